What follows belongs to an exercise in optimizing a design on an open flow for small area and a short achievable clock period; a production flow would make more cautious choices.
Where RTL was checked, it was by simulation tests only, not by an equivalence proof against the original.
The runs stand in the order in which they began. Some may have run side by side, so a run need not build on the results above it, and the first need not be the original design.
Some runs may be left out. An edit can pass the tests and still lose a function that they never use.
For runs 3, 4, 6 to 13 and 18, only the layout was checked, not whether the RTL still works.
No driver is modelled on the clock port, so clocking that relies on it looks cheaper here than on a real chip.

[flow/config.mk]
export PLATFORM = sky130hd
export DESIGN_NAME = IIR
export DESIGN_NICKNAME = IIR
export VERILOG_FILES = /design/flow/design.v
export SDC_FILE = /design/flow/constraint.sdc
export NUM_CORES = 4
export LEC_CHECK = 0
export CAP_MARGIN = 20
export CORE_MARGIN = 2
export CORE_UTILIZATION = 40
export SLEW_MARGIN = 20
[flow/run.sh]
#!/bin/bash
# synth_recipe.tcl (not shown) runs the flow's synth.tcl, then flattens the netlist and writes it again
# the make line also repeats each setting of config.mk as NAME=value (left out here)
make -C /OpenROAD-flow-scripts/flow DESIGN_CONFIG=/design/flow/config.mk WORK_HOME=/design/flow/orfs CLKGATE_MAP_FILE= SYNTH_SCRIPT=/design/flow/synth_recipe.tcl finish
[flow/constraint.sdc]
create_clock -name core_clock -period 17.0 [get_ports {clk}]
set_input_delay 3.4000 -clock core_clock [delete_from_list [all_inputs] [get_ports {clk}]]
set_output_delay 3.4000 -clock core_clock [all_outputs]
set_load 0.01 [all_outputs]
[flow/design.v]
module IIR (
    input               clk,
    input               rst_n,
    input               [7:0] adc,        
    output              [7:0] dac ,        
    output              adc_clk,
    output              dac_clk
);
reg [7:0] clk_divide_counter;
reg clk_1M_reg;
wire clk_1M;
always @(posedge clk or negedge rst_n) begin
    if(!rst_n) begin
        clk_1M_reg <= 1'b0;  
        clk_divide_counter <= 8'd0;  
    end
    else begin
        if(clk_divide_counter == 8'd11) begin  
            clk_1M_reg <= ~clk_1M_reg;  
            clk_divide_counter <= 8'd0;  
        end
        else begin
            clk_divide_counter <= clk_divide_counter + 1'b1;  
        end
    end
end
assign clk_1M = clk_1M_reg;  
assign adc_clk = clk_1M_reg;  
assign dac_clk = clk_1M_reg;  
localparam signed [15:0] A0 = 16'sd276;     
localparam signed [15:0] A1 = 16'sd553;     
localparam signed [15:0] A2 = 16'sd276;     
localparam signed [15:0] B1 = -16'sd4682;   
localparam signed [15:0] B2 = 16'sd1691;    
reg signed [8:0] x_d1, x_d2;
reg signed [8:0] y_d1, y_d2;
wire signed [31:0] term_a0, term_a1, term_a2;
wire signed [31:0] term_b1, term_b2;
wire signed [31:0] y_full;
assign term_a0 = A0 * x;
assign term_a1 = A1 * x_d1;
assign term_a2 = A2 * x_d2;
assign term_b1 = B1 * y_d1;
assign term_b2 = B2 * y_d2;
assign y_full = term_a0 + term_a1 + term_a2 - term_b1 - term_b2;
wire signed [8:0] y;
wire signed [8:0] x;
assign x = {1'b0,adc};  
assign y = {y_full >>> 12};
assign dac = y[7:0];  
wire sample_en = (clk_divide_counter == 8'd11) && !clk_1M_reg;
always @(posedge clk or negedge rst_n) begin
    if (!rst_n) begin
        x_d1 <= 8'd0;
        x_d2 <= 8'd0;
        y_d1 <= 8'd0;
        y_d2 <= 8'd0;
    end else if (sample_en) begin
        x_d1 <= x;
        x_d2 <= x_d1;
        y_d1 <= y;
        y_d2 <= y_d1;
    end
end
endmodule
==> results of run 1 <==
path summary, 6_finish.rpt:
| path | end | slack (ns) | cells past startpoint |
|---|---|---|---|
| worst max-delay path | dac[7] | 1.22 | 33 |
| worst min-delay path | clk_divide_counter[0] | 0.48 | 1 |
| worst max register to register | y_d1[8] | 7.62 | 35 |
| worst min register to register | clk_divide_counter[0] | 0.48 | 1 |
| max in group asynchronous | x_d2[0] | 13.37 | 2 |
| min in group asynchronous | x_d1[3] | 3.18 | 2 |
layout make-up:
type | count | area, µm² | share of cell area, %
multi-input combinational | 685 | 7790 | 73.4
sequential | 43 | 1080 | 10.1
inverter | 258 | 968 | 9.12
tap | 324 | 405 | 3.82
timing repair buffer | 21 | 200 | 1.89
clock buffer | 6 | 139 | 1.31
clock inverter | 2 | 38.8 | 0.365
layout by cell type, fill, tap and decap left out, types with 4 or more instances in the layout:
master and count:
inv_1 258, ha_1 233, fa_1 133, xnor2_1 49
dfrtp_1 43, a21oi_1 31, nor2_1 28, mux2_2 25
nand2_1 24, o21ai_0 22, clkdlybuf4s50_1 18, nor3_1 15
xor2_1 14, nand3_1 12, o21a_1 10, a21o_1 9
o21bai_1 7, and3_1 6, nor2b_1 6, or2_2 5
clkbuf_16 5, a211oi_1 4
kinds of logic (layout without fill, tap and decap cells):
kind of cell               after synthesis  in the layout
adders and majority gates              366            366
DFF                                     43             43
buffers and inverters                  272            287
xor gates and xnor gates                64             64
AOI/OAI and AO/OA                      111            111
and+or+nand+nor                        116            116
muxes                                   28             28
worst max-delay path: cells and delay by family:
family                     cells  cell delay [ns]
buffers and inverters          6             1.37
xor gates and xnor gates       2             0.38
adders and majority gates     13             5.12
and+or+nand+nor                4             0.74
AOI/OAI and AO/OA              8             1.36
layer usage:
metal / share of wire (%) / routed length, µm / track usage, %
met1: 49 / 9590 / 22.6
met2: 48 / 9410 / 28.7
met3: 1.8 / 354 / 1.93
met4: 1.9 / 369 / 3.86
met5: 0 / 0 / 0
through the flow:
step / hold WS (ns) / area (µm²) / cells / setup slack, ns / util (%)
after detailed placement: 0.473 / 10400 / 1331 / 1.19 / 42.9
after CTS: 0.484 / 10600 / 1339 / 1.18 / 43.7
after floorplan: 0.446 / 9920 / 1000 / 2.65 / -
final: 0.478 / 10600 / 1339 / 1.22 / 43.7
after global routing: 0.520 / 10600 / 1339 / 0.636 / 43.7
after global placement: 0.470 / 10400 / 1331 / 1.34 / 42.9
==> run notes, run 1 <==
status=no timing/DRC/antenna violations; Synth area leaders=ha_1 (29%), fa_1 (27%), dfrtp_1 (11%); Std-Cell Rows=57; Post-Synthesis Cells=roughly 1,000; Largest regs=y_d1 (9), y_d2 (9); post-synthesis sequential area ratio=roughly 11%; Inserted Diodes=0; Yosys top cell by area=ha_1; Cell variety after synth=56; Clock Skews=around 0.011 ns; post-cts sizing count=0; pin count of the biggest net entering global routing=44; DRT antenna net count=0; clock period minus worst slack=15.78 ns; Area Growth Syn to Fin=7.10%; HPWL Detailed=between 15,000 and 20,000 µm; post-DR wirelength/cell=approximately 15 µm; mux cell area share after synthesis=3.21%; Clock Tree Root=clkbuf_16; Hold Fails Final Rpt=0; post-synthesis compound-gate area fraction=between 7 and 8%; setup_tns=0 ns; post-CTS setup buffers=0; worst skew pair latency=0.31 ns; Slew headroom=between 50 and 60%; Post-synth top flop=dfrtp_1; remaining global-route overflow=0; Worst EP required=13.60 ns; fmax=about 0.063 GHz; remaining routing DRC violations=0; Post-Synth XOR/XNOR Area=around 5.8%; Critical Path AT=12.38 ns; GRT Total Usage=~17%; # H-tree levels=2; Slew @ Worst Pin=approximately 0.66 ns; area of the core=24,300 µm²; share of cells above drive strength 1=about 5%; adder and majority gate portion of the synthesized area=56.3%; most frequent cells after synthesis=inv_1 (258), ha_1 (233), fa_1 (133); #FFs+latches synth=43; Buffers on Ports=19; CP max FO=5; DIE WIDTH=161 µm; fillcell total=between 2,000 and 2,500; via count=around 6,500; count leader, synth=inv_1; RePlAce Congestion=between 0.8 and 0.9; CP max stage delay=~0.57 ns; Top Ports=20; Synth Warn #=1; vias in the first global route=around 7,000; clock-pin slew on the worst setup and hold paths=0.07 ns; Synth Area per Inst=between 9 and 10 µm²; TritonCTS clock tree=yes; first-pass GRT wire length=around 35,000 µm; area share of the largest cell type after synthesis=29.4%; crit path launch type=primary input; ys async rst share=100%; layout net count=about 1,400; hold crit path type=flop to flop; synthesized area=between 9000 and 10,000 µm²; max-slew violation count=0; final setup violation count=0; drt first-iter violations=between 150 and 200; critical path class=primary input to output pin; largest family of logic cells by synthesized area=adder cells; EDFF count, synth=0; cts bufs inserted=5; worst r2r src=y_d1[0]; hold path startpoint=clk_divide_counter[0]; initial antenna violation count=0; Crit. End Element=output pin; slowest cell on the critical path=clkdlybuf4s50_1; die height=between 150 and 200 µm; clock sink count=43; final worst-path cycle share=between 90% and 100%; most numerous cell on the critical path=fa_1; starting density of the core=40.8%; crit path launch=adc[3]; drt pass-1 iters=4; Clock Path Buffers=2; Post-Synth Simple-Gate Area=5.75%; via/cell ratio=4.82; Detailed Route WL=~20,000 µm; MaxCap Viol Count=0; full die area=between 20,000 and 30,000 µm²; Hold Buf Count CTS=0; RSZ-0062 raised after global routing=no
Power of run 1 is left out: the tool's default activity adds up to more than one toggle a clock period on the data nets, which glitch-free logic cannot reach.
==> run 2, diff against run 1 <==
==> flow/design.v (replaced) <==
module IIR (
    input              clk,
    input              rst_n,
    input        [7:0] adc,
    output       [7:0] dac,
    output             adc_clk,
    output             dac_clk
);
reg [3:0] c;
reg       s;
always @(posedge clk or negedge rst_n)
    if (!rst_n) begin c <= 4'd0; s <= 1'b0; end
    else if (c == 4'd11) begin c <= 4'd0; s <= ~s; end
    else c <= c + 4'd1;
assign adc_clk = s;
assign dac_clk = s;
wire en = (c == 4'd11) & ~s;
reg [7:0] x1;
reg [8:0] y1, y2;
reg [7:0] x2;
always @(posedge clk or negedge rst_n)
    if (!rst_n) x2 <= 8'd0;
    else if (en) x2 <= x1;
wire [8:0] y = acc[20:12];
assign dac = y[7:0];
always @(posedge clk or negedge rst_n)
    if (!rst_n) begin x1 <= 8'd0; y1 <= 9'd0; y2 <= 9'd0; end
    else if (en) begin x1 <= adc; y1 <= y; y2 <= y1; end
wire i1;
wire i2;
wire i3;
wire i4;
wire i5;
wire i6;
wire i7;
wire i8;
wire i9;
wire i10;
wire s11;
wire c12;
wire s13;
wire c14;
wire s15;
wire c16;
wire s17;
wire c18;
wire s19;
wire c20;
wire s21;
wire c22;
wire s23;
wire c24;
wire s25;
wire c26;
wire s27;
wire c28;
wire s29;
wire c30;
wire s31;
wire c32;
wire s33;
wire c34;
wire s35;
wire c36;
wire s37;
wire c38;
wire s39;
wire c40;
wire s41;
wire c42;
wire s43;
wire c44;
wire s45;
wire c46;
wire s47;
wire c48;
wire s49;
wire c50;
wire s51;
wire c52;
wire s53;
wire c54;
wire s55;
wire c56;
wire s57;
wire c58;
wire s59;
wire c60;
wire s61;
wire c62;
wire s63;
wire c64;
wire s65;
wire c66;
wire s67;
wire c68;
wire s69;
wire c70;
wire s71;
wire c72;
wire s73;
wire c74;
wire s75;
wire c76;
wire s77;
wire c78;
wire s79;
wire c80;
wire s81;
wire c82;
wire s83;
wire c84;
wire s85;
wire c86;
wire s87;
wire c88;
wire s89;
wire c90;
wire s91;
wire c92;
wire s93;
wire c94;
wire s95;
wire c96;
wire s97;
wire c98;
wire s99;
wire c100;
wire s101;
wire c102;
wire s103;
wire c104;
wire s105;
wire c106;
wire s107;
wire c108;
wire s109;
wire c110;
wire s111;
wire c112;
wire s113;
wire c114;
wire s115;
wire c116;
wire s117;
wire c118;
wire s119;
wire c120;
wire s121;
wire c122;
wire s123;
wire c124;
wire s125;
wire c126;
wire s127;
wire c128;
wire s129;
wire c130;
wire s131;
wire c132;
wire s133;
wire c134;
wire s135;
wire c136;
wire s137;
wire c138;
wire s139;
wire c140;
wire s141;
wire c142;
wire s143;
wire c144;
wire s145;
wire c146;
wire s147;
wire c148;
wire s149;
wire c150;
wire s151;
wire c152;
wire s153;
wire c154;
wire s155;
wire c156;
wire s157;
wire c158;
wire s159;
wire c160;
wire s161;
wire c162;
wire s163;
wire c164;
wire s165;
wire c166;
wire s167;
wire c168;
wire s169;
wire c170;
wire s171;
wire c172;
wire s173;
wire c174;
wire s175;
wire c176;
wire s177;
wire c178;
wire s179;
wire c180;
wire s181;
wire c182;
wire s183;
wire c184;
wire s185;
wire c186;
wire s187;
wire c188;
wire s189;
wire c190;
wire s191;
wire c192;
wire s193;
wire c194;
wire s195;
wire c196;
wire s197;
wire c198;
wire s199;
wire c200;
wire s201;
wire c202;
wire s203;
wire c204;
wire s205;
wire c206;
wire s207;
wire c208;
wire s209;
wire c210;
wire s211;
wire c212;
wire s213;
wire c214;
wire s215;
wire c216;
wire s217;
wire c218;
wire s219;
wire c220;
wire s221;
wire c222;
wire s223;
wire c224;
wire s225;
wire c226;
wire s227;
wire c228;
wire s229;
wire c230;
wire s231;
wire c232;
wire s233;
wire c234;
wire s235;
wire c236;
wire s237;
wire c238;
wire s239;
wire c240;
wire s241;
wire c242;
wire s243;
wire c244;
wire s245;
wire c246;
wire s247;
wire c248;
wire s249;
wire c250;
wire s251;
wire c252;
wire s253;
wire c254;
wire s255;
wire c256;
wire s257;
wire c258;
wire s259;
wire c260;
wire s261;
wire c262;
wire s263;
wire c264;
wire s265;
wire c266;
wire s267;
wire c268;
wire s269;
wire c270;
wire s271;
wire c272;
wire s273;
wire c274;
wire s275;
wire c276;
wire s277;
wire c278;
wire s279;
wire c280;
wire s281;
wire c282;
wire s283;
wire c284;
wire s285;
wire c286;
wire s287;
wire c288;
wire s289;
wire c290;
wire s291;
wire c292;
wire s293;
wire c294;
wire s295;
wire c296;
wire s297;
wire c298;
wire s299;
wire c300;
wire s301;
wire c302;
wire s303;
wire c304;
wire s305;
wire c306;
wire s307;
wire c308;
wire s309;
wire c310;
wire s311;
wire c312;
wire s313;
wire c314;
wire s315;
wire c316;
wire s317;
wire c318;
wire s319;
wire c320;
wire s321;
wire c322;
wire [20:0] ra = {s321, s319, s315, s309, c288, s287, s271, c234, s233, s209, c158, c130, c104, s103, c60, c42, s41, s27, s17, s11, x1[0]};
wire [20:0] rb = {1'b0, 1'b0, 1'b0, 1'b0, s299, 1'b0, 1'b0, s253, 1'b0, 1'b0, s183, s157, s129, 1'b0, s79, s59, 1'b0, 1'b0, 1'b0, 1'b0, y2[0]};
wire [20:0] acc = ra + rb;
assign i1 = ~y1[8];
assign i2 = ~y2[8];
assign i3 = ~y2[0];
assign i4 = ~y2[1];
assign i5 = ~y2[2];
assign i6 = ~y2[3];
assign i7 = ~y2[4];
assign i8 = ~y2[5];
assign i9 = ~y2[6];
assign i10 = ~y2[7];
iir_fa us11 (.a(x1[1]), .b(y1[0]), .c(y2[1]), .s(s11), .co(c12));
iir_fa us13 (.a(x1[2]), .b(x2[0]), .c(y1[1]), .s(s13), .co(c14));
iir_fa us15 (.a(y2[2]), .b(y2[0]), .c(c12), .s(s15), .co(c16));
iir_fa us17 (.a(s13), .b(s15), .c(adc[0]), .s(s17), .co(c18));
iir_fa us19 (.a(x1[3]), .b(x1[0]), .c(x2[1]), .s(s19), .co(c20));
iir_fa us21 (.a(y1[2]), .b(y1[0]), .c(y2[3]), .s(s21), .co(c22));
iir_fa us23 (.a(y2[1]), .b(c14), .c(s19), .s(s23), .co(c24));
iir_fa us25 (.a(s21), .b(c16), .c(s23), .s(s25), .co(c26));
iir_fa us27 (.a(s25), .b(adc[1]), .c(c18), .s(s27), .co(c28));
iir_fa us29 (.a(x1[4]), .b(x1[1]), .c(x2[2]), .s(s29), .co(c30));
iir_fa us31 (.a(x2[0]), .b(y1[3]), .c(y1[1]), .s(s31), .co(c32));
iir_fa us33 (.a(y2[4]), .b(y2[2]), .c(c20), .s(s33), .co(c34));
iir_fa us35 (.a(c22), .b(s29), .c(s31), .s(s35), .co(c36));
iir_fa us37 (.a(c24), .b(s33), .c(s35), .s(s37), .co(c38));
iir_fa us39 (.a(c26), .b(s37), .c(adc[2]), .s(s39), .co(c40));
iir_fa us41 (.a(adc[0]), .b(s39), .c(c28), .s(s41), .co(c42));
iir_fa us43 (.a(1'b1), .b(x1[5]), .c(x1[2]), .s(s43), .co(c44));
iir_fa us45 (.a(x1[0]), .b(x2[3]), .c(x2[1]), .s(s45), .co(c46));
iir_fa us47 (.a(y1[4]), .b(y1[2]), .c(y2[5]), .s(s47), .co(c48));
iir_fa us49 (.a(y2[3]), .b(i3), .c(c30), .s(s49), .co(c50));
iir_fa us51 (.a(c32), .b(s43), .c(s45), .s(s51), .co(c52));
iir_fa us53 (.a(s47), .b(c34), .c(c36), .s(s53), .co(c54));
iir_fa us55 (.a(s49), .b(s51), .c(c38), .s(s55), .co(c56));
iir_fa us57 (.a(s53), .b(s55), .c(adc[3]), .s(s57), .co(c58));
iir_fa us59 (.a(adc[1]), .b(c40), .c(s57), .s(s59), .co(c60));
iir_fa us61 (.a(x1[6]), .b(x1[3]), .c(x1[1]), .s(s61), .co(c62));
iir_fa us63 (.a(x2[4]), .b(x2[2]), .c(y1[5]), .s(s63), .co(c64));
iir_fa us65 (.a(y1[3]), .b(y1[0]), .c(y2[6]), .s(s65), .co(c66));
iir_fa us67 (.a(y2[4]), .b(i4), .c(c44), .s(s67), .co(c68));
iir_fa us69 (.a(c46), .b(c48), .c(s61), .s(s69), .co(c70));
iir_fa us71 (.a(s63), .b(s65), .c(c50), .s(s71), .co(c72));
iir_fa us73 (.a(c52), .b(s67), .c(s69), .s(s73), .co(c74));
iir_fa us75 (.a(s71), .b(c54), .c(s73), .s(s75), .co(c76));
iir_fa us77 (.a(c56), .b(s75), .c(adc[4]), .s(s77), .co(c78));
iir_fa us79 (.a(adc[2]), .b(c58), .c(s77), .s(s79), .co(c80));
iir_fa us81 (.a(1'b1), .b(x1[7]), .c(x1[4]), .s(s81), .co(c82));
iir_fa us83 (.a(x1[2]), .b(x2[5]), .c(x2[3]), .s(s83), .co(c84));
iir_fa us85 (.a(y1[6]), .b(y1[4]), .c(y1[1]), .s(s85), .co(c86));
iir_fa us87 (.a(y2[7]), .b(y2[5]), .c(i5), .s(s87), .co(c88));
iir_fa us89 (.a(i3), .b(c62), .c(c64), .s(s89), .co(c90));
iir_fa us91 (.a(c66), .b(s81), .c(s83), .s(s91), .co(c92));
iir_fa us93 (.a(s85), .b(s87), .c(c68), .s(s93), .co(c94));
iir_fa us95 (.a(c70), .b(s89), .c(s91), .s(s95), .co(c96));
iir_fa us97 (.a(c72), .b(s93), .c(c74), .s(s97), .co(c98));
iir_fa us99 (.a(s95), .b(c76), .c(s97), .s(s99), .co(c100));
iir_fa us101 (.a(s99), .b(adc[5]), .c(adc[3]), .s(s101), .co(c102));
iir_fa us103 (.a(c78), .b(s101), .c(c80), .s(s103), .co(c104));
iir_fa us105 (.a(1'b1), .b(x1[5]), .c(x1[3]), .s(s105), .co(c106));
iir_fa us107 (.a(x2[6]), .b(x2[4]), .c(x2[0]), .s(s107), .co(c108));
iir_fa us109 (.a(y1[7]), .b(y1[5]), .c(y1[2]), .s(s109), .co(c110));
iir_fa us111 (.a(y2[6]), .b(i2), .c(i6), .s(s111), .co(c112));
iir_fa us113 (.a(i4), .b(c82), .c(c84), .s(s113), .co(c114));
iir_fa us115 (.a(c86), .b(s105), .c(s107), .s(s115), .co(c116));
iir_fa us117 (.a(s109), .b(c88), .c(s111), .s(s117), .co(c118));
iir_fa us119 (.a(c90), .b(c92), .c(s113), .s(s119), .co(c120));
iir_fa us121 (.a(s115), .b(s117), .c(c94), .s(s121), .co(c122));
iir_fa us123 (.a(c96), .b(s119), .c(s121), .s(s123), .co(c124));
iir_fa us125 (.a(c98), .b(s123), .c(c100), .s(s125), .co(c126));
iir_fa us127 (.a(s125), .b(adc[6]), .c(adc[4]), .s(s127), .co(c128));
iir_fa us129 (.a(adc[0]), .b(c102), .c(s127), .s(s129), .co(c130));
iir_fa us131 (.a(x1[6]), .b(x1[4]), .c(x1[0]), .s(s131), .co(c132));
iir_fa us133 (.a(x2[7]), .b(x2[5]), .c(x2[1]), .s(s133), .co(c134));
iir_fa us135 (.a(y1[6]), .b(y1[3]), .c(y1[0]), .s(s135), .co(c136));
iir_fa us137 (.a(y2[7]), .b(y2[0]), .c(i1), .s(s137), .co(c138));
iir_fa us139 (.a(i7), .b(i5), .c(c106), .s(s139), .co(c140));
iir_fa us141 (.a(c108), .b(c110), .c(s131), .s(s141), .co(c142));
iir_fa us143 (.a(s133), .b(s135), .c(c112), .s(s143), .co(c144));
iir_fa us145 (.a(s137), .b(c114), .c(c116), .s(s145), .co(c146));
iir_fa us147 (.a(s139), .b(s141), .c(c118), .s(s147), .co(c148));
iir_fa us149 (.a(s143), .b(c120), .c(s145), .s(s149), .co(c150));
iir_fa us151 (.a(s147), .b(c122), .c(s149), .s(s151), .co(c152));
iir_fa us153 (.a(c124), .b(s151), .c(c126), .s(s153), .co(c154));
iir_fa us155 (.a(s153), .b(adc[7]), .c(adc[5]), .s(s155), .co(c156));
iir_fa us157 (.a(adc[1]), .b(c128), .c(s155), .s(s157), .co(c158));
iir_fa us159 (.a(x1[7]), .b(x1[5]), .c(x1[1]), .s(s159), .co(c160));
iir_fa us161 (.a(x2[6]), .b(x2[2]), .c(y1[7]), .s(s161), .co(c162));
iir_fa us163 (.a(y1[4]), .b(y1[1]), .c(y2[1]), .s(s163), .co(c164));
iir_fa us165 (.a(i2), .b(i8), .c(i6), .s(s165), .co(c166));
iir_fa us167 (.a(c132), .b(c134), .c(c136), .s(s167), .co(c168));
iir_fa us169 (.a(s159), .b(s161), .c(s163), .s(s169), .co(c170));
iir_fa us171 (.a(c138), .b(s165), .c(c140), .s(s171), .co(c172));
iir_fa us173 (.a(c142), .b(s167), .c(c144), .s(s173), .co(c174));
iir_fa us175 (.a(s169), .b(s171), .c(c146), .s(s175), .co(c176));
iir_fa us177 (.a(c148), .b(s173), .c(c150), .s(s177), .co(c178));
iir_fa us179 (.a(s175), .b(c152), .c(s177), .s(s179), .co(c180));
iir_fa us181 (.a(s179), .b(c154), .c(adc[6]), .s(s181), .co(c182));
iir_fa us183 (.a(adc[2]), .b(c156), .c(s181), .s(s183), .co(c184));
iir_fa us185 (.a(1'b1), .b(x1[6]), .c(x1[2]), .s(s185), .co(c186));
iir_fa us187 (.a(x2[7]), .b(x2[3]), .c(y1[5]), .s(s187), .co(c188));
iir_fa us189 (.a(y1[2]), .b(y2[2]), .c(i1), .s(s189), .co(c190));
iir_fa us191 (.a(i9), .b(i7), .c(i3), .s(s191), .co(c192));
iir_fa us193 (.a(c160), .b(c162), .c(c164), .s(s193), .co(c194));
iir_fa us195 (.a(s185), .b(s187), .c(c166), .s(s195), .co(c196));
iir_fa us197 (.a(s189), .b(s191), .c(c168), .s(s197), .co(c198));
iir_fa us199 (.a(c170), .b(s193), .c(s195), .s(s199), .co(c200));
iir_fa us201 (.a(c172), .b(s197), .c(c174), .s(s201), .co(c202));
iir_fa us203 (.a(s199), .b(c176), .c(s201), .s(s203), .co(c204));
iir_fa us205 (.a(c178), .b(s203), .c(c180), .s(s205), .co(c206));
iir_fa us207 (.a(s205), .b(adc[7]), .c(adc[3]), .s(s207), .co(c208));
iir_fa us209 (.a(c182), .b(s207), .c(c184), .s(s209), .co(c210));
iir_fa us211 (.a(1'b1), .b(x1[7]), .c(x1[3]), .s(s211), .co(c212));
iir_fa us213 (.a(x2[4]), .b(y1[6]), .c(y1[3]), .s(s213), .co(c214));
iir_fa us215 (.a(y1[0]), .b(y2[3]), .c(i10), .s(s215), .co(c216));
iir_fa us217 (.a(i8), .b(i4), .c(c186), .s(s217), .co(c218));
iir_fa us219 (.a(c188), .b(s211), .c(s213), .s(s219), .co(c220));
iir_fa us221 (.a(c190), .b(c192), .c(s215), .s(s221), .co(c222));
iir_fa us223 (.a(c194), .b(s217), .c(c196), .s(s223), .co(c224));
iir_fa us225 (.a(s219), .b(s221), .c(c198), .s(s225), .co(c226));
iir_fa us227 (.a(s223), .b(c200), .c(s225), .s(s227), .co(c228));
iir_fa us229 (.a(c202), .b(s227), .c(c204), .s(s229), .co(c230));
iir_fa us231 (.a(s229), .b(c206), .c(adc[4]), .s(s231), .co(c232));
iir_fa us233 (.a(c208), .b(s231), .c(c210), .s(s233), .co(c234));
iir_fa us235 (.a(x1[4]), .b(x2[5]), .c(y1[7]), .s(s235), .co(c236));
iir_fa us237 (.a(y1[4]), .b(y1[1]), .c(y2[8]), .s(s237), .co(c238));
iir_fa us239 (.a(y2[4]), .b(i9), .c(i5), .s(s239), .co(c240));
iir_fa us241 (.a(c212), .b(c214), .c(s235), .s(s241), .co(c242));
iir_fa us243 (.a(s237), .b(c216), .c(s239), .s(s243), .co(c244));
iir_fa us245 (.a(c218), .b(c220), .c(s241), .s(s245), .co(c246));
iir_fa us247 (.a(c222), .b(s243), .c(c224), .s(s247), .co(c248));
iir_fa us249 (.a(s245), .b(c226), .c(s247), .s(s249), .co(c250));
iir_fa us251 (.a(c228), .b(s249), .c(c230), .s(s251), .co(c252));
iir_fa us253 (.a(s251), .b(adc[5]), .c(c232), .s(s253), .co(c254));
iir_fa us255 (.a(x1[5]), .b(x2[6]), .c(y1[5]), .s(s255), .co(c256));
iir_fa us257 (.a(y1[2]), .b(y2[5]), .c(i1), .s(s257), .co(c258));
iir_fa us259 (.a(i10), .b(i6), .c(c236), .s(s259), .co(c260));
iir_fa us261 (.a(c238), .b(s255), .c(c240), .s(s261), .co(c262));
iir_fa us263 (.a(s257), .b(c242), .c(s259), .s(s263), .co(c264));
iir_fa us265 (.a(c244), .b(s261), .c(c246), .s(s265), .co(c266));
iir_fa us267 (.a(s263), .b(c248), .c(s265), .s(s267), .co(c268));
iir_fa us269 (.a(c250), .b(s267), .c(c252), .s(s269), .co(c270));
iir_fa us271 (.a(adc[6]), .b(s269), .c(c254), .s(s271), .co(c272));
iir_fa us273 (.a(x1[6]), .b(x2[7]), .c(y1[6]), .s(s273), .co(c274));
iir_fa us275 (.a(y1[3]), .b(y2[8]), .c(y2[6]), .s(s275), .co(c276));
iir_fa us277 (.a(i7), .b(c256), .c(s273), .s(s277), .co(c278));
iir_fa us279 (.a(s275), .b(c258), .c(c260), .s(s279), .co(c280));
iir_fa us281 (.a(c262), .b(s277), .c(s279), .s(s281), .co(c282));
iir_fa us283 (.a(c264), .b(c266), .c(s281), .s(s283), .co(c284));
iir_fa us285 (.a(c268), .b(s283), .c(adc[7]), .s(s285), .co(c286));
iir_fa us287 (.a(c270), .b(s285), .c(c272), .s(s287), .co(c288));
iir_fa us289 (.a(1'b1), .b(x1[7]), .c(y1[7]), .s(s289), .co(c290));
iir_fa us291 (.a(y1[4]), .b(y2[7]), .c(i8), .s(s291), .co(c292));
iir_fa us293 (.a(c274), .b(c276), .c(s289), .s(s293), .co(c294));
iir_fa us295 (.a(s291), .b(c278), .c(s293), .s(s295), .co(c296));
iir_fa us297 (.a(c280), .b(s295), .c(c282), .s(s297), .co(c298));
iir_fa us299 (.a(c284), .b(s297), .c(c286), .s(s299), .co(c300));
iir_fa us301 (.a(1'b1), .b(y1[5]), .c(i1), .s(s301), .co(c302));
iir_fa us303 (.a(i2), .b(i9), .c(c290), .s(s303), .co(c304));
iir_fa us305 (.a(c292), .b(s301), .c(c294), .s(s305), .co(c306));
iir_fa us307 (.a(s303), .b(c296), .c(s305), .s(s307), .co(c308));
iir_fa us309 (.a(s307), .b(c298), .c(c300), .s(s309), .co(c310));
iir_fa us311 (.a(y1[6]), .b(i10), .c(c302), .s(s311), .co(c312));
iir_fa us313 (.a(c304), .b(s311), .c(c306), .s(s313), .co(c314));
iir_fa us315 (.a(c308), .b(s313), .c(c310), .s(s315), .co(c316));
iir_fa us317 (.a(y1[7]), .b(y2[8]), .c(c312), .s(s317), .co(c318));
iir_fa us319 (.a(s317), .b(c314), .c(c316), .s(s319), .co(c320));
iir_fa us321 (.a(i1), .b(c318), .c(c320), .s(s321), .co(c322));
endmodule
module iir_fa (input a, input b, input c, output s, output co);
assign s = a ^ b ^ c;
assign co = (a & b) | (a & c) | (b & c);
endmodule
--- a/flow/config.mk
+++ b/flow/config.mk
@@ -9,3 +9,5 @@
 export CORE_MARGIN = 2
 export CORE_UTILIZATION = 40
 export SLEW_MARGIN = 20
+export SYNTH_HIERARCHICAL = 1
+export SYNTH_MINIMUM_KEEP_SIZE = 0
==> run 2 against run 1 <==
Highest routed layer unchanged. Die area shrank 47%. Non-clock buffer count shrank 1. Global-route usage grew 3.5 points. Cell count shrank 58%. Worst setup slack gained 4.7 ns. Count of clock-buffer cells in the layout shrank 1. Flip-flop and latch count shrank 4. Cell area shrank 47%. Sequential share of layout area grew 7.2 points. Largest cell class unchanged. Clock skew shrank 0.0039 ns.
==> run notes, run 2 <==
status=no timing/DRC/antenna violations; cts bufs inserted=5 (unchanged); Std-Cell Rows=41 (-28%); CP max stage delay=0.64 ns (+0.07 ns); starting density of the core=40.8% (about the same); Finished Core Util=44.8% (+1.1 points); remaining routing DRC violations=0 (unchanged); Yosys top cell by area=fa_1; area of the core=12,600 µm² (-48%); Finished Cell Area=5630 µm² (-47%); Clock Skews=0.00685 ns (-0.00393 ns); commonest cells after routing, fill and taps aside=fa_1 (156), nand2_1 (66), dfrtp_1 (39), clkdlybuf4s50_1 (18), inv_1 (14); die height=117 µm (-27%); area share of the largest cell type after synthesis=61.0% (+32 points); drt pass-1 iters=4 (unchanged); FF-to-FF End=y1[5]; clock-pin slew on the worst setup and hold paths=0.06 ns (about the same); Crit. End Element=output pin; clock sink count=39 (-9.3%); DIE WIDTH=117 µm (-27%); Top Ports=20 (unchanged); Slew headroom=34.9% (-21 points); Slew @ Worst Pin=0.976 ns (+0.319 ns); TritonCTS clock tree=yes; post-synthesis sequential area ratio=19.0% (+8.2 points); worst r2r src=x1[2]; reg2reg path depth=17 (-51%); Largest regs=y1 (9), y2 (9); area post-placement=5460 µm² (-48%); Hold Path Depth=1 (unchanged); most numerous cell on the critical path=fa_1; layout net count=561 (-60%); final setup violation count=0 (unchanged); CP max FO=7 (+2); final worst-path cycle share=65.4% (-27 points); pin count of the biggest net entering global routing=46 (+4.5%); # H-tree levels=2 (unchanged); EDFF count, synth=0 (unchanged); placed cells=552 (-59%); fillcell total=1,150 (-51%); clock period minus worst slack=11.13 ns (-4.65 ns); Clock Tree Root=clkbuf_16; initial antenna violation count=0 (unchanged); worst skew pair latency=0.29 ns (-0.02 ns); GRT Total Usage=20.2% (+3.5 points); Cell Chain, Critical Path=fa_1, fa_1, fa_1, fa_1, fa_1, fa_1, fa_1, fa_1, fa_1, fa_1, fa_1, ha_1, and3_4, and3_4, a221oi_4, nor3_1, or2_2, clkdlybuf4s50_1; vias in the first global route=3,361 (-52%); post-DR wirelength/cell=21.6 µm (+46%); crit path launch=x1[2]; Hold EP=c[0]; Hold Fails Final Rpt=0 (unchanged); synthesized area=5120 µm² (-48%); commonest non-fill, non-tap cell in the layout=fa_1; crit path launch type=flop; Detailed Route WL=12,100 µm (-39%); post-cts sizing count=0 (unchanged); RSZ-0062 raised after global routing=no; Critical Path AT=7.73 ns (-4.65 ns); Clock Path Buffers=2 (unchanged); Worst EP required=13.60 ns (about the same); Post-Synthesis Cells=370 (-63%); post-CTS setup buffers=0 (unchanged); HPWL Detailed=9810 µm (-44%); RePlAce Congestion=0.914 (+11%); Synth Area per Inst=13.8 µm² (+40%); remaining global-route overflow=0 (unchanged); internal reg-to-reg setup slack=9.89 ns (+2.27 ns); max-slew violation count=0 (unchanged); critical path class=flop to output pin; Post-synth top flop=dfrtp_1; DRT antenna net count=0 (unchanged); Synth Warn #=7 (+6); #FFs+latches synth=39 (-9.3%); Area Growth Syn to Fin=9.82%; ys async rst share=100% (unchanged); slowest cell on the critical path=dfrtp_1; via count=2,868 (-56%); fin cells=560 (-58%); share of cells above drive strength 1=6.96% (+1.8 points); full die area=13,700 µm² (-47%); MaxCap Viol Count=0 (unchanged); Buffers on Ports=19 (unchanged); most frequent cells after synthesis=fa_1 (156), nand2_1 (66), dfrtp_1 (39); drt first-iter violations=199 (+7.6%); fmax=0.0899 GHz (+42%); Inserted Diodes=0 (unchanged); Synth area leaders=fa_1 (61%), dfrtp_1 (19%), nand2_1 (4.8%); Cell variety after synth=38 (-32%); count leader, synth=fa_1; hold crit path type=flop to flop; first-pass GRT wire length=19,300 µm (-44%); setup_tns=0 ns (unchanged); Hold Buf Count CTS=0 (unchanged); hold path startpoint=c[0]; via/cell ratio=5.12 (+6.3%)
==> run 2: changes by cell type after synthesis, moves of 14 or more <==
cell     previous run  this run
xnor2_1            49         4
nor3_1             15         1
inv_1             258        14
fa_1              133       156
nor2_1             29         6
ha_1              233         8
mux2_2             25         6
nand2_1            24        66
a21oi_1            31         4
==> run 2: worst max-delay path by stage <==
stage / end / slack, ns / cells past startpoint
floorplan: dac[7] / 6.94 / 18
global placement: dac[7] / 5.96 / 12
detailed placement: dac[7] / 5.94 / 12
CTS: dac[7] / 5.78 / 18
global route: dac[7] / 5.56 / 18
finish: dac[7] / 5.87 / 18
==> run 2: per-module statistics from Yosys (local to each module, per instance) <==
module  cells inside  area (µm²)  copies in the design
IIR              214        2000                     1
iir_fa             1        20.0                   156
==> run 2: through the flow <==
stage / hold slack, ns / setup slack (ns)
4_1_cts: 0.465 / 5.78
6_report: 0.457 / 5.87
2_1_floorplan: 0.430 / 6.94
3_5_place_dp: 0.455 / 5.94
3_3_place_gp: 0.447 / 5.96
5_1_grt: 0.498 / 5.56
==> run 2: cell type report <==
type / count / area [µm²] / share of cell area (%)
multi-input combinational: 307 / 4020 / 71.5
sequential: 39 / 976 / 17.3
clock buffer: 5 / 125 / 2.22
clock inverter: 3 / 43.8 / 0.778
inverter: 14 / 52.6 / 0.934
timing repair buffer: 20 / 193 / 3.42
tap: 172 / 215 / 3.82
==> run 2: cells by family (layout without fill, tap and decap cells) <==
group / after synthesis / in the layout / synth area share, %
buffers and inverters: 30 / 42 / 3.03
AO/OA/AOI/OAI: 29 / 29 / 3.96
adder cells (fa/ha/maj): 164 / 164 / 62.9
flip-flops: 39 / 39 / 19.0
AND/OR/NAND/NOR: 93 / 93 / 8.18
XOR/XNOR: 7 / 7 / 1.20
multiplexers: 7 / 7 / 1.61
other: 1 / 7 / 0.0732
==> run 2: worst max-delay path: cells and delay by family, from the launching register on <==
kind,cells,cell delay [ns]
flip-flops,1,0.64
AND/OR/NAND/NOR,4,0.74
buffers and inverters,1,0.48
adder cells (fa/ha/maj),12,5.16
AO/OA/AOI/OAI,1,0.41
==> run 2: routing by layer <==
metal | routed length (µm) | vias up | global-route usage [%]
li1 | - | 1193 | -
met1 | 5040 | 1576 | 26.7
met2 | 6070 | 75 | 33.9
met3 | 657 | 24 | 4.27
met4 | 320 | 0 | 6.12
met5 | 0 | - | 0
Power of run 2 is left out for the same reason.
==> run 3, diff against run 2 <==
==> flow/design.v (replaced) <==
module IIR (
    input              clk,
    input              rst_n,
    input        [7:0] adc,
    output       [7:0] dac,
    output             adc_clk,
    output             dac_clk
);
reg [3:0] c;
reg       s;
always @(posedge clk or negedge rst_n)
    if (!rst_n) begin c <= 4'd0; s <= 1'b0; end
    else if (c == 4'd11) begin c <= 4'd0; s <= ~s; end
    else c <= c + 4'd1;
assign adc_clk = s;
assign dac_clk = s;
wire en = (c == 4'd11) & ~s;
reg [7:0] x1;
reg [8:0] y1, y2;
reg [9:0] w;    
always @(posedge clk or negedge rst_n)
    if (!rst_n) w <= 10'd0;
    else if (en) w <= wn;
wire [9:0] wn = {c300, s299, s297, s295, s293, s291, s289, s287, s285, x1[0]};
wire [8:0] y = acc[20:12];
assign dac = y[7:0];
always @(posedge clk or negedge rst_n)
    if (!rst_n) begin x1 <= 8'd0; y1 <= 9'd0; y2 <= 9'd0; end
    else if (en) begin x1 <= adc; y1 <= y; y2 <= y1; end
wire i1;
wire i2;
wire i3;
wire i4;
wire i5;
wire i6;
wire i7;
wire i8;
wire i9;
wire i10;
wire s11;
wire c12;
wire s13;
wire c14;
wire s15;
wire c16;
wire s17;
wire c18;
wire s19;
wire c20;
wire s21;
wire c22;
wire s23;
wire c24;
wire s25;
wire c26;
wire s27;
wire c28;
wire s29;
wire c30;
wire s31;
wire c32;
wire s33;
wire c34;
wire s35;
wire c36;
wire s37;
wire c38;
wire s39;
wire c40;
wire s41;
wire c42;
wire s43;
wire c44;
wire s45;
wire c46;
wire s47;
wire c48;
wire s49;
wire c50;
wire s51;
wire c52;
wire s53;
wire c54;
wire s55;
wire c56;
wire s57;
wire c58;
wire s59;
wire c60;
wire s61;
wire c62;
wire s63;
wire c64;
wire s65;
wire c66;
wire s67;
wire c68;
wire s69;
wire c70;
wire s71;
wire c72;
wire s73;
wire c74;
wire s75;
wire c76;
wire s77;
wire c78;
wire s79;
wire c80;
wire s81;
wire c82;
wire s83;
wire c84;
wire s85;
wire c86;
wire s87;
wire c88;
wire s89;
wire c90;
wire s91;
wire c92;
wire s93;
wire c94;
wire s95;
wire c96;
wire s97;
wire c98;
wire s99;
wire c100;
wire s101;
wire c102;
wire s103;
wire c104;
wire s105;
wire c106;
wire s107;
wire c108;
wire s109;
wire c110;
wire s111;
wire c112;
wire s113;
wire c114;
wire s115;
wire c116;
wire s117;
wire c118;
wire s119;
wire c120;
wire s121;
wire c122;
wire s123;
wire c124;
wire s125;
wire c126;
wire s127;
wire c128;
wire s129;
wire c130;
wire s131;
wire c132;
wire s133;
wire c134;
wire s135;
wire c136;
wire s137;
wire c138;
wire s139;
wire c140;
wire s141;
wire c142;
wire s143;
wire c144;
wire s145;
wire c146;
wire s147;
wire c148;
wire s149;
wire c150;
wire s151;
wire c152;
wire s153;
wire c154;
wire s155;
wire c156;
wire s157;
wire c158;
wire s159;
wire c160;
wire s161;
wire c162;
wire s163;
wire c164;
wire s165;
wire c166;
wire s167;
wire c168;
wire s169;
wire c170;
wire s171;
wire c172;
wire s173;
wire c174;
wire s175;
wire c176;
wire s177;
wire c178;
wire s179;
wire c180;
wire s181;
wire c182;
wire s183;
wire c184;
wire s185;
wire c186;
wire s187;
wire c188;
wire s189;
wire c190;
wire s191;
wire c192;
wire s193;
wire c194;
wire s195;
wire c196;
wire s197;
wire c198;
wire s199;
wire c200;
wire s201;
wire c202;
wire s203;
wire c204;
wire s205;
wire c206;
wire s207;
wire c208;
wire s209;
wire c210;
wire s211;
wire c212;
wire s213;
wire c214;
wire s215;
wire c216;
wire s217;
wire c218;
wire s219;
wire c220;
wire s221;
wire c222;
wire s223;
wire c224;
wire s225;
wire c226;
wire s227;
wire c228;
wire s229;
wire c230;
wire s231;
wire c232;
wire s233;
wire c234;
wire s235;
wire c236;
wire s237;
wire c238;
wire s239;
wire c240;
wire s241;
wire c242;
wire s243;
wire c244;
wire s245;
wire c246;
wire s247;
wire c248;
wire s249;
wire c250;
wire s251;
wire c252;
wire s253;
wire c254;
wire s255;
wire c256;
wire s257;
wire c258;
wire s259;
wire c260;
wire s261;
wire c262;
wire s263;
wire c264;
wire s265;
wire c266;
wire s267;
wire c268;
wire s269;
wire c270;
wire s271;
wire c272;
wire s273;
wire c274;
wire s275;
wire c276;
wire s277;
wire c278;
wire s279;
wire c280;
wire s281;
wire c282;
wire s283;
wire c284;
wire s285;
wire c286;
wire s287;
wire c288;
wire s289;
wire c290;
wire s291;
wire c292;
wire s293;
wire c294;
wire s295;
wire c296;
wire s297;
wire c298;
wire s299;
wire c300;
wire [20:0] ra = {s283, s281, s277, c262, s261, s249, s235, c202, c182, c160, c138, s137, c92, c72, s71, s53, s37, c18, s17, s11, x1[0]};
wire [20:0] rb = {1'b0, 1'b0, 1'b0, s271, 1'b0, 1'b0, 1'b0, s219, s201, s181, s159, 1'b0, s113, s91, 1'b0, 1'b0, 1'b0, s25, 1'b0, 1'b0, y2[0]};
wire [20:0] acc = ra + rb;
assign i1 = ~y1[8];
assign i2 = ~y2[8];
assign i3 = ~y2[0];
assign i4 = ~y2[1];
assign i5 = ~y2[2];
assign i6 = ~y2[3];
assign i7 = ~y2[4];
assign i8 = ~y2[5];
assign i9 = ~y2[6];
assign i10 = ~y2[7];
iir_fa us11 (.a(x1[1]), .b(y1[0]), .c(y2[1]), .s(s11), .co(c12));
iir_fa us13 (.a(w[0]), .b(x1[2]), .c(y1[1]), .s(s13), .co(c14));
iir_fa us15 (.a(y2[2]), .b(y2[0]), .c(c12), .s(s15), .co(c16));
iir_fa us17 (.a(s13), .b(s15), .c(adc[0]), .s(s17), .co(c18));
iir_fa us19 (.a(w[1]), .b(x1[3]), .c(y1[2]), .s(s19), .co(c20));
iir_fa us21 (.a(y1[0]), .b(y2[3]), .c(y2[1]), .s(s21), .co(c22));
iir_fa us23 (.a(c14), .b(s19), .c(s21), .s(s23), .co(c24));
iir_fa us25 (.a(c16), .b(s23), .c(adc[1]), .s(s25), .co(c26));
iir_fa us27 (.a(w[2]), .b(w[0]), .c(x1[4]), .s(s27), .co(c28));
iir_fa us29 (.a(y1[3]), .b(y1[1]), .c(y2[4]), .s(s29), .co(c30));
iir_fa us31 (.a(y2[2]), .b(c20), .c(c22), .s(s31), .co(c32));
iir_fa us33 (.a(s27), .b(s29), .c(c24), .s(s33), .co(c34));
iir_fa us35 (.a(s31), .b(s33), .c(adc[2]), .s(s35), .co(c36));
iir_fa us37 (.a(adc[0]), .b(c26), .c(s35), .s(s37), .co(c38));
assign s39 = ~(w[3] ^ w[1]);
assign c40 = w[3] | w[1];
iir_fa us41 (.a(x1[5]), .b(y1[4]), .c(y1[2]), .s(s41), .co(c42));
iir_fa us43 (.a(y2[5]), .b(y2[3]), .c(i3), .s(s43), .co(c44));
iir_fa us45 (.a(s39), .b(c28), .c(c30), .s(s45), .co(c46));
iir_fa us47 (.a(s41), .b(s43), .c(c32), .s(s47), .co(c48));
iir_fa us49 (.a(s45), .b(c34), .c(s47), .s(s49), .co(c50));
iir_fa us51 (.a(s49), .b(adc[3]), .c(adc[1]), .s(s51), .co(c52));
iir_fa us53 (.a(c36), .b(s51), .c(c38), .s(s53), .co(c54));
iir_fa us55 (.a(w[4]), .b(w[2]), .c(x1[6]), .s(s55), .co(c56));
iir_fa us57 (.a(y1[5]), .b(y1[3]), .c(y1[0]), .s(s57), .co(c58));
iir_fa us59 (.a(y2[6]), .b(y2[4]), .c(i4), .s(s59), .co(c60));
iir_fa us61 (.a(c40), .b(c42), .c(s55), .s(s61), .co(c62));
iir_fa us63 (.a(s57), .b(c44), .c(s59), .s(s63), .co(c64));
iir_fa us65 (.a(c46), .b(s61), .c(s63), .s(s65), .co(c66));
iir_fa us67 (.a(c48), .b(s65), .c(c50), .s(s67), .co(c68));
iir_fa us69 (.a(s67), .b(adc[4]), .c(adc[2]), .s(s69), .co(c70));
iir_fa us71 (.a(c52), .b(s69), .c(c54), .s(s71), .co(c72));
assign s73 = ~(w[5] ^ w[3]);
assign c74 = w[5] | w[3];
iir_fa us75 (.a(x1[7]), .b(y1[6]), .c(y1[4]), .s(s75), .co(c76));
iir_fa us77 (.a(y1[1]), .b(y2[7]), .c(y2[5]), .s(s77), .co(c78));
iir_fa us79 (.a(i5), .b(i3), .c(s73), .s(s79), .co(c80));
iir_fa us81 (.a(c56), .b(c58), .c(s75), .s(s81), .co(c82));
iir_fa us83 (.a(s77), .b(c60), .c(s79), .s(s83), .co(c84));
iir_fa us85 (.a(c62), .b(s81), .c(c64), .s(s85), .co(c86));
iir_fa us87 (.a(s83), .b(c66), .c(s85), .s(s87), .co(c88));
iir_fa us89 (.a(s87), .b(c68), .c(adc[5]), .s(s89), .co(c90));
iir_fa us91 (.a(adc[3]), .b(c70), .c(s89), .s(s91), .co(c92));
assign s93 = ~(w[6] ^ w[4]);
assign c94 = w[6] | w[4];
iir_fa us95 (.a(w[0]), .b(y1[7]), .c(y1[5]), .s(s95), .co(c96));
iir_fa us97 (.a(y1[2]), .b(y2[6]), .c(i2), .s(s97), .co(c98));
iir_fa us99 (.a(i6), .b(i4), .c(c74), .s(s99), .co(c100));
iir_fa us101 (.a(s93), .b(c76), .c(c78), .s(s101), .co(c102));
iir_fa us103 (.a(s95), .b(s97), .c(c80), .s(s103), .co(c104));
iir_fa us105 (.a(s99), .b(c82), .c(s101), .s(s105), .co(c106));
iir_fa us107 (.a(s103), .b(c84), .c(s105), .s(s107), .co(c108));
iir_fa us109 (.a(c86), .b(s107), .c(c88), .s(s109), .co(c110));
iir_fa us111 (.a(s109), .b(adc[6]), .c(adc[4]), .s(s111), .co(c112));
iir_fa us113 (.a(adc[0]), .b(c90), .c(s111), .s(s113), .co(c114));
iir_fa us115 (.a(w[7]), .b(w[5]), .c(w[1]), .s(s115), .co(c116));
iir_fa us117 (.a(y1[6]), .b(y1[3]), .c(y1[0]), .s(s117), .co(c118));
iir_fa us119 (.a(y2[7]), .b(y2[0]), .c(i1), .s(s119), .co(c120));
iir_fa us121 (.a(i7), .b(i5), .c(c94), .s(s121), .co(c122));
iir_fa us123 (.a(c96), .b(s115), .c(s117), .s(s123), .co(c124));
iir_fa us125 (.a(c98), .b(s119), .c(c100), .s(s125), .co(c126));
iir_fa us127 (.a(s121), .b(c102), .c(s123), .s(s127), .co(c128));
iir_fa us129 (.a(c104), .b(s125), .c(c106), .s(s129), .co(c130));
iir_fa us131 (.a(s127), .b(c108), .c(s129), .s(s131), .co(c132));
iir_fa us133 (.a(s131), .b(c110), .c(adc[7]), .s(s133), .co(c134));
iir_fa us135 (.a(adc[5]), .b(adc[1]), .c(c112), .s(s135), .co(c136));
iir_fa us137 (.a(s133), .b(c114), .c(s135), .s(s137), .co(c138));
iir_fa us139 (.a(w[8]), .b(w[6]), .c(w[2]), .s(s139), .co(c140));
iir_fa us141 (.a(y1[7]), .b(y1[4]), .c(y1[1]), .s(s141), .co(c142));
iir_fa us143 (.a(y2[1]), .b(i2), .c(i8), .s(s143), .co(c144));
iir_fa us145 (.a(i6), .b(c116), .c(c118), .s(s145), .co(c146));
iir_fa us147 (.a(s139), .b(s141), .c(c120), .s(s147), .co(c148));
iir_fa us149 (.a(s143), .b(c122), .c(c124), .s(s149), .co(c150));
iir_fa us151 (.a(s145), .b(s147), .c(c126), .s(s151), .co(c152));
iir_fa us153 (.a(s149), .b(c128), .c(s151), .s(s153), .co(c154));
iir_fa us155 (.a(c130), .b(s153), .c(c132), .s(s155), .co(c156));
iir_fa us157 (.a(s155), .b(adc[6]), .c(adc[2]), .s(s157), .co(c158));
iir_fa us159 (.a(c134), .b(s157), .c(c136), .s(s159), .co(c160));
assign s161 = ~(w[9] ^ w[7]);
assign c162 = w[9] | w[7];
iir_fa us163 (.a(w[3]), .b(y1[5]), .c(y1[2]), .s(s163), .co(c164));
iir_fa us165 (.a(y2[2]), .b(i1), .c(i9), .s(s165), .co(c166));
iir_fa us167 (.a(i7), .b(i3), .c(s161), .s(s167), .co(c168));
iir_fa us169 (.a(c140), .b(c142), .c(s163), .s(s169), .co(c170));
iir_fa us171 (.a(c144), .b(s165), .c(s167), .s(s171), .co(c172));
iir_fa us173 (.a(c146), .b(c148), .c(s169), .s(s173), .co(c174));
iir_fa us175 (.a(s171), .b(c150), .c(s173), .s(s175), .co(c176));
iir_fa us177 (.a(c152), .b(s175), .c(c154), .s(s177), .co(c178));
iir_fa us179 (.a(s177), .b(c156), .c(adc[7]), .s(s179), .co(c180));
iir_fa us181 (.a(adc[3]), .b(c158), .c(s179), .s(s181), .co(c182));
assign s183 = ~(w[8] ^ w[4]);
assign c184 = w[8] | w[4];
iir_fa us185 (.a(y1[6]), .b(y1[3]), .c(y1[0]), .s(s185), .co(c186));
iir_fa us187 (.a(y2[3]), .b(i10), .c(i8), .s(s187), .co(c188));
iir_fa us189 (.a(i4), .b(c162), .c(s183), .s(s189), .co(c190));
iir_fa us191 (.a(c164), .b(s185), .c(c166), .s(s191), .co(c192));
iir_fa us193 (.a(s187), .b(c168), .c(s189), .s(s193), .co(c194));
iir_fa us195 (.a(c170), .b(s191), .c(c172), .s(s195), .co(c196));
iir_fa us197 (.a(s193), .b(c174), .c(s195), .s(s197), .co(c198));
iir_fa us199 (.a(c176), .b(s197), .c(c178), .s(s199), .co(c200));
iir_fa us201 (.a(s199), .b(adc[4]), .c(c180), .s(s201), .co(c202));
iir_fa us203 (.a(w[9]), .b(w[5]), .c(y1[7]), .s(s203), .co(c204));
iir_fa us205 (.a(y1[4]), .b(y1[1]), .c(y2[8]), .s(s205), .co(c206));
iir_fa us207 (.a(y2[4]), .b(i9), .c(i5), .s(s207), .co(c208));
iir_fa us209 (.a(c184), .b(c186), .c(s203), .s(s209), .co(c210));
iir_fa us211 (.a(s205), .b(c188), .c(s207), .s(s211), .co(c212));
iir_fa us213 (.a(c190), .b(c192), .c(s209), .s(s213), .co(c214));
iir_fa us215 (.a(s211), .b(c194), .c(s213), .s(s215), .co(c216));
iir_fa us217 (.a(c196), .b(s215), .c(c198), .s(s217), .co(c218));
iir_fa us219 (.a(s217), .b(c200), .c(adc[5]), .s(s219), .co(c220));
iir_fa us221 (.a(w[6]), .b(y1[5]), .c(y1[2]), .s(s221), .co(c222));
iir_fa us223 (.a(y2[5]), .b(i1), .c(i10), .s(s223), .co(c224));
iir_fa us225 (.a(i6), .b(c204), .c(c206), .s(s225), .co(c226));
iir_fa us227 (.a(s221), .b(c208), .c(s223), .s(s227), .co(c228));
iir_fa us229 (.a(c210), .b(s225), .c(c212), .s(s229), .co(c230));
iir_fa us231 (.a(s227), .b(c214), .c(s229), .s(s231), .co(c232));
iir_fa us233 (.a(c216), .b(s231), .c(c218), .s(s233), .co(c234));
iir_fa us235 (.a(s233), .b(adc[6]), .c(c220), .s(s235), .co(c236));
iir_fa us237 (.a(w[7]), .b(y1[6]), .c(y1[3]), .s(s237), .co(c238));
iir_fa us239 (.a(y2[8]), .b(y2[6]), .c(i7), .s(s239), .co(c240));
iir_fa us241 (.a(c222), .b(s237), .c(c224), .s(s241), .co(c242));
iir_fa us243 (.a(s239), .b(c226), .c(c228), .s(s243), .co(c244));
iir_fa us245 (.a(s241), .b(c230), .c(s243), .s(s245), .co(c246));
iir_fa us247 (.a(c232), .b(s245), .c(c234), .s(s247), .co(c248));
iir_fa us249 (.a(adc[7]), .b(s247), .c(c236), .s(s249), .co(c250));
assign s251 = ~(w[8] ^ y1[7]);
assign c252 = w[8] | y1[7];
iir_fa us253 (.a(y1[4]), .b(y2[7]), .c(i8), .s(s253), .co(c254));
iir_fa us255 (.a(s251), .b(c238), .c(c240), .s(s255), .co(c256));
iir_fa us257 (.a(s253), .b(c242), .c(s255), .s(s257), .co(c258));
iir_fa us259 (.a(c244), .b(s257), .c(c246), .s(s259), .co(c260));
iir_fa us261 (.a(s259), .b(c248), .c(c250), .s(s261), .co(c262));
assign s263 = ~(w[9] ^ y1[5]);
assign c264 = w[9] | y1[5];
iir_fa us265 (.a(i1), .b(i2), .c(i9), .s(s265), .co(c266));
iir_fa us267 (.a(c252), .b(s263), .c(c254), .s(s267), .co(c268));
iir_fa us269 (.a(s265), .b(c256), .c(s267), .s(s269), .co(c270));
iir_fa us271 (.a(c258), .b(s269), .c(c260), .s(s271), .co(c272));
iir_fa us273 (.a(y1[6]), .b(i10), .c(c264), .s(s273), .co(c274));
iir_fa us275 (.a(c266), .b(s273), .c(c268), .s(s275), .co(c276));
iir_fa us277 (.a(s275), .b(c270), .c(c272), .s(s277), .co(c278));
iir_fa us279 (.a(y1[7]), .b(y2[8]), .c(c274), .s(s279), .co(c280));
iir_fa us281 (.a(s279), .b(c276), .c(c278), .s(s281), .co(c282));
iir_fa us283 (.a(i1), .b(c280), .c(c282), .s(s283), .co(c284));
assign s285 = adc[0] ^ x1[1];
assign c286 = adc[0] & x1[1];
iir_fa us287 (.a(adc[1]), .b(x1[2]), .c(c286), .s(s287), .co(c288));
iir_fa us289 (.a(adc[2]), .b(x1[3]), .c(c288), .s(s289), .co(c290));
iir_fa us291 (.a(adc[3]), .b(x1[4]), .c(c290), .s(s291), .co(c292));
iir_fa us293 (.a(adc[4]), .b(x1[5]), .c(c292), .s(s293), .co(c294));
iir_fa us295 (.a(adc[5]), .b(x1[6]), .c(c294), .s(s295), .co(c296));
iir_fa us297 (.a(adc[6]), .b(x1[7]), .c(c296), .s(s297), .co(c298));
assign s299 = adc[7] ^ c298;
assign c300 = adc[7] & c298;
endmodule
module iir_fa (input a, input b, input c, output s, output co);
assign s = a ^ b ^ c;
assign co = (a & b) | (a & c) | (b & c);
endmodule
==> run 3 against run 2 <==
Critical path depth shrank 6. Sequential share of layout area grew 1.7 points. Hold slack gained 0.0017 ns. Wire length shrank 12%. First-iteration DRC count shrank 41%. Global-route usage shrank 1.9 points. Register-to-register slack gained 0.82 ns. Cell area shrank 4.3%. Cell count shrank 5.0%.
==> run notes, run 3 <==
RePlAce Congestion=0.902 (-1.3%); clock-pin slew on the worst setup and hold paths=0.06 ns (about the same); die height=115 µm (-2.0%); Post-synth top flop=dfrtp_1; # H-tree levels=2 (unchanged); multi-input logic area=3660 µm² (-9.0%); first-pass GRT wire length=17,800 µm (-8.0%); fmax=0.0916 GHz (+1.9%); internal reg-to-reg setup slack=10.71 ns (+0.82 ns); via count=2,817 (-1.8%); Slew headroom=55.2% (+20 points); TritonCTS clock tree=yes; max-slew violation count=0 (unchanged); DRT antenna net count=0 (unchanged); Yosys top cell by area=fa_1; hold crit path type=flop to flop; Largest regs=w (10), y1 (9), y2 (9); HPWL Detailed=8770 µm (-11%); GRT Total Usage=18.4% (-1.9 points); Synth Area per Inst=13.1 µm² (-5.2%); Buffers on Ports=19 (unchanged); area share of the largest cell type after synthesis=55.4% (-5.5 points); Synth Warn #=7 (unchanged); share of cells above drive strength 1=5.97% (-0.98 points); clock period minus worst slack=10.92 ns (-0.210 ns); Top Ports=20 (unchanged); ys async rst share=100% (unchanged); DIE WIDTH=115 µm (-2.0%); Storage cell area=1030 µm² (+5.1%); Hold Fails Final Rpt=0 (unchanged); Clock Skews=0.00780 ns (+0.000955 ns); Crit. End Element=output pin; final setup violation count=0 (unchanged); slowest cell on the critical path=clkdlybuf4s50_1; Critical Path AT=7.52 ns (-0.21 ns); count leader, synth=fa_1; Inserted Diodes=0 (unchanged); starting density of the core=40.9% (+0.12 points); MaxCap Viol Count=0 (unchanged); worst skew pair latency=0.30 ns (about the same); crit path launch type=primary input; Hold Buf Count CTS=0 (unchanged); most numerous cell on the critical path=fa_1; fillcell total=1,120 (-2.6%); EDFF count, synth=0 (unchanged); vias in the first global route=3,311 (-1.5%); most frequent cells after synthesis=fa_1 (136), nand2_1 (59), dfrtp_1 (41); Detailed Route WL=10,600 µm (-12%); post-cts sizing count=0 (unchanged); commonest cells after routing, fill and taps aside=fa_1 (136), nand2_1 (59), dfrtp_1 (41), inv_1 (35), o21ai_0 (19); post-DR wirelength/cell=19.9 µm (-7.7%); Clock Path Buffers=2 (unchanged); remaining global-route overflow=0 (unchanged); drt pass-1 iters=4 (unchanged); Reg with most FFs=w; Cell variety after synth=32 (-16%); Cell Chain, Critical Path=clkdlybuf4s50_1, fa_1, fa_1, fa_1, fa_1, ha_1, nand3_1, o21ai_1, a31o_4, a22o_4, xor2_2, clkdlybuf4s50_1; Clock Tree Root=clkbuf_16; RSZ-0062 raised after global routing=no; remaining routing DRC violations=0 (unchanged); post-CTS setup buffers=0 (unchanged); Synth area leaders=fa_1 (55%), dfrtp_1 (21%), ha_1 (4.6%); Area Growth Syn to Fin=9.68%; final worst-path cycle share=64.2% (-1.2 points); setup_tns=0 ns (unchanged); pin count of the biggest net entering global routing=55 (+20%); CP max FO=6 (-1); drt first-iter violations=118 (-41%); critical path class=primary input to output pin; Std-Cell Rows=40 (-2.4%); Worst EP required=13.60 ns (about the same); Post-Synthesis Cells=374 (+1.1%); #FFs+latches synth=41 (+5.1%); clock sink count=41 (+5.1%); synthesized area=4910 µm² (-4.2%); post-synthesis sequential area ratio=20.9% (+1.8 points); CP max stage delay=0.65 ns (about the same); full die area=13,200 µm² (-4.0%); Largest register FFs=10; layout net count=548 (-2.3%); Slew @ Worst Pin=0.672 ns (-0.304 ns); initial antenna violation count=0 (unchanged); via/cell ratio=5.30 (+3.4%); cts bufs inserted=5 (unchanged); commonest non-fill, non-tap cell in the layout=fa_1; status=no timing/DRC/antenna violations; area of the core=12,000 µm² (-4.4%)
==> run 3: kinds of logic (layout without fill, tap and decap cells) <==
group	count (synthesis)	count (layout)	synth area share (%)
buffers and inverters	52	63	4.71
flip-flops	41	41	20.9
AO/OA/AOI/OAI	31	31	3.80
XOR/XNOR	7	7	1.40
multiplexers	9	9	2.14
adder cells (fa/ha/maj)	154	154	60.0
AND/OR/NAND/NOR	80	80	7.03
==> run 3: area by class of cell <==
type / count / share of cell area [%]
Multi-Input combinational cell: 281 / 67.9
Sequential cell: 41 / 19.0
Timing Repair Buffer: 20 / 3.62
Tap cell: 147 / 3.41
Inverter: 35 / 2.44
Clock buffer: 5 / 2.32
Clock inverter: 3 / 1.21
==> run 3: per-stage QoR <==
stage          std cells  area, µm²  setup slack (ns)  hold slack [ns]  utilization (%)
2_1_floorplan        374       4910              7.40            0.430                -
3_3_place_gp         524       5190              6.18            0.440             43.2
3_5_place_dp         524       5190              6.11            0.454             43.2
4_1_cts              532       5380              6.08            0.462             44.8
5_1_grt              532       5390              5.87            0.481             44.8
6_report             532       5390              6.08            0.458             44.8
==> run 3: worst paths after layout <==
check                        from     end  cells after the start
setup reg to reg            y1[2]   y1[7]                     15
min in group asynchronous   rst_n   y1[1]                      1
hold / removal               c[0]    c[0]                      1
max in group asynchronous   rst_n   y2[0]                      1
hold reg to reg              c[0]    c[0]                      1
setup / recovery           adc[2]  dac[7]                     12
==> run 3: Yosys stat by module (local to each module, per instance) <==
module  cells  cell area, µm²
IIR       238            2190
iir_fa      1            20.0
==> run 3: worst max-delay path: cells and delay by family <==
kind                     cells  cell delay (ns)
adder cells (fa/ha/maj)      5             1.94
buffers and inverters        2             1.21
AO/OA/AOI/OAI                3             0.72
XOR/XNOR                     1             0.16
AND/OR/NAND/NOR              1             0.07
==> run 3: per-layer routing <==
| layer | vias to the layer above | part of all wire [%] | global-route usage (%) |
|---|---|---|---|
| met1 | 1566 | 43 | 24.9 |
| li1 | 1172 | - | - |
| met5 | - | 0 | 0 |
| met3 | 14 | 4.0 | 3.32 |
| met4 | 0 | 1.7 | 4.50 |
| met2 | 65 | 51 | 31.0 |
Power of run 3 is left out for the same reason.
==> run 4, diff against run 3 <==
==> flow/flow/run.sh (new file) <==
#!/bin/bash
# Standard ORFS layout, with plain buffers (buf_2) on the ports instead of the
# delay-cell buffers buffer_ports picks by default.
set -o pipefail
cp standard.sh standard_sh.txt
export BUFFER_PORTS_ARGS="-buffer_cell sky130_fd_sc_hd__buf_2"
bash standard.sh > standard.log 2>&1
==> flow/standard.sh (new file) <==
#!/bin/bash
# synth_recipe.tcl (not shown) runs the flow's synth.tcl, then flattens the netlist and writes it again
# the make line also repeats each setting of config.mk as NAME=value (left out here)
make -C /OpenROAD-flow-scripts/flow DESIGN_CONFIG=/design/flow/config.mk WORK_HOME=/design/flow/orfs CLKGATE_MAP_FILE= SYNTH_SCRIPT=/design/flow/synth_recipe.tcl "${@:-finish}"
removed: flow/run.sh
==> run 4 against run 3 <==
Clock skew grew 0.00054 ns. Core utilization down 0.75 points. Still clean. Global-route usage is 0.29 points lower. Register-to-register slack got worse by 0.02 ns. Sequential share of layout area grew 0.32 points.
==> run notes, run 4 <==
commonest cells after routing, fill and taps aside=fa_1 (136), nand2_1 (59), dfrtp_1 (41), inv_1 (35), o21ai_0 (19); Reg with most FFs=w; Clock Skews=0.00834 ns (+0.000536 ns); status=no timing/DRC/antenna violations; clock sink count=41 (unchanged); #FFs+latches synth=41 (unchanged); Slew headroom=54.3% (-0.88 points); full die area=13,200 µm² (unchanged); final setup violation count=0 (unchanged); layout net count=548 (unchanged); hold path startpoint=c[0]; hold crit path type=flop to flop; initial antenna violation count=0 (unchanged); DRT antenna net count=0 (unchanged); Critical Path AT=6.53 ns (-0.99 ns); die height=115 µm (unchanged); drt first-iter violations=142 (+20%); Slew @ Worst Pin=0.685 ns (+0.0131 ns); cts bufs inserted=5 (unchanged); EDFF count, synth=0 (unchanged); remaining routing DRC violations=0 (unchanged); DIE WIDTH=115 µm (unchanged); Worst EP required=13.60 ns (about the same); Synth Area per Inst=13.1 µm² (unchanged); Clock Path Buffers=2 (unchanged); Hold Buf Count CTS=0 (unchanged); fmax=0.101 GHz (+9.9%); max-slew violation count=0 (unchanged); Post-Synthesis Cells=374 (unchanged); FF-to-FF End=y1[7]; slowest cell on the critical path=fa_1; CP max FO=6 (unchanged); post-cts sizing count=0 (unchanged); GRT Total Usage=18.1% (-0.29 points); via/cell ratio=5.19 (-1.9%); Cell Chain, Critical Path=buf_2, fa_1, fa_1, fa_1, fa_1, ha_1, nand3_1, o21ai_1, a31o_4, a22o_4, xor2_2, buf_2; Crit. End Element=output pin; starting density of the core=40.9% (unchanged); final worst-path cycle share=58.4% (-5.8 points); Hold WS=0.455 ns (-0.00327 ns); Hold Path Depth=1 (unchanged); share of cells above drive strength 1=10.6% (+4.7 points); post-DR wirelength/cell=19.5 µm (-2.2%); Hold EP=c[0]; area of the core=12,000 µm² (unchanged); worst skew pair latency=0.30 ns (about the same); multi-input logic area=3660 µm² (unchanged); Largest register FFs=10 (unchanged); fillcell total=1,088 (-2.9%); remaining global-route overflow=0 (unchanged); Inserted Diodes=0 (unchanged); Hold Fails Final Rpt=0 (unchanged); Cell variety after synth=32 (unchanged); Clock Tree Root=clkbuf_16; via count=2,763 (-1.9%); Buffers on Ports=19 (unchanged); HPWL Detailed=8750 µm (-0.26%); Detailed Route WL=10,400 µm (-2.2%); Area Growth Syn to Fin=7.85%; Storage cell area=1030 µm² (unchanged); internal reg-to-reg setup slack=10.69 ns (-0.02 ns); Top Ports=20 (unchanged); RePlAce Congestion=0.875 (-2.9%); reg2reg path depth=15 (unchanged); fin cells=532 (unchanged); critical path class=primary input to output pin; post-CTS setup buffers=0 (unchanged); most numerous cell on the critical path=fa_1; placed cells=524 (unchanged); CP max stage delay=0.45 ns (-0.20 ns); MaxCap Viol Count=0 (unchanged); Largest regs=w (10), y1 (9), y2 (9); commonest non-fill, non-tap cell in the layout=fa_1; Std-Cell Rows=40 (unchanged); first-pass GRT wire length=17,400 µm (-2.2%); Synth Warn #=7 (unchanged); drt pass-1 iters=4 (unchanged); post-synthesis sequential area ratio=20.9% (unchanged); crit path launch type=primary input; clock-pin slew on the worst setup and hold paths=0.06 ns (about the same); ys async rst share=100% (unchanged); worst r2r src=y1[2]; count leader, synth=fa_1; pin count of the biggest net entering global routing=55 (unchanged); Synth area leaders=fa_1 (55%), dfrtp_1 (21%), ha_1 (4.6%); Post-synth top flop=dfrtp_1; area share of the largest cell type after synthesis=55.4% (unchanged); TritonCTS clock tree=yes; vias in the first global route=3,166 (-4.4%); # H-tree levels=2 (unchanged); synthesized area=4910 µm² (unchanged); most frequent cells after synthesis=fa_1 (136), nand2_1 (59), dfrtp_1 (41); RSZ-0062 raised after global routing=no; setup_tns=0 ns (unchanged); clock period minus worst slack=9.93 ns (-0.981 ns); Yosys top cell by area=fa_1
run 4: routing by layer:
| layer | global-route usage [%] | vias up | share of wire [%] |
|---|---|---|---|
| met3 | 2.69 | 16 | 2.6 |
| met2 | 29.7 | 42 | 51 |
| met1 | 25.3 | 1533 | 44 |
| met4 | 5.46 | 0 | 2.2 |
| met5 | 0 | - | 0 |
| li1 | - | 1172 | - |
run 4: logic make-up (layout without fill, tap and decap cells):
logic type,after synthesis,after routing,synth area share [%]
adder cells (fa/ha/maj),154,154,60.0
AND/OR/NAND/NOR,80,80,7.03
buffers and inverters,52,63,4.71
flip-flops,41,41,20.9
AO/OA/AOI/OAI,31,31,3.80
multiplexers,9,9,2.14
XOR/XNOR,7,7,1.40
run 4: how the worst max path moves through the flow:
stage | startpoint | endpoint | slack (ns) | cells past startpoint
6_report | adc[2] | dac[7] | 7.07 | 12
3_3_place_gp | adc[2] | dac[6] | 7.12 | 12
5_1_grt | adc[2] | dac[6] | 6.91 | 12
4_1_cts | adc[2] | dac[7] | 7.06 | 12
3_5_place_dp | adc[2] | dac[7] | 7.08 | 12
2_1_floorplan | adc[2] | dac[7] | 7.40 | 11
run 4: Yosys stat by module (local to each module, per instance):
module	times used	area, µm²	cells inside
IIR	1	2190	238
iir_fa	136	20.0	1
run 4: area by class of cell:
cell class                 instances  area share (%)
clock inverter                     3            1.23
clock buffer                       5            2.36
sequential                        41            19.4
inverter                          35            2.48
timing repair buffer              20            1.98
tap                              147            3.47
multi-input combinational        281            69.1
run 4: worst max-delay path, delay by kind of cell:
| family | cells | cell delay [ns] |
|---|---|---|
| fa+ha+maj | 5 | 1.90 |
| compound gates | 3 | 0.67 |
| buf+inv | 2 | 0.32 |
| xor+xnor | 1 | 0.15 |
| simple gates | 1 | 0.08 |
run 4: metrics by stage:
step	setup slack (ns)	utilization [%]	instance area, µm²
floorplan	7.40	-	4910
global route	6.91	44.1	5300
finish	7.07	44.1	5300
CTS	7.06	44.1	5290
global placement	7.12	42.5	5100
detailed placement	7.08	42.5	5100
Power of run 4 is left out for the same reason.
==> run 5, diff against run 4 <==
--- a/flow/design.v
+++ b/flow/design.v
@@ -416,7 +416,7 @@
 iir_fa us151 (.a(s145), .b(s147), .c(c126), .s(s151), .co(c152));
 iir_fa us153 (.a(s149), .b(c128), .c(s151), .s(s153), .co(c154));
 iir_fa us155 (.a(c130), .b(s153), .c(c132), .s(s155), .co(c156));
-iir_fa us157 (.a(s155), .b(adc[6]), .c(adc[2]), .s(s157), .co(c158));
+iir_fa us157 (.a(adc[6]), .b(adc[2]), .c(s155), .s(s157), .co(c158));
 iir_fa us159 (.a(c134), .b(s157), .c(c136), .s(s159), .co(c160));
 assign s161 = ~(w[9] ^ w[7]);
 assign c162 = w[9] | w[7];
@@ -428,8 +428,8 @@
 iir_fa us173 (.a(c146), .b(c148), .c(s169), .s(s173), .co(c174));
 iir_fa us175 (.a(s171), .b(c150), .c(s173), .s(s175), .co(c176));
 iir_fa us177 (.a(c152), .b(s175), .c(c154), .s(s177), .co(c178));
-iir_fa us179 (.a(s177), .b(c156), .c(adc[7]), .s(s179), .co(c180));
-iir_fa us181 (.a(adc[3]), .b(c158), .c(s179), .s(s181), .co(c182));
+iir_fa us179 (.a(s177), .b(adc[7]), .c(adc[3]), .s(s179), .co(c180));
+iir_fa us181 (.a(c156), .b(s179), .c(c158), .s(s181), .co(c182));
 assign s183 = ~(w[8] ^ w[4]);
 assign c184 = w[8] | w[4];
 iir_fa us185 (.a(y1[6]), .b(y1[3]), .c(y1[0]), .s(s185), .co(c186));
@@ -440,7 +440,7 @@
 iir_fa us195 (.a(c170), .b(s191), .c(c172), .s(s195), .co(c196));
 iir_fa us197 (.a(s193), .b(c174), .c(s195), .s(s197), .co(c198));
 iir_fa us199 (.a(c176), .b(s197), .c(c178), .s(s199), .co(c200));
-iir_fa us201 (.a(s199), .b(adc[4]), .c(c180), .s(s201), .co(c202));
+iir_fa us201 (.a(adc[4]), .b(s199), .c(c180), .s(s201), .co(c202));
 iir_fa us203 (.a(w[9]), .b(w[5]), .c(y1[7]), .s(s203), .co(c204));
 iir_fa us205 (.a(y1[4]), .b(y1[1]), .c(y2[8]), .s(s205), .co(c206));
 iir_fa us207 (.a(y2[4]), .b(i9), .c(i5), .s(s207), .co(c208));
@@ -449,7 +449,7 @@
 iir_fa us213 (.a(c190), .b(c192), .c(s209), .s(s213), .co(c214));
 iir_fa us215 (.a(s211), .b(c194), .c(s213), .s(s215), .co(c216));
 iir_fa us217 (.a(c196), .b(s215), .c(c198), .s(s217), .co(c218));
-iir_fa us219 (.a(s217), .b(c200), .c(adc[5]), .s(s219), .co(c220));
+iir_fa us219 (.a(adc[5]), .b(s217), .c(c200), .s(s219), .co(c220));
 iir_fa us221 (.a(w[6]), .b(y1[5]), .c(y1[2]), .s(s221), .co(c222));
 iir_fa us223 (.a(y2[5]), .b(i1), .c(i10), .s(s223), .co(c224));
 iir_fa us225 (.a(i6), .b(c204), .c(c206), .s(s225), .co(c226));
@@ -457,14 +457,14 @@
 iir_fa us229 (.a(c210), .b(s225), .c(c212), .s(s229), .co(c230));
 iir_fa us231 (.a(s227), .b(c214), .c(s229), .s(s231), .co(c232));
 iir_fa us233 (.a(c216), .b(s231), .c(c218), .s(s233), .co(c234));
-iir_fa us235 (.a(s233), .b(adc[6]), .c(c220), .s(s235), .co(c236));
+iir_fa us235 (.a(adc[6]), .b(s233), .c(c220), .s(s235), .co(c236));
 iir_fa us237 (.a(w[7]), .b(y1[6]), .c(y1[3]), .s(s237), .co(c238));
 iir_fa us239 (.a(y2[8]), .b(y2[6]), .c(i7), .s(s239), .co(c240));
 iir_fa us241 (.a(c222), .b(s237), .c(c224), .s(s241), .co(c242));
 iir_fa us243 (.a(s239), .b(c226), .c(c228), .s(s243), .co(c244));
 iir_fa us245 (.a(s241), .b(c230), .c(s243), .s(s245), .co(c246));
-iir_fa us247 (.a(c232), .b(s245), .c(c234), .s(s247), .co(c248));
-iir_fa us249 (.a(adc[7]), .b(s247), .c(c236), .s(s249), .co(c250));
+iir_fa us247 (.a(c232), .b(s245), .c(adc[7]), .s(s247), .co(c248));
+iir_fa us249 (.a(c234), .b(s247), .c(c236), .s(s249), .co(c250));
 assign s251 = ~(w[8] ^ y1[7]);
 assign c252 = w[8] | y1[7];
 iir_fa us253 (.a(y1[4]), .b(y2[7]), .c(i8), .s(s253), .co(c254));
==> run 5 against run 4 <==
Synthesized cell count is the same. Wire length grew 0.45%. Hold slack lost 0.0016 ns. Core utilization is essentially flat. Highest routed layer unchanged.
==> run notes, run 5 <==
Synth Warn #=7 (unchanged); Top Ports=20 (unchanged); Crit path max-delay family=adder cells; final worst-path cycle share=58.7% (+0.30 points); Largest regs=w (10), y1 (9), y2 (9); count leader, synth=fa_1; #FFs+latches synth=41 (unchanged); initial antenna violation count=0 (unchanged); post-CTS setup buffers=0 (unchanged); fmax=0.100 GHz (-0.51%); hold crit path type=flop to flop; RSZ-0062 raised after global routing=no; CP max FO=6 (unchanged); ys async rst share=100% (unchanged); vias in the first global route=3,208 (+1.3%); Post-synth top flop=dfrtp_1; Area Growth Syn to Fin=7.80% (about the same); Hold Fails Final Rpt=0 (unchanged); Yosys top cell by area=fa_1; critical path class=primary input to output pin; Post-Synthesis Cells=374 (unchanged); Clock Path Buffers=2 (unchanged); die height=115 µm (unchanged); Buffers on Ports=19 (unchanged); Hold Buf Count CTS=0 (unchanged); final setup violation count=0 (unchanged); synthesized area=4910 µm² (unchanged); clock sink count=41 (unchanged); cts bufs inserted=5 (unchanged); remaining global-route overflow=0 (unchanged); post-DR wirelength/cell=19.6 µm (+0.45%); Inserted Diodes=0 (unchanged); Critical Path AT=6.59 ns (+0.06 ns); Largest register FFs=10 (unchanged); Crit. End Element=output pin; post-cts sizing count=0 (unchanged); setup_tns=0 ns (unchanged); # H-tree levels=2 (unchanged); area of the core=12,000 µm² (unchanged); share of cells above drive strength 1=10.6% (unchanged); clock-pin slew on the worst setup and hold paths=0.06 ns (about the same); via/cell ratio=5.20 (about the same); placed cells=524 (unchanged); Detailed Route WL=10,400 µm (+0.45%); CP max stage delay=0.45 ns (about the same); remaining routing DRC violations=0 (unchanged); MaxCap Viol Count=0 (unchanged); via count=2,764 (+0.036%); commonest cells after routing, fill and taps aside=fa_1 (136), nand2_1 (59), dfrtp_1 (41), inv_1 (35); commonest non-fill, non-tap cell in the layout=fa_1; layout net count=548 (unchanged); Cell Chain, Critical Path=buf_2, fa_1, fa_1, fa_1, fa_1, ha_1, nand3_1, o21ai_1, a31o_4, a22o_4, a21oi_1, buf_2; fillcell total=1,113 (+2.3%); max-slew violation count=0 (unchanged); crit path launch type=primary input; DIE WIDTH=115 µm (unchanged); area share of the largest cell type after synthesis=55.4% (unchanged); most numerous cell on the critical path=fa_1; pin count of the biggest net entering global routing=55 (unchanged); Synth Area per Inst=13.1 µm² (unchanged); Slew headroom=36.9% (-17 points); RePlAce Congestion=0.896 (+2.4%); worst skew pair latency=0.29 ns (about the same); EDFF count, synth=0 (unchanged); Clock Skews=0.00813 ns (-0.000207 ns); TritonCTS clock tree=yes; Cell variety after synth=32 (unchanged); Storage cell area=1030 µm² (unchanged); clock period minus worst slack=9.99 ns (+0.0513 ns); most frequent cells after synthesis=fa_1 (136), nand2_1 (59), dfrtp_1 (41); slowest cell on the critical path=fa_1; Clock Tree Root=clkbuf_16; starting density of the core=40.9% (unchanged); GRT Total Usage=17.9% (-0.13 points); Synth area leaders=fa_1 (55%), dfrtp_1 (21%), ha_1 (4.6%); fin cells=532 (unchanged); status=no timing/DRC/antenna violations; full die area=13,200 µm² (unchanged); Std-Cell Rows=40 (unchanged); first-pass GRT wire length=17,200 µm (-0.83%); Worst EP required=13.60 ns (about the same); worst path bufs/invs=2 (unchanged); post-synthesis sequential area ratio=20.9% (unchanged); DRT antenna net count=0 (unchanged); drt pass-1 iters=4 (unchanged); HPWL Detailed=8810 µm (+0.69%); Reg with most FFs=w; multi-input logic area=3660 µm² (unchanged); drt first-iter violations=129 (-9.2%); Slew @ Worst Pin=0.946 ns (+0.261 ns)
## run 5: cell counts after synthesis
Identical to the previous run, type by type.
## run 5: stage by stage
stage                     util (%)  hold slack, ns  area [µm²]  setup slack [ns]
final                         44.1           0.453        5290              7.01
after global routing          44.1           0.475        5290              6.85
after CTS                     44.1           0.460        5290              7.00
after detailed placement      42.5           0.452        5100              6.99
after global placement        42.5           0.440        5100              7.11
after floorplan                  -           0.430        4910              7.40
## run 5: worst reg2reg max path, stage by stage, from the launching register on
cell     delay (ns)
dfrtp_1        0.66
fa_1           0.54
fa_1           0.42
fa_1           0.54
fa_1           0.43
fa_1           0.42
fa_1           0.39
fa_1           0.38
fa_1           0.41
fa_1           0.39
fa_1           0.37
ha_1           0.34
and4_1         0.18
a22o_4         0.25
xor2_2         0.15
mux2_4         0.25
## run 5: metal layers
metal | vias up | part of all wire (%) | wire length [µm] | track usage [%]
li1 | 1173 | - | - | -
met1 | 1510 | 42 | 4410 | 24.5
met2 | 67 | 51 | 5300 | 29.9
met3 | 14 | 4.4 | 453 | 2.64
met4 | 0 | 2.4 | 248 | 6.02
met5 | - | 0 | 0 | 0
## run 5: final timing paths
path                            startpoint     end  slack (ns)  cells after the start
worst max register to register       y1[1]   y1[7]       10.76                     15
worst min-delay path                  c[0]    c[0]        0.45                      1
worst max-delay path                adc[2]  dac[6]        7.01                     12
worst min register to register        c[0]    c[0]        0.45                      1
min in group asynchronous            rst_n    w[7]        3.25                      1
max in group asynchronous            rst_n    c[2]       13.16                      1
## run 5: per-module statistics from Yosys, one instance, submodules excluded
module	cell area, µm²	copies in the design	cells inside
IIR	2190	1	238
iir_fa	20.0	136	1
## run 5: logic make-up after synthesis
family,count (synthesis),synth area share [%]
AOI/OAI and AO/OA,31,3.80
xor gates and xnor gates,7,1.40
adders and majority gates,154,60.0
buffers and inverters,52,4.71
DFF,41,20.9
muxes,9,2.14
and+or+nand+nor,80,7.03
## run 5: cell type report
type,count,share of cell area (%)
inverters,35,2.48
repair buffers,20,1.94
flip-flops and latches,41,19.4
multi-input cells,281,69.1
clock buffers,5,2.36
well taps,147,3.47
clock inverters,3,1.23
Power of run 5 is left out for the same reason.
==> run 6, diff against run 5 <==
--- a/flow/design.v
+++ b/flow/design.v
@@ -21,7 +21,7 @@
 always @(posedge clk or negedge rst_n)
     if (!rst_n) w <= 10'd0;
     else if (en) w <= wn;
-wire [9:0] wn = {c300, s299, s297, s295, s293, s291, s289, s287, s285, x1[0]};
+wire [9:0] wn = {c426, s425, s423, s421, s419, s417, s415, s413, s411, x1[0]};
 wire [8:0] y = acc[20:12];
 assign dac = y[7:0];
 always @(posedge clk or negedge rst_n)
@@ -311,25 +311,149 @@
 wire c282;
 wire s283;
 wire c284;
-wire s285;
-wire c286;
-wire s287;
-wire c288;
-wire s289;
-wire c290;
-wire s291;
-wire c292;
-wire s293;
-wire c294;
-wire s295;
-wire c296;
-wire s297;
-wire c298;
-wire s299;
-wire c300;
-wire [20:0] ra = {s283, s281, s277, c262, s261, s249, s235, c202, c182, c160, c138, s137, c92, c72, s71, s53, s37, c18, s17, s11, x1[0]};
-wire [20:0] rb = {1'b0, 1'b0, 1'b0, s271, 1'b0, 1'b0, 1'b0, s219, s201, s181, s159, 1'b0, s113, s91, 1'b0, 1'b0, 1'b0, s25, 1'b0, 1'b0, y2[0]};
-wire [20:0] acc = ra + rb;
+wire g285;
+wire p286;
+wire g287;
+wire p288;
+wire g289;
+wire p290;
+wire g291;
+wire p292;
+wire g293;
+wire p294;
+wire g295;
+wire p296;
+wire g297;
+wire p298;
+wire g299;
+wire p300;
+wire g301;
+wire p302;
+wire g303;
+wire p304;
+wire g305;
+wire p306;
+wire g307;
+wire p308;
+wire g309;
+wire p310;
+wire g311;
+wire p312;
+wire g313;
+wire p314;
+wire g315;
+wire p316;
+wire g317;
+wire p318;
+wire g319;
+wire p320;
+wire g321;
+wire p322;
+wire g323;
+wire p324;
+wire g325;
+wire p326;
+wire G327;
+wire P328;
+wire G329;
+wire P330;
+wire G331;
+wire P332;
+wire G333;
+wire P334;
+wire G335;
+wire P336;
+wire G337;
+wire P338;
+wire G339;
+wire P340;
+wire G341;
+wire P342;
+wire G343;
+wire P344;
+wire G345;
+wire P346;
+wire G347;
+wire P348;
+wire G349;
+wire P350;
+wire G351;
+wire P352;
+wire G353;
+wire P354;
+wire G355;
+wire P356;
+wire G357;
+wire P358;
+wire G359;
+wire P360;
+wire G361;
+wire P362;
+wire G363;
+wire P364;
+wire G365;
+wire P366;
+wire G367;
+wire P368;
+wire G369;
+wire P370;
+wire G371;
+wire P372;
+wire G373;
+wire P374;
+wire G375;
+wire P376;
+wire G377;
+wire P378;
+wire G379;
+wire P380;
+wire G381;
+wire P382;
+wire G383;
+wire P384;
+wire G385;
+wire P386;
+wire G387;
+wire P388;
+wire G389;
+wire P390;
+wire G391;
+wire P392;
+wire G393;
+wire P394;
+wire G395;
+wire P396;
+wire G397;
+wire P398;
+wire G399;
+wire P400;
+wire G401;
+wire P402;
+wire G403;
+wire P404;
+wire G405;
+wire P406;
+wire G407;
+wire P408;
+wire G409;
+wire P410;
+wire s411;
+wire c412;
+wire s413;
+wire c414;
+wire s415;
+wire c416;
+wire s417;
+wire c418;
+wire s419;
+wire c420;
+wire s421;
+wire c422;
+wire s423;
+wire c424;
+wire s425;
+wire c426;
+wire [20:0] acc;
 assign i1 = ~y1[8];
 assign i2 = ~y2[8];
 assign i3 = ~y2[0];
@@ -484,16 +608,163 @@
 iir_fa us279 (.a(y1[7]), .b(y2[8]), .c(c274), .s(s279), .co(c280));
 iir_fa us281 (.a(s279), .b(c276), .c(c278), .s(s281), .co(c282));
 iir_fa us283 (.a(i1), .b(c280), .c(c282), .s(s283), .co(c284));
-assign s285 = adc[0] ^ x1[1];
-assign c286 = adc[0] & x1[1];
-iir_fa us287 (.a(adc[1]), .b(x1[2]), .c(c286), .s(s287), .co(c288));
-iir_fa us289 (.a(adc[2]), .b(x1[3]), .c(c288), .s(s289), .co(c290));
-iir_fa us291 (.a(adc[3]), .b(x1[4]), .c(c290), .s(s291), .co(c292));
-iir_fa us293 (.a(adc[4]), .b(x1[5]), .c(c292), .s(s293), .co(c294));
-iir_fa us295 (.a(adc[5]), .b(x1[6]), .c(c294), .s(s295), .co(c296));
-iir_fa us297 (.a(adc[6]), .b(x1[7]), .c(c296), .s(s297), .co(c298));
-assign s299 = adc[7] ^ c298;
-assign c300 = adc[7] & c298;
+assign g285 = x1[0] & y2[0];
+assign p286 = x1[0] ^ y2[0];
+assign g287 = s11 & 1'b0;
+assign p288 = s11 ^ 1'b0;
+assign g289 = s17 & 1'b0;
+assign p290 = s17 ^ 1'b0;
+assign g291 = c18 & s25;
+assign p292 = c18 ^ s25;
+assign g293 = s37 & 1'b0;
+assign p294 = s37 ^ 1'b0;
+assign g295 = s53 & 1'b0;
+assign p296 = s53 ^ 1'b0;
+assign g297 = s71 & 1'b0;
+assign p298 = s71 ^ 1'b0;
+assign g299 = c72 & s91;
+assign p300 = c72 ^ s91;
+assign g301 = c92 & s113;
+assign p302 = c92 ^ s113;
+assign g303 = s137 & 1'b0;
+assign p304 = s137 ^ 1'b0;
+assign g305 = c138 & s159;
+assign p306 = c138 ^ s159;
+assign g307 = c160 & s181;
+assign p308 = c160 ^ s181;
+assign g309 = c182 & s201;
+assign p310 = c182 ^ s201;
+assign g311 = c202 & s219;
+assign p312 = c202 ^ s219;
+assign g313 = s235 & 1'b0;
+assign p314 = s235 ^ 1'b0;
+assign g315 = s249 & 1'b0;
+assign p316 = s249 ^ 1'b0;
+assign g317 = s261 & 1'b0;
+assign p318 = s261 ^ 1'b0;
+assign g319 = c262 & s271;
+assign p320 = c262 ^ s271;
+assign g321 = s277 & 1'b0;
+assign p322 = s277 ^ 1'b0;
+assign g323 = s281 & 1'b0;
+assign p324 = s281 ^ 1'b0;
+assign g325 = s283 & 1'b0;
+assign p326 = s283 ^ 1'b0;
+assign G327 = g287 | (p288 & g285);
+assign P328 = p288 & p286;
+assign G329 = g291 | (p292 & g289);
+assign P330 = p292 & p290;
+assign G331 = g295 | (p296 & g293);
+assign P332 = p296 & p294;
+assign G333 = g299 | (p300 & g297);
+assign P334 = p300 & p298;
+assign G335 = g303 | (p304 & g301);
+assign P336 = p304 & p302;
+assign G337 = g307 | (p308 & g305);
+assign P338 = p308 & p306;
+assign G339 = g311 | (p312 & g309);
+assign P340 = p312 & p310;
+assign G341 = g315 | (p316 & g313);
+assign P342 = p316 & p314;
+assign G343 = g319 | (p320 & g317);
+assign P344 = p320 & p318;
+assign G345 = g323 | (p324 & g321);
+assign P346 = p324 & p322;
+assign G347 = g289 | (p290 & G327);
+assign P348 = p290 & P328;
+assign G349 = G329 | (P330 & G327);
+assign P350 = P330 & P328;
+assign G351 = g297 | (p298 & G331);
+assign P352 = p298 & P332;
+assign G353 = G333 | (P334 & G331);
+assign P354 = P334 & P332;
+assign G355 = g305 | (p306 & G335);
+assign P356 = p306 & P336;
+assign G357 = G337 | (P338 & G335);
+assign P358 = P338 & P336;
+assign G359 = g313 | (p314 & G339);
+assign P360 = p314 & P340;
+assign G361 = G341 | (P342 & G339);
+assign P362 = P342 & P340;
+assign G363 = g321 | (p322 & G343);
+assign P364 = p322 & P344;
+assign G365 = G345 | (P346 & G343);
+assign P366 = P346 & P344;
+assign G367 = g293 | (p294 & G349);
+assign P368 = p294 & P350;
+assign G369 = G331 | (P332 & G349);
+assign P370 = P332 & P350;
+assign G371 = G351 | (P352 & G349);
+assign P372 = P352 & P350;
+assign G373 = G353 | (P354 & G349);
+assign P374 = P354 & P350;
+assign G375 = g309 | (p310 & G357);
+assign P376 = p310 & P358;
+assign G377 = G339 | (P340 & G357);
+assign P378 = P340 & P358;
+assign G379 = G359 | (P360 & G357);
+assign P380 = P360 & P358;
+assign G381 = G361 | (P362 & G357);
+assign P382 = P362 & P358;
+assign G383 = g325 | (p326 & G365);
+assign P384 = p326 & P366;
+assign G385 = g301 | (p302 & G373);
+assign P386 = p302 & P374;
+assign G387 = G335 | (P336 & G373);
+assign P388 = P336 & P374;
+assign G389 = G355 | (P356 & G373);
+assign P390 = P356 & P374;
+assign G391 = G357 | (P358 & G373);
+assign P392 = P358 & P374;
+assign G393 = G375 | (P376 & G373);
+assign P394 = P376 & P374;
+assign G395 = G377 | (P378 & G373);
+assign P396 = P378 & P374;
+assign G397 = G379 | (P380 & G373);
+assign P398 = P380 & P374;
+assign G399 = G381 | (P382 & G373);
+assign P400 = P382 & P374;
+assign G401 = g317 | (p318 & G399);
+assign P402 = p318 & P400;
+assign G403 = G343 | (P344 & G399);
+assign P404 = P344 & P400;
+assign G405 = G363 | (P364 & G399);
+assign P406 = P364 & P400;
+assign G407 = G365 | (P366 & G399);
+assign P408 = P366 & P400;
+assign G409 = G383 | (P384 & G399);
+assign P410 = P384 & P400;
+assign acc[0] = p286 ^ 1'b0;
+assign acc[1] = p288 ^ g285;
+assign acc[2] = p290 ^ G327;
+assign acc[3] = p292 ^ G347;
+assign acc[4] = p294 ^ G349;
+assign acc[5] = p296 ^ G367;
+assign acc[6] = p298 ^ G369;
+assign acc[7] = p300 ^ G371;
+assign acc[8] = p302 ^ G373;
+assign acc[9] = p304 ^ G385;
+assign acc[10] = p306 ^ G387;
+assign acc[11] = p308 ^ G389;
+assign acc[12] = p310 ^ G391;
+assign acc[13] = p312 ^ G393;
+assign acc[14] = p314 ^ G395;
+assign acc[15] = p316 ^ G397;
+assign acc[16] = p318 ^ G399;
+assign acc[17] = p320 ^ G401;
+assign acc[18] = p322 ^ G403;
+assign acc[19] = p324 ^ G405;
+assign acc[20] = p326 ^ G407;
+assign s411 = adc[0] ^ x1[1];
+assign c412 = adc[0] & x1[1];
+iir_fa us413 (.a(adc[1]), .b(x1[2]), .c(c412), .s(s413), .co(c414));
+iir_fa us415 (.a(adc[2]), .b(x1[3]), .c(c414), .s(s415), .co(c416));
+iir_fa us417 (.a(adc[3]), .b(x1[4]), .c(c416), .s(s417), .co(c418));
+iir_fa us419 (.a(adc[4]), .b(x1[5]), .c(c418), .s(s419), .co(c420));
+iir_fa us421 (.a(adc[5]), .b(x1[6]), .c(c420), .s(s421), .co(c422));
+iir_fa us423 (.a(adc[6]), .b(x1[7]), .c(c422), .s(s423), .co(c424));
+assign s425 = adc[7] ^ c424;
+assign c426 = adc[7] & c424;
 endmodule
 module iir_fa (input a, input b, input c, output s, output co);
 assign s = a ^ b ^ c;
==> run 6 against run 5 <==
Worst setup slack worse by 0.46 ns. Cell area rose by 0.43%. Via count is 0.80% higher. Wire length grew 3.6%. Die area increased by 0.46%.
==> run notes, run 6 <==
placed cells=526 (+0.38%); Inserted Diodes=0 (unchanged); setup_tns=0 ns (unchanged); fin cells=535 (+0.56%); post-cts sizing count=0 (unchanged); GRT Total Usage=19.5% (+1.6 points); share of cells above drive strength 1=11.6% (+0.95 points); clock-pin slew on the worst setup and hold paths=0.06 ns (about the same); via/cell ratio=5.21 (+0.23%); post-synthesis sequential area ratio=20.8% (-0.10 points); max-slew violation count=0 (unchanged); Hold WS=0.460 ns (+0.00631 ns); Largest register FFs=10 (unchanged); Slew @ Worst Pin=0.550 ns (-0.397 ns); initial antenna violation count=0 (unchanged); DIE WIDTH=115 µm (+0.23%); Detailed Route WL=10,800 µm (+3.6%); area share of the largest cell type after synthesis=55.2% (-0.27 points); GR Util met3=4.53% (+1.9 points); Critical Path AT=7.04 ns (+0.45 ns); Cell variety after synth=37 (+16%); Reg with most FFs=w; Clock Tree Root=clkbuf_16; post-DR wirelength/cell=20.2 µm (+3.0%); synthesized area=4930 µm² (+0.48%); Hold Buf Count CTS=0 (unchanged); Yosys top cell by area=fa_1; count leader, synth=fa_1; final worst-path cycle share=61.4% (+2.7 points); RePlAce Congestion=0.942 (+5.1%); vias in the first global route=3,385 (+5.5%); drt first-iter violations=185 (+43%); Std-Cell Rows=40 (unchanged); full die area=13,200 µm² (+0.46%); fmax=0.0958 GHz (-4.4%); first-pass GRT wire length=18,600 µm (+8.1%); most numerous cell on the critical path=fa_1; EDFF count, synth=0 (unchanged); final setup violation count=0 (unchanged); status=no timing/DRC/antenna violations; Hold Fails Final Rpt=0 (unchanged); Post-Synthesis Cells=376 (+0.53%); clock sink count=41 (unchanged); met2 global-route usage=31.2% (+1.4 points); RSZ-0062 raised after global routing=no; layout net count=552 (+0.73%); clock period minus worst slack=10.44 ns (+0.457 ns); Top Ports=20 (unchanged); drt pass-1 iters=4 (unchanged); pin count of the biggest net entering global routing=55 (unchanged); critical path class=primary input to output pin; Finished Core Util=44.3% (+0.19 points); Clock Skews=0.00197 ns (-0.00616 ns); remaining global-route overflow=0 (unchanged); M1 GR Usage=27.5% (+3.0 points); #FFs+latches synth=41 (unchanged); cts bufs inserted=5 (unchanged); HPWL Detailed=9020 µm (+2.3%); Post-synth top flop=dfrtp_1; multi-input logic area=3680 µm² (+0.58%); CP max stage delay=0.44 ns (about the same); worst skew pair latency=0.29 ns (about the same); Largest regs=w (10), y1 (9), y2 (9); most frequent cells after synthesis=fa_1 (136), nand2_1 (60), dfrtp_1 (41); Synth Area per Inst=13.1 µm² (about the same); Crit. End Element=output pin; ys async rst share=100% (unchanged); MaxCap Viol Count=0 (unchanged); Storage cell area=1030 µm² (unchanged); Cell Chain, Critical Path=buf_2, fa_1, fa_1, fa_1, fa_1, ha_1, a41oi_1, or2_1, or2_1, a31oi_2, and3_1, ha_1, xor2_1, buf_2; slowest cell on the critical path=fa_1; die height=115 µm (+0.23%); Synth Warn #=7 (unchanged); Slew headroom=63.4% (+26 points); CP max FO=5 (-1); Worst EP required=13.60 ns (about the same); Synth area leaders=fa_1 (55%), dfrtp_1 (21%), ha_1 (4.8%); TritonCTS clock tree=yes; hold crit path type=flop to flop; crit path launch type=primary input; layer with the highest usage=met2; commonest cells after routing, fill and taps aside=fa_1 (136), nand2_1 (60), dfrtp_1 (41), inv_1 (37), o21ai_0 (22); DRT antenna net count=0 (unchanged); fillcell total=1,119 (+0.54%); via count=2,786 (+0.80%); remaining routing DRC violations=0 (unchanged); starting density of the core=41.1% (+0.20 points); Buffers on Ports=19 (unchanged); Area Growth Syn to Fin=7.73% (about the same); Clock Path Buffers=2 (unchanged); post-CTS setup buffers=0 (unchanged); commonest non-fill, non-tap cell in the layout=fa_1; # H-tree levels=2 (unchanged); area of the core=12,000 µm² (unchanged)
[run 6: cell types whose count changed in the layout (fill, tap and decap cells not counted), sizes merged, moves of 2 or more]
cell   change
and3       -2
inv        +3
nand3      -2
a311o      +2
or2        +5
mux2       -4
o21ai      +2
a21oi      -4
[run 6: per-layer routing]
layer  routed length [µm]  vias to the layer above
li1                     -                     1189
met1                 4910                     1507
met2                 5130                       74
met3                  559                       16
met4                  189                        0
met5                    0                        -
[run 6: modules after synthesis (local to each module, per instance)]
module	cells	copies in the design	cell area, µm²
IIR	240	1	2210
iir_fa	1	136	20.0
[run 6: cell type report]
cell class | count | area share, %
repair buffers | 20 | 2.21
well taps | 147 | 3.46
multi-input cells | 282 | 69.2
clock inverters | 3 | 0.824
clock buffers | 5 | 2.35
inverters | 37 | 2.61
flip-flops and latches | 41 | 19.3
[run 6: worst paths after layout]
kind | from | endpoint | slack, ns | cells after the start
setup / recovery | adc[2] | dac[5] | 6.56 | 14
hold / removal | c[0] | c[0] | 0.46 | 1
setup reg to reg | y1[2] | y1[7] | 10.37 | 17
hold reg to reg | c[0] | c[0] | 0.46 | 1
max in group asynchronous | rst_n | x1[2] | 13.54 | 1
min in group asynchronous | rst_n | w[9] | 3.09 | 1
[run 6: cell families after synthesis]
family	after synthesis	share of synthesized area (%)
xor+xnor	8	1.72
buf+inv	53	4.72
simple gates	80	7.10
mux	5	1.22
flops	41	20.8
compound gates	34	4.46
fa+ha+maj	155	60.0
[run 6: critical path, delay by kind of cell]
kind	cells	cell delay, ns
AO/OA/AOI/OAI	2	0.30
XOR/XNOR	1	0.22
adder cells (fa/ha/maj)	6	2.04
buffers and inverters	2	0.33
AND/OR/NAND/NOR	3	0.75
[run 6: stage by stage]
stage / cell area [µm²] / setup WS (ns)
2_1_floorplan: 4930 / 6.99
3_3_place_gp: 5120 / 6.61
3_5_place_dp: 5120 / 6.54
4_1_cts: 5290 / 6.55
5_1_grt: 5320 / 6.34
6_report: 5320 / 6.56
Power of run 6 is left out for the same reason.
==> run 7, diff against run 6 <==
==> flow/design.v (replaced) <==
module IIR (
    input              clk,
    input              rst_n,
    input        [7:0] adc,
    output       [7:0] dac,
    output             adc_clk,
    output             dac_clk
);
reg [3:0] c;
reg       s;
always @(posedge clk or negedge rst_n)
    if (!rst_n) begin c <= 4'd0; s <= 1'b0; end
    else if (c == 4'd11) begin c <= 4'd0; s <= ~s; end
    else c <= c + 4'd1;
assign adc_clk = s;
assign dac_clk = s;
wire en = (c == 4'd11) & ~s;
reg [7:0] x1;
reg [9:0] w;     
reg [8:0] y1, y2;
wire [8:0] y;
always @(posedge clk or negedge rst_n)
    if (!rst_n) begin x1 <= 8'd0; w <= 10'd0; y1 <= 9'd0; y2 <= 9'd0; end
    else if (en) begin x1 <= adc; w <= wn; y1 <= y; y2 <= y1; end
wire i1;
wire i2;
wire i3;
wire i4;
wire i5;
wire i6;
wire i7;
wire i8;
wire i9;
wire i10;
wire s11;
wire c12;
wire s13;
wire c14;
wire s15;
wire c16;
wire s17;
wire c18;
wire s19;
wire c20;
wire s21;
wire c22;
wire s23;
wire c24;
wire s25;
wire c26;
wire s27;
wire c28;
wire s29;
wire c30;
wire s31;
wire c32;
wire s33;
wire c34;
wire s35;
wire c36;
wire s37;
wire c38;
wire s39;
wire c40;
wire s41;
wire c42;
wire s43;
wire c44;
wire s45;
wire c46;
wire s47;
wire c48;
wire s49;
wire c50;
wire s51;
wire c52;
wire s53;
wire c54;
wire s55;
wire c56;
wire s57;
wire c58;
wire s59;
wire c60;
wire s61;
wire c62;
wire s63;
wire c64;
wire s65;
wire c66;
wire s67;
wire c68;
wire s69;
wire c70;
wire s71;
wire c72;
wire s73;
wire c74;
wire s75;
wire c76;
wire s77;
wire c78;
wire s79;
wire c80;
wire s81;
wire c82;
wire s83;
wire c84;
wire s85;
wire c86;
wire s87;
wire c88;
wire s89;
wire c90;
wire s91;
wire c92;
wire s93;
wire c94;
wire s95;
wire c96;
wire s97;
wire c98;
wire s99;
wire c100;
wire s101;
wire c102;
wire s103;
wire c104;
wire s105;
wire c106;
wire s107;
wire c108;
wire s109;
wire c110;
wire s111;
wire c112;
wire s113;
wire c114;
wire s115;
wire c116;
wire s117;
wire c118;
wire s119;
wire c120;
wire s121;
wire c122;
wire s123;
wire c124;
wire s125;
wire c126;
wire s127;
wire c128;
wire s129;
wire c130;
wire s131;
wire c132;
wire s133;
wire c134;
wire s135;
wire c136;
wire s137;
wire c138;
wire s139;
wire c140;
wire s141;
wire c142;
wire s143;
wire c144;
wire s145;
wire c146;
wire s147;
wire c148;
wire s149;
wire c150;
wire s151;
wire c152;
wire s153;
wire c154;
wire s155;
wire c156;
wire s157;
wire c158;
wire s159;
wire c160;
wire s161;
wire c162;
wire s163;
wire c164;
wire s165;
wire c166;
wire s167;
wire c168;
wire s169;
wire c170;
wire s171;
wire c172;
wire s173;
wire c174;
wire s175;
wire c176;
wire s177;
wire c178;
wire s179;
wire c180;
wire s181;
wire c182;
wire s183;
wire c184;
wire s185;
wire c186;
wire s187;
wire c188;
wire s189;
wire c190;
wire s191;
wire c192;
wire s193;
wire c194;
wire s195;
wire c196;
wire s197;
wire c198;
wire s199;
wire c200;
wire s201;
wire c202;
wire s203;
wire c204;
wire s205;
wire c206;
wire s207;
wire c208;
wire s209;
wire c210;
wire s211;
wire c212;
wire s213;
wire c214;
wire s215;
wire c216;
wire s217;
wire c218;
wire s219;
wire c220;
wire s221;
wire c222;
wire s223;
wire c224;
wire s225;
wire c226;
wire s227;
wire c228;
wire s229;
wire c230;
wire s231;
wire c232;
wire s233;
wire c234;
wire s235;
wire c236;
wire s237;
wire c238;
wire s239;
wire c240;
wire s241;
wire c242;
wire s243;
wire c244;
wire s245;
wire c246;
wire s247;
wire c248;
wire s249;
wire c250;
wire s251;
wire c252;
wire s253;
wire c254;
wire s255;
wire c256;
wire s257;
wire c258;
wire s259;
wire c260;
wire s261;
wire c262;
wire s263;
wire c264;
wire s265;
wire c266;
wire s267;
wire c268;
wire s269;
wire c270;
wire s271;
wire c272;
wire s273;
wire c274;
wire s275;
wire c276;
wire s277;
wire c278;
wire s279;
wire c280;
wire s281;
wire c282;
wire s283;
wire c284;
wire s285;
wire c286;
wire s287;
wire c288;
wire [20:0] sum1;
assign sum1 = {c286, c284, c282, c280, c278, c276, c274, c272, c270, c268, c266, c264, c262, c260, c258, c256, c254, c252, c250, s249, x1[0]} + {s287, s285, s283, s281, s279, s277, s275, s273, s271, s269, s267, s265, s263, s261, s259, s257, s255, s253, s251, y2[1], y2[0]};
wire [9:0] wn = {1'b0, adc, 1'b0} + {2'b0, x1};
assign i1 = ~y1[8];
assign i2 = ~y2[8];
assign i3 = ~y2[0];
assign i4 = ~y2[1];
assign i5 = ~y2[2];
assign i6 = ~y2[3];
assign i7 = ~y2[4];
assign i8 = ~y2[5];
assign i9 = ~y2[6];
assign i10 = ~y2[7];
assign s11 = ~w[6];
assign c12 = w[6];
iir_fa us13 (.a(w[7]), .b(w[5]), .c(w[1]), .s(s13), .co(c14));
assign s15 = ~(w[3] ^ w[1]);
assign c16 = w[3] | w[1];
iir_fa us17 (.a(w[4]), .b(w[2]), .c(x1[6]), .s(s17), .co(c18));
assign s19 = y1[5] ^ y1[3];
assign c20 = y1[5] & y1[3];
assign s21 = ~(w[5] ^ w[3]);
assign c22 = w[5] | w[3];
iir_fa us23 (.a(x1[7]), .b(y1[6]), .c(y1[4]), .s(s23), .co(c24));
iir_fa us25 (.a(y1[1]), .b(y2[7]), .c(y2[5]), .s(s25), .co(c26));
iir_fa us27 (.a(w[4]), .b(w[0]), .c(y1[7]), .s(s27), .co(c28));
iir_fa us29 (.a(y1[5]), .b(y1[2]), .c(y2[6]), .s(s29), .co(c30));
iir_fa us31 (.a(s11), .b(i2), .c(i6), .s(s31), .co(c32));
assign s33 = i4 ^ adc[6];
assign c34 = i4 & adc[6];
iir_fa us35 (.a(c12), .b(y1[6]), .c(y1[3]), .s(s35), .co(c36));
iir_fa us37 (.a(y1[0]), .b(y2[7]), .c(y2[0]), .s(s37), .co(c38));
iir_fa us39 (.a(i1), .b(i7), .c(i5), .s(s39), .co(c40));
iir_fa us41 (.a(s13), .b(adc[7]), .c(adc[5]), .s(s41), .co(c42));
iir_fa us43 (.a(w[8]), .b(w[6]), .c(w[2]), .s(s43), .co(c44));
iir_fa us45 (.a(y1[7]), .b(y1[4]), .c(y1[1]), .s(s45), .co(c46));
iir_fa us47 (.a(y2[1]), .b(i2), .c(i8), .s(s47), .co(c48));
iir_fa us49 (.a(i6), .b(c14), .c(adc[6]), .s(s49), .co(c50));
assign s51 = ~(w[9] ^ w[7]);
assign c52 = w[9] | w[7];
iir_fa us53 (.a(w[3]), .b(y1[5]), .c(y1[2]), .s(s53), .co(c54));
iir_fa us55 (.a(y2[2]), .b(i1), .c(i9), .s(s55), .co(c56));
iir_fa us57 (.a(i7), .b(i3), .c(adc[7]), .s(s57), .co(c58));
assign s59 = ~(w[8] ^ w[4]);
assign c60 = w[8] | w[4];
iir_fa us61 (.a(y1[6]), .b(y1[3]), .c(y1[0]), .s(s61), .co(c62));
iir_fa us63 (.a(y2[3]), .b(i10), .c(i8), .s(s63), .co(c64));
iir_fa us65 (.a(w[9]), .b(w[5]), .c(y1[7]), .s(s65), .co(c66));
iir_fa us67 (.a(y1[4]), .b(y1[1]), .c(y2[8]), .s(s67), .co(c68));
assign s69 = w[6] ^ y1[5];
assign c70 = w[6] & y1[5];
assign s71 = w[1] ^ x1[3];
assign c72 = w[1] & x1[3];
iir_fa us73 (.a(w[2]), .b(w[0]), .c(x1[4]), .s(s73), .co(c74));
iir_fa us75 (.a(y1[3]), .b(y1[1]), .c(y2[4]), .s(s75), .co(c76));
iir_fa us77 (.a(x1[5]), .b(y1[4]), .c(y1[2]), .s(s77), .co(c78));
iir_fa us79 (.a(y2[5]), .b(y2[3]), .c(i3), .s(s79), .co(c80));
assign s81 = s15 ^ adc[3];
assign c82 = s15 & adc[3];
iir_fa us83 (.a(y1[0]), .b(y2[6]), .c(y2[4]), .s(s83), .co(c84));
iir_fa us85 (.a(i4), .b(c16), .c(s19), .s(s85), .co(c86));
iir_fa us87 (.a(s17), .b(adc[4]), .c(adc[2]), .s(s87), .co(c88));
iir_fa us89 (.a(i5), .b(i3), .c(c20), .s(s89), .co(c90));
iir_fa us91 (.a(s21), .b(c18), .c(s23), .s(s91), .co(c92));
iir_fa us93 (.a(s25), .b(adc[5]), .c(adc[3]), .s(s93), .co(c94));
iir_fa us95 (.a(c22), .b(c24), .c(c26), .s(s95), .co(c96));
iir_fa us97 (.a(s27), .b(s29), .c(s31), .s(s97), .co(c98));
iir_fa us99 (.a(adc[4]), .b(adc[0]), .c(s33), .s(s99), .co(c100));
iir_fa us101 (.a(c28), .b(c30), .c(s35), .s(s101), .co(c102));
iir_fa us103 (.a(s37), .b(c32), .c(s39), .s(s103), .co(c104));
iir_fa us105 (.a(adc[1]), .b(c34), .c(s41), .s(s105), .co(c106));
iir_fa us107 (.a(c36), .b(c38), .c(s43), .s(s107), .co(c108));
iir_fa us109 (.a(s45), .b(c40), .c(s47), .s(s109), .co(c110));
iir_fa us111 (.a(adc[2]), .b(c42), .c(s49), .s(s111), .co(c112));
iir_fa us113 (.a(s51), .b(c44), .c(c46), .s(s113), .co(c114));
iir_fa us115 (.a(s53), .b(c48), .c(s55), .s(s115), .co(c116));
iir_fa us117 (.a(adc[3]), .b(c50), .c(s57), .s(s117), .co(c118));
iir_fa us119 (.a(i4), .b(c52), .c(s59), .s(s119), .co(c120));
iir_fa us121 (.a(c54), .b(s61), .c(c56), .s(s121), .co(c122));
iir_fa us123 (.a(s63), .b(adc[4]), .c(c58), .s(s123), .co(c124));
iir_fa us125 (.a(y2[4]), .b(i9), .c(i5), .s(s125), .co(c126));
iir_fa us127 (.a(c60), .b(c62), .c(s65), .s(s127), .co(c128));
iir_fa us129 (.a(s67), .b(c64), .c(adc[5]), .s(s129), .co(c130));
iir_fa us131 (.a(y1[2]), .b(y2[5]), .c(i1), .s(s131), .co(c132));
iir_fa us133 (.a(i10), .b(i6), .c(s69), .s(s133), .co(c134));
iir_fa us135 (.a(c66), .b(c68), .c(adc[6]), .s(s135), .co(c136));
iir_fa us137 (.a(w[7]), .b(y1[6]), .c(y1[3]), .s(s137), .co(c138));
iir_fa us139 (.a(y2[8]), .b(y2[6]), .c(i7), .s(s139), .co(c140));
assign s141 = c70 ^ adc[7];
assign c142 = c70 & adc[7];
assign s143 = ~(w[8] ^ y1[7]);
assign c144 = w[8] | y1[7];
assign s145 = y1[4] ^ y2[7];
assign c146 = y1[4] & y2[7];
assign s147 = ~(w[9] ^ y1[5]);
assign c148 = w[9] | y1[5];
iir_fa us149 (.a(w[0]), .b(x1[2]), .c(y1[1]), .s(s149), .co(c150));
iir_fa us151 (.a(y1[2]), .b(y1[0]), .c(y2[3]), .s(s151), .co(c152));
assign s153 = y2[1] ^ s71;
assign c154 = y2[1] & s71;
iir_fa us155 (.a(y2[2]), .b(c72), .c(s73), .s(s155), .co(c156));
iir_fa us157 (.a(s75), .b(adc[2]), .c(adc[0]), .s(s157), .co(c158));
iir_fa us159 (.a(c74), .b(c76), .c(s77), .s(s159), .co(c160));
iir_fa us161 (.a(s79), .b(adc[1]), .c(s81), .s(s161), .co(c162));
iir_fa us163 (.a(c78), .b(s83), .c(c80), .s(s163), .co(c164));
iir_fa us165 (.a(s85), .b(c82), .c(s87), .s(s165), .co(c166));
iir_fa us167 (.a(c84), .b(c86), .c(s89), .s(s167), .co(c168));
iir_fa us169 (.a(s91), .b(c88), .c(s93), .s(s169), .co(c170));
iir_fa us171 (.a(c90), .b(c92), .c(s95), .s(s171), .co(c172));
iir_fa us173 (.a(s97), .b(c94), .c(s99), .s(s173), .co(c174));
iir_fa us175 (.a(c96), .b(s101), .c(c98), .s(s175), .co(c176));
iir_fa us177 (.a(s103), .b(c100), .c(s105), .s(s177), .co(c178));
iir_fa us179 (.a(c102), .b(s107), .c(c104), .s(s179), .co(c180));
iir_fa us181 (.a(s109), .b(c106), .c(s111), .s(s181), .co(c182));
iir_fa us183 (.a(c108), .b(s113), .c(c110), .s(s183), .co(c184));
iir_fa us185 (.a(s115), .b(c112), .c(s117), .s(s185), .co(c186));
iir_fa us187 (.a(s119), .b(c114), .c(c116), .s(s187), .co(c188));
iir_fa us189 (.a(s121), .b(c118), .c(s123), .s(s189), .co(c190));
iir_fa us191 (.a(s125), .b(c120), .c(c122), .s(s191), .co(c192));
iir_fa us193 (.a(s127), .b(s129), .c(c124), .s(s193), .co(c194));
iir_fa us195 (.a(c126), .b(s131), .c(s133), .s(s195), .co(c196));
iir_fa us197 (.a(c128), .b(c130), .c(s135), .s(s197), .co(c198));
iir_fa us199 (.a(s137), .b(c132), .c(s139), .s(s199), .co(c200));
iir_fa us201 (.a(c134), .b(s141), .c(c136), .s(s201), .co(c202));
iir_fa us203 (.a(i8), .b(s143), .c(s145), .s(s203), .co(c204));
iir_fa us205 (.a(c138), .b(c140), .c(c142), .s(s205), .co(c206));
iir_fa us207 (.a(i1), .b(i2), .c(i9), .s(s207), .co(c208));
iir_fa us209 (.a(c144), .b(c146), .c(s147), .s(s209), .co(c210));
assign s211 = y1[6] ^ i10;
assign c212 = y1[6] & i10;
assign s213 = y2[2] ^ y2[0];
assign c214 = y2[2] & y2[0];
iir_fa us215 (.a(c150), .b(s151), .c(s153), .s(s215), .co(c216));
iir_fa us217 (.a(c152), .b(c154), .c(s155), .s(s217), .co(c218));
iir_fa us219 (.a(c156), .b(s159), .c(c158), .s(s219), .co(c220));
iir_fa us221 (.a(c160), .b(s163), .c(c162), .s(s221), .co(c222));
iir_fa us223 (.a(c164), .b(s167), .c(c166), .s(s223), .co(c224));
iir_fa us225 (.a(c168), .b(s171), .c(c170), .s(s225), .co(c226));
iir_fa us227 (.a(c172), .b(s175), .c(c174), .s(s227), .co(c228));
iir_fa us229 (.a(c176), .b(s179), .c(c178), .s(s229), .co(c230));
iir_fa us231 (.a(c180), .b(s183), .c(c182), .s(s231), .co(c232));
iir_fa us233 (.a(c184), .b(s187), .c(c186), .s(s233), .co(c234));
iir_fa us235 (.a(s191), .b(c188), .c(c190), .s(s235), .co(c236));
iir_fa us237 (.a(s195), .b(c192), .c(s197), .s(s237), .co(c238));
iir_fa us239 (.a(s199), .b(c196), .c(c198), .s(s239), .co(c240));
iir_fa us241 (.a(s203), .b(c200), .c(s205), .s(s241), .co(c242));
iir_fa us243 (.a(s207), .b(c204), .c(s209), .s(s243), .co(c244));
iir_fa us245 (.a(c148), .b(s211), .c(c208), .s(s245), .co(c246));
assign s247 = y1[7] ^ y2[8];
assign c248 = y1[7] & y2[8];
assign s249 = x1[1] ^ y1[0];
assign c250 = x1[1] & y1[0];
iir_fa us251 (.a(s213), .b(s149), .c(adc[0]), .s(s251), .co(c252));
iir_fa us253 (.a(c214), .b(s215), .c(adc[1]), .s(s253), .co(c254));
iir_fa us255 (.a(c216), .b(s217), .c(s157), .s(s255), .co(c256));
iir_fa us257 (.a(c218), .b(s161), .c(s219), .s(s257), .co(c258));
iir_fa us259 (.a(c220), .b(s165), .c(s221), .s(s259), .co(c260));
iir_fa us261 (.a(s169), .b(c222), .c(s223), .s(s261), .co(c262));
iir_fa us263 (.a(s173), .b(c224), .c(s225), .s(s263), .co(c264));
iir_fa us265 (.a(c226), .b(s177), .c(s227), .s(s265), .co(c266));
iir_fa us267 (.a(s181), .b(c228), .c(s229), .s(s267), .co(c268));
iir_fa us269 (.a(s185), .b(c230), .c(s231), .s(s269), .co(c270));
iir_fa us271 (.a(s189), .b(c232), .c(s233), .s(s271), .co(c272));
iir_fa us273 (.a(s193), .b(c234), .c(s235), .s(s273), .co(c274));
iir_fa us275 (.a(c194), .b(s237), .c(c236), .s(s275), .co(c276));
iir_fa us277 (.a(s201), .b(c238), .c(s239), .s(s277), .co(c278));
iir_fa us279 (.a(c202), .b(s241), .c(c240), .s(s279), .co(c280));
iir_fa us281 (.a(s243), .b(c206), .c(c242), .s(s281), .co(c282));
iir_fa us283 (.a(c210), .b(s245), .c(c244), .s(s283), .co(c284));
iir_fa us285 (.a(s247), .b(c212), .c(c246), .s(s285), .co(c286));
assign s287 = i1 ^ c248;
assign c288 = i1 & c248;
assign y = sum1[20:12];
assign dac = y[7:0];
endmodule
module iir_fa (input a, input b, input c, output s, output co);
assign s = a ^ b ^ c;
assign co = (a & b) | (a & c) | (b & c);
endmodule
==> run 7 against run 6 <==
Wire length increased by 14%. Non-clock buffer count unchanged. Flip-flop and latch count unchanged. Largest cell class unchanged. Highest routed layer unchanged.
==> run notes, run 7 <==
status=no timing/DRC/antenna violations; hold crit path type=flop to flop; RePlAce Congestion=0.864 (-8.2%); # H-tree levels=2 (unchanged); Detailed Route WL=12,300 µm (+14%); first-pass GRT wire length=20,700 µm (+11%); FF-to-FF End=y1[4]; worst skew pair latency=0.29 ns (about the same); synthesized area=5330 µm² (+8.1%); area share of the largest cell type after synthesis=45.0% (-10 points); Yosys top cell by area=fa_1; cts bufs inserted=5 (unchanged); RSZ-0062 raised after global routing=no; Largest regs=w (10), y1 (9), y2 (9); clock period minus worst slack=10.95 ns (+0.507 ns); Slew headroom=36.1% (-27 points); commonest non-fill, non-tap cell in the layout=fa_1; area post-placement=5570 µm² (+8.7%); pin count of the biggest net entering global routing=42 (-24%); post-CTS setup buffers=0 (unchanged); Hold EP=c[0]; initial antenna violation count=0 (unchanged); via/cell ratio=5.35 (+2.7%); fillcell total=1,252 (+12%); Synth Area per Inst=11.9 µm² (-9.1%); Cell variety after synth=40 (+8.1%); die height=119 µm (+3.8%); Clock Tree Root=clkbuf_16; GRT Total Usage=19.5% (+0.046 points); hold path startpoint=c[0]; ys async rst share=100% (unchanged); Inserted Diodes=0 (unchanged); Std-Cell Rows=42 (+5.0%); Finished Cell Area=5710 µm² (+7.4%); share of cells above drive strength 1=9.61% (-2.0 points); max-slew violation count=0 (unchanged); clock sink count=41 (unchanged); CP max FO=8 (+3); post-DR wirelength/cell=19.4 µm (-3.6%); crit path launch type=primary input; full die area=14,300 µm² (+7.8%); DRT antenna net count=0 (unchanged); Largest register FFs=10 (unchanged); Synth Warn #=7 (unchanged); drt first-iter violations=170 (-8.1%); Crit. End Element=output pin; Clock Path Buffers=2 (unchanged); Reg with most FFs=w; Hold Fails Final Rpt=0 (unchanged); Top Ports=20 (unchanged); Hold Path Depth=1 (unchanged); DIE WIDTH=119 µm (+3.8%); reg2reg path depth=14 (-3); drt pass-1 iters=4 (unchanged); Worst EP required=13.60 ns (about the same); M1 GR Usage=26.3% (-1.2 points); count leader, synth=fa_1; setup_tns=0 ns (unchanged); fmax=0.0913 GHz (-4.6%); Area Growth Syn to Fin=7.06%; EDFF count, synth=0 (unchanged); remaining routing DRC violations=0 (unchanged); via count=3,392 (+22%); post-cts sizing count=0 (unchanged); vias in the first global route=3,855 (+14%); MaxCap Viol Count=0 (unchanged); HPWL Detailed=10,500 µm (+16%); commonest cells after routing, fill and taps aside=fa_1 (120), nand2_1 (60), ha_1 (45), dfrtp_1 (41), inv_1 (36); Slew @ Worst Pin=0.958 ns (+0.409 ns); CP max stage delay=0.53 ns (+0.09 ns); most numerous cell on the critical path=fa_1; most frequent cells after synthesis=fa_1 (120), nand2_1 (60), ha_1 (45); clock-pin slew on the worst setup and hold paths=0.06 ns (about the same); layer with the highest usage=met2; critical path class=primary input to output pin; Clock Skews=0.00541 ns (+0.00345 ns); Critical Path AT=7.55 ns (+0.51 ns); Hold Buf Count CTS=0 (unchanged); #FFs+latches synth=41 (unchanged); post-synthesis sequential area ratio=19.2% (-1.6 points); worst r2r src=w[7]; internal reg-to-reg setup slack=11.82 ns (+1.45 ns); GR Util met3=4.74% (+0.21 points); final setup violation count=0 (unchanged); Buffers on Ports=19 (unchanged); TritonCTS clock tree=yes; Post-synth top flop=dfrtp_1; layout net count=632 (+14%); starting density of the core=40.6% (-0.48 points); Synth area leaders=fa_1 (45%), dfrtp_1 (19%), ha_1 (11%); remaining global-route overflow=0 (unchanged); Post-Synthesis Cells=447 (+19%); met2 global-route usage=31.4% (+0.21 points); slowest cell on the critical path=fa_1; final worst-path cycle share=64.4% (+3.0 points); area of the core=13,100 µm² (+9.4%); Cell Chain, Critical Path=buf_2, fa_1, fa_1, fa_1, fa_1, fa_1, ha_1, nand2_1, o21a_1, a21o_1, a21oi_1, a31oi_1, xnor2_1, buf_2
==> run 7: cell count changes in the layout (fill, tap and decap cells not counted), moves of 3 or more <==
cell / delta
ha_1: +26
a21oi_1: +17
fa_1: -16
a21o_1: +7
o21ai_1: +7
xnor2_1: +7
nor2_1: +4
nand2b_1: +3
nor3b_1: +3
o21a_1: +3
xor2_1: +3
==> run 7: per-module statistics from Yosys (local to each module, per instance) <==
module / cell area, µm² / flops+latches
iir_fa: 20.0 / 0
IIR: 2950 / 41
==> run 7: worst max-delay path by stage <==
stage,endpoint,from,cells past startpoint,slack (ns)
CTS,dac[4],adc[7],14,6.02
global placement,dac[4],adc[7],14,6.11
detailed placement,dac[4],adc[7],14,6.03
global route,dac[7],adc[7],14,5.89
finish,dac[4],adc[7],14,6.05
floorplan,dac[7],adc[7],13,6.51
==> run 7: area by class of cell <==
| cell class | instances | area, µm² | area share [%] |
|---|---|---|---|
| clock buffer | 6 | 129 | 2.26 |
| multi-input combinational | 353 | 4090 | 71.5 |
| tap | 176 | 220 | 3.86 |
| clock inverter | 2 | 10.0 | 0.175 |
| inverter | 36 | 135 | 2.37 |
| timing repair buffer | 20 | 105 | 1.84 |
| sequential | 41 | 1030 | 18.0 |
==> run 7: kinds of logic (layout without fill, tap and decap cells) <==
logic type | Yosys count | after routing | synth area share, %
mux | 8 | 8 | 1.74
simple gates | 93 | 93 | 7.91
compound gates | 71 | 71 | 8.52
xor+xnor | 16 | 16 | 2.63
buf+inv | 53 | 64 | 4.39
flops | 41 | 41 | 19.2
fa+ha+maj | 165 | 165 | 55.6
==> run 7: per-layer routing <==
layer,vias up,share of wire (%)
li1,1482,-
met1,1803,43
met2,83,49
met3,24,4.8
met4,0,2.5
met5,-,0
==> run 7: worst max-delay path, delay by kind of cell <==
family,cells,cell delay [ns]
adder cells (fa/ha/maj),6,2.67
AO/OA/AOI/OAI,4,0.86
buffers and inverters,2,0.34
XOR/XNOR,1,0.20
AND/OR/NAND/NOR,1,0.07
==> run 7: per-stage QoR <==
stage	instances	worst slack, ns	utilization, %	hold slack [ns]
5_1_grt	634	5.89	43.5	0.503
2_1_floorplan	447	6.51	-	0.430
3_3_place_gp	626	6.11	42.3	0.441
6_report	634	6.05	43.5	0.454
4_1_cts	634	6.02	43.4	0.456
3_5_place_dp	626	6.03	42.4	0.448
Power of run 7 is left out for the same reason.
==> run 8, diff against run 7 <==
==> flow/design.v (replaced) <==
module IIR (
    input              clk,
    input              rst_n,
    input        [7:0] adc,
    output       [7:0] dac,
    output             adc_clk,
    output             dac_clk
);
reg [3:0] c;
reg       s;
always @(posedge clk or negedge rst_n)
    if (!rst_n) begin c <= 4'd0; s <= 1'b0; end
    else if (c == 4'd11) begin c <= 4'd0; s <= ~s; end
    else c <= c + 4'd1;
assign adc_clk = s;
assign dac_clk = s;
wire en = (c == 4'd11) & ~s;
reg [18:0] d;
reg [7:0]  x1;
reg [8:0]  y1;
wire [8:0] y;
always @(posedge clk or negedge rst_n)
    if (!rst_n) begin d <= 19'd0; x1 <= 8'd0; y1 <= 9'd0; end
    else if (en) begin d <= sum2[20:2]; x1 <= adc; y1 <= y; end
wire s1;
wire c2;
wire s3;
wire c4;
wire s5;
wire c6;
wire s7;
wire c8;
wire s9;
wire c10;
wire s11;
wire c12;
wire s13;
wire c14;
wire s15;
wire c16;
wire s17;
wire c18;
wire s19;
wire c20;
wire s21;
wire c22;
wire s23;
wire c24;
wire s25;
wire c26;
wire s27;
wire c28;
wire s29;
wire c30;
wire s31;
wire c32;
wire i33;
wire i34;
wire i35;
wire i36;
wire i37;
wire i38;
wire i39;
wire i40;
wire i41;
wire i42;
wire s43;
wire c44;
wire s45;
wire c46;
wire s47;
wire c48;
wire s49;
wire c50;
wire s51;
wire c52;
wire s53;
wire c54;
wire s55;
wire c56;
wire s57;
wire c58;
wire s59;
wire c60;
wire s61;
wire c62;
wire s63;
wire c64;
wire s65;
wire c66;
wire s67;
wire c68;
wire s69;
wire c70;
wire s71;
wire c72;
wire s73;
wire c74;
wire s75;
wire c76;
wire s77;
wire c78;
wire s79;
wire c80;
wire s81;
wire c82;
wire s83;
wire c84;
wire s85;
wire c86;
wire s87;
wire c88;
wire s89;
wire c90;
wire s91;
wire c92;
wire s93;
wire c94;
wire s95;
wire c96;
wire s97;
wire c98;
wire s99;
wire c100;
wire s101;
wire c102;
wire s103;
wire c104;
wire s105;
wire c106;
wire s107;
wire c108;
wire s109;
wire c110;
wire s111;
wire c112;
wire s113;
wire c114;
wire s115;
wire c116;
wire s117;
wire c118;
wire s119;
wire c120;
wire s121;
wire c122;
wire s123;
wire c124;
wire s125;
wire c126;
wire s127;
wire c128;
wire s129;
wire c130;
wire s131;
wire c132;
wire s133;
wire c134;
wire s135;
wire c136;
wire s137;
wire c138;
wire s139;
wire c140;
wire s141;
wire c142;
wire s143;
wire c144;
wire s145;
wire c146;
wire s147;
wire c148;
wire s149;
wire c150;
wire s151;
wire c152;
wire s153;
wire c154;
wire s155;
wire c156;
wire s157;
wire c158;
wire s159;
wire c160;
wire s161;
wire c162;
wire s163;
wire c164;
wire s165;
wire c166;
wire s167;
wire c168;
wire s169;
wire c170;
wire s171;
wire c172;
wire s173;
wire c174;
wire s175;
wire c176;
wire s177;
wire c178;
wire s179;
wire c180;
wire s181;
wire c182;
wire s183;
wire c184;
wire s185;
wire c186;
wire s187;
wire c188;
wire s189;
wire c190;
wire s191;
wire c192;
wire s193;
wire c194;
wire s195;
wire c196;
wire s197;
wire c198;
wire s199;
wire c200;
wire s201;
wire c202;
wire s203;
wire c204;
wire s205;
wire c206;
wire s207;
wire c208;
wire s209;
wire c210;
wire s211;
wire c212;
wire s213;
wire c214;
wire s215;
wire c216;
wire s217;
wire c218;
wire s219;
wire c220;
wire s221;
wire c222;
wire s223;
wire c224;
wire s225;
wire c226;
wire s227;
wire c228;
wire s229;
wire c230;
wire s231;
wire c232;
wire s233;
wire c234;
wire s235;
wire c236;
wire s237;
wire c238;
wire s239;
wire c240;
wire s241;
wire c242;
wire s243;
wire c244;
wire s245;
wire c246;
wire s247;
wire c248;
wire s249;
wire c250;
wire s251;
wire c252;
wire s253;
wire c254;
wire s255;
wire c256;
wire s257;
wire c258;
wire s259;
wire c260;
wire s261;
wire c262;
wire s263;
wire c264;
wire s265;
wire c266;
wire s267;
wire c268;
wire s269;
wire c270;
wire s271;
wire c272;
wire s273;
wire c274;
wire s275;
wire c276;
wire s277;
wire c278;
wire s279;
wire c280;
wire s281;
wire c282;
wire s283;
wire c284;
wire s285;
wire c286;
wire s287;
wire c288;
wire s289;
wire c290;
wire s291;
wire c292;
wire s293;
wire c294;
wire s295;
wire c296;
wire s297;
wire c298;
wire s299;
wire c300;
wire s301;
wire c302;
wire s303;
wire c304;
wire s305;
wire c306;
wire s307;
wire c308;
wire s309;
wire c310;
wire s311;
wire c312;
wire s313;
wire c314;
wire s315;
wire c316;
wire s317;
wire c318;
wire [18:0] sum1;
assign sum1 = {d[18], d[17], d[16], d[15], c32, c30, c28, c26, c24, c22, c20, c18, c16, c14, c12, c10, s9, d[1], d[0]} + {1'b0, 1'b0, 1'b0, 1'b0, d[14], s31, s29, s27, s25, s23, s21, s19, s17, s15, s13, s11, adc[0], adc[1], adc[0]};
wire [20:0] sum2;
assign sum2 = {c316, c314, c312, c310, c308, c306, c304, c302, c300, c298, c296, c294, c292, c290, c288, c286, c284, c282, c280, s279, y1[0]} + {s317, s315, s313, s311, s309, s307, s305, s303, s301, s299, s297, s295, s293, s291, s289, s287, s285, s283, s281, y[0], adc[0]};
assign s1 = d[6] ^ adc[6];
assign c2 = d[6] & adc[6];
iir_fa us3 (.a(d[7]), .b(adc[7]), .c(adc[5]), .s(s3), .co(c4));
assign s5 = d[8] ^ adc[6];
assign c6 = d[8] & adc[6];
assign s7 = d[9] ^ adc[7];
assign c8 = d[9] & adc[7];
assign s9 = d[2] ^ adc[2];
assign c10 = d[2] & adc[2];
iir_fa us11 (.a(d[3]), .b(adc[3]), .c(adc[1]), .s(s11), .co(c12));
iir_fa us13 (.a(d[4]), .b(adc[4]), .c(adc[2]), .s(s13), .co(c14));
iir_fa us15 (.a(d[5]), .b(adc[5]), .c(adc[3]), .s(s15), .co(c16));
iir_fa us17 (.a(adc[4]), .b(adc[0]), .c(s1), .s(s17), .co(c18));
iir_fa us19 (.a(adc[1]), .b(c2), .c(s3), .s(s19), .co(c20));
iir_fa us21 (.a(adc[2]), .b(s5), .c(c4), .s(s21), .co(c22));
iir_fa us23 (.a(adc[3]), .b(c6), .c(s7), .s(s23), .co(c24));
iir_fa us25 (.a(d[10]), .b(adc[4]), .c(c8), .s(s25), .co(c26));
assign s27 = d[11] ^ adc[5];
assign c28 = d[11] & adc[5];
assign s29 = d[12] ^ adc[6];
assign c30 = d[12] & adc[6];
assign s31 = d[13] ^ adc[7];
assign c32 = d[13] & adc[7];
assign i33 = ~y1[8];
assign i34 = ~y1[0];
assign i35 = ~y1[1];
assign i36 = ~y1[2];
assign i37 = ~y1[3];
assign i38 = ~y1[4];
assign i39 = ~y1[5];
assign i40 = ~y1[6];
assign i41 = ~y1[7];
assign i42 = ~y[8];
assign s43 = x1[7] ^ x1[5];
assign c44 = x1[7] & x1[5];
assign s45 = ~(x1[3] ^ x1[1]);
assign c46 = x1[3] | x1[1];
iir_fa us47 (.a(x1[4]), .b(x1[2]), .c(y1[6]), .s(s47), .co(c48));
assign s49 = y1[4] ^ i35;
assign c50 = y1[4] & i35;
assign s51 = ~(x1[5] ^ x1[3]);
assign c52 = x1[5] | x1[3];
iir_fa us53 (.a(y1[7]), .b(y1[5]), .c(i36), .s(s53), .co(c54));
iir_fa us55 (.a(i34), .b(adc[7]), .c(adc[4]), .s(s55), .co(c56));
assign s57 = ~(x1[6] ^ x1[4]);
assign c58 = x1[6] | x1[4];
iir_fa us59 (.a(x1[0]), .b(y1[6]), .c(i33), .s(s59), .co(c60));
iir_fa us61 (.a(i37), .b(i35), .c(adc[5]), .s(s61), .co(c62));
assign s63 = adc[3] ^ y[7];
assign c64 = adc[3] & y[7];
iir_fa us65 (.a(x1[1]), .b(y1[7]), .c(y1[0]), .s(s65), .co(c66));
iir_fa us67 (.a(i38), .b(i36), .c(s43), .s(s67), .co(c68));
iir_fa us69 (.a(adc[6]), .b(adc[4]), .c(adc[0]), .s(s69), .co(c70));
iir_fa us71 (.a(y[6]), .b(y[3]), .c(y[0]), .s(s71), .co(c72));
iir_fa us73 (.a(x1[6]), .b(x1[2]), .c(y1[1]), .s(s73), .co(c74));
iir_fa us75 (.a(i33), .b(i39), .c(i37), .s(s75), .co(c76));
iir_fa us77 (.a(c44), .b(adc[7]), .c(adc[5]), .s(s77), .co(c78));
iir_fa us79 (.a(adc[1]), .b(y[7]), .c(y[4]), .s(s79), .co(c80));
assign s81 = ~(x1[7] ^ x1[3]);
assign c82 = x1[7] | x1[3];
iir_fa us83 (.a(y1[2]), .b(i40), .c(i38), .s(s83), .co(c84));
iir_fa us85 (.a(i34), .b(adc[6]), .c(adc[2]), .s(s85), .co(c86));
assign s87 = y[5] ^ y[2];
assign c88 = y[5] & y[2];
assign s89 = ~(x1[4] ^ y1[3]);
assign c90 = x1[4] | y1[3];
iir_fa us91 (.a(i41), .b(i39), .c(i35), .s(s91), .co(c92));
iir_fa us93 (.a(adc[7]), .b(adc[3]), .c(y[6]), .s(s93), .co(c94));
iir_fa us95 (.a(x1[5]), .b(y1[8]), .c(y1[4]), .s(s95), .co(c96));
assign s97 = i40 ^ i36;
assign c98 = i40 & i36;
assign s99 = x1[6] ^ y1[5];
assign c100 = x1[6] & y1[5];
assign s101 = x1[1] ^ y1[3];
assign c102 = x1[1] & y1[3];
iir_fa us103 (.a(x1[2]), .b(x1[0]), .c(y1[4]), .s(s103), .co(c104));
assign s105 = y1[2] ^ adc[4];
assign c106 = y1[2] & adc[4];
iir_fa us107 (.a(y1[5]), .b(y1[3]), .c(i34), .s(s107), .co(c108));
iir_fa us109 (.a(s45), .b(adc[5]), .c(adc[2]), .s(s109), .co(c110));
assign s111 = adc[0] ^ y[4];
assign c112 = adc[0] & y[4];
iir_fa us113 (.a(c46), .b(s49), .c(s47), .s(s113), .co(c114));
iir_fa us115 (.a(adc[6]), .b(adc[3]), .c(adc[1]), .s(s115), .co(c116));
iir_fa us117 (.a(y[5]), .b(y[3]), .c(y[0]), .s(s117), .co(c118));
iir_fa us119 (.a(s51), .b(c50), .c(c48), .s(s119), .co(c120));
iir_fa us121 (.a(s53), .b(adc[2]), .c(s55), .s(s121), .co(c122));
iir_fa us123 (.a(y[6]), .b(y[4]), .c(y[1]), .s(s123), .co(c124));
iir_fa us125 (.a(c52), .b(s57), .c(c54), .s(s125), .co(c126));
iir_fa us127 (.a(s59), .b(c56), .c(s61), .s(s127), .co(c128));
iir_fa us129 (.a(y[5]), .b(y[2]), .c(s63), .s(s129), .co(c130));
iir_fa us131 (.a(c58), .b(s65), .c(c60), .s(s131), .co(c132));
iir_fa us133 (.a(s67), .b(c62), .c(s69), .s(s133), .co(c134));
iir_fa us135 (.a(i42), .b(c64), .c(s71), .s(s135), .co(c136));
iir_fa us137 (.a(c66), .b(s73), .c(s75), .s(s137), .co(c138));
iir_fa us139 (.a(c68), .b(c70), .c(s77), .s(s139), .co(c140));
iir_fa us141 (.a(y[1]), .b(c72), .c(s79), .s(s141), .co(c142));
iir_fa us143 (.a(s81), .b(c74), .c(c76), .s(s143), .co(c144));
iir_fa us145 (.a(s83), .b(c78), .c(s85), .s(s145), .co(c146));
iir_fa us147 (.a(i42), .b(s87), .c(c80), .s(s147), .co(c148));
iir_fa us149 (.a(c82), .b(s89), .c(c84), .s(s149), .co(c150));
iir_fa us151 (.a(s91), .b(c86), .c(y[3]), .s(s151), .co(c152));
iir_fa us153 (.a(y[0]), .b(c88), .c(s93), .s(s153), .co(c154));
iir_fa us155 (.a(c90), .b(s97), .c(s95), .s(s155), .co(c156));
iir_fa us157 (.a(c92), .b(adc[4]), .c(y[7]), .s(s157), .co(c158));
iir_fa us159 (.a(y[4]), .b(y[1]), .c(c94), .s(s159), .co(c160));
iir_fa us161 (.a(i41), .b(i37), .c(s99), .s(s161), .co(c162));
iir_fa us163 (.a(c98), .b(c96), .c(adc[5]), .s(s163), .co(c164));
iir_fa us165 (.a(y[5]), .b(y[2]), .c(i42), .s(s165), .co(c166));
iir_fa us167 (.a(x1[7]), .b(y1[8]), .c(y1[6]), .s(s167), .co(c168));
iir_fa us169 (.a(i38), .b(c100), .c(adc[6]), .s(s169), .co(c170));
assign s171 = y[6] ^ y[3];
assign c172 = y[6] & y[3];
assign s173 = ~(y1[7] ^ i39);
assign c174 = y1[7] | i39;
assign s175 = adc[7] ^ y[7];
assign c176 = adc[7] & y[7];
assign s177 = ~i33;
assign c178 = i33;
assign s179 = x1[0] ^ y1[2];
assign c180 = x1[0] & y1[2];
iir_fa us181 (.a(y1[1]), .b(s101), .c(adc[3]), .s(s181), .co(c182));
assign s183 = adc[0] ^ y[2];
assign c184 = adc[0] & y[2];
iir_fa us185 (.a(c102), .b(s103), .c(adc[1]), .s(s185), .co(c186));
iir_fa us187 (.a(s105), .b(y[3]), .c(y[1]), .s(s187), .co(c188));
iir_fa us189 (.a(c104), .b(s107), .c(c106), .s(s189), .co(c190));
iir_fa us191 (.a(s109), .b(y[2]), .c(s111), .s(s191), .co(c192));
iir_fa us193 (.a(c108), .b(s113), .c(c110), .s(s193), .co(c194));
iir_fa us195 (.a(s115), .b(c112), .c(s117), .s(s195), .co(c196));
iir_fa us197 (.a(c114), .b(s119), .c(c116), .s(s197), .co(c198));
iir_fa us199 (.a(s121), .b(c118), .c(s123), .s(s199), .co(c200));
iir_fa us201 (.a(c120), .b(s125), .c(c122), .s(s201), .co(c202));
iir_fa us203 (.a(s127), .b(c124), .c(s129), .s(s203), .co(c204));
iir_fa us205 (.a(c126), .b(s131), .c(c128), .s(s205), .co(c206));
iir_fa us207 (.a(s133), .b(c130), .c(s135), .s(s207), .co(c208));
iir_fa us209 (.a(c132), .b(s137), .c(c134), .s(s209), .co(c210));
iir_fa us211 (.a(s139), .b(c136), .c(s141), .s(s211), .co(c212));
iir_fa us213 (.a(c138), .b(s143), .c(c140), .s(s213), .co(c214));
iir_fa us215 (.a(s145), .b(c142), .c(s147), .s(s215), .co(c216));
iir_fa us217 (.a(c144), .b(s149), .c(c146), .s(s217), .co(c218));
iir_fa us219 (.a(s151), .b(c148), .c(s153), .s(s219), .co(c220));
iir_fa us221 (.a(c150), .b(s155), .c(c152), .s(s221), .co(c222));
iir_fa us223 (.a(s157), .b(c154), .c(s159), .s(s223), .co(c224));
iir_fa us225 (.a(s161), .b(c156), .c(s163), .s(s225), .co(c226));
iir_fa us227 (.a(c158), .b(s165), .c(c160), .s(s227), .co(c228));
iir_fa us229 (.a(s167), .b(c162), .c(c164), .s(s229), .co(c230));
iir_fa us231 (.a(s169), .b(s171), .c(c166), .s(s231), .co(c232));
iir_fa us233 (.a(s173), .b(c168), .c(c170), .s(s233), .co(c234));
iir_fa us235 (.a(y[4]), .b(c172), .c(s175), .s(s235), .co(c236));
iir_fa us237 (.a(i40), .b(s177), .c(c174), .s(s237), .co(c238));
iir_fa us239 (.a(y[5]), .b(i42), .c(c176), .s(s239), .co(c240));
assign s241 = c178 ^ i41;
assign c242 = c178 & i41;
assign s243 = y1[0] ^ s179;
assign c244 = y1[0] & s179;
iir_fa us245 (.a(c180), .b(s181), .c(y[0]), .s(s245), .co(c246));
iir_fa us247 (.a(c182), .b(s185), .c(c184), .s(s247), .co(c248));
iir_fa us249 (.a(c186), .b(s189), .c(c188), .s(s249), .co(c250));
iir_fa us251 (.a(c190), .b(s193), .c(c192), .s(s251), .co(c252));
iir_fa us253 (.a(c194), .b(s197), .c(c196), .s(s253), .co(c254));
iir_fa us255 (.a(c198), .b(s201), .c(c200), .s(s255), .co(c256));
iir_fa us257 (.a(c202), .b(s205), .c(c204), .s(s257), .co(c258));
iir_fa us259 (.a(c206), .b(s209), .c(c208), .s(s259), .co(c260));
iir_fa us261 (.a(c210), .b(s213), .c(c212), .s(s261), .co(c262));
iir_fa us263 (.a(c214), .b(s217), .c(c216), .s(s263), .co(c264));
iir_fa us265 (.a(c218), .b(s221), .c(c220), .s(s265), .co(c266));
iir_fa us267 (.a(s225), .b(c222), .c(c224), .s(s267), .co(c268));
iir_fa us269 (.a(c226), .b(s229), .c(s231), .s(s269), .co(c270));
iir_fa us271 (.a(c230), .b(s233), .c(s235), .s(s271), .co(c272));
iir_fa us273 (.a(s237), .b(c234), .c(c236), .s(s273), .co(c274));
iir_fa us275 (.a(s241), .b(c238), .c(y[6]), .s(s275), .co(c276));
assign s277 = y1[8] ^ c242;
assign c278 = y1[8] & c242;
assign s279 = y1[1] ^ adc[1];
assign c280 = y1[1] & adc[1];
iir_fa us281 (.a(s243), .b(adc[2]), .c(y[1]), .s(s281), .co(c282));
iir_fa us283 (.a(c244), .b(s183), .c(s245), .s(s283), .co(c284));
iir_fa us285 (.a(c246), .b(s187), .c(s247), .s(s285), .co(c286));
iir_fa us287 (.a(c248), .b(s191), .c(s249), .s(s287), .co(c288));
iir_fa us289 (.a(c250), .b(s195), .c(s251), .s(s289), .co(c290));
iir_fa us291 (.a(s199), .b(c252), .c(s253), .s(s291), .co(c292));
iir_fa us293 (.a(s203), .b(c254), .c(s255), .s(s293), .co(c294));
iir_fa us295 (.a(c256), .b(s207), .c(s257), .s(s295), .co(c296));
iir_fa us297 (.a(s211), .b(c258), .c(s259), .s(s297), .co(c298));
iir_fa us299 (.a(s215), .b(c260), .c(s261), .s(s299), .co(c300));
iir_fa us301 (.a(s219), .b(c262), .c(s263), .s(s301), .co(c302));
iir_fa us303 (.a(s223), .b(c264), .c(s265), .s(s303), .co(c304));
iir_fa us305 (.a(s227), .b(c266), .c(s267), .s(s305), .co(c306));
iir_fa us307 (.a(c228), .b(s269), .c(c268), .s(s307), .co(c308));
iir_fa us309 (.a(c232), .b(s271), .c(c270), .s(s309), .co(c310));
iir_fa us311 (.a(s239), .b(c272), .c(s273), .s(s311), .co(c312));
iir_fa us313 (.a(s275), .b(c240), .c(c274), .s(s313), .co(c314));
iir_fa us315 (.a(s277), .b(y[7]), .c(c276), .s(s315), .co(c316));
assign s317 = c278 ^ i42;
assign c318 = c278 & i42;
assign y = sum1[18:10];
assign dac = y[7:0];
endmodule
module iir_fa (input a, input b, input c, output s, output co);
assign s = a ^ b ^ c;
assign co = (a & b) | (a & c) | (b & c);
endmodule
==> run 8 against run 7 <==
Hold slack gained 0.00053 ns. Count of clock-buffer cells in the layout decreased by 1. Synthesized area increased by 6.5%. Sequential share of layout area shrank 1.2 points. Die area is 6.3% higher. Via count rose by 4.2%. Critical path depth up 13. Worst setup slack worse by 0.089 ns. Largest cell class unchanged. Highest routed layer unchanged.
==> run notes, run 8 <==
Critical Path AT=11.22 ns (+3.67 ns); via count=3,535 (+4.2%); CP max FO=8 (unchanged); Slew @ Worst Pin=1.03 ns (+0.0743 ns); Clock Tree Root=clkbuf_16; clock-pin slew on the worst setup and hold paths=0.06 ns (about the same); fmax=0.0906 GHz (-0.81%); max-slew violation count=0 (unchanged); area of the core=13,900 µm² (+5.7%); commonest cells after routing, fill and taps aside=fa_1 (122), ha_1 (64), dfrtp_1 (41), nand2_1 (39), inv_1 (32); final setup violation count=0 (unchanged); share of cells above drive strength 1=11.2% (+1.6 points); Post-Synth Simple-Gate Area=7.09% (-0.81 points); layout net count=677 (+7.1%); Clock Path Buffers=2 (unchanged); post-cts sizing count=0 (unchanged); Hold Fails Final Rpt=0 (unchanged); Yosys top cell by area=fa_1; Detailed Route WL=12,600 µm (+2.5%); Clock Skews=0.00773 ns (+0.00232 ns); Largest register FFs=19 (+9); Post-Synth XOR/XNOR Area=3.24% (+0.61 points); post-synthesis sequential area ratio=18.1% (-1.2 points); commonest non-fill, non-tap cell in the layout=fa_1; remaining global-route overflow=0 (unchanged); Slew headroom=30.9% (-5.2 points); Post-Synthesis Cells=468 (+4.7%); most frequent cells after synthesis=fa_1 (122), ha_1 (64), dfrtp_1 (41); HPWL Detailed=10,300 µm (-1.7%); drt first-iter violations=149 (-12%); fillcell total=1,325 (+5.8%); remaining routing DRC violations=0 (unchanged); TritonCTS clock tree=yes; EDFF count, synth=0 (unchanged); Synth Warn #=7 (unchanged); post-synthesis compound-gate area fraction=7.73% (-0.78 points); final worst-path cycle share=64.9% (+0.53 points); Inserted Diodes=0 (unchanged); status=no timing/DRC/antenna violations; RePlAce Congestion=0.864 (unchanged); Synth area leaders=fa_1 (43%), dfrtp_1 (18%), ha_1 (14%); RSZ-0062 raised after global routing=no; Synth Area per Inst=12.1 µm² (+1.7%); first-pass GRT wire length=21,700 µm (+4.6%); GRT Total Usage=19.3% (-0.27 points); Largest regs=d (19), y1 (9), x1 (8); full die area=15,200 µm² (+6.3%); Top Ports=20 (unchanged); critical path class=primary input to flop; CP max stage delay=0.67 ns (+0.14 ns); clock sink count=41 (unchanged); clock period minus worst slack=11.04 ns (+0.0894 ns); synthesized area=5680 µm² (+6.5%); largest family of logic cells by synthesized area=adder cells; most numerous cell on the critical path=fa_1; slowest cell on the critical path=xnor2_1; crit path launch type=primary input; via/cell ratio=5.34 (-0.19%); post-CTS setup buffers=0 (unchanged); cts bufs inserted=5 (unchanged); Storage cell area=1030 µm² (unchanged); Hold Buf Count CTS=0 (unchanged); initial antenna violation count=0 (unchanged); starting density of the core=40.9% (+0.32 points); Post-synth top flop=dfrtp_1; DRT antenna net count=0 (unchanged); Area Growth Syn to Fin=7.93%; Buffers on Ports=19 (unchanged); worst skew pair latency=0.29 ns (about the same); post-DR wirelength/cell=19.1 µm (-1.8%); area share of the largest cell type after synthesis=43.0% (-2.0 points); Crit. End Element=flop; count leader, synth=fa_1; Reg with most FFs=d; vias in the first global route=4,088 (+6.0%); pin count of the biggest net entering global routing=61 (+45%); setup_tns=0 ns (unchanged); die height=123 µm (+3.1%); # H-tree levels=2 (unchanged); multi-input logic area=4440 µm² (+8.7%); #FFs+latches synth=41 (unchanged); adder and majority gate portion of the synthesized area=57.1% (+1.5 points); Worst EP required=17.18 ns (+3.58 ns); DIE WIDTH=123 µm (+3.1%); Std-Cell Rows=43 (+2.4%); Cell variety after synth=40 (unchanged); drt pass-1 iters=4 (unchanged); MaxCap Viol Count=0 (unchanged); ys async rst share=100% (unchanged); hold crit path type=flop to flop; mux cell area share after synthesis=2.95% (+1.2 points)
[run 8: cell count changes in the layout (fill, tap and decap cells not counted), sizes merged, moves of 4 or more]
cell	delta
nand2	-21
ha	+19
nor2	+13
mux2	+7
o21ai	-7
o31ai	+6
a21o	-4
inv	-4
nand3	+4
xor2	+4
[run 8: cell families (layout without fill, tap and decap cells)]
logic type	Yosys count	count (layout)
adder cells (fa/ha/maj)	186	186
AND/OR/NAND/NOR	91	91
AO/OA/AOI/OAI	65	65
buffers and inverters	49	63
flip-flops	41	41
XOR/XNOR	21	21
multiplexers	15	15
[run 8: per-module statistics from Yosys (local to each module, per instance)]
module,flip-flops and latches,times used
iir_fa,0,122
IIR,41,1
[run 8: worst paths after layout]
path,start,slack (ns),endpoint,depth (start not counted)
max,adc[5],5.96,d[18],27
min,c[0],0.45,c[0],1
max reg2reg,d[7],8.93,d[18],26
min reg2reg,c[0],0.45,c[0],1
max in group asynchronous,rst_n,13.49,d[14],1
min in group asynchronous,rst_n,3.11,y1[0],1
[run 8: layout make-up]
| type | count | share of cell area [%] |
|---|---|---|
| Multi-Input combinational cell | 378 | 72.4 |
| Clock buffer | 5 | 2.04 |
| Timing Repair Buffer | 23 | 2.08 |
| Inverter | 32 | 1.96 |
| Clock inverter | 3 | 1.06 |
| Tap cell | 180 | 3.67 |
| Sequential cell | 41 | 16.7 |
[run 8: metrics by stage]
step / area (µm²) / util (%) / hold slack [ns] / std cells / setup WS (ns)
after global routing: 6130 / 44.2 / 0.495 / 662 / 5.45
after detailed placement: 5930 / 42.8 / 0.450 / 654 / 5.68
after global placement: 5930 / 42.8 / 0.444 / 654 / 5.88
after floorplan: 5680 / - / 0.430 / 468 / 6.74
after CTS: 6120 / 44.1 / 0.459 / 662 / 5.98
final: 6130 / 44.2 / 0.454 / 662 / 5.96
[run 8: per-layer routing]
| metal | up-vias | routed length [µm] | GRT usage, % |
|---|---|---|---|
| met4 | 0 | 173 | 4.19 |
| met3 | 16 | 667 | 3.74 |
| met5 | - | 0 | 0 |
| li1 | 1594 | - | - |
| met2 | 76 | 6170 | 31.9 |
| met1 | 1849 | 5620 | 26.4 |
[run 8: worst max-delay path: cells and delay by family]
kind	cells	cell delay (ns)
adders and majority gates	9	3.89
AOI/OAI and AO/OA	9	2.12
xor gates and xnor gates	2	0.80
and+or+nand+nor	5	0.58
buffers and inverters	1	0.29
muxes	1	0.10
Power of run 8 is left out for the same reason.
==> run 9, diff against run 8 <==
==> flow/design.v (replaced) <==
module IIR (
    input              clk,
    input              rst_n,
    input        [7:0] adc,
    output       [7:0] dac,
    output             adc_clk,
    output             dac_clk
);
reg [3:0] c;
reg       s;
always @(posedge clk or negedge rst_n)
    if (!rst_n) begin c <= 4'd0; s <= 1'b0; end
    else if (c == 4'd11) begin c <= 4'd0; s <= ~s; end
    else c <= c + 4'd1;
assign adc_clk = s;
assign dac_clk = s;
wire en = (c == 4'd11) & ~s;
reg [7:0] x1;
reg [9:0] w;     
reg [8:0] y1, y2;
wire [8:0] y;
always @(posedge clk or negedge rst_n)
    if (!rst_n) begin x1 <= 8'd0; w <= 10'd0; y1 <= 9'd0; y2 <= 9'd0; end
    else if (en) begin x1 <= adc; w <= wn; y1 <= y; y2 <= y1; end
wire i1;
wire i2;
wire i3;
wire i4;
wire i5;
wire i6;
wire i7;
wire i8;
wire i9;
wire i10;
wire s11;
wire c12;
wire s13;
wire c14;
wire s15;
wire c16;
wire s17;
wire c18;
wire s19;
wire c20;
wire s21;
wire c22;
wire s23;
wire c24;
wire s25;
wire c26;
wire s27;
wire c28;
wire s29;
wire c30;
wire s31;
wire c32;
wire s33;
wire c34;
wire s35;
wire c36;
wire s37;
wire c38;
wire s39;
wire c40;
wire s41;
wire c42;
wire s43;
wire c44;
wire s45;
wire c46;
wire s47;
wire c48;
wire s49;
wire c50;
wire s51;
wire c52;
wire s53;
wire c54;
wire s55;
wire c56;
wire s57;
wire c58;
wire s59;
wire c60;
wire s61;
wire c62;
wire s63;
wire c64;
wire s65;
wire c66;
wire s67;
wire c68;
wire s69;
wire c70;
wire s71;
wire c72;
wire s73;
wire c74;
wire s75;
wire c76;
wire s77;
wire c78;
wire s79;
wire c80;
wire s81;
wire c82;
wire s83;
wire c84;
wire s85;
wire c86;
wire s87;
wire c88;
wire s89;
wire c90;
wire s91;
wire c92;
wire s93;
wire c94;
wire s95;
wire c96;
wire s97;
wire c98;
wire s99;
wire c100;
wire s101;
wire c102;
wire s103;
wire c104;
wire s105;
wire c106;
wire s107;
wire c108;
wire s109;
wire c110;
wire s111;
wire c112;
wire s113;
wire c114;
wire s115;
wire c116;
wire s117;
wire c118;
wire s119;
wire c120;
wire s121;
wire c122;
wire s123;
wire c124;
wire s125;
wire c126;
wire s127;
wire c128;
wire s129;
wire c130;
wire s131;
wire c132;
wire s133;
wire c134;
wire s135;
wire c136;
wire s137;
wire c138;
wire s139;
wire c140;
wire s141;
wire c142;
wire s143;
wire c144;
wire s145;
wire c146;
wire s147;
wire c148;
wire s149;
wire c150;
wire s151;
wire c152;
wire s153;
wire c154;
wire s155;
wire c156;
wire s157;
wire c158;
wire s159;
wire c160;
wire s161;
wire c162;
wire s163;
wire c164;
wire s165;
wire c166;
wire s167;
wire c168;
wire s169;
wire c170;
wire s171;
wire c172;
wire s173;
wire c174;
wire s175;
wire c176;
wire s177;
wire c178;
wire s179;
wire c180;
wire s181;
wire c182;
wire s183;
wire c184;
wire s185;
wire c186;
wire s187;
wire c188;
wire s189;
wire c190;
wire s191;
wire c192;
wire s193;
wire c194;
wire s195;
wire c196;
wire s197;
wire c198;
wire s199;
wire c200;
wire s201;
wire c202;
wire s203;
wire c204;
wire s205;
wire c206;
wire s207;
wire c208;
wire s209;
wire c210;
wire s211;
wire c212;
wire s213;
wire c214;
wire s215;
wire c216;
wire s217;
wire c218;
wire s219;
wire c220;
wire s221;
wire c222;
wire s223;
wire c224;
wire s225;
wire c226;
wire s227;
wire c228;
wire s229;
wire c230;
wire s231;
wire c232;
wire s233;
wire c234;
wire s235;
wire c236;
wire s237;
wire c238;
wire s239;
wire c240;
wire s241;
wire c242;
wire s243;
wire c244;
wire s245;
wire c246;
wire s247;
wire c248;
wire s249;
wire c250;
wire s251;
wire c252;
wire s253;
wire c254;
wire s255;
wire c256;
wire s257;
wire c258;
wire s259;
wire c260;
wire s261;
wire c262;
wire s263;
wire c264;
wire s265;
wire c266;
wire s267;
wire c268;
wire s269;
wire c270;
wire s271;
wire c272;
wire s273;
wire c274;
wire s275;
wire c276;
wire s277;
wire c278;
wire s279;
wire c280;
wire s281;
wire c282;
wire s283;
wire c284;
wire s285;
wire c286;
wire s287;
wire c288;
wire s289;
wire c290;
wire s291;
wire c292;
wire s293;
wire c294;
wire s295;
wire c296;
wire s297;
wire c298;
wire s299;
wire c300;
wire s301;
wire c302;
wire s303;
wire c304;
wire s305;
wire c306;
wire s307;
wire c308;
wire s309;
wire c310;
wire s311;
wire c312;
wire s313;
wire c314;
wire s315;
wire c316;
wire s317;
wire c318;
wire s319;
wire c320;
wire s321;
wire c322;
wire s323;
wire c324;
wire s325;
wire c326;
wire s327;
wire c328;
wire s329;
wire c330;
wire [20:0] sum1;
assign sum1 = {c328, c326, c324, c322, c320, c318, c316, c314, c312, c310, c308, c306, c304, c302, c300, c298, c296, c294, s293, y2[1], x1[0]} + {s329, s327, s325, s323, s321, s319, s317, s315, s313, s311, s309, s307, s305, s303, s301, s299, s297, s295, adc[0], s147, y2[0]};
wire [9:0] wn = {1'b0, adc, 1'b0} + {2'b0, x1};
assign i1 = ~y1[8];
assign i2 = ~y2[8];
assign i3 = ~y2[0];
assign i4 = ~y2[1];
assign i5 = ~y2[2];
assign i6 = ~y2[3];
assign i7 = ~y2[4];
assign i8 = ~y2[5];
assign i9 = ~y2[6];
assign i10 = ~y2[7];
assign s11 = w[2] ^ w[0];
assign c12 = w[2] & w[0];
assign s13 = ~(w[3] ^ w[1]);
assign c14 = w[3] | w[1];
assign s15 = x1[5] ^ y1[4];
assign c16 = x1[5] & y1[4];
iir_fa us17 (.a(w[4]), .b(w[2]), .c(x1[6]), .s(s17), .co(c18));
iir_fa us19 (.a(y1[5]), .b(y1[3]), .c(y1[0]), .s(s19), .co(c20));
assign s21 = ~(w[5] ^ w[3]);
assign c22 = w[5] | w[3];
iir_fa us23 (.a(x1[7]), .b(y1[6]), .c(y1[4]), .s(s23), .co(c24));
assign s25 = y1[1] ^ y2[7];
assign c26 = y1[1] & y2[7];
assign s27 = ~(w[6] ^ w[4]);
assign c28 = w[6] | w[4];
iir_fa us29 (.a(w[0]), .b(y1[7]), .c(y1[5]), .s(s29), .co(c30));
assign s31 = y1[2] ^ y2[6];
assign c32 = y1[2] & y2[6];
iir_fa us33 (.a(w[7]), .b(w[5]), .c(w[1]), .s(s33), .co(c34));
iir_fa us35 (.a(y1[6]), .b(y1[3]), .c(y1[0]), .s(s35), .co(c36));
assign s37 = y2[7] ^ y2[0];
assign c38 = y2[7] & y2[0];
iir_fa us39 (.a(w[8]), .b(w[6]), .c(w[2]), .s(s39), .co(c40));
iir_fa us41 (.a(y1[7]), .b(y1[4]), .c(y1[1]), .s(s41), .co(c42));
assign s43 = ~(w[9] ^ w[7]);
assign c44 = w[9] | w[7];
assign s45 = w[3] ^ y1[5];
assign c46 = w[3] & y1[5];
assign s47 = ~(w[8] ^ w[4]);
assign c48 = w[8] | w[4];
assign s49 = y1[6] ^ y1[3];
assign c50 = y1[6] & y1[3];
iir_fa us51 (.a(w[9]), .b(w[5]), .c(y1[7]), .s(s51), .co(c52));
assign s53 = y1[4] ^ y1[1];
assign c54 = y1[4] & y1[1];
assign s55 = w[0] ^ x1[2];
assign c56 = w[0] & x1[2];
iir_fa us57 (.a(w[1]), .b(x1[3]), .c(y1[2]), .s(s57), .co(c58));
assign s59 = y1[0] ^ y2[3];
assign c60 = y1[0] & y2[3];
iir_fa us61 (.a(x1[4]), .b(y1[3]), .c(y1[1]), .s(s61), .co(c62));
iir_fa us63 (.a(y2[4]), .b(y2[2]), .c(s11), .s(s63), .co(c64));
iir_fa us65 (.a(y1[2]), .b(y2[5]), .c(y2[3]), .s(s65), .co(c66));
iir_fa us67 (.a(c12), .b(s13), .c(s15), .s(s67), .co(c68));
iir_fa us69 (.a(y2[6]), .b(y2[4]), .c(c14), .s(s69), .co(c70));
iir_fa us71 (.a(c16), .b(s17), .c(s19), .s(s71), .co(c72));
iir_fa us73 (.a(y2[5]), .b(s21), .c(s25), .s(s73), .co(c74));
iir_fa us75 (.a(c18), .b(c20), .c(s23), .s(s75), .co(c76));
iir_fa us77 (.a(c22), .b(c26), .c(s27), .s(s77), .co(c78));
iir_fa us79 (.a(s31), .b(c24), .c(s29), .s(s79), .co(c80));
iir_fa us81 (.a(c28), .b(c32), .c(s37), .s(s81), .co(c82));
iir_fa us83 (.a(c30), .b(s33), .c(s35), .s(s83), .co(c84));
iir_fa us85 (.a(y2[1]), .b(c38), .c(c34), .s(s85), .co(c86));
iir_fa us87 (.a(c36), .b(s39), .c(s41), .s(s87), .co(c88));
iir_fa us89 (.a(y1[2]), .b(y2[2]), .c(s43), .s(s89), .co(c90));
iir_fa us91 (.a(s45), .b(c40), .c(c42), .s(s91), .co(c92));
iir_fa us93 (.a(y1[0]), .b(y2[3]), .c(c44), .s(s93), .co(c94));
iir_fa us95 (.a(c46), .b(s47), .c(s49), .s(s95), .co(c96));
iir_fa us97 (.a(y2[8]), .b(y2[4]), .c(c48), .s(s97), .co(c98));
iir_fa us99 (.a(c50), .b(s53), .c(s51), .s(s99), .co(c100));
iir_fa us101 (.a(w[6]), .b(y1[5]), .c(y1[2]), .s(s101), .co(c102));
iir_fa us103 (.a(y2[5]), .b(c54), .c(c52), .s(s103), .co(c104));
iir_fa us105 (.a(w[7]), .b(y1[6]), .c(y1[3]), .s(s105), .co(c106));
assign s107 = y2[8] ^ y2[6];
assign c108 = y2[8] & y2[6];
assign s109 = ~(w[8] ^ y1[7]);
assign c110 = w[8] | y1[7];
assign s111 = y1[4] ^ y2[7];
assign c112 = y1[4] & y2[7];
assign s113 = ~w[9];
assign c114 = w[9];
assign s115 = y1[1] ^ y2[2];
assign c116 = y1[1] & y2[2];
iir_fa us117 (.a(y2[1]), .b(c56), .c(s59), .s(s117), .co(c118));
iir_fa us119 (.a(c60), .b(c58), .c(s61), .s(s119), .co(c120));
iir_fa us121 (.a(c62), .b(s65), .c(c64), .s(s121), .co(c122));
iir_fa us123 (.a(c66), .b(c68), .c(s69), .s(s123), .co(c124));
iir_fa us125 (.a(c70), .b(s73), .c(c72), .s(s125), .co(c126));
iir_fa us127 (.a(c74), .b(s77), .c(c76), .s(s127), .co(c128));
iir_fa us129 (.a(c78), .b(s81), .c(c80), .s(s129), .co(c130));
iir_fa us131 (.a(c82), .b(c84), .c(s85), .s(s131), .co(c132));
iir_fa us133 (.a(s89), .b(c86), .c(c88), .s(s133), .co(c134));
iir_fa us135 (.a(c90), .b(s93), .c(s95), .s(s135), .co(c136));
iir_fa us137 (.a(c94), .b(c96), .c(s97), .s(s137), .co(c138));
iir_fa us139 (.a(s101), .b(c98), .c(c100), .s(s139), .co(c140));
iir_fa us141 (.a(s107), .b(c102), .c(s105), .s(s141), .co(c142));
iir_fa us143 (.a(c108), .b(s109), .c(s111), .s(s143), .co(c144));
iir_fa us145 (.a(y1[5]), .b(s113), .c(c110), .s(s145), .co(c146));
assign s147 = x1[1] ^ y1[0];
assign c148 = x1[1] & y1[0];
iir_fa us149 (.a(y2[0]), .b(s115), .c(s55), .s(s149), .co(c150));
iir_fa us151 (.a(c116), .b(s57), .c(s117), .s(s151), .co(c152));
iir_fa us153 (.a(c118), .b(s63), .c(s119), .s(s153), .co(c154));
iir_fa us155 (.a(s67), .b(c120), .c(s121), .s(s155), .co(c156));
iir_fa us157 (.a(s71), .b(c122), .c(s123), .s(s157), .co(c158));
iir_fa us159 (.a(s75), .b(c124), .c(s125), .s(s159), .co(c160));
iir_fa us161 (.a(s79), .b(c126), .c(s127), .s(s161), .co(c162));
iir_fa us163 (.a(s83), .b(c128), .c(s129), .s(s163), .co(c164));
iir_fa us165 (.a(s87), .b(c130), .c(s131), .s(s165), .co(c166));
iir_fa us167 (.a(s91), .b(c132), .c(s133), .s(s167), .co(c168));
iir_fa us169 (.a(c92), .b(s135), .c(c134), .s(s169), .co(c170));
iir_fa us171 (.a(s99), .b(c136), .c(s137), .s(s171), .co(c172));
iir_fa us173 (.a(s103), .b(c138), .c(s139), .s(s173), .co(c174));
iir_fa us175 (.a(c104), .b(s141), .c(c140), .s(s175), .co(c176));
iir_fa us177 (.a(c106), .b(s143), .c(c142), .s(s177), .co(c178));
iir_fa us179 (.a(c112), .b(c144), .c(s145), .s(s179), .co(c180));
iir_fa us181 (.a(c114), .b(y1[6]), .c(c146), .s(s181), .co(c182));
assign s183 = y1[7] ^ y2[8];
assign c184 = y1[7] & y2[8];
assign s185 = i2 ^ i6;
assign c186 = i2 & i6;
iir_fa us187 (.a(i1), .b(i7), .c(i5), .s(s187), .co(c188));
iir_fa us189 (.a(i2), .b(i8), .c(i6), .s(s189), .co(c190));
iir_fa us191 (.a(i1), .b(i9), .c(i7), .s(s191), .co(c192));
assign s193 = i3 ^ c166;
assign c194 = i3 & c166;
iir_fa us195 (.a(i10), .b(i8), .c(i4), .s(s195), .co(c196));
assign s197 = c168 ^ s169;
assign c198 = c168 & s169;
iir_fa us199 (.a(i9), .b(i5), .c(s171), .s(s199), .co(c200));
iir_fa us201 (.a(i1), .b(i10), .c(i6), .s(s201), .co(c202));
assign s203 = i1 ^ i2;
assign c204 = i1 & i2;
assign s205 = i5 ^ i3;
assign c206 = i5 & i3;
iir_fa us207 (.a(i4), .b(s185), .c(c160), .s(s207), .co(c208));
iir_fa us209 (.a(c186), .b(s187), .c(c162), .s(s209), .co(c210));
iir_fa us211 (.a(c188), .b(s189), .c(c164), .s(s211), .co(c212));
iir_fa us213 (.a(c190), .b(s191), .c(s167), .s(s213), .co(c214));
iir_fa us215 (.a(c192), .b(s195), .c(c194), .s(s215), .co(c216));
iir_fa us217 (.a(c196), .b(c170), .c(c198), .s(s217), .co(c218));
iir_fa us219 (.a(s201), .b(c172), .c(s173), .s(s219), .co(c220));
iir_fa us221 (.a(i7), .b(c202), .c(c174), .s(s221), .co(c222));
assign s223 = i8 ^ s177;
assign c224 = i8 & s177;
iir_fa us225 (.a(i9), .b(s203), .c(s179), .s(s225), .co(c226));
iir_fa us227 (.a(i10), .b(c204), .c(s181), .s(s227), .co(c228));
assign s229 = i3 ^ c154;
assign c230 = i3 & c154;
iir_fa us231 (.a(i4), .b(c156), .c(s157), .s(s231), .co(c232));
iir_fa us233 (.a(s205), .b(c158), .c(s159), .s(s233), .co(c234));
iir_fa us235 (.a(c206), .b(s161), .c(s207), .s(s235), .co(c236));
iir_fa us237 (.a(s163), .b(c208), .c(s209), .s(s237), .co(c238));
iir_fa us239 (.a(s165), .b(c210), .c(s211), .s(s239), .co(c240));
iir_fa us241 (.a(s193), .b(c212), .c(s213), .s(s241), .co(c242));
iir_fa us243 (.a(s197), .b(c214), .c(s215), .s(s243), .co(c244));
iir_fa us245 (.a(s199), .b(c216), .c(s217), .s(s245), .co(c246));
iir_fa us247 (.a(c200), .b(s219), .c(c218), .s(s247), .co(c248));
iir_fa us249 (.a(s175), .b(c220), .c(s221), .s(s249), .co(c250));
iir_fa us251 (.a(s223), .b(c176), .c(c222), .s(s251), .co(c252));
iir_fa us253 (.a(c178), .b(c224), .c(s225), .s(s253), .co(c254));
iir_fa us255 (.a(c180), .b(s227), .c(c226), .s(s255), .co(c256));
iir_fa us257 (.a(s183), .b(c182), .c(c228), .s(s257), .co(c258));
assign s259 = i1 ^ c184;
assign c260 = i1 & c184;
assign s261 = c234 ^ adc[6];
assign c262 = c234 & adc[6];
iir_fa us263 (.a(adc[7]), .b(adc[5]), .c(adc[1]), .s(s263), .co(c264));
assign s265 = adc[6] ^ adc[2];
assign c266 = adc[6] & adc[2];
assign s267 = adc[7] ^ adc[3];
assign c268 = adc[7] & adc[3];
assign s269 = c152 ^ s153;
assign c270 = c152 & s153;
iir_fa us271 (.a(s229), .b(s155), .c(adc[3]), .s(s271), .co(c272));
iir_fa us273 (.a(c230), .b(s231), .c(adc[4]), .s(s273), .co(c274));
iir_fa us275 (.a(c232), .b(s233), .c(adc[5]), .s(s275), .co(c276));
iir_fa us277 (.a(adc[4]), .b(adc[0]), .c(s235), .s(s277), .co(c278));
iir_fa us279 (.a(c236), .b(c262), .c(s237), .s(s279), .co(c280));
iir_fa us281 (.a(c238), .b(s239), .c(s265), .s(s281), .co(c282));
iir_fa us283 (.a(c240), .b(c266), .c(s267), .s(s283), .co(c284));
iir_fa us285 (.a(adc[4]), .b(c268), .c(c242), .s(s285), .co(c286));
assign s287 = adc[5] ^ c244;
assign c288 = adc[5] & c244;
assign s289 = adc[6] ^ c246;
assign c290 = adc[6] & c246;
assign s291 = adc[7] ^ s249;
assign c292 = adc[7] & s249;
assign s293 = c148 ^ s149;
assign c294 = c148 & s149;
iir_fa us295 (.a(c150), .b(s151), .c(adc[1]), .s(s295), .co(c296));
iir_fa us297 (.a(s269), .b(adc[2]), .c(adc[0]), .s(s297), .co(c298));
iir_fa us299 (.a(c270), .b(adc[1]), .c(s271), .s(s299), .co(c300));
iir_fa us301 (.a(adc[2]), .b(c272), .c(s273), .s(s301), .co(c302));
iir_fa us303 (.a(adc[3]), .b(c274), .c(s275), .s(s303), .co(c304));
iir_fa us305 (.a(s261), .b(c276), .c(s277), .s(s305), .co(c306));
iir_fa us307 (.a(s263), .b(c278), .c(s279), .s(s307), .co(c308));
iir_fa us309 (.a(c264), .b(c280), .c(s281), .s(s309), .co(c310));
iir_fa us311 (.a(s241), .b(c282), .c(s283), .s(s311), .co(c312));
iir_fa us313 (.a(s243), .b(c284), .c(s285), .s(s313), .co(c314));
iir_fa us315 (.a(s245), .b(c286), .c(s287), .s(s315), .co(c316));
iir_fa us317 (.a(s247), .b(c288), .c(s289), .s(s317), .co(c318));
iir_fa us319 (.a(c248), .b(s291), .c(c290), .s(s319), .co(c320));
iir_fa us321 (.a(c250), .b(s251), .c(c292), .s(s321), .co(c322));
assign s323 = s253 ^ c252;
assign c324 = s253 & c252;
assign s325 = c254 ^ s255;
assign c326 = c254 & s255;
assign s327 = s257 ^ c256;
assign c328 = s257 & c256;
assign s329 = s259 ^ c258;
assign c330 = s259 & c258;
assign y = sum1[20:12];
assign dac = y[7:0];
endmodule
module iir_fa (input a, input b, input c, output s, output co);
assign s = a ^ b ^ c;
assign co = (a & b) | (a & c) | (b & c);
endmodule
==> run 9 against run 8 <==
Die area decreased by 0.73%. Clock skew decreased by 0.0011 ns. First-iteration DRC count increased by 8.1%. Sequential share of layout area increased by 0.26 points. Fmax increased by 9.4%. Critical endpoint is now dac[7].
==> run notes, run 9 <==
crit path launch type=primary input; Worst EP required=13.60 ns (-3.58 ns); via/cell ratio=5.35 (+0.12%); critical path class=primary input to output pin; Synth area leaders=fa_1 (42%), dfrtp_1 (18%), ha_1 (15%); Top Ports=20 (unchanged); area of the core=13,800 µm² (-0.39%); Clock Path Buffers=2 (unchanged); vias in the first global route=4,088 (unchanged); clock-pin slew on the worst setup and hold paths=0.07 ns (about the same); drt pass-1 iters=4 (unchanged); post-CTS setup buffers=0 (unchanged); count leader, synth=fa_1; EDFF count, synth=0 (unchanged); hold crit path type=flop to flop; drt first-iter violations=161 (+8.1%); Synth Warn #=7 (unchanged); Hold WS=0.459 ns (+0.00430 ns); reg2reg path depth=16 (-38%); DIE WIDTH=123 µm (-0.37%); post-DR wirelength/cell=19.4 µm (+1.7%); worst skew pair latency=0.30 ns (about the same); pin count of the biggest net entering global routing=42 (-31%); synthesized area=5640 µm² (-0.75%); MaxCap Viol Count=0 (unchanged); layout net count=675 (-0.30%); Reg with most FFs=w; crit path to=dac[7]; commonest non-fill, non-tap cell in the layout=fa_1; Clock Skews=0.00660 ns (-0.00113 ns); post-cts sizing count=0 (unchanged); full die area=15,100 µm² (-0.73%); final setup violation count=0 (unchanged); max-slew violation count=0 (unchanged); Yosys top cell by area=fa_1; ys async rst share=100% (unchanged); commonest cells after routing, fill and taps aside=fa_1 (119), ha_1 (66), nand2_1 (58), dfrtp_1 (41), inv_1 (37); Clock Tree Root=clkbuf_16; HPWL Detailed=10,900 µm (+5.4%); fmax=0.0991 GHz (+9.4%); Critical Path AT=6.69 ns (-4.53 ns); RePlAce Congestion=0.902 (+4.4%); Detailed Route WL=12,800 µm (+1.6%); Largest regs=w (10), y1 (9), y2 (9); CP max FO=5 (-3); post-synthesis sequential area ratio=18.2% (+0.14 points); Slew @ Worst Pin=1.05 ns (+0.0186 ns); Hold Fails Final Rpt=0 (unchanged); FF-to-FF End=y1[5]; first-pass GRT wire length=21,800 µm (+0.48%); remaining global-route overflow=0 (unchanged); Largest register FFs=10 (-9); die height=123 µm (-0.37%); Slew headroom=29.9% (-0.99 points); Std-Cell Rows=43 (unchanged); most frequent cells after synthesis=fa_1 (119), ha_1 (66), nand2_1 (58); fillcell total=1,290 (-2.6%); internal reg-to-reg setup slack=10.63 ns (+1.70 ns); GRT Total Usage=19.7% (+0.46 points); Post-synth top flop=dfrtp_1; initial antenna violation count=0 (unchanged); Hold Buf Count CTS=0 (unchanged); status=no timing/DRC/antenna violations; Buffers on Ports=19 (unchanged); DRT antenna net count=0 (unchanged); Synth Area per Inst=12.0 µm² (-0.96%); #FFs+latches synth=41 (unchanged); cts bufs inserted=5 (unchanged); crit path launch=adc[2]; starting density of the core=40.8% (-0.15 points); clock period minus worst slack=10.09 ns (-0.947 ns); Post-Synthesis Cells=469 (+0.21%); Storage cell area=1030 µm² (unchanged); Inserted Diodes=0 (unchanged); RSZ-0062 raised after global routing=no; Crit. End Element=output pin; via count=3,534 (-0.028%); worst r2r src=y1[5]; # H-tree levels=2 (unchanged); multi-input logic area=4380 µm² (-1.3%); share of cells above drive strength 1=10.2% (-1.0 points); Area Growth Syn to Fin=7.08%; remaining routing DRC violations=0 (unchanged); setup_tns=0 ns (unchanged); Cell variety after synth=53 (+33%); area share of the largest cell type after synthesis=42.3% (-0.74 points); clock sink count=41 (unchanged); TritonCTS clock tree=yes; final worst-path cycle share=59.4% (-5.6 points); fin cells=661 (-0.15%); placed cells=653 (-0.15%)
-- run 9: changes by cell type after synthesis, moves of 6 or more --
cell,before,now
a21o_1,3,9
nand2_1,39,58
mux2_2,14,7
o31ai_1,7,1
nor2_1,21,5
xor2_1,10,4
-- run 9: worst min-delay path by stage --
stage | to | startpoint | slack [ns] | cells past startpoint
after floorplan | c[0] | c[0] | 0.43 | 1
after global placement | c[0] | c[0] | 0.44 | 1
after detailed placement | c[0] | c[0] | 0.45 | 1
after CTS | c[0] | c[0] | 0.46 | 1
after global routing | c[0] | c[0] | 0.49 | 1
final | c[0] | c[0] | 0.46 | 1
-- run 9: cell families (layout without fill, tap and decap cells) --
group	Yosys count	in the layout	synth area share (%)
and+or+nand+nor	89	89	7.46
adders and majority gates	185	185	56.9
buffers and inverters	53	65	4.13
AOI/OAI and AO/OA	77	77	9.12
DFF	41	41	18.2
muxes	8	8	1.58
xor gates and xnor gates	16	16	2.62
-- run 9: routing by layer --
layer	track usage, %	share of wire (%)
met5	0	0
met4	5.39	1.7
met3	3.02	3.5
met2	32.4	50
met1	27.2	44
-- run 9: area by class of cell --
cell class / count / area share, %
Inverter: 37 / 2.30
Sequential cell: 41 / 17.0
Timing Repair Buffer: 20 / 1.74
Clock buffer: 7 / 2.53
Tap cell: 180 / 3.73
Multi-Input combinational cell: 375 / 72.6
Clock inverter: 1 / 0.0829
-- run 9: Yosys stat by module, one instance, submodules excluded --
module  times used  cell area [µm²]  flip-flops and latches  cells
iir_fa         118             20.0                       0      1
IIR              1             3280                      41    351
-- run 9: critical path, cell delays in order --
cell     delay [ns]
buf_2          0.15
ha_1           0.32
fa_1           0.50
fa_1           0.41
ha_1           0.40
nand4_2        0.17
nor3_2         0.22
or4b_4         0.52
nand3_2        0.12
and3b_1        0.18
nor3_1         0.07
nor2_1         0.10
buf_2          0.14
-- run 9: per-stage QoR --
stage	setup WS (ns)	area, µm²	util (%)
3_3_place_gp	7.01	5880	42.5
5_1_grt	6.73	6040	43.7
6_report	6.91	6040	43.7
2_1_floorplan	7.34	5640	-
4_1_cts	6.89	6030	43.6
3_5_place_dp	6.91	5880	42.5
Power of run 9 is left out for the same reason.
==> run 10, diff against run 9 <==
==> flow/design.v (replaced) <==
module IIR (
    input              clk,
    input              rst_n,
    input        [7:0] adc,
    output       [7:0] dac,
    output             adc_clk,
    output             dac_clk
);
reg [3:0] c;
reg       s;
always @(posedge clk or negedge rst_n)
    if (!rst_n) begin c <= 4'd0; s <= 1'b0; end
    else if (c == 4'd11) begin c <= 4'd0; s <= ~s; end
    else c <= c + 4'd1;
assign adc_clk = s;
assign dac_clk = s;
wire en = (c == 4'd11) & ~s;
reg [7:0] x1;
reg [9:0] w;     
reg [8:0] y1, y2;
wire [8:0] y;
always @(posedge clk or negedge rst_n)
    if (!rst_n) begin x1 <= 8'd0; w <= 10'd0; y1 <= 9'd0; y2 <= 9'd0; end
    else if (en) begin x1 <= adc; w <= wn; y1 <= y; y2 <= y1; end
wire i1;
wire i2;
wire i3;
wire i4;
wire i5;
wire i6;
wire i7;
wire i8;
wire i9;
wire i10;
wire s11;
wire c12;
wire s13;
wire c14;
wire s15;
wire c16;
wire s17;
wire c18;
wire s19;
wire c20;
wire s21;
wire c22;
wire s23;
wire c24;
wire s25;
wire c26;
wire s27;
wire c28;
wire s29;
wire c30;
wire s31;
wire c32;
wire s33;
wire c34;
wire s35;
wire c36;
wire s37;
wire c38;
wire s39;
wire c40;
wire s41;
wire c42;
wire s43;
wire c44;
wire s45;
wire c46;
wire s47;
wire c48;
wire s49;
wire c50;
wire s51;
wire c52;
wire s53;
wire c54;
wire s55;
wire c56;
wire s57;
wire c58;
wire s59;
wire c60;
wire s61;
wire c62;
wire s63;
wire c64;
wire s65;
wire c66;
wire s67;
wire c68;
wire s69;
wire c70;
wire s71;
wire c72;
wire s73;
wire c74;
wire s75;
wire c76;
wire s77;
wire c78;
wire s79;
wire c80;
wire s81;
wire c82;
wire s83;
wire c84;
wire s85;
wire c86;
wire s87;
wire c88;
wire s89;
wire c90;
wire s91;
wire c92;
wire s93;
wire c94;
wire s95;
wire c96;
wire s97;
wire c98;
wire s99;
wire c100;
wire s101;
wire c102;
wire s103;
wire c104;
wire s105;
wire c106;
wire s107;
wire c108;
wire s109;
wire c110;
wire s111;
wire c112;
wire s113;
wire c114;
wire s115;
wire c116;
wire s117;
wire c118;
wire s119;
wire c120;
wire s121;
wire c122;
wire s123;
wire c124;
wire s125;
wire c126;
wire s127;
wire c128;
wire s129;
wire c130;
wire s131;
wire c132;
wire s133;
wire c134;
wire s135;
wire c136;
wire s137;
wire c138;
wire s139;
wire c140;
wire s141;
wire c142;
wire s143;
wire c144;
wire s145;
wire c146;
wire s147;
wire c148;
wire s149;
wire c150;
wire s151;
wire c152;
wire s153;
wire c154;
wire s155;
wire c156;
wire s157;
wire c158;
wire s159;
wire c160;
wire s161;
wire c162;
wire s163;
wire c164;
wire s165;
wire c166;
wire s167;
wire c168;
wire s169;
wire c170;
wire s171;
wire c172;
wire s173;
wire c174;
wire s175;
wire c176;
wire s177;
wire c178;
wire s179;
wire c180;
wire s181;
wire c182;
wire s183;
wire c184;
wire s185;
wire c186;
wire s187;
wire c188;
wire s189;
wire c190;
wire s191;
wire c192;
wire s193;
wire c194;
wire s195;
wire c196;
wire s197;
wire c198;
wire s199;
wire c200;
wire s201;
wire c202;
wire s203;
wire c204;
wire s205;
wire c206;
wire s207;
wire c208;
wire s209;
wire c210;
wire s211;
wire c212;
wire s213;
wire c214;
wire s215;
wire c216;
wire s217;
wire c218;
wire s219;
wire c220;
wire s221;
wire c222;
wire s223;
wire c224;
wire s225;
wire c226;
wire s227;
wire c228;
wire s229;
wire c230;
wire s231;
wire c232;
wire s233;
wire c234;
wire s235;
wire c236;
wire s237;
wire c238;
wire s239;
wire c240;
wire s241;
wire c242;
wire s243;
wire c244;
wire s245;
wire c246;
wire s247;
wire c248;
wire s249;
wire c250;
wire s251;
wire c252;
wire s253;
wire c254;
wire s255;
wire c256;
wire s257;
wire c258;
wire s259;
wire c260;
wire s261;
wire c262;
wire s263;
wire c264;
wire s265;
wire c266;
wire s267;
wire c268;
wire s269;
wire c270;
wire s271;
wire c272;
wire s273;
wire c274;
wire s275;
wire c276;
wire s277;
wire c278;
wire s279;
wire c280;
wire s281;
wire c282;
wire s283;
wire c284;
wire [20:0] sum1;
assign sum1 = {c282, c278, c272, c262, c250, c236, c220, c202, c182, c160, c138, s135, c92, c72, c54, s51, s37, adc[1], adc[0], s11, x1[0]} + {s283, s281, s277, s271, s261, s249, s235, s219, s201, s181, s159, s137, s113, s91, s71, s53, 1'b0, s25, s17, 1'b0, y2[0]};
wire [9:0] wn = {1'b0, adc, 1'b0} + {2'b0, x1};
assign i1 = ~y1[8];
assign i2 = ~y2[8];
assign i3 = ~y2[0];
assign i4 = ~y2[1];
assign i5 = ~y2[2];
assign i6 = ~y2[3];
assign i7 = ~y2[4];
assign i8 = ~y2[5];
assign i9 = ~y2[6];
assign i10 = ~y2[7];
iir_fa us11 (.a(x1[1]), .b(y1[0]), .c(y2[1]), .s(s11), .co(c12));
iir_fa us13 (.a(w[0]), .b(x1[2]), .c(y1[1]), .s(s13), .co(c14));
iir_fa us15 (.a(y2[2]), .b(y2[0]), .c(c12), .s(s15), .co(c16));
assign s17 = s13 ^ s15;
assign c18 = s13 & s15;
iir_fa us19 (.a(w[1]), .b(x1[3]), .c(y1[2]), .s(s19), .co(c20));
iir_fa us21 (.a(y1[0]), .b(y2[3]), .c(y2[1]), .s(s21), .co(c22));
iir_fa us23 (.a(c14), .b(s19), .c(s21), .s(s23), .co(c24));
iir_fa us25 (.a(c16), .b(s23), .c(c18), .s(s25), .co(c26));
iir_fa us27 (.a(w[2]), .b(w[0]), .c(x1[4]), .s(s27), .co(c28));
iir_fa us29 (.a(y1[3]), .b(y1[1]), .c(y2[4]), .s(s29), .co(c30));
iir_fa us31 (.a(y2[2]), .b(c20), .c(c22), .s(s31), .co(c32));
iir_fa us33 (.a(s27), .b(s29), .c(c24), .s(s33), .co(c34));
iir_fa us35 (.a(s31), .b(s33), .c(c26), .s(s35), .co(c36));
iir_fa us37 (.a(s35), .b(adc[2]), .c(adc[0]), .s(s37), .co(c38));
assign s39 = ~(w[3] ^ w[1]);
assign c40 = w[3] | w[1];
iir_fa us41 (.a(x1[5]), .b(y1[4]), .c(y1[2]), .s(s41), .co(c42));
iir_fa us43 (.a(y2[5]), .b(y2[3]), .c(i3), .s(s43), .co(c44));
iir_fa us45 (.a(s39), .b(c28), .c(c30), .s(s45), .co(c46));
iir_fa us47 (.a(s41), .b(s43), .c(c32), .s(s47), .co(c48));
iir_fa us49 (.a(s45), .b(c34), .c(s47), .s(s49), .co(c50));
iir_fa us51 (.a(s49), .b(c36), .c(adc[3]), .s(s51), .co(c52));
assign s53 = adc[1] ^ c38;
assign c54 = adc[1] & c38;
iir_fa us55 (.a(w[4]), .b(w[2]), .c(x1[6]), .s(s55), .co(c56));
iir_fa us57 (.a(y1[5]), .b(y1[3]), .c(y1[0]), .s(s57), .co(c58));
iir_fa us59 (.a(y2[6]), .b(y2[4]), .c(i4), .s(s59), .co(c60));
iir_fa us61 (.a(c40), .b(c42), .c(s55), .s(s61), .co(c62));
iir_fa us63 (.a(s57), .b(c44), .c(s59), .s(s63), .co(c64));
iir_fa us65 (.a(c46), .b(s61), .c(s63), .s(s65), .co(c66));
iir_fa us67 (.a(c48), .b(s65), .c(c50), .s(s67), .co(c68));
iir_fa us69 (.a(s67), .b(adc[4]), .c(adc[2]), .s(s69), .co(c70));
assign s71 = c52 ^ s69;
assign c72 = c52 & s69;
assign s73 = ~(w[5] ^ w[3]);
assign c74 = w[5] | w[3];
iir_fa us75 (.a(x1[7]), .b(y1[6]), .c(y1[4]), .s(s75), .co(c76));
iir_fa us77 (.a(y1[1]), .b(y2[7]), .c(y2[5]), .s(s77), .co(c78));
iir_fa us79 (.a(i5), .b(i3), .c(s73), .s(s79), .co(c80));
iir_fa us81 (.a(c56), .b(c58), .c(s75), .s(s81), .co(c82));
iir_fa us83 (.a(s77), .b(c60), .c(s79), .s(s83), .co(c84));
iir_fa us85 (.a(c62), .b(s81), .c(c64), .s(s85), .co(c86));
iir_fa us87 (.a(s83), .b(c66), .c(s85), .s(s87), .co(c88));
iir_fa us89 (.a(s87), .b(c68), .c(adc[5]), .s(s89), .co(c90));
iir_fa us91 (.a(adc[3]), .b(c70), .c(s89), .s(s91), .co(c92));
assign s93 = ~(w[6] ^ w[4]);
assign c94 = w[6] | w[4];
iir_fa us95 (.a(w[0]), .b(y1[7]), .c(y1[5]), .s(s95), .co(c96));
iir_fa us97 (.a(y1[2]), .b(y2[6]), .c(i2), .s(s97), .co(c98));
iir_fa us99 (.a(i6), .b(i4), .c(c74), .s(s99), .co(c100));
iir_fa us101 (.a(s93), .b(c76), .c(c78), .s(s101), .co(c102));
iir_fa us103 (.a(s95), .b(s97), .c(c80), .s(s103), .co(c104));
iir_fa us105 (.a(s99), .b(c82), .c(s101), .s(s105), .co(c106));
iir_fa us107 (.a(s103), .b(c84), .c(s105), .s(s107), .co(c108));
iir_fa us109 (.a(c86), .b(s107), .c(c88), .s(s109), .co(c110));
iir_fa us111 (.a(s109), .b(adc[6]), .c(adc[4]), .s(s111), .co(c112));
iir_fa us113 (.a(adc[0]), .b(c90), .c(s111), .s(s113), .co(c114));
iir_fa us115 (.a(w[7]), .b(w[5]), .c(w[1]), .s(s115), .co(c116));
iir_fa us117 (.a(y1[6]), .b(y1[3]), .c(y1[0]), .s(s117), .co(c118));
iir_fa us119 (.a(y2[7]), .b(y2[0]), .c(i1), .s(s119), .co(c120));
iir_fa us121 (.a(i7), .b(i5), .c(c94), .s(s121), .co(c122));
iir_fa us123 (.a(c96), .b(s115), .c(s117), .s(s123), .co(c124));
iir_fa us125 (.a(c98), .b(s119), .c(c100), .s(s125), .co(c126));
iir_fa us127 (.a(s121), .b(c102), .c(s123), .s(s127), .co(c128));
iir_fa us129 (.a(c104), .b(s125), .c(c106), .s(s129), .co(c130));
iir_fa us131 (.a(s127), .b(c108), .c(s129), .s(s131), .co(c132));
iir_fa us133 (.a(s131), .b(c110), .c(adc[7]), .s(s133), .co(c134));
iir_fa us135 (.a(adc[5]), .b(adc[1]), .c(c112), .s(s135), .co(c136));
assign s137 = s133 ^ c114;
assign c138 = s133 & c114;
iir_fa us139 (.a(w[8]), .b(w[6]), .c(w[2]), .s(s139), .co(c140));
iir_fa us141 (.a(y1[7]), .b(y1[4]), .c(y1[1]), .s(s141), .co(c142));
iir_fa us143 (.a(y2[1]), .b(i2), .c(i8), .s(s143), .co(c144));
iir_fa us145 (.a(i6), .b(c116), .c(c118), .s(s145), .co(c146));
iir_fa us147 (.a(s139), .b(s141), .c(c120), .s(s147), .co(c148));
iir_fa us149 (.a(s143), .b(c122), .c(c124), .s(s149), .co(c150));
iir_fa us151 (.a(s145), .b(s147), .c(c126), .s(s151), .co(c152));
iir_fa us153 (.a(s149), .b(c128), .c(s151), .s(s153), .co(c154));
iir_fa us155 (.a(c130), .b(s153), .c(c132), .s(s155), .co(c156));
iir_fa us157 (.a(adc[6]), .b(adc[2]), .c(s155), .s(s157), .co(c158));
iir_fa us159 (.a(c134), .b(s157), .c(c136), .s(s159), .co(c160));
assign s161 = ~(w[9] ^ w[7]);
assign c162 = w[9] | w[7];
iir_fa us163 (.a(w[3]), .b(y1[5]), .c(y1[2]), .s(s163), .co(c164));
iir_fa us165 (.a(y2[2]), .b(i1), .c(i9), .s(s165), .co(c166));
iir_fa us167 (.a(i7), .b(i3), .c(s161), .s(s167), .co(c168));
iir_fa us169 (.a(c140), .b(c142), .c(s163), .s(s169), .co(c170));
iir_fa us171 (.a(c144), .b(s165), .c(s167), .s(s171), .co(c172));
iir_fa us173 (.a(c146), .b(c148), .c(s169), .s(s173), .co(c174));
iir_fa us175 (.a(s171), .b(c150), .c(s173), .s(s175), .co(c176));
iir_fa us177 (.a(c152), .b(s175), .c(c154), .s(s177), .co(c178));
iir_fa us179 (.a(s177), .b(adc[7]), .c(adc[3]), .s(s179), .co(c180));
iir_fa us181 (.a(c156), .b(s179), .c(c158), .s(s181), .co(c182));
assign s183 = ~(w[8] ^ w[4]);
assign c184 = w[8] | w[4];
iir_fa us185 (.a(y1[6]), .b(y1[3]), .c(y1[0]), .s(s185), .co(c186));
iir_fa us187 (.a(y2[3]), .b(i10), .c(i8), .s(s187), .co(c188));
iir_fa us189 (.a(i4), .b(c162), .c(s183), .s(s189), .co(c190));
iir_fa us191 (.a(c164), .b(s185), .c(c166), .s(s191), .co(c192));
iir_fa us193 (.a(s187), .b(c168), .c(s189), .s(s193), .co(c194));
iir_fa us195 (.a(c170), .b(s191), .c(c172), .s(s195), .co(c196));
iir_fa us197 (.a(s193), .b(c174), .c(s195), .s(s197), .co(c198));
iir_fa us199 (.a(c176), .b(s197), .c(c178), .s(s199), .co(c200));
iir_fa us201 (.a(adc[4]), .b(s199), .c(c180), .s(s201), .co(c202));
iir_fa us203 (.a(w[9]), .b(w[5]), .c(y1[7]), .s(s203), .co(c204));
iir_fa us205 (.a(y1[4]), .b(y1[1]), .c(y2[8]), .s(s205), .co(c206));
iir_fa us207 (.a(y2[4]), .b(i9), .c(i5), .s(s207), .co(c208));
iir_fa us209 (.a(c184), .b(c186), .c(s203), .s(s209), .co(c210));
iir_fa us211 (.a(s205), .b(c188), .c(s207), .s(s211), .co(c212));
iir_fa us213 (.a(c190), .b(c192), .c(s209), .s(s213), .co(c214));
iir_fa us215 (.a(s211), .b(c194), .c(s213), .s(s215), .co(c216));
iir_fa us217 (.a(c196), .b(s215), .c(c198), .s(s217), .co(c218));
iir_fa us219 (.a(adc[5]), .b(s217), .c(c200), .s(s219), .co(c220));
iir_fa us221 (.a(w[6]), .b(y1[5]), .c(y1[2]), .s(s221), .co(c222));
iir_fa us223 (.a(y2[5]), .b(i1), .c(i10), .s(s223), .co(c224));
iir_fa us225 (.a(i6), .b(c204), .c(c206), .s(s225), .co(c226));
iir_fa us227 (.a(s221), .b(c208), .c(s223), .s(s227), .co(c228));
iir_fa us229 (.a(c210), .b(s225), .c(c212), .s(s229), .co(c230));
iir_fa us231 (.a(s227), .b(c214), .c(s229), .s(s231), .co(c232));
iir_fa us233 (.a(c216), .b(s231), .c(c218), .s(s233), .co(c234));
assign s235 = adc[6] ^ s233;
assign c236 = adc[6] & s233;
iir_fa us237 (.a(w[7]), .b(y1[6]), .c(y1[3]), .s(s237), .co(c238));
iir_fa us239 (.a(y2[8]), .b(y2[6]), .c(i7), .s(s239), .co(c240));
iir_fa us241 (.a(c222), .b(s237), .c(c224), .s(s241), .co(c242));
iir_fa us243 (.a(s239), .b(c226), .c(c228), .s(s243), .co(c244));
iir_fa us245 (.a(s241), .b(c230), .c(s243), .s(s245), .co(c246));
iir_fa us247 (.a(c232), .b(s245), .c(adc[7]), .s(s247), .co(c248));
assign s249 = c234 ^ s247;
assign c250 = c234 & s247;
assign s251 = ~(w[8] ^ y1[7]);
assign c252 = w[8] | y1[7];
iir_fa us253 (.a(y1[4]), .b(y2[7]), .c(i8), .s(s253), .co(c254));
iir_fa us255 (.a(s251), .b(c238), .c(c240), .s(s255), .co(c256));
iir_fa us257 (.a(s253), .b(c242), .c(s255), .s(s257), .co(c258));
iir_fa us259 (.a(c244), .b(s257), .c(c246), .s(s259), .co(c260));
assign s261 = s259 ^ c248;
assign c262 = s259 & c248;
assign s263 = ~(w[9] ^ y1[5]);
assign c264 = w[9] | y1[5];
iir_fa us265 (.a(i1), .b(i2), .c(i9), .s(s265), .co(c266));
iir_fa us267 (.a(c252), .b(s263), .c(c254), .s(s267), .co(c268));
iir_fa us269 (.a(s265), .b(c256), .c(s267), .s(s269), .co(c270));
iir_fa us271 (.a(c258), .b(s269), .c(c260), .s(s271), .co(c272));
iir_fa us273 (.a(y1[6]), .b(i10), .c(c264), .s(s273), .co(c274));
iir_fa us275 (.a(c266), .b(s273), .c(c268), .s(s275), .co(c276));
assign s277 = s275 ^ c270;
assign c278 = s275 & c270;
iir_fa us279 (.a(y1[7]), .b(y2[8]), .c(c274), .s(s279), .co(c280));
assign s281 = s279 ^ c276;
assign c282 = s279 & c276;
assign s283 = i1 ^ c280;
assign c284 = i1 & c280;
assign y = sum1[20:12];
assign dac = y[7:0];
endmodule
module iir_fa (input a, input b, input c, output s, output co);
assign s = a ^ b ^ c;
assign co = (a & b) | (a & c) | (b & c);
endmodule
==> run 10 against run 9 <==
Wire length is 0.59% higher. Synthesized cell count is 0.64% higher. Non-clock buffer count is 1 higher. Global-route usage hardly changed. Critical path depth is 1 lower. Die area is 4.1% lower. Via count is 0.65% lower. Synthesized area is 4.3% lower. Critical path type unchanged. Critical endpoint unchanged. Core utilization is 0.27 points higher. Largest cell class unchanged.
==> run notes, run 10 <==
worst skew pair latency=0.30 ns (about the same); Std-Cell Rows=42 (-2.3%); commonest cells after routing, fill and taps aside=fa_1 (121), nand2_1 (61), inv_1 (41), ha_1 (41), dfrtp_1 (41); Clock Skews=0.00707 ns (+0.000471 ns); status=no timing/DRC/antenna violations; Synth Area per Inst=11.4 µm² (-4.9%); Synth Warn #=7 (unchanged); Hold Fails Final Rpt=0 (unchanged); DP Worst Slack=6.85 ns (-0.0689 ns); RSZ-0062 raised after global routing=no; Clock Tree Root=clkbuf_16; Slew @ Worst Pin=0.582 ns (-0.469 ns); initial antenna violation count=0 (unchanged); post-DR wirelength/cell=19.6 µm (+1.1%); DRT antenna net count=0 (unchanged); Post-Synthesis Cells=472 (+0.64%); max-slew violation count=0 (unchanged); vias in the first global route=3,823 (-6.5%); Slew headroom=61.2% (+31 points); drt first-iter violations=207 (+29%); commonest non-fill, non-tap cell in the layout=fa_1; Inserted Diodes=0 (unchanged); Top Ports=20 (unchanged); critical path class=primary input to output pin; HPWL Detailed=10,800 µm (-1.1%); fillcell total=1,232 (-4.5%); Largest register FFs=10 (unchanged); Worst EP required=13.60 ns (about the same); via/cell ratio=5.34 (-0.20%); multi-input logic area=4110 µm² (-6.3%); clock-pin slew on the worst setup and hold paths=0.06 ns (about the same); worst path bufs/invs=2 (unchanged); post-synthesis sequential area ratio=19.0% (+0.81 points); count leader, synth=fa_1; ys async rst share=100% (unchanged); most frequent cells after synthesis=fa_1 (121), nand2_1 (61), dfrtp_1 (41), ha_1 (41), inv_1 (41); final setup margin=6.82 ns (-0.0862 ns); pin count of the biggest net entering global routing=42 (unchanged); # H-tree levels=2 (unchanged); post-CTS setup buffers=0 (unchanged); Critical Path AT=6.78 ns (+0.09 ns); drt pass-1 iters=4 (unchanged); Storage cell area=1030 µm² (unchanged); Synth area leaders=fa_1 (45%), dfrtp_1 (19%), ha_1 (9.5%); first-pass GRT wire length=21,000 µm (-3.5%); remaining global-route overflow=0 (unchanged); area of the core=13,200 µm² (-4.6%); GRT Total Usage=19.8% (+0.041 points); setup_tns=0 ns (unchanged); RePlAce Congestion=0.935 (+3.7%); remaining routing DRC violations=0 (unchanged); area share of the largest cell type after synthesis=44.9% (+2.6 points); CP max FO=6 (+1); via count=3,511 (-0.65%); hold crit path type=flop to flop; final setup violation count=0 (unchanged); #FFs+latches synth=41 (unchanged); layout net count=653 (-3.3%); fmax=0.0983 GHz (-0.85%); CP max stage delay=0.55 ns (+0.03 ns); MaxCap Viol Count=0 (unchanged); post-cts sizing count=0 (unchanged); Buffers on Ports=19 (unchanged); share of cells above drive strength 1=7.88% (-2.3 points); final worst-path cycle share=59.9% (+0.51 points); clock period minus worst slack=10.18 ns (+0.0862 ns); Crit. End Element=output pin; Yosys top cell by area=fa_1; Clock Path Buffers=2 (unchanged); die height=120 µm (-2.1%); Cell variety after synth=42 (-21%); synthesized area=5400 µm² (-4.3%); Detailed Route WL=12,900 µm (+0.59%); slowest cell on the critical path=a2111oi_2; Reg with most FFs=w; cts bufs inserted=5 (unchanged); TritonCTS clock tree=yes; EDFF count, synth=0 (unchanged); Crit path max-delay family=adder cells; Area Growth Syn to Fin=7.37%; crit path launch type=primary input; starting density of the core=40.9% (+0.14 points); Hold Buf Count CTS=0 (unchanged); clock sink count=41 (unchanged); DIE WIDTH=120 µm (-2.1%); Largest regs=w (10), y1 (9), y2 (9); Post-synth top flop=dfrtp_1; full die area=14,400 µm² (-4.1%); Cell Chain, Critical Path=buf_2, fa_1, fa_1, fa_1, ha_1, nand4_1, nor3_1, nor3_1, a2111oi_2, nor3_1, xnor2_1, buf_2
-- run 10: cell count changes in the layout (fill, tap and decap cells not counted), moves of 3 or more --
cell	delta
a21o_1	-6
a21oi_1	+3
a31oi_1	+3
ha_1	-25
inv_1	+4
nand2_1	+3
nand4_1	+6
nor2_1	+11
nor3_1	+5
nor3b_1	+4
o21ai_0	+4
o31ai_1	+5
xnor2_1	-6
-- run 10: final timing paths --
path	start	endpoint	slack [ns]	depth (start not counted)
hold reg to reg	c[0]	c[0]	0.45	1
min in group asynchronous	rst_n	w[0]	3.10	1
max in group asynchronous	rst_n	w[9]	13.51	1
setup / recovery	adc[6]	dac[7]	6.82	12
hold / removal	c[0]	c[0]	0.45	1
setup reg to reg	y1[6]	y1[7]	10.66	15
-- run 10: through the flow --
stage          std cells  utilization (%)  hold WS, ns  area [µm²]
2_1_floorplan        472                -        0.430        5400
3_3_place_gp         650             42.6        0.441        5620
3_5_place_dp         650             42.6        0.448        5620
4_1_cts              658             43.9        0.456        5790
5_1_grt              658             43.9        0.495        5790
6_report             658             43.9        0.452        5790
-- run 10: layout make-up --
type	count	area share, %
Tap cell	176	3.80
Multi-Input combinational cell	371	70.9
Clock inverter	1	0.518
Sequential cell	41	17.7
Inverter	41	2.66
Clock buffer	7	2.46
Timing Repair Buffer	21	1.94
-- run 10: layer usage --
metal,track usage [%],vias up,wire length [µm],part of all wire [%]
li1,-,1576,-,-
met1,27.2,1852,5640,44
met3,2.80,9,546,4.2
met5,0,-,0,0
met4,3.97,0,141,1.1
met2,33.5,74,6580,51
-- run 10: modules after synthesis, one instance, submodules excluded --
module	cell area, µm²	times used
IIR	2990	1
iir_fa	20.0	120
-- run 10: logic make-up (layout without fill, tap and decap cells) --
group,Yosys count,in the layout,synth area share [%]
compound gates,82,82,9.55
xor+xnor,11,11,1.79
fa+ha+maj,162,162,54.4
buf+inv,60,70,4.94
flops,41,41,19.0
mux,6,6,1.23
simple gates,110,110,9.09
Power of run 10 is left out for the same reason.
==> run 11, diff against run 10 <==
==> flow/flow/run.sh (replaced) <==
#!/bin/bash
# Standard ORFS layout with two changes: plain buffers (buf_2) on the ports
# instead of the delay cells buffer_ports picks by default, and a clock tree
# without dummy load cells, built from small clock buffers.
set -o pipefail
cp standard.sh standard_sh.txt
export BUFFER_PORTS_ARGS="-buffer_cell sky130_fd_sc_hd__buf_2"
export CTS_ARGS="-sink_clustering_enable -repair_clock_nets -dont_use_dummy_load -buf_list {sky130_fd_sc_hd__clkbuf_4 sky130_fd_sc_hd__clkbuf_8}"
bash standard.sh > standard.log 2>&1
==> run 11 against run 10 <==
Largest cell class unchanged. Die area unchanged. Synthesized area unchanged. Still clean on timing, DRC and antenna. Clock skew about the same. Critical endpoint unchanged.
==> run notes, run 11 <==
status=no timing/DRC/antenna violations; Synth Warn #=7 (unchanged); EDFF count, synth=0 (unchanged); area of the core=13,200 µm² (unchanged); Post-Synth XOR/XNOR Area=1.79% (unchanged); drt pass-1 iters=7 (+3); setup_tns=0 ns (unchanged); clock sink count=41 (unchanged); CP max FO=6 (unchanged); Post-synth top flop=dfrtp_1; via count=3,524 (+0.37%); full die area=14,400 µm² (unchanged); RePlAce Congestion=0.935 (unchanged); Std-Cell Rows=42 (unchanged); fmax=0.0983 GHz (about the same); remaining routing DRC violations=0 (unchanged); DRT antenna net count=0 (unchanged); DRT met1 WL=5640 µm (about the same); Detailed Route WL=12,900 µm (-0.10%); Finished Core Util=43.1% (-0.79 points); Clock Path Buffers=2 (unchanged); GRT Total Usage=19.8% (+0.082 points); area share of the largest cell type after synthesis=44.9% (unchanged); Cell Chain, Critical Path=buf_2, fa_1, fa_1, fa_1, ha_1, nand4_1, nor3_1, nor3_1, a2111oi_2, nor3_1, xnor2_1, buf_2; Inserted Diodes=0 (unchanged); Hold Buf Count CTS=0 (unchanged); slowest cell on the critical path=a2111oi_2; layout net count=653 (unchanged); post-cts sizing count=0 (unchanged); final worst-path cycle share=59.8% (about the same); Crit path max-delay family=adder cells; fin cells=655 (-0.46%); CP max stage delay=0.55 ns (about the same); post-synthesis sequential area ratio=19.0% (unchanged); largest family of logic cells by synthesized area=adder cells; RSZ-0062 raised after global routing=no; worst skew pair latency=0.32 ns (+0.02 ns); Cell variety after synth=42 (unchanged); Hold Fails Final Rpt=0 (unchanged); Yosys top cell by area=fa_1; Crit. End Element=output pin; DIE WIDTH=120 µm (unchanged); Max Used Layer=met4; count leader, synth=fa_1; Detail Route met3 WL=538 µm (-1.5%); post-CTS setup buffers=0 (unchanged); clock-pin slew on the worst setup and hold paths=0.08 ns (+0.02 ns); most frequent cells after synthesis=fa_1 (121), nand2_1 (61), dfrtp_1 (41), ha_1 (41), inv_1 (41); MaxCap Viol Count=0 (unchanged); hold crit path type=flop to flop; commonest cells after routing, fill and taps aside=fa_1 (121), nand2_1 (61), inv_1 (41), ha_1 (41), dfrtp_1 (41); synthesized area=5400 µm² (unchanged); adder and majority gate portion of the synthesized area=54.4% (unchanged); placed cells=650 (unchanged); Area Growth Syn to Fin=5.45%; die height=120 µm (unchanged); Buffers on Ports=19 (unchanged); Synth area leaders=fa_1 (45%), dfrtp_1 (19%), ha_1 (9.5%); mux cell area share after synthesis=1.23% (unchanged); Worst EP required=13.60 ns (about the same); initial antenna violation count=0 (unchanged); max-slew violation count=0 (unchanged); remaining global-route overflow=0 (unchanged); metal2 WL=6510 µm (-1.1%); # H-tree levels=2 (unchanged); #FFs+latches synth=41 (unchanged); share of cells above drive strength 1=7.52% (-0.37 points); Synth Area per Inst=11.4 µm² (unchanged); TritonCTS clock tree=yes; cts bufs inserted=5 (unchanged); internal reg-to-reg setup slack=10.65 ns (about the same); first-pass GRT wire length=21,000 µm (-0.20%); Post-Synthesis Cells=472 (unchanged); Slew headroom=61.1% (-0.093 points); commonest non-fill, non-tap cell in the layout=fa_1; via/cell ratio=5.38 (+0.83%); Clock Tree Root=clkbuf_8; worst path bufs/invs=2 (unchanged); drt first-iter violations=248 (+20%); Reg with most FFs=w; post-synthesis compound-gate area fraction=9.55% (unchanged); Post-Synth Simple-Gate Area=9.09% (unchanged); vias in the first global route=3,817 (-0.16%); critical path class=primary input to output pin; Top Ports=20 (unchanged); clock period minus worst slack=10.17 ns (-0.00439 ns); Clock Skews=0.00659 ns (-0.000481 ns); crit path launch type=primary input; starting density of the core=40.9% (unchanged); Largest register FFs=10 (unchanged); Critical Path AT=6.77 ns (about the same); final setup violation count=0 (unchanged); Slew @ Worst Pin=0.584 ns (+0.00140 ns); post-DR wirelength/cell=19.7 µm (+0.36%); ys async rst share=100% (unchanged); HPWL Detailed=10,800 µm (unchanged); Largest regs=w (10), y1 (9), y2 (9); pin count of the biggest net entering global routing=42 (unchanged)
run 11: cell count changes in the layout (fill, tap and decap cells not counted), sizes merged:
| cell | delta |
|---|---|
| bufinv | -1 |
| clkbuf | -2 |
run 11: final timing paths:
kind	startpoint	endpoint	depth (start not counted)
worst max-delay path	adc[6]	dac[7]	12
worst min-delay path	c[0]	c[0]	1
worst max register to register	y1[4]	y1[7]	15
worst min register to register	c[0]	c[0]	1
max in group asynchronous	rst_n	w[8]	1
min in group asynchronous	rst_n	x1[0]	1
run 11: metrics by stage:
step	setup slack [ns]	cell area, µm²	hold WS [ns]
6_report	6.83	5690	0.455
5_1_grt	6.62	5690	0.499
4_1_cts	6.84	5690	0.459
3_5_place_dp	6.85	5620	0.448
3_3_place_gp	6.95	5620	0.441
2_1_floorplan	7.37	5400	0.430
run 11: kinds of logic after synthesis:
kind of cell | after synthesis
AOI/OAI and AO/OA | 82
xor gates and xnor gates | 11
adders and majority gates | 162
buffers and inverters | 60
DFF | 41
muxes | 6
and+or+nand+nor | 110
run 11: modules after synthesis (local to each module, per instance):
module | copies in the design | flip-flops and latches
IIR | 1 | 41
iir_fa | 120 | 0
run 11: per-layer routing:
metal	up-vias	track usage, %
met5	-	0
met4	0	5.22
met3	12	2.85
met2	74	33.2
met1	1867	27.2
li1	1571	-
run 11: final cells by class:
class / count / area (µm²)
fill: 1246 / 7500
multi-input combinational: 371 / 4110
sequential: 41 / 1030
tap: 176 / 220
inverter: 41 / 154
timing repair buffer: 21 / 113
clock buffer: 5 / 68.8
Power of run 11 is left out for the same reason.
==> run 12, diff against run 11 <==
--- a/flow/design.v
+++ b/flow/design.v
@@ -306,8 +306,43 @@
 wire c282;
 wire s283;
 wire c284;
+wire g285;
+wire p286;
+wire g287;
+wire p288;
+wire g289;
+wire p290;
+wire g291;
+wire p292;
+wire g293;
+wire p294;
+wire g295;
+wire p296;
+wire G297;
+wire P298;
+wire G299;
+wire P300;
+wire G301;
+wire P302;
+wire G303;
+wire P304;
+wire G305;
+wire P306;
+wire G307;
+wire P308;
+wire G309;
+wire P310;
+wire G311;
+wire P312;
+wire G313;
+wire P314;
+wire G315;
+wire P316;
+wire G317;
+wire P318;
 wire [20:0] sum1;
-assign sum1 = {c282, c278, c272, c262, c250, c236, c220, c202, c182, c160, c138, s135, c92, c72, c54, s51, s37, adc[1], adc[0], s11, x1[0]} + {s283, s281, s277, s271, s261, s249, s235, s219, s201, s181, s159, s137, s113, s91, s71, s53, 1'b0, s25, s17, 1'b0, y2[0]};
+wire [8:0] sum1_hi = {s283, s281, s277, c262, s261, s249, s235, c202, c182} + {1'b0, 1'b0, 1'b0, s271, 1'b0, 1'b0, 1'b0, s219, s201} + G317;
+assign sum1 = {sum1_hi, 12'b0};
 wire [9:0] wn = {1'b0, adc, 1'b0} + {2'b0, x1};
 assign i1 = ~y1[8];
 assign i2 = ~y2[8];
@@ -322,18 +357,17 @@
 iir_fa us11 (.a(x1[1]), .b(y1[0]), .c(y2[1]), .s(s11), .co(c12));
 iir_fa us13 (.a(w[0]), .b(x1[2]), .c(y1[1]), .s(s13), .co(c14));
 iir_fa us15 (.a(y2[2]), .b(y2[0]), .c(c12), .s(s15), .co(c16));
-assign s17 = s13 ^ s15;
-assign c18 = s13 & s15;
+iir_fa us17 (.a(s13), .b(s15), .c(adc[0]), .s(s17), .co(c18));
 iir_fa us19 (.a(w[1]), .b(x1[3]), .c(y1[2]), .s(s19), .co(c20));
 iir_fa us21 (.a(y1[0]), .b(y2[3]), .c(y2[1]), .s(s21), .co(c22));
 iir_fa us23 (.a(c14), .b(s19), .c(s21), .s(s23), .co(c24));
-iir_fa us25 (.a(c16), .b(s23), .c(c18), .s(s25), .co(c26));
+iir_fa us25 (.a(c16), .b(s23), .c(adc[1]), .s(s25), .co(c26));
 iir_fa us27 (.a(w[2]), .b(w[0]), .c(x1[4]), .s(s27), .co(c28));
 iir_fa us29 (.a(y1[3]), .b(y1[1]), .c(y2[4]), .s(s29), .co(c30));
 iir_fa us31 (.a(y2[2]), .b(c20), .c(c22), .s(s31), .co(c32));
 iir_fa us33 (.a(s27), .b(s29), .c(c24), .s(s33), .co(c34));
-iir_fa us35 (.a(s31), .b(s33), .c(c26), .s(s35), .co(c36));
-iir_fa us37 (.a(s35), .b(adc[2]), .c(adc[0]), .s(s37), .co(c38));
+iir_fa us35 (.a(s31), .b(s33), .c(adc[2]), .s(s35), .co(c36));
+iir_fa us37 (.a(adc[0]), .b(c26), .c(s35), .s(s37), .co(c38));
 assign s39 = ~(w[3] ^ w[1]);
 assign c40 = w[3] | w[1];
 iir_fa us41 (.a(x1[5]), .b(y1[4]), .c(y1[2]), .s(s41), .co(c42));
@@ -341,9 +375,8 @@
 iir_fa us45 (.a(s39), .b(c28), .c(c30), .s(s45), .co(c46));
 iir_fa us47 (.a(s41), .b(s43), .c(c32), .s(s47), .co(c48));
 iir_fa us49 (.a(s45), .b(c34), .c(s47), .s(s49), .co(c50));
-iir_fa us51 (.a(s49), .b(c36), .c(adc[3]), .s(s51), .co(c52));
-assign s53 = adc[1] ^ c38;
-assign c54 = adc[1] & c38;
+iir_fa us51 (.a(s49), .b(adc[3]), .c(adc[1]), .s(s51), .co(c52));
+iir_fa us53 (.a(c36), .b(s51), .c(c38), .s(s53), .co(c54));
 iir_fa us55 (.a(w[4]), .b(w[2]), .c(x1[6]), .s(s55), .co(c56));
 iir_fa us57 (.a(y1[5]), .b(y1[3]), .c(y1[0]), .s(s57), .co(c58));
 iir_fa us59 (.a(y2[6]), .b(y2[4]), .c(i4), .s(s59), .co(c60));
@@ -352,8 +385,7 @@
 iir_fa us65 (.a(c46), .b(s61), .c(s63), .s(s65), .co(c66));
 iir_fa us67 (.a(c48), .b(s65), .c(c50), .s(s67), .co(c68));
 iir_fa us69 (.a(s67), .b(adc[4]), .c(adc[2]), .s(s69), .co(c70));
-assign s71 = c52 ^ s69;
-assign c72 = c52 & s69;
+iir_fa us71 (.a(c52), .b(s69), .c(c54), .s(s71), .co(c72));
 assign s73 = ~(w[5] ^ w[3]);
 assign c74 = w[5] | w[3];
 iir_fa us75 (.a(x1[7]), .b(y1[6]), .c(y1[4]), .s(s75), .co(c76));
@@ -388,8 +420,7 @@
 iir_fa us131 (.a(s127), .b(c108), .c(s129), .s(s131), .co(c132));
 iir_fa us133 (.a(s131), .b(c110), .c(adc[7]), .s(s133), .co(c134));
 iir_fa us135 (.a(adc[5]), .b(adc[1]), .c(c112), .s(s135), .co(c136));
-assign s137 = s133 ^ c114;
-assign c138 = s133 & c114;
+iir_fa us137 (.a(s133), .b(c114), .c(s135), .s(s137), .co(c138));
 iir_fa us139 (.a(w[8]), .b(w[6]), .c(w[2]), .s(s139), .co(c140));
 iir_fa us141 (.a(y1[7]), .b(y1[4]), .c(y1[1]), .s(s141), .co(c142));
 iir_fa us143 (.a(y2[1]), .b(i2), .c(i8), .s(s143), .co(c144));
@@ -440,24 +471,21 @@
 iir_fa us229 (.a(c210), .b(s225), .c(c212), .s(s229), .co(c230));
 iir_fa us231 (.a(s227), .b(c214), .c(s229), .s(s231), .co(c232));
 iir_fa us233 (.a(c216), .b(s231), .c(c218), .s(s233), .co(c234));
-assign s235 = adc[6] ^ s233;
-assign c236 = adc[6] & s233;
+iir_fa us235 (.a(adc[6]), .b(s233), .c(c220), .s(s235), .co(c236));
 iir_fa us237 (.a(w[7]), .b(y1[6]), .c(y1[3]), .s(s237), .co(c238));
 iir_fa us239 (.a(y2[8]), .b(y2[6]), .c(i7), .s(s239), .co(c240));
 iir_fa us241 (.a(c222), .b(s237), .c(c224), .s(s241), .co(c242));
 iir_fa us243 (.a(s239), .b(c226), .c(c228), .s(s243), .co(c244));
 iir_fa us245 (.a(s241), .b(c230), .c(s243), .s(s245), .co(c246));
 iir_fa us247 (.a(c232), .b(s245), .c(adc[7]), .s(s247), .co(c248));
-assign s249 = c234 ^ s247;
-assign c250 = c234 & s247;
+iir_fa us249 (.a(c234), .b(s247), .c(c236), .s(s249), .co(c250));
 assign s251 = ~(w[8] ^ y1[7]);
 assign c252 = w[8] | y1[7];
 iir_fa us253 (.a(y1[4]), .b(y2[7]), .c(i8), .s(s253), .co(c254));
 iir_fa us255 (.a(s251), .b(c238), .c(c240), .s(s255), .co(c256));
 iir_fa us257 (.a(s253), .b(c242), .c(s255), .s(s257), .co(c258));
 iir_fa us259 (.a(c244), .b(s257), .c(c246), .s(s259), .co(c260));
-assign s261 = s259 ^ c248;
-assign c262 = s259 & c248;
+iir_fa us261 (.a(s259), .b(c248), .c(c250), .s(s261), .co(c262));
 assign s263 = ~(w[9] ^ y1[5]);
 assign c264 = w[9] | y1[5];
 iir_fa us265 (.a(i1), .b(i2), .c(i9), .s(s265), .co(c266));
@@ -466,13 +494,44 @@
 iir_fa us271 (.a(c258), .b(s269), .c(c260), .s(s271), .co(c272));
 iir_fa us273 (.a(y1[6]), .b(i10), .c(c264), .s(s273), .co(c274));
 iir_fa us275 (.a(c266), .b(s273), .c(c268), .s(s275), .co(c276));
-assign s277 = s275 ^ c270;
-assign c278 = s275 & c270;
+iir_fa us277 (.a(s275), .b(c270), .c(c272), .s(s277), .co(c278));
 iir_fa us279 (.a(y1[7]), .b(y2[8]), .c(c274), .s(s279), .co(c280));
-assign s281 = s279 ^ c276;
-assign c282 = s279 & c276;
-assign s283 = i1 ^ c280;
-assign c284 = i1 & c280;
+iir_fa us281 (.a(s279), .b(c276), .c(c278), .s(s281), .co(c282));
+iir_fa us283 (.a(i1), .b(c280), .c(c282), .s(s283), .co(c284));
+assign g285 = x1[0] & y2[0];
+assign p286 = x1[0] | y2[0];
+assign g287 = c18 & s25;
+assign p288 = c18 | s25;
+assign g289 = c72 & s91;
+assign p290 = c72 | s91;
+assign g291 = c92 & s113;
+assign p292 = c92 | s113;
+assign g293 = c138 & s159;
+assign p294 = c138 | s159;
+assign g295 = c160 & s181;
+assign p296 = c160 | s181;
+assign G297 = 1'b0 | (s17 & 1'b0);
+assign P298 = s17 & s11;
+assign G299 = G297 | (P298 & g285);
+assign P300 = P298 & p286;
+assign G301 = 1'b0 | (s53 & 1'b0);
+assign P302 = s53 & s37;
+assign G303 = G301 | (P302 & g287);
+assign P304 = P302 & p288;
+assign G305 = G303 | (P304 & G299);
+assign P306 = P304 & P300;
+assign G307 = g291 | (p292 & g289);
+assign P308 = p292 & p290;
+assign G309 = G307 | (P308 & 1'b0);
+assign P310 = P308 & s71;
+assign G311 = g295 | (p296 & g293);
+assign P312 = p296 & p294;
+assign G313 = G311 | (P312 & 1'b0);
+assign P314 = P312 & s137;
+assign G315 = G313 | (P314 & G309);
+assign P316 = P314 & P310;
+assign G317 = G315 | (P316 & G305);
+assign P318 = P316 & P306;
 assign y = sum1[20:12];
 assign dac = y[7:0];
 endmodule
==> run 12 against run 11 <==
Highest routed layer unchanged. Critical endpoint is now dac[4]. Synthesized cell count shrank 16%. Clock skew increased by 0.019 ns. Via count down 18%. Non-clock buffer count is 1 lower. Wire length decreased by 14%. Fmax decreased by 8.3%. Die area shrank 7.5%. Flip-flop and latch count stayed put. Core utilization increased by 0.48 points. Count of clock-buffer cells in the layout unchanged. Critical path depth rose by 2.
==> run notes, run 12 <==
initial antenna violation count=0 (unchanged); remaining global-route overflow=0 (unchanged); Synth area leaders=fa_1 (53%), dfrtp_1 (21%), ha_1 (4.3%); count leader, synth=fa_1; DIE WIDTH=116 µm (-3.8%); worst r2r src=y1[4]; RePlAce Congestion=0.871 (-6.8%); Detailed Route WL=11,000 µm (-14%); GRT Total Usage=19.1% (-0.73 points); HPWL Detailed=9130 µm (-15%); post-synthesis sequential area ratio=20.6% (+1.6 points); Finished Cell Area=5260 µm² (-7.5%); clock period minus worst slack=11.09 ns (+0.920 ns); Largest register FFs=10 (unchanged); MaxCap Viol Count=0 (unchanged); Hold Path Depth=1 (unchanged); Top Ports=20 (unchanged); reg2reg path depth=18 (+3); vias in the first global route=3,307 (-13%); FF-to-FF End=y1[8]; internal reg-to-reg setup slack=10.03 ns (-0.62 ns); Yosys top cell by area=fa_1; Synth Warn #=7 (unchanged); commonest non-fill, non-tap cell in the layout=fa_1; CP max FO=5 (-1); Post-Synthesis Cells=395 (-16%); final setup violation count=0 (unchanged); die height=116 µm (-3.8%); commonest cells after routing, fill and taps aside=fa_1 (133), nand2_1 (51), inv_1 (47), dfrtp_1 (41), o21ai_0 (27); status=no timing/DRC/antenna violations; starting density of the core=41.3% (+0.36 points); Hold Buf Count CTS=0 (unchanged); RSZ-0062 raised after global routing=no; full die area=13,400 µm² (-7.5%); ys async rst share=100% (unchanged); first-pass GRT wire length=18,400 µm (-12%); critical path class=primary input to output pin; fmax=0.0901 GHz (-8.3%); max-slew violation count=0 (unchanged); Largest regs=w (10), y1 (9), y2 (9); Critical Path AT=7.69 ns (+0.92 ns); drt pass-1 iters=4 (-3); Std-Cell Rows=40 (-4.8%); Hold EP=c[0]; Clock Skews=0.0252 ns (+0.0186 ns); area post-placement=5190 µm² (-7.6%); synthesized area=4980 µm² (-7.7%); TritonCTS clock tree=yes; via/cell ratio=5.08 (-5.6%); Cell variety after synth=40 (-4.8%); layout net count=565 (-13%); post-DR wirelength/cell=19.3 µm (-1.7%); drt first-iter violations=152 (-39%); Reg with most FFs=w; Buffers on Ports=19 (unchanged); crit path launch type=primary input; post-CTS setup buffers=0 (unchanged); area of the core=12,100 µm² (-8.6%); EDFF count, synth=0 (unchanged); Synth Area per Inst=12.6 µm² (+10%); via count=2,899 (-18%); hold crit path type=flop to flop; most frequent cells after synthesis=fa_1 (133), nand2_1 (51), inv_1 (47); Worst EP required=13.60 ns (about the same); # H-tree levels=2 (unchanged); Area Growth Syn to Fin=5.68%; clock sink count=41 (unchanged); remaining routing DRC violations=0 (unchanged); Inserted Diodes=0 (unchanged); share of cells above drive strength 1=8.19% (+0.67 points); cts bufs inserted=5 (unchanged); worst skew pair latency=0.32 ns (about the same); post-cts sizing count=0 (unchanged); setup_tns=0 ns (unchanged); DRT antenna net count=0 (unchanged); clock-pin slew on the worst setup and hold paths=0.10 ns (+0.02 ns); Clock Path Buffers=2 (unchanged); pin count of the biggest net entering global routing=43 (+2.4%); hold path startpoint=c[0]; Post-synth top flop=dfrtp_1; #FFs+latches synth=41 (unchanged); Slew headroom=36.1% (-25 points); area share of the largest cell type after synthesis=53.5% (+8.6 points); Crit. End Element=output pin; Hold Fails Final Rpt=0 (unchanged); final worst-path cycle share=65.3% (+5.4 points); Slew @ Worst Pin=0.959 ns (+0.375 ns); Clock Tree Root=clkbuf_8
## run 12: cell types whose count changed in the layout (fill, tap and decap cells not counted), moves of 6 or more
cell	delta
nand4_1	-7
nor2_1	-9
nor3_1	-7
fa_1	+12
inv_1	+6
a21oi_1	-17
ha_1	-24
nand2_1	-10
## run 12: layer usage
| layer | vias up | GRT usage [%] | routed length, µm |
|---|---|---|---|
| met5 | - | 0 | 0 |
| met4 | 0 | 5.38 | 223 |
| met2 | 76 | 31.0 | 5550 |
| met1 | 1559 | 26.1 | 4660 |
| li1 | 1249 | - | - |
| met3 | 15 | 4.29 | 620 |
## run 12: area by class of cell
cell class | instances | area [µm²]
multi-input combinational | 290 | 3670
fill | 1111 | 6800
tap | 168 | 210
clock buffer | 5 | 68.8
inverter | 47 | 176
sequential | 41 | 1030
timing repair buffer | 20 | 105
## run 12: worst max-delay path by stage
stage,slack (ns),to,from,depth (start not counted)
floorplan,6.34,dac[6],adc[2],14
global placement,5.95,dac[4],adc[2],14
detailed placement,5.89,dac[4],adc[2],14
CTS,5.87,dac[4],adc[2],14
global route,5.72,dac[6],adc[2],15
finish,5.91,dac[4],adc[2],14
## run 12: per-stage QoR
stage,util (%),setup WS [ns],hold slack [ns],std cells
2_1_floorplan,-,6.34,0.430,395
3_3_place_gp,43.0,5.95,0.441,566
3_5_place_dp,43.0,5.89,0.454,566
4_1_cts,43.6,5.87,0.470,571
5_1_grt,43.6,5.72,0.490,571
6_report,43.6,5.91,0.462,571
## run 12: worst max-delay path: stages
cell and delay, ns:
buf_2 0.17, fa_1 0.45, fa_1 0.39, fa_1 0.38
fa_1 0.49, o2111a_1 0.18, a222oi_1 0.06, a2bb2oi_1 0.14
maj3_1 0.36, fa_1 0.45, fa_1 0.42, and3b_1 0.27
xor2_1 0.30, buf_2 0.20
## run 12: kinds of logic (layout without fill, tap and decap cells)
logic type | Yosys count | after routing | share of synthesized area (%)
muxes | 6 | 6 | 1.36
buffers and inverters | 64 | 72 | 5.70
and+or+nand+nor | 74 | 74 | 6.56
adders and majority gates | 152 | 152 | 58.2
xor gates and xnor gates | 10 | 10 | 1.76
AOI/OAI and AO/OA | 48 | 48 | 5.86
DFF | 41 | 41 | 20.6
## run 12: Yosys stat by module (local to each module, per instance)
module | area (µm²) | flops+latches | copies in the design
IIR | 2380 | 41 | 1
iir_fa | 20.0 | 0 | 130
Power of run 12 is left out for the same reason.
==> run 13, diff against run 12 <==
--- a/flow/design.v
+++ b/flow/design.v
@@ -306,43 +306,8 @@
 wire c282;
 wire s283;
 wire c284;
-wire g285;
-wire p286;
-wire g287;
-wire p288;
-wire g289;
-wire p290;
-wire g291;
-wire p292;
-wire g293;
-wire p294;
-wire g295;
-wire p296;
-wire G297;
-wire P298;
-wire G299;
-wire P300;
-wire G301;
-wire P302;
-wire G303;
-wire P304;
-wire G305;
-wire P306;
-wire G307;
-wire P308;
-wire G309;
-wire P310;
-wire G311;
-wire P312;
-wire G313;
-wire P314;
-wire G315;
-wire P316;
-wire G317;
-wire P318;
 wire [20:0] sum1;
-wire [8:0] sum1_hi = {s283, s281, s277, c262, s261, s249, s235, c202, c182} + {1'b0, 1'b0, 1'b0, s271, 1'b0, 1'b0, 1'b0, s219, s201} + G317;
-assign sum1 = {sum1_hi, 12'b0};
+assign sum1 = {s283, s281, s277, c262, s261, s249, s235, c202, c182, c160, c138, s137, c92, c72, s71, s53, s37, c18, s17, s11, x1[0]} + {1'b0, 1'b0, 1'b0, s271, 1'b0, 1'b0, 1'b0, s219, s201, s181, s159, 1'b0, s113, s91, 1'b0, 1'b0, 1'b0, s25, 1'b0, 1'b0, y2[0]};
 wire [9:0] wn = {1'b0, adc, 1'b0} + {2'b0, x1};
 assign i1 = ~y1[8];
 assign i2 = ~y2[8];
@@ -498,40 +463,6 @@
 iir_fa us279 (.a(y1[7]), .b(y2[8]), .c(c274), .s(s279), .co(c280));
 iir_fa us281 (.a(s279), .b(c276), .c(c278), .s(s281), .co(c282));
 iir_fa us283 (.a(i1), .b(c280), .c(c282), .s(s283), .co(c284));
-assign g285 = x1[0] & y2[0];
-assign p286 = x1[0] | y2[0];
-assign g287 = c18 & s25;
-assign p288 = c18 | s25;
-assign g289 = c72 & s91;
-assign p290 = c72 | s91;
-assign g291 = c92 & s113;
-assign p292 = c92 | s113;
-assign g293 = c138 & s159;
-assign p294 = c138 | s159;
-assign g295 = c160 & s181;
-assign p296 = c160 | s181;
-assign G297 = 1'b0 | (s17 & 1'b0);
-assign P298 = s17 & s11;
-assign G299 = G297 | (P298 & g285);
-assign P300 = P298 & p286;
-assign G301 = 1'b0 | (s53 & 1'b0);
-assign P302 = s53 & s37;
-assign G303 = G301 | (P302 & g287);
-assign P304 = P302 & p288;
-assign G305 = G303 | (P304 & G299);
-assign P306 = P304 & P300;
-assign G307 = g291 | (p292 & g289);
-assign P308 = p292 & p290;
-assign G309 = G307 | (P308 & 1'b0);
-assign P310 = P308 & s71;
-assign G311 = g295 | (p296 & g293);
-assign P312 = p296 & p294;
-assign G313 = G311 | (P312 & 1'b0);
-assign P314 = P312 & s137;
-assign G315 = G313 | (P314 & G309);
-assign P316 = P314 & P310;
-assign G317 = G315 | (P316 & G305);
-assign P318 = P316 & P306;
 assign y = sum1[20:12];
 assign dac = y[7:0];
 endmodule
==> run 13 against run 12 <==
Non-clock buffer count stayed put. Register-to-register slack better by 0.68 ns. Clock skew is 0.015 ns lower. Sequential share of layout area is 0.083 points lower. Worst setup slack improved by 0.71 ns. Largest cell class unchanged.
==> run notes, run 13 <==
CP max FO=5 (unchanged); Inserted Diodes=0 (unchanged); Worst EP required=13.60 ns (about the same); Clock Skews=0.00988 ns (-0.0153 ns); status=no timing/DRC/antenna violations; area share of the largest cell type after synthesis=52.6% (-0.88 points); DRT antenna net count=0 (unchanged); final setup violation count=0 (unchanged); Largest register FFs=10 (unchanged); TritonCTS clock tree=yes; pin count of the biggest net entering global routing=51 (+19%); worst skew pair latency=0.30 ns (-0.02 ns); die height=116 µm (about the same); most numerous cell on the critical path=fa_1; final worst-path cycle share=61.1% (-4.2 points); Finished Cell Area=5280 µm² (+0.43%); EDFF count, synth=0 (unchanged); cts bufs inserted=5 (unchanged); Largest regs=w (10), y1 (9), y2 (9); Synth Area per Inst=12.8 µm² (+1.4%); layout net count=565 (unchanged); # H-tree levels=2 (unchanged); critical path class=primary input to output pin; most frequent cells after synthesis=fa_1 (131), nand2_1 (51), dfrtp_1 (41); Area Growth Syn to Fin=5.97%; DIE WIDTH=116 µm (about the same); drt first-iter violations=132 (-13%); via count=2,830 (-2.4%); Synth area leaders=fa_1 (53%), dfrtp_1 (21%), ha_1 (5.8%); Cell Chain, Critical Path=buf_2, fa_1, fa_1, fa_1, fa_1, ha_1, and4_1, nand4_1, o22ai_2, a31o_4, a41oi_4, or3_1, nand2_1, buf_2; Std-Cell Rows=40 (unchanged); remaining routing DRC violations=0 (unchanged); max-slew violation count=0 (unchanged); Synth Warn #=7 (unchanged); ys async rst share=100% (unchanged); fmax=0.0963 GHz (+6.8%); area post-placement=5210 µm² (+0.43%); via/cell ratio=4.99 (-1.7%); post-DR wirelength/cell=18.6 µm (-3.7%); placed cells=562 (-0.71%); MaxCap Viol Count=0 (unchanged); Hold Buf Count CTS=0 (unchanged); worst path bufs/invs=2 (unchanged); Clock Path Buffers=2 (unchanged); Hold Fails Final Rpt=0 (unchanged); Max Used Layer=met4; Slew @ Worst Pin=0.580 ns (-0.379 ns); post-CTS setup buffers=0 (unchanged); slowest cell on the critical path=fa_1; fillcell total=1,153 (+3.8%); internal reg-to-reg setup slack=10.71 ns (+0.68 ns); commonest cells after routing, fill and taps aside=fa_1 (131), nand2_1 (51), dfrtp_1 (41), inv_1 (38), ha_1 (23); RSZ-0062 raised after global routing=no; Yosys top cell by area=fa_1; remaining global-route overflow=0 (unchanged); metal2 WL=5480 µm (-1.2%); Post-Synthesis Cells=390 (-1.3%); clock-pin slew on the worst setup and hold paths=0.08 ns (-0.02 ns); starting density of the core=41.2% (-0.11 points); post-synthesis sequential area ratio=20.6% (-0.031 points); Buffers on Ports=19 (unchanged); full die area=13,400 µm² (+0.14%); RePlAce Congestion=0.900 (+3.3%); commonest non-fill, non-tap cell in the layout=fa_1; count leader, synth=fa_1; drt pass-1 iters=4 (unchanged); share of cells above drive strength 1=9.77% (+1.6 points); clock sink count=41 (unchanged); first-pass GRT wire length=17,500 µm (-4.9%); crit path launch type=primary input; vias in the first global route=3,242 (-2.0%); Reg with most FFs=w; area of the core=12,100 µm² (+0.41%); fin cells=567 (-0.70%); DRT met1 WL=4570 µm (-2.0%); CP max stage delay=0.45 ns (-0.04 ns); setup_tns=0 ns (unchanged); #FFs+latches synth=41 (unchanged); Post-synth top flop=dfrtp_1; Top Ports=20 (unchanged); synthesized area=4990 µm² (+0.15%); Detail Route met3 WL=345 µm (-44%); initial antenna violation count=0 (unchanged); Critical Path AT=6.99 ns (-0.70 ns); hold crit path type=flop to flop; HPWL Detailed=8950 µm (-2.0%); Cell variety after synth=34 (-15%); clock period minus worst slack=10.39 ns (-0.708 ns); Clock Tree Root=clkbuf_8; Crit. End Element=output pin; post-cts sizing count=0 (unchanged); Crit path max-delay family=adder cells; Slew headroom=61.3% (+25 points); Detailed Route WL=10,600 µm (-4.4%); GRT Total Usage=17.8% (-1.3 points)
## run 13: final timing paths
check                           startpoint     end  cells past startpoint
worst min register to register        c[0]    c[0]                      1
worst max register to register       y1[4]   y1[7]                     16
worst max-delay path                adc[2]  dac[7]                     14
max in group asynchronous            rst_n    w[1]                      1
worst min-delay path                  c[0]    c[0]                      1
min in group asynchronous            rst_n   y1[0]                      1
## run 13: layout make-up
type | count | area [µm²] | area share, %
multi-input combinational | 295 | 3730 | 70.6
sequential | 41 | 1030 | 19.4
tap | 168 | 210 | 3.98
inverter | 38 | 143 | 2.70
timing repair buffer | 20 | 105 | 1.99
clock buffer | 5 | 68.8 | 1.30
## run 13: per-module statistics from Yosys (local to each module, per instance)
module / cells inside / copies in the design / cell area (µm²)
iir_fa: 1 / 130 / 20.0
IIR: 260 / 1 / 2380
## run 13: worst reg2reg max path, cell delays in order (launching register included)
cell and delay, ns:
dfrtp_1 0.65, fa_1 0.54, fa_1 0.41, fa_1 0.54
fa_1 0.44, fa_1 0.50, fa_1 0.51, fa_1 0.41
fa_1 0.41, ha_1 0.31, and4_1 0.20, nand4_1 0.14
o22ai_2 0.21, a31o_4 0.25, a41oi_4 0.17, or3_1 0.36
a31oi_1 0.18
## run 13: per-stage QoR
stage	hold WS, ns	setup slack (ns)	util [%]
3_5_place_dp	0.455	6.60	43.0
6_report	0.458	6.61	43.6
2_1_floorplan	0.428	7.09	-
4_1_cts	0.467	6.59	43.6
5_1_grt	0.509	6.46	43.6
3_3_place_gp	0.443	6.76	43.0
## run 13: logic make-up (layout without fill, tap and decap cells)
logic type / Yosys count / in the layout / share of synthesized area (%)
adder cells (fa/ha/maj): 154 / 154 / 58.4
flip-flops: 41 / 41 / 20.6
AND/OR/NAND/NOR: 76 / 76 / 6.55
AO/OA/AOI/OAI: 47 / 47 / 6.17
XOR/XNOR: 11 / 11 / 1.93
buffers and inverters: 54 / 63 / 4.74
multiplexers: 7 / 7 / 1.66
## run 13: per-layer routing
layer / vias to the layer above / track usage, %
met5: - / 0
met4: 0 / 4.60
met3: 14 / 2.62
met2: 51 / 30.6
met1: 1523 / 24.1
li1: 1242 / -
Power of run 13 is left out for the same reason.
==> run 14, diff against run 13 <==
==> flow/design.v: back to that of run 5 <==
==> flow/flow/run.sh (replaced) <==
#!/bin/bash
# Standard ORFS layout (standard.sh) with two changes:
#  - the ports get plain buffers (buf_2) instead of the delay cells that
#    buffer_ports picks by default;
#  - the clock tree is built from clkbuf_8 cells, without dummy load cells.
# standard.sh's and ORFS's output go to standard.log and orfs/logs/.
set -o pipefail
cp standard.sh standard_sh.txt
export BUFFER_PORTS_ARGS="-buffer_cell sky130_fd_sc_hd__buf_2"
export CTS_ARGS="-sink_clustering_enable -repair_clock_nets -dont_use_dummy_load -buf_list sky130_fd_sc_hd__clkbuf_8"
bash standard.sh > standard.log 2>&1
==> run 14 against run 13 <==
Worst setup slack improved by 0.40 ns. First-iteration DRC count rose by 18%. Critical path depth fell by 2. Cell area fell by 2.1%. Register-to-register slack improved by 0.05 ns. Global-route usage fell by 0.20 points. Cell count fell by 6.7%. Synthesized area fell by 1.5%.
==> run notes, run 14 <==
#FFs+latches synth=41 (unchanged); Largest register FFs=10 (unchanged); clock sink count=41 (unchanged); share of cells above drive strength 1=9.95% (+0.17 points); Synth Warn #=7 (unchanged); max-slew violation count=0 (unchanged); Finished Cell Area=5170 µm² (-2.1%); synthesized area=4910 µm² (-1.5%); HPWL Detailed=8810 µm (-1.6%); area of the core=12,000 µm² (-0.83%); fmax=0.100 GHz (+4.0%); Finished Core Util=43.1% (-0.56 points); full die area=13,200 µm² (-1.4%); Hold Path Depth=1 (unchanged); CP max stage delay=0.45 ns (about the same); FF-to-FF End=y1[7]; EDFF count, synth=0 (unchanged); Synth Area per Inst=13.1 µm² (+2.7%); worst skew pair latency=0.30 ns (about the same); starting density of the core=40.9% (-0.28 points); hold path startpoint=c[0]; Hold Fails Final Rpt=0 (unchanged); Critical Path AT=6.59 ns (-0.40 ns); Detailed Route WL=10,300 µm (-2.5%); most frequent cells after synthesis=fa_1 (136), nand2_1 (59), dfrtp_1 (41); die height=115 µm (-0.73%); setup_tns=0 ns (unchanged); reg2reg path depth=15 (-1); pin count of the biggest net entering global routing=55 (+7.8%); cts bufs inserted=5 (unchanged); RSZ-0062 raised after global routing=no; final setup violation count=0 (unchanged); drt first-iter violations=156 (+18%); area share of the largest cell type after synthesis=55.4% (+2.8 points); Cell Chain, Critical Path=buf_2, fa_1, fa_1, fa_1, fa_1, ha_1, nand3_1, o21ai_1, a31o_4, a22o_4, a21oi_1, buf_2; first-pass GRT wire length=17,100 µm (-2.3%); post-CTS setup buffers=0 (unchanged); Cell variety after synth=32 (-5.9%); clock period minus worst slack=9.99 ns (-0.397 ns); MaxCap Viol Count=0 (unchanged); Slew headroom=36.6% (-25 points); commonest cells after routing, fill and taps aside=fa_1 (136), nand2_1 (59), dfrtp_1 (41), inv_1 (35); internal reg-to-reg setup slack=10.76 ns (+0.05 ns); layout net count=548 (-3.0%); initial antenna violation count=0 (unchanged); GRT Total Usage=17.6% (-0.20 points); Inserted Diodes=0 (unchanged); Reg with most FFs=w; Std-Cell Rows=40 (unchanged); via/cell ratio=5.20 (+4.2%); Post-synth top flop=dfrtp_1; fillcell total=1,122 (-2.7%); slowest cell on the critical path=fa_1; worst r2r src=y1[1]; post-synthesis sequential area ratio=20.9% (+0.31 points); Synth area leaders=fa_1 (55%), dfrtp_1 (21%), ha_1 (4.6%); final setup margin=7.01 ns (+0.397 ns); post-cts sizing count=0 (unchanged); DRT antenna net count=0 (unchanged); Clock Path Buffers=2 (unchanged); CP max FO=6 (+1); DIE WIDTH=115 µm (-0.73%); final worst-path cycle share=58.8% (-2.3 points); ys async rst share=100% (unchanged); Crit. End Element=output pin; Buffers on Ports=19 (unchanged); Crit path max-delay family=adder cells; post-DR wirelength/cell=19.5 µm (+4.5%); clock-pin slew on the worst setup and hold paths=0.08 ns (about the same); hold crit path type=flop to flop; status=no timing/DRC/antenna violations; TritonCTS clock tree=yes; Clock Tree Root=clkbuf_8; commonest non-fill, non-tap cell in the layout=fa_1; remaining routing DRC violations=0 (unchanged); Clock Skews=0.0120 ns (+0.00209 ns); Post-Synthesis Cells=374 (-4.1%); worst path bufs/invs=2 (unchanged); # H-tree levels=2 (unchanged); Hold EP=c[0]; RePlAce Congestion=0.896 (-0.46%); Worst EP required=13.60 ns (about the same); vias in the first global route=3,160 (-2.5%); Hold Buf Count CTS=0 (unchanged); Area Growth Syn to Fin=5.32%; DP Worst Slack=6.99 ns (+0.388 ns); via count=2,751 (-2.8%); area post-placement=5100 µm² (-2.1%); Largest regs=w (10), y1 (9), y2 (9); remaining global-route overflow=0 (unchanged); Yosys top cell by area=fa_1; crit path launch type=primary input; critical path class=primary input to output pin; most numerous cell on the critical path=fa_1; Top Ports=20 (unchanged); drt pass-1 iters=4 (unchanged); Slew @ Worst Pin=0.951 ns (+0.371 ns); count leader, synth=fa_1
[run 14: changes by cell type in the layout (fill, tap and decap cells not counted), moves of 3 or more]
cell	change
nand2_1	+8
fa_1	+5
ha_1	-5
a21oi_1	-4
inv_1	-3
o21ai_0	-3
xnor2_1	-3
[run 14: cells by family (layout without fill, tap and decap cells)]
logic type / Yosys count / in the layout / share of synthesized area [%]
AND/OR/NAND/NOR: 80 / 80 / 7.03
AO/OA/AOI/OAI: 31 / 31 / 3.80
XOR/XNOR: 7 / 7 / 1.40
adder cells (fa/ha/maj): 154 / 154 / 60.0
multiplexers: 9 / 9 / 2.14
buffers and inverters: 52 / 60 / 4.71
flip-flops: 41 / 41 / 20.9
[run 14: area by class of cell]
type                            count  area, µm²  share of cell area (%)
Clock buffer                        5       68.8                    1.33
Inverter                           35        131                    2.54
Multi-Input combinational cell    281       3660                    70.8
Sequential cell                    41       1030                    19.8
Tap cell                          147        184                    3.56
Timing Repair Buffer               20        103                    1.98
[run 14: per-stage QoR]
| step | std cells | hold WS, ns |
|---|---|---|
| 6_report | 529 | 0.456 |
| 5_1_grt | 529 | 0.479 |
| 4_1_cts | 529 | 0.464 |
| 3_5_place_dp | 524 | 0.452 |
| 3_3_place_gp | 524 | 0.440 |
| 2_1_floorplan | 374 | 0.430 |
[run 14: worst max-delay path by stage]
| stage | start | endpoint | slack, ns | cells past startpoint |
|---|---|---|---|---|
| final | adc[2] | dac[6] | 7.01 | 12 |
| after CTS | adc[2] | dac[6] | 7.00 | 12 |
| after global routing | adc[2] | dac[7] | 6.85 | 12 |
| after floorplan | adc[2] | dac[7] | 7.40 | 11 |
| after detailed placement | adc[2] | dac[6] | 6.99 | 12 |
| after global placement | adc[2] | dac[7] | 7.11 | 12 |
[run 14: Yosys stat by module (local to each module, per instance)]
module / times used / flip-flops and latches / area, µm²
IIR: 1 / 41 / 2190
iir_fa: 136 / 0 / 20.0
[run 14: routing by layer]
metal | vias to the layer above | global-route usage, % | share of wire, %
li1 | 1167 | - | -
met4 | 0 | 4.74 | 2.0
met2 | 60 | 29.5 | 51
met5 | - | 0 | 0
met3 | 13 | 2.53 | 4.2
met1 | 1511 | 24.5 | 43
Power of run 14 is left out for the same reason.
==> run 15, diff against run 14 <==
==> flow/design.v (replaced) <==
module IIR (
    input              clk,
    input              rst_n,
    input        [7:0] adc,
    output       [7:0] dac,
    output             adc_clk,
    output             dac_clk
);
reg [3:0] c;
reg       s;
always @(posedge clk or negedge rst_n)
    if (!rst_n) begin c <= 4'd0; s <= 1'b0; end
    else if (c == 4'd11) begin c <= 4'd0; s <= ~s; end
    else c <= c + 4'd1;
assign adc_clk = s;
assign dac_clk = s;
wire en = (c == 4'd11) & ~s;
wire en_n = ~en;
reg [7:0] x1;
reg [9:0] w;    
reg [8:0] y1, y2;
wire [7:0] x1_d;
wire [9:0] w_d;
wire [8:0] y1_d, y2_d;
always @(posedge clk or negedge rst_n)
    if (!rst_n) begin x1 <= 8'd0; w <= 10'd0; y1 <= 9'd0; y2 <= 9'd0; end
    else begin x1 <= x1_d; w <= w_d; y1 <= y1_d; y2 <= y2_d; end
assign dac = y[7:0];
wire n1;
wire n2;
wire n3;
wire n4;
wire n5;
wire n6;
wire n7;
wire n8;
wire n9;
wire n10;
wire s11;
wire c12;
wire s13;
wire c14;
wire s15;
wire c16;
wire s17;
wire c18;
wire s19;
wire c20;
wire s21;
wire c22;
wire s23;
wire c24;
wire s25;
wire c26;
wire s27;
wire c28;
wire s29;
wire c30;
wire s31;
wire c32;
wire s33;
wire c34;
wire s35;
wire c36;
wire s37;
wire c38;
wire s39;
wire c40;
wire s41;
wire c42;
wire s43;
wire c44;
wire s45;
wire c46;
wire s47;
wire c48;
wire s49;
wire c50;
wire s51;
wire c52;
wire s53;
wire c54;
wire s55;
wire c56;
wire s57;
wire c58;
wire s59;
wire c60;
wire s61;
wire c62;
wire s63;
wire c64;
wire s65;
wire c66;
wire s67;
wire c68;
wire s69;
wire c70;
wire s71;
wire c72;
wire s73;
wire c74;
wire s75;
wire c76;
wire s77;
wire c78;
wire s79;
wire c80;
wire n81;
wire n82;
wire s83;
wire c84;
wire s85;
wire c86;
wire s87;
wire c88;
wire s89;
wire c90;
wire s91;
wire c92;
wire s93;
wire c94;
wire s95;
wire c96;
wire s97;
wire c98;
wire s99;
wire c100;
wire s101;
wire c102;
wire s103;
wire c104;
wire s105;
wire c106;
wire s107;
wire c108;
wire s109;
wire c110;
wire s111;
wire c112;
wire s113;
wire c114;
wire s115;
wire c116;
wire s117;
wire c118;
wire s119;
wire c120;
wire s121;
wire c122;
wire s123;
wire c124;
wire s125;
wire c126;
wire s127;
wire c128;
wire s129;
wire c130;
wire s131;
wire c132;
wire s133;
wire c134;
wire n135;
wire n136;
wire s137;
wire c138;
wire s139;
wire c140;
wire s141;
wire c142;
wire s143;
wire c144;
wire s145;
wire c146;
wire s147;
wire c148;
wire s149;
wire c150;
wire s151;
wire c152;
wire n153;
wire n154;
wire s155;
wire c156;
wire s157;
wire c158;
wire s159;
wire c160;
wire s161;
wire c162;
wire s163;
wire c164;
wire s165;
wire c166;
wire s167;
wire c168;
wire s169;
wire c170;
wire s171;
wire c172;
wire s173;
wire c174;
wire s175;
wire c176;
wire s177;
wire c178;
wire s179;
wire c180;
wire s181;
wire c182;
wire s183;
wire c184;
wire s185;
wire c186;
wire n187;
wire n188;
wire s189;
wire c190;
wire s191;
wire c192;
wire s193;
wire c194;
wire s195;
wire c196;
wire s197;
wire c198;
wire s199;
wire c200;
wire s201;
wire c202;
wire s203;
wire c204;
wire s205;
wire c206;
wire s207;
wire c208;
wire s209;
wire c210;
wire s211;
wire c212;
wire s213;
wire c214;
wire s215;
wire c216;
wire s217;
wire c218;
wire s219;
wire c220;
wire s221;
wire c222;
wire s223;
wire c224;
wire s225;
wire c226;
wire s227;
wire c228;
wire s229;
wire c230;
wire n231;
wire n232;
wire s233;
wire c234;
wire s235;
wire c236;
wire s237;
wire c238;
wire s239;
wire c240;
wire s241;
wire c242;
wire s243;
wire c244;
wire s245;
wire c246;
wire s247;
wire c248;
wire s249;
wire c250;
wire s251;
wire c252;
wire s253;
wire c254;
wire s255;
wire c256;
wire s257;
wire c258;
wire s259;
wire c260;
wire s261;
wire c262;
wire s263;
wire c264;
wire s265;
wire c266;
wire s267;
wire c268;
wire s269;
wire c270;
wire s271;
wire c272;
wire s273;
wire c274;
wire s275;
wire c276;
wire s277;
wire c278;
wire s279;
wire c280;
wire s281;
wire c282;
wire s283;
wire c284;
wire s285;
wire c286;
wire s287;
wire c288;
wire s289;
wire c290;
wire s291;
wire c292;
wire s293;
wire c294;
wire s295;
wire c296;
wire [20:0] ra = {s241, s239, s235, s229, s221, s279, c276, c274, c272, c268, c264, c258, s257, s251, c246, c244, s243, s25, s17, s11, x1[0]};
wire [20:0] rb = {1'b0, 1'b0, 1'b0, 1'b0, c280, 1'b0, s277, s275, s273, s271, s267, s263, 1'b0, 1'b0, s247, s245, 1'b0, adc[1], adc[0], 1'b0, y2[0]};
wire [20:0] acc = ra + rb;
wire [8:0] y = acc[20:12];
wire [9:0] wn = {c296, s295, s293, s291, s289, s287, s285, s283, s281, x1[0]};
c_inv un1 (.a(y1[8]), .y(n1));
c_inv un2 (.a(y2[0]), .y(n2));
c_inv un3 (.a(y2[1]), .y(n3));
c_inv un4 (.a(y2[2]), .y(n4));
c_inv un5 (.a(y2[3]), .y(n5));
c_inv un6 (.a(y2[4]), .y(n6));
c_inv un7 (.a(y2[5]), .y(n7));
c_inv un8 (.a(y2[6]), .y(n8));
c_inv un9 (.a(y2[7]), .y(n9));
c_inv un10 (.a(y2[8]), .y(n10));
iir_fa us11 (.a(x1[1]), .b(y1[0]), .c(y2[1]), .s(s11), .co(c12));
iir_fa us13 (.a(w[0]), .b(x1[2]), .c(y1[1]), .s(s13), .co(c14));
iir_fa us15 (.a(y2[0]), .b(y2[2]), .c(c12), .s(s15), .co(c16));
iir_ha us17 (.a(s13), .b(s15), .s(s17), .co(c18));
iir_fa us19 (.a(w[1]), .b(x1[3]), .c(y1[2]), .s(s19), .co(c20));
iir_fa us21 (.a(y1[0]), .b(y2[1]), .c(y2[3]), .s(s21), .co(c22));
iir_fa us23 (.a(c14), .b(s19), .c(s21), .s(s23), .co(c24));
iir_fa us25 (.a(c16), .b(s23), .c(c18), .s(s25), .co(c26));
iir_fa us27 (.a(w[2]), .b(w[0]), .c(x1[4]), .s(s27), .co(c28));
iir_fa us29 (.a(y1[3]), .b(y1[1]), .c(y2[2]), .s(s29), .co(c30));
iir_fa us31 (.a(y2[4]), .b(c20), .c(c22), .s(s31), .co(c32));
iir_fa us33 (.a(s27), .b(s29), .c(c24), .s(s33), .co(c34));
iir_fa us35 (.a(s31), .b(s33), .c(c26), .s(s35), .co(c36));
iir_fa us37 (.a(w[3]), .b(w[1]), .c(x1[5]), .s(s37), .co(c38));
iir_fa us39 (.a(y1[4]), .b(y1[2]), .c(y2[0]), .s(s39), .co(c40));
iir_fa us41 (.a(y2[3]), .b(y2[5]), .c(c28), .s(s41), .co(c42));
iir_fa us43 (.a(c30), .b(s37), .c(s39), .s(s43), .co(c44));
iir_fa us45 (.a(c32), .b(s41), .c(s43), .s(s45), .co(c46));
iir_fa us47 (.a(c34), .b(s45), .c(c36), .s(s47), .co(c48));
iir_fa us49 (.a(w[4]), .b(w[2]), .c(x1[6]), .s(s49), .co(c50));
iir_fa us51 (.a(y1[5]), .b(y1[3]), .c(y1[0]), .s(s51), .co(c52));
iir_fa us53 (.a(y2[0]), .b(y2[1]), .c(y2[4]), .s(s53), .co(c54));
iir_fa us55 (.a(y2[6]), .b(c38), .c(c40), .s(s55), .co(c56));
iir_fa us57 (.a(s49), .b(s51), .c(s53), .s(s57), .co(c58));
iir_fa us59 (.a(c42), .b(c44), .c(s55), .s(s59), .co(c60));
iir_fa us61 (.a(s57), .b(s59), .c(c46), .s(s61), .co(c62));
iir_ha us63 (.a(s61), .b(c48), .s(s63), .co(c64));
iir_fa us65 (.a(w[5]), .b(w[3]), .c(x1[7]), .s(s65), .co(c66));
iir_fa us67 (.a(y1[6]), .b(y1[4]), .c(y1[1]), .s(s67), .co(c68));
iir_fa us69 (.a(y2[1]), .b(y2[2]), .c(y2[5]), .s(s69), .co(c70));
iir_fa us71 (.a(y2[7]), .b(c50), .c(c52), .s(s71), .co(c72));
iir_fa us73 (.a(c54), .b(s65), .c(s67), .s(s73), .co(c74));
iir_fa us75 (.a(s69), .b(c56), .c(c58), .s(s75), .co(c76));
iir_fa us77 (.a(s71), .b(s73), .c(c60), .s(s77), .co(c78));
iir_fa us79 (.a(s75), .b(s77), .c(c62), .s(s79), .co(c80));
c_xnor2 un81 (.a(w[6]), .b(w[4]), .y(n81));
c_or2 un82 (.a(w[6]), .b(w[4]), .y(n82));
iir_fa us83 (.a(w[0]), .b(y1[7]), .c(y1[5]), .s(s83), .co(c84));
iir_fa us85 (.a(y1[2]), .b(y2[0]), .c(y2[2]), .s(s85), .co(c86));
iir_fa us87 (.a(y2[3]), .b(y2[6]), .c(n10), .s(s87), .co(c88));
iir_fa us89 (.a(n81), .b(c66), .c(c68), .s(s89), .co(c90));
iir_fa us91 (.a(c70), .b(s83), .c(s85), .s(s91), .co(c92));
iir_fa us93 (.a(s87), .b(c72), .c(c74), .s(s93), .co(c94));
iir_fa us95 (.a(s89), .b(s91), .c(c76), .s(s95), .co(c96));
iir_fa us97 (.a(s93), .b(c78), .c(s95), .s(s97), .co(c98));
iir_fa us99 (.a(w[7]), .b(w[5]), .c(w[1]), .s(s99), .co(c100));
iir_fa us101 (.a(y1[6]), .b(y1[3]), .c(y1[0]), .s(s101), .co(c102));
iir_fa us103 (.a(y2[1]), .b(y2[3]), .c(y2[4]), .s(s103), .co(c104));
iir_fa us105 (.a(y2[7]), .b(n1), .c(n82), .s(s105), .co(c106));
iir_fa us107 (.a(c84), .b(c86), .c(c88), .s(s107), .co(c108));
iir_fa us109 (.a(s99), .b(s101), .c(s103), .s(s109), .co(c110));
iir_fa us111 (.a(s105), .b(c90), .c(c92), .s(s111), .co(c112));
iir_fa us113 (.a(s107), .b(s109), .c(c94), .s(s113), .co(c114));
iir_fa us115 (.a(s111), .b(c96), .c(s113), .s(s115), .co(c116));
iir_fa us117 (.a(w[8]), .b(w[6]), .c(w[2]), .s(s117), .co(c118));
iir_fa us119 (.a(y1[7]), .b(y1[4]), .c(y1[1]), .s(s119), .co(c120));
iir_fa us121 (.a(y2[2]), .b(y2[4]), .c(y2[5]), .s(s121), .co(c122));
iir_fa us123 (.a(n10), .b(c100), .c(c102), .s(s123), .co(c124));
iir_fa us125 (.a(c104), .b(s117), .c(s119), .s(s125), .co(c126));
iir_fa us127 (.a(s121), .b(c106), .c(c108), .s(s127), .co(c128));
iir_fa us129 (.a(c110), .b(s123), .c(s125), .s(s129), .co(c130));
iir_fa us131 (.a(c112), .b(s127), .c(s129), .s(s131), .co(c132));
iir_fa us133 (.a(c114), .b(s131), .c(c116), .s(s133), .co(c134));
c_xnor2 un135 (.a(w[9]), .b(w[7]), .y(n135));
c_or2 un136 (.a(w[9]), .b(w[7]), .y(n136));
iir_fa us137 (.a(w[3]), .b(y1[5]), .c(y1[2]), .s(s137), .co(c138));
iir_fa us139 (.a(y2[3]), .b(y2[5]), .c(y2[6]), .s(s139), .co(c140));
iir_fa us141 (.a(n1), .b(n2), .c(n135), .s(s141), .co(c142));
iir_fa us143 (.a(c118), .b(c120), .c(c122), .s(s143), .co(c144));
iir_fa us145 (.a(s137), .b(s139), .c(s141), .s(s145), .co(c146));
iir_fa us147 (.a(c124), .b(c126), .c(s143), .s(s147), .co(c148));
iir_fa us149 (.a(s145), .b(c128), .c(s147), .s(s149), .co(c150));
iir_fa us151 (.a(c130), .b(c132), .c(s149), .s(s151), .co(c152));
c_xnor2 un153 (.a(w[8]), .b(w[4]), .y(n153));
c_or2 un154 (.a(w[8]), .b(w[4]), .y(n154));
iir_fa us155 (.a(y1[6]), .b(y1[3]), .c(y1[0]), .s(s155), .co(c156));
iir_fa us157 (.a(y2[4]), .b(y2[6]), .c(y2[7]), .s(s157), .co(c158));
iir_fa us159 (.a(n3), .b(n153), .c(n136), .s(s159), .co(c160));
iir_fa us161 (.a(c138), .b(c140), .c(s155), .s(s161), .co(c162));
iir_fa us163 (.a(s157), .b(c142), .c(s159), .s(s163), .co(c164));
iir_fa us165 (.a(c144), .b(s161), .c(c146), .s(s165), .co(c166));
iir_fa us167 (.a(s163), .b(c148), .c(s165), .s(s167), .co(c168));
iir_fa us169 (.a(c150), .b(s167), .c(c152), .s(s169), .co(c170));
iir_fa us171 (.a(w[9]), .b(w[5]), .c(y1[7]), .s(s171), .co(c172));
iir_fa us173 (.a(y1[4]), .b(y1[1]), .c(y2[5]), .s(s173), .co(c174));
iir_fa us175 (.a(y2[7]), .b(n4), .c(n10), .s(s175), .co(c176));
iir_fa us177 (.a(n154), .b(c156), .c(c158), .s(s177), .co(c178));
iir_fa us179 (.a(s171), .b(s173), .c(s175), .s(s179), .co(c180));
iir_fa us181 (.a(c160), .b(c162), .c(s177), .s(s181), .co(c182));
iir_fa us183 (.a(s179), .b(c164), .c(s181), .s(s183), .co(c184));
iir_fa us185 (.a(c166), .b(s183), .c(c168), .s(s185), .co(c186));
c_xnor2 un187 (.a(w[6]), .b(y1[5]), .y(n187));
c_or2 un188 (.a(w[6]), .b(y1[5]), .y(n188));
iir_fa us189 (.a(y1[2]), .b(y2[6]), .c(n1), .s(s189), .co(c190));
iir_fa us191 (.a(n5), .b(n10), .c(n187), .s(s191), .co(c192));
iir_fa us193 (.a(c172), .b(c174), .c(c176), .s(s193), .co(c194));
iir_fa us195 (.a(s189), .b(s191), .c(c178), .s(s195), .co(c196));
iir_fa us197 (.a(c180), .b(s193), .c(s195), .s(s197), .co(c198));
iir_fa us199 (.a(c182), .b(c184), .c(s197), .s(s199), .co(c200));
iir_fa us201 (.a(w[7]), .b(y1[6]), .c(y1[3]), .s(s201), .co(c202));
iir_fa us203 (.a(y2[7]), .b(n6), .c(n188), .s(s203), .co(c204));
iir_fa us205 (.a(c190), .b(s201), .c(c192), .s(s205), .co(c206));
iir_fa us207 (.a(s203), .b(c194), .c(s205), .s(s207), .co(c208));
iir_fa us209 (.a(c196), .b(s207), .c(c198), .s(s209), .co(c210));
iir_ha us211 (.a(c200), .b(s209), .s(s211), .co(c212));
iir_fa us213 (.a(w[8]), .b(y1[7]), .c(y1[4]), .s(s213), .co(c214));
iir_fa us215 (.a(n7), .b(n10), .c(c202), .s(s215), .co(c216));
iir_fa us217 (.a(s213), .b(c204), .c(s215), .s(s217), .co(c218));
iir_fa us219 (.a(c206), .b(s217), .c(c208), .s(s219), .co(c220));
iir_fa us221 (.a(s219), .b(c210), .c(c212), .s(s221), .co(c222));
iir_fa us223 (.a(w[9]), .b(y1[5]), .c(n1), .s(s223), .co(c224));
iir_fa us225 (.a(n8), .b(c214), .c(s223), .s(s225), .co(c226));
iir_fa us227 (.a(c216), .b(s225), .c(c218), .s(s227), .co(c228));
iir_fa us229 (.a(s227), .b(c220), .c(c222), .s(s229), .co(c230));
c_xnor2 un231 (.a(y1[6]), .b(n9), .y(n231));
c_or2 un232 (.a(y1[6]), .b(n9), .y(n232));
iir_fa us233 (.a(n231), .b(c224), .c(c226), .s(s233), .co(c234));
iir_fa us235 (.a(s233), .b(c228), .c(c230), .s(s235), .co(c236));
iir_fa us237 (.a(y1[7]), .b(y2[8]), .c(n232), .s(s237), .co(c238));
iir_fa us239 (.a(s237), .b(c234), .c(c236), .s(s239), .co(c240));
iir_fa us241 (.a(n1), .b(c238), .c(c240), .s(s241), .co(c242));
iir_fa us243 (.a(s35), .b(adc[2]), .c(adc[0]), .s(s243), .co(c244));
iir_fa us245 (.a(s47), .b(adc[3]), .c(adc[1]), .s(s245), .co(c246));
iir_fa us247 (.a(adc[4]), .b(adc[2]), .c(s63), .s(s247), .co(c248));
iir_fa us249 (.a(s79), .b(adc[5]), .c(adc[3]), .s(s249), .co(c250));
iir_fa us251 (.a(c64), .b(c248), .c(s249), .s(s251), .co(c252));
iir_fa us253 (.a(c80), .b(s97), .c(adc[6]), .s(s253), .co(c254));
iir_fa us255 (.a(adc[4]), .b(adc[0]), .c(c250), .s(s255), .co(c256));
iir_fa us257 (.a(s253), .b(c252), .c(s255), .s(s257), .co(c258));
iir_fa us259 (.a(c98), .b(s115), .c(adc[7]), .s(s259), .co(c260));
iir_fa us261 (.a(adc[5]), .b(adc[1]), .c(c254), .s(s261), .co(c262));
iir_fa us263 (.a(s259), .b(c256), .c(s261), .s(s263), .co(c264));
iir_fa us265 (.a(adc[6]), .b(adc[2]), .c(s133), .s(s265), .co(c266));
iir_fa us267 (.a(c260), .b(s265), .c(c262), .s(s267), .co(c268));
iir_fa us269 (.a(s151), .b(adc[7]), .c(adc[3]), .s(s269), .co(c270));
iir_fa us271 (.a(c134), .b(s269), .c(c266), .s(s271), .co(c272));
iir_fa us273 (.a(adc[4]), .b(s169), .c(c270), .s(s273), .co(c274));
iir_fa us275 (.a(adc[5]), .b(s185), .c(c170), .s(s275), .co(c276));
iir_fa us277 (.a(s199), .b(c186), .c(adc[6]), .s(s277), .co(c278));
iir_fa us279 (.a(s211), .b(adc[7]), .c(c278), .s(s279), .co(c280));
iir_ha us281 (.a(adc[0]), .b(x1[1]), .s(s281), .co(c282));
iir_fa us283 (.a(adc[1]), .b(x1[2]), .c(c282), .s(s283), .co(c284));
iir_fa us285 (.a(adc[2]), .b(x1[3]), .c(c284), .s(s285), .co(c286));
iir_fa us287 (.a(adc[3]), .b(x1[4]), .c(c286), .s(s287), .co(c288));
iir_fa us289 (.a(adc[4]), .b(x1[5]), .c(c288), .s(s289), .co(c290));
iir_fa us291 (.a(adc[5]), .b(x1[6]), .c(c290), .s(s291), .co(c292));
iir_fa us293 (.a(adc[6]), .b(x1[7]), .c(c292), .s(s293), .co(c294));
iir_ha us295 (.a(adc[7]), .b(c294), .s(s295), .co(c296));
c_ao22 ux1_d0 (.s(en), .sn(en_n), .d(adc[0]), .q(x1[0]), .y(x1_d[0]));
c_ao22 ux1_d1 (.s(en), .sn(en_n), .d(adc[1]), .q(x1[1]), .y(x1_d[1]));
c_ao22 ux1_d2 (.s(en), .sn(en_n), .d(adc[2]), .q(x1[2]), .y(x1_d[2]));
c_ao22 ux1_d3 (.s(en), .sn(en_n), .d(adc[3]), .q(x1[3]), .y(x1_d[3]));
c_ao22 ux1_d4 (.s(en), .sn(en_n), .d(adc[4]), .q(x1[4]), .y(x1_d[4]));
c_ao22 ux1_d5 (.s(en), .sn(en_n), .d(adc[5]), .q(x1[5]), .y(x1_d[5]));
c_ao22 ux1_d6 (.s(en), .sn(en_n), .d(adc[6]), .q(x1[6]), .y(x1_d[6]));
c_ao22 ux1_d7 (.s(en), .sn(en_n), .d(adc[7]), .q(x1[7]), .y(x1_d[7]));
c_ao22 uw_d0 (.s(en), .sn(en_n), .d(wn[0]), .q(w[0]), .y(w_d[0]));
c_ao22 uw_d1 (.s(en), .sn(en_n), .d(wn[1]), .q(w[1]), .y(w_d[1]));
c_ao22 uw_d2 (.s(en), .sn(en_n), .d(wn[2]), .q(w[2]), .y(w_d[2]));
c_ao22 uw_d3 (.s(en), .sn(en_n), .d(wn[3]), .q(w[3]), .y(w_d[3]));
c_ao22 uw_d4 (.s(en), .sn(en_n), .d(wn[4]), .q(w[4]), .y(w_d[4]));
c_ao22 uw_d5 (.s(en), .sn(en_n), .d(wn[5]), .q(w[5]), .y(w_d[5]));
c_ao22 uw_d6 (.s(en), .sn(en_n), .d(wn[6]), .q(w[6]), .y(w_d[6]));
c_ao22 uw_d7 (.s(en), .sn(en_n), .d(wn[7]), .q(w[7]), .y(w_d[7]));
c_ao22 uw_d8 (.s(en), .sn(en_n), .d(wn[8]), .q(w[8]), .y(w_d[8]));
c_ao22 uw_d9 (.s(en), .sn(en_n), .d(wn[9]), .q(w[9]), .y(w_d[9]));
c_ao22 uy1_d0 (.s(en), .sn(en_n), .d(y[0]), .q(y1[0]), .y(y1_d[0]));
c_ao22 uy1_d1 (.s(en), .sn(en_n), .d(y[1]), .q(y1[1]), .y(y1_d[1]));
c_ao22 uy1_d2 (.s(en), .sn(en_n), .d(y[2]), .q(y1[2]), .y(y1_d[2]));
c_ao22 uy1_d3 (.s(en), .sn(en_n), .d(y[3]), .q(y1[3]), .y(y1_d[3]));
c_ao22 uy1_d4 (.s(en), .sn(en_n), .d(y[4]), .q(y1[4]), .y(y1_d[4]));
c_ao22 uy1_d5 (.s(en), .sn(en_n), .d(y[5]), .q(y1[5]), .y(y1_d[5]));
c_ao22 uy1_d6 (.s(en), .sn(en_n), .d(y[6]), .q(y1[6]), .y(y1_d[6]));
c_ao22 uy1_d7 (.s(en), .sn(en_n), .d(y[7]), .q(y1[7]), .y(y1_d[7]));
c_ao22 uy1_d8 (.s(en), .sn(en_n), .d(y[8]), .q(y1[8]), .y(y1_d[8]));
c_ao22 uy2_d0 (.s(en), .sn(en_n), .d(y1[0]), .q(y2[0]), .y(y2_d[0]));
c_ao22 uy2_d1 (.s(en), .sn(en_n), .d(y1[1]), .q(y2[1]), .y(y2_d[1]));
c_ao22 uy2_d2 (.s(en), .sn(en_n), .d(y1[2]), .q(y2[2]), .y(y2_d[2]));
c_ao22 uy2_d3 (.s(en), .sn(en_n), .d(y1[3]), .q(y2[3]), .y(y2_d[3]));
c_ao22 uy2_d4 (.s(en), .sn(en_n), .d(y1[4]), .q(y2[4]), .y(y2_d[4]));
c_ao22 uy2_d5 (.s(en), .sn(en_n), .d(y1[5]), .q(y2[5]), .y(y2_d[5]));
c_ao22 uy2_d6 (.s(en), .sn(en_n), .d(y1[6]), .q(y2[6]), .y(y2_d[6]));
c_ao22 uy2_d7 (.s(en), .sn(en_n), .d(y1[7]), .q(y2[7]), .y(y2_d[7]));
c_ao22 uy2_d8 (.s(en), .sn(en_n), .d(y1[8]), .q(y2[8]), .y(y2_d[8]));
endmodule
module iir_fa (input a, input b, input c, output s, output co);
assign s = a ^ b ^ c;
assign co = (a & b) | (a & c) | (b & c);
endmodule
module iir_ha (input a, input b, output s, output co);
assign s = a ^ b;
assign co = a & b;
endmodule
module c_ao22 (input s, input sn, input d, input q, output y);
assign y = (s & d) | (sn & q);
endmodule
module c_inv (input a, output y);
assign y = ~a;
endmodule
module c_or2 (input a, input b, output y);
assign y = a | b;
endmodule
module c_xnor2 (input a, input b, output y);
assign y = ~(a ^ b);
endmodule
==> run 15 against run 14 <==
Still clean on timing, DRC and antenna. Register-to-register slack worse by 0.06 ns. Die area down 1.9%. Cell area down 0.70%. Synthesized cell count down 13%. Critical path type unchanged. Critical endpoint is now dac[5].
==> run notes, run 15 <==
Post-synth top flop=dfrtp_1; synthesized area=4810 µm² (-2.0%); Clock Path Buffers=2 (unchanged); most frequent cells after synthesis=fa_1 (133), dfrtp_1 (41), a22o_1 (36); Synth area leaders=fa_1 (55%), dfrtp_1 (21%), a22o_1 (6.6%); share of cells above drive strength 1=9.06% (-0.88 points); #FFs+latches synth=41 (unchanged); clock sink count=41 (unchanged); setup_tns=0 ns (unchanged); RSZ-0062 raised after global routing=no; Std-Cell Rows=40 (unchanged); starting density of the core=40.6% (-0.31 points); Reg with most FFs=w; pin count of the biggest net entering global routing=42 (-24%); Crit. End Element=output pin; Post-Synth Simple-Gate Area=4.16% (-2.9 points); max-slew violation count=0 (unchanged); area of the core=11,900 µm² (-1.2%); Slew @ Worst Pin=0.641 ns (-0.311 ns); clock-pin slew on the worst setup and hold paths=0.07 ns (about the same); slowest cell on the critical path=fa_1; largest family of logic cells by synthesized area=adder cells; cts bufs inserted=5 (unchanged); post-synthesis sequential area ratio=21.3% (+0.42 points); crit path launch type=primary input; Inserted Diodes=0 (unchanged); DIE WIDTH=114 µm (-0.97%); worst skew pair latency=0.30 ns (about the same); TritonCTS clock tree=yes; Yosys top cell by area=fa_1; CP max stage delay=0.51 ns (+0.06 ns); DP Worst Slack=7.10 ns (+0.114 ns); Finished Core Util=43.3% (+0.24 points); MaxCap Viol Count=0 (unchanged); GRT Total Usage=19.8% (+2.2 points); Worst EP required=13.60 ns (about the same); fmax=0.101 GHz (+0.72%); Buffers on Ports=19 (unchanged); post-CTS setup buffers=0 (unchanged); # H-tree levels=2 (unchanged); critical path class=primary input to output pin; vias in the first global route=3,229 (+2.2%); DRT antenna net count=0 (unchanged); adder and majority gate portion of the synthesized area=59.7% (-0.29 points); Synth Warn #=7 (unchanged); Slew headroom=57.3% (+21 points); Largest register FFs=10 (unchanged); initial antenna violation count=0 (unchanged); Top Ports=20 (unchanged); Critical Path AT=6.52 ns (-0.07 ns); status=no timing/DRC/antenna violations; most numerous cell on the critical path=fa_1; via count=2,783 (+1.2%); Synth Area per Inst=14.9 µm² (+13%); Hold Fails Final Rpt=0 (unchanged); commonest cells after routing, fill and taps aside=fa_1 (133), dfrtp_1 (41), a22o_1 (36), buf_2 (19), ha_1 (17); area share of the largest cell type after synthesis=55.3% (-0.12 points); layout net count=504 (-8.0%); Post-Synth XOR/XNOR Area=2.55% (+1.1 points); CP max FO=5 (-1); Clock Tree Root=clkbuf_8; Detailed Route WL=11,500 µm (+12%); remaining global-route overflow=0 (unchanged); HPWL Detailed=9120 µm (+3.5%); full die area=12,900 µm² (-1.9%); final setup margin=7.08 ns (+0.0715 ns); drt first-iter violations=110 (-29%); Clock Skews=0.0119 ns (-0.000102 ns); Cell Chain, Critical Path=buf_2, fa_1, fa_1, fa_1, ha_1, nand3_1, nor4_1, a2111o_1, a311oi_1, nor2_1, buf_2; hold crit path type=flop to flop; Hold Buf Count CTS=0 (unchanged); via/cell ratio=5.69 (+9.4%); RePlAce Congestion=0.876 (-2.3%); die height=114 µm (-0.97%); Largest regs=w (10), y1 (9), y2 (9); EDFF count, synth=0 (unchanged); post-DR wirelength/cell=23.5 µm (+21%); mux cell area share after synthesis=0.234% (-1.9 points); first-pass GRT wire length=18,700 µm (+9.8%); ys async rst share=100% (unchanged); Area Growth Syn to Fin=6.71%; final worst-path cycle share=58.3% (-0.42 points); final setup violation count=0 (unchanged); Post-Synthesis Cells=324 (-13%); post-synthesis compound-gate area fraction=9.67% (+5.9 points); Cell variety after synth=30 (-6.3%); count leader, synth=fa_1; remaining routing DRC violations=0 (unchanged); fillcell total=1,082 (-3.6%); commonest non-fill, non-tap cell in the layout=fa_1; post-cts sizing count=0 (unchanged); drt pass-1 iters=4 (unchanged); clock period minus worst slack=9.92 ns (-0.0715 ns)
## run 15: changes by cell type after synthesis, sizes merged, moves of 3 or more
| cell | previous run | this run |
|---|---|---|
| mux2 | 9 | 1 |
| nand2 | 59 | 9 |
| o21ai | 20 | 3 |
| o211ai | 0 | 3 |
| a22o | 1 | 36 |
| and3 | 4 | 0 |
| or2 | 0 | 5 |
| fa | 136 | 133 |
| clkbuf | 6 | 0 |
| inv | 35 | 12 |
| nor2 | 5 | 9 |
| xnor2 | 4 | 9 |
## run 15: final timing paths
kind	cells after the start	startpoint	endpoint	slack (ns)
worst max-delay path	11	adc[6]	dac[5]	7.08
worst min-delay path	1	c[0]	c[0]	0.46
worst max register to register	16	y1[2]	y1[5]	10.70
worst min register to register	1	c[0]	c[0]	0.46
max in group asynchronous	2	rst_n	w[6]	13.43
min in group asynchronous	1	rst_n	y1[2]	3.07
## run 15: stage by stage
stage / cell area (µm²) / std cells / hold slack, ns
after floorplan: 4810 / 324 / 0.430
after global placement: 5040 / 483 / 0.443
after detailed placement: 5040 / 483 / 0.456
after CTS: 5110 / 488 / 0.463
after global routing: 5140 / 489 / 0.492
final: 5140 / 489 / 0.463
## run 15: logic make-up after synthesis
logic type                 count (synthesis)
adders and majority gates                150
AOI/OAI and AO/OA                         57
DFF                                       41
and+or+nand+nor                           40
buffers and inverters                     21
xor gates and xnor gates                  14
muxes                                      1
## run 15: metal layers
metal	part of all wire (%)	track usage, %	vias up
met1	45	29.2	1579
met5	0	0	-
li1	-	-	1140
met3	3.0	2.76	11
met4	1.2	4.23	0
met2	51	31.9	53
## run 15: per-module statistics from Yosys, one instance, submodules excluded
module,cells inside,area (µm²)
IIR,130,1660
c_ao22,1,8.76
c_inv,1,3.75
c_or2,1,6.26
c_xnor2,1,8.76
iir_fa,1,20.0
iir_ha,1,12.5
## run 15: worst max-delay path: cells and delay by family
family	cells	cell delay, ns
and+or+nand+nor	3	0.34
buffers and inverters	2	0.32
adders and majority gates	4	1.62
AOI/OAI and AO/OA	2	0.84
## run 15: layout make-up
| type | count | area [µm²] | area share (%) |
|---|---|---|---|
| multi-input cells | 262 | 3670 | 71.5 |
| flip-flops and latches | 41 | 1030 | 20.0 |
| well taps | 147 | 184 | 3.58 |
| repair buffers | 22 | 138 | 2.68 |
| clock buffers | 5 | 68.8 | 1.34 |
| inverters | 12 | 45.0 | 0.877 |
Power of run 15 is left out for the same reason.
==> run 16, diff against run 15 <==
==> flow/flow/run.sh (replaced) <==
#!/bin/bash
# The standard layout (standard.sh: ORFS, synthesis to final layout), with
# these changes:
#  - the ports get plain buffers (buf_2) instead of the delay cells that
#    buffer_ports picks by default, and the reset port, which drives every
#    flip-flop, a buf_8 (flow/pre_resize.tcl, before repair_design);
#  - the clock port drives three clkbuf_8, each of which drives the registers
#    of one third of the core (flow/pre_cts.tcl), instead of a five-buffer
#    tree with dummy loads.
# standard.sh's output goes to standard.log, ORFS's logs to orfs/logs/.
set -o pipefail
HERE=$(pwd)
cp standard.sh standard_sh.txt
export BUFFER_PORTS_ARGS="-buffer_cell sky130_fd_sc_hd__buf_2"
export PRE_RESIZE_TCL=$HERE/flow/pre_resize.tcl
export PRE_CTS_TCL=$HERE/flow/pre_cts.tcl
export CTS_ARGS="-clk_nets clk -repair_clock_nets -dont_use_dummy_load -buf_list sky130_fd_sc_hd__clkbuf_8"
bash standard.sh > standard.log 2>&1
==> flow/flow/pre_cts.tcl (new file) <==
# The clock port drives NBUF clock buffers (clkbuf_8) directly; each drives the
# registers of one vertical strip of the core and sits at their centre.
# clock_tree_synthesis is then run on the port net only.
set NBUF 3
set block [ord::get_db_block]
set dbu [$block getDbUnitsPerMicron]
set regs {}
foreach oi [$block getInsts] {
  if {[string match "*__df*" [[$oi getMaster] getName]]} {
    lassign [$oi getLocation] x y
    lappend regs [list $x $y [$oi getName]]
  }
}
set regs [lsort -integer -index 0 $regs]
set n [llength $regs]
for {set k 0} {$k < $NBUF} {incr k} {
  set lo [expr {$k * $n / $NBUF}]
  set hi [expr {($k + 1) * $n / $NBUF - 1}]
  set grp [lrange $regs $lo $hi]
  set sx 0; set sy 0; set pins {}
  foreach r $grp {
    lassign $r x y name
    set sx [expr {$sx + $x}]; set sy [expr {$sy + $y}]
    lappend pins [get_pins -of_objects [get_cells $name] -filter "name == CLK"]
  }
  set m [llength $grp]
  set cx [expr {double($sx) / $m / $dbu}]
  set cy [expr {double($sy) / $m / $dbu}]
  puts "pre_cts: clock buffer $k drives $m registers, at $cx $cy"
  insert_buffer -buffer_cell sky130_fd_sc_hd__clkbuf_8 -net clk -load_pins $pins \
    -buffer_name clkbuf_$k -net_name clk_$k -location [list $cx $cy]
}
==> flow/flow/pre_resize.tcl (new file) <==
# The reset input drives every flip-flop: give its port buffer more drive
# (buf_8) instead of leaving repair_design to add a second buffer for slew.
set rst_net [get_nets rst_n]
foreach pin [get_pins -of_objects $rst_net] {
  set inst [get_cells -of_objects $pin]
  if {[get_property $inst ref_name] eq "sky130_fd_sc_hd__buf_2"} {
    puts "pre_resize: [get_full_name $inst] -> sky130_fd_sc_hd__buf_8"
    replace_cell $inst sky130_fd_sc_hd__buf_8
  }
}
==> run 16 against run 15 <==
Core utilization decreased by 0.38 points. Via count increased by 0.75%. Cell area decreased by 0.88%. Still clean on timing, DRC and antenna. Synthesized cell count unchanged. Critical path depth unchanged. Cell count decreased by 0.61%. Flip-flop and latch count unchanged. Wire length decreased by 0.21%. Fmax about the same. First-iteration DRC count decreased by 3.6%. Register-to-register slack about the same.
==> run notes, run 16 <==
Detailed Route WL=11,500 µm (-0.21%); Synth area leaders=fa_1 (55%), dfrtp_1 (21%), a22o_1 (6.6%); Slew @ Worst Pin=0.630 ns (-0.0112 ns); post-DR wirelength/cell=23.6 µm (+0.41%); fillcell total=1,090 (+0.74%); RePlAce Congestion=0.876 (unchanged); share of cells above drive strength 1=8.26% (-0.80 points); DIE WIDTH=114 µm (unchanged); fin cells=486 (-0.61%); slowest cell on the critical path=fa_1; drt first-iter violations=106 (-3.6%); internal reg-to-reg setup slack=10.70 ns (about the same); Buffers on Ports=19 (unchanged); Largest register FFs=10 (unchanged); Cell Chain, Critical Path=buf_2, fa_1, fa_1, fa_1, ha_1, nand3_1, nor4_1, a2111o_1, a311oi_1, nor2_1, buf_2; Crit. End Element=output pin; starting density of the core=40.6% (unchanged); Synth Area per Inst=14.9 µm² (unchanged); clock period minus worst slack=9.91 ns (-0.00491 ns); post-synthesis sequential area ratio=21.3% (unchanged); multi-input logic area=3670 µm² (unchanged); commonest non-fill, non-tap cell in the layout=fa_1; Std-Cell Rows=40 (unchanged); Largest regs=w (10), y1 (9), y2 (9); final worst-path cycle share=58.3% (about the same); vias in the first global route=3,200 (-0.90%); remaining routing DRC violations=0 (unchanged); setup_tns=0 ns (unchanged); Yosys top cell by area=fa_1; fmax=0.101 GHz (about the same); Storage cell area=1030 µm² (unchanged); Inserted Diodes=0 (unchanged); hold crit path type=flop to flop; Hold Buf Count CTS=0 (unchanged); drt pass-1 iters=4 (unchanged); worst skew pair latency=0.16 ns (-0.14 ns); Synth Warn #=7 (unchanged); Hold Fails Final Rpt=0 (unchanged); Slew headroom=58.0% (+0.70 points); count leader, synth=fa_1; remaining global-route overflow=0 (unchanged); Critical Path AT=6.51 ns (about the same); Hold WS=0.464 ns (+0.00112 ns); first-pass GRT wire length=18,800 µm (about the same); critical path class=primary input to output pin; via/cell ratio=5.77 (+1.4%); pin count of the biggest net entering global routing=42 (unchanged); final setup violation count=0 (unchanged); post-cts sizing count=0 (unchanged); Area Growth Syn to Fin=5.77%; CP max stage delay=0.51 ns (about the same); DRT antenna net count=0 (unchanged); area share of the largest cell type after synthesis=55.3% (unchanged); Clock Skews=0.00891 ns (-0.00296 ns); Reg with most FFs=w; placed cells=483 (unchanged); MaxCap Viol Count=0 (unchanged); clock-pin slew on the worst setup and hold paths=0.11 ns (+0.04 ns); commonest cells after routing, fill and taps aside=fa_1 (133), dfrtp_1 (41), a22o_1 (36), buf_2 (18), ha_1 (17); initial antenna violation count=0 (unchanged); post-CTS setup buffers=0 (unchanged); most frequent cells after synthesis=fa_1 (133), dfrtp_1 (41), a22o_1 (36); die height=114 µm (unchanged); Top Ports=20 (unchanged); Post-Synthesis Cells=324 (unchanged); Post-synth top flop=dfrtp_1; full die area=12,900 µm² (unchanged); synthesized area=4810 µm² (unchanged); max-slew violation count=0 (unchanged); most numerous cell on the critical path=fa_1; crit path launch type=primary input; area of the core=11,900 µm² (unchanged); layout net count=501 (-0.60%); HPWL Detailed=9140 µm (+0.23%); final setup margin=7.09 ns (+0.00491 ns); Worst EP required=13.60 ns (about the same); ys async rst share=100% (unchanged); CP max FO=5 (unchanged); Cell variety after synth=30 (unchanged); GRT Total Usage=19.3% (-0.51 points); #FFs+latches synth=41 (unchanged); via count=2,804 (+0.75%); DP Worst Slack=7.10 ns (-0.00737 ns); status=no timing/DRC/antenna violations; RSZ-0062 raised after global routing=no; EDFF count, synth=0 (unchanged)
## run 16: stage by stage
stage	util [%]	area, µm²
2_1_floorplan	-	4810
5_1_grt	42.9	5090
6_report	42.9	5090
4_1_cts	42.9	5090
3_3_place_gp	42.5	5040
3_5_place_dp	42.6	5050
## run 16: cell type report, without the clock buffers
type / count / share of cell area [%]
Tap cell: 147 / 3.61
Inverter: 12 / 0.885
Sequential cell: 41 / 20.2
Timing Repair Buffer: 21 / 2.36
Multi-Input combinational cell: 262 / 72.2
## run 16: final timing paths
path / startpoint / end / depth (start not counted)
worst max register to register: y1[2] / y1[5] / 16
worst max-delay path: adc[6] / dac[5] / 11
worst min register to register: c[0] / c[0] / 1
worst min-delay path: c[0] / c[0] / 1
max in group asynchronous: rst_n / y2[7] / 1
min in group asynchronous: rst_n / x1[0] / 1
## run 16: kinds of logic after synthesis
kind of cell    after synthesis  share of synthesized area (%)
fa+ha+maj                   150                           59.7
buf+inv                      21                           2.34
xor+xnor                     14                           2.55
flops                        41                           21.3
simple gates                 40                           4.16
mux                           1                          0.234
compound gates               57                           9.67
## run 16: worst max-delay path: cells and delay by family
| kind | cells | cell delay, ns |
|---|---|---|
| AOI/OAI and AO/OA | 2 | 0.85 |
| adders and majority gates | 4 | 1.61 |
| buffers and inverters | 2 | 0.33 |
| and+or+nand+nor | 3 | 0.34 |
## run 16: per-layer routing
layer / wire (µm) / global-route usage, %
met5: 0 / 0
met4: 143 / 1.79
met1: 5080 / 29.1
met2: 5850 / 32.6
met3: 414 / 1.22
## run 16: Yosys stat by module, one instance, submodules excluded
module,cell area (µm²),copies in the design
IIR,1660,1
c_ao22,8.76,36
c_inv,3.75,10
c_or2,6.26,5
c_xnor2,8.76,5
iir_fa,20.0,133
iir_ha,12.5,5
Power of run 16 is left out for the same reason.
==> run 17, diff against run 16 <==
--- a/flow/design.v
+++ b/flow/design.v
@@ -306,27 +306,162 @@
 wire c278;
 wire s279;
 wire c280;
-wire s281;
-wire c282;
-wire s283;
-wire c284;
-wire s285;
-wire c286;
-wire s287;
-wire c288;
-wire s289;
-wire c290;
-wire s291;
-wire c292;
-wire s293;
-wire c294;
-wire s295;
-wire c296;
-wire [20:0] ra = {s241, s239, s235, s229, s221, s279, c276, c274, c272, c268, c264, c258, s257, s251, c246, c244, s243, s25, s17, s11, x1[0]};
-wire [20:0] rb = {1'b0, 1'b0, 1'b0, 1'b0, c280, 1'b0, s277, s275, s273, s271, s267, s263, 1'b0, 1'b0, s247, s245, 1'b0, adc[1], adc[0], 1'b0, y2[0]};
-wire [20:0] acc = ra + rb;
-wire [8:0] y = acc[20:12];
-wire [9:0] wn = {c296, s295, s293, s291, s289, s287, s285, s283, s281, x1[0]};
+wire n281;
+wire n282;
+wire n283;
+wire n284;
+wire n285;
+wire n286;
+wire n287;
+wire n288;
+wire n289;
+wire n290;
+wire n291;
+wire n292;
+wire n293;
+wire n294;
+wire n295;
+wire n296;
+wire n297;
+wire n298;
+wire n299;
+wire n300;
+wire n301;
+wire n302;
+wire n303;
+wire n304;
+wire n305;
+wire n306;
+wire n307;
+wire n308;
+wire s309;
+wire c310;
+wire s311;
+wire c312;
+wire s313;
+wire c314;
+wire s315;
+wire c316;
+wire s317;
+wire c318;
+wire s319;
+wire c320;
+wire s321;
+wire c322;
+wire s323;
+wire c324;
+wire [20:0] cg = {1'b0, 1'b0, 1'b0, 1'b0, ~n306, 1'b0, ~n303, ~n300, ~n297, ~n295, ~n293, ~n291, 1'b0, 1'b0, ~n289, ~n287, 1'b0, ~n285, ~n283, 1'b0, ~n281};
+wire [20:0] ct = {s241, s239, s235, s229, ~n307, s279, ~n304, ~n301, ~n298, ~n296, ~n294, ~n292, s257, s251, ~n290, ~n288, s243, ~n286, ~n284, s11, ~n282};
+wire [20:0] cx = {s241, s239, s235, s229, n308, s279, n305, n302, n299, 1'b0, 1'b0, 1'b0, s257, s251, 1'b0, 1'b0, s243, 1'b0, 1'b0, s11, 1'b0};
+wire [21:0] cc;
+assign cc[0] = 1'b0;
+wire pg0_1 = cg[1] | (ct[1] & cg[0]);
+wire pt0_1 = ct[1] & ct[0];
+wire pg0_3 = cg[3] | (ct[3] & cg[2]);
+wire pt0_3 = ct[3] & ct[2];
+wire pg0_5 = cg[5] | (ct[5] & cg[4]);
+wire pt0_5 = ct[5] & ct[4];
+wire pg0_7 = cg[7] | (ct[7] & cg[6]);
+wire pt0_7 = ct[7] & ct[6];
+wire pg0_9 = cg[9] | (ct[9] & cg[8]);
+wire pt0_9 = ct[9] & ct[8];
+wire pg0_11 = cg[11] | (ct[11] & cg[10]);
+wire pt0_11 = ct[11] & ct[10];
+wire pg0_13 = cg[13] | (ct[13] & cg[12]);
+wire pt0_13 = ct[13] & ct[12];
+wire pg0_15 = cg[15] | (ct[15] & cg[14]);
+wire pt0_15 = ct[15] & ct[14];
+wire pg0_17 = cg[17] | (ct[17] & cg[16]);
+wire pt0_17 = ct[17] & ct[16];
+wire pg0_19 = cg[19] | (ct[19] & cg[18]);
+wire pt0_19 = ct[19] & ct[18];
+wire pg1_2 = cg[2] | (ct[2] & pg0_1);
+wire pt1_2 = ct[2] & pt0_1;
+wire pg1_3 = pg0_3 | (pt0_3 & pg0_1);
+wire pt1_3 = pt0_3 & pt0_1;
+wire pg1_6 = cg[6] | (ct[6] & pg0_5);
+wire pt1_6 = ct[6] & pt0_5;
+wire pg1_7 = pg0_7 | (pt0_7 & pg0_5);
+wire pt1_7 = pt0_7 & pt0_5;
+wire pg1_10 = cg[10] | (ct[10] & pg0_9);
+wire pt1_10 = ct[10] & pt0_9;
+wire pg1_11 = pg0_11 | (pt0_11 & pg0_9);
+wire pt1_11 = pt0_11 & pt0_9;
+wire pg1_14 = cg[14] | (ct[14] & pg0_13);
+wire pt1_14 = ct[14] & pt0_13;
+wire pg1_15 = pg0_15 | (pt0_15 & pg0_13);
+wire pt1_15 = pt0_15 & pt0_13;
+wire pg1_18 = cg[18] | (ct[18] & pg0_17);
+wire pt1_18 = ct[18] & pt0_17;
+wire pg1_19 = pg0_19 | (pt0_19 & pg0_17);
+wire pt1_19 = pt0_19 & pt0_17;
+wire pg2_4 = cg[4] | (ct[4] & pg1_3);
+wire pt2_4 = ct[4] & pt1_3;
+wire pg2_5 = pg0_5 | (pt0_5 & pg1_3);
+wire pt2_5 = pt0_5 & pt1_3;
+wire pg2_6 = pg1_6 | (pt1_6 & pg1_3);
+wire pt2_6 = pt1_6 & pt1_3;
+wire pg2_7 = pg1_7 | (pt1_7 & pg1_3);
+wire pt2_7 = pt1_7 & pt1_3;
+wire pg2_12 = cg[12] | (ct[12] & pg1_11);
+wire pt2_12 = ct[12] & pt1_11;
+wire pg2_13 = pg0_13 | (pt0_13 & pg1_11);
+wire pt2_13 = pt0_13 & pt1_11;
+wire pg2_14 = pg1_14 | (pt1_14 & pg1_11);
+wire pt2_14 = pt1_14 & pt1_11;
+wire pg2_15 = pg1_15 | (pt1_15 & pg1_11);
+wire pt2_15 = pt1_15 & pt1_11;
+wire pg2_20 = cg[20] | (ct[20] & pg1_19);
+wire pt2_20 = ct[20] & pt1_19;
+wire pg3_8 = cg[8] | (ct[8] & pg2_7);
+wire pt3_8 = ct[8] & pt2_7;
+wire pg3_9 = pg0_9 | (pt0_9 & pg2_7);
+wire pt3_9 = pt0_9 & pt2_7;
+wire pg3_10 = pg1_10 | (pt1_10 & pg2_7);
+wire pt3_10 = pt1_10 & pt2_7;
+wire pg3_11 = pg1_11 | (pt1_11 & pg2_7);
+wire pt3_11 = pt1_11 & pt2_7;
+wire pg3_12 = pg2_12 | (pt2_12 & pg2_7);
+wire pt3_12 = pt2_12 & pt2_7;
+wire pg3_13 = pg2_13 | (pt2_13 & pg2_7);
+wire pt3_13 = pt2_13 & pt2_7;
+wire pg3_14 = pg2_14 | (pt2_14 & pg2_7);
+wire pt3_14 = pt2_14 & pt2_7;
+wire pg3_15 = pg2_15 | (pt2_15 & pg2_7);
+wire pt3_15 = pt2_15 & pt2_7;
+wire pg4_16 = cg[16] | (ct[16] & pg3_15);
+wire pt4_16 = ct[16] & pt3_15;
+wire pg4_17 = pg0_17 | (pt0_17 & pg3_15);
+wire pt4_17 = pt0_17 & pt3_15;
+wire pg4_18 = pg1_18 | (pt1_18 & pg3_15);
+wire pt4_18 = pt1_18 & pt3_15;
+wire pg4_19 = pg1_19 | (pt1_19 & pg3_15);
+wire pt4_19 = pt1_19 & pt3_15;
+wire pg4_20 = pg2_20 | (pt2_20 & pg3_15);
+wire pt4_20 = pt2_20 & pt3_15;
+assign cc[1] = cg[0];
+assign cc[2] = pg0_1;
+assign cc[3] = pg1_2;
+assign cc[4] = pg1_3;
+assign cc[5] = pg2_4;
+assign cc[6] = pg2_5;
+assign cc[7] = pg2_6;
+assign cc[8] = pg2_7;
+assign cc[9] = pg3_8;
+assign cc[10] = pg3_9;
+assign cc[11] = pg3_10;
+assign cc[12] = pg3_11;
+assign cc[13] = pg3_12;
+assign cc[14] = pg3_13;
+assign cc[15] = pg3_14;
+assign cc[16] = pg3_15;
+assign cc[17] = pg4_16;
+assign cc[18] = pg4_17;
+assign cc[19] = pg4_18;
+assign cc[20] = pg4_19;
+assign cc[21] = pg4_20;
+wire [8:0] y = cx[20:12] ^ cc[20:12];
+wire [9:0] wn = {c324, s323, s321, s319, s317, s315, s313, s311, s309, x1[0]};
 c_inv un1 (.a(y1[8]), .y(n1));
 c_inv un2 (.a(y2[0]), .y(n2));
 c_inv un3 (.a(y2[1]), .y(n3));
@@ -477,14 +612,42 @@
 iir_fa us275 (.a(adc[5]), .b(s185), .c(c170), .s(s275), .co(c276));
 iir_fa us277 (.a(s199), .b(c186), .c(adc[6]), .s(s277), .co(c278));
 iir_fa us279 (.a(s211), .b(adc[7]), .c(c278), .s(s279), .co(c280));
-iir_ha us281 (.a(adc[0]), .b(x1[1]), .s(s281), .co(c282));
-iir_fa us283 (.a(adc[1]), .b(x1[2]), .c(c282), .s(s283), .co(c284));
-iir_fa us285 (.a(adc[2]), .b(x1[3]), .c(c284), .s(s285), .co(c286));
-iir_fa us287 (.a(adc[3]), .b(x1[4]), .c(c286), .s(s287), .co(c288));
-iir_fa us289 (.a(adc[4]), .b(x1[5]), .c(c288), .s(s289), .co(c290));
-iir_fa us291 (.a(adc[5]), .b(x1[6]), .c(c290), .s(s291), .co(c292));
-iir_fa us293 (.a(adc[6]), .b(x1[7]), .c(c292), .s(s293), .co(c294));
-iir_ha us295 (.a(adc[7]), .b(c294), .s(s295), .co(c296));
+c_nand2 un281 (.a(x1[0]), .b(y2[0]), .y(n281));
+c_nor2 un282 (.a(x1[0]), .b(y2[0]), .y(n282));
+c_nand2 un283 (.a(s17), .b(adc[0]), .y(n283));
+c_nor2 un284 (.a(s17), .b(adc[0]), .y(n284));
+c_nand2 un285 (.a(s25), .b(adc[1]), .y(n285));
+c_nor2 un286 (.a(s25), .b(adc[1]), .y(n286));
+c_nand2 un287 (.a(c244), .b(s245), .y(n287));
+c_nor2 un288 (.a(c244), .b(s245), .y(n288));
+c_nand2 un289 (.a(c246), .b(s247), .y(n289));
+c_nor2 un290 (.a(c246), .b(s247), .y(n290));
+c_nand2 un291 (.a(c258), .b(s263), .y(n291));
+c_nor2 un292 (.a(c258), .b(s263), .y(n292));
+c_nand2 un293 (.a(c264), .b(s267), .y(n293));
+c_nor2 un294 (.a(c264), .b(s267), .y(n294));
+c_nand2 un295 (.a(c268), .b(s271), .y(n295));
+c_nor2 un296 (.a(c268), .b(s271), .y(n296));
+c_nand2 un297 (.a(c272), .b(s273), .y(n297));
+c_nor2 un298 (.a(c272), .b(s273), .y(n298));
+c_xor2 un299 (.a(c272), .b(s273), .y(n299));
+c_nand2 un300 (.a(c274), .b(s275), .y(n300));
+c_nor2 un301 (.a(c274), .b(s275), .y(n301));
+c_xor2 un302 (.a(c274), .b(s275), .y(n302));
+c_nand2 un303 (.a(c276), .b(s277), .y(n303));
+c_nor2 un304 (.a(c276), .b(s277), .y(n304));
+c_xor2 un305 (.a(c276), .b(s277), .y(n305));
+c_nand2 un306 (.a(s221), .b(c280), .y(n306));
+c_nor2 un307 (.a(s221), .b(c280), .y(n307));
+c_xor2 un308 (.a(s221), .b(c280), .y(n308));
+iir_ha us309 (.a(adc[0]), .b(x1[1]), .s(s309), .co(c310));
+iir_fa us311 (.a(adc[1]), .b(x1[2]), .c(c310), .s(s311), .co(c312));
+iir_fa us313 (.a(adc[2]), .b(x1[3]), .c(c312), .s(s313), .co(c314));
+iir_fa us315 (.a(adc[3]), .b(x1[4]), .c(c314), .s(s315), .co(c316));
+iir_fa us317 (.a(adc[4]), .b(x1[5]), .c(c316), .s(s317), .co(c318));
+iir_fa us319 (.a(adc[5]), .b(x1[6]), .c(c318), .s(s319), .co(c320));
+iir_fa us321 (.a(adc[6]), .b(x1[7]), .c(c320), .s(s321), .co(c322));
+iir_ha us323 (.a(adc[7]), .b(c322), .s(s323), .co(c324));
 c_ao22 ux1_d0 (.s(en), .sn(en_n), .d(adc[0]), .q(x1[0]), .y(x1_d[0]));
 c_ao22 ux1_d1 (.s(en), .sn(en_n), .d(adc[1]), .q(x1[1]), .y(x1_d[1]));
 c_ao22 ux1_d2 (.s(en), .sn(en_n), .d(adc[2]), .q(x1[2]), .y(x1_d[2]));
@@ -536,9 +699,18 @@
 module c_inv (input a, output y);
 assign y = ~a;
 endmodule
+module c_nand2 (input a, input b, output y);
+assign y = ~(a & b);
+endmodule
+module c_nor2 (input a, input b, output y);
+assign y = ~(a | b);
+endmodule
 module c_or2 (input a, input b, output y);
 assign y = a | b;
 endmodule
 module c_xnor2 (input a, input b, output y);
 assign y = ~(a ^ b);
 endmodule
+module c_xor2 (input a, input b, output y);
+assign y = a ^ b;
+endmodule
==> run 17 against run 16 <==
Global-route usage fell by 1.0 points. Clock skew rose by 0.0055 ns. First-iteration DRC count rose by 47%. Fmax rose by 2.0%. Hold slack got worse by 0.0017 ns. Critical path depth did not move. Critical endpoint is now dac[7]. Highest routed layer unchanged.
==> run notes, run 17 <==
status=no timing/DRC/antenna violations; Post-Synth XOR/XNOR Area=3.50% (+0.95 points); ys async rst share=100% (unchanged); drt pass-1 iters=15 (+11); DIE WIDTH=113 µm (-0.55%); Synth Warn #=7 (unchanged); max-slew violation count=0 (unchanged); FF-to-FF End=y1[8]; area share of the largest cell type after synthesis=56.0% (+0.64 points); Yosys top cell by area=fa_1; Std-Cell Rows=39 (-2.5%); final setup margin=7.29 ns (+0.198 ns); area post-placement=4980 µm² (-1.3%); Hold Path Depth=1 (unchanged); Clock Skews=0.0145 ns (+0.00555 ns); area of the core=11,500 µm² (-2.9%); count leader, synth=fa_1; layout net count=492 (-1.8%); slowest cell on the critical path=fa_1; RSZ-0062 raised after global routing=no; share of cells above drive strength 1=9.09% (+0.83 points); Slew headroom=47.1% (-11 points); clock period minus worst slack=9.71 ns (-0.198 ns); post-DR wirelength/cell=22.1 µm (-6.6%); synthesized area=4760 µm² (-1.1%); DRT antenna net count=0 (unchanged); pin count of the biggest net entering global routing=42 (unchanged); Inserted Diodes=0 (unchanged); worst skew pair latency=0.16 ns (about the same); internal reg-to-reg setup slack=11.10 ns (+0.40 ns); drt first-iter violations=156 (+47%); hold crit path type=flop to flop; final setup violation count=0 (unchanged); via/cell ratio=5.56 (-3.7%); Area Growth Syn to Fin=5.57%; Detailed Route WL=10,700 µm (-7.0%); die height=113 µm (-0.55%); largest family of logic cells by synthesized area=adder cells; starting density of the core=41.3% (+0.74 points); Post-Synthesis Cells=327 (+0.93%); Crit. End Element=output pin; MaxCap Viol Count=0 (unchanged); fmax=0.103 GHz (+2.0%); remaining global-route overflow=0 (unchanged); #FFs+latches synth=41 (unchanged); Synth area leaders=fa_1 (56%), dfrtp_1 (22%), a22o_1 (6.6%); adder and majority gate portion of the synthesized area=57.5% (-2.2 points); critical path class=primary input to output pin; Cell Chain, Critical Path=buf_2, fa_1, fa_1, fa_1, nor2_1, nor3_2, nand3_2, nor4_2, o31a_1, xor2_1, buf_2; Largest regs=w (10), y1 (9), y2 (9); post-CTS setup buffers=0 (unchanged); Buffers on Ports=19 (unchanged); Critical Path AT=6.31 ns (-0.20 ns); Largest register FFs=10 (unchanged); Post-Synth Simple-Gate Area=5.86% (+1.7 points); Hold EP=c[0]; crit path launch type=primary input; hold path startpoint=c[0]; Finished Cell Area=5020 µm² (-1.3%); via count=2,690 (-4.1%); RePlAce Congestion=0.863 (-1.4%); most numerous cell on the critical path=fa_1; post-cts sizing count=0 (unchanged); Cell variety after synth=33 (+10%); post-synthesis compound-gate area fraction=8.94% (-0.73 points); initial antenna violation count=0 (unchanged); clock-pin slew on the worst setup and hold paths=0.09 ns (-0.02 ns); commonest non-fill, non-tap cell in the layout=fa_1; Post-synth top flop=dfrtp_1; worst r2r src=y1[4]; HPWL Detailed=8710 µm (-4.8%); full die area=12,800 µm² (-1.1%); GRT Total Usage=18.3% (-1.0 points); mux cell area share after synthesis=0.237% (+0.0027 points); Hold Buf Count CTS=0 (unchanged); Hold Fails Final Rpt=0 (unchanged); CP max stage delay=0.52 ns (about the same); Worst EP required=13.60 ns (about the same); Synth Area per Inst=14.6 µm² (-2.1%); post-synthesis sequential area ratio=21.6% (+0.25 points); final worst-path cycle share=57.1% (-1.2 points); EDFF count, synth=0 (unchanged); Top Ports=20 (unchanged); CP max FO=5 (unchanged); fillcell total=1,068 (-2.0%); reg2reg path depth=15 (-1); Finished Core Util=43.6% (+0.70 points); remaining routing DRC violations=0 (unchanged); Slew @ Worst Pin=0.793 ns (+0.164 ns); vias in the first global route=3,137 (-2.0%); first-pass GRT wire length=17,800 µm (-5.0%); Reg with most FFs=w; DP Worst Slack=7.29 ns (+0.189 ns); most frequent cells after synthesis=fa_1 (133), dfrtp_1 (41), a22o_1 (36); commonest cells after routing, fill and taps aside=fa_1 (133), dfrtp_1 (41), a22o_1 (36), nand2_1 (19), buf_2 (18); setup_tns=0 ns (unchanged)
-- run 17: cell count changes after synthesis, moves of 3 or more --
cell / change
ha_1: -11
a21oi_1: -7
xnor2_1: +3
o21ai_1: +4
nand2_1: +10
o211ai_1: -3
nand4_1: -3
nor2_1: +6
nand3_1: -5
-- run 17: layer usage --
metal  wire length (µm)  part of all wire [%]  GRT usage (%)
met5                  0                     0              0
met2               5430                    51           29.2
met3                356                   3.3           1.23
met4                238                   2.2           5.61
met1               4660                    44           27.2
-- run 17: through the flow --
| step | cells | hold slack (ns) |
|---|---|---|
| 3_5_place_dp | 481 | 0.454 |
| 4_1_cts | 484 | 0.456 |
| 5_1_grt | 484 | 0.501 |
| 6_report | 484 | 0.462 |
| 3_3_place_gp | 481 | 0.444 |
| 2_1_floorplan | 327 | 0.431 |
-- run 17: worst max-delay path, delay by kind of cell --
family	cells	cell delay [ns]
adder cells (fa/ha/maj)	3	1.38
AO/OA/AOI/OAI	1	0.19
XOR/XNOR	1	0.18
buffers and inverters	2	0.34
AND/OR/NAND/NOR	4	0.83
-- run 17: layout make-up, without the clock buffers --
type                            count  area, µm²  area share (%)
Inverter                           12       45.0           0.897
Timing Repair Buffer               20        113            2.24
Multi-Input combinational cell    265       3620            72.1
Tap cell                          143        179            3.56
Sequential cell                    41       1030            20.4
-- run 17: logic make-up after synthesis --
| group | after synthesis |
|---|---|
| AOI/OAI and AO/OA | 52 |
| xor gates and xnor gates | 19 |
| adders and majority gates | 139 |
| buffers and inverters | 21 |
| DFF | 41 |
| muxes | 1 |
| and+or+nand+nor | 54 |
-- run 17: how the worst max path moves through the flow --
| stage | start | endpoint | slack (ns) | depth (start not counted) |
|---|---|---|---|---|
| 3_5_place_dp | adc[6] | dac[7] | 7.29 | 11 |
| 4_1_cts | adc[6] | dac[7] | 7.27 | 11 |
| 6_report | adc[6] | dac[7] | 7.29 | 11 |
| 2_1_floorplan | adc[6] | dac[2] | 7.74 | 10 |
| 5_1_grt | adc[6] | dac[7] | 7.12 | 11 |
| 3_3_place_gp | adc[6] | dac[7] | 7.35 | 11 |
-- run 17: modules after synthesis, one instance, submodules excluded, excerpt --
module,flip-flops and latches,cell area (µm²),copies in the design,cells
IIR,41,1480,1,106
c_ao22,0,8.76,36,1
c_inv,0,3.75,10,1
c_nand2,0,3.75,12,1
c_nor2,0,3.75,11,1
c_xor2,0,8.76,4,1
iir_fa,0,20.0,133,1
Power of run 17 is left out for the same reason.
==> run 18, diff against run 17 <==
==> flow/design.v (replaced) <==
module IIR (
    input              clk,
    input              rst_n,
    input        [7:0] adc,
    output       [7:0] dac,
    output             adc_clk,
    output             dac_clk
);
reg [3:0] c;
reg       s;
always @(posedge clk or negedge rst_n)
    if (!rst_n) begin c <= 4'd0; s <= 1'b0; end
    else if (c == 4'd11) begin c <= 4'd0; s <= ~s; end
    else c <= c + 4'd1;
assign adc_clk = s;
assign dac_clk = s;
wire en = (c == 4'd11) & ~s;
wire en_n = ~en;
reg [7:0] x1;
reg [9:0] w;    
reg [8:0] y1, y2;
wire [7:0] x1_d;
wire [9:0] w_d;
wire [8:0] y1_d, y2_d;
always @(posedge clk or negedge rst_n)
    if (!rst_n) begin x1 <= 8'd0; w <= 10'd0; y1 <= 9'd0; y2 <= 9'd0; end
    else begin x1 <= x1_d; w <= w_d; y1 <= y1_d; y2 <= y2_d; end
assign dac = y[7:0];
wire n1;
wire n2;
wire n3;
wire n4;
wire n5;
wire n6;
wire n7;
wire n8;
wire n9;
wire n10;
wire s11;
wire c12;
wire s13;
wire c14;
wire s15;
wire c16;
wire s17;
wire c18;
wire s19;
wire c20;
wire s21;
wire c22;
wire s23;
wire c24;
wire s25;
wire c26;
wire s27;
wire c28;
wire s29;
wire c30;
wire s31;
wire c32;
wire s33;
wire c34;
wire s35;
wire c36;
wire s37;
wire c38;
wire s39;
wire c40;
wire s41;
wire c42;
wire s43;
wire c44;
wire s45;
wire c46;
wire s47;
wire c48;
wire s49;
wire c50;
wire s51;
wire c52;
wire s53;
wire c54;
wire s55;
wire c56;
wire s57;
wire c58;
wire s59;
wire c60;
wire s61;
wire c62;
wire s63;
wire c64;
wire s65;
wire c66;
wire s67;
wire c68;
wire s69;
wire c70;
wire s71;
wire c72;
wire s73;
wire c74;
wire n75;
wire n76;
wire s77;
wire c78;
wire s79;
wire c80;
wire s81;
wire c82;
wire s83;
wire c84;
wire s85;
wire c86;
wire s87;
wire c88;
wire s89;
wire c90;
wire s91;
wire c92;
wire s93;
wire c94;
wire s95;
wire c96;
wire s97;
wire c98;
wire s99;
wire c100;
wire s101;
wire c102;
wire s103;
wire c104;
wire s105;
wire c106;
wire s107;
wire c108;
wire s109;
wire c110;
wire s111;
wire c112;
wire s113;
wire c114;
wire s115;
wire c116;
wire s117;
wire c118;
wire s119;
wire c120;
wire s121;
wire c122;
wire s123;
wire c124;
wire s125;
wire c126;
wire s127;
wire c128;
wire s129;
wire c130;
wire s131;
wire c132;
wire n133;
wire n134;
wire s135;
wire c136;
wire s137;
wire c138;
wire s139;
wire c140;
wire s141;
wire c142;
wire s143;
wire c144;
wire s145;
wire c146;
wire s147;
wire c148;
wire s149;
wire c150;
wire n151;
wire n152;
wire s153;
wire c154;
wire s155;
wire c156;
wire s157;
wire c158;
wire s159;
wire c160;
wire s161;
wire c162;
wire s163;
wire c164;
wire s165;
wire c166;
wire s167;
wire c168;
wire s169;
wire c170;
wire s171;
wire c172;
wire s173;
wire c174;
wire s175;
wire c176;
wire s177;
wire c178;
wire s179;
wire c180;
wire s181;
wire c182;
wire s183;
wire c184;
wire n185;
wire n186;
wire s187;
wire c188;
wire s189;
wire c190;
wire s191;
wire c192;
wire s193;
wire c194;
wire s195;
wire c196;
wire s197;
wire c198;
wire s199;
wire c200;
wire s201;
wire c202;
wire s203;
wire c204;
wire s205;
wire c206;
wire s207;
wire c208;
wire s209;
wire c210;
wire s211;
wire c212;
wire s213;
wire c214;
wire s215;
wire c216;
wire s217;
wire c218;
wire s219;
wire c220;
wire s221;
wire c222;
wire n223;
wire n224;
wire s225;
wire c226;
wire s227;
wire c228;
wire s229;
wire c230;
wire s231;
wire c232;
wire s233;
wire c234;
wire s235;
wire c236;
wire s237;
wire c238;
wire s239;
wire c240;
wire s241;
wire c242;
wire s243;
wire c244;
wire s245;
wire c246;
wire s247;
wire c248;
wire s249;
wire c250;
wire s251;
wire c252;
wire s253;
wire c254;
wire s255;
wire c256;
wire s257;
wire c258;
wire s259;
wire c260;
wire s261;
wire c262;
wire s263;
wire c264;
wire s265;
wire c266;
wire s267;
wire c268;
wire s269;
wire c270;
wire s271;
wire c272;
wire s273;
wire c274;
wire s275;
wire c276;
wire s277;
wire c278;
wire n279;
wire n280;
wire n281;
wire n282;
wire n283;
wire n284;
wire n285;
wire n286;
wire n287;
wire n288;
wire n289;
wire n290;
wire n291;
wire n292;
wire n293;
wire n294;
wire n295;
wire n296;
wire n297;
wire n298;
wire n299;
wire n300;
wire n301;
wire n302;
wire n303;
wire n304;
wire n305;
wire n306;
wire n307;
wire n308;
wire n309;
wire s310;
wire c311;
wire s312;
wire c313;
wire s314;
wire c315;
wire s316;
wire c317;
wire s318;
wire c319;
wire s320;
wire c321;
wire s322;
wire c323;
wire s324;
wire c325;
wire [20:0] cg = {1'b0, ~n307, 1'b0, 1'b0, 1'b0, ~n304, ~n301, ~n298, ~n295, ~n293, ~n291, ~n289, ~n287, 1'b0, 1'b0, ~n285, ~n283, ~n281, 1'b0, 1'b0, ~n279};
wire [20:0] ct = {s231, ~n308, s277, s275, s273, ~n305, ~n302, ~n299, ~n296, ~n294, ~n292, ~n290, ~n288, s247, s243, ~n286, ~n284, ~n282, s233, s11, ~n280};
wire [20:0] cx = {s231, n309, s277, s275, s273, n306, n303, n300, n297, 1'b0, 1'b0, 1'b0, 1'b0, s247, s243, 1'b0, 1'b0, 1'b0, s233, s11, 1'b0};
wire [21:0] cc;
assign cc[0] = 1'b0;
wire pg0_1 = cg[1] | (ct[1] & cg[0]);
wire pt0_1 = ct[1] & ct[0];
wire pg0_3 = cg[3] | (ct[3] & cg[2]);
wire pt0_3 = ct[3] & ct[2];
wire pg0_5 = cg[5] | (ct[5] & cg[4]);
wire pt0_5 = ct[5] & ct[4];
wire pg0_7 = cg[7] | (ct[7] & cg[6]);
wire pt0_7 = ct[7] & ct[6];
wire pg0_9 = cg[9] | (ct[9] & cg[8]);
wire pt0_9 = ct[9] & ct[8];
wire pg0_11 = cg[11] | (ct[11] & cg[10]);
wire pt0_11 = ct[11] & ct[10];
wire pg0_13 = cg[13] | (ct[13] & cg[12]);
wire pt0_13 = ct[13] & ct[12];
wire pg0_15 = cg[15] | (ct[15] & cg[14]);
wire pt0_15 = ct[15] & ct[14];
wire pg0_17 = cg[17] | (ct[17] & cg[16]);
wire pt0_17 = ct[17] & ct[16];
wire pg0_19 = cg[19] | (ct[19] & cg[18]);
wire pt0_19 = ct[19] & ct[18];
wire pg1_2 = cg[2] | (ct[2] & pg0_1);
wire pt1_2 = ct[2] & pt0_1;
wire pg1_3 = pg0_3 | (pt0_3 & pg0_1);
wire pt1_3 = pt0_3 & pt0_1;
wire pg1_6 = cg[6] | (ct[6] & pg0_5);
wire pt1_6 = ct[6] & pt0_5;
wire pg1_7 = pg0_7 | (pt0_7 & pg0_5);
wire pt1_7 = pt0_7 & pt0_5;
wire pg1_10 = cg[10] | (ct[10] & pg0_9);
wire pt1_10 = ct[10] & pt0_9;
wire pg1_11 = pg0_11 | (pt0_11 & pg0_9);
wire pt1_11 = pt0_11 & pt0_9;
wire pg1_14 = cg[14] | (ct[14] & pg0_13);
wire pt1_14 = ct[14] & pt0_13;
wire pg1_15 = pg0_15 | (pt0_15 & pg0_13);
wire pt1_15 = pt0_15 & pt0_13;
wire pg1_18 = cg[18] | (ct[18] & pg0_17);
wire pt1_18 = ct[18] & pt0_17;
wire pg1_19 = pg0_19 | (pt0_19 & pg0_17);
wire pt1_19 = pt0_19 & pt0_17;
wire pg2_4 = cg[4] | (ct[4] & pg1_3);
wire pt2_4 = ct[4] & pt1_3;
wire pg2_5 = pg0_5 | (pt0_5 & pg1_3);
wire pt2_5 = pt0_5 & pt1_3;
wire pg2_6 = pg1_6 | (pt1_6 & pg1_3);
wire pt2_6 = pt1_6 & pt1_3;
wire pg2_7 = pg1_7 | (pt1_7 & pg1_3);
wire pt2_7 = pt1_7 & pt1_3;
wire pg2_12 = cg[12] | (ct[12] & pg1_11);
wire pt2_12 = ct[12] & pt1_11;
wire pg2_13 = pg0_13 | (pt0_13 & pg1_11);
wire pt2_13 = pt0_13 & pt1_11;
wire pg2_14 = pg1_14 | (pt1_14 & pg1_11);
wire pt2_14 = pt1_14 & pt1_11;
wire pg2_15 = pg1_15 | (pt1_15 & pg1_11);
wire pt2_15 = pt1_15 & pt1_11;
wire pg2_20 = cg[20] | (ct[20] & pg1_19);
wire pt2_20 = ct[20] & pt1_19;
wire pg3_8 = cg[8] | (ct[8] & pg2_7);
wire pt3_8 = ct[8] & pt2_7;
wire pg3_9 = pg0_9 | (pt0_9 & pg2_7);
wire pt3_9 = pt0_9 & pt2_7;
wire pg3_10 = pg1_10 | (pt1_10 & pg2_7);
wire pt3_10 = pt1_10 & pt2_7;
wire pg3_11 = pg1_11 | (pt1_11 & pg2_7);
wire pt3_11 = pt1_11 & pt2_7;
wire pg3_12 = pg2_12 | (pt2_12 & pg2_7);
wire pt3_12 = pt2_12 & pt2_7;
wire pg3_13 = pg2_13 | (pt2_13 & pg2_7);
wire pt3_13 = pt2_13 & pt2_7;
wire pg3_14 = pg2_14 | (pt2_14 & pg2_7);
wire pt3_14 = pt2_14 & pt2_7;
wire pg3_15 = pg2_15 | (pt2_15 & pg2_7);
wire pt3_15 = pt2_15 & pt2_7;
wire pg4_16 = cg[16] | (ct[16] & pg3_15);
wire pt4_16 = ct[16] & pt3_15;
wire pg4_17 = pg0_17 | (pt0_17 & pg3_15);
wire pt4_17 = pt0_17 & pt3_15;
wire pg4_18 = pg1_18 | (pt1_18 & pg3_15);
wire pt4_18 = pt1_18 & pt3_15;
wire pg4_19 = pg1_19 | (pt1_19 & pg3_15);
wire pt4_19 = pt1_19 & pt3_15;
wire pg4_20 = pg2_20 | (pt2_20 & pg3_15);
wire pt4_20 = pt2_20 & pt3_15;
assign cc[1] = cg[0];
assign cc[2] = pg0_1;
assign cc[3] = pg1_2;
assign cc[4] = pg1_3;
assign cc[5] = pg2_4;
assign cc[6] = pg2_5;
assign cc[7] = pg2_6;
assign cc[8] = pg2_7;
assign cc[9] = pg3_8;
assign cc[10] = pg3_9;
assign cc[11] = pg3_10;
assign cc[12] = pg3_11;
assign cc[13] = pg3_12;
assign cc[14] = pg3_13;
assign cc[15] = pg3_14;
assign cc[16] = pg3_15;
assign cc[17] = pg4_16;
assign cc[18] = pg4_17;
assign cc[19] = pg4_18;
assign cc[20] = pg4_19;
assign cc[21] = pg4_20;
wire [8:0] y = cx[20:12] ^ cc[20:12];
wire [9:0] wn = {c325, s324, s322, s320, s318, s316, s314, s312, s310, x1[0]};
c_inv un1 (.a(y1[8]), .y(n1));
c_inv un2 (.a(y2[0]), .y(n2));
c_inv un3 (.a(y2[1]), .y(n3));
c_inv un4 (.a(y2[2]), .y(n4));
c_inv un5 (.a(y2[3]), .y(n5));
c_inv un6 (.a(y2[4]), .y(n6));
c_inv un7 (.a(y2[5]), .y(n7));
c_inv un8 (.a(y2[6]), .y(n8));
c_inv un9 (.a(y2[7]), .y(n9));
c_inv un10 (.a(y2[8]), .y(n10));
iir_fa us11 (.a(x1[1]), .b(y1[0]), .c(y2[1]), .s(s11), .co(c12));
iir_fa us13 (.a(w[0]), .b(x1[2]), .c(y1[1]), .s(s13), .co(c14));
iir_fa us15 (.a(y2[0]), .b(y2[2]), .c(c12), .s(s15), .co(c16));
iir_fa us17 (.a(w[1]), .b(x1[3]), .c(y1[2]), .s(s17), .co(c18));
iir_fa us19 (.a(y1[0]), .b(y2[1]), .c(y2[3]), .s(s19), .co(c20));
iir_fa us21 (.a(c14), .b(s17), .c(s19), .s(s21), .co(c22));
iir_fa us23 (.a(w[2]), .b(w[0]), .c(x1[4]), .s(s23), .co(c24));
iir_fa us25 (.a(y1[3]), .b(y1[1]), .c(y2[2]), .s(s25), .co(c26));
iir_fa us27 (.a(y2[4]), .b(c18), .c(c20), .s(s27), .co(c28));
iir_fa us29 (.a(s23), .b(s25), .c(c22), .s(s29), .co(c30));
iir_ha us31 (.a(s27), .b(s29), .s(s31), .co(c32));
iir_fa us33 (.a(w[3]), .b(w[1]), .c(x1[5]), .s(s33), .co(c34));
iir_fa us35 (.a(y1[4]), .b(y1[2]), .c(y2[0]), .s(s35), .co(c36));
iir_fa us37 (.a(y2[3]), .b(y2[5]), .c(c24), .s(s37), .co(c38));
iir_fa us39 (.a(c26), .b(s33), .c(s35), .s(s39), .co(c40));
iir_fa us41 (.a(c28), .b(s37), .c(s39), .s(s41), .co(c42));
iir_fa us43 (.a(c30), .b(s41), .c(c32), .s(s43), .co(c44));
iir_fa us45 (.a(w[4]), .b(w[2]), .c(x1[6]), .s(s45), .co(c46));
iir_fa us47 (.a(y1[5]), .b(y1[3]), .c(y1[0]), .s(s47), .co(c48));
iir_fa us49 (.a(y2[0]), .b(y2[1]), .c(y2[4]), .s(s49), .co(c50));
iir_fa us51 (.a(y2[6]), .b(c34), .c(c36), .s(s51), .co(c52));
iir_fa us53 (.a(s45), .b(s47), .c(s49), .s(s53), .co(c54));
iir_fa us55 (.a(c38), .b(c40), .c(s51), .s(s55), .co(c56));
iir_fa us57 (.a(s53), .b(s55), .c(c42), .s(s57), .co(c58));
iir_fa us59 (.a(w[5]), .b(w[3]), .c(x1[7]), .s(s59), .co(c60));
iir_fa us61 (.a(y1[6]), .b(y1[4]), .c(y1[1]), .s(s61), .co(c62));
iir_fa us63 (.a(y2[1]), .b(y2[2]), .c(y2[5]), .s(s63), .co(c64));
iir_fa us65 (.a(y2[7]), .b(c46), .c(c48), .s(s65), .co(c66));
iir_fa us67 (.a(c50), .b(s59), .c(s61), .s(s67), .co(c68));
iir_fa us69 (.a(s63), .b(c52), .c(c54), .s(s69), .co(c70));
iir_fa us71 (.a(s65), .b(s67), .c(c56), .s(s71), .co(c72));
iir_fa us73 (.a(s69), .b(s71), .c(c58), .s(s73), .co(c74));
c_xnor2 un75 (.a(w[6]), .b(w[4]), .y(n75));
c_or2 un76 (.a(w[6]), .b(w[4]), .y(n76));
iir_fa us77 (.a(w[0]), .b(y1[7]), .c(y1[5]), .s(s77), .co(c78));
iir_fa us79 (.a(y1[2]), .b(y2[0]), .c(y2[2]), .s(s79), .co(c80));
iir_fa us81 (.a(y2[3]), .b(y2[6]), .c(n10), .s(s81), .co(c82));
iir_fa us83 (.a(n75), .b(c60), .c(c62), .s(s83), .co(c84));
iir_fa us85 (.a(c64), .b(s77), .c(s79), .s(s85), .co(c86));
iir_fa us87 (.a(s81), .b(c66), .c(c68), .s(s87), .co(c88));
iir_fa us89 (.a(s83), .b(s85), .c(c70), .s(s89), .co(c90));
iir_fa us91 (.a(s87), .b(c72), .c(s89), .s(s91), .co(c92));
iir_ha us93 (.a(c74), .b(s91), .s(s93), .co(c94));
iir_fa us95 (.a(w[7]), .b(w[5]), .c(w[1]), .s(s95), .co(c96));
iir_fa us97 (.a(y1[6]), .b(y1[3]), .c(y1[0]), .s(s97), .co(c98));
iir_fa us99 (.a(y2[1]), .b(y2[3]), .c(y2[4]), .s(s99), .co(c100));
iir_fa us101 (.a(y2[7]), .b(n1), .c(n76), .s(s101), .co(c102));
iir_fa us103 (.a(c78), .b(c80), .c(c82), .s(s103), .co(c104));
iir_fa us105 (.a(s95), .b(s97), .c(s99), .s(s105), .co(c106));
iir_fa us107 (.a(s101), .b(c84), .c(c86), .s(s107), .co(c108));
iir_fa us109 (.a(s103), .b(s105), .c(c88), .s(s109), .co(c110));
iir_fa us111 (.a(s107), .b(c90), .c(s109), .s(s111), .co(c112));
iir_fa us113 (.a(c92), .b(s111), .c(c94), .s(s113), .co(c114));
iir_fa us115 (.a(w[8]), .b(w[6]), .c(w[2]), .s(s115), .co(c116));
iir_fa us117 (.a(y1[7]), .b(y1[4]), .c(y1[1]), .s(s117), .co(c118));
iir_fa us119 (.a(y2[2]), .b(y2[4]), .c(y2[5]), .s(s119), .co(c120));
iir_fa us121 (.a(n10), .b(c96), .c(c98), .s(s121), .co(c122));
iir_fa us123 (.a(c100), .b(s115), .c(s117), .s(s123), .co(c124));
iir_fa us125 (.a(s119), .b(c102), .c(c104), .s(s125), .co(c126));
iir_fa us127 (.a(c106), .b(s121), .c(s123), .s(s127), .co(c128));
iir_fa us129 (.a(c108), .b(s125), .c(s127), .s(s129), .co(c130));
iir_fa us131 (.a(c110), .b(s129), .c(c112), .s(s131), .co(c132));
c_xnor2 un133 (.a(w[9]), .b(w[7]), .y(n133));
c_or2 un134 (.a(w[9]), .b(w[7]), .y(n134));
iir_fa us135 (.a(w[3]), .b(y1[5]), .c(y1[2]), .s(s135), .co(c136));
iir_fa us137 (.a(y2[3]), .b(y2[5]), .c(y2[6]), .s(s137), .co(c138));
iir_fa us139 (.a(n1), .b(n2), .c(n133), .s(s139), .co(c140));
iir_fa us141 (.a(c116), .b(c118), .c(c120), .s(s141), .co(c142));
iir_fa us143 (.a(s135), .b(s137), .c(s139), .s(s143), .co(c144));
iir_fa us145 (.a(c122), .b(c124), .c(s141), .s(s145), .co(c146));
iir_fa us147 (.a(s143), .b(c126), .c(s145), .s(s147), .co(c148));
iir_fa us149 (.a(c128), .b(c130), .c(s147), .s(s149), .co(c150));
c_xnor2 un151 (.a(w[8]), .b(w[4]), .y(n151));
c_or2 un152 (.a(w[8]), .b(w[4]), .y(n152));
iir_fa us153 (.a(y1[6]), .b(y1[3]), .c(y1[0]), .s(s153), .co(c154));
iir_fa us155 (.a(y2[4]), .b(y2[6]), .c(y2[7]), .s(s155), .co(c156));
iir_fa us157 (.a(n3), .b(n151), .c(n134), .s(s157), .co(c158));
iir_fa us159 (.a(c136), .b(c138), .c(s153), .s(s159), .co(c160));
iir_fa us161 (.a(s155), .b(c140), .c(s157), .s(s161), .co(c162));
iir_fa us163 (.a(c142), .b(s159), .c(c144), .s(s163), .co(c164));
iir_fa us165 (.a(s161), .b(c146), .c(s163), .s(s165), .co(c166));
iir_fa us167 (.a(c148), .b(s165), .c(c150), .s(s167), .co(c168));
iir_fa us169 (.a(w[9]), .b(w[5]), .c(y1[7]), .s(s169), .co(c170));
iir_fa us171 (.a(y1[4]), .b(y1[1]), .c(y2[5]), .s(s171), .co(c172));
iir_fa us173 (.a(y2[7]), .b(n4), .c(n10), .s(s173), .co(c174));
iir_fa us175 (.a(n152), .b(c154), .c(c156), .s(s175), .co(c176));
iir_fa us177 (.a(s169), .b(s171), .c(s173), .s(s177), .co(c178));
iir_fa us179 (.a(c158), .b(c160), .c(s175), .s(s179), .co(c180));
iir_fa us181 (.a(s177), .b(c162), .c(s179), .s(s181), .co(c182));
iir_fa us183 (.a(c164), .b(s181), .c(c166), .s(s183), .co(c184));
c_xnor2 un185 (.a(w[6]), .b(y1[5]), .y(n185));
c_or2 un186 (.a(w[6]), .b(y1[5]), .y(n186));
iir_fa us187 (.a(y1[2]), .b(y2[6]), .c(n1), .s(s187), .co(c188));
iir_fa us189 (.a(n5), .b(n10), .c(n185), .s(s189), .co(c190));
iir_fa us191 (.a(c170), .b(c172), .c(c174), .s(s191), .co(c192));
iir_fa us193 (.a(s187), .b(s189), .c(c176), .s(s193), .co(c194));
iir_fa us195 (.a(c178), .b(s191), .c(s193), .s(s195), .co(c196));
iir_fa us197 (.a(c180), .b(c182), .c(s195), .s(s197), .co(c198));
iir_fa us199 (.a(w[7]), .b(y1[6]), .c(y1[3]), .s(s199), .co(c200));
iir_fa us201 (.a(y2[7]), .b(n6), .c(n186), .s(s201), .co(c202));
iir_fa us203 (.a(c188), .b(s199), .c(c190), .s(s203), .co(c204));
iir_fa us205 (.a(s201), .b(c192), .c(s203), .s(s205), .co(c206));
iir_fa us207 (.a(c194), .b(s205), .c(c196), .s(s207), .co(c208));
iir_fa us209 (.a(w[8]), .b(y1[7]), .c(y1[4]), .s(s209), .co(c210));
iir_fa us211 (.a(n7), .b(n10), .c(c200), .s(s211), .co(c212));
iir_fa us213 (.a(s209), .b(c202), .c(s211), .s(s213), .co(c214));
iir_fa us215 (.a(c204), .b(s213), .c(c206), .s(s215), .co(c216));
iir_fa us217 (.a(w[9]), .b(y1[5]), .c(n1), .s(s217), .co(c218));
iir_fa us219 (.a(n8), .b(c210), .c(s217), .s(s219), .co(c220));
iir_fa us221 (.a(c212), .b(s219), .c(c214), .s(s221), .co(c222));
c_xnor2 un223 (.a(y1[6]), .b(n9), .y(n223));
c_or2 un224 (.a(y1[6]), .b(n9), .y(n224));
iir_fa us225 (.a(n223), .b(c218), .c(c220), .s(s225), .co(c226));
iir_fa us227 (.a(y1[7]), .b(y2[8]), .c(n224), .s(s227), .co(c228));
iir_ha us229 (.a(s227), .b(c226), .s(s229), .co(c230));
iir_fa us231 (.a(n1), .b(c228), .c(c230), .s(s231), .co(c232));
iir_fa us233 (.a(s13), .b(s15), .c(adc[0]), .s(s233), .co(c234));
iir_fa us235 (.a(c16), .b(s21), .c(adc[1]), .s(s235), .co(c236));
iir_fa us237 (.a(s31), .b(adc[2]), .c(adc[0]), .s(s237), .co(c238));
iir_fa us239 (.a(s43), .b(adc[3]), .c(adc[1]), .s(s239), .co(c240));
iir_fa us241 (.a(s57), .b(c44), .c(adc[4]), .s(s241), .co(c242));
iir_fa us243 (.a(adc[2]), .b(c240), .c(s241), .s(s243), .co(c244));
iir_fa us245 (.a(s73), .b(adc[5]), .c(adc[3]), .s(s245), .co(c246));
iir_fa us247 (.a(c242), .b(s245), .c(c244), .s(s247), .co(c248));
iir_fa us249 (.a(adc[6]), .b(adc[4]), .c(adc[0]), .s(s249), .co(c250));
iir_fa us251 (.a(s93), .b(c246), .c(s249), .s(s251), .co(c252));
iir_fa us253 (.a(adc[7]), .b(adc[5]), .c(adc[1]), .s(s253), .co(c254));
iir_fa us255 (.a(c250), .b(s253), .c(s113), .s(s255), .co(c256));
iir_fa us257 (.a(adc[6]), .b(adc[2]), .c(s131), .s(s257), .co(c258));
iir_fa us259 (.a(c254), .b(c114), .c(s257), .s(s259), .co(c260));
iir_fa us261 (.a(s149), .b(adc[7]), .c(adc[3]), .s(s261), .co(c262));
iir_fa us263 (.a(c132), .b(s261), .c(c258), .s(s263), .co(c264));
iir_fa us265 (.a(adc[4]), .b(s167), .c(c262), .s(s265), .co(c266));
iir_fa us267 (.a(adc[5]), .b(s183), .c(c168), .s(s267), .co(c268));
iir_fa us269 (.a(s197), .b(c184), .c(adc[6]), .s(s269), .co(c270));
iir_fa us271 (.a(c198), .b(s207), .c(adc[7]), .s(s271), .co(c272));
iir_fa us273 (.a(s215), .b(c208), .c(c272), .s(s273), .co(c274));
iir_fa us275 (.a(s221), .b(c216), .c(c274), .s(s275), .co(c276));
iir_fa us277 (.a(s225), .b(c222), .c(c276), .s(s277), .co(c278));
c_nand2 un279 (.a(x1[0]), .b(y2[0]), .y(n279));
c_nor2 un280 (.a(x1[0]), .b(y2[0]), .y(n280));
c_nand2 un281 (.a(c234), .b(s235), .y(n281));
c_nor2 un282 (.a(c234), .b(s235), .y(n282));
c_nand2 un283 (.a(c236), .b(s237), .y(n283));
c_nor2 un284 (.a(c236), .b(s237), .y(n284));
c_nand2 un285 (.a(c238), .b(s239), .y(n285));
c_nor2 un286 (.a(c238), .b(s239), .y(n286));
c_nand2 un287 (.a(c248), .b(s251), .y(n287));
c_nor2 un288 (.a(c248), .b(s251), .y(n288));
c_nand2 un289 (.a(c252), .b(s255), .y(n289));
c_nor2 un290 (.a(c252), .b(s255), .y(n290));
c_nand2 un291 (.a(c256), .b(s259), .y(n291));
c_nor2 un292 (.a(c256), .b(s259), .y(n292));
c_nand2 un293 (.a(c260), .b(s263), .y(n293));
c_nor2 un294 (.a(c260), .b(s263), .y(n294));
c_nand2 un295 (.a(c264), .b(s265), .y(n295));
c_nor2 un296 (.a(c264), .b(s265), .y(n296));
c_xor2 un297 (.a(c264), .b(s265), .y(n297));
c_nand2 un298 (.a(c266), .b(s267), .y(n298));
c_nor2 un299 (.a(c266), .b(s267), .y(n299));
c_xor2 un300 (.a(c266), .b(s267), .y(n300));
c_nand2 un301 (.a(c268), .b(s269), .y(n301));
c_nor2 un302 (.a(c268), .b(s269), .y(n302));
c_xor2 un303 (.a(c268), .b(s269), .y(n303));
c_nand2 un304 (.a(c270), .b(s271), .y(n304));
c_nor2 un305 (.a(c270), .b(s271), .y(n305));
c_xor2 un306 (.a(c270), .b(s271), .y(n306));
c_nand2 un307 (.a(s229), .b(c278), .y(n307));
c_nor2 un308 (.a(s229), .b(c278), .y(n308));
c_xor2 un309 (.a(s229), .b(c278), .y(n309));
iir_ha us310 (.a(adc[0]), .b(x1[1]), .s(s310), .co(c311));
iir_fa us312 (.a(adc[1]), .b(x1[2]), .c(c311), .s(s312), .co(c313));
iir_fa us314 (.a(adc[2]), .b(x1[3]), .c(c313), .s(s314), .co(c315));
iir_fa us316 (.a(adc[3]), .b(x1[4]), .c(c315), .s(s316), .co(c317));
iir_fa us318 (.a(adc[4]), .b(x1[5]), .c(c317), .s(s318), .co(c319));
iir_fa us320 (.a(adc[5]), .b(x1[6]), .c(c319), .s(s320), .co(c321));
iir_fa us322 (.a(adc[6]), .b(x1[7]), .c(c321), .s(s322), .co(c323));
iir_ha us324 (.a(adc[7]), .b(c323), .s(s324), .co(c325));
c_ao22 ux1_d0 (.s(en), .sn(en_n), .d(adc[0]), .q(x1[0]), .y(x1_d[0]));
c_ao22 ux1_d1 (.s(en), .sn(en_n), .d(adc[1]), .q(x1[1]), .y(x1_d[1]));
c_ao22 ux1_d2 (.s(en), .sn(en_n), .d(adc[2]), .q(x1[2]), .y(x1_d[2]));
c_ao22 ux1_d3 (.s(en), .sn(en_n), .d(adc[3]), .q(x1[3]), .y(x1_d[3]));
c_ao22 ux1_d4 (.s(en), .sn(en_n), .d(adc[4]), .q(x1[4]), .y(x1_d[4]));
c_ao22 ux1_d5 (.s(en), .sn(en_n), .d(adc[5]), .q(x1[5]), .y(x1_d[5]));
c_ao22 ux1_d6 (.s(en), .sn(en_n), .d(adc[6]), .q(x1[6]), .y(x1_d[6]));
c_ao22 ux1_d7 (.s(en), .sn(en_n), .d(adc[7]), .q(x1[7]), .y(x1_d[7]));
c_ao22 uw_d0 (.s(en), .sn(en_n), .d(wn[0]), .q(w[0]), .y(w_d[0]));
c_ao22 uw_d1 (.s(en), .sn(en_n), .d(wn[1]), .q(w[1]), .y(w_d[1]));
c_ao22 uw_d2 (.s(en), .sn(en_n), .d(wn[2]), .q(w[2]), .y(w_d[2]));
c_ao22 uw_d3 (.s(en), .sn(en_n), .d(wn[3]), .q(w[3]), .y(w_d[3]));
c_ao22 uw_d4 (.s(en), .sn(en_n), .d(wn[4]), .q(w[4]), .y(w_d[4]));
c_ao22 uw_d5 (.s(en), .sn(en_n), .d(wn[5]), .q(w[5]), .y(w_d[5]));
c_ao22 uw_d6 (.s(en), .sn(en_n), .d(wn[6]), .q(w[6]), .y(w_d[6]));
c_ao22 uw_d7 (.s(en), .sn(en_n), .d(wn[7]), .q(w[7]), .y(w_d[7]));
c_ao22 uw_d8 (.s(en), .sn(en_n), .d(wn[8]), .q(w[8]), .y(w_d[8]));
c_ao22 uw_d9 (.s(en), .sn(en_n), .d(wn[9]), .q(w[9]), .y(w_d[9]));
c_ao22 uy1_d0 (.s(en), .sn(en_n), .d(y[0]), .q(y1[0]), .y(y1_d[0]));
c_ao22 uy1_d1 (.s(en), .sn(en_n), .d(y[1]), .q(y1[1]), .y(y1_d[1]));
c_ao22 uy1_d2 (.s(en), .sn(en_n), .d(y[2]), .q(y1[2]), .y(y1_d[2]));
c_ao22 uy1_d3 (.s(en), .sn(en_n), .d(y[3]), .q(y1[3]), .y(y1_d[3]));
c_ao22 uy1_d4 (.s(en), .sn(en_n), .d(y[4]), .q(y1[4]), .y(y1_d[4]));
c_ao22 uy1_d5 (.s(en), .sn(en_n), .d(y[5]), .q(y1[5]), .y(y1_d[5]));
c_ao22 uy1_d6 (.s(en), .sn(en_n), .d(y[6]), .q(y1[6]), .y(y1_d[6]));
c_ao22 uy1_d7 (.s(en), .sn(en_n), .d(y[7]), .q(y1[7]), .y(y1_d[7]));
c_ao22 uy1_d8 (.s(en), .sn(en_n), .d(y[8]), .q(y1[8]), .y(y1_d[8]));
c_ao22 uy2_d0 (.s(en), .sn(en_n), .d(y1[0]), .q(y2[0]), .y(y2_d[0]));
c_ao22 uy2_d1 (.s(en), .sn(en_n), .d(y1[1]), .q(y2[1]), .y(y2_d[1]));
c_ao22 uy2_d2 (.s(en), .sn(en_n), .d(y1[2]), .q(y2[2]), .y(y2_d[2]));
c_ao22 uy2_d3 (.s(en), .sn(en_n), .d(y1[3]), .q(y2[3]), .y(y2_d[3]));
c_ao22 uy2_d4 (.s(en), .sn(en_n), .d(y1[4]), .q(y2[4]), .y(y2_d[4]));
c_ao22 uy2_d5 (.s(en), .sn(en_n), .d(y1[5]), .q(y2[5]), .y(y2_d[5]));
c_ao22 uy2_d6 (.s(en), .sn(en_n), .d(y1[6]), .q(y2[6]), .y(y2_d[6]));
c_ao22 uy2_d7 (.s(en), .sn(en_n), .d(y1[7]), .q(y2[7]), .y(y2_d[7]));
c_ao22 uy2_d8 (.s(en), .sn(en_n), .d(y1[8]), .q(y2[8]), .y(y2_d[8]));
endmodule
module iir_fa (input a, input b, input c, output s, output co);
assign s = a ^ b ^ c;
assign co = (a & b) | (a & c) | (b & c);
endmodule
module iir_ha (input a, input b, output s, output co);
assign s = a ^ b;
assign co = a & b;
endmodule
module c_ao22 (input s, input sn, input d, input q, output y);
assign y = (s & d) | (sn & q);
endmodule
module c_inv (input a, output y);
assign y = ~a;
endmodule
module c_nand2 (input a, input b, output y);
assign y = ~(a & b);
endmodule
module c_nor2 (input a, input b, output y);
assign y = ~(a | b);
endmodule
module c_or2 (input a, input b, output y);
assign y = a | b;
endmodule
module c_xnor2 (input a, input b, output y);
assign y = ~(a ^ b);
endmodule
module c_xor2 (input a, input b, output y);
assign y = a ^ b;
endmodule
==> run 18 against run 17 <==
Hold slack better by 0.0078 ns. Die area is 0.56% lower. Register-to-register slack better by 0.10 ns. Critical path depth rose by 2. Wire length grew 0.93%. Cell area shrank 0.40%. Fmax is 2.7% higher.
==> run notes, run 18 <==
Area Growth Syn to Fin=5.77%; layout net count=498 (+1.2%); GRT Total Usage=18.3% (+0.024 points); remaining routing DRC violations=0 (unchanged); Crit path max-delay family=adder cells; pin count of the biggest net entering global routing=42 (unchanged); worst skew pair latency=0.16 ns (about the same); worst path bufs/invs=2 (unchanged); first-pass GRT wire length=17,900 µm (+0.35%); Synth Warn #=7 (unchanged); Std-Cell Rows=39 (unchanged); Critical Path AT=6.06 ns (-0.25 ns); Top Ports=20 (unchanged); drt first-iter violations=143 (-8.3%); Slew headroom=61.9% (+15 points); Finished Cell Area=5000 µm² (-0.40%); post-synthesis sequential area ratio=21.7% (+0.13 points); Max Used Layer=met4; post-cts sizing count=0 (unchanged); Post-Synthesis Cells=332 (+1.5%); DRT met1 WL=4680 µm (+0.45%); RePlAce Congestion=0.971 (+12%); post-CTS setup buffers=0 (unchanged); drt pass-1 iters=4 (-11); Detail Route met3 WL=472 µm (+33%); status=no timing/DRC/antenna violations; Clock Skews=0.00988 ns (-0.00458 ns); starting density of the core=41.3% (-0.064 points); CP max FO=5 (unchanged); count leader, synth=fa_1; synthesized area=4730 µm² (-0.58%); commonest cells after routing, fill and taps aside=fa_1 (132), dfrtp_1 (41), a22o_1 (36), nand2_1 (22), buf_2 (18); #FFs+latches synth=41 (unchanged); MaxCap Viol Count=0 (unchanged); final worst-path cycle share=55.6% (-1.5 points); share of cells above drive strength 1=7.49% (-1.6 points); area of the core=11,500 µm² (-0.42%); metal2 WL=5420 µm (-0.24%); DRT antenna net count=0 (unchanged); most frequent cells after synthesis=fa_1 (132), dfrtp_1 (41), a22o_1 (36); Storage cell area=1030 µm² (unchanged); Synth Area per Inst=14.2 µm² (-2.1%); HPWL Detailed=8590 µm (-1.3%); clock period minus worst slack=9.46 ns (-0.254 ns); via count=2,728 (+1.4%); ys async rst share=100% (unchanged); Hold Buf Count CTS=0 (unchanged); fmax=0.106 GHz (+2.7%); initial antenna violation count=0 (unchanged); Post-synth top flop=dfrtp_1; full die area=12,700 µm² (-0.56%); slowest cell on the critical path=fa_1; final setup violation count=0 (unchanged); Largest register FFs=10 (unchanged); clock-pin slew on the worst setup and hold paths=0.09 ns (about the same); DIE WIDTH=113 µm (-0.28%); via/cell ratio=5.57 (+0.17%); die height=113 µm (-0.28%); remaining global-route overflow=0 (unchanged); commonest non-fill, non-tap cell in the layout=fa_1; Synth area leaders=fa_1 (56%), dfrtp_1 (22%), a22o_1 (6.7%); hold crit path type=flop to flop; Cell Chain, Critical Path=buf_2, fa_1, fa_1, fa_1, nor2_1, nor2_1, nand4_1, a31o_1, a21o_1, nand2_1, ha_1, xor2_1, buf_2; Inserted Diodes=0 (unchanged); Largest regs=w (10), y1 (9), y2 (9); Hold Fails Final Rpt=0 (unchanged); post-DR wirelength/cell=22.0 µm (-0.31%); max-slew violation count=0 (unchanged); DP Worst Slack=7.53 ns (+0.240 ns); RSZ-0062 raised after global routing=no; EDFF count, synth=0 (unchanged); Yosys top cell by area=fa_1; vias in the first global route=3,167 (+0.96%); crit path launch type=primary input; Buffers on Ports=19 (unchanged); Detailed Route WL=10,800 µm (+0.93%); final setup margin=7.54 ns (+0.254 ns); multi-input logic area=3590 µm² (-0.76%); setup_tns=0 ns (unchanged); Worst EP required=13.60 ns (about the same); fillcell total=1,062 (-0.56%); Reg with most FFs=w; Slew @ Worst Pin=0.572 ns (-0.221 ns); most numerous cell on the critical path=fa_1; Cell variety after synth=27 (-18%); area share of the largest cell type after synthesis=55.9% (-0.098 points); critical path class=primary input to output pin; Crit. End Element=output pin; area post-placement=4960 µm² (-0.40%); CP max stage delay=0.45 ns (-0.07 ns)
-- run 18: changes by cell type after synthesis, moves of 2 or more --
cell,before,now
a21oi_1,1,6
nand2_1,19,22
nand3_1,0,2
nor2_1,15,17
nor3_1,3,0
nor3_2,2,0
o21ai_0,2,4
o31a_1,2,0
xnor2_1,12,9
xor2_1,7,10
-- run 18: cell families after synthesis --
logic type / count (synthesis) / share of synthesized area (%)
simple gates: 56 / 5.58
xor+xnor: 19 / 3.52
flops: 41 / 21.7
fa+ha+maj: 139 / 57.7
buf+inv: 21 / 2.38
compound gates: 55 / 8.89
mux: 1 / 0.238
-- run 18: metrics by stage --
stage	instances	hold slack [ns]	utilization [%]
3_5_place_dp	487	0.457	43.3
5_1_grt	490	0.492	43.6
2_1_floorplan	332	0.431	-
3_3_place_gp	487	0.448	43.2
6_report	490	0.470	43.6
4_1_cts	490	0.458	43.6
-- run 18: worst paths after layout --
| path | to | slack, ns | from | depth (start not counted) |
|---|---|---|---|---|
| max reg2reg | y1[8] | 11.20 | y1[4] | 16 |
| max in group asynchronous | c[3] | 13.61 | rst_n | 1 |
| max | dac[5] | 7.54 | adc[4] | 13 |
| min | c[0] | 0.47 | c[0] | 1 |
| min in group asynchronous | y1[1] | 3.12 | rst_n | 1 |
| min reg2reg | c[0] | 0.47 | c[0] | 1 |
-- run 18: cell type report, without the clock buffers --
| class | instances | share of cell area [%] |
|---|---|---|
| Inverter | 12 | 0.900 |
| Multi-Input combinational cell | 270 | 71.8 |
| Sequential cell | 41 | 20.5 |
| Tap cell | 143 | 3.58 |
| Timing Repair Buffer | 21 | 2.40 |
-- run 18: per-layer routing --
metal / global-route usage, % / up-vias
met5: 0 / -
met3: 1.39 / 18
met4: 3.17 / 0
li1: - / 1123
met2: 30.9 / 69
met1: 26.8 / 1518
-- run 18: per-module statistics from Yosys, one instance, submodules excluded, excerpt --
module,cells inside,copies in the design
IIR,109,1
iir_fa,1,132
iir_ha,1,5
c_ao22,1,36
c_xor2,1,5
c_or2,1,5
c_nand2,1,13
c_nor2,1,12
Power of run 18 is left out for the same reason.
==> run 19, diff against run 18 <==
==> flow/design.v (replaced) <==
module IIR (
    input              clk,
    input              rst_n,
    input        [7:0] adc,
    output       [7:0] dac,
    output             adc_clk,
    output             dac_clk
);
reg [3:0] c;
reg       s;
always @(posedge clk or negedge rst_n)
    if (!rst_n) begin c <= 4'd0; s <= 1'b0; end
    else if (c == 4'd11) begin c <= 4'd0; s <= ~s; end
    else c <= c + 4'd1;
assign adc_clk = s;
assign dac_clk = s;
wire en = (c == 4'd11) & ~s;
wire en_n = ~en;
reg [7:0] x1;
reg [9:0] w;    
reg [8:0] y1, y2;
wire [7:0] x1_d;
wire [9:0] w_d;
wire [8:0] y1_d, y2_d;
always @(posedge clk or negedge rst_n)
    if (!rst_n) begin x1 <= 8'd0; w <= 10'd0; y1 <= 9'd0; y2 <= 9'd0; end
    else begin x1 <= x1_d; w <= w_d; y1 <= y1_d; y2 <= y2_d; end
assign dac = y[7:0];
wire n1;
wire n2;
wire n3;
wire n4;
wire n5;
wire n6;
wire n7;
wire n8;
wire n9;
wire n10;
wire s11;
wire c12;
wire s13;
wire c14;
wire s15;
wire c16;
wire s17;
wire c18;
wire s19;
wire c20;
wire s21;
wire c22;
wire s23;
wire c24;
wire s25;
wire c26;
wire s27;
wire c28;
wire s29;
wire c30;
wire s31;
wire c32;
wire s33;
wire c34;
wire s35;
wire c36;
wire s37;
wire c38;
wire s39;
wire c40;
wire s41;
wire c42;
wire s43;
wire c44;
wire s45;
wire c46;
wire s47;
wire c48;
wire s49;
wire c50;
wire s51;
wire c52;
wire s53;
wire c54;
wire s55;
wire c56;
wire s57;
wire c58;
wire s59;
wire c60;
wire s61;
wire c62;
wire s63;
wire c64;
wire s65;
wire c66;
wire s67;
wire c68;
wire s69;
wire c70;
wire s71;
wire c72;
wire s73;
wire c74;
wire s75;
wire c76;
wire s77;
wire c78;
wire n79;
wire n80;
wire s81;
wire c82;
wire s83;
wire c84;
wire s85;
wire c86;
wire s87;
wire c88;
wire s89;
wire c90;
wire s91;
wire c92;
wire s93;
wire c94;
wire s95;
wire c96;
wire s97;
wire c98;
wire s99;
wire c100;
wire s101;
wire c102;
wire s103;
wire c104;
wire s105;
wire c106;
wire s107;
wire c108;
wire s109;
wire c110;
wire s111;
wire c112;
wire s113;
wire c114;
wire s115;
wire c116;
wire s117;
wire c118;
wire s119;
wire c120;
wire s121;
wire c122;
wire s123;
wire c124;
wire s125;
wire c126;
wire s127;
wire c128;
wire s129;
wire c130;
wire s131;
wire c132;
wire s133;
wire c134;
wire s135;
wire c136;
wire n137;
wire n138;
wire s139;
wire c140;
wire s141;
wire c142;
wire s143;
wire c144;
wire s145;
wire c146;
wire s147;
wire c148;
wire s149;
wire c150;
wire s151;
wire c152;
wire s153;
wire c154;
wire n155;
wire n156;
wire s157;
wire c158;
wire s159;
wire c160;
wire s161;
wire c162;
wire s163;
wire c164;
wire s165;
wire c166;
wire s167;
wire c168;
wire s169;
wire c170;
wire s171;
wire c172;
wire s173;
wire c174;
wire s175;
wire c176;
wire s177;
wire c178;
wire s179;
wire c180;
wire s181;
wire c182;
wire s183;
wire c184;
wire s185;
wire c186;
wire s187;
wire c188;
wire n189;
wire n190;
wire s191;
wire c192;
wire s193;
wire c194;
wire s195;
wire c196;
wire s197;
wire c198;
wire s199;
wire c200;
wire s201;
wire c202;
wire s203;
wire c204;
wire s205;
wire c206;
wire s207;
wire c208;
wire s209;
wire c210;
wire s211;
wire c212;
wire s213;
wire c214;
wire s215;
wire c216;
wire s217;
wire c218;
wire s219;
wire c220;
wire s221;
wire c222;
wire s223;
wire c224;
wire s225;
wire c226;
wire s227;
wire c228;
wire s229;
wire c230;
wire s231;
wire c232;
wire n233;
wire n234;
wire s235;
wire c236;
wire s237;
wire c238;
wire s239;
wire c240;
wire s241;
wire c242;
wire s243;
wire c244;
wire s245;
wire c246;
wire s247;
wire c248;
wire s249;
wire c250;
wire s251;
wire c252;
wire s253;
wire c254;
wire s255;
wire c256;
wire s257;
wire c258;
wire s259;
wire c260;
wire s261;
wire c262;
wire s263;
wire c264;
wire s265;
wire c266;
wire s267;
wire c268;
wire s269;
wire c270;
wire s271;
wire c272;
wire s273;
wire c274;
wire s275;
wire c276;
wire s277;
wire c278;
wire s279;
wire c280;
wire n281;
wire n282;
wire n283;
wire n284;
wire n285;
wire n286;
wire n287;
wire n288;
wire n289;
wire n290;
wire n291;
wire n292;
wire n293;
wire n294;
wire n295;
wire n296;
wire n297;
wire n298;
wire n299;
wire n300;
wire n301;
wire n302;
wire n303;
wire n304;
wire n305;
wire n306;
wire n307;
wire n308;
wire s309;
wire c310;
wire s311;
wire c312;
wire s313;
wire c314;
wire s315;
wire c316;
wire s317;
wire c318;
wire s319;
wire c320;
wire s321;
wire c322;
wire s323;
wire c324;
wire [20:0] cg = {1'b0, 1'b0, 1'b0, 1'b0, ~n306, 1'b0, ~n303, ~n300, ~n297, ~n295, ~n293, ~n291, ~n289, 1'b0, 1'b0, ~n287, 1'b0, ~n285, ~n283, 1'b0, ~n281};
wire [20:0] ct = {s243, s241, s237, s231, ~n307, s279, ~n304, ~n301, ~n298, ~n296, ~n294, ~n292, ~n290, s255, s251, ~n288, s245, ~n286, ~n284, s11, ~n282};
wire [20:0] cx = {s243, s241, s237, s231, n308, s279, n305, n302, n299, 1'b0, 1'b0, 1'b0, 1'b0, s255, s251, 1'b0, s245, 1'b0, 1'b0, s11, 1'b0};
wire [21:0] cc;
assign cc[0] = 1'b0;
wire pg0_1 = cg[1] | (ct[1] & cg[0]);
wire pt0_1 = ct[1] & ct[0];
wire pg0_3 = cg[3] | (ct[3] & cg[2]);
wire pt0_3 = ct[3] & ct[2];
wire pg0_5 = cg[5] | (ct[5] & cg[4]);
wire pt0_5 = ct[5] & ct[4];
wire pg0_7 = cg[7] | (ct[7] & cg[6]);
wire pt0_7 = ct[7] & ct[6];
wire pg0_9 = cg[9] | (ct[9] & cg[8]);
wire pt0_9 = ct[9] & ct[8];
wire pg0_11 = cg[11] | (ct[11] & cg[10]);
wire pt0_11 = ct[11] & ct[10];
wire pg0_13 = cg[13] | (ct[13] & cg[12]);
wire pt0_13 = ct[13] & ct[12];
wire pg0_15 = cg[15] | (ct[15] & cg[14]);
wire pt0_15 = ct[15] & ct[14];
wire pg0_17 = cg[17] | (ct[17] & cg[16]);
wire pt0_17 = ct[17] & ct[16];
wire pg0_19 = cg[19] | (ct[19] & cg[18]);
wire pt0_19 = ct[19] & ct[18];
wire pg1_2 = cg[2] | (ct[2] & pg0_1);
wire pt1_2 = ct[2] & pt0_1;
wire pg1_3 = pg0_3 | (pt0_3 & pg0_1);
wire pt1_3 = pt0_3 & pt0_1;
wire pg1_6 = cg[6] | (ct[6] & pg0_5);
wire pt1_6 = ct[6] & pt0_5;
wire pg1_7 = pg0_7 | (pt0_7 & pg0_5);
wire pt1_7 = pt0_7 & pt0_5;
wire pg1_10 = cg[10] | (ct[10] & pg0_9);
wire pt1_10 = ct[10] & pt0_9;
wire pg1_11 = pg0_11 | (pt0_11 & pg0_9);
wire pt1_11 = pt0_11 & pt0_9;
wire pg1_14 = cg[14] | (ct[14] & pg0_13);
wire pt1_14 = ct[14] & pt0_13;
wire pg1_15 = pg0_15 | (pt0_15 & pg0_13);
wire pt1_15 = pt0_15 & pt0_13;
wire pg1_18 = cg[18] | (ct[18] & pg0_17);
wire pt1_18 = ct[18] & pt0_17;
wire pg1_19 = pg0_19 | (pt0_19 & pg0_17);
wire pt1_19 = pt0_19 & pt0_17;
wire pg2_4 = cg[4] | (ct[4] & pg1_3);
wire pt2_4 = ct[4] & pt1_3;
wire pg2_5 = pg0_5 | (pt0_5 & pg1_3);
wire pt2_5 = pt0_5 & pt1_3;
wire pg2_6 = pg1_6 | (pt1_6 & pg1_3);
wire pt2_6 = pt1_6 & pt1_3;
wire pg2_7 = pg1_7 | (pt1_7 & pg1_3);
wire pt2_7 = pt1_7 & pt1_3;
wire pg2_12 = cg[12] | (ct[12] & pg1_11);
wire pt2_12 = ct[12] & pt1_11;
wire pg2_13 = pg0_13 | (pt0_13 & pg1_11);
wire pt2_13 = pt0_13 & pt1_11;
wire pg2_14 = pg1_14 | (pt1_14 & pg1_11);
wire pt2_14 = pt1_14 & pt1_11;
wire pg2_15 = pg1_15 | (pt1_15 & pg1_11);
wire pt2_15 = pt1_15 & pt1_11;
wire pg2_20 = cg[20] | (ct[20] & pg1_19);
wire pt2_20 = ct[20] & pt1_19;
wire pg3_8 = cg[8] | (ct[8] & pg2_7);
wire pt3_8 = ct[8] & pt2_7;
wire pg3_9 = pg0_9 | (pt0_9 & pg2_7);
wire pt3_9 = pt0_9 & pt2_7;
wire pg3_10 = pg1_10 | (pt1_10 & pg2_7);
wire pt3_10 = pt1_10 & pt2_7;
wire pg3_11 = pg1_11 | (pt1_11 & pg2_7);
wire pt3_11 = pt1_11 & pt2_7;
wire pg3_12 = pg2_12 | (pt2_12 & pg2_7);
wire pt3_12 = pt2_12 & pt2_7;
wire pg3_13 = pg2_13 | (pt2_13 & pg2_7);
wire pt3_13 = pt2_13 & pt2_7;
wire pg3_14 = pg2_14 | (pt2_14 & pg2_7);
wire pt3_14 = pt2_14 & pt2_7;
wire pg3_15 = pg2_15 | (pt2_15 & pg2_7);
wire pt3_15 = pt2_15 & pt2_7;
wire pg4_16 = cg[16] | (ct[16] & pg3_15);
wire pt4_16 = ct[16] & pt3_15;
wire pg4_17 = pg0_17 | (pt0_17 & pg3_15);
wire pt4_17 = pt0_17 & pt3_15;
wire pg4_18 = pg1_18 | (pt1_18 & pg3_15);
wire pt4_18 = pt1_18 & pt3_15;
wire pg4_19 = pg1_19 | (pt1_19 & pg3_15);
wire pt4_19 = pt1_19 & pt3_15;
wire pg4_20 = pg2_20 | (pt2_20 & pg3_15);
wire pt4_20 = pt2_20 & pt3_15;
assign cc[1] = cg[0];
assign cc[2] = pg0_1;
assign cc[3] = pg1_2;
assign cc[4] = pg1_3;
assign cc[5] = pg2_4;
assign cc[6] = pg2_5;
assign cc[7] = pg2_6;
assign cc[8] = pg2_7;
assign cc[9] = pg3_8;
assign cc[10] = pg3_9;
assign cc[11] = pg3_10;
assign cc[12] = pg3_11;
assign cc[13] = pg3_12;
assign cc[14] = pg3_13;
assign cc[15] = pg3_14;
assign cc[16] = pg3_15;
assign cc[17] = pg4_16;
assign cc[18] = pg4_17;
assign cc[19] = pg4_18;
assign cc[20] = pg4_19;
assign cc[21] = pg4_20;
wire [8:0] y = cx[20:12] ^ cc[20:12];
wire [9:0] wn = {c324, s323, s321, s319, s317, s315, s313, s311, s309, x1[0]};
c_inv un1 (.a(y1[8]), .y(n1));
c_inv un2 (.a(y2[0]), .y(n2));
c_inv un3 (.a(y2[1]), .y(n3));
c_inv un4 (.a(y2[2]), .y(n4));
c_inv un5 (.a(y2[3]), .y(n5));
c_inv un6 (.a(y2[4]), .y(n6));
c_inv un7 (.a(y2[5]), .y(n7));
c_inv un8 (.a(y2[6]), .y(n8));
c_inv un9 (.a(y2[7]), .y(n9));
c_inv un10 (.a(y2[8]), .y(n10));
iir_fa us11 (.a(x1[1]), .b(y1[0]), .c(y2[1]), .s(s11), .co(c12));
iir_fa us13 (.a(w[0]), .b(x1[2]), .c(y1[1]), .s(s13), .co(c14));
iir_fa us15 (.a(y2[0]), .b(y2[2]), .c(c12), .s(s15), .co(c16));
iir_ha us17 (.a(s13), .b(s15), .s(s17), .co(c18));
iir_fa us19 (.a(w[1]), .b(x1[3]), .c(y1[2]), .s(s19), .co(c20));
iir_fa us21 (.a(y1[0]), .b(y2[1]), .c(y2[3]), .s(s21), .co(c22));
iir_fa us23 (.a(c14), .b(s19), .c(s21), .s(s23), .co(c24));
iir_fa us25 (.a(c16), .b(s23), .c(c18), .s(s25), .co(c26));
iir_fa us27 (.a(w[2]), .b(w[0]), .c(x1[4]), .s(s27), .co(c28));
iir_fa us29 (.a(y1[3]), .b(y1[1]), .c(y2[2]), .s(s29), .co(c30));
iir_fa us31 (.a(y2[4]), .b(c20), .c(c22), .s(s31), .co(c32));
iir_fa us33 (.a(s27), .b(s29), .c(c24), .s(s33), .co(c34));
iir_fa us35 (.a(s31), .b(s33), .c(c26), .s(s35), .co(c36));
iir_fa us37 (.a(w[3]), .b(w[1]), .c(x1[5]), .s(s37), .co(c38));
iir_fa us39 (.a(y1[4]), .b(y1[2]), .c(y2[0]), .s(s39), .co(c40));
iir_fa us41 (.a(y2[3]), .b(y2[5]), .c(c28), .s(s41), .co(c42));
iir_fa us43 (.a(c30), .b(s37), .c(s39), .s(s43), .co(c44));
iir_fa us45 (.a(c32), .b(s41), .c(s43), .s(s45), .co(c46));
iir_fa us47 (.a(c34), .b(s45), .c(c36), .s(s47), .co(c48));
iir_fa us49 (.a(w[4]), .b(w[2]), .c(x1[6]), .s(s49), .co(c50));
iir_fa us51 (.a(y1[5]), .b(y1[3]), .c(y1[0]), .s(s51), .co(c52));
iir_fa us53 (.a(y2[0]), .b(y2[1]), .c(y2[4]), .s(s53), .co(c54));
iir_fa us55 (.a(y2[6]), .b(c38), .c(c40), .s(s55), .co(c56));
iir_fa us57 (.a(s49), .b(s51), .c(s53), .s(s57), .co(c58));
iir_fa us59 (.a(c42), .b(c44), .c(s55), .s(s59), .co(c60));
iir_fa us61 (.a(s57), .b(s59), .c(c46), .s(s61), .co(c62));
iir_fa us63 (.a(w[5]), .b(w[3]), .c(x1[7]), .s(s63), .co(c64));
iir_fa us65 (.a(y1[6]), .b(y1[4]), .c(y1[1]), .s(s65), .co(c66));
iir_fa us67 (.a(y2[1]), .b(y2[2]), .c(y2[5]), .s(s67), .co(c68));
iir_fa us69 (.a(y2[7]), .b(c50), .c(c52), .s(s69), .co(c70));
iir_fa us71 (.a(c54), .b(s63), .c(s65), .s(s71), .co(c72));
iir_fa us73 (.a(s67), .b(c56), .c(c58), .s(s73), .co(c74));
iir_fa us75 (.a(s69), .b(s71), .c(c60), .s(s75), .co(c76));
iir_fa us77 (.a(s73), .b(s75), .c(c62), .s(s77), .co(c78));
c_xnor2 un79 (.a(w[6]), .b(w[4]), .y(n79));
c_or2 un80 (.a(w[6]), .b(w[4]), .y(n80));
iir_fa us81 (.a(w[0]), .b(y1[7]), .c(y1[5]), .s(s81), .co(c82));
iir_fa us83 (.a(y1[2]), .b(y2[0]), .c(y2[2]), .s(s83), .co(c84));
iir_fa us85 (.a(y2[3]), .b(y2[6]), .c(n10), .s(s85), .co(c86));
iir_fa us87 (.a(n79), .b(c64), .c(c66), .s(s87), .co(c88));
iir_fa us89 (.a(c68), .b(s81), .c(s83), .s(s89), .co(c90));
iir_fa us91 (.a(s85), .b(c70), .c(c72), .s(s91), .co(c92));
iir_fa us93 (.a(s87), .b(s89), .c(c74), .s(s93), .co(c94));
iir_fa us95 (.a(s91), .b(c76), .c(s93), .s(s95), .co(c96));
iir_ha us97 (.a(c78), .b(s95), .s(s97), .co(c98));
iir_fa us99 (.a(w[7]), .b(w[5]), .c(w[1]), .s(s99), .co(c100));
iir_fa us101 (.a(y1[6]), .b(y1[3]), .c(y1[0]), .s(s101), .co(c102));
iir_fa us103 (.a(y2[1]), .b(y2[3]), .c(y2[4]), .s(s103), .co(c104));
iir_fa us105 (.a(y2[7]), .b(n1), .c(n80), .s(s105), .co(c106));
iir_fa us107 (.a(c82), .b(c84), .c(c86), .s(s107), .co(c108));
iir_fa us109 (.a(s99), .b(s101), .c(s103), .s(s109), .co(c110));
iir_fa us111 (.a(s105), .b(c88), .c(c90), .s(s111), .co(c112));
iir_fa us113 (.a(s107), .b(s109), .c(c92), .s(s113), .co(c114));
iir_fa us115 (.a(s111), .b(c94), .c(s113), .s(s115), .co(c116));
iir_fa us117 (.a(c96), .b(s115), .c(c98), .s(s117), .co(c118));
iir_fa us119 (.a(w[8]), .b(w[6]), .c(w[2]), .s(s119), .co(c120));
iir_fa us121 (.a(y1[7]), .b(y1[4]), .c(y1[1]), .s(s121), .co(c122));
iir_fa us123 (.a(y2[2]), .b(y2[4]), .c(y2[5]), .s(s123), .co(c124));
iir_fa us125 (.a(n10), .b(c100), .c(c102), .s(s125), .co(c126));
iir_fa us127 (.a(c104), .b(s119), .c(s121), .s(s127), .co(c128));
iir_fa us129 (.a(s123), .b(c106), .c(c108), .s(s129), .co(c130));
iir_fa us131 (.a(c110), .b(s125), .c(s127), .s(s131), .co(c132));
iir_fa us133 (.a(c112), .b(s129), .c(s131), .s(s133), .co(c134));
iir_fa us135 (.a(c114), .b(s133), .c(c116), .s(s135), .co(c136));
c_xnor2 un137 (.a(w[9]), .b(w[7]), .y(n137));
c_or2 un138 (.a(w[9]), .b(w[7]), .y(n138));
iir_fa us139 (.a(w[3]), .b(y1[5]), .c(y1[2]), .s(s139), .co(c140));
iir_fa us141 (.a(y2[3]), .b(y2[5]), .c(y2[6]), .s(s141), .co(c142));
iir_fa us143 (.a(n1), .b(n2), .c(n137), .s(s143), .co(c144));
iir_fa us145 (.a(c120), .b(c122), .c(c124), .s(s145), .co(c146));
iir_fa us147 (.a(s139), .b(s141), .c(s143), .s(s147), .co(c148));
iir_fa us149 (.a(c126), .b(c128), .c(s145), .s(s149), .co(c150));
iir_fa us151 (.a(s147), .b(c130), .c(s149), .s(s151), .co(c152));
iir_fa us153 (.a(c132), .b(c134), .c(s151), .s(s153), .co(c154));
c_xnor2 un155 (.a(w[8]), .b(w[4]), .y(n155));
c_or2 un156 (.a(w[8]), .b(w[4]), .y(n156));
iir_fa us157 (.a(y1[6]), .b(y1[3]), .c(y1[0]), .s(s157), .co(c158));
iir_fa us159 (.a(y2[4]), .b(y2[6]), .c(y2[7]), .s(s159), .co(c160));
iir_fa us161 (.a(n3), .b(n155), .c(n138), .s(s161), .co(c162));
iir_fa us163 (.a(c140), .b(c142), .c(s157), .s(s163), .co(c164));
iir_fa us165 (.a(s159), .b(c144), .c(s161), .s(s165), .co(c166));
iir_fa us167 (.a(c146), .b(s163), .c(c148), .s(s167), .co(c168));
iir_fa us169 (.a(s165), .b(c150), .c(s167), .s(s169), .co(c170));
iir_fa us171 (.a(c152), .b(s169), .c(c154), .s(s171), .co(c172));
iir_fa us173 (.a(w[9]), .b(w[5]), .c(y1[7]), .s(s173), .co(c174));
iir_fa us175 (.a(y1[4]), .b(y1[1]), .c(y2[5]), .s(s175), .co(c176));
iir_fa us177 (.a(y2[7]), .b(n4), .c(n10), .s(s177), .co(c178));
iir_fa us179 (.a(n156), .b(c158), .c(c160), .s(s179), .co(c180));
iir_fa us181 (.a(s173), .b(s175), .c(s177), .s(s181), .co(c182));
iir_fa us183 (.a(c162), .b(c164), .c(s179), .s(s183), .co(c184));
iir_fa us185 (.a(s181), .b(c166), .c(s183), .s(s185), .co(c186));
iir_fa us187 (.a(c168), .b(s185), .c(c170), .s(s187), .co(c188));
c_xnor2 un189 (.a(w[6]), .b(y1[5]), .y(n189));
c_or2 un190 (.a(w[6]), .b(y1[5]), .y(n190));
iir_fa us191 (.a(y1[2]), .b(y2[6]), .c(n1), .s(s191), .co(c192));
iir_fa us193 (.a(n5), .b(n10), .c(n189), .s(s193), .co(c194));
iir_fa us195 (.a(c174), .b(c176), .c(c178), .s(s195), .co(c196));
iir_fa us197 (.a(s191), .b(s193), .c(c180), .s(s197), .co(c198));
iir_fa us199 (.a(c182), .b(s195), .c(s197), .s(s199), .co(c200));
iir_fa us201 (.a(c184), .b(c186), .c(s199), .s(s201), .co(c202));
iir_fa us203 (.a(w[7]), .b(y1[6]), .c(y1[3]), .s(s203), .co(c204));
iir_fa us205 (.a(y2[7]), .b(n6), .c(n190), .s(s205), .co(c206));
iir_fa us207 (.a(c192), .b(s203), .c(c194), .s(s207), .co(c208));
iir_fa us209 (.a(s205), .b(c196), .c(s207), .s(s209), .co(c210));
iir_fa us211 (.a(c198), .b(s209), .c(c200), .s(s211), .co(c212));
iir_ha us213 (.a(c202), .b(s211), .s(s213), .co(c214));
iir_fa us215 (.a(w[8]), .b(y1[7]), .c(y1[4]), .s(s215), .co(c216));
iir_fa us217 (.a(n7), .b(n10), .c(c204), .s(s217), .co(c218));
iir_fa us219 (.a(s215), .b(c206), .c(s217), .s(s219), .co(c220));
iir_fa us221 (.a(c208), .b(s219), .c(c210), .s(s221), .co(c222));
iir_fa us223 (.a(s221), .b(c212), .c(c214), .s(s223), .co(c224));
iir_fa us225 (.a(w[9]), .b(y1[5]), .c(n1), .s(s225), .co(c226));
iir_fa us227 (.a(n8), .b(c216), .c(s225), .s(s227), .co(c228));
iir_fa us229 (.a(c218), .b(s227), .c(c220), .s(s229), .co(c230));
iir_fa us231 (.a(s229), .b(c222), .c(c224), .s(s231), .co(c232));
c_xnor2 un233 (.a(y1[6]), .b(n9), .y(n233));
c_or2 un234 (.a(y1[6]), .b(n9), .y(n234));
iir_fa us235 (.a(n233), .b(c226), .c(c228), .s(s235), .co(c236));
iir_fa us237 (.a(s235), .b(c230), .c(c232), .s(s237), .co(c238));
iir_fa us239 (.a(y1[7]), .b(y2[8]), .c(n234), .s(s239), .co(c240));
iir_fa us241 (.a(s239), .b(c236), .c(c238), .s(s241), .co(c242));
iir_fa us243 (.a(n1), .b(c240), .c(c242), .s(s243), .co(c244));
iir_fa us245 (.a(s35), .b(adc[2]), .c(adc[0]), .s(s245), .co(c246));
iir_fa us247 (.a(s47), .b(adc[3]), .c(adc[1]), .s(s247), .co(c248));
iir_fa us249 (.a(s61), .b(c48), .c(adc[4]), .s(s249), .co(c250));
iir_fa us251 (.a(adc[2]), .b(c248), .c(s249), .s(s251), .co(c252));
iir_fa us253 (.a(s77), .b(adc[5]), .c(adc[3]), .s(s253), .co(c254));
iir_fa us255 (.a(c250), .b(s253), .c(c252), .s(s255), .co(c256));
iir_fa us257 (.a(adc[6]), .b(adc[4]), .c(adc[0]), .s(s257), .co(c258));
iir_fa us259 (.a(s97), .b(c254), .c(s257), .s(s259), .co(c260));
iir_fa us261 (.a(adc[7]), .b(adc[5]), .c(adc[1]), .s(s261), .co(c262));
iir_fa us263 (.a(c258), .b(s261), .c(s117), .s(s263), .co(c264));
iir_fa us265 (.a(adc[6]), .b(adc[2]), .c(s135), .s(s265), .co(c266));
iir_fa us267 (.a(c262), .b(c118), .c(s265), .s(s267), .co(c268));
iir_fa us269 (.a(s153), .b(adc[7]), .c(adc[3]), .s(s269), .co(c270));
iir_fa us271 (.a(c136), .b(s269), .c(c266), .s(s271), .co(c272));
iir_fa us273 (.a(adc[4]), .b(s171), .c(c270), .s(s273), .co(c274));
iir_fa us275 (.a(adc[5]), .b(s187), .c(c172), .s(s275), .co(c276));
iir_fa us277 (.a(s201), .b(c188), .c(adc[6]), .s(s277), .co(c278));
iir_fa us279 (.a(s213), .b(adc[7]), .c(c278), .s(s279), .co(c280));
c_nand2 un281 (.a(x1[0]), .b(y2[0]), .y(n281));
c_nor2 un282 (.a(x1[0]), .b(y2[0]), .y(n282));
c_nand2 un283 (.a(s17), .b(adc[0]), .y(n283));
c_nor2 un284 (.a(s17), .b(adc[0]), .y(n284));
c_nand2 un285 (.a(s25), .b(adc[1]), .y(n285));
c_nor2 un286 (.a(s25), .b(adc[1]), .y(n286));
c_nand2 un287 (.a(c246), .b(s247), .y(n287));
c_nor2 un288 (.a(c246), .b(s247), .y(n288));
c_nand2 un289 (.a(c256), .b(s259), .y(n289));
c_nor2 un290 (.a(c256), .b(s259), .y(n290));
c_nand2 un291 (.a(c260), .b(s263), .y(n291));
c_nor2 un292 (.a(c260), .b(s263), .y(n292));
c_nand2 un293 (.a(c264), .b(s267), .y(n293));
c_nor2 un294 (.a(c264), .b(s267), .y(n294));
c_nand2 un295 (.a(c268), .b(s271), .y(n295));
c_nor2 un296 (.a(c268), .b(s271), .y(n296));
c_nand2 un297 (.a(c272), .b(s273), .y(n297));
c_nor2 un298 (.a(c272), .b(s273), .y(n298));
c_xor2 un299 (.a(c272), .b(s273), .y(n299));
c_nand2 un300 (.a(c274), .b(s275), .y(n300));
c_nor2 un301 (.a(c274), .b(s275), .y(n301));
c_xor2 un302 (.a(c274), .b(s275), .y(n302));
c_nand2 un303 (.a(c276), .b(s277), .y(n303));
c_nor2 un304 (.a(c276), .b(s277), .y(n304));
c_xor2 un305 (.a(c276), .b(s277), .y(n305));
c_nand2 un306 (.a(s223), .b(c280), .y(n306));
c_nor2 un307 (.a(s223), .b(c280), .y(n307));
c_xor2 un308 (.a(s223), .b(c280), .y(n308));
iir_ha us309 (.a(adc[0]), .b(x1[1]), .s(s309), .co(c310));
iir_fa us311 (.a(adc[1]), .b(x1[2]), .c(c310), .s(s311), .co(c312));
iir_fa us313 (.a(adc[2]), .b(x1[3]), .c(c312), .s(s313), .co(c314));
iir_fa us315 (.a(adc[3]), .b(x1[4]), .c(c314), .s(s315), .co(c316));
iir_fa us317 (.a(adc[4]), .b(x1[5]), .c(c316), .s(s317), .co(c318));
iir_fa us319 (.a(adc[5]), .b(x1[6]), .c(c318), .s(s319), .co(c320));
iir_fa us321 (.a(adc[6]), .b(x1[7]), .c(c320), .s(s321), .co(c322));
iir_ha us323 (.a(adc[7]), .b(c322), .s(s323), .co(c324));
c_ao22 ux1_d0 (.s(en), .sn(en_n), .d(adc[0]), .q(x1[0]), .y(x1_d[0]));
c_ao22 ux1_d1 (.s(en), .sn(en_n), .d(adc[1]), .q(x1[1]), .y(x1_d[1]));
c_ao22 ux1_d2 (.s(en), .sn(en_n), .d(adc[2]), .q(x1[2]), .y(x1_d[2]));
c_ao22 ux1_d3 (.s(en), .sn(en_n), .d(adc[3]), .q(x1[3]), .y(x1_d[3]));
c_ao22 ux1_d4 (.s(en), .sn(en_n), .d(adc[4]), .q(x1[4]), .y(x1_d[4]));
c_ao22 ux1_d5 (.s(en), .sn(en_n), .d(adc[5]), .q(x1[5]), .y(x1_d[5]));
c_ao22 ux1_d6 (.s(en), .sn(en_n), .d(adc[6]), .q(x1[6]), .y(x1_d[6]));
c_ao22 ux1_d7 (.s(en), .sn(en_n), .d(adc[7]), .q(x1[7]), .y(x1_d[7]));
c_ao22 uw_d0 (.s(en), .sn(en_n), .d(wn[0]), .q(w[0]), .y(w_d[0]));
c_ao22 uw_d1 (.s(en), .sn(en_n), .d(wn[1]), .q(w[1]), .y(w_d[1]));
c_ao22 uw_d2 (.s(en), .sn(en_n), .d(wn[2]), .q(w[2]), .y(w_d[2]));
c_ao22 uw_d3 (.s(en), .sn(en_n), .d(wn[3]), .q(w[3]), .y(w_d[3]));
c_ao22 uw_d4 (.s(en), .sn(en_n), .d(wn[4]), .q(w[4]), .y(w_d[4]));
c_ao22 uw_d5 (.s(en), .sn(en_n), .d(wn[5]), .q(w[5]), .y(w_d[5]));
c_ao22 uw_d6 (.s(en), .sn(en_n), .d(wn[6]), .q(w[6]), .y(w_d[6]));
c_ao22 uw_d7 (.s(en), .sn(en_n), .d(wn[7]), .q(w[7]), .y(w_d[7]));
c_ao22 uw_d8 (.s(en), .sn(en_n), .d(wn[8]), .q(w[8]), .y(w_d[8]));
c_ao22 uw_d9 (.s(en), .sn(en_n), .d(wn[9]), .q(w[9]), .y(w_d[9]));
c_ao22 uy1_d0 (.s(en), .sn(en_n), .d(y[0]), .q(y1[0]), .y(y1_d[0]));
c_ao22 uy1_d1 (.s(en), .sn(en_n), .d(y[1]), .q(y1[1]), .y(y1_d[1]));
c_ao22 uy1_d2 (.s(en), .sn(en_n), .d(y[2]), .q(y1[2]), .y(y1_d[2]));
c_ao22 uy1_d3 (.s(en), .sn(en_n), .d(y[3]), .q(y1[3]), .y(y1_d[3]));
c_ao22 uy1_d4 (.s(en), .sn(en_n), .d(y[4]), .q(y1[4]), .y(y1_d[4]));
c_ao22 uy1_d5 (.s(en), .sn(en_n), .d(y[5]), .q(y1[5]), .y(y1_d[5]));
c_ao22 uy1_d6 (.s(en), .sn(en_n), .d(y[6]), .q(y1[6]), .y(y1_d[6]));
c_ao22 uy1_d7 (.s(en), .sn(en_n), .d(y[7]), .q(y1[7]), .y(y1_d[7]));
c_ao22 uy1_d8 (.s(en), .sn(en_n), .d(y[8]), .q(y1[8]), .y(y1_d[8]));
c_ao22 uy2_d0 (.s(en), .sn(en_n), .d(y1[0]), .q(y2[0]), .y(y2_d[0]));
c_ao22 uy2_d1 (.s(en), .sn(en_n), .d(y1[1]), .q(y2[1]), .y(y2_d[1]));
c_ao22 uy2_d2 (.s(en), .sn(en_n), .d(y1[2]), .q(y2[2]), .y(y2_d[2]));
c_ao22 uy2_d3 (.s(en), .sn(en_n), .d(y1[3]), .q(y2[3]), .y(y2_d[3]));
c_ao22 uy2_d4 (.s(en), .sn(en_n), .d(y1[4]), .q(y2[4]), .y(y2_d[4]));
c_ao22 uy2_d5 (.s(en), .sn(en_n), .d(y1[5]), .q(y2[5]), .y(y2_d[5]));
c_ao22 uy2_d6 (.s(en), .sn(en_n), .d(y1[6]), .q(y2[6]), .y(y2_d[6]));
c_ao22 uy2_d7 (.s(en), .sn(en_n), .d(y1[7]), .q(y2[7]), .y(y2_d[7]));
c_ao22 uy2_d8 (.s(en), .sn(en_n), .d(y1[8]), .q(y2[8]), .y(y2_d[8]));
endmodule
module iir_fa (input a, input b, input c, output s, output co);
assign s = a ^ b ^ c;
assign co = (a & b) | (a & c) | (b & c);
endmodule
module iir_ha (input a, input b, output s, output co);
assign s = a ^ b;
assign co = a & b;
endmodule
module c_ao22 (input s, input sn, input d, input q, output y);
assign y = (s & d) | (sn & q);
endmodule
module c_inv (input a, output y);
assign y = ~a;
endmodule
module c_nand2 (input a, input b, output y);
assign y = ~(a & b);
endmodule
module c_nor2 (input a, input b, output y);
assign y = ~(a | b);
endmodule
module c_or2 (input a, input b, output y);
assign y = a | b;
endmodule
module c_xnor2 (input a, input b, output y);
assign y = ~(a ^ b);
endmodule
module c_xor2 (input a, input b, output y);
assign y = a ^ b;
endmodule
==> run 19 against run 18 <==
Still clean on timing, DRC and antenna. Critical path depth is 1 lower. Cell area is 0.40% lower. Core utilization is 0.17 points lower. Die area is 0.26% lower. Sequential share of layout area is 0.082 points higher. Fmax is 0.52% lower. First-iteration DRC count is 2.8% higher. Worst setup slack worse by 0.049 ns. Critical endpoint unchanged. Largest cell class unchanged.
==> run notes, run 19 <==
RePlAce Congestion=0.896 (-7.7%); Slew @ Worst Pin=0.842 ns (+0.270 ns); Std-Cell Rows=39 (unchanged); drt pass-1 iters=4 (unchanged); most numerous cell on the critical path=fa_1; clock-pin slew on the worst setup and hold paths=0.09 ns (about the same); Reg with most FFs=w; Clock Skews=0.00722 ns (-0.00266 ns); Critical Path AT=6.11 ns (+0.05 ns); Area Growth Syn to Fin=5.62%; HPWL Detailed=8550 µm (-0.48%); Synth area leaders=fa_1 (56%), dfrtp_1 (22%), a22o_1 (6.7%); ys async rst share=100% (unchanged); hold path startpoint=c[0]; commonest cells after routing, fill and taps aside=fa_1 (133), dfrtp_1 (41), a22o_1 (36), nand2_1 (19), buf_2 (18); vias in the first global route=3,128 (-1.2%); Inserted Diodes=0 (unchanged); GRT Total Usage=18.0% (-0.33 points); DRT antenna net count=0 (unchanged); layout net count=490 (-1.6%); share of cells above drive strength 1=8.85% (+1.4 points); Top Ports=20 (unchanged); via/cell ratio=5.46 (-2.0%); Buffers on Ports=19 (unchanged); EDFF count, synth=0 (unchanged); worst r2r src=y1[1]; post-CTS setup buffers=0 (unchanged); GR Util met3=2.00% (+0.61 points); commonest non-fill, non-tap cell in the layout=fa_1; initial antenna violation count=0 (unchanged); Largest register FFs=10 (unchanged); Hold EP=c[0]; internal reg-to-reg setup slack=11.15 ns (-0.05 ns); max-slew violation count=0 (unchanged); pin count of the biggest net entering global routing=42 (unchanged); remaining routing DRC violations=0 (unchanged); CP max FO=5 (unchanged); drt first-iter violations=147 (+2.8%); Synth Warn #=7 (unchanged); met2 global-route usage=31.0% (+0.12 points); Slew headroom=43.9% (-18 points); Hold Fails Final Rpt=0 (unchanged); post-DR wirelength/cell=21.9 µm (-0.65%); area post-placement=4940 µm² (-0.40%); M1 GR Usage=25.8% (-1.1 points); Synth Area per Inst=14.5 µm² (+1.9%); crit path launch type=primary input; critical path class=primary input to output pin; area of the core=11,500 µm² (unchanged); Largest regs=w (10), y1 (9), y2 (9); worst path bufs/invs=2 (unchanged); #FFs+latches synth=41 (unchanged); via count=2,631 (-3.6%); Cell Chain, Critical Path=buf_2, fa_1, fa_1, fa_1, nand2_1, o21ai_0, a21oi_1, o2bb2ai_1, o21bai_2, a21oi_2, a31oi_1, buf_2; first-pass GRT wire length=17,500 µm (-2.2%); reg2reg path depth=16 (unchanged); setup_tns=0 ns (unchanged); MaxCap Viol Count=0 (unchanged); layer with the highest usage=met2; Crit. End Element=output pin; post-cts sizing count=0 (unchanged); clock period minus worst slack=9.51 ns (+0.0492 ns); die height=113 µm (-0.13%); Finished Cell Area=4980 µm² (-0.40%); Crit path max-delay family=adder cells; FF-to-FF End=y1[8]; final setup violation count=0 (unchanged); area share of the largest cell type after synthesis=56.4% (+0.57 points); Post-synth top flop=dfrtp_1; CP max stage delay=0.46 ns (about the same); DIE WIDTH=113 µm (-0.13%); starting density of the core=41.1% (-0.11 points); Cell variety after synth=32 (+19%); slowest cell on the critical path=fa_1; worst skew pair latency=0.16 ns (about the same); post-synthesis sequential area ratio=21.7% (+0.058 points); DP Worst Slack=7.49 ns (-0.0382 ns); fmax=0.105 GHz (-0.52%); Hold Buf Count CTS=0 (unchanged); most frequent cells after synthesis=fa_1 (133), dfrtp_1 (41), a22o_1 (36); Yosys top cell by area=fa_1; count leader, synth=fa_1; synthesized area=4720 µm² (-0.26%); final setup margin=7.49 ns (-0.0492 ns); hold crit path type=flop to flop; instance count on the critical path=12 (-1); Worst EP required=13.60 ns (about the same); RSZ-0062 raised after global routing=no; final worst-path cycle share=55.9% (+0.29 points); full die area=12,700 µm² (-0.26%); Post-Synthesis Cells=325 (-2.1%); Detailed Route WL=10,500 µm (-2.3%); Hold Path Depth=1 (unchanged); fillcell total=1,036 (-2.4%); remaining global-route overflow=0 (unchanged); status=no timing/DRC/antenna violations
-- run 19: metal layers --
metal,wire [µm],share of wire (%),vias up
met2,5510,52,58
met1,4450,42,1463
met4,131,1.2,0
li1,-,-,1098
met3,448,4.3,12
met5,0,0,-
-- run 19: cell type report, without the clock buffers --
type                            count  area [µm²]  area share [%]
Sequential cell                    41        1030            20.6
Multi-Input combinational cell    262        3580            71.8
Inverter                           13        48.8           0.979
Timing Repair Buffer               20         113            2.26
Tap cell                          143         179            3.59
-- run 19: worst max path at each step --
stage | from | endpoint | slack [ns]
after global placement | adc[4] | dac[6] | 7.57
after global routing | adc[4] | dac[6] | 7.27
final | adc[4] | dac[5] | 7.49
after floorplan | adc[7] | dac[7] | 7.90
after detailed placement | adc[4] | dac[6] | 7.49
after CTS | adc[4] | dac[6] | 7.48
-- run 19: cell families after synthesis --
kind of cell               Yosys count  synth area share, %
AOI/OAI and AO/OA                   54                 9.26
xor gates and xnor gates            17                 3.16
adders and majority gates          139                 58.0
buffers and inverters               22                 2.47
DFF                                 41                 21.7
muxes                                1                0.239
and+or+nand+nor                     51                 5.12
-- run 19: metrics by stage --
step	util (%)	hold slack [ns]	instances
floorplan	-	0.431	325
global placement	43.0	0.444	479
detailed placement	43.1	0.458	479
CTS	43.5	0.459	482
global route	43.5	0.498	482
finish	43.5	0.468	482
-- run 19: Yosys stat by module (local to each module, per instance) --
| module | cell area [µm²] | flops+latches | cells |
|---|---|---|---|
| c_nand2 | 3.75 | 0 | 1 |
| iir_ha | 12.5 | 0 | 1 |
| c_xor2 | 8.76 | 0 | 1 |
| c_nor2 | 3.75 | 0 | 1 |
| c_or2 | 6.26 | 0 | 1 |
| c_ao22 | 8.76 | 0 | 1 |
| IIR | 1440 | 41 | 104 |
| c_inv | 3.75 | 0 | 1 |
| c_xnor2 | 8.76 | 0 | 1 |
| iir_fa | 20.0 | 0 | 1 |
Power of run 19 is left out for the same reason.
==> run 20, diff against run 19 <==
--- a/flow/config.mk
+++ b/flow/config.mk
@@ -7,7 +7,8 @@
 export LEC_CHECK = 0
 export CAP_MARGIN = 20
 export CORE_MARGIN = 2
-export CORE_UTILIZATION = 40
+export CORE_UTILIZATION = 65
+export PLACE_DENSITY = 0.75
 export SLEW_MARGIN = 20
 export SYNTH_HIERARCHICAL = 1
 export SYNTH_MINIMUM_KEEP_SIZE = 0
==> run 20 against run 19 <==
Clock skew grew 0.0037 ns. Synthesized cell count is the same. Fmax is essentially flat. Flip-flop and latch count is the same. Register-to-register slack gained 0.04 ns. Core utilization grew 26 points. Wire length shrank 3.1%. Global-route usage grew 11 points. Via count grew 3.7%. Cell count shrank 9.1%. First-iteration DRC count grew 16%.
==> run notes, run 20 <==
Hold Path Depth=1 (unchanged); Post-synth top flop=dfrtp_1; adder and majority gate portion of the synthesized area=58.0% (unchanged); Inserted Diodes=0 (unchanged); first-pass GRT wire length=16,500 µm (-5.7%); post-synthesis compound-gate area fraction=9.25% (unchanged); Yosys top cell by area=fa_1; HPWL Detailed=8370 µm (-2.1%); pin count of the biggest net entering global routing=42 (unchanged); Reg with most FFs=w; clock-pin slew on the worst setup and hold paths=0.09 ns (about the same); hold crit path type=flop to flop; post-synthesis sequential area ratio=21.7% (unchanged); fillcell total=533 (-49%); drt pass-1 iters=5 (+1); Hold Buf Count CTS=0 (unchanged); area of the core=7140 µm² (-38%); RePlAce Congestion=0.884 (-1.3%); most frequent cells after synthesis=fa_1 (133), dfrtp_1 (41), a22o_1 (36); final setup violation count=0 (unchanged); Slew @ Worst Pin=0.793 ns (-0.0485 ns); Detailed Route WL=10,200 µm (-3.1%); MaxCap Viol Count=0 (unchanged); post-DR wirelength/cell=23.3 µm (+6.6%); full die area=7960 µm² (-37%); GRT Total Usage=28.7% (+11 points); Post-Synth XOR/XNOR Area=3.16% (unchanged); Slew headroom=47.1% (+3.2 points); max-slew violation count=0 (unchanged); area share of the largest cell type after synthesis=56.4% (unchanged); CP max FO=5 (unchanged); final worst-path cycle share=56.0% (about the same); drt first-iter violations=170 (+16%); post-CTS setup buffers=0 (unchanged); FF-to-FF End=y1[7]; Cell variety after synth=32 (unchanged); Std-Cell Rows=31 (-21%); Synth area leaders=fa_1 (56%), dfrtp_1 (22%), a22o_1 (6.7%); Buffers on Ports=19 (unchanged); setup_tns=0 ns (unchanged); fmax=0.105 GHz (about the same); Critical Path AT=6.11 ns (about the same); post-cts sizing count=0 (unchanged); Storage cell area=1030 µm² (unchanged); Largest regs=w (10), y1 (9), y2 (9); reg2reg path depth=16 (unchanged); via count=2,729 (+3.7%); EDFF count, synth=0 (unchanged); Largest register FFs=10 (unchanged); Crit. End Element=output pin; Area Growth Syn to Fin=4.46%; worst r2r src=y1[3]; crit path launch type=primary input; Post-Synthesis Cells=325 (unchanged); initial antenna violation count=0 (unchanged); count leader, synth=fa_1; Worst EP required=13.60 ns (about the same); via/cell ratio=6.23 (+14%); remaining routing DRC violations=0 (unchanged); Hold Fails Final Rpt=0 (unchanged); #FFs+latches synth=41 (unchanged); fin cells=438 (-9.1%); status=no timing/DRC/antenna violations; die height=89.2 µm (-21%); multi-input logic area=3580 µm² (unchanged); critical path class=primary input to output pin; Post-Synth Simple-Gate Area=5.12% (unchanged); RSZ-0062 raised after global routing=no; starting density of the core=66.1% (+25 points); share of cells above drive strength 1=8.85% (unchanged); layout net count=490 (unchanged); ys async rst share=100% (unchanged); DIE WIDTH=89.2 µm (-21%); commonest non-fill, non-tap cell in the layout=fa_1; mux cell area share after synthesis=0.239% (unchanged); remaining global-route overflow=0 (unchanged); Clock Skews=0.0109 ns (+0.00370 ns); Synth Warn #=7 (unchanged); vias in the first global route=3,073 (-1.8%); DRT antenna net count=0 (unchanged); Synth Area per Inst=14.5 µm² (unchanged); hold path startpoint=c[0]; internal reg-to-reg setup slack=11.19 ns (+0.04 ns); Hold EP=c[0]; synthesized area=4720 µm² (unchanged); largest family of logic cells by synthesized area=adder cells; Hold WS=0.482 ns (+0.0136 ns); placed cells=435 (-9.2%); clock period minus worst slack=9.51 ns (+0.00276 ns); commonest cells after routing, fill and taps aside=fa_1 (133), dfrtp_1 (41), a22o_1 (36), nand2_1 (19), buf_2 (18); worst skew pair latency=0.16 ns (about the same); Top Ports=20 (unchanged)
==> run 20: cell counts after synthesis <==
No cell type changed its count.
==> run 20: logic make-up (layout without fill, tap and decap cells) <==
logic type / count (synthesis) / in the layout
AO/OA/AOI/OAI: 54 / 54
XOR/XNOR: 17 / 17
buffers and inverters: 22 / 36
adder cells (fa/ha/maj): 139 / 139
AND/OR/NAND/NOR: 51 / 51
flip-flops: 41 / 41
multiplexers: 1 / 1
==> run 20: worst max-delay path by stage <==
stage	start	end	slack [ns]	cells past startpoint
floorplan	adc[7]	dac[7]	7.90	9
global placement	adc[7]	dac[7]	7.58	10
detailed placement	adc[4]	dac[7]	7.52	10
CTS	adc[4]	dac[7]	7.51	10
global route	adc[4]	dac[7]	7.30	12
finish	adc[4]	dac[7]	7.49	10
==> run 20: modules after synthesis (local to each module, per instance) <==
module,flip-flops and latches,times used
IIR,41,1
c_ao22,0,36
c_inv,0,10
c_nand2,0,12
c_nor2,0,11
c_or2,0,5
c_xnor2,0,5
c_xor2,0,4
iir_fa,0,133
iir_ha,0,5
==> run 20: final cells by class, without the clock buffers <==
class                           instances  area share [%]
Sequential cell                        41            20.8
Timing Repair Buffer                   20            2.28
Tap cell                               99            2.51
Inverter                               13           0.990
Multi-Input combinational cell        262            72.6
==> run 20: critical path, cell delays in order <==
cell	delay [ns]
buf_2	0.18
fa_1	0.47
fa_1	0.42
fa_1	0.49
nand4_1	0.14
a211oi_2	0.29
o21bai_2	0.15
a21oi_1	0.20
xor2_1	0.21
buf_2	0.16
==> run 20: routing by layer <==
| layer | wire, µm | GRT usage (%) | part of all wire, % | vias up |
|---|---|---|---|---|
| met5 | 0 | 0 | 0 | - |
| met1 | 3800 | 39.3 | 37 | 1508 |
| met3 | 577 | 2.40 | 5.7 | 23 |
| met4 | 314 | 6.51 | 3.1 | 0 |
| met2 | 5520 | 51.1 | 54 | 95 |
| li1 | - | - | - | 1103 |
==> run 20: stage by stage <==
stage	instance area [µm²]	utilization, %	worst slack (ns)
5_1_grt	4930	69.1	7.30
2_1_floorplan	4720	-	7.90
3_3_place_gp	4880	68.3	7.58
6_report	4930	69.1	7.49
3_5_place_dp	4890	68.5	7.52
4_1_cts	4930	69.1	7.51
Power of run 20 is left out for the same reason.

[afterwards: timing with drivers on the ports]
In the flow no input, the clock included, has a driving cell. The finished layouts below were timed again as built, in two steps.
Step 1 assumes that a clkbuf_16 drives the clock port and a buf_2 every other input.
Step 2 also shifts input and output timing later by t, the mid clock arrival at the registers, as if the neighbouring blocks saw the same clock.
Slacks: ideal / step 1 / step 2; pairs: ideal / step 1.
| run | t (ns) | setup slack, ns | worst setup path at the end | latest minus earliest clock arrival (ns) | worst data-port slew with drivers (ns) |
|---|---|---|---|---|---|
| run 1 | 0.344 | 1.222 / 1.201 / 1.201 | input to output | 0.011 / 0.011 | 0.03 |
| run 2 | 0.327 | 5.875 / 5.838 / 5.909 | input to output | 0.007 / 0.007 | 0.03 |
| run 3 | 0.328 | 6.085 / 6.055 / 6.055 | input to output | 0.007 / 0.008 | 0.03 |
| run 4 | 0.327 | 7.066 / 7.044 / 7.044 | input to output | 0.008 / 0.009 | 0.03 |
| run 5 | 0.329 | 7.015 / 6.990 / 6.990 | input to output | 0.008 / 0.008 | 0.03 |
| run 6 | 0.330 | 6.558 / 6.532 / 6.532 | input to output | 0.002 / 0.002 | 0.04 |
| run 7 | 0.332 | 6.051 / 6.028 / 6.028 | input to output | 0.005 / 0.005 | 0.03 |
| run 8 | 0.327 | 5.962 / 5.977 / 5.650 | input to register | 0.007 / 0.008 | 0.03 |
| run 9 | 0.335 | 6.909 / 6.890 / 6.890 | input to output | 0.007 / 0.007 | 0.03 |
| run 10 | 0.335 | 6.823 / 6.796 / 6.796 | input to output | 0.007 / 0.007 | 0.03 |
| run 11 | 0.355 | 6.827 / 6.800 / 6.800 | input to output | 0.006 / 0.006 | 0.03 |
| run 12 | 0.344 | 5.907 / 5.883 / 5.883 | input to output | 0.025 / 0.025 | 0.03 |
| run 13 | 0.332 | 6.614 / 6.587 / 6.587 | input to output | 0.010 / 0.010 | 0.03 |
| run 14 | 0.330 | 7.011 / 6.986 / 6.986 | input to output | 0.012 / 0.011 | 0.03 |
| run 15 | 0.329 | 7.083 / 7.063 / 7.063 | input to output | 0.012 / 0.012 | 0.03 |
| run 16 | 0.215 | 7.087 / 7.068 / 7.068 | input to output | 0.009 / 0.009 | 0.05 |
| run 17 | 0.207 | 7.286 / 7.265 / 7.265 | input to output | 0.014 / 0.015 | 0.05 |
| run 18 | 0.207 | 7.540 / 7.508 / 7.508 | input to output | 0.009 / 0.010 | 0.05 |
| run 19 | 0.208 | 7.491 / 7.466 / 7.466 | input to output | 0.007 / 0.008 | 0.05 |
| run 20 | 0.205 | 7.488 / 7.462 / 7.462 | input to output | 0.010 / 0.011 | 0.05 |
After both steps every run listed still meets setup and hold. The setup slack of run 8, which loses most, moves by +0.015 ns with the drivers and by -0.312 ns with both steps.
